Source: an optimization exercise on an open RTL-to-GDS flow (aim: small area and a short achievable clock period). Production flows keep margins and buffers that such runs may drop.
RTL that was checked went through simulation tests only; none was proved equivalent to the original.
The runs stand in the order in which they began. Some may have run side by side, so a run need not build on the results above it, and the first need not be the original design.
The series may have gaps, and a smaller design here may also do less where the tests do not look.
The RTL of runs 2 to 7 and 9 was laid out without a check of its function.
No activity file was given, so power comes from the tool's default toggle rates.

$ cat design/flow/config.mk
export PLATFORM = sky130hd
export DESIGN_NAME = alu
export DESIGN_NICKNAME = alu
export VERILOG_FILES = /design/flow/design.v
export SDC_FILE = /design/flow/constraint.sdc
export NUM_CORES = 4
export LEC_CHECK = 0
export CAP_MARGIN = 20
export CORE_MARGIN = 2
export CORE_UTILIZATION = 40
export PLACE_DENSITY = 0.6
export SLEW_MARGIN = 20
$ cat design/flow/constraint.sdc
create_clock -name core_clock -period 16.0 [get_ports {clk}]
set_input_delay 3.2000 -clock core_clock [delete_from_list [all_inputs] [get_ports {clk}]]
set_output_delay 3.2000 -clock core_clock [all_outputs]
set_load 0.01 [all_outputs]
$ cat design/flow/design.v
module alu(instr,clk,rst,alucon,result,zero,so1,so2);
input[31:0] instr;
input clk;
input rst;
output reg [3:0] alucon;
output zero;
output reg [31:0]so1;
output reg [31:0]so2;
output reg [31:0]result;
reg[31:0] memory [26:0];
integer i;
reg[31:0] s0;
reg[31:0] s1;
reg[31:0] s2;
reg[31:0] s3;
reg[31:0] s4;
reg[31:0] s5;
reg[31:0] s6;
reg[31:0] s7;
reg[31:0] rdata;
assign zero = (result == 32'b0);
always@(posedge clk)
  if(rst)
  begin
    s0=32'b0; s1=32'b0; s2=32'b0; s3=32'b0;
    s4=32'b0; s5=32'b0; s6=32'b0; s7=32'b0;
    alucon=4'b0; so1=32'b0; so2=32'b0; result=32'b0;
    for(i=0;i<27;i=i+1)
      memory[i] = (i<18) ? i+1 : 32'b0;
  end
  else
  begin
    if(instr[31:26]==6'b000000)
      begin
        if(instr[5:0]==6'b100000)alucon=4'b0010;
        else if(instr[5:0]==6'b100010)alucon=4'b0011;
        else if(instr[5:0]==6'b100100)alucon=4'b0000;
        else if(instr[5:0]==6'b100101)alucon=4'b0001;
        else if(instr[5:0]==6'b011000)alucon=4'b0100;
      end
    else if(instr[31:26]==6'b100011)
      begin
        alucon=4'b0010;
      end
    else if(instr[31:26]==6'b101011)
      begin
        alucon=4'b0010;
      end
    else if(instr[31:26]==6'b000100)
      begin
        alucon=4'b0011;
      end
    else if(instr[31:26]==6'b001000)
      begin
        alucon=4'b0010;
      end
  if(instr[31:26]==6'b000000|| instr[31:26]==6'b000100)
      begin
        case(instr[25:21])
          5'b10000:so1=s0;
          5'b10001:so1=s1;
          5'b10010:so1=s2;
          5'b10011:so1=s3;
          5'b10100:so1=s4;
          5'b10101:so1=s5;
          5'b10110:so1=s6;
          5'b10111:so1=s7;
        endcase
        case(instr[20:16])
          5'b10000:so2=s0;
          5'b10001:so2=s1;
          5'b10010:so2=s2;
          5'b10011:so2=s3;
          5'b10100:so2=s4;
          5'b10101:so2=s5;
          5'b10110:so2=s6;
          5'b10111:so2=s7;
        endcase
      end
    else if(instr[31:26]==6'b100011 || instr[31:26]==6'b101011 || instr[31:26]==6'b001000)
      begin
        case(instr[25:21])
          5'b10000:so1=s0;
          5'b10001:so1=s1;
          5'b10010:so1=s2;
          5'b10011:so1=s3;
          5'b10100:so1=s4;
          5'b10101:so1=s5;
          5'b10110:so1=s6;
          5'b10111:so1=s7;
        endcase
        so2 = instr[15:0];
      end
    case(alucon)
        4'b0000:  result = so1&so2;
        4'b0001:  result = so1|so2;
        4'b0010:result = so1+so2;
        4'b0011:
            begin
                  result = so1-so2;
            end
        4'b0100:result = so1*so2;
    endcase
    rdata = (result < 32'd27) ? memory[result[4:0]] : 32'b0;
      case(instr[31:26])
            6'b100011: 
                  begin
                  case(instr[20:16])
                        5'b10000:s0=rdata;
                        5'b10001:s1=rdata;
                        5'b10010:s2=rdata;
                        5'b10011:s3=rdata;
                        5'b10100:s4=rdata;
                        5'b10101:s5=rdata;
                        5'b10110:s6=rdata;
                        5'b10111:s7=rdata;
                  endcase
                  end
            6'b101011: 
                  if(result < 32'd27)
                  begin
                  case(instr[20:16])
                        5'b10000:memory[result[4:0]]=s0;
                        5'b10001:memory[result[4:0]]=s1;
                        5'b10010:memory[result[4:0]]=s2;
                        5'b10011:memory[result[4:0]]=s3;
                        5'b10100:memory[result[4:0]]=s4;
                        5'b10101:memory[result[4:0]]=s5;
                        5'b10110:memory[result[4:0]]=s6;
                        5'b10111:memory[result[4:0]]=s7;
                  endcase
                  end
            6'b000000:
                  case(instr[15:11])
                        5'b10000:s0=result;
                        5'b10001:s1=result;
                        5'b10010:s2=result;
                        5'b10011:s3=result;
                        5'b10100:s4=result;
                        5'b10101:s5=result;
                        5'b10110:s6=result;
                        5'b10111:s7=result;
                  endcase
            6'b001000:
                  case(instr[20:16])
                        5'b10000:s0=result;
                        5'b10001:s1=result;
                        5'b10010:s2=result;
                        5'b10011:s3=result;
                        5'b10100:s4=result;
                        5'b10101:s5=result;
                        5'b10110:s6=result;
                        5'b10111:s7=result;
                  endcase
      endcase
      end
endmodule
$ cat design/flow/run.sh
#!/bin/bash
# synth_recipe.tcl (not shown) runs the flow's synth.tcl, then flattens the netlist and writes it again
# the make line also repeats each setting of config.mk as NAME=value (left out here)
make -C /OpenROAD-flow-scripts/flow DESIGN_CONFIG=/design/flow/config.mk WORK_HOME=/design/flow/orfs CLKGATE_MAP_FILE= SYNTH_SCRIPT=/design/flow/synth_recipe.tcl finish
==> impl_metrics.py, run 1 <==
metrics = {
    "global_routing": {
        "grt_util_all_layers": 0.3438,
        "grt_pass1_vias": 64550,
        "grt.overflow.total": 0,
        "antenna_found_initial": 14,
        "grt_first_pass_wirelength_um": 467200,
        "grt_max_degree": 294,
    },
    "worst_setup_path": {
        "rr_endpoint": "memory[0][16]$_SDFFE_PP0P_",
        "cpMostUsedCell": "fa_1",
        "criticalPathCategory": "primary input to flop",
        "crit_path_end": "s7[19]$_SDFFE_PP0P_",
        "arrival_ps": 15870,
        "cp.required_ps": 16690,
        "r2r_slack_ps": 4340,
        "reg2reg_from": "s3[3]$_SDFFE_PP0P_",
        "cp_slowest_cell": "nor2_1",
        "reg2regPathDepth": 37,
        "start_kind": "primary input",
        "max_stage_delay_ps": 840,
        "endpoint_kind": "flop",
        "startpoint": "instr[23]",
        "crit_fanout": 10,
    },
    "timing": {
        "final_hold_viol_count": 0,
        "fmax_mhz": 65.86,
        "worst-slew-pin-transition_ps": 1248,
        "slew-limit-headroom": 0.1673,
        "drv_slew": 0,
        "tns_ps": 0,
        "finalCritPeriodShare": 0.9490,
        "finClkSkew_ps": 34.81,
        "setup_viol": 0,
        "period_minus_slack_ps": 15180,
        "rsz0062_at_grt": "no",
        "setup_ws_ps": 815.7,
    },
    "detailed_routing": {
        "wl_per_cell_um": 30.53,
        "vias_per_cell": 6.394,
        "first_pass_iters": 10,
        "drc": 0,
        "num_vias": 68440,
        "wl_um": 326800,
        "ant_nets": 0,
        "drtIter0Drc": 9387,
    },
    "placement": {
        "hpwl_um": 224100,
        "place.gp.congestion": 1.034,
        "dp.cells": 10450,
        "io_buffer_count": 134,
        "post-place-ws_ps": 395.1,
    },
    "synthesis": {
        "syn_area_mm2": 0.07209,
        "synth.largest_area_cell": "dfxtp_1",
        "synth-async-reset-ratio": 0,
        "ys_ff_latch": 1220,
        "synth_cell_types": 97,
        "synth_cells": 8351,
        "yosysTopAreaCellShare": 0.3388,
        "synth-edff-count": 0,
        "synthFlopType": "dfxtp_1",
        "yosysWarnings": 2,
        "yosysMostFrequentCell": "dfxtp_1",
        "synth.net_count": 8949,
        "synthTopCellsByCount": "1220 x dfxtp_1, 935 x nor2_1, 779 x o21ai_0, 684 x nand3b_1, 660 x clkbuf_1",
        "ys_top_cells_by_area": "dfxtp_1 34%, fa_1 11%, nand3b_1 7.1%, o21ai_0 5.4%, nor2_1 4.9%",
        "seq_area_frac_synth": 0.3388,
        "synth.avg_cell_area_um2": 8.632,
    },
    "clock_tree": {
        "clkTransAtPathRegs_ps": 60,
        "clock_path_buffers": 3,
        "cts_max_level": 4,
        "cts_tree": "built",
        "clockRootBuffer": "clkbuf_16",
        "clk_latency_ps": 820,
        "postCtsHoldBufs": 0,
        "cts-resized-gates": 0,
        "cts-buffers-inserted": 137,
        "postCtsSetupBuffers": 0,
        "cts_sinks": 1220,
    },
    "power_and_ir_drop": {
        "power.density_mw_per_mm2": 88.38,
        "cellLeakagePower_nw": 29.76,
        "ir_drop_v": 0.0001006,
    },
    "job": {
        "cap_violations": 0,
    },
    "layout": {
        "nNetsFinal": 8832,
        "fillCellCount": 17370,
        "area_delta_synth_final_pct": 13.16,
        "layout-drive-gt1-share": 0.08442,
        "instances_no_fill": 10700,
    },
    "floorplanning": {
        "num_rows": 155,
        "initial_core_util": 0.4031,
        "die-area_mm2": 0.1836,
        "die_w_um": 428.5,
        "core_mm2": 0.1788,
        "io_pins": 135,
        "dieHeight_um": 428.5,
    },
    "run_status": {
        "status": "timing/DRC/antenna clean",
    },
    "hold_path": {
        "hp-class": "flop to flop",
    },
}
## worst min path at each step
stage | startpoint | end | depth (start not counted)
CTS | memory[26][3]$_SDFFE_PP0P_ | memory[26][3]$_SDFFE_PP0P_ | 2
finish | memory[24][3]$_SDFFE_PP0P_ | memory[24][3]$_SDFFE_PP0P_ | 2
global route | memory[26][3]$_SDFFE_PP0P_ | memory[26][3]$_SDFFE_PP0P_ | 2
detailed placement | memory[24][2]$_SDFFE_PP0P_ | memory[24][2]$_SDFFE_PP0P_ | 2
floorplan | memory[24][2]$_SDFFE_PP0P_ | memory[24][2]$_SDFFE_PP0P_ | 2
global placement | memory[24][3]$_SDFFE_PP0P_ | memory[24][3]$_SDFFE_PP0P_ | 2
## cell type report
class | count | area (um^2) | area share
Tap cell | 2355 | 2947 | 0.03612
Multi-Input combinational cell | 5921 | 43570 | 0.5341
Clock buffer | 212 | 4001 | 0.04905
Timing Repair Buffer | 488 | 4369 | 0.05356
Antenna cell | 10 | 25.02 | 0.0003068
Inverter | 466 | 1749 | 0.02144
Clock inverter | 32 | 493.0 | 0.006043
Sequential cell | 1220 | 24420 | 0.2994
## critical path: cells and delay by family
kind | cells | cell delay [ps]
AO/OA/AOI/OAI | 12 | 2880
AND/OR/NAND/NOR | 8 | 4070
adder cells (fa/ha/maj) | 9 | 3840
XOR/XNOR | 1 | 180
buffers and inverters | 9 | 1700
## sequential cells by signal (all words and copies together) (netlist names)
signal,count
alucon,4
memory,864
result,32
s0,32
s1,32
s2,32
s3,32
s4,32
s5,32
s6,32
s7,32
so1,32
so2,32
## report_power, final
part	total, mW	switching [mW]	internal (mW)
sequential	3.10	0.0387	3.06
clock	3.22	1.41	1.81
combinational	0.891	0.639	0.251
total	7.21	2.09	5.12
## routing by layer
layer / global-route usage / part of all wire / vias to the layer above
met5: 0 / 0.00025 / -
li1: - / - / 29370
met1: 0.4485 / 0.39 / 33820
met4: 0.2173 / 0.075 / 12
met2: 0.5118 / 0.42 / 4271
met3: 0.08015 / 0.11 / 968
## cell families (layout without fill, tap and decap cells)
kind of cell | after synthesis | after routing | share of synthesized area
and+or+nand+nor | 2789 | 2789 | 0.2067
AOI/OAI and AO/OA | 2242 | 2242 | 0.2059
DFF | 1220 | 1220 | 0.3388
buffers and inverters | 1210 | 1198 | 0.06380
adders and majority gates | 564 | 564 | 0.1405
muxes | 206 | 206 | 0.02878
xor gates and xnor gates | 120 | 120 | 0.01553
other | 0 | 10 | 0
## stage by stage
| stage | hold slack, ps | power, mW | area, um^2 | utilization |
|---|---|---|---|---|
| global route | 475.0 | 7.361 | 81550 | 0.4561 |
| floorplan | 431.7 | 3.625 | 72090 | - |
| detailed placement | 455.6 | 4.017 | 77040 | 0.4308 |
| CTS | 466.5 | 7.184 | 81530 | 0.4560 |
| finish | 465.0 | 7.210 | 81570 | 0.4562 |
| global placement | 451.8 | 4.020 | 77020 | 0.4308 |
## placed cells by master (no fill, tap or decap), types with 286 or more instances in the layout
master    count
buf_4       324
fa_1        409
a211oi_1    286
dfxtp_1    1220
inv_1       456
nor2_1      911
nand2_1     412
a22oi_1     308
nand3b_1    684
o21ai_0     776
==> run 2, diff against run 1 <==
==> design/flow/design.v (replaced) <==
module alu(instr,clk,rst,alucon,result,zero,so1,so2);
input [31:0] instr;
input clk;
input rst;
output [3:0] alucon;
output zero;
output reg [31:0] so1;
output reg [31:0] so2;
output [31:0] result;
  reg [2:0] ac;
  assign alucon = {1'b0, ac};
  reg [31:0] s0, s1, s2, s3, s4, s5, s6, s7;
  reg [32*27-1:0] mem;   
  reg        pend;       
  reg [2:0]  pend_rd;    
  reg        pend_ld;    
  reg [4:0]  maddr;      
  reg        mok;        
  reg [31:0] row0;
  reg [31:0] row1;
  reg [31:0] row2;
  reg [31:0] row3;
  reg cin;
  wire ps1 = row0[0] ^ row1[0];
  wire pc2 = row0[0] & row1[0];
  wire ps3 = row0[1] ^ row1[1] ^ row2[1];
  wire pc4 = (row0[1] & row1[1]) | (row0[1] & row2[1]) | (row1[1] & row2[1]);
  wire ps5 = row0[2] ^ row1[2] ^ row2[2];
  wire pc6 = (row0[2] & row1[2]) | (row0[2] & row2[2]) | (row1[2] & row2[2]);
  wire ps7 = row0[3] ^ row1[3] ^ row2[3];
  wire pc8 = (row0[3] & row1[3]) | (row0[3] & row2[3]) | (row1[3] & row2[3]);
  wire ps9 = row0[4] ^ row1[4] ^ row2[4];
  wire pc10 = (row0[4] & row1[4]) | (row0[4] & row2[4]) | (row1[4] & row2[4]);
  wire ps11 = row0[5] ^ row1[5] ^ row2[5];
  wire pc12 = (row0[5] & row1[5]) | (row0[5] & row2[5]) | (row1[5] & row2[5]);
  wire ps13 = row0[6] ^ row1[6] ^ row2[6];
  wire pc14 = (row0[6] & row1[6]) | (row0[6] & row2[6]) | (row1[6] & row2[6]);
  wire ps15 = row0[7] ^ row1[7] ^ row2[7];
  wire pc16 = (row0[7] & row1[7]) | (row0[7] & row2[7]) | (row1[7] & row2[7]);
  wire ps17 = row0[8] ^ row1[8] ^ row2[8];
  wire pc18 = (row0[8] & row1[8]) | (row0[8] & row2[8]) | (row1[8] & row2[8]);
  wire ps19 = row0[9] ^ row1[9] ^ row2[9];
  wire pc20 = (row0[9] & row1[9]) | (row0[9] & row2[9]) | (row1[9] & row2[9]);
  wire ps21 = row0[10] ^ row1[10] ^ row2[10];
  wire pc22 = (row0[10] & row1[10]) | (row0[10] & row2[10]) | (row1[10] & row2[10]);
  wire ps23 = row0[11] ^ row1[11] ^ row2[11];
  wire pc24 = (row0[11] & row1[11]) | (row0[11] & row2[11]) | (row1[11] & row2[11]);
  wire ps25 = row0[12] ^ row1[12] ^ row2[12];
  wire pc26 = (row0[12] & row1[12]) | (row0[12] & row2[12]) | (row1[12] & row2[12]);
  wire ps27 = row0[13] ^ row1[13] ^ row2[13];
  wire pc28 = (row0[13] & row1[13]) | (row0[13] & row2[13]) | (row1[13] & row2[13]);
  wire ps29 = row0[14] ^ row1[14] ^ row2[14];
  wire pc30 = (row0[14] & row1[14]) | (row0[14] & row2[14]) | (row1[14] & row2[14]);
  wire ps31 = row0[15] ^ row1[15] ^ row2[15];
  wire pc32 = (row0[15] & row1[15]) | (row0[15] & row2[15]) | (row1[15] & row2[15]);
  wire ps33 = row0[16] ^ row1[16] ^ row2[16];
  wire pc34 = (row0[16] & row1[16]) | (row0[16] & row2[16]) | (row1[16] & row2[16]);
  wire ps35 = row0[17] ^ row1[17] ^ row2[17];
  wire pc36 = (row0[17] & row1[17]) | (row0[17] & row2[17]) | (row1[17] & row2[17]);
  wire ps37 = row0[18] ^ row1[18] ^ row2[18];
  wire pc38 = (row0[18] & row1[18]) | (row0[18] & row2[18]) | (row1[18] & row2[18]);
  wire ps39 = row0[19] ^ row1[19] ^ row2[19];
  wire pc40 = (row0[19] & row1[19]) | (row0[19] & row2[19]) | (row1[19] & row2[19]);
  wire ps41 = row0[20] ^ row1[20] ^ row2[20];
  wire pc42 = (row0[20] & row1[20]) | (row0[20] & row2[20]) | (row1[20] & row2[20]);
  wire ps43 = row0[21] ^ row1[21] ^ row2[21];
  wire pc44 = (row0[21] & row1[21]) | (row0[21] & row2[21]) | (row1[21] & row2[21]);
  wire ps45 = row0[22] ^ row1[22] ^ row2[22];
  wire pc46 = (row0[22] & row1[22]) | (row0[22] & row2[22]) | (row1[22] & row2[22]);
  wire ps47 = row0[23] ^ row1[23] ^ row2[23];
  wire pc48 = (row0[23] & row1[23]) | (row0[23] & row2[23]) | (row1[23] & row2[23]);
  wire ps49 = row0[24] ^ row1[24] ^ row2[24];
  wire pc50 = (row0[24] & row1[24]) | (row0[24] & row2[24]) | (row1[24] & row2[24]);
  wire ps51 = row0[25] ^ row1[25] ^ row2[25];
  wire pc52 = (row0[25] & row1[25]) | (row0[25] & row2[25]) | (row1[25] & row2[25]);
  wire ps53 = row0[26] ^ row1[26] ^ row2[26];
  wire pc54 = (row0[26] & row1[26]) | (row0[26] & row2[26]) | (row1[26] & row2[26]);
  wire ps55 = row0[27] ^ row1[27] ^ row2[27];
  wire pc56 = (row0[27] & row1[27]) | (row0[27] & row2[27]) | (row1[27] & row2[27]);
  wire ps57 = row0[28] ^ row1[28] ^ row2[28];
  wire pc58 = (row0[28] & row1[28]) | (row0[28] & row2[28]) | (row1[28] & row2[28]);
  wire ps59 = row0[29] ^ row1[29] ^ row2[29];
  wire pc60 = (row0[29] & row1[29]) | (row0[29] & row2[29]) | (row1[29] & row2[29]);
  wire ps61 = row0[30] ^ row1[30] ^ row2[30];
  wire pc62 = (row0[30] & row1[30]) | (row0[30] & row2[30]) | (row1[30] & row2[30]);
  wire ps63 = row0[31] ^ row1[31] ^ row2[31];
  wire pc64 = (row0[31] & row1[31]) | (row0[31] & row2[31]) | (row1[31] & row2[31]);
  wire ps65 = row2[0] ^ row3[0];
  wire pc66 = row2[0] & row3[0];
  wire ps67 = row3[1] ^ ps3 ^ pc2;
  wire pc68 = (row3[1] & ps3) | (row3[1] & pc2) | (ps3 & pc2);
  wire ps69 = row3[2] ^ ps5 ^ pc4;
  wire pc70 = (row3[2] & ps5) | (row3[2] & pc4) | (ps5 & pc4);
  wire ps71 = row3[3] ^ ps7 ^ pc6;
  wire pc72 = (row3[3] & ps7) | (row3[3] & pc6) | (ps7 & pc6);
  wire ps73 = row3[4] ^ ps9 ^ pc8;
  wire pc74 = (row3[4] & ps9) | (row3[4] & pc8) | (ps9 & pc8);
  wire ps75 = row3[5] ^ ps11 ^ pc10;
  wire pc76 = (row3[5] & ps11) | (row3[5] & pc10) | (ps11 & pc10);
  wire ps77 = row3[6] ^ ps13 ^ pc12;
  wire pc78 = (row3[6] & ps13) | (row3[6] & pc12) | (ps13 & pc12);
  wire ps79 = row3[7] ^ ps15 ^ pc14;
  wire pc80 = (row3[7] & ps15) | (row3[7] & pc14) | (ps15 & pc14);
  wire ps81 = row3[8] ^ ps17 ^ pc16;
  wire pc82 = (row3[8] & ps17) | (row3[8] & pc16) | (ps17 & pc16);
  wire ps83 = row3[9] ^ ps19 ^ pc18;
  wire pc84 = (row3[9] & ps19) | (row3[9] & pc18) | (ps19 & pc18);
  wire ps85 = row3[10] ^ ps21 ^ pc20;
  wire pc86 = (row3[10] & ps21) | (row3[10] & pc20) | (ps21 & pc20);
  wire ps87 = row3[11] ^ ps23 ^ pc22;
  wire pc88 = (row3[11] & ps23) | (row3[11] & pc22) | (ps23 & pc22);
  wire ps89 = row3[12] ^ ps25 ^ pc24;
  wire pc90 = (row3[12] & ps25) | (row3[12] & pc24) | (ps25 & pc24);
  wire ps91 = row3[13] ^ ps27 ^ pc26;
  wire pc92 = (row3[13] & ps27) | (row3[13] & pc26) | (ps27 & pc26);
  wire ps93 = row3[14] ^ ps29 ^ pc28;
  wire pc94 = (row3[14] & ps29) | (row3[14] & pc28) | (ps29 & pc28);
  wire ps95 = row3[15] ^ ps31 ^ pc30;
  wire pc96 = (row3[15] & ps31) | (row3[15] & pc30) | (ps31 & pc30);
  wire ps97 = row3[16] ^ ps33 ^ pc32;
  wire pc98 = (row3[16] & ps33) | (row3[16] & pc32) | (ps33 & pc32);
  wire ps99 = row3[17] ^ ps35 ^ pc34;
  wire pc100 = (row3[17] & ps35) | (row3[17] & pc34) | (ps35 & pc34);
  wire ps101 = row3[18] ^ ps37 ^ pc36;
  wire pc102 = (row3[18] & ps37) | (row3[18] & pc36) | (ps37 & pc36);
  wire ps103 = row3[19] ^ ps39 ^ pc38;
  wire pc104 = (row3[19] & ps39) | (row3[19] & pc38) | (ps39 & pc38);
  wire ps105 = row3[20] ^ ps41 ^ pc40;
  wire pc106 = (row3[20] & ps41) | (row3[20] & pc40) | (ps41 & pc40);
  wire ps107 = row3[21] ^ ps43 ^ pc42;
  wire pc108 = (row3[21] & ps43) | (row3[21] & pc42) | (ps43 & pc42);
  wire ps109 = row3[22] ^ ps45 ^ pc44;
  wire pc110 = (row3[22] & ps45) | (row3[22] & pc44) | (ps45 & pc44);
  wire ps111 = row3[23] ^ ps47 ^ pc46;
  wire pc112 = (row3[23] & ps47) | (row3[23] & pc46) | (ps47 & pc46);
  wire ps113 = row3[24] ^ ps49 ^ pc48;
  wire pc114 = (row3[24] & ps49) | (row3[24] & pc48) | (ps49 & pc48);
  wire ps115 = row3[25] ^ ps51 ^ pc50;
  wire pc116 = (row3[25] & ps51) | (row3[25] & pc50) | (ps51 & pc50);
  wire ps117 = row3[26] ^ ps53 ^ pc52;
  wire pc118 = (row3[26] & ps53) | (row3[26] & pc52) | (ps53 & pc52);
  wire ps119 = row3[27] ^ ps55 ^ pc54;
  wire pc120 = (row3[27] & ps55) | (row3[27] & pc54) | (ps55 & pc54);
  wire ps121 = row3[28] ^ ps57 ^ pc56;
  wire pc122 = (row3[28] & ps57) | (row3[28] & pc56) | (ps57 & pc56);
  wire ps123 = row3[29] ^ ps59 ^ pc58;
  wire pc124 = (row3[29] & ps59) | (row3[29] & pc58) | (ps59 & pc58);
  wire ps125 = row3[30] ^ ps61 ^ pc60;
  wire pc126 = (row3[30] & ps61) | (row3[30] & pc60) | (ps61 & pc60);
  wire ps127 = row3[31] ^ ps63 ^ pc62;
  wire pc128 = (row3[31] & ps63) | (row3[31] & pc62) | (ps63 & pc62);
  wire [31:0] fa_ = {ps127, ps125, ps123, ps121, ps119, ps117, ps115, ps113, ps111, ps109, ps107, ps105, ps103, ps101, ps99, ps97, ps95, ps93, ps91, ps89, ps87, ps85, ps83, ps81, ps79, ps77, ps75, ps73, ps71, ps69, ps67, ps1};
  wire [31:0] fb_ = {pc126, pc124, pc122, pc120, pc118, pc116, pc114, pc112, pc110, pc108, pc106, pc104, pc102, pc100, pc98, pc96, pc94, pc92, pc90, pc88, pc86, pc84, pc82, pc80, pc78, pc76, pc74, pc72, pc70, pc68, pc66, ps65};
  wire [31:0] sum = fa_ + fb_ + {31'b0, cin};
  wire zsum = ~|(fa_ ^ fb_ ^ {fa_[30:0] | fb_[30:0], cin});
  wire [31:0] andv = so1 & so2;
  wire [31:0] orv = so1 | so2;
  assign result = (ac == 3'd0) ? andv : (ac == 3'd1) ? orv : sum;
  assign zero = (ac == 3'd0) ? ~|andv : (ac == 3'd1) ? ~|orv : zsum;
  reg [31:0] mrd;
  always @* begin
    case (maddr)
      5'd0: mrd = mem[31:0];
      5'd1: mrd = mem[63:32];
      5'd2: mrd = mem[95:64];
      5'd3: mrd = mem[127:96];
      5'd4: mrd = mem[159:128];
      5'd5: mrd = mem[191:160];
      5'd6: mrd = mem[223:192];
      5'd7: mrd = mem[255:224];
      5'd8: mrd = mem[287:256];
      5'd9: mrd = mem[319:288];
      5'd10: mrd = mem[351:320];
      5'd11: mrd = mem[383:352];
      5'd12: mrd = mem[415:384];
      5'd13: mrd = mem[447:416];
      5'd14: mrd = mem[479:448];
      5'd15: mrd = mem[511:480];
      5'd16: mrd = mem[543:512];
      5'd17: mrd = mem[575:544];
      5'd18: mrd = mem[607:576];
      5'd19: mrd = mem[639:608];
      5'd20: mrd = mem[671:640];
      5'd21: mrd = mem[703:672];
      5'd22: mrd = mem[735:704];
      5'd23: mrd = mem[767:736];
      5'd24: mrd = mem[799:768];
      5'd25: mrd = mem[831:800];
      5'd26: mrd = mem[863:832];
      default: mrd = 32'b0;
    endcase
  end
  wire [31:0] pv = pend_ld ? (mok ? mrd : 32'b0) : result;
  wire [5:0] op = instr[31:26];
  wire [5:0] fn = instr[5:0];
  wire [4:0] rs = instr[25:21];
  wire [4:0] rt = instr[20:16];
  wire [4:0] rd = instr[15:11];
  wire [15:0] imm = instr[15:0];
  wire isR  = op == 6'h00;
  wire isLW = op == 6'h23;
  wire isSW = op == 6'h2b;
  wire isAI = op == 6'h08;
  wire isBQ = op == 6'h04;
  wire isI  = isLW | isSW | isAI;
  wire rs_ok = rs[4:3] == 2'b10;
  wire rt_ok = rt[4:3] == 2'b10;
  wire rd_ok = rd[4:3] == 2'b10;
  reg [2:0] ac_n;
  always @* begin
    ac_n = ac;
    if (isR) begin
      if (fn == 6'h20) ac_n = 3'd2;
      else if (fn == 6'h22) ac_n = 3'd3;
      else if (fn == 6'h24) ac_n = 3'd0;
      else if (fn == 6'h25) ac_n = 3'd1;
      else if (fn == 6'h18) ac_n = 3'd4;
    end else if (isI) ac_n = 3'd2;
    else if (isBQ) ac_n = 3'd3;
  end
  function [31:0] rdreg(input [2:0] a);
    case (a)
      3'd0: rdreg = s0; 3'd1: rdreg = s1; 3'd2: rdreg = s2; 3'd3: rdreg = s3;
      3'd4: rdreg = s4; 3'd5: rdreg = s5; 3'd6: rdreg = s6; default: rdreg = s7;
    endcase
  endfunction
  wire [31:0] r1 = (pend && pend_rd == rs[2:0]) ? pv : rdreg(rs[2:0]);
  wire [31:0] r2 = (pend && pend_rd == rt[2:0]) ? pv : rdreg(rt[2:0]);
  wire [31:0] x = ((isR | isBQ | isI) & rs_ok) ? r1 : so1;
  wire [31:0] y = ((isR | isBQ) & rt_ok) ? r2 : isI ? {16'b0, imm} : so2;
  wire [31:0] eb = {16'b0, imm};
  wire [5:0] ea_lo = {1'b0, x[4:0]} + {1'b0, imm[4:0]};
  wire [31:0] ea_ph = x ^ eb;
  wire [31:0] ea_pg = x | eb;
  wire ea_hz = (ea_ph[5] == ea_lo[5]) & (ea_ph[31:6] == ea_pg[30:5]);
  wire ea_ok = ea_hz & (ea_lo[4:0] < 5'd27);
  wire bn0 = y[1] & ~(y[0] & 1'b0);
  wire b10 = y[0] ^ 1'b0;
  wire b20 = (y[1] & ~y[0] & ~1'b0) | (~y[1] & y[0] & 1'b0);
  wire [31:0] pp0 = ({32{b10}} & x[31:0] | {32{b20}} & {x[30:0], 1'b0}) ^ {32{bn0}};
  wire bn1 = y[3] & ~(y[2] & y[1]);
  wire b11 = y[2] ^ y[1];
  wire b21 = (y[3] & ~y[2] & ~y[1]) | (~y[3] & y[2] & y[1]);
  wire [29:0] pp1 = ({30{b11}} & x[29:0] | {30{b21}} & {x[28:0], 1'b0}) ^ {30{bn1}};
  wire bn2 = y[5] & ~(y[4] & y[3]);
  wire b12 = y[4] ^ y[3];
  wire b22 = (y[5] & ~y[4] & ~y[3]) | (~y[5] & y[4] & y[3]);
  wire [27:0] pp2 = ({28{b12}} & x[27:0] | {28{b22}} & {x[26:0], 1'b0}) ^ {28{bn2}};
  wire bn3 = y[7] & ~(y[6] & y[5]);
  wire b13 = y[6] ^ y[5];
  wire b23 = (y[7] & ~y[6] & ~y[5]) | (~y[7] & y[6] & y[5]);
  wire [25:0] pp3 = ({26{b13}} & x[25:0] | {26{b23}} & {x[24:0], 1'b0}) ^ {26{bn3}};
  wire bn4 = y[9] & ~(y[8] & y[7]);
  wire b14 = y[8] ^ y[7];
  wire b24 = (y[9] & ~y[8] & ~y[7]) | (~y[9] & y[8] & y[7]);
  wire [23:0] pp4 = ({24{b14}} & x[23:0] | {24{b24}} & {x[22:0], 1'b0}) ^ {24{bn4}};
  wire bn5 = y[11] & ~(y[10] & y[9]);
  wire b15 = y[10] ^ y[9];
  wire b25 = (y[11] & ~y[10] & ~y[9]) | (~y[11] & y[10] & y[9]);
  wire [21:0] pp5 = ({22{b15}} & x[21:0] | {22{b25}} & {x[20:0], 1'b0}) ^ {22{bn5}};
  wire bn6 = y[13] & ~(y[12] & y[11]);
  wire b16 = y[12] ^ y[11];
  wire b26 = (y[13] & ~y[12] & ~y[11]) | (~y[13] & y[12] & y[11]);
  wire [19:0] pp6 = ({20{b16}} & x[19:0] | {20{b26}} & {x[18:0], 1'b0}) ^ {20{bn6}};
  wire bn7 = y[15] & ~(y[14] & y[13]);
  wire b17 = y[14] ^ y[13];
  wire b27 = (y[15] & ~y[14] & ~y[13]) | (~y[15] & y[14] & y[13]);
  wire [17:0] pp7 = ({18{b17}} & x[17:0] | {18{b27}} & {x[16:0], 1'b0}) ^ {18{bn7}};
  wire bn8 = y[17] & ~(y[16] & y[15]);
  wire b18 = y[16] ^ y[15];
  wire b28 = (y[17] & ~y[16] & ~y[15]) | (~y[17] & y[16] & y[15]);
  wire [15:0] pp8 = ({16{b18}} & x[15:0] | {16{b28}} & {x[14:0], 1'b0}) ^ {16{bn8}};
  wire bn9 = y[19] & ~(y[18] & y[17]);
  wire b19 = y[18] ^ y[17];
  wire b29 = (y[19] & ~y[18] & ~y[17]) | (~y[19] & y[18] & y[17]);
  wire [13:0] pp9 = ({14{b19}} & x[13:0] | {14{b29}} & {x[12:0], 1'b0}) ^ {14{bn9}};
  wire bn10 = y[21] & ~(y[20] & y[19]);
  wire b110 = y[20] ^ y[19];
  wire b210 = (y[21] & ~y[20] & ~y[19]) | (~y[21] & y[20] & y[19]);
  wire [11:0] pp10 = ({12{b110}} & x[11:0] | {12{b210}} & {x[10:0], 1'b0}) ^ {12{bn10}};
  wire bn11 = y[23] & ~(y[22] & y[21]);
  wire b111 = y[22] ^ y[21];
  wire b211 = (y[23] & ~y[22] & ~y[21]) | (~y[23] & y[22] & y[21]);
  wire [9:0] pp11 = ({10{b111}} & x[9:0] | {10{b211}} & {x[8:0], 1'b0}) ^ {10{bn11}};
  wire bn12 = y[25] & ~(y[24] & y[23]);
  wire b112 = y[24] ^ y[23];
  wire b212 = (y[25] & ~y[24] & ~y[23]) | (~y[25] & y[24] & y[23]);
  wire [7:0] pp12 = ({8{b112}} & x[7:0] | {8{b212}} & {x[6:0], 1'b0}) ^ {8{bn12}};
  wire bn13 = y[27] & ~(y[26] & y[25]);
  wire b113 = y[26] ^ y[25];
  wire b213 = (y[27] & ~y[26] & ~y[25]) | (~y[27] & y[26] & y[25]);
  wire [5:0] pp13 = ({6{b113}} & x[5:0] | {6{b213}} & {x[4:0], 1'b0}) ^ {6{bn13}};
  wire bn14 = y[29] & ~(y[28] & y[27]);
  wire b114 = y[28] ^ y[27];
  wire b214 = (y[29] & ~y[28] & ~y[27]) | (~y[29] & y[28] & y[27]);
  wire [3:0] pp14 = ({4{b114}} & x[3:0] | {4{b214}} & {x[2:0], 1'b0}) ^ {4{bn14}};
  wire bn15 = y[31] & ~(y[30] & y[29]);
  wire b115 = y[30] ^ y[29];
  wire b215 = (y[31] & ~y[30] & ~y[29]) | (~y[31] & y[30] & y[29]);
  wire pp15_0 = b115 & x[0];
  wire pp15_1 = b115 ? (x[1] ^ (bn15 & x[0])) : (b215 & x[0]);
  wire ms129 = pp0[24] ^ pp1[22];
  wire mc130 = pp0[24] & pp1[22];
  wire ms131 = pp0[25] ^ pp1[23];
  wire mc132 = pp0[25] & pp1[23];
  wire ms133 = pp0[26] ^ pp1[24] ^ pp2[22];
  wire mc134 = (pp0[26] & pp1[24]) | (pp0[26] & pp2[22]) | (pp1[24] & pp2[22]);
  wire ms135 = pp3[20] ^ pp4[18];
  wire mc136 = pp3[20] & pp4[18];
  wire ms137 = pp0[27] ^ pp1[25] ^ pp2[23];
  wire mc138 = (pp0[27] & pp1[25]) | (pp0[27] & pp2[23]) | (pp1[25] & pp2[23]);
  wire ms139 = pp3[21] ^ pp4[19];
  wire mc140 = pp3[21] & pp4[19];
  wire ms141 = pp0[28] ^ pp1[26] ^ pp2[24];
  wire mc142 = (pp0[28] & pp1[26]) | (pp0[28] & pp2[24]) | (pp1[26] & pp2[24]);
  wire ms143 = pp3[22] ^ pp4[20] ^ pp5[18];
  wire mc144 = (pp3[22] & pp4[20]) | (pp3[22] & pp5[18]) | (pp4[20] & pp5[18]);
  wire ms145 = pp6[16] ^ pp7[14];
  wire mc146 = pp6[16] & pp7[14];
  wire ms147 = pp0[29] ^ pp1[27] ^ pp2[25];
  wire mc148 = (pp0[29] & pp1[27]) | (pp0[29] & pp2[25]) | (pp1[27] & pp2[25]);
  wire ms149 = pp3[23] ^ pp4[21] ^ pp5[19];
  wire mc150 = (pp3[23] & pp4[21]) | (pp3[23] & pp5[19]) | (pp4[21] & pp5[19]);
  wire ms151 = pp6[17] ^ pp7[15];
  wire mc152 = pp6[17] & pp7[15];
  wire ms153 = pp0[30] ^ pp1[28] ^ pp2[26];
  wire mc154 = (pp0[30] & pp1[28]) | (pp0[30] & pp2[26]) | (pp1[28] & pp2[26]);
  wire ms155 = pp3[24] ^ pp4[22] ^ pp5[20];
  wire mc156 = (pp3[24] & pp4[22]) | (pp3[24] & pp5[20]) | (pp4[22] & pp5[20]);
  wire ms157 = pp6[18] ^ pp7[16] ^ pp8[14];
  wire mc158 = (pp6[18] & pp7[16]) | (pp6[18] & pp8[14]) | (pp7[16] & pp8[14]);
  wire ms159 = pp0[31] ^ pp1[29] ^ pp2[27];
  wire mc160 = (pp0[31] & pp1[29]) | (pp0[31] & pp2[27]) | (pp1[29] & pp2[27]);
  wire ms161 = pp3[25] ^ pp4[23] ^ pp5[21];
  wire mc162 = (pp3[25] & pp4[23]) | (pp3[25] & pp5[21]) | (pp4[23] & pp5[21]);
  wire ms163 = pp6[19] ^ pp7[17] ^ pp8[15];
  wire mc164 = (pp6[19] & pp7[17]) | (pp6[19] & pp8[15]) | (pp7[17] & pp8[15]);
  wire ms165 = pp0[16] ^ pp1[14];
  wire mc166 = pp0[16] & pp1[14];
  wire ms167 = pp0[17] ^ pp1[15];
  wire mc168 = pp0[17] & pp1[15];
  wire ms169 = pp0[18] ^ pp1[16] ^ pp2[14];
  wire mc170 = (pp0[18] & pp1[16]) | (pp0[18] & pp2[14]) | (pp1[16] & pp2[14]);
  wire ms171 = pp3[12] ^ pp4[10];
  wire mc172 = pp3[12] & pp4[10];
  wire ms173 = pp0[19] ^ pp1[17] ^ pp2[15];
  wire mc174 = (pp0[19] & pp1[17]) | (pp0[19] & pp2[15]) | (pp1[17] & pp2[15]);
  wire ms175 = pp3[13] ^ pp4[11];
  wire mc176 = pp3[13] & pp4[11];
  wire ms177 = pp0[20] ^ pp1[18] ^ pp2[16];
  wire mc178 = (pp0[20] & pp1[18]) | (pp0[20] & pp2[16]) | (pp1[18] & pp2[16]);
  wire ms179 = pp3[14] ^ pp4[12] ^ pp5[10];
  wire mc180 = (pp3[14] & pp4[12]) | (pp3[14] & pp5[10]) | (pp4[12] & pp5[10]);
  wire ms181 = pp6[8] ^ pp7[6];
  wire mc182 = pp6[8] & pp7[6];
  wire ms183 = pp0[21] ^ pp1[19] ^ pp2[17];
  wire mc184 = (pp0[21] & pp1[19]) | (pp0[21] & pp2[17]) | (pp1[19] & pp2[17]);
  wire ms185 = pp3[15] ^ pp4[13] ^ pp5[11];
  wire mc186 = (pp3[15] & pp4[13]) | (pp3[15] & pp5[11]) | (pp4[13] & pp5[11]);
  wire ms187 = pp6[9] ^ pp7[7];
  wire mc188 = pp6[9] & pp7[7];
  wire ms189 = pp0[22] ^ pp1[20] ^ pp2[18];
  wire mc190 = (pp0[22] & pp1[20]) | (pp0[22] & pp2[18]) | (pp1[20] & pp2[18]);
  wire ms191 = pp3[16] ^ pp4[14] ^ pp5[12];
  wire mc192 = (pp3[16] & pp4[14]) | (pp3[16] & pp5[12]) | (pp4[14] & pp5[12]);
  wire ms193 = pp6[10] ^ pp7[8] ^ pp8[6];
  wire mc194 = (pp6[10] & pp7[8]) | (pp6[10] & pp8[6]) | (pp7[8] & pp8[6]);
  wire ms195 = pp9[4] ^ pp10[2];
  wire mc196 = pp9[4] & pp10[2];
  wire ms197 = pp0[23] ^ pp1[21] ^ pp2[19];
  wire mc198 = (pp0[23] & pp1[21]) | (pp0[23] & pp2[19]) | (pp1[21] & pp2[19]);
  wire ms199 = pp3[17] ^ pp4[15] ^ pp5[13];
  wire mc200 = (pp3[17] & pp4[15]) | (pp3[17] & pp5[13]) | (pp4[15] & pp5[13]);
  wire ms201 = pp6[11] ^ pp7[9] ^ pp8[7];
  wire mc202 = (pp6[11] & pp7[9]) | (pp6[11] & pp8[7]) | (pp7[9] & pp8[7]);
  wire ms203 = pp9[5] ^ pp10[3];
  wire mc204 = pp9[5] & pp10[3];
  wire ms205 = pp2[20] ^ pp3[18] ^ pp4[16];
  wire mc206 = (pp2[20] & pp3[18]) | (pp2[20] & pp4[16]) | (pp3[18] & pp4[16]);
  wire ms207 = pp5[14] ^ pp6[12] ^ pp7[10];
  wire mc208 = (pp5[14] & pp6[12]) | (pp5[14] & pp7[10]) | (pp6[12] & pp7[10]);
  wire ms209 = pp8[8] ^ pp9[6] ^ pp10[4];
  wire mc210 = (pp8[8] & pp9[6]) | (pp8[8] & pp10[4]) | (pp9[6] & pp10[4]);
  wire ms211 = pp11[2] ^ pp12[0] ^ bn12;
  wire mc212 = (pp11[2] & pp12[0]) | (pp11[2] & bn12) | (pp12[0] & bn12);
  wire ms213 = pp2[21] ^ pp3[19] ^ pp4[17];
  wire mc214 = (pp2[21] & pp3[19]) | (pp2[21] & pp4[17]) | (pp3[19] & pp4[17]);
  wire ms215 = pp5[15] ^ pp6[13] ^ pp7[11];
  wire mc216 = (pp5[15] & pp6[13]) | (pp5[15] & pp7[11]) | (pp6[13] & pp7[11]);
  wire ms217 = pp8[9] ^ pp9[7] ^ pp10[5];
  wire mc218 = (pp8[9] & pp9[7]) | (pp8[9] & pp10[5]) | (pp9[7] & pp10[5]);
  wire ms219 = pp11[3] ^ pp12[1] ^ ms131;
  wire mc220 = (pp11[3] & pp12[1]) | (pp11[3] & ms131) | (pp12[1] & ms131);
  wire ms221 = pp5[16] ^ pp6[14] ^ pp7[12];
  wire mc222 = (pp5[16] & pp6[14]) | (pp5[16] & pp7[12]) | (pp6[14] & pp7[12]);
  wire ms223 = pp8[10] ^ pp9[8] ^ pp10[6];
  wire mc224 = (pp8[10] & pp9[8]) | (pp8[10] & pp10[6]) | (pp9[8] & pp10[6]);
  wire ms225 = pp11[4] ^ pp12[2] ^ pp13[0];
  wire mc226 = (pp11[4] & pp12[2]) | (pp11[4] & pp13[0]) | (pp12[2] & pp13[0]);
  wire ms227 = bn13 ^ ms133 ^ ms135;
  wire mc228 = (bn13 & ms133) | (bn13 & ms135) | (ms133 & ms135);
  wire ms229 = pp5[17] ^ pp6[15] ^ pp7[13];
  wire mc230 = (pp5[17] & pp6[15]) | (pp5[17] & pp7[13]) | (pp6[15] & pp7[13]);
  wire ms231 = pp8[11] ^ pp9[9] ^ pp10[7];
  wire mc232 = (pp8[11] & pp9[9]) | (pp8[11] & pp10[7]) | (pp9[9] & pp10[7]);
  wire ms233 = pp11[5] ^ pp12[3] ^ pp13[1];
  wire mc234 = (pp11[5] & pp12[3]) | (pp11[5] & pp13[1]) | (pp12[3] & pp13[1]);
  wire ms235 = ms137 ^ ms139 ^ mc134;
  wire mc236 = (ms137 & ms139) | (ms137 & mc134) | (ms139 & mc134);
  wire ms237 = pp8[12] ^ pp9[10] ^ pp10[8];
  wire mc238 = (pp8[12] & pp9[10]) | (pp8[12] & pp10[8]) | (pp9[10] & pp10[8]);
  wire ms239 = pp11[6] ^ pp12[4] ^ pp13[2];
  wire mc240 = (pp11[6] & pp12[4]) | (pp11[6] & pp13[2]) | (pp12[4] & pp13[2]);
  wire ms241 = pp14[0] ^ bn14 ^ ms141;
  wire mc242 = (pp14[0] & bn14) | (pp14[0] & ms141) | (bn14 & ms141);
  wire ms243 = ms143 ^ ms145 ^ mc138;
  wire mc244 = (ms143 & ms145) | (ms143 & mc138) | (ms145 & mc138);
  wire ms245 = pp8[13] ^ pp9[11] ^ pp10[9];
  wire mc246 = (pp8[13] & pp9[11]) | (pp8[13] & pp10[9]) | (pp9[11] & pp10[9]);
  wire ms247 = pp11[7] ^ pp12[5] ^ pp13[3];
  wire mc248 = (pp11[7] & pp12[5]) | (pp11[7] & pp13[3]) | (pp12[5] & pp13[3]);
  wire ms249 = pp14[1] ^ ms147 ^ ms149;
  wire mc250 = (pp14[1] & ms147) | (pp14[1] & ms149) | (ms147 & ms149);
  wire ms251 = ms151 ^ mc142 ^ mc144;
  wire mc252 = (ms151 & mc142) | (ms151 & mc144) | (mc142 & mc144);
  wire ms253 = pp9[12] ^ pp10[10] ^ pp11[8];
  wire mc254 = (pp9[12] & pp10[10]) | (pp9[12] & pp11[8]) | (pp10[10] & pp11[8]);
  wire ms255 = pp12[6] ^ pp13[4] ^ pp14[2];
  wire mc256 = (pp12[6] & pp13[4]) | (pp12[6] & pp14[2]) | (pp13[4] & pp14[2]);
  wire ms257 = pp15_0 ^ ms153 ^ ms155;
  wire mc258 = (pp15_0 & ms153) | (pp15_0 & ms155) | (ms153 & ms155);
  wire ms259 = ms157 ^ mc148 ^ mc150;
  wire mc260 = (ms157 & mc148) | (ms157 & mc150) | (mc148 & mc150);
  wire ms261 = pp9[13] ^ pp10[11] ^ pp11[9];
  wire mc262 = (pp9[13] & pp10[11]) | (pp9[13] & pp11[9]) | (pp10[11] & pp11[9]);
  wire ms263 = pp12[7] ^ pp13[5] ^ pp14[3];
  wire mc264 = (pp12[7] & pp13[5]) | (pp12[7] & pp14[3]) | (pp13[5] & pp14[3]);
  wire ms265 = pp15_1 ^ ms159 ^ ms161;
  wire mc266 = (pp15_1 & ms159) | (pp15_1 & ms161) | (ms159 & ms161);
  wire ms267 = ms163 ^ mc154 ^ mc156;
  wire mc268 = (ms163 & mc154) | (ms163 & mc156) | (mc154 & mc156);
  wire ms269 = pp0[10] ^ pp1[8];
  wire mc270 = pp0[10] & pp1[8];
  wire ms271 = pp0[11] ^ pp1[9];
  wire mc272 = pp0[11] & pp1[9];
  wire ms273 = pp0[12] ^ pp1[10] ^ pp2[8];
  wire mc274 = (pp0[12] & pp1[10]) | (pp0[12] & pp2[8]) | (pp1[10] & pp2[8]);
  wire ms275 = pp3[6] ^ pp4[4];
  wire mc276 = pp3[6] & pp4[4];
  wire ms277 = pp0[13] ^ pp1[11] ^ pp2[9];
  wire mc278 = (pp0[13] & pp1[11]) | (pp0[13] & pp2[9]) | (pp1[11] & pp2[9]);
  wire ms279 = pp3[7] ^ pp4[5];
  wire mc280 = pp3[7] & pp4[5];
  wire ms281 = pp0[14] ^ pp1[12] ^ pp2[10];
  wire mc282 = (pp0[14] & pp1[12]) | (pp0[14] & pp2[10]) | (pp1[12] & pp2[10]);
  wire ms283 = pp3[8] ^ pp4[6] ^ pp5[4];
  wire mc284 = (pp3[8] & pp4[6]) | (pp3[8] & pp5[4]) | (pp4[6] & pp5[4]);
  wire ms285 = pp6[2] ^ pp7[0];
  wire mc286 = pp6[2] & pp7[0];
  wire ms287 = pp0[15] ^ pp1[13] ^ pp2[11];
  wire mc288 = (pp0[15] & pp1[13]) | (pp0[15] & pp2[11]) | (pp1[13] & pp2[11]);
  wire ms289 = pp3[9] ^ pp4[7] ^ pp5[5];
  wire mc290 = (pp3[9] & pp4[7]) | (pp3[9] & pp5[5]) | (pp4[7] & pp5[5]);
  wire ms291 = pp6[3] ^ pp7[1];
  wire mc292 = pp6[3] & pp7[1];
  wire ms293 = pp2[12] ^ pp3[10] ^ pp4[8];
  wire mc294 = (pp2[12] & pp3[10]) | (pp2[12] & pp4[8]) | (pp3[10] & pp4[8]);
  wire ms295 = pp5[6] ^ pp6[4] ^ pp7[2];
  wire mc296 = (pp5[6] & pp6[4]) | (pp5[6] & pp7[2]) | (pp6[4] & pp7[2]);
  wire ms297 = pp8[0] ^ bn8 ^ ms165;
  wire mc298 = (pp8[0] & bn8) | (pp8[0] & ms165) | (bn8 & ms165);
  wire ms299 = pp2[13] ^ pp3[11] ^ pp4[9];
  wire mc300 = (pp2[13] & pp3[11]) | (pp2[13] & pp4[9]) | (pp3[11] & pp4[9]);
  wire ms301 = pp5[7] ^ pp6[5] ^ pp7[3];
  wire mc302 = (pp5[7] & pp6[5]) | (pp5[7] & pp7[3]) | (pp6[5] & pp7[3]);
  wire ms303 = pp8[1] ^ ms167 ^ mc166;
  wire mc304 = (pp8[1] & ms167) | (pp8[1] & mc166) | (ms167 & mc166);
  wire ms305 = pp5[8] ^ pp6[6] ^ pp7[4];
  wire mc306 = (pp5[8] & pp6[6]) | (pp5[8] & pp7[4]) | (pp6[6] & pp7[4]);
  wire ms307 = pp8[2] ^ pp9[0] ^ bn9;
  wire mc308 = (pp8[2] & pp9[0]) | (pp8[2] & bn9) | (pp9[0] & bn9);
  wire ms309 = ms169 ^ ms171 ^ mc168;
  wire mc310 = (ms169 & ms171) | (ms169 & mc168) | (ms171 & mc168);
  wire ms311 = pp5[9] ^ pp6[7] ^ pp7[5];
  wire mc312 = (pp5[9] & pp6[7]) | (pp5[9] & pp7[5]) | (pp6[7] & pp7[5]);
  wire ms313 = pp8[3] ^ pp9[1] ^ ms173;
  wire mc314 = (pp8[3] & pp9[1]) | (pp8[3] & ms173) | (pp9[1] & ms173);
  wire ms315 = ms175 ^ mc170 ^ mc172;
  wire mc316 = (ms175 & mc170) | (ms175 & mc172) | (mc170 & mc172);
  wire ms317 = pp8[4] ^ pp9[2] ^ pp10[0];
  wire mc318 = (pp8[4] & pp9[2]) | (pp8[4] & pp10[0]) | (pp9[2] & pp10[0]);
  wire ms319 = bn10 ^ ms177 ^ ms179;
  wire mc320 = (bn10 & ms177) | (bn10 & ms179) | (ms177 & ms179);
  wire ms321 = ms181 ^ mc174 ^ mc176;
  wire mc322 = (ms181 & mc174) | (ms181 & mc176) | (mc174 & mc176);
  wire ms323 = pp8[5] ^ pp9[3] ^ pp10[1];
  wire mc324 = (pp8[5] & pp9[3]) | (pp8[5] & pp10[1]) | (pp9[3] & pp10[1]);
  wire ms325 = ms183 ^ ms185 ^ ms187;
  wire mc326 = (ms183 & ms185) | (ms183 & ms187) | (ms185 & ms187);
  wire ms327 = mc178 ^ mc180 ^ mc182;
  wire mc328 = (mc178 & mc180) | (mc178 & mc182) | (mc180 & mc182);
  wire ms329 = pp11[0] ^ bn11 ^ ms189;
  wire mc330 = (pp11[0] & bn11) | (pp11[0] & ms189) | (bn11 & ms189);
  wire ms331 = ms191 ^ ms193 ^ ms195;
  wire mc332 = (ms191 & ms193) | (ms191 & ms195) | (ms193 & ms195);
  wire ms333 = mc184 ^ mc186 ^ mc188;
  wire mc334 = (mc184 & mc186) | (mc184 & mc188) | (mc186 & mc188);
  wire ms335 = pp11[1] ^ ms197 ^ ms199;
  wire mc336 = (pp11[1] & ms197) | (pp11[1] & ms199) | (ms197 & ms199);
  wire ms337 = ms201 ^ ms203 ^ mc190;
  wire mc338 = (ms201 & ms203) | (ms201 & mc190) | (ms203 & mc190);
  wire ms339 = mc192 ^ mc194 ^ mc196;
  wire mc340 = (mc192 & mc194) | (mc192 & mc196) | (mc194 & mc196);
  wire ms341 = ms129 ^ ms205 ^ ms207;
  wire mc342 = (ms129 & ms205) | (ms129 & ms207) | (ms205 & ms207);
  wire ms343 = ms209 ^ ms211 ^ mc198;
  wire mc344 = (ms209 & ms211) | (ms209 & mc198) | (ms211 & mc198);
  wire ms345 = mc200 ^ mc202 ^ mc204;
  wire mc346 = (mc200 & mc202) | (mc200 & mc204) | (mc202 & mc204);
  wire ms347 = mc130 ^ ms213 ^ ms215;
  wire mc348 = (mc130 & ms213) | (mc130 & ms215) | (ms213 & ms215);
  wire ms349 = ms217 ^ ms219 ^ mc206;
  wire mc350 = (ms217 & ms219) | (ms217 & mc206) | (ms219 & mc206);
  wire ms351 = mc208 ^ mc210 ^ mc212;
  wire mc352 = (mc208 & mc210) | (mc208 & mc212) | (mc210 & mc212);
  wire ms353 = mc132 ^ ms221 ^ ms223;
  wire mc354 = (mc132 & ms221) | (mc132 & ms223) | (ms221 & ms223);
  wire ms355 = ms225 ^ ms227 ^ mc214;
  wire mc356 = (ms225 & ms227) | (ms225 & mc214) | (ms227 & mc214);
  wire ms357 = mc216 ^ mc218 ^ mc220;
  wire mc358 = (mc216 & mc218) | (mc216 & mc220) | (mc218 & mc220);
  wire ms359 = mc136 ^ ms229 ^ ms231;
  wire mc360 = (mc136 & ms229) | (mc136 & ms231) | (ms229 & ms231);
  wire ms361 = ms233 ^ ms235 ^ mc222;
  wire mc362 = (ms233 & ms235) | (ms233 & mc222) | (ms235 & mc222);
  wire ms363 = mc224 ^ mc226 ^ mc228;
  wire mc364 = (mc224 & mc226) | (mc224 & mc228) | (mc226 & mc228);
  wire ms365 = mc140 ^ ms237 ^ ms239;
  wire mc366 = (mc140 & ms237) | (mc140 & ms239) | (ms237 & ms239);
  wire ms367 = ms241 ^ ms243 ^ mc230;
  wire mc368 = (ms241 & ms243) | (ms241 & mc230) | (ms243 & mc230);
  wire ms369 = mc232 ^ mc234 ^ mc236;
  wire mc370 = (mc232 & mc234) | (mc232 & mc236) | (mc234 & mc236);
  wire ms371 = mc146 ^ ms245 ^ ms247;
  wire mc372 = (mc146 & ms245) | (mc146 & ms247) | (ms245 & ms247);
  wire ms373 = ms249 ^ ms251 ^ mc238;
  wire mc374 = (ms249 & ms251) | (ms249 & mc238) | (ms251 & mc238);
  wire ms375 = mc240 ^ mc242 ^ mc244;
  wire mc376 = (mc240 & mc242) | (mc240 & mc244) | (mc242 & mc244);
  wire ms377 = mc152 ^ ms253 ^ ms255;
  wire mc378 = (mc152 & ms253) | (mc152 & ms255) | (ms253 & ms255);
  wire ms379 = ms257 ^ ms259 ^ mc246;
  wire mc380 = (ms257 & ms259) | (ms257 & mc246) | (ms259 & mc246);
  wire ms381 = mc248 ^ mc250 ^ mc252;
  wire mc382 = (mc248 & mc250) | (mc248 & mc252) | (mc250 & mc252);
  wire ms383 = mc158 ^ ms261 ^ ms263;
  wire mc384 = (mc158 & ms261) | (mc158 & ms263) | (ms261 & ms263);
  wire ms385 = ms265 ^ ms267 ^ mc254;
  wire mc386 = (ms265 & ms267) | (ms265 & mc254) | (ms267 & mc254);
  wire ms387 = mc256 ^ mc258 ^ mc260;
  wire mc388 = (mc256 & mc258) | (mc256 & mc260) | (mc258 & mc260);
  wire ms389 = pp0[6] ^ pp1[4];
  wire mc390 = pp0[6] & pp1[4];
  wire ms391 = pp0[7] ^ pp1[5];
  wire mc392 = pp0[7] & pp1[5];
  wire ms393 = pp0[8] ^ pp1[6] ^ pp2[4];
  wire mc394 = (pp0[8] & pp1[6]) | (pp0[8] & pp2[4]) | (pp1[6] & pp2[4]);
  wire ms395 = pp3[2] ^ pp4[0];
  wire mc396 = pp3[2] & pp4[0];
  wire ms397 = pp0[9] ^ pp1[7] ^ pp2[5];
  wire mc398 = (pp0[9] & pp1[7]) | (pp0[9] & pp2[5]) | (pp1[7] & pp2[5]);
  wire ms399 = pp3[3] ^ pp4[1];
  wire mc400 = pp3[3] & pp4[1];
  wire ms401 = pp2[6] ^ pp3[4] ^ pp4[2];
  wire mc402 = (pp2[6] & pp3[4]) | (pp2[6] & pp4[2]) | (pp3[4] & pp4[2]);
  wire ms403 = pp5[0] ^ bn5 ^ ms269;
  wire mc404 = (pp5[0] & bn5) | (pp5[0] & ms269) | (bn5 & ms269);
  wire ms405 = pp2[7] ^ pp3[5] ^ pp4[3];
  wire mc406 = (pp2[7] & pp3[5]) | (pp2[7] & pp4[3]) | (pp3[5] & pp4[3]);
  wire ms407 = pp5[1] ^ ms271 ^ mc270;
  wire mc408 = (pp5[1] & ms271) | (pp5[1] & mc270) | (ms271 & mc270);
  wire ms409 = pp5[2] ^ pp6[0] ^ bn6;
  wire mc410 = (pp5[2] & pp6[0]) | (pp5[2] & bn6) | (pp6[0] & bn6);
  wire ms411 = ms273 ^ ms275 ^ mc272;
  wire mc412 = (ms273 & ms275) | (ms273 & mc272) | (ms275 & mc272);
  wire ms413 = pp5[3] ^ pp6[1] ^ ms277;
  wire mc414 = (pp5[3] & pp6[1]) | (pp5[3] & ms277) | (pp6[1] & ms277);
  wire ms415 = ms279 ^ mc274 ^ mc276;
  wire mc416 = (ms279 & mc274) | (ms279 & mc276) | (mc274 & mc276);
  wire ms417 = bn7 ^ ms281 ^ ms283;
  wire mc418 = (bn7 & ms281) | (bn7 & ms283) | (ms281 & ms283);
  wire ms419 = ms285 ^ mc278 ^ mc280;
  wire mc420 = (ms285 & mc278) | (ms285 & mc280) | (mc278 & mc280);
  wire ms421 = ms287 ^ ms289 ^ ms291;
  wire mc422 = (ms287 & ms289) | (ms287 & ms291) | (ms289 & ms291);
  wire ms423 = mc282 ^ mc284 ^ mc286;
  wire mc424 = (mc282 & mc284) | (mc282 & mc286) | (mc284 & mc286);
  wire ms425 = ms293 ^ ms295 ^ ms297;
  wire mc426 = (ms293 & ms295) | (ms293 & ms297) | (ms295 & ms297);
  wire ms427 = mc288 ^ mc290 ^ mc292;
  wire mc428 = (mc288 & mc290) | (mc288 & mc292) | (mc290 & mc292);
  wire ms429 = ms299 ^ ms301 ^ ms303;
  wire mc430 = (ms299 & ms301) | (ms299 & ms303) | (ms301 & ms303);
  wire ms431 = mc294 ^ mc296 ^ mc298;
  wire mc432 = (mc294 & mc296) | (mc294 & mc298) | (mc296 & mc298);
  wire ms433 = ms305 ^ ms307 ^ ms309;
  wire mc434 = (ms305 & ms307) | (ms305 & ms309) | (ms307 & ms309);
  wire ms435 = mc300 ^ mc302 ^ mc304;
  wire mc436 = (mc300 & mc302) | (mc300 & mc304) | (mc302 & mc304);
  wire ms437 = ms311 ^ ms313 ^ ms315;
  wire mc438 = (ms311 & ms313) | (ms311 & ms315) | (ms313 & ms315);
  wire ms439 = mc306 ^ mc308 ^ mc310;
  wire mc440 = (mc306 & mc308) | (mc306 & mc310) | (mc308 & mc310);
  wire ms441 = ms317 ^ ms319 ^ ms321;
  wire mc442 = (ms317 & ms319) | (ms317 & ms321) | (ms319 & ms321);
  wire ms443 = mc312 ^ mc314 ^ mc316;
  wire mc444 = (mc312 & mc314) | (mc312 & mc316) | (mc314 & mc316);
  wire ms445 = ms323 ^ ms325 ^ ms327;
  wire mc446 = (ms323 & ms325) | (ms323 & ms327) | (ms325 & ms327);
  wire ms447 = mc318 ^ mc320 ^ mc322;
  wire mc448 = (mc318 & mc320) | (mc318 & mc322) | (mc320 & mc322);
  wire ms449 = ms329 ^ ms331 ^ ms333;
  wire mc450 = (ms329 & ms331) | (ms329 & ms333) | (ms331 & ms333);
  wire ms451 = mc324 ^ mc326 ^ mc328;
  wire mc452 = (mc324 & mc326) | (mc324 & mc328) | (mc326 & mc328);
  wire ms453 = ms335 ^ ms337 ^ ms339;
  wire mc454 = (ms335 & ms337) | (ms335 & ms339) | (ms337 & ms339);
  wire ms455 = mc330 ^ mc332 ^ mc334;
  wire mc456 = (mc330 & mc332) | (mc330 & mc334) | (mc332 & mc334);
  wire ms457 = ms341 ^ ms343 ^ ms345;
  wire mc458 = (ms341 & ms343) | (ms341 & ms345) | (ms343 & ms345);
  wire ms459 = mc336 ^ mc338 ^ mc340;
  wire mc460 = (mc336 & mc338) | (mc336 & mc340) | (mc338 & mc340);
  wire ms461 = ms347 ^ ms349 ^ ms351;
  wire mc462 = (ms347 & ms349) | (ms347 & ms351) | (ms349 & ms351);
  wire ms463 = mc342 ^ mc344 ^ mc346;
  wire mc464 = (mc342 & mc344) | (mc342 & mc346) | (mc344 & mc346);
  wire ms465 = ms353 ^ ms355 ^ ms357;
  wire mc466 = (ms353 & ms355) | (ms353 & ms357) | (ms355 & ms357);
  wire ms467 = mc348 ^ mc350 ^ mc352;
  wire mc468 = (mc348 & mc350) | (mc348 & mc352) | (mc350 & mc352);
  wire ms469 = ms359 ^ ms361 ^ ms363;
  wire mc470 = (ms359 & ms361) | (ms359 & ms363) | (ms361 & ms363);
  wire ms471 = mc354 ^ mc356 ^ mc358;
  wire mc472 = (mc354 & mc356) | (mc354 & mc358) | (mc356 & mc358);
  wire ms473 = ms365 ^ ms367 ^ ms369;
  wire mc474 = (ms365 & ms367) | (ms365 & ms369) | (ms367 & ms369);
  wire ms475 = mc360 ^ mc362 ^ mc364;
  wire mc476 = (mc360 & mc362) | (mc360 & mc364) | (mc362 & mc364);
  wire ms477 = ms371 ^ ms373 ^ ms375;
  wire mc478 = (ms371 & ms373) | (ms371 & ms375) | (ms373 & ms375);
  wire ms479 = mc366 ^ mc368 ^ mc370;
  wire mc480 = (mc366 & mc368) | (mc366 & mc370) | (mc368 & mc370);
  wire ms481 = ms377 ^ ms379 ^ ms381;
  wire mc482 = (ms377 & ms379) | (ms377 & ms381) | (ms379 & ms381);
  wire ms483 = mc372 ^ mc374 ^ mc376;
  wire mc484 = (mc372 & mc374) | (mc372 & mc376) | (mc374 & mc376);
  wire ms485 = ms383 ^ ms385 ^ ms387;
  wire mc486 = (ms383 & ms385) | (ms383 & ms387) | (ms385 & ms387);
  wire ms487 = mc378 ^ mc380 ^ mc382;
  wire mc488 = (mc378 & mc380) | (mc378 & mc382) | (mc380 & mc382);
  wire [31:0] mrow0 = {ms485, ms481, ms477, ms473, ms469, ms465, ms461, ms457, ms453, ms449, ms445, ms441, ms437, ms433, ms429, ms425, ms421, ms417, ms413, ms409, ms405, ms401, ms397, bn4, pp2[3], pp2[2], pp0[5], pp0[4], pp0[3], pp0[2], pp0[1], pp0[0]};
  wire [31:0] mrow1 = {ms487, ms483, ms479, ms475, ms471, ms467, ms463, ms459, ms455, ms451, ms447, ms443, ms439, ms435, ms431, ms427, ms423, ms419, ms415, ms411, ms407, ms403, ms399, ms393, pp3[1], pp3[0], pp1[3], pp1[2], pp1[1], pp1[0], 1'b0, bn0};
  wire [31:0] mrow2 = {mc482, mc478, mc474, mc470, mc466, mc462, mc458, mc454, mc450, mc446, mc442, mc438, mc434, mc430, mc426, mc422, mc418, mc414, mc410, mc406, mc402, mc398, mc394, ms395, ms391, bn3, pp2[1], pp2[0], 1'b0, bn1, 1'b0, 1'b0};
  wire [31:0] mrow3 = {mc484, mc480, mc476, mc472, mc468, mc464, mc460, mc456, mc452, mc448, mc444, mc440, mc436, mc432, mc428, mc424, mc420, mc416, mc412, mc408, mc404, mc400, mc396, mc392, mc390, ms389, 1'b0, bn2, 1'b0, 1'b0, 1'b0, 1'b0};
  wire mul_n = ac_n == 3'd4;
  wire sub_n = ac_n == 3'd3;
  always @(posedge clk) begin
    if (rst) begin
      ac <= 3'd0; so1 <= 32'b0; so2 <= 32'b0;
      pend <= 1'b0;
    end else begin
      ac <= ac_n; so1 <= x; so2 <= y;
      pend <= (isR & rd_ok) | ((isAI | isLW) & rt_ok);
    end
    pend_rd <= isR ? rd[2:0] : rt[2:0];
    pend_ld <= isLW;
    maddr <= ea_lo[4:0];
    mok <= ea_ok;
    row0 <= mul_n ? mrow0 : x;
    row1 <= mul_n ? mrow1 : (sub_n ? ~y : y);
    row2 <= mul_n ? mrow2 : 32'b0;
    row3 <= mul_n ? mrow3 : 32'b0;
    cin <= sub_n & ~mul_n;
  end
  wire [31:0] pv0 = pv & {32{~rst}};
  wire [7:0] swe;
  genvar w;
  generate
    for (w = 0; w < 8; w = w + 1) begin : g_swe
      assign swe[w] = rst | (pend && pend_rd == w);
    end
  endgenerate
  always @(posedge clk) begin
    if (swe[0]) s0 <= pv0;
    if (swe[1]) s1 <= pv0;
    if (swe[2]) s2 <= pv0;
    if (swe[3]) s3 <= pv0;
    if (swe[4]) s4 <= pv0;
    if (swe[5]) s5 <= pv0;
    if (swe[6]) s6 <= pv0;
    if (swe[7]) s7 <= pv0;
  end
  wire st = isSW & rt_ok & ea_ok;
  wire [31:0] sd = r2;
  wire [31:0] sd0 = sd & {32{~rst}};
  wire [31:0] sd1 = sd | {32{rst}};
  generate
    for (w = 0; w < 27; w = w + 1) begin : g_mem
      wire we = rst | (st && ea_lo[4:0] == w);
      wire [31:0] c = (w < 18) ? w + 1 : 32'b0;
      always @(posedge clk)
        if (we) mem[32*w +: 32] <= (c & sd1) | (~c & sd0);
    end
  endgenerate
endmodule
==> run 2 against run 1 <==
Still clean. Total power grew 15%. Non-clock buffer count is 128 lower. Hold slack improved by 480 ps. Critical path depth down 15. Clock-buffer cell count fell by 34. Largest power group is now registers.
==> impl_metrics.py, run 2 <==
metrics = {
    "timing": {
        "finalHoldWorstSlack_ps": 942.4,
        "rsz0062_at_grt": "no",
        "worst-slew-pin-transition_ps": 1337,
        "finClkSkew_ps": 62.35,
        "drv_slew": 0,
        "final_hold_viol_count": 0,
        "fmax_mhz": 89.20,
        "period_minus_slack_ps": 11210,
        "finalCritPeriodShare": 0.7006,
        "slew-limit-headroom": 0.1088,
        "tns_ps": 0,
        "setup_viol": 0,
    },
    "power_and_ir_drop": {
        "power.density_mw_per_mm2": 107.7,
        "clkPwrFrac": 0.400,
        "internal-power_mw": 6.068,
        "ir_drop_v": 0.00009082,
        "cellLeakagePower_nw": 28.18,
        "p_switching_mw": 2.213,
        "comb_power_share": 0.114,
        "swShare": 0.2672,
        "p_total_mw": 8.281,
        "p_seq_frac": 0.487,
    },
    "synthesis": {
        "synthTopCellsByCount": "1120 x edfxtp_1, 468 x a22oi_1, 322 x nor2_1, 295 x clkbuf_1, 293 x inv_1",
        "synth_cells": 5527,
        "syn_area_mm2": 0.06766,
        "synth_cell_types": 98,
        "yosysMostFrequentCell": "edfxtp_1",
        "synth.avg_cell_area_um2": 12.24,
        "ys_top_cells_by_area": "edfxtp_1 50%, dfxtp_1 5.9%, fa_1 5.7%, a22oi_1 5.2%, xnor2_1 3.0%",
        "yosysTopAreaCellShare": 0.4971,
        "synth.largest_area_cell": "edfxtp_1",
        "ys_ff_latch": 1319,
        "synth-edff-count": 1120,
        "yosysWarnings": 1,
        "synth-async-reset-ratio": 0,
        "synth.net_count": 5876,
        "synthFlopType": "edfxtp_1",
        "seq_area_frac_synth": 0.5559,
    },
    "detailed_routing": {
        "first_pass_iters": 7,
        "vias_per_cell": 6.494,
        "ant_nets": 0,
        "drc": 0,
        "wl_per_cell_um": 36.31,
        "drtIter0Drc": 8632,
        "wl_um": 288200,
        "num_vias": 51540,
    },
    "worst_setup_path": {
        "crit_fanout": 53,
        "cp_slowest_cell": "ha_1",
        "max_stage_delay_ps": 960,
        "criticalPathCategory": "primary input to flop",
        "cp.required_ps": 16720,
        "start_kind": "primary input",
        "arrival_ps": 11930,
        "path_cells": "buf_4 -> buf_4 -> and2_1 -> nand2_1 -> o221a_2 -> a211oi_1 -> o21ai_0 -> ha_1 -> a22oi_1 -> xnor2_1 -> fa_1 -> inv_1 -> fa_1 -> xnor2_1 -> xnor2_1 -> xnor2_1 -> xnor2_1 -> xnor2_1 -> xnor2_1 -> xnor3_1 -> xnor3_1 -> xnor3_1 -> xnor3_1 -> mux2i_1",
        "cpMostUsedCell": "xnor2_1",
        "endpoint_kind": "flop",
    },
    "placement": {
        "hpwl_um": 192700,
        "place.gp.congestion": 1.004,
        "io_buffer_count": 133,
        "placed_cell_area_mm2": 0.07213,
    },
    "global_routing": {
        "grt_most_used_layer": "met2",
        "use_met2": 0.4592,
        "grt_pass1_vias": 48010,
        "grt_util_all_layers": 0.3266,
        "antenna_found_initial": 22,
        "grtUsageMet3": 0.09672,
        "grt.overflow.total": 0,
        "grt_max_degree": 92,
        "grt_util_met1": 0.4437,
        "grt_first_pass_wirelength_um": 394100,
    },
    "job": {
        "cap_violations": 0,
    },
    "layout": {
        "final_area_mm2": 0.07687,
        "largest_register_ffs": 864,
        "area_delta_synth_final_pct": 13.62,
        "nNetsFinal": 5958,
        "layout-drive-gt1-share": 0.1210,
        "fin_util": 0.4587,
        "final_common_cell": "edfxtp_1",
        "layout_common_cells": "1120 x edfxtp_1, 468 x a22oi_1, 293 x inv_1",
    },
    "clock_tree": {
        "cts-resized-gates": 0,
        "cts_max_level": 4,
        "cts_tree": "built",
        "cts-buffers-inserted": 142,
        "clock_path_buffers": 3,
        "postCtsSetupBuffers": 0,
        "clockRootBuffer": "clkbuf_16",
        "cts_sinks": 1319,
        "clkTransAtPathRegs_ps": 70,
        "postCtsHoldBufs": 0,
        "clk_latency_ps": 830,
    },
    "hold_path": {
        "hp-class": "flop to flop",
    },
    "floorplanning": {
        "num_rows": 150,
        "core_mm2": 0.1676,
        "die_w_um": 415.3,
        "initial_core_util": 0.4037,
        "die-area_mm2": 0.1725,
        "dieHeight_um": 415.3,
        "io_pins": 135,
    },
    "run_status": {
        "status": "timing/DRC/antenna clean",
    },
}
## run 2: cell count changes after synthesis, moves of 145 or more
cell      before   now
dfxtp_1     1220   199
a22oi_1      308   468
a211oi_1     286    24
xnor2_1       90   235
nand3b_1     684     9
fa_1         409   192
clkbuf_1     660   295
nor2_1       935   322
edfxtp_1       0  1120
o21ai_0      779   137
inv_1        456   293
## run 2: per-layer routing
layer	vias to the layer above	routed length [um]
li1	20880	-
met1	25980	110000
met2	3930	118800
met3	739	38820
met4	14	20510
met5	-	93
## run 2: cell families (layout without fill, tap and decap cells)
kind of cell | count (synthesis) | count (layout) | synth area share
muxes | 162 | 162 | 0.03379
adders and majority gates | 332 | 332 | 0.08207
xor gates and xnor gates | 375 | 375 | 0.04967
AOI/OAI and AO/OA | 1333 | 1333 | 0.1419
DFF | 1319 | 1319 | 0.5559
and+or+nand+nor | 1288 | 1288 | 0.09516
other | 1 | 13 | 0.00005542
buffers and inverters | 717 | 911 | 0.04142
## run 2: power by group through the flow
stage | Clock, mW | Sequential (mW) | Combinational (mW)
2_1_floorplan | 0 | 4.07 | 0.487
3_3_place_gp | 0 | 4.09 | 0.897
3_5_place_dp | 0 | 4.10 | 0.903
4_1_cts | 3.32 | 4.03 | 0.907
5_1_grt | 3.45 | 4.05 | 0.967
6_report | 3.31 | 4.03 | 0.943
## run 2: worst max-delay path: cells and delay by family
kind | cells | cell delay [ps]
XOR/XNOR | 11 | 2720
adder cells (fa/ha/maj) | 3 | 1940
AO/OA/AOI/OAI | 4 | 1690
buffers and inverters | 3 | 1310
AND/OR/NAND/NOR | 2 | 850
multiplexers | 1 | 140
## run 2: metrics by stage
stage	instances	setup slack, ps
6_report	7937	4790
5_1_grt	7929	4444
4_1_cts	7923	5033
3_5_place_dp	7667	4198
3_3_place_gp	7667	4491
2_1_floorplan	5527	4512
## run 2: layout make-up
cell class                      instances  area, um^2
Fill cell                           15130       90720
Sequential cell                      1319       37620
Multi-Input combinational cell       3491       27680
Clock buffer                          178        3781
Timing Repair Buffer                  360        3020
Tap cell                             2204        2758
Inverter                              295        1107
Clock inverter                         78       883.3
Antenna cell                           12       30.03
## run 2: path summary, 6_finish.rpt
check,start,to,slack [ps],cells past startpoint
max,instr[16],row0[31]$_DFF_P_,4790,24
min,so1[12]$_SDFF_PP0_,so1[12]$_SDFF_PP0_,940,5
max reg2reg,maddr[4]$_DFF_P_,row0[31]$_DFF_P_,5700,27
min reg2reg,so1[12]$_SDFF_PP0_,so1[12]$_SDFF_PP0_,940,5
==> run 3, diff against run 2 <==
--- a/design/flow/config.mk
+++ b/design/flow/config.mk
@@ -5,6 +5,7 @@
 export SDC_FILE = /design/flow/constraint.sdc
 export NUM_CORES = 4
 export LEC_CHECK = 0
+export ABC_AREA = 1
 export CAP_MARGIN = 20
 export CORE_MARGIN = 2
 export CORE_UTILIZATION = 40
==> run 3 against run 2 <==
Still clean. Core utilization is essentially flat. Die area grew 2.0%. Synthesized area grew 2.0%. Clock power is essentially flat. Clock skew grew 2.8 ps. Via count grew 9.1%. Synthesized cell count grew 31%. Critical path type unchanged. Largest cell class unchanged. Largest power group unchanged. Highest routed layer unchanged.
==> impl_metrics.py, run 3 <==
metrics = {
    "run_status": {
        "status": "timing/DRC/antenna clean",
    },
    "layout": {
        "layout_common_cells": "1931 x nand2_1, 1120 x edfxtp_1, 845 x inv_1",
        "nNetsFinal": 7703,
        "fin_util": 0.4584,
        "largest_register_ffs": 864,
        "fillCellCount": 16270,
        "area_delta_synth_final_pct": 13.94,
        "final_area_mm2": 0.07863,
        "final_common_cell": "nand2_1",
        "layout-drive-gt1-share": 0.07428,
    },
    "floorplanning": {
        "die-area_mm2": 0.1759,
        "io_pins": 135,
        "core_mm2": 0.1715,
        "die_w_um": 419.4,
        "dieHeight_um": 419.4,
        "num_rows": 152,
        "initial_core_util": 0.4023,
    },
    "synthesis": {
        "synth_cell_types": 63,
        "ys_top_cells_by_area": "edfxtp_1 49%, nand2_1 11%, dfxtp_1 5.8%, fa_1 5.6%, inv_1 4.6%",
        "seq_area_frac_synth": 0.5451,
        "synth.largest_area_cell": "edfxtp_1",
        "synthFlopType": "edfxtp_1",
        "synth.avg_cell_area_um2": 9.546,
        "synth_cells": 7229,
        "ys_ff_latch": 1319,
        "synth-edff-count": 1120,
        "yosysWarnings": 1,
        "yosysMostFrequentCell": "nand2_1",
        "yosysTopAreaCellShare": 0.4873,
        "syn_area_mm2": 0.06901,
        "synthTopCellsByCount": "1934 x nand2_1, 1120 x edfxtp_1, 848 x inv_1, 585 x nor2_1, 363 x o22ai_1",
        "synth.net_count": 7578,
        "synth-async-reset-ratio": 0,
    },
    "detailed_routing": {
        "drc": 0,
        "num_vias": 56250,
        "wl_um": 274500,
        "wl_per_cell_um": 28.04,
        "first_pass_iters": 8,
        "ant_nets": 0,
        "drtIter0Drc": 8133,
        "vias_per_cell": 5.748,
    },
    "worst_setup_path": {
        "crit_fanout": 37,
        "criticalPathCategory": "primary input to flop",
        "arrival_ps": 11020,
        "cp_slowest_cell": "o21ai_4",
        "start_kind": "primary input",
        "max_stage_delay_ps": 650,
        "cp.required_ps": 16500,
        "endpoint_kind": "flop",
    },
    "power_and_ir_drop": {
        "p_seq_frac": 0.483,
        "comb_power_share": 0.125,
        "power.density_mw_per_mm2": 107.7,
        "p_switching_mw": 2.321,
        "swShare": 0.2740,
        "ir_drop_v": 0.00009876,
        "clkPwrFrac": 0.392,
        "cellLeakagePower_nw": 32.77,
        "internal-power_mw": 6.151,
    },
    "clock_tree": {
        "clk_latency_ps": 820,
        "postCtsSetupBuffers": 0,
        "cts_tree": "built",
        "postCtsHoldBufs": 0,
        "cts_sinks": 1319,
        "cts-buffers-inserted": 144,
        "cts-resized-gates": 0,
        "clock_path_buffers": 3,
        "clkTransAtPathRegs_ps": 70,
        "cts_max_level": 4,
        "clockRootBuffer": "clkbuf_16",
    },
    "job": {
        "cap_violations": 0,
    },
    "timing": {
        "setup_ws_ps": 5481,
        "drv_slew": 0,
        "worst-slew-pin-transition_ps": 1291,
        "final_hold_viol_count": 0,
        "rsz0062_at_grt": "no",
        "period_minus_slack_ps": 10520,
        "setup_viol": 0,
        "finClkSkew_ps": 65.17,
        "fmax_mhz": 95.06,
        "finalCritPeriodShare": 0.6575,
        "slew-limit-headroom": 0.1303,
        "tns_ps": 0,
    },
    "global_routing": {
        "antenna_found_initial": 10,
        "grt_max_degree": 68,
        "grt.overflow.total": 0,
        "grt_pass1_vias": 52510,
        "grt_util_all_layers": 0.3075,
        "grt_first_pass_wirelength_um": 386000,
    },
    "placement": {
        "placed_cell_area_mm2": 0.07382,
        "io_buffer_count": 133,
        "hpwl_um": 189300,
        "post-place-ws_ps": 4392,
        "place.gp.congestion": 1.034,
    },
    "hold_path": {
        "hp-class": "flop to flop",
    },
}
-- run 3: path summary, 6_finish.rpt --
path | start | endpoint | slack, ps | cells after the start
max | instr[27] | mem[576]$_DFFE_PP_ | 5480 | 27
min | so2[31]$_SDFF_PP0_ | so2[31]$_SDFF_PP0_ | 760 | 4
max reg2reg | row0[6]$_DFF_P_ | mem[576]$_DFFE_PP_ | 7070 | 30
min reg2reg | so2[31]$_SDFF_PP0_ | so2[31]$_SDFF_PP0_ | 760 | 4
-- run 3: critical path, delay by kind of cell --
family                     cells  cell delay (ps)
adders and majority gates      2              620
AOI/OAI and AO/OA              3             1250
and+or+nand+nor               11             2560
buffers and inverters         10             3090
xor gates and xnor gates       1              230
-- run 3: metal layers --
| metal | wire length [um] | global-route usage | share of wire |
|---|---|---|---|
| met5 | 69 | 0 | 0.00025 |
| met3 | 29370 | 0.06607 | 0.11 |
| met2 | 119200 | 0.4632 | 0.43 |
| met4 | 18770 | 0.1749 | 0.068 |
| met1 | 107000 | 0.4106 | 0.39 |
-- run 3: cell type report --
cell class / instances / area [um^2] / share of cell area
tap: 2310 / 2890 / 0.03676
inverter: 894 / 3358 / 0.04271
timing repair buffer: 302 / 2701 / 0.03435
clock inverter: 88 / 947.2 / 0.01205
clock buffer: 176 / 3784 / 0.04812
antenna: 5 / 12.51 / 0.0001591
multi-input combinational: 4693 / 27330 / 0.3475
sequential: 1319 / 37620 / 0.4784
-- run 3: logic make-up after synthesis --
family | Yosys count | share of synthesized area
AO/OA/AOI/OAI | 1018 | 0.09080
flip-flops | 1319 | 0.5451
other | 1 | 0.00005434
multiplexers | 2 | 0.0002901
AND/OR/NAND/NOR | 3104 | 0.1845
buffers and inverters | 1217 | 0.06919
adder cells (fa/ha/maj) | 315 | 0.07800
XOR/XNOR | 253 | 0.03211
-- run 3: power by group through the flow --
| stage | clock [mW] | sequential (mW) | combinational [mW] |
|---|---|---|---|
| global route | 3.49 | 4.11 | 1.11 |
| detailed placement | 0 | 4.16 | 1.03 |
| CTS | 3.36 | 4.09 | 1.03 |
| global placement | 0 | 4.15 | 1.02 |
| floorplan | 0 | 4.14 | 0.540 |
| finish | 3.32 | 4.09 | 1.06 |
-- run 3: per-stage QoR --
stage	cells	power [mW]	hold slack (ps)
2_1_floorplan	7229	4.684	611.4
3_3_place_gp	9512	5.172	746.7
3_5_place_dp	9515	5.189	734.8
4_1_cts	9779	8.483	747.7
5_1_grt	9783	8.712	770.9
6_report	9787	8.473	762.4
==> run 4, diff against run 3 <==
==> design/flow/design.v (replaced) <==
module alu(instr,clk,rst,alucon,result,zero,so1,so2);
input [31:0] instr;
input clk;
input rst;
output [3:0] alucon;
output zero;
output reg [31:0] so1;
output reg [31:0] so2;
output [31:0] result;
  reg [2:0] ac;
  assign alucon = {1'b0, ac};
  reg [31:0] s0, s1, s2, s3, s4, s5, s6, s7;
  reg [32*27-1:0] mem;   
  reg        pend;       
  reg [2:0]  pend_rd;    
  reg        pend_ld;    
  reg [4:0]  maddr;      
  reg        mok;        
  reg        st;         
  reg [31:0] sdr;        
  reg [31:0] row0;
  reg [31:0] row1;
  reg [31:0] row2;
  reg [31:0] row3;
  wire ps1 = row0[0] ^ row1[0];
  wire pc2 = row0[0] & row1[0];
  wire ps3 = row0[1] ^ row1[1] ^ row2[1];
  wire pc4 = (row0[1] & row1[1]) | (row0[1] & row2[1]) | (row1[1] & row2[1]);
  wire ps5 = row0[2] ^ row1[2] ^ row2[2];
  wire pc6 = (row0[2] & row1[2]) | (row0[2] & row2[2]) | (row1[2] & row2[2]);
  wire ps7 = row0[3] ^ row1[3] ^ row2[3];
  wire pc8 = (row0[3] & row1[3]) | (row0[3] & row2[3]) | (row1[3] & row2[3]);
  wire ps9 = row0[4] ^ row1[4] ^ row2[4];
  wire pc10 = (row0[4] & row1[4]) | (row0[4] & row2[4]) | (row1[4] & row2[4]);
  wire ps11 = row0[5] ^ row1[5] ^ row2[5];
  wire pc12 = (row0[5] & row1[5]) | (row0[5] & row2[5]) | (row1[5] & row2[5]);
  wire ps13 = row0[6] ^ row1[6] ^ row2[6];
  wire pc14 = (row0[6] & row1[6]) | (row0[6] & row2[6]) | (row1[6] & row2[6]);
  wire ps15 = row0[7] ^ row1[7] ^ row2[7];
  wire pc16 = (row0[7] & row1[7]) | (row0[7] & row2[7]) | (row1[7] & row2[7]);
  wire ps17 = row0[8] ^ row1[8] ^ row2[8];
  wire pc18 = (row0[8] & row1[8]) | (row0[8] & row2[8]) | (row1[8] & row2[8]);
  wire ps19 = row0[9] ^ row1[9] ^ row2[9];
  wire pc20 = (row0[9] & row1[9]) | (row0[9] & row2[9]) | (row1[9] & row2[9]);
  wire ps21 = row0[10] ^ row1[10] ^ row2[10];
  wire pc22 = (row0[10] & row1[10]) | (row0[10] & row2[10]) | (row1[10] & row2[10]);
  wire ps23 = row0[11] ^ row1[11] ^ row2[11];
  wire pc24 = (row0[11] & row1[11]) | (row0[11] & row2[11]) | (row1[11] & row2[11]);
  wire ps25 = row0[12] ^ row1[12] ^ row2[12];
  wire pc26 = (row0[12] & row1[12]) | (row0[12] & row2[12]) | (row1[12] & row2[12]);
  wire ps27 = row0[13] ^ row1[13] ^ row2[13];
  wire pc28 = (row0[13] & row1[13]) | (row0[13] & row2[13]) | (row1[13] & row2[13]);
  wire ps29 = row0[14] ^ row1[14] ^ row2[14];
  wire pc30 = (row0[14] & row1[14]) | (row0[14] & row2[14]) | (row1[14] & row2[14]);
  wire ps31 = row0[15] ^ row1[15] ^ row2[15];
  wire pc32 = (row0[15] & row1[15]) | (row0[15] & row2[15]) | (row1[15] & row2[15]);
  wire ps33 = row0[16] ^ row1[16] ^ row2[16];
  wire pc34 = (row0[16] & row1[16]) | (row0[16] & row2[16]) | (row1[16] & row2[16]);
  wire ps35 = row0[17] ^ row1[17] ^ row2[17];
  wire pc36 = (row0[17] & row1[17]) | (row0[17] & row2[17]) | (row1[17] & row2[17]);
  wire ps37 = row0[18] ^ row1[18] ^ row2[18];
  wire pc38 = (row0[18] & row1[18]) | (row0[18] & row2[18]) | (row1[18] & row2[18]);
  wire ps39 = row0[19] ^ row1[19] ^ row2[19];
  wire pc40 = (row0[19] & row1[19]) | (row0[19] & row2[19]) | (row1[19] & row2[19]);
  wire ps41 = row0[20] ^ row1[20] ^ row2[20];
  wire pc42 = (row0[20] & row1[20]) | (row0[20] & row2[20]) | (row1[20] & row2[20]);
  wire ps43 = row0[21] ^ row1[21] ^ row2[21];
  wire pc44 = (row0[21] & row1[21]) | (row0[21] & row2[21]) | (row1[21] & row2[21]);
  wire ps45 = row0[22] ^ row1[22] ^ row2[22];
  wire pc46 = (row0[22] & row1[22]) | (row0[22] & row2[22]) | (row1[22] & row2[22]);
  wire ps47 = row0[23] ^ row1[23] ^ row2[23];
  wire pc48 = (row0[23] & row1[23]) | (row0[23] & row2[23]) | (row1[23] & row2[23]);
  wire ps49 = row0[24] ^ row1[24] ^ row2[24];
  wire pc50 = (row0[24] & row1[24]) | (row0[24] & row2[24]) | (row1[24] & row2[24]);
  wire ps51 = row0[25] ^ row1[25] ^ row2[25];
  wire pc52 = (row0[25] & row1[25]) | (row0[25] & row2[25]) | (row1[25] & row2[25]);
  wire ps53 = row0[26] ^ row1[26] ^ row2[26];
  wire pc54 = (row0[26] & row1[26]) | (row0[26] & row2[26]) | (row1[26] & row2[26]);
  wire ps55 = row0[27] ^ row1[27] ^ row2[27];
  wire pc56 = (row0[27] & row1[27]) | (row0[27] & row2[27]) | (row1[27] & row2[27]);
  wire ps57 = row0[28] ^ row1[28] ^ row2[28];
  wire pc58 = (row0[28] & row1[28]) | (row0[28] & row2[28]) | (row1[28] & row2[28]);
  wire ps59 = row0[29] ^ row1[29] ^ row2[29];
  wire pc60 = (row0[29] & row1[29]) | (row0[29] & row2[29]) | (row1[29] & row2[29]);
  wire ps61 = row0[30] ^ row1[30] ^ row2[30];
  wire pc62 = (row0[30] & row1[30]) | (row0[30] & row2[30]) | (row1[30] & row2[30]);
  wire ps63 = row0[31] ^ row1[31] ^ row2[31];
  wire pc64 = (row0[31] & row1[31]) | (row0[31] & row2[31]) | (row1[31] & row2[31]);
  wire ps65 = row2[0] ^ row3[0];
  wire pc66 = row2[0] & row3[0];
  wire ps67 = row3[1] ^ ps3 ^ pc2;
  wire pc68 = (row3[1] & ps3) | (row3[1] & pc2) | (ps3 & pc2);
  wire ps69 = row3[2] ^ ps5 ^ pc4;
  wire pc70 = (row3[2] & ps5) | (row3[2] & pc4) | (ps5 & pc4);
  wire ps71 = row3[3] ^ ps7 ^ pc6;
  wire pc72 = (row3[3] & ps7) | (row3[3] & pc6) | (ps7 & pc6);
  wire ps73 = row3[4] ^ ps9 ^ pc8;
  wire pc74 = (row3[4] & ps9) | (row3[4] & pc8) | (ps9 & pc8);
  wire ps75 = row3[5] ^ ps11 ^ pc10;
  wire pc76 = (row3[5] & ps11) | (row3[5] & pc10) | (ps11 & pc10);
  wire ps77 = row3[6] ^ ps13 ^ pc12;
  wire pc78 = (row3[6] & ps13) | (row3[6] & pc12) | (ps13 & pc12);
  wire ps79 = row3[7] ^ ps15 ^ pc14;
  wire pc80 = (row3[7] & ps15) | (row3[7] & pc14) | (ps15 & pc14);
  wire ps81 = row3[8] ^ ps17 ^ pc16;
  wire pc82 = (row3[8] & ps17) | (row3[8] & pc16) | (ps17 & pc16);
  wire ps83 = row3[9] ^ ps19 ^ pc18;
  wire pc84 = (row3[9] & ps19) | (row3[9] & pc18) | (ps19 & pc18);
  wire ps85 = row3[10] ^ ps21 ^ pc20;
  wire pc86 = (row3[10] & ps21) | (row3[10] & pc20) | (ps21 & pc20);
  wire ps87 = row3[11] ^ ps23 ^ pc22;
  wire pc88 = (row3[11] & ps23) | (row3[11] & pc22) | (ps23 & pc22);
  wire ps89 = row3[12] ^ ps25 ^ pc24;
  wire pc90 = (row3[12] & ps25) | (row3[12] & pc24) | (ps25 & pc24);
  wire ps91 = row3[13] ^ ps27 ^ pc26;
  wire pc92 = (row3[13] & ps27) | (row3[13] & pc26) | (ps27 & pc26);
  wire ps93 = row3[14] ^ ps29 ^ pc28;
  wire pc94 = (row3[14] & ps29) | (row3[14] & pc28) | (ps29 & pc28);
  wire ps95 = row3[15] ^ ps31 ^ pc30;
  wire pc96 = (row3[15] & ps31) | (row3[15] & pc30) | (ps31 & pc30);
  wire ps97 = row3[16] ^ ps33 ^ pc32;
  wire pc98 = (row3[16] & ps33) | (row3[16] & pc32) | (ps33 & pc32);
  wire ps99 = row3[17] ^ ps35 ^ pc34;
  wire pc100 = (row3[17] & ps35) | (row3[17] & pc34) | (ps35 & pc34);
  wire ps101 = row3[18] ^ ps37 ^ pc36;
  wire pc102 = (row3[18] & ps37) | (row3[18] & pc36) | (ps37 & pc36);
  wire ps103 = row3[19] ^ ps39 ^ pc38;
  wire pc104 = (row3[19] & ps39) | (row3[19] & pc38) | (ps39 & pc38);
  wire ps105 = row3[20] ^ ps41 ^ pc40;
  wire pc106 = (row3[20] & ps41) | (row3[20] & pc40) | (ps41 & pc40);
  wire ps107 = row3[21] ^ ps43 ^ pc42;
  wire pc108 = (row3[21] & ps43) | (row3[21] & pc42) | (ps43 & pc42);
  wire ps109 = row3[22] ^ ps45 ^ pc44;
  wire pc110 = (row3[22] & ps45) | (row3[22] & pc44) | (ps45 & pc44);
  wire ps111 = row3[23] ^ ps47 ^ pc46;
  wire pc112 = (row3[23] & ps47) | (row3[23] & pc46) | (ps47 & pc46);
  wire ps113 = row3[24] ^ ps49 ^ pc48;
  wire pc114 = (row3[24] & ps49) | (row3[24] & pc48) | (ps49 & pc48);
  wire ps115 = row3[25] ^ ps51 ^ pc50;
  wire pc116 = (row3[25] & ps51) | (row3[25] & pc50) | (ps51 & pc50);
  wire ps117 = row3[26] ^ ps53 ^ pc52;
  wire pc118 = (row3[26] & ps53) | (row3[26] & pc52) | (ps53 & pc52);
  wire ps119 = row3[27] ^ ps55 ^ pc54;
  wire pc120 = (row3[27] & ps55) | (row3[27] & pc54) | (ps55 & pc54);
  wire ps121 = row3[28] ^ ps57 ^ pc56;
  wire pc122 = (row3[28] & ps57) | (row3[28] & pc56) | (ps57 & pc56);
  wire ps123 = row3[29] ^ ps59 ^ pc58;
  wire pc124 = (row3[29] & ps59) | (row3[29] & pc58) | (ps59 & pc58);
  wire ps125 = row3[30] ^ ps61 ^ pc60;
  wire pc126 = (row3[30] & ps61) | (row3[30] & pc60) | (ps61 & pc60);
  wire ps127 = row3[31] ^ ps63 ^ pc62;
  wire pc128 = (row3[31] & ps63) | (row3[31] & pc62) | (ps63 & pc62);
  wire [31:0] fa_ = {ps127, ps125, ps123, ps121, ps119, ps117, ps115, ps113, ps111, ps109, ps107, ps105, ps103, ps101, ps99, ps97, ps95, ps93, ps91, ps89, ps87, ps85, ps83, ps81, ps79, ps77, ps75, ps73, ps71, ps69, ps67, ps1};
  wire [31:0] fb_ = {pc126, pc124, pc122, pc120, pc118, pc116, pc114, pc112, pc110, pc108, pc106, pc104, pc102, pc100, pc98, pc96, pc94, pc92, pc90, pc88, pc86, pc84, pc82, pc80, pc78, pc76, pc74, pc72, pc70, pc68, pc66, ps65};
  wire mul = ac[2];
  wire sub = ~ac[2] & ac[1] & ac[0];
  wire arith = ac[2] | ac[1];
  wire [31:0] aa = mul ? fa_ : so1;
  wire [31:0] ab = mul ? fb_ : so2 ^ {32{sub}};
  wire [31:0] sum = aa + ab + {31'b0, sub};
  wire zsum = ~|(aa ^ ab ^ {aa[30:0] | ab[30:0], sub});
  wire [31:0] andv = so1 & so2;
  wire [31:0] orv = so1 | so2;
  assign result = arith ? sum : ac[0] ? orv : andv;
  assign zero = arith ? zsum : ac[0] ? ~|orv : ~|andv;
  reg [31:0] mrd;
  always @* begin
    case (maddr)
      5'd0: mrd = mem[31:0];
      5'd1: mrd = mem[63:32];
      5'd2: mrd = mem[95:64];
      5'd3: mrd = mem[127:96];
      5'd4: mrd = mem[159:128];
      5'd5: mrd = mem[191:160];
      5'd6: mrd = mem[223:192];
      5'd7: mrd = mem[255:224];
      5'd8: mrd = mem[287:256];
      5'd9: mrd = mem[319:288];
      5'd10: mrd = mem[351:320];
      5'd11: mrd = mem[383:352];
      5'd12: mrd = mem[415:384];
      5'd13: mrd = mem[447:416];
      5'd14: mrd = mem[479:448];
      5'd15: mrd = mem[511:480];
      5'd16: mrd = mem[543:512];
      5'd17: mrd = mem[575:544];
      5'd18: mrd = mem[607:576];
      5'd19: mrd = mem[639:608];
      5'd20: mrd = mem[671:640];
      5'd21: mrd = mem[703:672];
      5'd22: mrd = mem[735:704];
      5'd23: mrd = mem[767:736];
      5'd24: mrd = mem[799:768];
      5'd25: mrd = mem[831:800];
      5'd26: mrd = mem[863:832];
      default: mrd = 32'b0;
    endcase
  end
  wire [31:0] pv = pend_ld ? (mok ? mrd : 32'b0) : result;
  wire [5:0] op = instr[31:26];
  wire [5:0] fn = instr[5:0];
  wire [4:0] rs = instr[25:21];
  wire [4:0] rt = instr[20:16];
  wire [4:0] rd = instr[15:11];
  wire [15:0] imm = instr[15:0];
  wire isR  = op == 6'h00;
  wire isLW = op == 6'h23;
  wire isSW = op == 6'h2b;
  wire isAI = op == 6'h08;
  wire isBQ = op == 6'h04;
  wire isI  = isLW | isSW | isAI;
  wire rs_ok = rs[4:3] == 2'b10;
  wire rt_ok = rt[4:3] == 2'b10;
  wire rd_ok = rd[4:3] == 2'b10;
  reg [2:0] ac_n;
  always @* begin
    ac_n = ac;
    if (isR) begin
      if (fn == 6'h20) ac_n = 3'd2;
      else if (fn == 6'h22) ac_n = 3'd3;
      else if (fn == 6'h24) ac_n = 3'd0;
      else if (fn == 6'h25) ac_n = 3'd1;
      else if (fn == 6'h18) ac_n = 3'd4;
    end else if (isI) ac_n = 3'd2;
    else if (isBQ) ac_n = 3'd3;
  end
  function [31:0] rdreg(input [2:0] a);
    case (a)
      3'd0: rdreg = s0; 3'd1: rdreg = s1; 3'd2: rdreg = s2; 3'd3: rdreg = s3;
      3'd4: rdreg = s4; 3'd5: rdreg = s5; 3'd6: rdreg = s6; default: rdreg = s7;
    endcase
  endfunction
  wire [31:0] r1 = (pend && pend_rd == rs[2:0]) ? pv : rdreg(rs[2:0]);
  wire [31:0] r2 = (pend && pend_rd == rt[2:0]) ? pv : rdreg(rt[2:0]);
  wire [31:0] x = ((isR | isBQ | isI) & rs_ok) ? r1 : so1;
  wire [31:0] y = ((isR | isBQ) & rt_ok) ? r2 : isI ? {16'b0, imm} : so2;
  wire [31:0] eb = {16'b0, imm};
  wire [5:0] ea_lo = {1'b0, x[4:0]} + {1'b0, imm[4:0]};
  wire [31:0] ea_ph = x ^ eb;
  wire [31:0] ea_pg = x | eb;
  wire ea_hz = (ea_ph[5] == ea_lo[5]) & (ea_ph[31:6] == ea_pg[30:5]);
  wire ea_ok = ea_hz & (ea_lo[4:0] < 5'd27);
  wire bn0 = y[1] & ~(y[0] & 1'b0);
  wire b10 = y[0] ^ 1'b0;
  wire b20 = (y[1] & ~y[0] & ~1'b0) | (~y[1] & y[0] & 1'b0);
  wire [31:0] pp0 = ({32{b10}} & x[31:0] | {32{b20}} & {x[30:0], 1'b0}) ^ {32{bn0}};
  wire bn1 = y[3] & ~(y[2] & y[1]);
  wire b11 = y[2] ^ y[1];
  wire b21 = (y[3] & ~y[2] & ~y[1]) | (~y[3] & y[2] & y[1]);
  wire [29:0] pp1 = ({30{b11}} & x[29:0] | {30{b21}} & {x[28:0], 1'b0}) ^ {30{bn1}};
  wire bn2 = y[5] & ~(y[4] & y[3]);
  wire b12 = y[4] ^ y[3];
  wire b22 = (y[5] & ~y[4] & ~y[3]) | (~y[5] & y[4] & y[3]);
  wire [27:0] pp2 = ({28{b12}} & x[27:0] | {28{b22}} & {x[26:0], 1'b0}) ^ {28{bn2}};
  wire bn3 = y[7] & ~(y[6] & y[5]);
  wire b13 = y[6] ^ y[5];
  wire b23 = (y[7] & ~y[6] & ~y[5]) | (~y[7] & y[6] & y[5]);
  wire [25:0] pp3 = ({26{b13}} & x[25:0] | {26{b23}} & {x[24:0], 1'b0}) ^ {26{bn3}};
  wire bn4 = y[9] & ~(y[8] & y[7]);
  wire b14 = y[8] ^ y[7];
  wire b24 = (y[9] & ~y[8] & ~y[7]) | (~y[9] & y[8] & y[7]);
  wire [23:0] pp4 = ({24{b14}} & x[23:0] | {24{b24}} & {x[22:0], 1'b0}) ^ {24{bn4}};
  wire bn5 = y[11] & ~(y[10] & y[9]);
  wire b15 = y[10] ^ y[9];
  wire b25 = (y[11] & ~y[10] & ~y[9]) | (~y[11] & y[10] & y[9]);
  wire [21:0] pp5 = ({22{b15}} & x[21:0] | {22{b25}} & {x[20:0], 1'b0}) ^ {22{bn5}};
  wire bn6 = y[13] & ~(y[12] & y[11]);
  wire b16 = y[12] ^ y[11];
  wire b26 = (y[13] & ~y[12] & ~y[11]) | (~y[13] & y[12] & y[11]);
  wire [19:0] pp6 = ({20{b16}} & x[19:0] | {20{b26}} & {x[18:0], 1'b0}) ^ {20{bn6}};
  wire bn7 = y[15] & ~(y[14] & y[13]);
  wire b17 = y[14] ^ y[13];
  wire b27 = (y[15] & ~y[14] & ~y[13]) | (~y[15] & y[14] & y[13]);
  wire [17:0] pp7 = ({18{b17}} & x[17:0] | {18{b27}} & {x[16:0], 1'b0}) ^ {18{bn7}};
  wire bn8 = y[17] & ~(y[16] & y[15]);
  wire b18 = y[16] ^ y[15];
  wire b28 = (y[17] & ~y[16] & ~y[15]) | (~y[17] & y[16] & y[15]);
  wire [15:0] pp8 = ({16{b18}} & x[15:0] | {16{b28}} & {x[14:0], 1'b0}) ^ {16{bn8}};
  wire bn9 = y[19] & ~(y[18] & y[17]);
  wire b19 = y[18] ^ y[17];
  wire b29 = (y[19] & ~y[18] & ~y[17]) | (~y[19] & y[18] & y[17]);
  wire [13:0] pp9 = ({14{b19}} & x[13:0] | {14{b29}} & {x[12:0], 1'b0}) ^ {14{bn9}};
  wire bn10 = y[21] & ~(y[20] & y[19]);
  wire b110 = y[20] ^ y[19];
  wire b210 = (y[21] & ~y[20] & ~y[19]) | (~y[21] & y[20] & y[19]);
  wire [11:0] pp10 = ({12{b110}} & x[11:0] | {12{b210}} & {x[10:0], 1'b0}) ^ {12{bn10}};
  wire bn11 = y[23] & ~(y[22] & y[21]);
  wire b111 = y[22] ^ y[21];
  wire b211 = (y[23] & ~y[22] & ~y[21]) | (~y[23] & y[22] & y[21]);
  wire [9:0] pp11 = ({10{b111}} & x[9:0] | {10{b211}} & {x[8:0], 1'b0}) ^ {10{bn11}};
  wire bn12 = y[25] & ~(y[24] & y[23]);
  wire b112 = y[24] ^ y[23];
  wire b212 = (y[25] & ~y[24] & ~y[23]) | (~y[25] & y[24] & y[23]);
  wire [7:0] pp12 = ({8{b112}} & x[7:0] | {8{b212}} & {x[6:0], 1'b0}) ^ {8{bn12}};
  wire bn13 = y[27] & ~(y[26] & y[25]);
  wire b113 = y[26] ^ y[25];
  wire b213 = (y[27] & ~y[26] & ~y[25]) | (~y[27] & y[26] & y[25]);
  wire [5:0] pp13 = ({6{b113}} & x[5:0] | {6{b213}} & {x[4:0], 1'b0}) ^ {6{bn13}};
  wire bn14 = y[29] & ~(y[28] & y[27]);
  wire b114 = y[28] ^ y[27];
  wire b214 = (y[29] & ~y[28] & ~y[27]) | (~y[29] & y[28] & y[27]);
  wire [3:0] pp14 = ({4{b114}} & x[3:0] | {4{b214}} & {x[2:0], 1'b0}) ^ {4{bn14}};
  wire bn15 = y[31] & ~(y[30] & y[29]);
  wire b115 = y[30] ^ y[29];
  wire b215 = (y[31] & ~y[30] & ~y[29]) | (~y[31] & y[30] & y[29]);
  wire pp15_0 = b115 & x[0];
  wire pp15_1 = b115 ? (x[1] ^ (bn15 & x[0])) : (b215 & x[0]);
  wire ms129 = pp0[24] ^ pp1[22];
  wire mc130 = pp0[24] & pp1[22];
  wire ms131 = pp0[25] ^ pp1[23];
  wire mc132 = pp0[25] & pp1[23];
  wire ms133 = pp0[26] ^ pp1[24] ^ pp2[22];
  wire mc134 = (pp0[26] & pp1[24]) | (pp0[26] & pp2[22]) | (pp1[24] & pp2[22]);
  wire ms135 = pp3[20] ^ pp4[18];
  wire mc136 = pp3[20] & pp4[18];
  wire ms137 = pp0[27] ^ pp1[25] ^ pp2[23];
  wire mc138 = (pp0[27] & pp1[25]) | (pp0[27] & pp2[23]) | (pp1[25] & pp2[23]);
  wire ms139 = pp3[21] ^ pp4[19];
  wire mc140 = pp3[21] & pp4[19];
  wire ms141 = pp0[28] ^ pp1[26] ^ pp2[24];
  wire mc142 = (pp0[28] & pp1[26]) | (pp0[28] & pp2[24]) | (pp1[26] & pp2[24]);
  wire ms143 = pp3[22] ^ pp4[20] ^ pp5[18];
  wire mc144 = (pp3[22] & pp4[20]) | (pp3[22] & pp5[18]) | (pp4[20] & pp5[18]);
  wire ms145 = pp6[16] ^ pp7[14];
  wire mc146 = pp6[16] & pp7[14];
  wire ms147 = pp0[29] ^ pp1[27] ^ pp2[25];
  wire mc148 = (pp0[29] & pp1[27]) | (pp0[29] & pp2[25]) | (pp1[27] & pp2[25]);
  wire ms149 = pp3[23] ^ pp4[21] ^ pp5[19];
  wire mc150 = (pp3[23] & pp4[21]) | (pp3[23] & pp5[19]) | (pp4[21] & pp5[19]);
  wire ms151 = pp6[17] ^ pp7[15];
  wire mc152 = pp6[17] & pp7[15];
  wire ms153 = pp0[30] ^ pp1[28] ^ pp2[26];
  wire mc154 = (pp0[30] & pp1[28]) | (pp0[30] & pp2[26]) | (pp1[28] & pp2[26]);
  wire ms155 = pp3[24] ^ pp4[22] ^ pp5[20];
  wire mc156 = (pp3[24] & pp4[22]) | (pp3[24] & pp5[20]) | (pp4[22] & pp5[20]);
  wire ms157 = pp6[18] ^ pp7[16] ^ pp8[14];
  wire mc158 = (pp6[18] & pp7[16]) | (pp6[18] & pp8[14]) | (pp7[16] & pp8[14]);
  wire ms159 = pp0[16] ^ pp1[14];
  wire mc160 = pp0[16] & pp1[14];
  wire ms161 = pp0[17] ^ pp1[15];
  wire mc162 = pp0[17] & pp1[15];
  wire ms163 = pp0[18] ^ pp1[16] ^ pp2[14];
  wire mc164 = (pp0[18] & pp1[16]) | (pp0[18] & pp2[14]) | (pp1[16] & pp2[14]);
  wire ms165 = pp3[12] ^ pp4[10];
  wire mc166 = pp3[12] & pp4[10];
  wire ms167 = pp0[19] ^ pp1[17] ^ pp2[15];
  wire mc168 = (pp0[19] & pp1[17]) | (pp0[19] & pp2[15]) | (pp1[17] & pp2[15]);
  wire ms169 = pp3[13] ^ pp4[11];
  wire mc170 = pp3[13] & pp4[11];
  wire ms171 = pp0[20] ^ pp1[18] ^ pp2[16];
  wire mc172 = (pp0[20] & pp1[18]) | (pp0[20] & pp2[16]) | (pp1[18] & pp2[16]);
  wire ms173 = pp3[14] ^ pp4[12] ^ pp5[10];
  wire mc174 = (pp3[14] & pp4[12]) | (pp3[14] & pp5[10]) | (pp4[12] & pp5[10]);
  wire ms175 = pp6[8] ^ pp7[6];
  wire mc176 = pp6[8] & pp7[6];
  wire ms177 = pp0[21] ^ pp1[19] ^ pp2[17];
  wire mc178 = (pp0[21] & pp1[19]) | (pp0[21] & pp2[17]) | (pp1[19] & pp2[17]);
  wire ms179 = pp3[15] ^ pp4[13] ^ pp5[11];
  wire mc180 = (pp3[15] & pp4[13]) | (pp3[15] & pp5[11]) | (pp4[13] & pp5[11]);
  wire ms181 = pp6[9] ^ pp7[7];
  wire mc182 = pp6[9] & pp7[7];
  wire ms183 = pp0[22] ^ pp1[20] ^ pp2[18];
  wire mc184 = (pp0[22] & pp1[20]) | (pp0[22] & pp2[18]) | (pp1[20] & pp2[18]);
  wire ms185 = pp3[16] ^ pp4[14] ^ pp5[12];
  wire mc186 = (pp3[16] & pp4[14]) | (pp3[16] & pp5[12]) | (pp4[14] & pp5[12]);
  wire ms187 = pp6[10] ^ pp7[8] ^ pp8[6];
  wire mc188 = (pp6[10] & pp7[8]) | (pp6[10] & pp8[6]) | (pp7[8] & pp8[6]);
  wire ms189 = pp9[4] ^ pp10[2];
  wire mc190 = pp9[4] & pp10[2];
  wire ms191 = pp0[23] ^ pp1[21] ^ pp2[19];
  wire mc192 = (pp0[23] & pp1[21]) | (pp0[23] & pp2[19]) | (pp1[21] & pp2[19]);
  wire ms193 = pp3[17] ^ pp4[15] ^ pp5[13];
  wire mc194 = (pp3[17] & pp4[15]) | (pp3[17] & pp5[13]) | (pp4[15] & pp5[13]);
  wire ms195 = pp6[11] ^ pp7[9] ^ pp8[7];
  wire mc196 = (pp6[11] & pp7[9]) | (pp6[11] & pp8[7]) | (pp7[9] & pp8[7]);
  wire ms197 = pp9[5] ^ pp10[3];
  wire mc198 = pp9[5] & pp10[3];
  wire ms199 = pp2[20] ^ pp3[18] ^ pp4[16];
  wire mc200 = (pp2[20] & pp3[18]) | (pp2[20] & pp4[16]) | (pp3[18] & pp4[16]);
  wire ms201 = pp5[14] ^ pp6[12] ^ pp7[10];
  wire mc202 = (pp5[14] & pp6[12]) | (pp5[14] & pp7[10]) | (pp6[12] & pp7[10]);
  wire ms203 = pp8[8] ^ pp9[6] ^ pp10[4];
  wire mc204 = (pp8[8] & pp9[6]) | (pp8[8] & pp10[4]) | (pp9[6] & pp10[4]);
  wire ms205 = pp11[2] ^ pp12[0] ^ bn12;
  wire mc206 = (pp11[2] & pp12[0]) | (pp11[2] & bn12) | (pp12[0] & bn12);
  wire ms207 = pp2[21] ^ pp3[19] ^ pp4[17];
  wire mc208 = (pp2[21] & pp3[19]) | (pp2[21] & pp4[17]) | (pp3[19] & pp4[17]);
  wire ms209 = pp5[15] ^ pp6[13] ^ pp7[11];
  wire mc210 = (pp5[15] & pp6[13]) | (pp5[15] & pp7[11]) | (pp6[13] & pp7[11]);
  wire ms211 = pp8[9] ^ pp9[7] ^ pp10[5];
  wire mc212 = (pp8[9] & pp9[7]) | (pp8[9] & pp10[5]) | (pp9[7] & pp10[5]);
  wire ms213 = pp11[3] ^ pp12[1] ^ ms131;
  wire mc214 = (pp11[3] & pp12[1]) | (pp11[3] & ms131) | (pp12[1] & ms131);
  wire ms215 = pp5[16] ^ pp6[14] ^ pp7[12];
  wire mc216 = (pp5[16] & pp6[14]) | (pp5[16] & pp7[12]) | (pp6[14] & pp7[12]);
  wire ms217 = pp8[10] ^ pp9[8] ^ pp10[6];
  wire mc218 = (pp8[10] & pp9[8]) | (pp8[10] & pp10[6]) | (pp9[8] & pp10[6]);
  wire ms219 = pp11[4] ^ pp12[2] ^ pp13[0];
  wire mc220 = (pp11[4] & pp12[2]) | (pp11[4] & pp13[0]) | (pp12[2] & pp13[0]);
  wire ms221 = bn13 ^ ms133 ^ ms135;
  wire mc222 = (bn13 & ms133) | (bn13 & ms135) | (ms133 & ms135);
  wire ms223 = pp5[17] ^ pp6[15] ^ pp7[13];
  wire mc224 = (pp5[17] & pp6[15]) | (pp5[17] & pp7[13]) | (pp6[15] & pp7[13]);
  wire ms225 = pp8[11] ^ pp9[9] ^ pp10[7];
  wire mc226 = (pp8[11] & pp9[9]) | (pp8[11] & pp10[7]) | (pp9[9] & pp10[7]);
  wire ms227 = pp11[5] ^ pp12[3] ^ pp13[1];
  wire mc228 = (pp11[5] & pp12[3]) | (pp11[5] & pp13[1]) | (pp12[3] & pp13[1]);
  wire ms229 = ms137 ^ ms139 ^ mc134;
  wire mc230 = (ms137 & ms139) | (ms137 & mc134) | (ms139 & mc134);
  wire ms231 = pp8[12] ^ pp9[10] ^ pp10[8];
  wire mc232 = (pp8[12] & pp9[10]) | (pp8[12] & pp10[8]) | (pp9[10] & pp10[8]);
  wire ms233 = pp11[6] ^ pp12[4] ^ pp13[2];
  wire mc234 = (pp11[6] & pp12[4]) | (pp11[6] & pp13[2]) | (pp12[4] & pp13[2]);
  wire ms235 = pp14[0] ^ bn14 ^ ms141;
  wire mc236 = (pp14[0] & bn14) | (pp14[0] & ms141) | (bn14 & ms141);
  wire ms237 = ms143 ^ ms145 ^ mc138;
  wire mc238 = (ms143 & ms145) | (ms143 & mc138) | (ms145 & mc138);
  wire ms239 = pp8[13] ^ pp9[11] ^ pp10[9];
  wire mc240 = (pp8[13] & pp9[11]) | (pp8[13] & pp10[9]) | (pp9[11] & pp10[9]);
  wire ms241 = pp11[7] ^ pp12[5] ^ pp13[3];
  wire mc242 = (pp11[7] & pp12[5]) | (pp11[7] & pp13[3]) | (pp12[5] & pp13[3]);
  wire ms243 = pp14[1] ^ ms147 ^ ms149;
  wire mc244 = (pp14[1] & ms147) | (pp14[1] & ms149) | (ms147 & ms149);
  wire ms245 = ms151 ^ mc142 ^ mc144;
  wire mc246 = (ms151 & mc142) | (ms151 & mc144) | (mc142 & mc144);
  wire ms247 = pp9[12] ^ pp10[10] ^ pp11[8];
  wire mc248 = (pp9[12] & pp10[10]) | (pp9[12] & pp11[8]) | (pp10[10] & pp11[8]);
  wire ms249 = pp12[6] ^ pp13[4] ^ pp14[2];
  wire mc250 = (pp12[6] & pp13[4]) | (pp12[6] & pp14[2]) | (pp13[4] & pp14[2]);
  wire ms251 = pp15_0 ^ ms153 ^ ms155;
  wire mc252 = (pp15_0 & ms153) | (pp15_0 & ms155) | (ms153 & ms155);
  wire ms253 = ms157 ^ mc148 ^ mc150;
  wire mc254 = (ms157 & mc148) | (ms157 & mc150) | (mc148 & mc150);
  wire ms255 = pp0[10] ^ pp1[8];
  wire mc256 = pp0[10] & pp1[8];
  wire ms257 = pp0[11] ^ pp1[9];
  wire mc258 = pp0[11] & pp1[9];
  wire ms259 = pp0[12] ^ pp1[10] ^ pp2[8];
  wire mc260 = (pp0[12] & pp1[10]) | (pp0[12] & pp2[8]) | (pp1[10] & pp2[8]);
  wire ms261 = pp3[6] ^ pp4[4];
  wire mc262 = pp3[6] & pp4[4];
  wire ms263 = pp0[13] ^ pp1[11] ^ pp2[9];
  wire mc264 = (pp0[13] & pp1[11]) | (pp0[13] & pp2[9]) | (pp1[11] & pp2[9]);
  wire ms265 = pp3[7] ^ pp4[5];
  wire mc266 = pp3[7] & pp4[5];
  wire ms267 = pp0[14] ^ pp1[12] ^ pp2[10];
  wire mc268 = (pp0[14] & pp1[12]) | (pp0[14] & pp2[10]) | (pp1[12] & pp2[10]);
  wire ms269 = pp3[8] ^ pp4[6] ^ pp5[4];
  wire mc270 = (pp3[8] & pp4[6]) | (pp3[8] & pp5[4]) | (pp4[6] & pp5[4]);
  wire ms271 = pp6[2] ^ pp7[0];
  wire mc272 = pp6[2] & pp7[0];
  wire ms273 = pp0[15] ^ pp1[13] ^ pp2[11];
  wire mc274 = (pp0[15] & pp1[13]) | (pp0[15] & pp2[11]) | (pp1[13] & pp2[11]);
  wire ms275 = pp3[9] ^ pp4[7] ^ pp5[5];
  wire mc276 = (pp3[9] & pp4[7]) | (pp3[9] & pp5[5]) | (pp4[7] & pp5[5]);
  wire ms277 = pp6[3] ^ pp7[1];
  wire mc278 = pp6[3] & pp7[1];
  wire ms279 = pp2[12] ^ pp3[10] ^ pp4[8];
  wire mc280 = (pp2[12] & pp3[10]) | (pp2[12] & pp4[8]) | (pp3[10] & pp4[8]);
  wire ms281 = pp5[6] ^ pp6[4] ^ pp7[2];
  wire mc282 = (pp5[6] & pp6[4]) | (pp5[6] & pp7[2]) | (pp6[4] & pp7[2]);
  wire ms283 = pp8[0] ^ bn8 ^ ms159;
  wire mc284 = (pp8[0] & bn8) | (pp8[0] & ms159) | (bn8 & ms159);
  wire ms285 = pp2[13] ^ pp3[11] ^ pp4[9];
  wire mc286 = (pp2[13] & pp3[11]) | (pp2[13] & pp4[9]) | (pp3[11] & pp4[9]);
  wire ms287 = pp5[7] ^ pp6[5] ^ pp7[3];
  wire mc288 = (pp5[7] & pp6[5]) | (pp5[7] & pp7[3]) | (pp6[5] & pp7[3]);
  wire ms289 = pp8[1] ^ ms161 ^ mc160;
  wire mc290 = (pp8[1] & ms161) | (pp8[1] & mc160) | (ms161 & mc160);
  wire ms291 = pp5[8] ^ pp6[6] ^ pp7[4];
  wire mc292 = (pp5[8] & pp6[6]) | (pp5[8] & pp7[4]) | (pp6[6] & pp7[4]);
  wire ms293 = pp8[2] ^ pp9[0] ^ bn9;
  wire mc294 = (pp8[2] & pp9[0]) | (pp8[2] & bn9) | (pp9[0] & bn9);
  wire ms295 = ms163 ^ ms165 ^ mc162;
  wire mc296 = (ms163 & ms165) | (ms163 & mc162) | (ms165 & mc162);
  wire ms297 = pp5[9] ^ pp6[7] ^ pp7[5];
  wire mc298 = (pp5[9] & pp6[7]) | (pp5[9] & pp7[5]) | (pp6[7] & pp7[5]);
  wire ms299 = pp8[3] ^ pp9[1] ^ ms167;
  wire mc300 = (pp8[3] & pp9[1]) | (pp8[3] & ms167) | (pp9[1] & ms167);
  wire ms301 = ms169 ^ mc164 ^ mc166;
  wire mc302 = (ms169 & mc164) | (ms169 & mc166) | (mc164 & mc166);
  wire ms303 = pp8[4] ^ pp9[2] ^ pp10[0];
  wire mc304 = (pp8[4] & pp9[2]) | (pp8[4] & pp10[0]) | (pp9[2] & pp10[0]);
  wire ms305 = bn10 ^ ms171 ^ ms173;
  wire mc306 = (bn10 & ms171) | (bn10 & ms173) | (ms171 & ms173);
  wire ms307 = ms175 ^ mc168 ^ mc170;
  wire mc308 = (ms175 & mc168) | (ms175 & mc170) | (mc168 & mc170);
  wire ms309 = pp8[5] ^ pp9[3] ^ pp10[1];
  wire mc310 = (pp8[5] & pp9[3]) | (pp8[5] & pp10[1]) | (pp9[3] & pp10[1]);
  wire ms311 = ms177 ^ ms179 ^ ms181;
  wire mc312 = (ms177 & ms179) | (ms177 & ms181) | (ms179 & ms181);
  wire ms313 = mc172 ^ mc174 ^ mc176;
  wire mc314 = (mc172 & mc174) | (mc172 & mc176) | (mc174 & mc176);
  wire ms315 = pp11[0] ^ bn11 ^ ms183;
  wire mc316 = (pp11[0] & bn11) | (pp11[0] & ms183) | (bn11 & ms183);
  wire ms317 = ms185 ^ ms187 ^ ms189;
  wire mc318 = (ms185 & ms187) | (ms185 & ms189) | (ms187 & ms189);
  wire ms319 = mc178 ^ mc180 ^ mc182;
  wire mc320 = (mc178 & mc180) | (mc178 & mc182) | (mc180 & mc182);
  wire ms321 = pp11[1] ^ ms191 ^ ms193;
  wire mc322 = (pp11[1] & ms191) | (pp11[1] & ms193) | (ms191 & ms193);
  wire ms323 = ms195 ^ ms197 ^ mc184;
  wire mc324 = (ms195 & ms197) | (ms195 & mc184) | (ms197 & mc184);
  wire ms325 = mc186 ^ mc188 ^ mc190;
  wire mc326 = (mc186 & mc188) | (mc186 & mc190) | (mc188 & mc190);
  wire ms327 = ms129 ^ ms199 ^ ms201;
  wire mc328 = (ms129 & ms199) | (ms129 & ms201) | (ms199 & ms201);
  wire ms329 = ms203 ^ ms205 ^ mc192;
  wire mc330 = (ms203 & ms205) | (ms203 & mc192) | (ms205 & mc192);
  wire ms331 = mc194 ^ mc196 ^ mc198;
  wire mc332 = (mc194 & mc196) | (mc194 & mc198) | (mc196 & mc198);
  wire ms333 = mc130 ^ ms207 ^ ms209;
  wire mc334 = (mc130 & ms207) | (mc130 & ms209) | (ms207 & ms209);
  wire ms335 = ms211 ^ ms213 ^ mc200;
  wire mc336 = (ms211 & ms213) | (ms211 & mc200) | (ms213 & mc200);
  wire ms337 = mc202 ^ mc204 ^ mc206;
  wire mc338 = (mc202 & mc204) | (mc202 & mc206) | (mc204 & mc206);
  wire ms339 = mc132 ^ ms215 ^ ms217;
  wire mc340 = (mc132 & ms215) | (mc132 & ms217) | (ms215 & ms217);
  wire ms341 = ms219 ^ ms221 ^ mc208;
  wire mc342 = (ms219 & ms221) | (ms219 & mc208) | (ms221 & mc208);
  wire ms343 = mc210 ^ mc212 ^ mc214;
  wire mc344 = (mc210 & mc212) | (mc210 & mc214) | (mc212 & mc214);
  wire ms345 = mc136 ^ ms223 ^ ms225;
  wire mc346 = (mc136 & ms223) | (mc136 & ms225) | (ms223 & ms225);
  wire ms347 = ms227 ^ ms229 ^ mc216;
  wire mc348 = (ms227 & ms229) | (ms227 & mc216) | (ms229 & mc216);
  wire ms349 = mc218 ^ mc220 ^ mc222;
  wire mc350 = (mc218 & mc220) | (mc218 & mc222) | (mc220 & mc222);
  wire ms351 = mc140 ^ ms231 ^ ms233;
  wire mc352 = (mc140 & ms231) | (mc140 & ms233) | (ms231 & ms233);
  wire ms353 = ms235 ^ ms237 ^ mc224;
  wire mc354 = (ms235 & ms237) | (ms235 & mc224) | (ms237 & mc224);
  wire ms355 = mc226 ^ mc228 ^ mc230;
  wire mc356 = (mc226 & mc228) | (mc226 & mc230) | (mc228 & mc230);
  wire ms357 = mc146 ^ ms239 ^ ms241;
  wire mc358 = (mc146 & ms239) | (mc146 & ms241) | (ms239 & ms241);
  wire ms359 = ms243 ^ ms245 ^ mc232;
  wire mc360 = (ms243 & ms245) | (ms243 & mc232) | (ms245 & mc232);
  wire ms361 = mc234 ^ mc236 ^ mc238;
  wire mc362 = (mc234 & mc236) | (mc234 & mc238) | (mc236 & mc238);
  wire ms363 = mc152 ^ ms247 ^ ms249;
  wire mc364 = (mc152 & ms247) | (mc152 & ms249) | (ms247 & ms249);
  wire ms365 = ms251 ^ ms253 ^ mc240;
  wire mc366 = (ms251 & ms253) | (ms251 & mc240) | (ms253 & mc240);
  wire ms367 = mc242 ^ mc244 ^ mc246;
  wire mc368 = (mc242 & mc244) | (mc242 & mc246) | (mc244 & mc246);
  wire ms369 = pp0[6] ^ pp1[4];
  wire mc370 = pp0[6] & pp1[4];
  wire ms371 = pp0[7] ^ pp1[5];
  wire mc372 = pp0[7] & pp1[5];
  wire ms373 = pp0[8] ^ pp1[6] ^ pp2[4];
  wire mc374 = (pp0[8] & pp1[6]) | (pp0[8] & pp2[4]) | (pp1[6] & pp2[4]);
  wire ms375 = pp3[2] ^ pp4[0];
  wire mc376 = pp3[2] & pp4[0];
  wire ms377 = pp0[9] ^ pp1[7] ^ pp2[5];
  wire mc378 = (pp0[9] & pp1[7]) | (pp0[9] & pp2[5]) | (pp1[7] & pp2[5]);
  wire ms379 = pp3[3] ^ pp4[1];
  wire mc380 = pp3[3] & pp4[1];
  wire ms381 = pp2[6] ^ pp3[4] ^ pp4[2];
  wire mc382 = (pp2[6] & pp3[4]) | (pp2[6] & pp4[2]) | (pp3[4] & pp4[2]);
  wire ms383 = pp5[0] ^ bn5 ^ ms255;
  wire mc384 = (pp5[0] & bn5) | (pp5[0] & ms255) | (bn5 & ms255);
  wire ms385 = pp2[7] ^ pp3[5] ^ pp4[3];
  wire mc386 = (pp2[7] & pp3[5]) | (pp2[7] & pp4[3]) | (pp3[5] & pp4[3]);
  wire ms387 = pp5[1] ^ ms257 ^ mc256;
  wire mc388 = (pp5[1] & ms257) | (pp5[1] & mc256) | (ms257 & mc256);
  wire ms389 = pp5[2] ^ pp6[0] ^ bn6;
  wire mc390 = (pp5[2] & pp6[0]) | (pp5[2] & bn6) | (pp6[0] & bn6);
  wire ms391 = ms259 ^ ms261 ^ mc258;
  wire mc392 = (ms259 & ms261) | (ms259 & mc258) | (ms261 & mc258);
  wire ms393 = pp5[3] ^ pp6[1] ^ ms263;
  wire mc394 = (pp5[3] & pp6[1]) | (pp5[3] & ms263) | (pp6[1] & ms263);
  wire ms395 = ms265 ^ mc260 ^ mc262;
  wire mc396 = (ms265 & mc260) | (ms265 & mc262) | (mc260 & mc262);
  wire ms397 = bn7 ^ ms267 ^ ms269;
  wire mc398 = (bn7 & ms267) | (bn7 & ms269) | (ms267 & ms269);
  wire ms399 = ms271 ^ mc264 ^ mc266;
  wire mc400 = (ms271 & mc264) | (ms271 & mc266) | (mc264 & mc266);
  wire ms401 = ms273 ^ ms275 ^ ms277;
  wire mc402 = (ms273 & ms275) | (ms273 & ms277) | (ms275 & ms277);
  wire ms403 = mc268 ^ mc270 ^ mc272;
  wire mc404 = (mc268 & mc270) | (mc268 & mc272) | (mc270 & mc272);
  wire ms405 = ms279 ^ ms281 ^ ms283;
  wire mc406 = (ms279 & ms281) | (ms279 & ms283) | (ms281 & ms283);
  wire ms407 = mc274 ^ mc276 ^ mc278;
  wire mc408 = (mc274 & mc276) | (mc274 & mc278) | (mc276 & mc278);
  wire ms409 = ms285 ^ ms287 ^ ms289;
  wire mc410 = (ms285 & ms287) | (ms285 & ms289) | (ms287 & ms289);
  wire ms411 = mc280 ^ mc282 ^ mc284;
  wire mc412 = (mc280 & mc282) | (mc280 & mc284) | (mc282 & mc284);
  wire ms413 = ms291 ^ ms293 ^ ms295;
  wire mc414 = (ms291 & ms293) | (ms291 & ms295) | (ms293 & ms295);
  wire ms415 = mc286 ^ mc288 ^ mc290;
  wire mc416 = (mc286 & mc288) | (mc286 & mc290) | (mc288 & mc290);
  wire ms417 = ms297 ^ ms299 ^ ms301;
  wire mc418 = (ms297 & ms299) | (ms297 & ms301) | (ms299 & ms301);
  wire ms419 = mc292 ^ mc294 ^ mc296;
  wire mc420 = (mc292 & mc294) | (mc292 & mc296) | (mc294 & mc296);
  wire ms421 = ms303 ^ ms305 ^ ms307;
  wire mc422 = (ms303 & ms305) | (ms303 & ms307) | (ms305 & ms307);
  wire ms423 = mc298 ^ mc300 ^ mc302;
  wire mc424 = (mc298 & mc300) | (mc298 & mc302) | (mc300 & mc302);
  wire ms425 = ms309 ^ ms311 ^ ms313;
  wire mc426 = (ms309 & ms311) | (ms309 & ms313) | (ms311 & ms313);
  wire ms427 = mc304 ^ mc306 ^ mc308;
  wire mc428 = (mc304 & mc306) | (mc304 & mc308) | (mc306 & mc308);
  wire ms429 = ms315 ^ ms317 ^ ms319;
  wire mc430 = (ms315 & ms317) | (ms315 & ms319) | (ms317 & ms319);
  wire ms431 = mc310 ^ mc312 ^ mc314;
  wire mc432 = (mc310 & mc312) | (mc310 & mc314) | (mc312 & mc314);
  wire ms433 = ms321 ^ ms323 ^ ms325;
  wire mc434 = (ms321 & ms323) | (ms321 & ms325) | (ms323 & ms325);
  wire ms435 = mc316 ^ mc318 ^ mc320;
  wire mc436 = (mc316 & mc318) | (mc316 & mc320) | (mc318 & mc320);
  wire ms437 = ms327 ^ ms329 ^ ms331;
  wire mc438 = (ms327 & ms329) | (ms327 & ms331) | (ms329 & ms331);
  wire ms439 = mc322 ^ mc324 ^ mc326;
  wire mc440 = (mc322 & mc324) | (mc322 & mc326) | (mc324 & mc326);
  wire ms441 = ms333 ^ ms335 ^ ms337;
  wire mc442 = (ms333 & ms335) | (ms333 & ms337) | (ms335 & ms337);
  wire ms443 = mc328 ^ mc330 ^ mc332;
  wire mc444 = (mc328 & mc330) | (mc328 & mc332) | (mc330 & mc332);
  wire ms445 = ms339 ^ ms341 ^ ms343;
  wire mc446 = (ms339 & ms341) | (ms339 & ms343) | (ms341 & ms343);
  wire ms447 = mc334 ^ mc336 ^ mc338;
  wire mc448 = (mc334 & mc336) | (mc334 & mc338) | (mc336 & mc338);
  wire ms449 = ms345 ^ ms347 ^ ms349;
  wire mc450 = (ms345 & ms347) | (ms345 & ms349) | (ms347 & ms349);
  wire ms451 = mc340 ^ mc342 ^ mc344;
  wire mc452 = (mc340 & mc342) | (mc340 & mc344) | (mc342 & mc344);
  wire ms453 = ms351 ^ ms353 ^ ms355;
  wire mc454 = (ms351 & ms353) | (ms351 & ms355) | (ms353 & ms355);
  wire ms455 = mc346 ^ mc348 ^ mc350;
  wire mc456 = (mc346 & mc348) | (mc346 & mc350) | (mc348 & mc350);
  wire ms457 = ms357 ^ ms359 ^ ms361;
  wire mc458 = (ms357 & ms359) | (ms357 & ms361) | (ms359 & ms361);
  wire ms459 = mc352 ^ mc354 ^ mc356;
  wire mc460 = (mc352 & mc354) | (mc352 & mc356) | (mc354 & mc356);
  wire ms461 = ms363 ^ ms365 ^ ms367;
  wire mc462 = (ms363 & ms365) | (ms363 & ms367) | (ms365 & ms367);
  wire ms463 = mc358 ^ mc360 ^ mc362;
  wire mc464 = (mc358 & mc360) | (mc358 & mc362) | (mc360 & mc362);
  wire x465 = pp0[31] ^ pp1[29];
  wire x466 = pp2[27] ^ pp3[25];
  wire x467 = pp4[23] ^ pp5[21];
  wire x468 = pp6[19] ^ pp7[17];
  wire x469 = pp8[15] ^ pp9[13];
  wire x470 = pp10[11] ^ pp11[9];
  wire x471 = pp12[7] ^ pp13[5];
  wire x472 = pp14[3] ^ pp15_1;
  wire x473 = x465 ^ x466;
  wire x474 = x467 ^ x468;
  wire x475 = x469 ^ x470;
  wire x476 = x471 ^ x472;
  wire x477 = x473 ^ x474;
  wire x478 = x475 ^ x476;
  wire x479 = x477 ^ x478;
  wire x480 = mc154 ^ mc248;
  wire x481 = mc254 ^ mc368;
  wire x482 = x480 ^ x481;
  wire x483 = mc156 ^ mc250;
  wire x484 = mc364 ^ mc462;
  wire x485 = x483 ^ x484;
  wire x486 = mc158 ^ mc252;
  wire x487 = mc366 ^ mc464;
  wire x488 = x486 ^ x487;
  wire [31:0] mrow0 = {x479, ms461, ms457, ms453, ms449, ms445, ms441, ms437, ms433, ms429, ms425, ms421, ms417, ms413, ms409, ms405, ms401, ms397, ms393, ms389, ms385, ms381, ms377, bn4, pp2[3], pp2[2], pp0[5], pp0[4], pp0[3], pp0[2], pp0[1], pp0[0]};
  wire [31:0] mrow1 = {x482, ms463, ms459, ms455, ms451, ms447, ms443, ms439, ms435, ms431, ms427, ms423, ms419, ms415, ms411, ms407, ms403, ms399, ms395, ms391, ms387, ms383, ms379, ms373, pp3[1], pp3[0], pp1[3], pp1[2], pp1[1], pp1[0], 1'b0, bn0};
  wire [31:0] mrow2 = {x485, mc458, mc454, mc450, mc446, mc442, mc438, mc434, mc430, mc426, mc422, mc418, mc414, mc410, mc406, mc402, mc398, mc394, mc390, mc386, mc382, mc378, mc374, ms375, ms371, bn3, pp2[1], pp2[0], 1'b0, bn1, 1'b0, 1'b0};
  wire [31:0] mrow3 = {x488, mc460, mc456, mc452, mc448, mc444, mc440, mc436, mc432, mc428, mc424, mc420, mc416, mc412, mc408, mc404, mc400, mc396, mc392, mc388, mc384, mc380, mc376, mc372, mc370, ms369, 1'b0, bn2, 1'b0, 1'b0, 1'b0, 1'b0};
  always @(posedge clk) begin
    if (rst) begin
      ac <= 3'd0; so1 <= 32'b0; so2 <= 32'b0;
      pend <= 1'b0; st <= 1'b0;
    end else begin
      ac <= ac_n; so1 <= x; so2 <= y;
      pend <= (isR & rd_ok) | ((isAI | isLW) & rt_ok);
      st <= isSW & rt_ok & ea_ok;
    end
    pend_rd <= isR ? rd[2:0] : rt[2:0];
    pend_ld <= isLW;
    maddr <= ea_lo[4:0];
    mok <= ea_ok;
    sdr <= r2;
    row0 <= mrow0;
    row1 <= mrow1;
    row2 <= mrow2;
    row3 <= mrow3;
  end
  wire [31:0] pv0 = pv & {32{~rst}};
  wire [7:0] swe;
  genvar w;
  generate
    for (w = 0; w < 8; w = w + 1) begin : g_swe
      assign swe[w] = rst | (pend && pend_rd == w);
    end
  endgenerate
  always @(posedge clk) begin
    if (swe[0]) s0 <= pv0;
    if (swe[1]) s1 <= pv0;
    if (swe[2]) s2 <= pv0;
    if (swe[3]) s3 <= pv0;
    if (swe[4]) s4 <= pv0;
    if (swe[5]) s5 <= pv0;
    if (swe[6]) s6 <= pv0;
    if (swe[7]) s7 <= pv0;
  end
  wire [31:0] sd = sdr;
  wire [31:0] sd0 = sd & {32{~rst}};
  wire [31:0] sd1 = sd | {32{rst}};
  generate
    for (w = 0; w < 27; w = w + 1) begin : g_mem
      wire we = rst | (st && maddr == w);
      wire [31:0] c = (w < 18) ? w + 1 : 32'b0;
      always @(posedge clk)
        if (we) mem[32*w +: 32] <= (c & sd1) | (~c & sd0);
    end
  endgenerate
endmodule
==> design/flow/flow/run.sh (new file) <==
#!/bin/bash
# Layout flow: the standard ORFS flow (standard synthesis, floorplan,
# placement, CTS, routing) with a larger setup-slack target for the timing
# repair steps, so that the repair keeps improving paths that already meet
# the 16 ns clock. The clock, I/O delays and all constraints are the standard flow's.
set -euo pipefail
MARGIN=9
TNS=10
sed -e "s/\"\${@:-finish}\"/SETUP_SLACK_MARGIN=$MARGIN TNS_END_PERCENT=$TNS \"\${@:-finish}\"/" standard.sh > standard_margin.sh
grep -q "SETUP_SLACK_MARGIN=$MARGIN TNS_END_PERCENT" standard_margin.sh
bash standard_margin.sh > standard.log 2>&1
==> design/flow/standard.sh (new file) <==
#!/bin/bash
# synth_recipe.tcl (not shown) runs the flow's synth.tcl, then flattens the netlist and writes it again
# the make line also repeats each setting of config.mk as NAME=value (left out here)
make -C /OpenROAD-flow-scripts/flow DESIGN_CONFIG=/design/flow/config.mk WORK_HOME=/design/flow/orfs CLKGATE_MAP_FILE= SYNTH_SCRIPT=/design/flow/synth_recipe.tcl "${@:-finish}"
--- a/design/flow/config.mk
+++ b/design/flow/config.mk
@@ -5,7 +5,6 @@
 export SDC_FILE = /design/flow/constraint.sdc
 export NUM_CORES = 4
 export LEC_CHECK = 0
-export ABC_AREA = 1
 export CAP_MARGIN = 20
 export CORE_MARGIN = 2
 export CORE_UTILIZATION = 40
removed: design/flow/run.sh
==> run 4 against run 3 <==
Clock-buffer cell count increased by 13. Register-to-register slack improved by 1100 ps. Final area increased by 3.6%. Cell count decreased by 17%. Combinational power about the same. Total power increased by 1.4%. Critical path type is now flop to output pin. Critical endpoint is now result[28].
==> impl_metrics.py, run 4 <==
metrics = {
    "layout": {
        "fin_util": 0.4798,
        "multi_input_area_mm2": 0.02964,
        "layout-drive-gt1-share": 0.1944,
        "layout_common_cells": "1120 x edfxtp_1, 509 x a22oi_1, 329 x buf_4",
        "fillCellCount": 14900,
        "final_common_cell": "edfxtp_1",
        "seqCellArea_mm2": 0.03825,
        "largest_register_ffs": 864,
        "area_delta_synth_final_pct": 18.85,
        "nNetsFinal": 6112,
    },
    "worst_setup_path": {
        "rr_endpoint": "row2[31]$_DFF_P_",
        "criticalPathCategory": "flop to output pin",
        "startpoint": "row0[13]$_DFF_P_",
        "r2r_slack_ps": 8160,
        "start_kind": "flop",
        "cp.required_ps": 12800,
        "crit_path_end": "result[28]",
        "arrival_ps": 4840,
        "reg2regPathDepth": 23,
        "endpoint_kind": "output pin",
        "crit_fanout": 5,
        "reg2reg_from": "maddr[4]$_DFF_P_",
    },
    "synthesis": {
        "ys_top_cells_by_area": "edfxtp_1 49%, dfxtp_1 6.7%, fa_1 5.7%, a22oi_1 5.6%, xnor2_1 3.7%",
        "synth-async-reset-ratio": 0,
        "seq_area_frac_synth": 0.5576,
        "yosysWarnings": 1,
        "ys_ff_latch": 1350,
        "synthTopCellsByCount": "1120 x edfxtp_1, 516 x a22oi_1, 310 x inv_1, 290 x xnor2_1, 281 x nor2_1",
        "synth-edff-count": 1120,
        "synthFlopType": "edfxtp_1",
        "yosysTopAreaCellShare": 0.4904,
        "synth.net_count": 5865,
        "synth_cell_types": 122,
        "yosysMostFrequentCell": "edfxtp_1",
        "synth_cells": 5516,
        "synth.avg_cell_area_um2": 12.43,
        "syn_area_mm2": 0.06858,
        "synth.largest_area_cell": "edfxtp_1",
    },
    "clock_tree": {
        "clk_latency_ps": 840,
        "clockRootBuffer": "clkbuf_16",
        "postCtsHoldBufs": 0,
        "cts-buffers-inserted": 142,
        "cts_tree": "built",
        "cts_max_level": 4,
        "cts_sinks": 1350,
        "clkTransAtPathRegs_ps": 70,
        "clock_path_buffers": 3,
    },
    "detailed_routing": {
        "vias_per_cell": 6.523,
        "wl_per_cell_um": 36.18,
        "first_pass_iters": 11,
        "ant_nets": 0,
        "num_vias": 52850,
        "wl_um": 293100,
        "drtIter0Drc": 8749,
        "drc": 0,
    },
    "timing": {
        "finalCritPeriodShare": 0.5025,
        "slew-limit-headroom": 0.1367,
        "finalHoldWorstSlack_ps": 614.8,
        "tns_ps": 0,
        "fmax_mhz": 124.4,
        "period_minus_slack_ps": 8039,
        "final_hold_viol_count": 0,
        "setup_ws_ps": 7961,
        "drv_slew": 0,
        "finClkSkew_ps": 49.76,
        "rsz0062_at_grt": "yes",
        "setup_viol": 0,
        "worst-slew-pin-transition_ps": 1284,
    },
    "placement": {
        "hpwl_um": 189900,
        "place.gp.congestion": 1.015,
        "io_buffer_count": 133,
        "post-place-ws_ps": 5829,
    },
    "floorplanning": {
        "dieHeight_um": 418.1,
        "num_rows": 151,
        "die_w_um": 418.1,
        "initial_core_util": 0.4037,
        "io_pins": 135,
        "die-area_mm2": 0.1748,
        "core_mm2": 0.1698,
    },
    "job": {
        "cap_violations": 0,
    },
    "global_routing": {
        "grt.overflow.total": 0,
        "grt_pass1_vias": 49740,
        "grt_first_pass_wirelength_um": 401400,
        "grt_util_all_layers": 0.3292,
        "grt_max_degree": 67,
        "antenna_found_initial": 14,
    },
    "power_and_ir_drop": {
        "power.density_mw_per_mm2": 105.4,
        "cellLeakagePower_nw": 29.42,
        "ir_drop_v": 0.0001253,
        "p_total_mw": 8.591,
    },
    "hold_path": {
        "hp-class": "flop to flop",
    },
    "run_status": {
        "status": "timing/DRC/antenna clean",
    },
}
[run 4: cell types whose count changed after synthesis, moves of 51 or more]
cell	before	now
clkbuf_1	181	248
nor2_1	585	281
o21ai_0	187	136
o22ai_1	363	40
nor2b_1	0	87
xnor2_1	21	290
and3_1	1	168
nand2_1	1934	236
inv_1	848	310
mux2i_1	2	59
mux2_2	0	55
xor2_1	232	92
a22oi_1	22	516
nand3_1	355	81
[run 4: per-stage QoR]
step | std cells | instance area (um^2)
floorplan | 5516 | 68930
global placement | 7689 | 73010
global route | 8093 | 81480
finish | 8102 | 81500
detailed placement | 7691 | 73060
CTS | 8051 | 80590
[run 4: worst min-delay path by stage]
stage | endpoint | depth (start not counted) | start | slack [ps]
global placement | mem[484]$_DFFE_PP_ | 1 | sdr[4]$_DFF_P_ | 620
floorplan | mem[484]$_DFFE_PP_ | 1 | sdr[4]$_DFF_P_ | 500
CTS | mem[548]$_DFFE_PP_ | 1 | sdr[4]$_DFF_P_ | 610
detailed placement | mem[484]$_DFFE_PP_ | 1 | sdr[4]$_DFF_P_ | 620
finish | mem[548]$_DFFE_PP_ | 1 | sdr[4]$_DFF_P_ | 610
global route | mem[548]$_DFFE_PP_ | 1 | sdr[4]$_DFF_P_ | 630
[run 4: worst max-delay path, cell delays in order, from the launching register on]
cell and delay (ps):
dfxtp_1 310, inv_1 60, fa_1 550, fa_1 440, a21oi_1 250, ha_2 390, a21oi_1 270, o21bai_1 120
a21oi_2 220, a21boi_2 210, buf_4 140, o21ai_2 80, a21oi_4 260, xnor2_2 160, nor2_2 80, a31oi_4 340
buf_6 160
[run 4: cells by family after synthesis]
kind of cell / Yosys count / synth area share
AOI/OAI and AO/OA: 1389 / 0.1452
xor gates and xnor gates: 392 / 0.05200
adders and majority gates: 334 / 0.08148
buffers and inverters: 732 / 0.04432
DFF: 1350 / 0.5576
muxes: 157 / 0.03164
other: 1 / 0.00005468
and+or+nand+nor: 1161 / 0.08774
[run 4: what timing repair did]
action | 4_1_cts | 5_1_grt
setup endpoints to repair | 138 | 99
gates cloned | 13 | 2
pin swaps | 81 | 52
resized for setup | 461 | 117
setup buffers | 91 | 37
[run 4: cell type report]
| class | count | area share |
|---|---|---|
| Antenna cell | 9 | 0.0002763 |
| Timing Repair Buffer | 519 | 0.06041 |
| Multi-Input combinational cell | 3434 | 0.3637 |
| Clock buffer | 189 | 0.04704 |
| Tap cell | 2218 | 0.03405 |
| Inverter | 316 | 0.01514 |
| Sequential cell | 1350 | 0.4693 |
| Clock inverter | 67 | 0.01009 |
[run 4: where the power goes]
group | internal (mW) | total, mW | switching [mW]
logic | 0.333 | 1.08 | 0.748
clock network | 1.90 | 3.35 | 1.45
registers | 4.07 | 4.16 | 0.0834
[run 4: metal layers]
| metal | GRT usage | vias up | share of wire |
|---|---|---|---|
| met4 | 0.2046 | 6 | 0.075 |
| met2 | 0.4649 | 4217 | 0.42 |
| met3 | 0.09478 | 828 | 0.13 |
| met1 | 0.4446 | 26550 | 0.38 |
| met5 | 0 | - | 0.00028 |
| li1 | - | 21250 | - |
==> run 5, diff against run 4 <==
--- a/design/flow/flow/run.sh
+++ b/design/flow/flow/run.sh
@@ -4,7 +4,7 @@
 # repair steps, so that the repair keeps improving paths that already meet
 # the 16 ns clock. The clock, I/O delays and all constraints are the standard flow's.
 set -euo pipefail
-MARGIN=9
+MARGIN=7
 TNS=10
 sed -e "s/\"\${@:-finish}\"/SETUP_SLACK_MARGIN=$MARGIN TNS_END_PERCENT=$TNS \"\${@:-finish}\"/" standard.sh > standard_margin.sh
 grep -q "SETUP_SLACK_MARGIN=$MARGIN TNS_END_PERCENT" standard_margin.sh
==> run 5 against run 4 <==
Highest routed layer unchanged. Synthesized cell count stayed put. Setup slack got worse by 1100 ps. Flip-flop and latch count unchanged. Still clean. Critical path type unchanged. Combinational power decreased by 7%. Largest cell class unchanged. Non-clock buffer count shrank 141. First-iteration DRC count shrank 4.4%.
==> impl_metrics.py, run 5 <==
metrics = {
    "synthesis": {
        "syn_area_mm2": 0.06858,
        "yosysMostFrequentCell": "edfxtp_1",
        "yosysWarnings": 1,
        "ys_top_cells_by_area": "edfxtp_1 49%, dfxtp_1 6.7%, fa_1 5.7%, a22oi_1 5.6%, xnor2_1 3.7%",
        "synth.largest_area_cell": "edfxtp_1",
        "synthFlopType": "edfxtp_1",
        "yosysTopAreaCellShare": 0.4904,
        "synth-async-reset-ratio": 0,
        "synth_cell_types": 122,
        "synth_cells": 5516,
        "synth.avg_cell_area_um2": 12.43,
        "synth.net_count": 5865,
        "synth-edff-count": 1120,
        "seq_area_frac_synth": 0.5576,
        "ys_ff_latch": 1350,
        "synthTopCellsByCount": "1120 x edfxtp_1, 516 x a22oi_1, 310 x inv_1, 290 x xnor2_1, 281 x nor2_1",
    },
    "layout": {
        "largest_register_ffs": 864,
        "fillCellCount": 15070,
        "final_common_cell": "edfxtp_1",
        "layout_common_cells": "1120 x edfxtp_1, 516 x a22oi_1, 309 x inv_1",
        "nNetsFinal": 5975,
        "seqCellArea_mm2": 0.03824,
        "area_delta_synth_final_pct": 14.02,
        "multi_input_area_mm2": 0.02785,
        "layout-drive-gt1-share": 0.1327,
    },
    "placement": {
        "place.gp.congestion": 1.009,
        "hpwl_um": 190300,
        "io_buffer_count": 133,
    },
    "timing": {
        "rsz0062_at_grt": "yes",
        "finalHoldWorstSlack_ps": 625.7,
        "tns_ps": 0,
        "setup_viol": 0,
        "final_hold_viol_count": 0,
        "finClkSkew_ps": 42.99,
        "drv_slew": 0,
        "slew-limit-headroom": 0.1448,
        "fmax_mhz": 109.2,
        "period_minus_slack_ps": 9157,
        "worst-slew-pin-transition_ps": 1274,
        "finalCritPeriodShare": 0.5723,
    },
    "clock_tree": {
        "cts_tree": "built",
        "cts_max_level": 4,
        "clock_path_buffers": 3,
        "clk_latency_ps": 830,
        "cts_sinks": 1350,
        "cts-buffers-inserted": 144,
        "clockRootBuffer": "clkbuf_16",
        "clkTransAtPathRegs_ps": 60,
    },
    "detailed_routing": {
        "wl_um": 289400,
        "wl_per_cell_um": 36.31,
        "drtIter0Drc": 8364,
        "vias_per_cell": 6.502,
        "ant_nets": 0,
        "first_pass_iters": 6,
        "num_vias": 51820,
        "drc": 0,
    },
    "floorplanning": {
        "initial_core_util": 0.4037,
        "die-area_mm2": 0.1748,
        "num_rows": 151,
        "dieHeight_um": 418.1,
        "io_pins": 135,
        "core_mm2": 0.1698,
        "die_w_um": 418.1,
    },
    "power_and_ir_drop": {
        "cellLeakagePower_nw": 28.32,
        "power.density_mw_per_mm2": 110.5,
        "ir_drop_v": 0.0001239,
        "p_switching_mw": 2.269,
        "clkPwrFrac": 0.403,
        "p_seq_frac": 0.481,
        "comb_power_share": 0.116,
        "swShare": 0.2628,
        "internal-power_mw": 6.367,
    },
    "worst_setup_path": {
        "criticalPathCategory": "flop to output pin",
        "endpoint_kind": "output pin",
        "cp.required_ps": 12800,
        "crit_fanout": 11,
        "start_kind": "flop",
        "arrival_ps": 5960,
    },
    "global_routing": {
        "grt_pass1_vias": 48040,
        "antenna_found_initial": 20,
        "grt.overflow.total": 0,
        "grt_util_all_layers": 0.3227,
        "grt_first_pass_wirelength_um": 393300,
        "grt_max_degree": 77,
    },
    "hold_path": {
        "hp-class": "flop to flop",
    },
    "job": {
        "cap_violations": 0,
    },
    "run_status": {
        "status": "timing/DRC/antenna clean",
    },
}
run 5: cell counts after synthesis:
No cell type changed its count.
run 5: path summary, 6_finish.rpt:
path                      startpoint            endpoint  slack [ps]  depth (start not counted)
setup / recovery    row0[19]$_DFF_P_          result[28]        6840                         15
hold / removal        sdr[4]$_DFF_P_  mem[484]$_DFFE_PP_         630                          1
setup reg to reg  ac[2]$_SDFFE_PP0P_    row2[31]$_DFF_P_        6940                         24
hold reg to reg       sdr[4]$_DFF_P_  mem[484]$_DFFE_PP_         630                          1
run 5: cells by family (layout without fill, tap and decap cells):
family	Yosys count	count (layout)	synth area share
compound gates	1389	1390	0.1452
xor+xnor	392	392	0.05200
fa+ha+maj	334	334	0.08148
buf+inv	732	959	0.04432
flops	1350	1350	0.5576
mux	157	157	0.03164
other cells	1	9	0.00005468
simple gates	1161	1161	0.08774
run 5: metrics by stage:
stage | setup slack, ps | power, mW | utilization | cell area [um^2] | std cells
after floorplan | 7032 | 4.719 | - | 68590 | 5516
after global placement | 5861 | 5.172 | 0.4296 | 72970 | 7691
after detailed placement | 5794 | 5.188 | 0.4297 | 72980 | 7691
after CTS | 6874 | 8.616 | 0.4592 | 78000 | 7957
after global routing | 6808 | 8.832 | 0.4603 | 78170 | 7963
final | 6843 | 8.637 | 0.4604 | 78190 | 7970
run 5: layout make-up:
| cell class | instances | share of cell area |
|---|---|---|
| Timing Repair inverter | 1 | 0.00006401 |
| Inverter | 316 | 0.01536 |
| Tap cell | 2218 | 0.03549 |
| Multi-Input combinational cell | 3435 | 0.3562 |
| Timing Repair Buffer | 378 | 0.04104 |
| Sequential cell | 1350 | 0.4891 |
| Antenna cell | 8 | 0.0002560 |
| Clock buffer | 190 | 0.05026 |
| Clock inverter | 74 | 0.01219 |
run 5: critical path, stage by stage, from the launching register on:
cell             delay, ps
dfxtp_1                300
inv_1                   50
fa_1                   550
fa_1                   510
a21oi_1                340
ha_2                   440
a21oi_1                240
o21a_1                 340
o31ai_1                150
a221oi_1               280
o21ai_0                200
a21oi_2                350
xnor2_1                240
nor2_1                 160
a31oi_4                360
clkdlybuf4s50_1        610
run 5: power by group through the flow:
stage	clock [mW]	sequential [mW]	combinational, mW
2_1_floorplan	0	4.20	0.521
3_3_place_gp	0	4.22	0.953
3_5_place_dp	0	4.23	0.962
4_1_cts	3.50	4.15	0.969
5_1_grt	3.63	4.17	1.04
6_report	3.48	4.15	1.00
run 5: metal layers:
layer	vias up	track usage	part of all wire
li1	20950	-	-
met3	747	0.08363	0.13
met2	3952	0.4613	0.42
met5	-	0.005557	0.0010
met4	24	0.2015	0.073
met1	26150	0.4362	0.38
run 5: repair_timing:
item,CTS,global route
cloned,0,2
gates resized for setup,34,34
setup buffers,2,2
endpoints found under the setup margin,41,22
hold buffers,0,0
pin swaps,1,2
==> run 6, diff against run 5 <==
--- a/design/flow/flow/run.sh
+++ b/design/flow/flow/run.sh
@@ -4,7 +4,7 @@
 # repair steps, so that the repair keeps improving paths that already meet
 # the 16 ns clock. The clock, I/O delays and all constraints are the standard flow's.
 set -euo pipefail
-MARGIN=7
+MARGIN=9
 TNS=10
 sed -e "s/\"\${@:-finish}\"/SETUP_SLACK_MARGIN=$MARGIN TNS_END_PERCENT=$TNS \"\${@:-finish}\"/" standard.sh > standard_margin.sh
 grep -q "SETUP_SLACK_MARGIN=$MARGIN TNS_END_PERCENT" standard_margin.sh
==> design/flow/config.mk (replaced) <==
export PLATFORM = sky130hd
export DESIGN_NAME = alu
export DESIGN_NICKNAME = alu
export VERILOG_FILES = /design/flow/design.v
export SDC_FILE = /design/flow/constraint.sdc
export NUM_CORES = 4
export LEC_CHECK = 0
export ABC_AREA = 1
export CAP_MARGIN = 20
export CORE_MARGIN = 2
export CORE_UTILIZATION = 55
export CTS_BUF_LIST = sky130_fd_sc_hd__clkbuf_8
export PLACE_DENSITY = 0.7
export SLEW_MARGIN = 20
==> run 6 against run 5 <==
Cell count is 19% higher. Hold slack better by 5.5 ps. Still clean on timing, DRC and antenna. Flip-flop and latch count stayed put. Non-clock buffer count is 107 higher. Clock power is 18% lower.
==> impl_metrics.py, run 6 <==
metrics = {
    "detailed_routing": {
        "wl_per_cell_um": 29.48,
        "drc": 0,
        "wl_um": 279100,
        "ant_nets": 0,
        "num_vias": 58520,
        "first_pass_iters": 10,
        "vias_per_cell": 6.182,
        "drtIter0Drc": 9790,
    },
    "synthesis": {
        "yosysWarnings": 1,
        "yosysMostFrequentCell": "nand2_1",
        "ys_ff_latch": 1350,
        "seq_area_frac_synth": 0.5484,
        "synth.avg_cell_area_um2": 9.633,
        "ys_top_cells_by_area": "edfxtp_1 48%, nand2_1 11%, dfxtp_1 6.6%, fa_1 5.6%, inv_1 4.4%",
        "synthFlopType": "edfxtp_1",
        "synth.largest_area_cell": "edfxtp_1",
        "syn_area_mm2": 0.06973,
        "synthSimpleGateAreaFrac": 0.1915,
        "synth_cells": 7238,
        "synth-async-reset-ratio": 0,
        "synth_fa_ha_area_frac": 0.07770,
        "synth_top_family_by_area": "simple AND/OR/NAND/NOR gates",
        "synth_cell_types": 63,
        "yosysTopAreaCellShare": 0.4823,
        "synth-xor-area-share": 0.03819,
        "synth-edff-count": 1120,
        "synth_compound_area_frac": 0.07468,
        "synthTopCellsByCount": "2040 x nand2_1, 1120 x edfxtp_1, 824 x inv_1, 516 x nor2_1, 375 x nand3_1",
        "synth.net_count": 7587,
        "synthMuxAreaShare": 0.0004307,
    },
    "layout": {
        "fin_util": 0.6568,
        "layout-drive-gt1-share": 0.1661,
        "largest_register_ffs": 864,
        "final_area_mm2": 0.08258,
        "fillCellCount": 9907,
        "area_delta_synth_final_pct": 18.44,
        "seqCellArea_mm2": 0.03826,
        "instances_no_fill": 9467,
        "final_common_cell": "nand2_1",
        "multi_input_area_mm2": 0.02977,
        "nNetsFinal": 7982,
        "layout_common_cells": "1916 x nand2_1, 1120 x edfxtp_1, 825 x inv_1",
    },
    "worst_setup_path": {
        "reg2regPathDepth": 27,
        "endpoint_kind": "output pin",
        "start_kind": "flop",
        "reg2reg_from": "maddr[3]$_DFF_P_",
        "crit_path_end": "result[4]",
        "startpoint": "ac[2]$_SDFFE_PP0P_",
        "crit_fanout": 32,
        "criticalPathCategory": "flop to output pin",
        "cp.required_ps": 12800,
        "arrival_ps": 4550,
        "r2r_slack_ps": 8740,
        "rr_endpoint": "row2[31]$_DFF_P_",
    },
    "timing": {
        "period_minus_slack_ps": 7747,
        "rsz0062_at_grt": "yes",
        "tns_ps": 0,
        "worst-slew-pin-transition_ps": 1217,
        "setup_viol": 0,
        "slew-limit-headroom": 0.1885,
        "finalCritPeriodShare": 0.4842,
        "final_hold_viol_count": 0,
        "finClkSkew_ps": 81.33,
        "drv_slew": 0,
        "fmax_mhz": 129.1,
    },
    "clock_tree": {
        "clock_path_buffers": 3,
        "clk_latency_ps": 990,
        "clockRootBuffer": "clkbuf_8",
        "cts_sinks": 1350,
        "cts_max_level": 4,
        "cts-buffers-inserted": 215,
        "clkTransAtPathRegs_ps": 60,
        "cts_tree": "built",
    },
    "global_routing": {
        "grt_util_all_layers": 0.4233,
        "antenna_found_initial": 20,
        "grt_first_pass_wirelength_um": 391500,
        "grt_pass1_vias": 54400,
        "grt.overflow.total": 0,
        "grt_max_degree": 74,
    },
    "power_and_ir_drop": {
        "internal-power_mw": 5.854,
        "comb_power_share": 0.143,
        "swShare": 0.2874,
        "ir_drop_v": 0.0001138,
        "clkPwrFrac": 0.347,
        "cellLeakagePower_nw": 34.81,
        "p_seq_frac": 0.509,
        "power.density_mw_per_mm2": 99.47,
        "p_switching_mw": 2.361,
        "p_total_mw": 8.215,
    },
    "placement": {
        "place.gp.congestion": 1.059,
        "placed_cell_area_mm2": 0.07325,
        "dp.cells": 8852,
        "io_buffer_count": 133,
        "hpwl_um": 185800,
    },
    "floorplanning": {
        "core_mm2": 0.1257,
        "initial_core_util": 0.5546,
        "dieHeight_um": 360.1,
        "num_rows": 130,
        "io_pins": 135,
        "die-area_mm2": 0.1296,
        "die_w_um": 360.1,
    },
    "run_status": {
        "status": "timing/DRC/antenna clean",
    },
    "job": {
        "cap_violations": 0,
    },
    "hold_path": {
        "hp-class": "flop to flop",
    },
}
run 6: cell types whose count changed after synthesis, sizes merged, moves of 55 or more:
| cell | before | now |
|---|---|---|
| a21oi | 222 | 165 |
| a22oi | 517 | 5 |
| and3 | 169 | 1 |
| clkbuf | 252 | 154 |
| inv | 314 | 865 |
| mux2 | 55 | 0 |
| mux2i | 61 | 3 |
| nand2 | 238 | 2065 |
| nand3 | 82 | 379 |
| nor2 | 292 | 547 |
| nor2b | 88 | 0 |
| o22ai | 40 | 359 |
| xnor2 | 290 | 25 |
| xor2 | 93 | 279 |
run 6: how the worst min path moves through the flow:
stage	from	end	slack, ps	depth (start not counted)
5_1_grt	sdr[3]$_DFF_P_	mem[163]$_DFFE_PP_	630	2
2_1_floorplan	sdr[4]$_DFF_P_	mem[484]$_DFFE_PP_	510	2
4_1_cts	sdr[4]$_DFF_P_	mem[484]$_DFFE_PP_	640	2
6_report	sdr[3]$_DFF_P_	mem[163]$_DFFE_PP_	630	2
3_3_place_gp	sdr[4]$_DFF_P_	mem[548]$_DFFE_PP_	610	2
3_5_place_dp	sdr[4]$_DFF_P_	mem[548]$_DFFE_PP_	620	2
run 6: cell families after synthesis:
group / Yosys count
DFF: 1350
AOI/OAI and AO/OA: 850
adders and majority gates: 317
other: 1
and+or+nand+nor: 3214
muxes: 3
xor gates and xnor gates: 304
buffers and inverters: 1199
run 6: what timing repair did:
item	in CTS	in global routing
setup buffers	178	12
endpoints found under the hold margin	0	0
hold buffers	0	0
gates cloned	23	0
gates resized for setup	763	124
endpoints found under the setup margin	142	77
pin swaps	169	63
run 6: metal layers:
metal  vias up  GRT usage  routed length, um
met1     28050     0.5961             107400
li1      25010          -                  -
met2      4568     0.5818             113000
met5         -          0                114
met3       880     0.1440              42310
met4        18     0.2118              16300
run 6: through the flow:
stage / hold slack [ps] / setup WS [ps]
5_1_grt: 634.0 / 8189
3_5_place_dp: 624.9 / 5970
6_report: 631.2 / 8253
2_1_floorplan: 509.0 / 8562
3_3_place_gp: 607.1 / 5964
4_1_cts: 639.0 / 8271
run 6: critical path: stages, from the launching register on:
cell	delay (ps)
dfxtp_4	350
buf_12	120
buf_4	240
nor2_2	110
buf_4	390
clkinvlp_4	610
buf_4	480
nor3_1	440
a31oi_2	200
clkdlybuf4s50_1	600
run 6: final cells by class:
cell class	instances	share of cell area
diodes	13	0.0003939
clock buffers	227	0.03783
clock inverters	161	0.01144
inverters	884	0.04347
multi-input cells	4691	0.3605
flip-flops and latches	1350	0.4633
well taps	1650	0.02500
repair buffers	485	0.05759
repair inverters	6	0.0005000
run 6: power groups by stage:
| stage | clock [mW] | sequential (mW) | combinational (mW) |
|---|---|---|---|
| global placement | 0 | 4.24 | 0.998 |
| CTS | 2.86 | 4.18 | 1.13 |
| detailed placement | 0 | 4.25 | 1.01 |
| global route | 3.01 | 4.20 | 1.23 |
| floorplan | 0 | 4.23 | 0.550 |
| finish | 2.85 | 4.18 | 1.18 |
==> run 7, diff against run 6 <==
--- a/design/flow/design.v
+++ b/design/flow/design.v
@@ -16,6 +16,7 @@
   reg        pend_ld;    
   reg [4:0]  maddr;      
   reg        mok;        
+  reg [26:0] lsel;       
   reg        st;         
   reg [31:0] sdr;        
   reg [31:0] row0;
@@ -164,39 +165,13 @@
   assign result = arith ? sum : ac[0] ? orv : andv;
   assign zero = arith ? zsum : ac[0] ? ~|orv : ~|andv;
   reg [31:0] mrd;
+  integer k;
   always @* begin
-    case (maddr)
-      5'd0: mrd = mem[31:0];
-      5'd1: mrd = mem[63:32];
-      5'd2: mrd = mem[95:64];
-      5'd3: mrd = mem[127:96];
-      5'd4: mrd = mem[159:128];
-      5'd5: mrd = mem[191:160];
-      5'd6: mrd = mem[223:192];
-      5'd7: mrd = mem[255:224];
-      5'd8: mrd = mem[287:256];
-      5'd9: mrd = mem[319:288];
-      5'd10: mrd = mem[351:320];
-      5'd11: mrd = mem[383:352];
-      5'd12: mrd = mem[415:384];
-      5'd13: mrd = mem[447:416];
-      5'd14: mrd = mem[479:448];
-      5'd15: mrd = mem[511:480];
-      5'd16: mrd = mem[543:512];
-      5'd17: mrd = mem[575:544];
-      5'd18: mrd = mem[607:576];
-      5'd19: mrd = mem[639:608];
-      5'd20: mrd = mem[671:640];
-      5'd21: mrd = mem[703:672];
-      5'd22: mrd = mem[735:704];
-      5'd23: mrd = mem[767:736];
-      5'd24: mrd = mem[799:768];
-      5'd25: mrd = mem[831:800];
-      5'd26: mrd = mem[863:832];
-      default: mrd = 32'b0;
-    endcase
+    mrd = 32'b0;
+    for (k = 0; k < 27; k = k + 1)
+      mrd = mrd | (mem[32*k +: 32] & {32{lsel[k]}});
   end
-  wire [31:0] pv = pend_ld ? (mok ? mrd : 32'b0) : result;
+  wire [31:0] pv = mrd | (result & {32{~pend_ld}});
   wire [5:0] op = instr[31:26];
   wire [5:0] fn = instr[5:0];
   wire [4:0] rs = instr[25:21];
@@ -230,8 +205,30 @@
       3'd4: rdreg = s4; 3'd5: rdreg = s5; 3'd6: rdreg = s6; default: rdreg = s7;
     endcase
   endfunction
-  wire [31:0] r1 = (pend && pend_rd == rs[2:0]) ? pv : rdreg(rs[2:0]);
-  wire [31:0] r2 = (pend && pend_rd == rt[2:0]) ? pv : rdreg(rt[2:0]);
+  wire [7:0] pf, d1, d2;
+  wire [31:0] sv [0:7];
+  assign sv[0] = s0; assign sv[1] = s1; assign sv[2] = s2; assign sv[3] = s3;
+  assign sv[4] = s4; assign sv[5] = s5; assign sv[6] = s6; assign sv[7] = s7;
+  genvar g;
+  generate
+    for (g = 0; g < 8; g = g + 1) begin : g_rsel
+      assign pf[g] = pend & (pend_rd == g);
+      assign d1[g] = rs[2:0] == g;
+      assign d2[g] = rt[2:0] == g;
+    end
+  endgenerate
+  wire h1 = |(d1 & pf);
+  wire h2 = |(d2 & pf);
+  reg [31:0] r1, r2;
+  integer m;
+  always @* begin
+    r1 = pv & {32{h1}};
+    r2 = pv & {32{h2}};
+    for (m = 0; m < 8; m = m + 1) begin
+      r1 = r1 | (sv[m] & {32{d1[m] & ~pf[m]}});
+      r2 = r2 | (sv[m] & {32{d2[m] & ~pf[m]}});
+    end
+  end
   wire [31:0] x = ((isR | isBQ | isI) & rs_ok) ? r1 : so1;
   wire [31:0] y = ((isR | isBQ) & rt_ok) ? r2 : isI ? {16'b0, imm} : so2;
   wire [31:0] eb = {16'b0, imm};
@@ -240,69 +237,76 @@
   wire [31:0] ea_pg = x | eb;
   wire ea_hz = (ea_ph[5] == ea_lo[5]) & (ea_ph[31:6] == ea_pg[30:5]);
   wire ea_ok = ea_hz & (ea_lo[4:0] < 5'd27);
-  wire bn0 = y[1] & ~(y[0] & 1'b0);
+  wire [26:0] lsel_n;
+  genvar q;
+  generate
+    for (q = 0; q < 27; q = q + 1) begin : g_lsel
+      assign lsel_n[q] = isLW & ea_ok & (ea_lo[4:0] == q);
+    end
+  endgenerate
+  wire bn0 = y[1];
   wire b10 = y[0] ^ 1'b0;
-  wire b20 = (y[1] & ~y[0] & ~1'b0) | (~y[1] & y[0] & 1'b0);
+  wire b20 = (y[1] ^ y[0]) & ~(y[0] ^ 1'b0);
   wire [31:0] pp0 = ({32{b10}} & x[31:0] | {32{b20}} & {x[30:0], 1'b0}) ^ {32{bn0}};
-  wire bn1 = y[3] & ~(y[2] & y[1]);
+  wire bn1 = y[3];
   wire b11 = y[2] ^ y[1];
-  wire b21 = (y[3] & ~y[2] & ~y[1]) | (~y[3] & y[2] & y[1]);
+  wire b21 = (y[3] ^ y[2]) & ~(y[2] ^ y[1]);
   wire [29:0] pp1 = ({30{b11}} & x[29:0] | {30{b21}} & {x[28:0], 1'b0}) ^ {30{bn1}};
-  wire bn2 = y[5] & ~(y[4] & y[3]);
+  wire bn2 = y[5];
   wire b12 = y[4] ^ y[3];
-  wire b22 = (y[5] & ~y[4] & ~y[3]) | (~y[5] & y[4] & y[3]);
+  wire b22 = (y[5] ^ y[4]) & ~(y[4] ^ y[3]);
   wire [27:0] pp2 = ({28{b12}} & x[27:0] | {28{b22}} & {x[26:0], 1'b0}) ^ {28{bn2}};
-  wire bn3 = y[7] & ~(y[6] & y[5]);
+  wire bn3 = y[7];
   wire b13 = y[6] ^ y[5];
-  wire b23 = (y[7] & ~y[6] & ~y[5]) | (~y[7] & y[6] & y[5]);
+  wire b23 = (y[7] ^ y[6]) & ~(y[6] ^ y[5]);
   wire [25:0] pp3 = ({26{b13}} & x[25:0] | {26{b23}} & {x[24:0], 1'b0}) ^ {26{bn3}};
-  wire bn4 = y[9] & ~(y[8] & y[7]);
+  wire bn4 = y[9];
   wire b14 = y[8] ^ y[7];
-  wire b24 = (y[9] & ~y[8] & ~y[7]) | (~y[9] & y[8] & y[7]);
+  wire b24 = (y[9] ^ y[8]) & ~(y[8] ^ y[7]);
   wire [23:0] pp4 = ({24{b14}} & x[23:0] | {24{b24}} & {x[22:0], 1'b0}) ^ {24{bn4}};
-  wire bn5 = y[11] & ~(y[10] & y[9]);
+  wire bn5 = y[11];
   wire b15 = y[10] ^ y[9];
-  wire b25 = (y[11] & ~y[10] & ~y[9]) | (~y[11] & y[10] & y[9]);
+  wire b25 = (y[11] ^ y[10]) & ~(y[10] ^ y[9]);
   wire [21:0] pp5 = ({22{b15}} & x[21:0] | {22{b25}} & {x[20:0], 1'b0}) ^ {22{bn5}};
-  wire bn6 = y[13] & ~(y[12] & y[11]);
+  wire bn6 = y[13];
   wire b16 = y[12] ^ y[11];
-  wire b26 = (y[13] & ~y[12] & ~y[11]) | (~y[13] & y[12] & y[11]);
+  wire b26 = (y[13] ^ y[12]) & ~(y[12] ^ y[11]);
   wire [19:0] pp6 = ({20{b16}} & x[19:0] | {20{b26}} & {x[18:0], 1'b0}) ^ {20{bn6}};
-  wire bn7 = y[15] & ~(y[14] & y[13]);
+  wire bn7 = y[15];
   wire b17 = y[14] ^ y[13];
-  wire b27 = (y[15] & ~y[14] & ~y[13]) | (~y[15] & y[14] & y[13]);
+  wire b27 = (y[15] ^ y[14]) & ~(y[14] ^ y[13]);
   wire [17:0] pp7 = ({18{b17}} & x[17:0] | {18{b27}} & {x[16:0], 1'b0}) ^ {18{bn7}};
-  wire bn8 = y[17] & ~(y[16] & y[15]);
+  wire bn8 = y[17];
   wire b18 = y[16] ^ y[15];
-  wire b28 = (y[17] & ~y[16] & ~y[15]) | (~y[17] & y[16] & y[15]);
+  wire b28 = (y[17] ^ y[16]) & ~(y[16] ^ y[15]);
   wire [15:0] pp8 = ({16{b18}} & x[15:0] | {16{b28}} & {x[14:0], 1'b0}) ^ {16{bn8}};
-  wire bn9 = y[19] & ~(y[18] & y[17]);
+  wire bn9 = y[19];
   wire b19 = y[18] ^ y[17];
-  wire b29 = (y[19] & ~y[18] & ~y[17]) | (~y[19] & y[18] & y[17]);
+  wire b29 = (y[19] ^ y[18]) & ~(y[18] ^ y[17]);
   wire [13:0] pp9 = ({14{b19}} & x[13:0] | {14{b29}} & {x[12:0], 1'b0}) ^ {14{bn9}};
-  wire bn10 = y[21] & ~(y[20] & y[19]);
+  wire bn10 = y[21];
   wire b110 = y[20] ^ y[19];
-  wire b210 = (y[21] & ~y[20] & ~y[19]) | (~y[21] & y[20] & y[19]);
+  wire b210 = (y[21] ^ y[20]) & ~(y[20] ^ y[19]);
   wire [11:0] pp10 = ({12{b110}} & x[11:0] | {12{b210}} & {x[10:0], 1'b0}) ^ {12{bn10}};
-  wire bn11 = y[23] & ~(y[22] & y[21]);
+  wire bn11 = y[23];
   wire b111 = y[22] ^ y[21];
-  wire b211 = (y[23] & ~y[22] & ~y[21]) | (~y[23] & y[22] & y[21]);
+  wire b211 = (y[23] ^ y[22]) & ~(y[22] ^ y[21]);
   wire [9:0] pp11 = ({10{b111}} & x[9:0] | {10{b211}} & {x[8:0], 1'b0}) ^ {10{bn11}};
-  wire bn12 = y[25] & ~(y[24] & y[23]);
+  wire bn12 = y[25];
   wire b112 = y[24] ^ y[23];
-  wire b212 = (y[25] & ~y[24] & ~y[23]) | (~y[25] & y[24] & y[23]);
+  wire b212 = (y[25] ^ y[24]) & ~(y[24] ^ y[23]);
   wire [7:0] pp12 = ({8{b112}} & x[7:0] | {8{b212}} & {x[6:0], 1'b0}) ^ {8{bn12}};
-  wire bn13 = y[27] & ~(y[26] & y[25]);
+  wire bn13 = y[27];
   wire b113 = y[26] ^ y[25];
-  wire b213 = (y[27] & ~y[26] & ~y[25]) | (~y[27] & y[26] & y[25]);
+  wire b213 = (y[27] ^ y[26]) & ~(y[26] ^ y[25]);
   wire [5:0] pp13 = ({6{b113}} & x[5:0] | {6{b213}} & {x[4:0], 1'b0}) ^ {6{bn13}};
-  wire bn14 = y[29] & ~(y[28] & y[27]);
+  wire bn14 = y[29];
   wire b114 = y[28] ^ y[27];
-  wire b214 = (y[29] & ~y[28] & ~y[27]) | (~y[29] & y[28] & y[27]);
+  wire b214 = (y[29] ^ y[28]) & ~(y[28] ^ y[27]);
   wire [3:0] pp14 = ({4{b114}} & x[3:0] | {4{b214}} & {x[2:0], 1'b0}) ^ {4{bn14}};
-  wire bn15 = y[31] & ~(y[30] & y[29]);
+  wire bn15 = y[31];
   wire b115 = y[30] ^ y[29];
-  wire b215 = (y[31] & ~y[30] & ~y[29]) | (~y[31] & y[30] & y[29]);
+  wire b215 = (y[31] ^ y[30]) & ~(y[30] ^ y[29]);
   wire pp15_0 = b115 & x[0];
   wire pp15_1 = b115 ? (x[1] ^ (bn15 & x[0])) : (b215 & x[0]);
   wire ms129 = pp0[24] ^ pp1[22];
@@ -682,6 +686,7 @@
     pend_ld <= isLW;
     maddr <= ea_lo[4:0];
     mok <= ea_ok;
+    lsel <= lsel_n;
     sdr <= r2;
     row0 <= mrow0;
     row1 <= mrow1;
--- a/design/flow/config.mk
+++ b/design/flow/config.mk
@@ -9,6 +9,7 @@
 export CAP_MARGIN = 20
 export CORE_MARGIN = 2
 export CORE_UTILIZATION = 55
-export CTS_BUF_LIST = sky130_fd_sc_hd__clkbuf_8
+export CTS_CLUSTER_DIAMETER = 100
+export CTS_CLUSTER_SIZE = 30
 export PLACE_DENSITY = 0.7
 export SLEW_MARGIN = 20
==> run 7 against run 6 <==
Still clean. Non-clock buffer count is 129 higher. Sequential share of layout area is 1.6 points higher. Sequential power is 2% higher. Total power is 14% lower.
==> impl_metrics.py, run 7 <==
metrics = {
    "layout": {
        "instances_no_fill": 8649,
        "largest_register_ffs": 864,
        "layout-drive-gt1-share": 0.1994,
        "area_delta_synth_final_pct": 19.11,
        "final_common_cell": "nand2_1",
        "fillCellCount": 9430,
        "nNetsFinal": 7291,
        "layout_common_cells": "1501 x nand2_1, 1120 x edfxtp_1, 629 x inv_1",
    },
    "synthesis": {
        "synth_cells": 6565,
        "syn_area_mm2": 0.06805,
        "synth.net_count": 6899,
        "yosysWarnings": 1,
        "synth-edff-count": 1120,
        "ys_ff_latch": 1376,
        "synth.avg_cell_area_um2": 10.37,
        "yosysTopAreaCellShare": 0.4942,
        "synth-async-reset-ratio": 0,
        "synthFlopType": "edfxtp_1",
        "yosysMostFrequentCell": "nand2_1",
        "synth_cell_types": 71,
        "synthTopCellsByCount": "1699 x nand2_1, 1120 x edfxtp_1, 693 x inv_1, 348 x nor2_1, 285 x o22ai_1",
        "seq_area_frac_synth": 0.5695,
        "ys_top_cells_by_area": "edfxtp_1 49%, nand2_1 9.4%, dfxtp_1 7.5%, fa_1 5.7%, inv_1 3.8%",
        "synth.largest_area_cell": "edfxtp_1",
    },
    "detailed_routing": {
        "num_vias": 56330,
        "ant_nets": 0,
        "wl_um": 286400,
        "first_pass_iters": 7,
        "drc": 0,
        "vias_per_cell": 6.513,
        "wl_per_cell_um": 33.12,
        "drtIter0Drc": 9012,
    },
    "worst_setup_path": {
        "path_cells": "buf_6 -> nand2_4 -> nor3_4 -> o21ai_2 -> nand2_2 -> buf_12 -> inv_8 -> o21ai_4 -> nand2_2 -> buf_12 -> buf_12 -> nor4_4 -> a21boi_2 -> inv_2 -> buf_6 -> o22ai_1 -> xor2_1 -> fa_2 -> fa_1 -> fa_1 -> inv_1 -> fa_1",
        "cp_slowest_cell": "fa_1",
        "start_kind": "primary input",
        "cp.required_ps": 16660,
        "max_stage_delay_ps": 550,
        "reg2reg_from": "row0[4]$_DFF_P_",
        "endpoint_kind": "flop",
        "r2r_slack_ps": 8880,
        "arrival_ps": 7980,
        "crit_fanout": 8,
        "criticalPathCategory": "primary input to flop",
        "startpoint": "instr[31]",
    },
    "clock_tree": {
        "cts-buffers-inserted": 54,
        "cts_max_level": 2,
        "cts_tree": "built",
        "clockRootBuffer": "clkbuf_16",
        "cts_sinks": 1376,
        "clock_path_buffers": 3,
        "clkTransAtPathRegs_ps": 120,
        "postCtsHoldBufs": 0,
        "clk_latency_ps": 750,
    },
    "placement": {
        "hpwl_um": 179600,
        "io_buffer_count": 133,
        "place.gp.congestion": 1.132,
        "dp.cells": 8183,
    },
    "floorplanning": {
        "dieHeight_um": 355.8,
        "num_rows": 129,
        "initial_core_util": 0.5519,
        "die-area_mm2": 0.1266,
        "io_pins": 135,
        "core_mm2": 0.1233,
        "die_w_um": 355.8,
    },
    "timing": {
        "rsz0062_at_grt": "yes",
        "tns_ps": 0,
        "slew-limit-headroom": 0.1179,
        "fmax_mhz": 136.6,
        "setup_viol": 0,
        "final_hold_viol_count": 0,
        "period_minus_slack_ps": 7322,
        "finalCritPeriodShare": 0.4577,
        "drv_slew": 0,
        "worst-slew-pin-transition_ps": 1316,
        "finClkSkew_ps": 46.67,
    },
    "run_status": {
        "status": "timing/DRC/antenna clean",
    },
    "power_and_ir_drop": {
        "ir_drop_v": 0.0001288,
        "cellLeakagePower_nw": 32.53,
        "power.density_mw_per_mm2": 87.57,
    },
    "global_routing": {
        "antenna_found_initial": 16,
        "grt_first_pass_wirelength_um": 394900,
        "grt_util_all_layers": 0.4471,
        "grt.overflow.total": 0,
        "grt_pass1_vias": 52930,
        "grt_max_degree": 57,
    },
    "job": {
        "cap_violations": 0,
    },
    "hold_path": {
        "min_from": "sdr[4]$_DFF_P_",
        "hp-class": "flop to flop",
    },
}
==> run 7: cell types whose count changed after synthesis, sizes merged, moves of 34 or more <==
cell | previous run | this run
a22o | 0 | 87
a221oi | 68 | 113
a21oi | 165 | 131
nand4 | 119 | 167
nor3 | 27 | 61
nand2 | 2065 | 1730
o22ai | 359 | 286
inv | 865 | 733
nor2 | 547 | 369
nand3 | 379 | 271
==> run 7: cell families (layout without fill, tap and decap cells) <==
family | count (synthesis) | count (layout) | synth area share
and+or+nand+nor | 2673 | 2678 | 0.1660
DFF | 1376 | 1376 | 0.5695
buffers and inverters | 1034 | 1466 | 0.06110
AOI/OAI and AO/OA | 888 | 888 | 0.08882
adders and majority gates | 300 | 300 | 0.07656
xor gates and xnor gates | 288 | 288 | 0.03718
muxes | 5 | 5 | 0.0007538
other | 1 | 11 | 0.00005510
==> run 7: final timing paths <==
check / end / cells past startpoint
worst max-delay path: row0[28]$_DFF_P_ / 22
worst min register to register: mem[484]$_DFFE_PP_ / 2
worst min-delay path: mem[484]$_DFFE_PP_ / 2
worst max register to register: row2[31]$_DFF_P_ / 33
==> run 7: where the power goes <==
part	switching, mW	internal (mW)
clock	1.13	0.681
combinational	0.700	0.323
sequential	0.105	4.16
total	1.94	5.16
==> run 7: through the flow <==
step                  util  instance area [um^2]  setup slack (ps)  hold WS [ps]  power [mW]
detailed placement  0.5816                 71720              5847         573.3       5.164
floorplan                -                 68440              8765         477.3       4.784
finish              0.6573                 81060              8678         605.3       7.098
global placement    0.5815                 71710              5881         562.0       5.148
global route        0.6571                 81030              8584         632.8       7.260
CTS                 0.6497                 80110              8744         603.1       7.014
==> run 7: area by class of cell <==
class	instances	area, um^2	area share
Antenna cell	10	25.02	0.0003087
Clock buffer	89	1483	0.01829
Multi-Input combinational cell	4160	29150	0.3597
Tap cell	1637	2048	0.02527
Sequential cell	1376	38820	0.4789
Inverter	742	3055	0.03769
Timing Repair inverter	9	53.80	0.0006637
Timing Repair Buffer	614	6223	0.07678
Clock inverter	12	195.2	0.002408
==> run 7: repair_timing <==
item | 4_1_cts | 5_1_grt
pin swaps | 259 | 118
gates cloned | 37 | 0
resized for setup | 987 | 190
buffers inserted | 294 | 24
setup endpoints to repair | 161 | 100
==> run 7: critical path: cells and delay by family <==
family | cells | cell delay, ps
AOI/OAI and AO/OA | 4 | 430
xor gates and xnor gates | 1 | 280
adders and majority gates | 4 | 2040
buffers and inverters | 8 | 980
and+or+nand+nor | 5 | 1030
==> run 7: metal layers <==
metal	GRT usage	up-vias	routed length (um)
li1	-	23240	-
met1	0.5364	26780	93890
met2	0.6735	4966	123000
met3	0.1544	1334	42330
met4	0.3219	18	27050
met5	0	-	196
==> run 8, diff against run 7 <==
--- a/design/flow/design.v
+++ b/design/flow/design.v
@@ -23,6 +23,7 @@
   reg [31:0] row1;
   reg [31:0] row2;
   reg [31:0] row3;
+  reg cin;
   wire ps1 = row0[0] ^ row1[0];
   wire pc2 = row0[0] & row1[0];
   wire ps3 = row0[1] ^ row1[1] ^ row2[1];
@@ -153,13 +154,9 @@
   wire pc128 = (row3[31] & ps63) | (row3[31] & pc62) | (ps63 & pc62);
   wire [31:0] fa_ = {ps127, ps125, ps123, ps121, ps119, ps117, ps115, ps113, ps111, ps109, ps107, ps105, ps103, ps101, ps99, ps97, ps95, ps93, ps91, ps89, ps87, ps85, ps83, ps81, ps79, ps77, ps75, ps73, ps71, ps69, ps67, ps1};
   wire [31:0] fb_ = {pc126, pc124, pc122, pc120, pc118, pc116, pc114, pc112, pc110, pc108, pc106, pc104, pc102, pc100, pc98, pc96, pc94, pc92, pc90, pc88, pc86, pc84, pc82, pc80, pc78, pc76, pc74, pc72, pc70, pc68, pc66, ps65};
-  wire mul = ac[2];
-  wire sub = ~ac[2] & ac[1] & ac[0];
   wire arith = ac[2] | ac[1];
-  wire [31:0] aa = mul ? fa_ : so1;
-  wire [31:0] ab = mul ? fb_ : so2 ^ {32{sub}};
-  wire [31:0] sum = aa + ab + {31'b0, sub};
-  wire zsum = ~|(aa ^ ab ^ {aa[30:0] | ab[30:0], sub});
+  wire [31:0] sum = fa_ + fb_ + {31'b0, cin};
+  wire zsum = ~|(fa_ ^ fb_ ^ {fa_[30:0] | fb_[30:0], cin});
   wire [31:0] andv = so1 & so2;
   wire [31:0] orv = so1 | so2;
   assign result = arith ? sum : ac[0] ? orv : andv;
@@ -673,6 +670,8 @@
   wire [31:0] mrow1 = {x482, ms463, ms459, ms455, ms451, ms447, ms443, ms439, ms435, ms431, ms427, ms423, ms419, ms415, ms411, ms407, ms403, ms399, ms395, ms391, ms387, ms383, ms379, ms373, pp3[1], pp3[0], pp1[3], pp1[2], pp1[1], pp1[0], 1'b0, bn0};
   wire [31:0] mrow2 = {x485, mc458, mc454, mc450, mc446, mc442, mc438, mc434, mc430, mc426, mc422, mc418, mc414, mc410, mc406, mc402, mc398, mc394, mc390, mc386, mc382, mc378, mc374, ms375, ms371, bn3, pp2[1], pp2[0], 1'b0, bn1, 1'b0, 1'b0};
   wire [31:0] mrow3 = {x488, mc460, mc456, mc452, mc448, mc444, mc440, mc436, mc432, mc428, mc424, mc420, mc416, mc412, mc408, mc404, mc400, mc396, mc392, mc388, mc384, mc380, mc376, mc372, mc370, ms369, 1'b0, bn2, 1'b0, 1'b0, 1'b0, 1'b0};
+  wire mul_n = ac_n == 3'd4;
+  wire sub_n = ac_n == 3'd3;
   always @(posedge clk) begin
     if (rst) begin
       ac <= 3'd0; so1 <= 32'b0; so2 <= 32'b0;
@@ -688,10 +687,11 @@
     mok <= ea_ok;
     lsel <= lsel_n;
     sdr <= r2;
-    row0 <= mrow0;
-    row1 <= mrow1;
-    row2 <= mrow2;
-    row3 <= mrow3;
+    row0 <= mul_n ? mrow0 : x;
+    row1 <= mul_n ? mrow1 : (sub_n ? ~y : y);
+    row2 <= mul_n ? mrow2 : 32'b0;
+    row3 <= mul_n ? mrow3 : 32'b0;
+    cin <= sub_n & ~mul_n;
   end
   wire [31:0] pv0 = pv & {32{~rst}};
   wire [7:0] swe;
--- a/design/flow/config.mk
+++ b/design/flow/config.mk
@@ -9,7 +9,7 @@
 export CAP_MARGIN = 20
 export CORE_MARGIN = 2
 export CORE_UTILIZATION = 55
-export CTS_CLUSTER_DIAMETER = 100
-export CTS_CLUSTER_SIZE = 30
+export CTS_CLUSTER_DIAMETER = 80
+export CTS_CLUSTER_SIZE = 20
 export PLACE_DENSITY = 0.7
 export SLEW_MARGIN = 20
==> run 8 against run 7 <==
Register-to-register slack improved by 100 ps. Non-clock buffer count down 37. Fmax is 1.8% lower.
==> impl_metrics.py, run 8 <==
metrics = {
    "run_status": {
        "status": "timing/DRC/antenna clean",
    },
    "layout": {
        "nNetsFinal": 7419,
        "layout-drive-gt1-share": 0.1672,
        "area_delta_synth_final_pct": 18.03,
        "final_common_cell": "nand2_1",
        "layout_common_cells": "1647 x nand2_1, 1120 x edfxtp_1, 639 x inv_1",
        "instances_no_fill": 8795,
        "largest_register_ffs": 864,
    },
    "synthesis": {
        "ys_ff_latch": 1378,
        "synth-async-reset-ratio": 0,
        "yosysWarnings": 1,
        "seq_area_frac_synth": 0.5663,
        "syn_area_mm2": 0.06850,
        "synth.largest_area_cell": "edfxtp_1",
        "synthTopCellsByCount": "1761 x nand2_1, 1120 x edfxtp_1, 676 x inv_1, 427 x nor2_1, 270 x o22ai_1",
        "synth-edff-count": 1120,
        "ys_top_cells_by_area": "edfxtp_1 49%, nand2_1 9.6%, dfxtp_1 7.5%, fa_1 5.6%, inv_1 3.7%",
        "synthFlopType": "edfxtp_1",
        "synth_cell_types": 70,
        "synth.avg_cell_area_um2": 10.22,
        "synth.net_count": 7038,
        "yosysTopAreaCellShare": 0.4909,
        "synth_cells": 6704,
        "yosysMostFrequentCell": "nand2_1",
    },
    "timing": {
        "finClkSkew_ps": 78.15,
        "slew-limit-headroom": 0.1700,
        "rsz0062_at_grt": "yes",
        "drv_slew": 0,
        "fmax_mhz": 134.1,
        "final_hold_viol_count": 0,
        "worst-slew-pin-transition_ps": 1240,
        "setup_viol": 0,
        "finalCritPeriodShare": 0.4659,
        "period_minus_slack_ps": 7455,
        "tns_ps": 0,
    },
    "worst_setup_path": {
        "crit_fanout": 15,
        "start_kind": "primary input",
        "endpoint_kind": "flop",
        "criticalPathCategory": "primary input to flop",
        "cp.required_ps": 16570,
        "arrival_ps": 8020,
        "r2r_slack_ps": 8980,
    },
    "clock_tree": {
        "cts-buffers-inserted": 83,
        "cts_max_level": 3,
        "clk_latency_ps": 770,
        "clock_path_buffers": 3,
        "clockRootBuffer": "clkbuf_16",
        "cts_sinks": 1378,
        "clkTransAtPathRegs_ps": 90,
        "cts_tree": "built",
    },
    "floorplanning": {
        "die-area_mm2": 0.1274,
        "io_pins": 135,
        "dieHeight_um": 356.9,
        "initial_core_util": 0.5541,
        "num_rows": 129,
        "die_w_um": 356.9,
        "core_mm2": 0.1236,
    },
    "global_routing": {
        "grt_pass1_vias": 53590,
        "grt.overflow.total": 0,
        "grt_util_all_layers": 0.4468,
        "grt_first_pass_wirelength_um": 397000,
        "grt_max_degree": 66,
        "antenna_found_initial": 19,
    },
    "power_and_ir_drop": {
        "cellLeakagePower_nw": 32.49,
        "power.density_mw_per_mm2": 91.30,
        "comb_power_share": 0.126,
        "clkPwrFrac": 0.306,
        "p_switching_mw": 1.973,
        "ir_drop_v": 0.0001194,
        "p_seq_frac": 0.568,
        "internal-power_mw": 5.409,
        "swShare": 0.2672,
    },
    "detailed_routing": {
        "drc": 0,
        "wl_per_cell_um": 32.52,
        "vias_per_cell": 6.439,
        "drtIter0Drc": 9190,
        "ant_nets": 0,
        "num_vias": 56630,
        "wl_um": 286000,
        "first_pass_iters": 9,
    },
    "hold_path": {
        "hp-class": "flop to flop",
    },
    "placement": {
        "dp.cells": 8322,
        "place.gp.congestion": 1.041,
        "io_buffer_count": 133,
        "hpwl_um": 179000,
    },
    "job": {
        "cap_violations": 0,
    },
}
-- run 8: kinds of logic after synthesis --
| logic type | count (synthesis) | share of synthesized area |
|---|---|---|
| XOR/XNOR | 262 | 0.03350 |
| buffers and inverters | 1026 | 0.06133 |
| adder cells (fa/ha/maj) | 300 | 0.07583 |
| AO/OA/AOI/OAI | 908 | 0.08849 |
| other | 1 | 0.00005474 |
| AND/OR/NAND/NOR | 2827 | 0.1742 |
| flip-flops | 1378 | 0.5663 |
| multiplexers | 2 | 0.0002922 |
-- run 8: worst paths after layout --
kind,end,depth (start not counted),start
setup / recovery,row0[20]$_DFF_P_,24,instr[17]
hold reg to reg,sdr[1]$_DFF_P_,4,s1[1]$_DFFE_PP_
setup reg to reg,row2[31]$_SDFF_PP0_,34,row0[6]$_DFF_P_
hold / removal,sdr[1]$_DFF_P_,4,s1[1]$_DFFE_PP_
-- run 8: metal layers --
layer	GRT usage	vias to the layer above	part of all wire	wire length (um)
met1	0.5452	27050	0.34	96570
li1	-	23650	-	-
met5	0	-	0.00060	171
met4	0.2971	20	0.085	24200
met2	0.6577	4642	0.42	120500
met3	0.1764	1273	0.16	44520
-- run 8: timing repair --
| action | in CTS | in global routing |
|---|---|---|
| cloned | 34 | 0 |
| pin swaps | 178 | 49 |
| gates resized for setup | 747 | 73 |
| endpoints found under the setup margin | 171 | 116 |
| hold buffers | 0 | 0 |
| hold endpoints to repair | 0 | 0 |
| buffers inserted | 260 | 16 |
-- run 8: critical path, stage by stage --
cell,delay (ps)
buf_12,130
inv_12,50
nor2_4,40
nand2_4,120
buf_6,120
nor2_4,40
buf_12,180
buf_16,130
nand2_1,50
o2111ai_1,120
nor2_2,260
nand2_2,110
nand2_1,120
nand2_4,110
buf_4,230
nor2_1,150
buf_4,290
nor3_1,70
a221oi_1,760
fa_1,610
fa_1,530
fa_1,410
nand2_1,70
o21ai_0,90
-- run 8: power by group through the flow --
| stage | Combinational, mW | Sequential [mW] | Clock [mW] |
|---|---|---|---|
| 2_1_floorplan | 0.418 | 4.26 | 0 |
| 3_3_place_gp | 0.729 | 4.27 | 0 |
| 3_5_place_dp | 0.733 | 4.27 | 0 |
| 4_1_cts | 0.869 | 4.19 | 2.25 |
| 5_1_grt | 0.957 | 4.21 | 2.38 |
| 6_report | 0.927 | 4.20 | 2.26 |
-- run 8: final cells by class --
cell class / instances / area, um^2
inverter: 726 / 3042
multi-input combinational: 4309 / 28640
fill: 9761 / 42780
timing repair buffer: 577 / 5670
clock buffer: 139 / 2297
clock inverter: 15 / 252.7
tap: 1637 / 2048
antenna: 4 / 10.01
timing repair inverter: 10 / 60.06
sequential: 1378 / 38830
-- run 8: metrics by stage --
stage	power, mW	setup WS (ps)	area [um^2]	hold WS, ps	util
5_1_grt	7.555	8420	80850	672.4	0.6539
4_1_cts	7.314	8767	80330	680.8	0.6497
3_5_place_dp	5.006	5559	72140	637.0	0.5835
6_report	7.382	8545	80860	691.3	0.6540
3_3_place_gp	4.996	5650	72120	636.5	0.5833
2_1_floorplan	4.673	8607	68880	495.7	-
==> run 9, diff against run 8 <==
==> design/flow/design.v (replaced) <==
module alu(instr,clk,rst,alucon,result,zero,so1,so2);
input [31:0] instr;
input clk;
input rst;
output [3:0] alucon;
output zero;
output reg [31:0] so1;
output reg [31:0] so2;
output [31:0] result;
  reg [2:0] ac;
  assign alucon = {1'b0, ac};
  reg [31:0] s0, s1, s2, s3, s4, s5, s6, s7;
  reg [32*27-1:0] mem;   
  reg        pend;       
  reg [2:0]  pend_rd;    
  reg        pend_ld;    
  reg [4:0]  maddr;      
  reg        mok;        
  reg [26:0] lsel;       
  reg        st;         
  reg [31:0] sdr;        
  reg [31:0] row0;
  reg [31:0] row1;
  reg cin;
  wire [31:0] fa_ = {row0[31], row0[30], row0[29], row0[28], row0[27], row0[26], row0[25], row0[24], row0[23], row0[22], row0[21], row0[20], row0[19], row0[18], row0[17], row0[16], row0[15], row0[14], row0[13], row0[12], row0[11], row0[10], row0[9], row0[8], row0[7], row0[6], row0[5], row0[4], row0[3], row0[2], row0[1], row0[0]};
  wire [31:0] fb_ = {row1[31], row1[30], row1[29], row1[28], row1[27], row1[26], row1[25], row1[24], row1[23], row1[22], row1[21], row1[20], row1[19], row1[18], row1[17], row1[16], row1[15], row1[14], row1[13], row1[12], row1[11], row1[10], row1[9], row1[8], row1[7], row1[6], row1[5], row1[4], row1[3], row1[2], row1[1], row1[0]};
  wire arith = ac[2] | ac[1];
  wire [31:0] sum = fa_ + fb_ + {31'b0, cin};
  wire zsum = ~|(fa_ ^ fb_ ^ {fa_[30:0] | fb_[30:0], cin});
  wire [31:0] andv = so1 & so2;
  wire [31:0] orv = so1 | so2;
  assign result = arith ? sum : ac[0] ? orv : andv;
  assign zero = arith ? zsum : ac[0] ? ~|orv : ~|andv;
  reg [31:0] mrd;
  integer k;
  always @* begin
    mrd = 32'b0;
    for (k = 0; k < 27; k = k + 1)
      mrd = mrd | (mem[32*k +: 32] & {32{lsel[k]}});
  end
  wire [31:0] pv = mrd | (result & {32{~pend_ld}});
  wire [5:0] op = instr[31:26];
  wire [5:0] fn = instr[5:0];
  wire [4:0] rs = instr[25:21];
  wire [4:0] rt = instr[20:16];
  wire [4:0] rd = instr[15:11];
  wire [15:0] imm = instr[15:0];
  wire isR  = op == 6'h00;
  wire isLW = op == 6'h23;
  wire isSW = op == 6'h2b;
  wire isAI = op == 6'h08;
  wire isBQ = op == 6'h04;
  wire isI  = isLW | isSW | isAI;
  wire rs_ok = rs[4:3] == 2'b10;
  wire rt_ok = rt[4:3] == 2'b10;
  wire rd_ok = rd[4:3] == 2'b10;
  reg [2:0] ac_n;
  always @* begin
    ac_n = ac;
    if (isR) begin
      if (fn == 6'h20) ac_n = 3'd2;
      else if (fn == 6'h22) ac_n = 3'd3;
      else if (fn == 6'h24) ac_n = 3'd0;
      else if (fn == 6'h25) ac_n = 3'd1;
      else if (fn == 6'h18) ac_n = 3'd4;
    end else if (isI) ac_n = 3'd2;
    else if (isBQ) ac_n = 3'd3;
  end
  function [31:0] rdreg(input [2:0] a);
    case (a)
      3'd0: rdreg = s0; 3'd1: rdreg = s1; 3'd2: rdreg = s2; 3'd3: rdreg = s3;
      3'd4: rdreg = s4; 3'd5: rdreg = s5; 3'd6: rdreg = s6; default: rdreg = s7;
    endcase
  endfunction
  wire [7:0] pf, d1, d2;
  wire [31:0] sv [0:7];
  assign sv[0] = s0; assign sv[1] = s1; assign sv[2] = s2; assign sv[3] = s3;
  assign sv[4] = s4; assign sv[5] = s5; assign sv[6] = s6; assign sv[7] = s7;
  genvar g;
  generate
    for (g = 0; g < 8; g = g + 1) begin : g_rsel
      assign pf[g] = pend & (pend_rd == g);
      assign d1[g] = rs[2:0] == g;
      assign d2[g] = rt[2:0] == g;
    end
  endgenerate
  wire h1 = |(d1 & pf);
  wire h2 = |(d2 & pf);
  reg [31:0] r1, r2;
  integer m;
  always @* begin
    r1 = pv & {32{h1}};
    r2 = pv & {32{h2}};
    for (m = 0; m < 8; m = m + 1) begin
      r1 = r1 | (sv[m] & {32{d1[m] & ~pf[m]}});
      r2 = r2 | (sv[m] & {32{d2[m] & ~pf[m]}});
    end
  end
  wire [31:0] x = ((isR | isBQ | isI) & rs_ok) ? r1 : so1;
  wire [31:0] y = ((isR | isBQ) & rt_ok) ? r2 : isI ? {16'b0, imm} : so2;
  wire [31:0] eb = {16'b0, imm};
  wire [5:0] ea_lo = {1'b0, x[4:0]} + {1'b0, imm[4:0]};
  wire [31:0] ea_ph = x ^ eb;
  wire [31:0] ea_pg = x | eb;
  wire ea_hz = (ea_ph[5] == ea_lo[5]) & (ea_ph[31:6] == ea_pg[30:5]);
  wire ea_ok = ea_hz & (ea_lo[4:0] < 5'd27);
  wire [26:0] lsel_n;
  genvar q;
  generate
    for (q = 0; q < 27; q = q + 1) begin : g_lsel
      assign lsel_n[q] = isLW & ea_ok & (ea_lo[4:0] == q);
    end
  endgenerate
  wire bn0 = y[1];
  wire b10 = y[0] ^ 1'b0;
  wire b20 = (y[1] ^ y[0]) & ~(y[0] ^ 1'b0);
  wire [31:0] pp0 = ({32{b10}} & x[31:0] | {32{b20}} & {x[30:0], 1'b0}) ^ {32{bn0}};
  wire bn1 = y[3];
  wire b11 = y[2] ^ y[1];
  wire b21 = (y[3] ^ y[2]) & ~(y[2] ^ y[1]);
  wire [29:0] pp1 = ({30{b11}} & x[29:0] | {30{b21}} & {x[28:0], 1'b0}) ^ {30{bn1}};
  wire bn2 = y[5];
  wire b12 = y[4] ^ y[3];
  wire b22 = (y[5] ^ y[4]) & ~(y[4] ^ y[3]);
  wire [27:0] pp2 = ({28{b12}} & x[27:0] | {28{b22}} & {x[26:0], 1'b0}) ^ {28{bn2}};
  wire bn3 = y[7];
  wire b13 = y[6] ^ y[5];
  wire b23 = (y[7] ^ y[6]) & ~(y[6] ^ y[5]);
  wire [25:0] pp3 = ({26{b13}} & x[25:0] | {26{b23}} & {x[24:0], 1'b0}) ^ {26{bn3}};
  wire bn4 = y[9];
  wire b14 = y[8] ^ y[7];
  wire b24 = (y[9] ^ y[8]) & ~(y[8] ^ y[7]);
  wire [23:0] pp4 = ({24{b14}} & x[23:0] | {24{b24}} & {x[22:0], 1'b0}) ^ {24{bn4}};
  wire bn5 = y[11];
  wire b15 = y[10] ^ y[9];
  wire b25 = (y[11] ^ y[10]) & ~(y[10] ^ y[9]);
  wire [21:0] pp5 = ({22{b15}} & x[21:0] | {22{b25}} & {x[20:0], 1'b0}) ^ {22{bn5}};
  wire bn6 = y[13];
  wire b16 = y[12] ^ y[11];
  wire b26 = (y[13] ^ y[12]) & ~(y[12] ^ y[11]);
  wire [19:0] pp6 = ({20{b16}} & x[19:0] | {20{b26}} & {x[18:0], 1'b0}) ^ {20{bn6}};
  wire bn7 = y[15];
  wire b17 = y[14] ^ y[13];
  wire b27 = (y[15] ^ y[14]) & ~(y[14] ^ y[13]);
  wire [17:0] pp7 = ({18{b17}} & x[17:0] | {18{b27}} & {x[16:0], 1'b0}) ^ {18{bn7}};
  wire bn8 = y[17];
  wire b18 = y[16] ^ y[15];
  wire b28 = (y[17] ^ y[16]) & ~(y[16] ^ y[15]);
  wire [15:0] pp8 = ({16{b18}} & x[15:0] | {16{b28}} & {x[14:0], 1'b0}) ^ {16{bn8}};
  wire bn9 = y[19];
  wire b19 = y[18] ^ y[17];
  wire b29 = (y[19] ^ y[18]) & ~(y[18] ^ y[17]);
  wire [13:0] pp9 = ({14{b19}} & x[13:0] | {14{b29}} & {x[12:0], 1'b0}) ^ {14{bn9}};
  wire bn10 = y[21];
  wire b110 = y[20] ^ y[19];
  wire b210 = (y[21] ^ y[20]) & ~(y[20] ^ y[19]);
  wire [11:0] pp10 = ({12{b110}} & x[11:0] | {12{b210}} & {x[10:0], 1'b0}) ^ {12{bn10}};
  wire bn11 = y[23];
  wire b111 = y[22] ^ y[21];
  wire b211 = (y[23] ^ y[22]) & ~(y[22] ^ y[21]);
  wire [9:0] pp11 = ({10{b111}} & x[9:0] | {10{b211}} & {x[8:0], 1'b0}) ^ {10{bn11}};
  wire bn12 = y[25];
  wire b112 = y[24] ^ y[23];
  wire b212 = (y[25] ^ y[24]) & ~(y[24] ^ y[23]);
  wire [7:0] pp12 = ({8{b112}} & x[7:0] | {8{b212}} & {x[6:0], 1'b0}) ^ {8{bn12}};
  wire bn13 = y[27];
  wire b113 = y[26] ^ y[25];
  wire b213 = (y[27] ^ y[26]) & ~(y[26] ^ y[25]);
  wire [5:0] pp13 = ({6{b113}} & x[5:0] | {6{b213}} & {x[4:0], 1'b0}) ^ {6{bn13}};
  wire bn14 = y[29];
  wire b114 = y[28] ^ y[27];
  wire b214 = (y[29] ^ y[28]) & ~(y[28] ^ y[27]);
  wire [3:0] pp14 = ({4{b114}} & x[3:0] | {4{b214}} & {x[2:0], 1'b0}) ^ {4{bn14}};
  wire bn15 = y[31];
  wire b115 = y[30] ^ y[29];
  wire b215 = (y[31] ^ y[30]) & ~(y[30] ^ y[29]);
  wire pp15_0 = b115 & x[0];
  wire pp15_1 = b115 ? (x[1] ^ (bn15 & x[0])) : (b215 & x[0]);
  wire ms1 = pp0[24] ^ pp1[22];
  wire mc2 = pp0[24] & pp1[22];
  wire ms3 = pp0[25] ^ pp1[23];
  wire mc4 = pp0[25] & pp1[23];
  wire ms5 = pp0[26] ^ pp1[24] ^ pp2[22];
  wire mc6 = (pp0[26] & pp1[24]) | (pp0[26] & pp2[22]) | (pp1[24] & pp2[22]);
  wire ms7 = pp3[20] ^ pp4[18];
  wire mc8 = pp3[20] & pp4[18];
  wire ms9 = pp0[27] ^ pp1[25] ^ pp2[23];
  wire mc10 = (pp0[27] & pp1[25]) | (pp0[27] & pp2[23]) | (pp1[25] & pp2[23]);
  wire ms11 = pp3[21] ^ pp4[19];
  wire mc12 = pp3[21] & pp4[19];
  wire ms13 = pp0[28] ^ pp1[26] ^ pp2[24];
  wire mc14 = (pp0[28] & pp1[26]) | (pp0[28] & pp2[24]) | (pp1[26] & pp2[24]);
  wire ms15 = pp3[22] ^ pp4[20] ^ pp5[18];
  wire mc16 = (pp3[22] & pp4[20]) | (pp3[22] & pp5[18]) | (pp4[20] & pp5[18]);
  wire ms17 = pp6[16] ^ pp7[14];
  wire mc18 = pp6[16] & pp7[14];
  wire ms19 = pp0[29] ^ pp1[27] ^ pp2[25];
  wire mc20 = (pp0[29] & pp1[27]) | (pp0[29] & pp2[25]) | (pp1[27] & pp2[25]);
  wire ms21 = pp3[23] ^ pp4[21] ^ pp5[19];
  wire mc22 = (pp3[23] & pp4[21]) | (pp3[23] & pp5[19]) | (pp4[21] & pp5[19]);
  wire ms23 = pp6[17] ^ pp7[15];
  wire mc24 = pp6[17] & pp7[15];
  wire ms25 = pp0[30] ^ pp1[28] ^ pp2[26];
  wire mc26 = (pp0[30] & pp1[28]) | (pp0[30] & pp2[26]) | (pp1[28] & pp2[26]);
  wire ms27 = pp3[24] ^ pp4[22] ^ pp5[20];
  wire mc28 = (pp3[24] & pp4[22]) | (pp3[24] & pp5[20]) | (pp4[22] & pp5[20]);
  wire ms29 = pp6[18] ^ pp7[16] ^ pp8[14];
  wire mc30 = (pp6[18] & pp7[16]) | (pp6[18] & pp8[14]) | (pp7[16] & pp8[14]);
  wire ms31 = pp0[16] ^ pp1[14];
  wire mc32 = pp0[16] & pp1[14];
  wire ms33 = pp0[17] ^ pp1[15];
  wire mc34 = pp0[17] & pp1[15];
  wire ms35 = pp0[18] ^ pp1[16] ^ pp2[14];
  wire mc36 = (pp0[18] & pp1[16]) | (pp0[18] & pp2[14]) | (pp1[16] & pp2[14]);
  wire ms37 = pp3[12] ^ pp4[10];
  wire mc38 = pp3[12] & pp4[10];
  wire ms39 = pp0[19] ^ pp1[17] ^ pp2[15];
  wire mc40 = (pp0[19] & pp1[17]) | (pp0[19] & pp2[15]) | (pp1[17] & pp2[15]);
  wire ms41 = pp3[13] ^ pp4[11];
  wire mc42 = pp3[13] & pp4[11];
  wire ms43 = pp0[20] ^ pp1[18] ^ pp2[16];
  wire mc44 = (pp0[20] & pp1[18]) | (pp0[20] & pp2[16]) | (pp1[18] & pp2[16]);
  wire ms45 = pp3[14] ^ pp4[12] ^ pp5[10];
  wire mc46 = (pp3[14] & pp4[12]) | (pp3[14] & pp5[10]) | (pp4[12] & pp5[10]);
  wire ms47 = pp6[8] ^ pp7[6];
  wire mc48 = pp6[8] & pp7[6];
  wire ms49 = pp0[21] ^ pp1[19] ^ pp2[17];
  wire mc50 = (pp0[21] & pp1[19]) | (pp0[21] & pp2[17]) | (pp1[19] & pp2[17]);
  wire ms51 = pp3[15] ^ pp4[13] ^ pp5[11];
  wire mc52 = (pp3[15] & pp4[13]) | (pp3[15] & pp5[11]) | (pp4[13] & pp5[11]);
  wire ms53 = pp6[9] ^ pp7[7];
  wire mc54 = pp6[9] & pp7[7];
  wire ms55 = pp0[22] ^ pp1[20] ^ pp2[18];
  wire mc56 = (pp0[22] & pp1[20]) | (pp0[22] & pp2[18]) | (pp1[20] & pp2[18]);
  wire ms57 = pp3[16] ^ pp4[14] ^ pp5[12];
  wire mc58 = (pp3[16] & pp4[14]) | (pp3[16] & pp5[12]) | (pp4[14] & pp5[12]);
  wire ms59 = pp6[10] ^ pp7[8] ^ pp8[6];
  wire mc60 = (pp6[10] & pp7[8]) | (pp6[10] & pp8[6]) | (pp7[8] & pp8[6]);
  wire ms61 = pp9[4] ^ pp10[2];
  wire mc62 = pp9[4] & pp10[2];
  wire ms63 = pp0[23] ^ pp1[21] ^ pp2[19];
  wire mc64 = (pp0[23] & pp1[21]) | (pp0[23] & pp2[19]) | (pp1[21] & pp2[19]);
  wire ms65 = pp3[17] ^ pp4[15] ^ pp5[13];
  wire mc66 = (pp3[17] & pp4[15]) | (pp3[17] & pp5[13]) | (pp4[15] & pp5[13]);
  wire ms67 = pp6[11] ^ pp7[9] ^ pp8[7];
  wire mc68 = (pp6[11] & pp7[9]) | (pp6[11] & pp8[7]) | (pp7[9] & pp8[7]);
  wire ms69 = pp9[5] ^ pp10[3];
  wire mc70 = pp9[5] & pp10[3];
  wire ms71 = pp2[20] ^ pp3[18] ^ pp4[16];
  wire mc72 = (pp2[20] & pp3[18]) | (pp2[20] & pp4[16]) | (pp3[18] & pp4[16]);
  wire ms73 = pp5[14] ^ pp6[12] ^ pp7[10];
  wire mc74 = (pp5[14] & pp6[12]) | (pp5[14] & pp7[10]) | (pp6[12] & pp7[10]);
  wire ms75 = pp8[8] ^ pp9[6] ^ pp10[4];
  wire mc76 = (pp8[8] & pp9[6]) | (pp8[8] & pp10[4]) | (pp9[6] & pp10[4]);
  wire ms77 = pp11[2] ^ pp12[0] ^ bn12;
  wire mc78 = (pp11[2] & pp12[0]) | (pp11[2] & bn12) | (pp12[0] & bn12);
  wire ms79 = pp2[21] ^ pp3[19] ^ pp4[17];
  wire mc80 = (pp2[21] & pp3[19]) | (pp2[21] & pp4[17]) | (pp3[19] & pp4[17]);
  wire ms81 = pp5[15] ^ pp6[13] ^ pp7[11];
  wire mc82 = (pp5[15] & pp6[13]) | (pp5[15] & pp7[11]) | (pp6[13] & pp7[11]);
  wire ms83 = pp8[9] ^ pp9[7] ^ pp10[5];
  wire mc84 = (pp8[9] & pp9[7]) | (pp8[9] & pp10[5]) | (pp9[7] & pp10[5]);
  wire ms85 = pp11[3] ^ pp12[1] ^ ms3;
  wire mc86 = (pp11[3] & pp12[1]) | (pp11[3] & ms3) | (pp12[1] & ms3);
  wire ms87 = pp5[16] ^ pp6[14] ^ pp7[12];
  wire mc88 = (pp5[16] & pp6[14]) | (pp5[16] & pp7[12]) | (pp6[14] & pp7[12]);
  wire ms89 = pp8[10] ^ pp9[8] ^ pp10[6];
  wire mc90 = (pp8[10] & pp9[8]) | (pp8[10] & pp10[6]) | (pp9[8] & pp10[6]);
  wire ms91 = pp11[4] ^ pp12[2] ^ pp13[0];
  wire mc92 = (pp11[4] & pp12[2]) | (pp11[4] & pp13[0]) | (pp12[2] & pp13[0]);
  wire ms93 = bn13 ^ ms5 ^ ms7;
  wire mc94 = (bn13 & ms5) | (bn13 & ms7) | (ms5 & ms7);
  wire ms95 = pp5[17] ^ pp6[15] ^ pp7[13];
  wire mc96 = (pp5[17] & pp6[15]) | (pp5[17] & pp7[13]) | (pp6[15] & pp7[13]);
  wire ms97 = pp8[11] ^ pp9[9] ^ pp10[7];
  wire mc98 = (pp8[11] & pp9[9]) | (pp8[11] & pp10[7]) | (pp9[9] & pp10[7]);
  wire ms99 = pp11[5] ^ pp12[3] ^ pp13[1];
  wire mc100 = (pp11[5] & pp12[3]) | (pp11[5] & pp13[1]) | (pp12[3] & pp13[1]);
  wire ms101 = ms9 ^ ms11 ^ mc6;
  wire mc102 = (ms9 & ms11) | (ms9 & mc6) | (ms11 & mc6);
  wire ms103 = pp8[12] ^ pp9[10] ^ pp10[8];
  wire mc104 = (pp8[12] & pp9[10]) | (pp8[12] & pp10[8]) | (pp9[10] & pp10[8]);
  wire ms105 = pp11[6] ^ pp12[4] ^ pp13[2];
  wire mc106 = (pp11[6] & pp12[4]) | (pp11[6] & pp13[2]) | (pp12[4] & pp13[2]);
  wire ms107 = pp14[0] ^ bn14 ^ ms13;
  wire mc108 = (pp14[0] & bn14) | (pp14[0] & ms13) | (bn14 & ms13);
  wire ms109 = ms15 ^ ms17 ^ mc10;
  wire mc110 = (ms15 & ms17) | (ms15 & mc10) | (ms17 & mc10);
  wire ms111 = pp8[13] ^ pp9[11] ^ pp10[9];
  wire mc112 = (pp8[13] & pp9[11]) | (pp8[13] & pp10[9]) | (pp9[11] & pp10[9]);
  wire ms113 = pp11[7] ^ pp12[5] ^ pp13[3];
  wire mc114 = (pp11[7] & pp12[5]) | (pp11[7] & pp13[3]) | (pp12[5] & pp13[3]);
  wire ms115 = pp14[1] ^ ms19 ^ ms21;
  wire mc116 = (pp14[1] & ms19) | (pp14[1] & ms21) | (ms19 & ms21);
  wire ms117 = ms23 ^ mc14 ^ mc16;
  wire mc118 = (ms23 & mc14) | (ms23 & mc16) | (mc14 & mc16);
  wire ms119 = pp9[12] ^ pp10[10] ^ pp11[8];
  wire mc120 = (pp9[12] & pp10[10]) | (pp9[12] & pp11[8]) | (pp10[10] & pp11[8]);
  wire ms121 = pp12[6] ^ pp13[4] ^ pp14[2];
  wire mc122 = (pp12[6] & pp13[4]) | (pp12[6] & pp14[2]) | (pp13[4] & pp14[2]);
  wire ms123 = pp15_0 ^ ms25 ^ ms27;
  wire mc124 = (pp15_0 & ms25) | (pp15_0 & ms27) | (ms25 & ms27);
  wire ms125 = ms29 ^ mc20 ^ mc22;
  wire mc126 = (ms29 & mc20) | (ms29 & mc22) | (mc20 & mc22);
  wire ms127 = pp0[10] ^ pp1[8];
  wire mc128 = pp0[10] & pp1[8];
  wire ms129 = pp0[11] ^ pp1[9];
  wire mc130 = pp0[11] & pp1[9];
  wire ms131 = pp0[12] ^ pp1[10] ^ pp2[8];
  wire mc132 = (pp0[12] & pp1[10]) | (pp0[12] & pp2[8]) | (pp1[10] & pp2[8]);
  wire ms133 = pp3[6] ^ pp4[4];
  wire mc134 = pp3[6] & pp4[4];
  wire ms135 = pp0[13] ^ pp1[11] ^ pp2[9];
  wire mc136 = (pp0[13] & pp1[11]) | (pp0[13] & pp2[9]) | (pp1[11] & pp2[9]);
  wire ms137 = pp3[7] ^ pp4[5];
  wire mc138 = pp3[7] & pp4[5];
  wire ms139 = pp0[14] ^ pp1[12] ^ pp2[10];
  wire mc140 = (pp0[14] & pp1[12]) | (pp0[14] & pp2[10]) | (pp1[12] & pp2[10]);
  wire ms141 = pp3[8] ^ pp4[6] ^ pp5[4];
  wire mc142 = (pp3[8] & pp4[6]) | (pp3[8] & pp5[4]) | (pp4[6] & pp5[4]);
  wire ms143 = pp6[2] ^ pp7[0];
  wire mc144 = pp6[2] & pp7[0];
  wire ms145 = pp0[15] ^ pp1[13] ^ pp2[11];
  wire mc146 = (pp0[15] & pp1[13]) | (pp0[15] & pp2[11]) | (pp1[13] & pp2[11]);
  wire ms147 = pp3[9] ^ pp4[7] ^ pp5[5];
  wire mc148 = (pp3[9] & pp4[7]) | (pp3[9] & pp5[5]) | (pp4[7] & pp5[5]);
  wire ms149 = pp6[3] ^ pp7[1];
  wire mc150 = pp6[3] & pp7[1];
  wire ms151 = pp2[12] ^ pp3[10] ^ pp4[8];
  wire mc152 = (pp2[12] & pp3[10]) | (pp2[12] & pp4[8]) | (pp3[10] & pp4[8]);
  wire ms153 = pp5[6] ^ pp6[4] ^ pp7[2];
  wire mc154 = (pp5[6] & pp6[4]) | (pp5[6] & pp7[2]) | (pp6[4] & pp7[2]);
  wire ms155 = pp8[0] ^ bn8 ^ ms31;
  wire mc156 = (pp8[0] & bn8) | (pp8[0] & ms31) | (bn8 & ms31);
  wire ms157 = pp2[13] ^ pp3[11] ^ pp4[9];
  wire mc158 = (pp2[13] & pp3[11]) | (pp2[13] & pp4[9]) | (pp3[11] & pp4[9]);
  wire ms159 = pp5[7] ^ pp6[5] ^ pp7[3];
  wire mc160 = (pp5[7] & pp6[5]) | (pp5[7] & pp7[3]) | (pp6[5] & pp7[3]);
  wire ms161 = pp8[1] ^ ms33 ^ mc32;
  wire mc162 = (pp8[1] & ms33) | (pp8[1] & mc32) | (ms33 & mc32);
  wire ms163 = pp5[8] ^ pp6[6] ^ pp7[4];
  wire mc164 = (pp5[8] & pp6[6]) | (pp5[8] & pp7[4]) | (pp6[6] & pp7[4]);
  wire ms165 = pp8[2] ^ pp9[0] ^ bn9;
  wire mc166 = (pp8[2] & pp9[0]) | (pp8[2] & bn9) | (pp9[0] & bn9);
  wire ms167 = ms35 ^ ms37 ^ mc34;
  wire mc168 = (ms35 & ms37) | (ms35 & mc34) | (ms37 & mc34);
  wire ms169 = pp5[9] ^ pp6[7] ^ pp7[5];
  wire mc170 = (pp5[9] & pp6[7]) | (pp5[9] & pp7[5]) | (pp6[7] & pp7[5]);
  wire ms171 = pp8[3] ^ pp9[1] ^ ms39;
  wire mc172 = (pp8[3] & pp9[1]) | (pp8[3] & ms39) | (pp9[1] & ms39);
  wire ms173 = ms41 ^ mc36 ^ mc38;
  wire mc174 = (ms41 & mc36) | (ms41 & mc38) | (mc36 & mc38);
  wire ms175 = pp8[4] ^ pp9[2] ^ pp10[0];
  wire mc176 = (pp8[4] & pp9[2]) | (pp8[4] & pp10[0]) | (pp9[2] & pp10[0]);
  wire ms177 = bn10 ^ ms43 ^ ms45;
  wire mc178 = (bn10 & ms43) | (bn10 & ms45) | (ms43 & ms45);
  wire ms179 = ms47 ^ mc40 ^ mc42;
  wire mc180 = (ms47 & mc40) | (ms47 & mc42) | (mc40 & mc42);
  wire ms181 = pp8[5] ^ pp9[3] ^ pp10[1];
  wire mc182 = (pp8[5] & pp9[3]) | (pp8[5] & pp10[1]) | (pp9[3] & pp10[1]);
  wire ms183 = ms49 ^ ms51 ^ ms53;
  wire mc184 = (ms49 & ms51) | (ms49 & ms53) | (ms51 & ms53);
  wire ms185 = mc44 ^ mc46 ^ mc48;
  wire mc186 = (mc44 & mc46) | (mc44 & mc48) | (mc46 & mc48);
  wire ms187 = pp11[0] ^ bn11 ^ ms55;
  wire mc188 = (pp11[0] & bn11) | (pp11[0] & ms55) | (bn11 & ms55);
  wire ms189 = ms57 ^ ms59 ^ ms61;
  wire mc190 = (ms57 & ms59) | (ms57 & ms61) | (ms59 & ms61);
  wire ms191 = mc50 ^ mc52 ^ mc54;
  wire mc192 = (mc50 & mc52) | (mc50 & mc54) | (mc52 & mc54);
  wire ms193 = pp11[1] ^ ms63 ^ ms65;
  wire mc194 = (pp11[1] & ms63) | (pp11[1] & ms65) | (ms63 & ms65);
  wire ms195 = ms67 ^ ms69 ^ mc56;
  wire mc196 = (ms67 & ms69) | (ms67 & mc56) | (ms69 & mc56);
  wire ms197 = mc58 ^ mc60 ^ mc62;
  wire mc198 = (mc58 & mc60) | (mc58 & mc62) | (mc60 & mc62);
  wire ms199 = ms1 ^ ms71 ^ ms73;
  wire mc200 = (ms1 & ms71) | (ms1 & ms73) | (ms71 & ms73);
  wire ms201 = ms75 ^ ms77 ^ mc64;
  wire mc202 = (ms75 & ms77) | (ms75 & mc64) | (ms77 & mc64);
  wire ms203 = mc66 ^ mc68 ^ mc70;
  wire mc204 = (mc66 & mc68) | (mc66 & mc70) | (mc68 & mc70);
  wire ms205 = mc2 ^ ms79 ^ ms81;
  wire mc206 = (mc2 & ms79) | (mc2 & ms81) | (ms79 & ms81);
  wire ms207 = ms83 ^ ms85 ^ mc72;
  wire mc208 = (ms83 & ms85) | (ms83 & mc72) | (ms85 & mc72);
  wire ms209 = mc74 ^ mc76 ^ mc78;
  wire mc210 = (mc74 & mc76) | (mc74 & mc78) | (mc76 & mc78);
  wire ms211 = mc4 ^ ms87 ^ ms89;
  wire mc212 = (mc4 & ms87) | (mc4 & ms89) | (ms87 & ms89);
  wire ms213 = ms91 ^ ms93 ^ mc80;
  wire mc214 = (ms91 & ms93) | (ms91 & mc80) | (ms93 & mc80);
  wire ms215 = mc82 ^ mc84 ^ mc86;
  wire mc216 = (mc82 & mc84) | (mc82 & mc86) | (mc84 & mc86);
  wire ms217 = mc8 ^ ms95 ^ ms97;
  wire mc218 = (mc8 & ms95) | (mc8 & ms97) | (ms95 & ms97);
  wire ms219 = ms99 ^ ms101 ^ mc88;
  wire mc220 = (ms99 & ms101) | (ms99 & mc88) | (ms101 & mc88);
  wire ms221 = mc90 ^ mc92 ^ mc94;
  wire mc222 = (mc90 & mc92) | (mc90 & mc94) | (mc92 & mc94);
  wire ms223 = mc12 ^ ms103 ^ ms105;
  wire mc224 = (mc12 & ms103) | (mc12 & ms105) | (ms103 & ms105);
  wire ms225 = ms107 ^ ms109 ^ mc96;
  wire mc226 = (ms107 & ms109) | (ms107 & mc96) | (ms109 & mc96);
  wire ms227 = mc98 ^ mc100 ^ mc102;
  wire mc228 = (mc98 & mc100) | (mc98 & mc102) | (mc100 & mc102);
  wire ms229 = mc18 ^ ms111 ^ ms113;
  wire mc230 = (mc18 & ms111) | (mc18 & ms113) | (ms111 & ms113);
  wire ms231 = ms115 ^ ms117 ^ mc104;
  wire mc232 = (ms115 & ms117) | (ms115 & mc104) | (ms117 & mc104);
  wire ms233 = mc106 ^ mc108 ^ mc110;
  wire mc234 = (mc106 & mc108) | (mc106 & mc110) | (mc108 & mc110);
  wire ms235 = mc24 ^ ms119 ^ ms121;
  wire mc236 = (mc24 & ms119) | (mc24 & ms121) | (ms119 & ms121);
  wire ms237 = ms123 ^ ms125 ^ mc112;
  wire mc238 = (ms123 & ms125) | (ms123 & mc112) | (ms125 & mc112);
  wire ms239 = mc114 ^ mc116 ^ mc118;
  wire mc240 = (mc114 & mc116) | (mc114 & mc118) | (mc116 & mc118);
  wire ms241 = pp0[6] ^ pp1[4];
  wire mc242 = pp0[6] & pp1[4];
  wire ms243 = pp0[7] ^ pp1[5];
  wire mc244 = pp0[7] & pp1[5];
  wire ms245 = pp0[8] ^ pp1[6] ^ pp2[4];
  wire mc246 = (pp0[8] & pp1[6]) | (pp0[8] & pp2[4]) | (pp1[6] & pp2[4]);
  wire ms247 = pp3[2] ^ pp4[0];
  wire mc248 = pp3[2] & pp4[0];
  wire ms249 = pp0[9] ^ pp1[7] ^ pp2[5];
  wire mc250 = (pp0[9] & pp1[7]) | (pp0[9] & pp2[5]) | (pp1[7] & pp2[5]);
  wire ms251 = pp3[3] ^ pp4[1];
  wire mc252 = pp3[3] & pp4[1];
  wire ms253 = pp2[6] ^ pp3[4] ^ pp4[2];
  wire mc254 = (pp2[6] & pp3[4]) | (pp2[6] & pp4[2]) | (pp3[4] & pp4[2]);
  wire ms255 = pp5[0] ^ bn5 ^ ms127;
  wire mc256 = (pp5[0] & bn5) | (pp5[0] & ms127) | (bn5 & ms127);
  wire ms257 = pp2[7] ^ pp3[5] ^ pp4[3];
  wire mc258 = (pp2[7] & pp3[5]) | (pp2[7] & pp4[3]) | (pp3[5] & pp4[3]);
  wire ms259 = pp5[1] ^ ms129 ^ mc128;
  wire mc260 = (pp5[1] & ms129) | (pp5[1] & mc128) | (ms129 & mc128);
  wire ms261 = pp5[2] ^ pp6[0] ^ bn6;
  wire mc262 = (pp5[2] & pp6[0]) | (pp5[2] & bn6) | (pp6[0] & bn6);
  wire ms263 = ms131 ^ ms133 ^ mc130;
  wire mc264 = (ms131 & ms133) | (ms131 & mc130) | (ms133 & mc130);
  wire ms265 = pp5[3] ^ pp6[1] ^ ms135;
  wire mc266 = (pp5[3] & pp6[1]) | (pp5[3] & ms135) | (pp6[1] & ms135);
  wire ms267 = ms137 ^ mc132 ^ mc134;
  wire mc268 = (ms137 & mc132) | (ms137 & mc134) | (mc132 & mc134);
  wire ms269 = bn7 ^ ms139 ^ ms141;
  wire mc270 = (bn7 & ms139) | (bn7 & ms141) | (ms139 & ms141);
  wire ms271 = ms143 ^ mc136 ^ mc138;
  wire mc272 = (ms143 & mc136) | (ms143 & mc138) | (mc136 & mc138);
  wire ms273 = ms145 ^ ms147 ^ ms149;
  wire mc274 = (ms145 & ms147) | (ms145 & ms149) | (ms147 & ms149);
  wire ms275 = mc140 ^ mc142 ^ mc144;
  wire mc276 = (mc140 & mc142) | (mc140 & mc144) | (mc142 & mc144);
  wire ms277 = ms151 ^ ms153 ^ ms155;
  wire mc278 = (ms151 & ms153) | (ms151 & ms155) | (ms153 & ms155);
  wire ms279 = mc146 ^ mc148 ^ mc150;
  wire mc280 = (mc146 & mc148) | (mc146 & mc150) | (mc148 & mc150);
  wire ms281 = ms157 ^ ms159 ^ ms161;
  wire mc282 = (ms157 & ms159) | (ms157 & ms161) | (ms159 & ms161);
  wire ms283 = mc152 ^ mc154 ^ mc156;
  wire mc284 = (mc152 & mc154) | (mc152 & mc156) | (mc154 & mc156);
  wire ms285 = ms163 ^ ms165 ^ ms167;
  wire mc286 = (ms163 & ms165) | (ms163 & ms167) | (ms165 & ms167);
  wire ms287 = mc158 ^ mc160 ^ mc162;
  wire mc288 = (mc158 & mc160) | (mc158 & mc162) | (mc160 & mc162);
  wire ms289 = ms169 ^ ms171 ^ ms173;
  wire mc290 = (ms169 & ms171) | (ms169 & ms173) | (ms171 & ms173);
  wire ms291 = mc164 ^ mc166 ^ mc168;
  wire mc292 = (mc164 & mc166) | (mc164 & mc168) | (mc166 & mc168);
  wire ms293 = ms175 ^ ms177 ^ ms179;
  wire mc294 = (ms175 & ms177) | (ms175 & ms179) | (ms177 & ms179);
  wire ms295 = mc170 ^ mc172 ^ mc174;
  wire mc296 = (mc170 & mc172) | (mc170 & mc174) | (mc172 & mc174);
  wire ms297 = ms181 ^ ms183 ^ ms185;
  wire mc298 = (ms181 & ms183) | (ms181 & ms185) | (ms183 & ms185);
  wire ms299 = mc176 ^ mc178 ^ mc180;
  wire mc300 = (mc176 & mc178) | (mc176 & mc180) | (mc178 & mc180);
  wire ms301 = ms187 ^ ms189 ^ ms191;
  wire mc302 = (ms187 & ms189) | (ms187 & ms191) | (ms189 & ms191);
  wire ms303 = mc182 ^ mc184 ^ mc186;
  wire mc304 = (mc182 & mc184) | (mc182 & mc186) | (mc184 & mc186);
  wire ms305 = ms193 ^ ms195 ^ ms197;
  wire mc306 = (ms193 & ms195) | (ms193 & ms197) | (ms195 & ms197);
  wire ms307 = mc188 ^ mc190 ^ mc192;
  wire mc308 = (mc188 & mc190) | (mc188 & mc192) | (mc190 & mc192);
  wire ms309 = ms199 ^ ms201 ^ ms203;
  wire mc310 = (ms199 & ms201) | (ms199 & ms203) | (ms201 & ms203);
  wire ms311 = mc194 ^ mc196 ^ mc198;
  wire mc312 = (mc194 & mc196) | (mc194 & mc198) | (mc196 & mc198);
  wire ms313 = ms205 ^ ms207 ^ ms209;
  wire mc314 = (ms205 & ms207) | (ms205 & ms209) | (ms207 & ms209);
  wire ms315 = mc200 ^ mc202 ^ mc204;
  wire mc316 = (mc200 & mc202) | (mc200 & mc204) | (mc202 & mc204);
  wire ms317 = ms211 ^ ms213 ^ ms215;
  wire mc318 = (ms211 & ms213) | (ms211 & ms215) | (ms213 & ms215);
  wire ms319 = mc206 ^ mc208 ^ mc210;
  wire mc320 = (mc206 & mc208) | (mc206 & mc210) | (mc208 & mc210);
  wire ms321 = ms217 ^ ms219 ^ ms221;
  wire mc322 = (ms217 & ms219) | (ms217 & ms221) | (ms219 & ms221);
  wire ms323 = mc212 ^ mc214 ^ mc216;
  wire mc324 = (mc212 & mc214) | (mc212 & mc216) | (mc214 & mc216);
  wire ms325 = ms223 ^ ms225 ^ ms227;
  wire mc326 = (ms223 & ms225) | (ms223 & ms227) | (ms225 & ms227);
  wire ms327 = mc218 ^ mc220 ^ mc222;
  wire mc328 = (mc218 & mc220) | (mc218 & mc222) | (mc220 & mc222);
  wire ms329 = ms229 ^ ms231 ^ ms233;
  wire mc330 = (ms229 & ms231) | (ms229 & ms233) | (ms231 & ms233);
  wire ms331 = mc224 ^ mc226 ^ mc228;
  wire mc332 = (mc224 & mc226) | (mc224 & mc228) | (mc226 & mc228);
  wire ms333 = ms235 ^ ms237 ^ ms239;
  wire mc334 = (ms235 & ms237) | (ms235 & ms239) | (ms237 & ms239);
  wire ms335 = mc230 ^ mc232 ^ mc234;
  wire mc336 = (mc230 & mc232) | (mc230 & mc234) | (mc232 & mc234);
  wire ms337 = pp0[4] ^ pp1[2];
  wire mc338 = pp0[4] & pp1[2];
  wire ms339 = pp0[5] ^ pp1[3];
  wire mc340 = pp0[5] & pp1[3];
  wire ms341 = pp2[2] ^ pp3[0] ^ bn3;
  wire mc342 = (pp2[2] & pp3[0]) | (pp2[2] & bn3) | (pp3[0] & bn3);
  wire ms343 = pp2[3] ^ pp3[1] ^ ms243;
  wire mc344 = (pp2[3] & pp3[1]) | (pp2[3] & ms243) | (pp3[1] & ms243);
  wire ms345 = bn4 ^ ms245 ^ ms247;
  wire mc346 = (bn4 & ms245) | (bn4 & ms247) | (ms245 & ms247);
  wire ms347 = ms249 ^ ms251 ^ mc246;
  wire mc348 = (ms249 & ms251) | (ms249 & mc246) | (ms251 & mc246);
  wire ms349 = ms253 ^ ms255 ^ mc250;
  wire mc350 = (ms253 & ms255) | (ms253 & mc250) | (ms255 & mc250);
  wire ms351 = ms257 ^ ms259 ^ mc254;
  wire mc352 = (ms257 & ms259) | (ms257 & mc254) | (ms259 & mc254);
  wire ms353 = ms261 ^ ms263 ^ mc258;
  wire mc354 = (ms261 & ms263) | (ms261 & mc258) | (ms263 & mc258);
  wire ms355 = ms265 ^ ms267 ^ mc262;
  wire mc356 = (ms265 & ms267) | (ms265 & mc262) | (ms267 & mc262);
  wire ms357 = ms269 ^ ms271 ^ mc266;
  wire mc358 = (ms269 & ms271) | (ms269 & mc266) | (ms271 & mc266);
  wire ms359 = ms273 ^ ms275 ^ mc270;
  wire mc360 = (ms273 & ms275) | (ms273 & mc270) | (ms275 & mc270);
  wire ms361 = ms277 ^ ms279 ^ mc274;
  wire mc362 = (ms277 & ms279) | (ms277 & mc274) | (ms279 & mc274);
  wire ms363 = ms281 ^ ms283 ^ mc278;
  wire mc364 = (ms281 & ms283) | (ms281 & mc278) | (ms283 & mc278);
  wire ms365 = ms285 ^ ms287 ^ mc282;
  wire mc366 = (ms285 & ms287) | (ms285 & mc282) | (ms287 & mc282);
  wire ms367 = ms289 ^ ms291 ^ mc286;
  wire mc368 = (ms289 & ms291) | (ms289 & mc286) | (ms291 & mc286);
  wire ms369 = ms293 ^ ms295 ^ mc290;
  wire mc370 = (ms293 & ms295) | (ms293 & mc290) | (ms295 & mc290);
  wire ms371 = ms297 ^ ms299 ^ mc294;
  wire mc372 = (ms297 & ms299) | (ms297 & mc294) | (ms299 & mc294);
  wire ms373 = ms301 ^ ms303 ^ mc298;
  wire mc374 = (ms301 & ms303) | (ms301 & mc298) | (ms303 & mc298);
  wire ms375 = ms305 ^ ms307 ^ mc302;
  wire mc376 = (ms305 & ms307) | (ms305 & mc302) | (ms307 & mc302);
  wire ms377 = ms309 ^ ms311 ^ mc306;
  wire mc378 = (ms309 & ms311) | (ms309 & mc306) | (ms311 & mc306);
  wire ms379 = ms313 ^ ms315 ^ mc310;
  wire mc380 = (ms313 & ms315) | (ms313 & mc310) | (ms315 & mc310);
  wire ms381 = ms317 ^ ms319 ^ mc314;
  wire mc382 = (ms317 & ms319) | (ms317 & mc314) | (ms319 & mc314);
  wire ms383 = ms321 ^ ms323 ^ mc318;
  wire mc384 = (ms321 & ms323) | (ms321 & mc318) | (ms323 & mc318);
  wire ms385 = ms325 ^ ms327 ^ mc322;
  wire mc386 = (ms325 & ms327) | (ms325 & mc322) | (ms327 & mc322);
  wire ms387 = ms329 ^ ms331 ^ mc326;
  wire mc388 = (ms329 & ms331) | (ms329 & mc326) | (ms331 & mc326);
  wire ms389 = ms333 ^ ms335 ^ mc330;
  wire mc390 = (ms333 & ms335) | (ms333 & mc330) | (ms335 & mc330);
  wire ms391 = pp0[2] ^ pp1[0];
  wire mc392 = pp0[2] & pp1[0];
  wire ms393 = pp0[3] ^ pp1[1];
  wire mc394 = pp0[3] & pp1[1];
  wire ms395 = pp2[0] ^ bn2 ^ ms337;
  wire mc396 = (pp2[0] & bn2) | (pp2[0] & ms337) | (bn2 & ms337);
  wire ms397 = pp2[1] ^ ms339 ^ mc338;
  wire mc398 = (pp2[1] & ms339) | (pp2[1] & mc338) | (ms339 & mc338);
  wire ms399 = ms241 ^ ms341 ^ mc340;
  wire mc400 = (ms241 & ms341) | (ms241 & mc340) | (ms341 & mc340);
  wire ms401 = mc242 ^ ms343 ^ mc342;
  wire mc402 = (mc242 & ms343) | (mc242 & mc342) | (ms343 & mc342);
  wire ms403 = mc244 ^ ms345 ^ mc344;
  wire mc404 = (mc244 & ms345) | (mc244 & mc344) | (ms345 & mc344);
  wire ms405 = mc248 ^ ms347 ^ mc346;
  wire mc406 = (mc248 & ms347) | (mc248 & mc346) | (ms347 & mc346);
  wire ms407 = mc252 ^ ms349 ^ mc348;
  wire mc408 = (mc252 & ms349) | (mc252 & mc348) | (ms349 & mc348);
  wire ms409 = mc256 ^ ms351 ^ mc350;
  wire mc410 = (mc256 & ms351) | (mc256 & mc350) | (ms351 & mc350);
  wire ms411 = mc260 ^ ms353 ^ mc352;
  wire mc412 = (mc260 & ms353) | (mc260 & mc352) | (ms353 & mc352);
  wire ms413 = mc264 ^ ms355 ^ mc354;
  wire mc414 = (mc264 & ms355) | (mc264 & mc354) | (ms355 & mc354);
  wire ms415 = mc268 ^ ms357 ^ mc356;
  wire mc416 = (mc268 & ms357) | (mc268 & mc356) | (ms357 & mc356);
  wire ms417 = mc272 ^ ms359 ^ mc358;
  wire mc418 = (mc272 & ms359) | (mc272 & mc358) | (ms359 & mc358);
  wire ms419 = mc276 ^ ms361 ^ mc360;
  wire mc420 = (mc276 & ms361) | (mc276 & mc360) | (ms361 & mc360);
  wire ms421 = mc280 ^ ms363 ^ mc362;
  wire mc422 = (mc280 & ms363) | (mc280 & mc362) | (ms363 & mc362);
  wire ms423 = mc284 ^ ms365 ^ mc364;
  wire mc424 = (mc284 & ms365) | (mc284 & mc364) | (ms365 & mc364);
  wire ms425 = mc288 ^ ms367 ^ mc366;
  wire mc426 = (mc288 & ms367) | (mc288 & mc366) | (ms367 & mc366);
  wire ms427 = mc292 ^ ms369 ^ mc368;
  wire mc428 = (mc292 & ms369) | (mc292 & mc368) | (ms369 & mc368);
  wire ms429 = mc296 ^ ms371 ^ mc370;
  wire mc430 = (mc296 & ms371) | (mc296 & mc370) | (ms371 & mc370);
  wire ms431 = mc300 ^ ms373 ^ mc372;
  wire mc432 = (mc300 & ms373) | (mc300 & mc372) | (ms373 & mc372);
  wire ms433 = mc304 ^ ms375 ^ mc374;
  wire mc434 = (mc304 & ms375) | (mc304 & mc374) | (ms375 & mc374);
  wire ms435 = mc308 ^ ms377 ^ mc376;
  wire mc436 = (mc308 & ms377) | (mc308 & mc376) | (ms377 & mc376);
  wire ms437 = mc312 ^ ms379 ^ mc378;
  wire mc438 = (mc312 & ms379) | (mc312 & mc378) | (ms379 & mc378);
  wire ms439 = mc316 ^ ms381 ^ mc380;
  wire mc440 = (mc316 & ms381) | (mc316 & mc380) | (ms381 & mc380);
  wire ms441 = mc320 ^ ms383 ^ mc382;
  wire mc442 = (mc320 & ms383) | (mc320 & mc382) | (ms383 & mc382);
  wire ms443 = mc324 ^ ms385 ^ mc384;
  wire mc444 = (mc324 & ms385) | (mc324 & mc384) | (ms385 & mc384);
  wire ms445 = mc328 ^ ms387 ^ mc386;
  wire mc446 = (mc328 & ms387) | (mc328 & mc386) | (ms387 & mc386);
  wire ms447 = mc332 ^ ms389 ^ mc388;
  wire mc448 = (mc332 & ms389) | (mc332 & mc388) | (ms389 & mc388);
  wire x449 = pp0[31] ^ pp1[29];
  wire x450 = pp2[27] ^ pp3[25];
  wire x451 = pp4[23] ^ pp5[21];
  wire x452 = pp6[19] ^ pp7[17];
  wire x453 = pp8[15] ^ pp9[13];
  wire x454 = pp10[11] ^ pp11[9];
  wire x455 = pp12[7] ^ pp13[5];
  wire x456 = pp14[3] ^ pp15_1;
  wire x457 = x449 ^ x450;
  wire x458 = x451 ^ x452;
  wire x459 = x453 ^ x454;
  wire x460 = x455 ^ x456;
  wire x461 = x457 ^ x458;
  wire x462 = x459 ^ x460;
  wire x463 = x461 ^ x462;
  wire x464 = mc26 ^ mc28;
  wire x465 = mc30 ^ mc120;
  wire x466 = mc122 ^ mc124;
  wire x467 = mc126 ^ mc236;
  wire x468 = mc238 ^ mc240;
  wire x469 = mc334 ^ mc336;
  wire x470 = mc390 ^ mc448;
  wire x471 = x464 ^ x465;
  wire x472 = x466 ^ x467;
  wire x473 = x468 ^ x469;
  wire x474 = x471 ^ x472;
  wire x475 = x473 ^ x470;
  wire x476 = x474 ^ x475;
  wire [31:0] mrow0 = {x463, ms447, ms445, ms443, ms441, ms439, ms437, ms435, ms433, ms431, ms429, ms427, ms425, ms423, ms421, ms419, ms417, ms415, ms413, ms411, ms409, ms407, ms405, ms403, ms401, ms399, ms397, ms395, ms393, bn1, pp0[1], pp0[0]};
  wire [31:0] mrow1 = {x476, mc446, mc444, mc442, mc440, mc438, mc436, mc434, mc432, mc430, mc428, mc426, mc424, mc422, mc420, mc418, mc416, mc414, mc412, mc410, mc408, mc406, mc404, mc402, mc400, mc398, mc396, mc394, mc392, ms391, 1'b0, bn0};
  wire mul_n = ac_n == 3'd4;
  wire sub_n = ac_n == 3'd3;
  always @(posedge clk) begin
    if (rst) begin
      ac <= 3'd0; so1 <= 32'b0; so2 <= 32'b0;
      pend <= 1'b0; st <= 1'b0;
    end else begin
      ac <= ac_n; so1 <= x; so2 <= y;
      pend <= (isR & rd_ok) | ((isAI | isLW) & rt_ok);
      st <= isSW & rt_ok & ea_ok;
    end
    pend_rd <= isR ? rd[2:0] : rt[2:0];
    pend_ld <= isLW;
    maddr <= ea_lo[4:0];
    mok <= ea_ok;
    lsel <= lsel_n;
    sdr <= r2;
    row0 <= mul_n ? mrow0 : x;
    row1 <= mul_n ? mrow1 : (sub_n ? ~y : y);
    cin <= sub_n & ~mul_n;
  end
  wire [31:0] pv0 = pv & {32{~rst}};
  wire [7:0] swe;
  genvar w;
  generate
    for (w = 0; w < 8; w = w + 1) begin : g_swe
      assign swe[w] = rst | (pend && pend_rd == w);
    end
  endgenerate
  always @(posedge clk) begin
    if (swe[0]) s0 <= pv0;
    if (swe[1]) s1 <= pv0;
    if (swe[2]) s2 <= pv0;
    if (swe[3]) s3 <= pv0;
    if (swe[4]) s4 <= pv0;
    if (swe[5]) s5 <= pv0;
    if (swe[6]) s6 <= pv0;
    if (swe[7]) s7 <= pv0;
  end
  wire [31:0] sd = sdr;
  wire [31:0] sd0 = sd & {32{~rst}};
  wire [31:0] sd1 = sd | {32{rst}};
  generate
    for (w = 0; w < 27; w = w + 1) begin : g_mem
      wire we = rst | (st && maddr == w);
      wire [31:0] c = (w < 18) ? w + 1 : 32'b0;
      always @(posedge clk)
        if (we) mem[32*w +: 32] <= (c & sd1) | (~c & sd0);
    end
  endgenerate
endmodule
==> design/flow/flow/run.sh (replaced) <==
#!/bin/bash
# Layout flow: the standard ORFS flow (standard synthesis, floorplan,
# placement, CTS, routing) with a larger setup-slack target for the timing
# repair steps, so that the repair keeps improving paths that already meet
# the 16 ns clock. The clock, I/O delays and all constraints are the standard flow's.
# Synthesis is the standard script with ADDER_MAP_FILE empty, so that
# full and half adders are mapped as ordinary gates rather than as the
# (slower) fa/ha cells; registers are unaffected.
set -euo pipefail
MARGIN=9
TNS=10
sed -e "s/\"\${@:-finish}\"/SETUP_SLACK_MARGIN=$MARGIN TNS_END_PERCENT=$TNS ADDER_MAP_FILE= \"\${@:-finish}\"/" standard.sh > standard_margin.sh
grep -q "SETUP_SLACK_MARGIN=$MARGIN TNS_END_PERCENT=$TNS ADDER_MAP_FILE=" standard_margin.sh
bash standard_margin.sh > standard.log 2>&1
==> run 9 against run 8 <==
Still clean on timing, DRC and antenna. Critical path depth increased by 12. Sequential power decreased by 3%. Non-clock buffer count increased by 58. Register-to-register slack improved by 600 ps. Critical path type unchanged.
==> impl_metrics.py, run 9 <==
metrics = {
    "run_status": {
        "status": "timing/DRC/antenna clean",
    },
    "power_and_ir_drop": {
        "ir_drop_v": 0.0001408,
        "cellLeakagePower_nw": 35.92,
        "power.density_mw_per_mm2": 90.92,
    },
    "timing": {
        "tns_ps": 0,
        "fmax_mhz": 137.8,
        "worst-slew-pin-transition_ps": 1328,
        "rsz0062_at_grt": "yes",
        "period_minus_slack_ps": 7254,
        "finalCritPeriodShare": 0.4534,
        "setup_viol": 0,
        "drv_slew": 0,
        "finClkSkew_ps": 74.25,
        "final_hold_viol_count": 0,
        "slew-limit-headroom": 0.1113,
    },
    "synthesis": {
        "synth-edff-count": 1120,
        "synth.net_count": 8195,
        "syn_area_mm2": 0.07079,
        "yosysMostFrequentCell": "nand2_1",
        "yosysWarnings": 1,
        "seq_area_frac_synth": 0.5323,
        "yosysTopAreaCellShare": 0.4751,
        "synth.largest_area_cell": "edfxtp_1",
        "synth_cell_types": 76,
        "ys_ff_latch": 1322,
        "synthFlopType": "edfxtp_1",
        "synth.avg_cell_area_um2": 8.674,
        "synth_cells": 8161,
        "synthTopCellsByCount": "2882 x nand2_1, 1120 x edfxtp_1, 662 x nand3_1, 645 x inv_1, 390 x nor2_1",
        "synth-async-reset-ratio": 0,
        "ys_top_cells_by_area": "edfxtp_1 48%, nand2_1 15%, dfxtp_1 5.7%, nand3_1 4.7%, inv_1 3.4%",
    },
    "floorplanning": {
        "initial_core_util": 0.5544,
        "io_pins": 135,
        "die-area_mm2": 0.1316,
        "core_mm2": 0.1277,
        "dieHeight_um": 362.8,
        "num_rows": 131,
        "die_w_um": 362.8,
    },
    "layout": {
        "area_delta_synth_final_pct": 19.83,
        "fin_util": 0.6643,
        "final_common_cell": "nand2_1",
        "nNetsFinal": 8618,
        "fillCellCount": 10170,
        "largest_register_ffs": 864,
        "layout_common_cells": "2631 x nand2_1, 1120 x edfxtp_1, 609 x inv_1",
        "layout-drive-gt1-share": 0.1793,
    },
    "placement": {
        "hpwl_um": 195200,
        "io_buffer_count": 133,
        "place.gp.congestion": 1.048,
    },
    "clock_tree": {
        "postCtsHoldBufs": 0,
        "cts-buffers-inserted": 85,
        "cts_max_level": 3,
        "clock_path_buffers": 3,
        "cts_sinks": 1322,
        "clkTransAtPathRegs_ps": 90,
        "clockRootBuffer": "clkbuf_16",
        "cts_tree": "built",
        "clk_latency_ps": 760,
    },
    "detailed_routing": {
        "drtIter0Drc": 11510,
        "drc": 0,
        "wl_per_cell_um": 30.43,
        "first_pass_iters": 14,
        "ant_nets": 0,
        "num_vias": 67320,
        "vias_per_cell": 6.519,
        "wl_um": 314200,
    },
    "worst_setup_path": {
        "cp_slowest_cell": "nand4_1",
        "cpMostUsedCell": "buf_4",
        "arrival_ps": 7880,
        "crit_fanout": 4,
        "cp.required_ps": 16630,
        "start_kind": "primary input",
        "endpoint_kind": "flop",
        "criticalPathCategory": "primary input to flop",
        "max_stage_delay_ps": 250,
    },
    "hold_path": {
        "hp-class": "flop to flop",
    },
    "global_routing": {
        "grt_pass1_vias": 60160,
        "grt_first_pass_wirelength_um": 425000,
        "grt_util_all_layers": 0.4534,
        "grt_max_degree": 63,
        "grt.overflow.total": 0,
        "antenna_found_initial": 25,
    },
    "job": {
        "cap_violations": 0,
    },
}
run 9: changes by cell type after synthesis, moves of 35 or more:
cell / previous run / this run
xnor2_1: 19 / 58
a21oi_1: 129 / 199
nand2_1: 1761 / 2882
o22ai_1: 270 / 215
nand2_2: 40 / 80
dfxtp_1: 258 / 202
clkbuf_1: 129 / 92
nand3_1: 248 / 662
fa_1: 192 / 0
nor2_1: 427 / 390
buf_2: 105 / 148
ha_1: 108 / 0
o21ai_0: 167 / 202
run 9: path summary, 6_finish.rpt:
path	startpoint	to	slack (ps)	cells after the start
worst min-delay path	s2[0]$_DFFE_PP_	sdr[0]$_DFF_P_	680	2
worst max-delay path	instr[30]	lsel[13]$_DFF_P_	8750	36
worst min register to register	s2[0]$_DFFE_PP_	sdr[0]$_DFF_P_	680	2
worst max register to register	ac[2]$_SDFF_PP0_	row0[24]$_DFF_P_	9580	33
run 9: layout make-up:
cell class                      instances  area, um^2  area share
Antenna cell                           19       47.55   0.0005605
Clock buffer                          126        2323     0.02739
Clock inverter                         22       310.3    0.003658
Inverter                              721        3065     0.03614
Multi-Input combinational cell       5813       32410      0.3821
Sequential cell                      1322       37720      0.4447
Tap cell                             1662        2079     0.02452
Timing Repair Buffer                  635        6822     0.08042
Timing Repair inverter                  6       51.30   0.0006048
run 9: critical path: cells and delay by family:
family,cells,cell delay [ps]
buffers and inverters,31,3560
AND/OR/NAND/NOR,5,1110
run 9: routing by layer:
layer,GRT usage,share of wire,up-vias
met4,0.2799,0.085,38
met1,0.5618,0.34,31630
li1,-,-,28590
met5,0.005919,0.0013,-
met2,0.6803,0.42,5528
met3,0.1576,0.16,1528
run 9: metrics by stage:
stage | instance area [um^2] | cells | worst slack (ps) | hold slack, ps | total power, mW
6_report | 84820 | 10330 | 8746 | 677.3 | 7.712
2_1_floorplan | 70790 | 8161 | 9266 | 482.2 | 4.838
3_5_place_dp | 74280 | 9813 | 6072 | 602.3 | 5.219
3_3_place_gp | 74270 | 9812 | 6131 | 587.5 | 5.195
5_1_grt | 84770 | 10310 | 8565 | 670.6 | 7.913
4_1_cts | 81570 | 10170 | 8991 | 656.2 | 7.528
run 9: logic make-up (layout without fill, tap and decap cells):
family                 Yosys count  in the layout  share of synthesized area
AO/OA/AOI/OAI                 1040           1040                    0.09844
XOR/XNOR                       338            338                    0.04278
buffers and inverters         1030           1510                    0.06065
flip-flops                    1322           1322                     0.5323
other                            1             20                 0.00005298
AND/OR/NAND/NOR               4430           4434                     0.2658
run 9: what timing repair did:
action,CTS,global route
cloned,29,14
endpoints found under the hold margin,0,0
setup buffers,175,127
resized for setup,634,448
pin swaps,87,180
setup endpoints to repair,92,77
run 9: report_power, final:
part	internal, mW	switching [mW]	total (mW)	leakage (nW)
Combinational	0.425	0.954	1.38	21.5
Sequential	3.98	0.0831	4.06	13.1
Clock	1.04	1.23	2.27	1.26
==> run 10, diff against run 9 <==
==> design/flow/design.v: back to that of run 8 <==
==> run 10 against run 9 <==
Synthesized area grew 2.4%. Register-to-register slack gained 660 ps. Critical path depth shrank 16. Synthesized cell count shrank 0.42%. Total power shrank 1.1%.
==> impl_metrics.py, run 10 <==
metrics = {
    "synthesis": {
        "synthTopCellsByCount": "2723 x nand2_1, 1120 x edfxtp_1, 658 x nand3_1, 656 x inv_1, 349 x nor2_1",
        "yosysTopAreaCellShare": 0.4640,
        "seq_area_frac_synth": 0.5352,
        "synth_cells": 8127,
        "synth_cell_types": 88,
        "synthFlopType": "edfxtp_1",
        "synth-async-reset-ratio": 0,
        "syn_area_mm2": 0.07248,
        "ys_top_cells_by_area": "edfxtp_1 46%, nand2_1 14%, dfxtp_1 7.1%, nand3_1 4.5%, inv_1 3.4%",
        "synth.net_count": 8161,
        "synth-edff-count": 1120,
        "synth.largest_area_cell": "edfxtp_1",
        "yosysMostFrequentCell": "nand2_1",
        "synth.avg_cell_area_um2": 8.919,
        "yosysWarnings": 1,
        "ys_ff_latch": 1378,
    },
    "power_and_ir_drop": {
        "power.density_mw_per_mm2": 90.55,
        "cellLeakagePower_nw": 35.05,
        "ir_drop_v": 0.0001211,
    },
    "floorplanning": {
        "dieHeight_um": 367.0,
        "core_mm2": 0.1311,
        "die_w_um": 367.0,
        "die-area_mm2": 0.1347,
        "num_rows": 133,
        "initial_core_util": 0.5528,
        "io_pins": 135,
    },
    "worst_setup_path": {
        "crit_fanout": 6,
        "path_cells": "inv_1 -> nand2_1 -> nand2_1 -> nand2_1 -> nand3_1 -> nand2_1 -> nand2_1 -> nand2_4 -> nor2_1 -> inv_1 -> nand2_2 -> nor2_1 -> inv_2 -> nor3_4 -> nand3_1 -> nand2_1 -> nand2_1 -> nand3_2 -> and2_4 -> clkdlybuf4s50_1",
        "crit_family": "simple AND/OR/NAND/NOR gates",
        "cp.required_ps": 12800,
        "cp_slowest_cell": "clkdlybuf4s50_1",
        "endpoint_kind": "output pin",
        "criticalPathCategory": "flop to output pin",
        "arrival_ps": 3870,
        "start_kind": "flop",
        "max_stage_delay_ps": 540,
        "cpMostUsedCell": "nand2_1",
        "crit_buf_inv": 4,
    },
    "layout": {
        "largest_register_ffs": 864,
        "layout-drive-gt1-share": 0.1702,
        "area_delta_synth_final_pct": 16.22,
        "fillCellCount": 10830,
        "final_common_cell": "nand2_1",
        "seqCellArea_mm2": 0.03883,
        "multi_input_area_mm2": 0.03175,
        "layout_common_cells": "2612 x nand2_1, 1120 x edfxtp_1, 619 x inv_1",
        "nNetsFinal": 8510,
        "fin_util": 0.6424,
    },
    "run_status": {
        "status": "timing/DRC/antenna clean",
    },
    "detailed_routing": {
        "vias_per_cell": 6.361,
        "ant_nets": 0,
        "num_vias": 65600,
        "wl_per_cell_um": 29.67,
        "drtIter0Drc": 10230,
        "first_pass_iters": 7,
        "drc": 0,
        "wl_um": 306000,
    },
    "timing": {
        "drv_slew": 0,
        "worst-slew-pin-transition_ps": 1283,
        "period_minus_slack_ps": 7067,
        "rsz0062_at_grt": "yes",
        "fmax_mhz": 141.5,
        "tns_ps": 0,
        "setup_viol": 0,
        "finalHoldWorstSlack_ps": 668.2,
        "finalCritPeriodShare": 0.4417,
        "finClkSkew_ps": 62.83,
        "final_hold_viol_count": 0,
        "slew-limit-headroom": 0.1337,
    },
    "clock_tree": {
        "clkTransAtPathRegs_ps": 80,
        "clockRootBuffer": "clkbuf_16",
        "clk_latency_ps": 780,
        "cts_sinks": 1378,
        "clock_path_buffers": 3,
        "postCtsHoldBufs": 0,
        "cts_tree": "built",
        "cts-buffers-inserted": 86,
        "cts_max_level": 3,
    },
    "global_routing": {
        "grt_util_all_layers": 0.4341,
        "grt_max_degree": 107,
        "grt_pass1_vias": 59040,
        "grt_first_pass_wirelength_um": 418900,
        "antenna_found_initial": 23,
        "grt.overflow.total": 0,
    },
    "job": {
        "cap_violations": 0,
    },
    "placement": {
        "place.gp.congestion": 1.041,
        "io_buffer_count": 133,
        "hpwl_um": 195800,
    },
    "hold_path": {
        "hp-class": "flop to flop",
    },
}
[run 10: changes by cell type after synthesis, sizes merged, moves of 19 or more]
cell	before	now
nand2	2971	2907
nand3	673	713
nor2	411	386
a221oi	110	129
inv	711	738
clkbuf	92	144
o21ai	265	225
a2111oi	16	36
xor2	275	245
a22o	96	73
xnor2	63	44
dfxtp	202	258
buf	217	158
[run 10: routing by layer]
metal | up-vias | wire length [um] | track usage | share of wire
met3 | 1282 | 44240 | 0.1317 | 0.14
met4 | 20 | 23650 | 0.2573 | 0.077
li1 | 28460 | - | - | -
met1 | 30840 | 109400 | 0.5623 | 0.36
met5 | - | 129 | 0 | 0.00042
met2 | 5003 | 128600 | 0.6436 | 0.42
[run 10: final cells by class]
| class | count | share of cell area |
|---|---|---|
| Antenna cell | 10 | 0.0002970 |
| Clock buffer | 134 | 0.02768 |
| Clock inverter | 26 | 0.004634 |
| Inverter | 746 | 0.03667 |
| Multi-Input combinational cell | 5707 | 0.3769 |
| Sequential cell | 1378 | 0.4609 |
| Tap cell | 1755 | 0.02607 |
| Timing Repair Buffer | 555 | 0.06654 |
| Timing Repair inverter | 2 | 0.0002376 |
[run 10: stage by stage]
step / setup WS [ps] / cells / power, mW / cell area [um^2]
2_1_floorplan: 9565 / 8127 / 4.818 / 72480
3_3_place_gp: 6626 / 9895 / 5.159 / 76300
3_5_place_dp: 6551 / 9895 / 5.176 / 76300
4_1_cts: 8843 / 10200 / 7.525 / 81940
5_1_grt: 8784 / 10300 / 7.812 / 84220
6_report: 8933 / 10310 / 7.628 / 84240
[run 10: logic make-up (layout without fill, tap and decap cells)]
family | after synthesis | count (layout) | share of synthesized area
and+or+nand+nor | 4360 | 4366 | 0.2656
buffers and inverters | 1048 | 1463 | 0.06083
AOI/OAI and AO/OA | 1051 | 1051 | 0.1022
other | 1 | 11 | 0.00005174
DFF | 1378 | 1378 | 0.5352
xor gates and xnor gates | 289 | 289 | 0.03606
[run 10: power by group]
group	internal, mW	switching, mW	total [mW]
sequential	4.12	0.0792	4.20
clock	1.07	1.29	2.36
combinational	0.300	0.773	1.07
total	5.48	2.14	7.63
[run 10: final timing paths]
kind,startpoint,to,slack [ps],depth (start not counted)
worst max-delay path,row0[25]$_DFF_P_,result[27],8930,20
worst min register to register,sdr[4]$_DFF_P_,mem[548]$_DFFE_PP_,670,2
worst max register to register,row0[3]$_DFF_P_,row0[31]$_DFF_P_,10240,36
worst min-delay path,sdr[4]$_DFF_P_,mem[548]$_DFFE_PP_,670,2
[run 10: worst reg2reg max path: cells and delay by family, from the launching register on]
kind	cells	cell delay, ps
XOR/XNOR	1	350
flip-flops	1	430
buffers and inverters	5	560
AND/OR/NAND/NOR	28	4020
AO/OA/AOI/OAI	2	280
[run 10: repair_timing]
item / CTS / global route
setup endpoints to repair: 150 / 122
gates resized for setup: 352 / 321
pin swaps: 48 / 69
buffers inserted: 123 / 96
cloned: 17 / 12
==> run 11, diff against run 10 <==
==> design/flow/design.v (replaced) <==
module alu(instr,clk,rst,alucon,result,zero,so1,so2);
input [31:0] instr;
input clk;
input rst;
output [3:0] alucon;
output zero;
output reg [31:0] so1;
output reg [31:0] so2;
output [31:0] result;
  reg [2:0] ac;
  assign alucon = {1'b0, ac};
  reg [31:0] s0, s1, s2, s3, s4, s5, s6, s7;
  reg [32*27-1:0] mem;   
  reg        pend;       
  reg [2:0]  pend_rd;    
  reg        pend_ld;    
  reg [4:0]  maddr;      
  reg        mok;        
  reg [26:0] lsel;       
  reg        st;         
  reg [31:0] sdr;        
  reg [31:0] row0;
  reg [31:0] row1;
  reg [31:0] row2;
  reg [31:0] row3;
  reg cin;
  wire ps1 = row0[0] ^ row1[0];
  wire pc2 = row0[0] & row1[0];
  wire ph5 = row0[1] ^ row1[1];
  wire ps3 = ph5 ^ row2[1];
  wire pc4 = ph5 ? row2[1] : row0[1];
  wire ph8 = row0[2] ^ row1[2];
  wire ps6 = ph8 ^ row2[2];
  wire pc7 = ph8 ? row2[2] : row0[2];
  wire ph11 = row0[3] ^ row1[3];
  wire ps9 = ph11 ^ row2[3];
  wire pc10 = ph11 ? row2[3] : row0[3];
  wire ph14 = row0[4] ^ row1[4];
  wire ps12 = ph14 ^ row2[4];
  wire pc13 = ph14 ? row2[4] : row0[4];
  wire ph17 = row0[5] ^ row1[5];
  wire ps15 = ph17 ^ row2[5];
  wire pc16 = ph17 ? row2[5] : row0[5];
  wire ph20 = row0[6] ^ row1[6];
  wire ps18 = ph20 ^ row2[6];
  wire pc19 = ph20 ? row2[6] : row0[6];
  wire ph23 = row0[7] ^ row1[7];
  wire ps21 = ph23 ^ row2[7];
  wire pc22 = ph23 ? row2[7] : row0[7];
  wire ph26 = row0[8] ^ row1[8];
  wire ps24 = ph26 ^ row2[8];
  wire pc25 = ph26 ? row2[8] : row0[8];
  wire ph29 = row0[9] ^ row1[9];
  wire ps27 = ph29 ^ row2[9];
  wire pc28 = ph29 ? row2[9] : row0[9];
  wire ph32 = row0[10] ^ row1[10];
  wire ps30 = ph32 ^ row2[10];
  wire pc31 = ph32 ? row2[10] : row0[10];
  wire ph35 = row0[11] ^ row1[11];
  wire ps33 = ph35 ^ row2[11];
  wire pc34 = ph35 ? row2[11] : row0[11];
  wire ph38 = row0[12] ^ row1[12];
  wire ps36 = ph38 ^ row2[12];
  wire pc37 = ph38 ? row2[12] : row0[12];
  wire ph41 = row0[13] ^ row1[13];
  wire ps39 = ph41 ^ row2[13];
  wire pc40 = ph41 ? row2[13] : row0[13];
  wire ph44 = row0[14] ^ row1[14];
  wire ps42 = ph44 ^ row2[14];
  wire pc43 = ph44 ? row2[14] : row0[14];
  wire ph47 = row0[15] ^ row1[15];
  wire ps45 = ph47 ^ row2[15];
  wire pc46 = ph47 ? row2[15] : row0[15];
  wire ph50 = row0[16] ^ row1[16];
  wire ps48 = ph50 ^ row2[16];
  wire pc49 = ph50 ? row2[16] : row0[16];
  wire ph53 = row0[17] ^ row1[17];
  wire ps51 = ph53 ^ row2[17];
  wire pc52 = ph53 ? row2[17] : row0[17];
  wire ph56 = row0[18] ^ row1[18];
  wire ps54 = ph56 ^ row2[18];
  wire pc55 = ph56 ? row2[18] : row0[18];
  wire ph59 = row0[19] ^ row1[19];
  wire ps57 = ph59 ^ row2[19];
  wire pc58 = ph59 ? row2[19] : row0[19];
  wire ph62 = row0[20] ^ row1[20];
  wire ps60 = ph62 ^ row2[20];
  wire pc61 = ph62 ? row2[20] : row0[20];
  wire ph65 = row0[21] ^ row1[21];
  wire ps63 = ph65 ^ row2[21];
  wire pc64 = ph65 ? row2[21] : row0[21];
  wire ph68 = row0[22] ^ row1[22];
  wire ps66 = ph68 ^ row2[22];
  wire pc67 = ph68 ? row2[22] : row0[22];
  wire ph71 = row0[23] ^ row1[23];
  wire ps69 = ph71 ^ row2[23];
  wire pc70 = ph71 ? row2[23] : row0[23];
  wire ph74 = row0[24] ^ row1[24];
  wire ps72 = ph74 ^ row2[24];
  wire pc73 = ph74 ? row2[24] : row0[24];
  wire ph77 = row0[25] ^ row1[25];
  wire ps75 = ph77 ^ row2[25];
  wire pc76 = ph77 ? row2[25] : row0[25];
  wire ph80 = row0[26] ^ row1[26];
  wire ps78 = ph80 ^ row2[26];
  wire pc79 = ph80 ? row2[26] : row0[26];
  wire ph83 = row0[27] ^ row1[27];
  wire ps81 = ph83 ^ row2[27];
  wire pc82 = ph83 ? row2[27] : row0[27];
  wire ph86 = row0[28] ^ row1[28];
  wire ps84 = ph86 ^ row2[28];
  wire pc85 = ph86 ? row2[28] : row0[28];
  wire ph89 = row0[29] ^ row1[29];
  wire ps87 = ph89 ^ row2[29];
  wire pc88 = ph89 ? row2[29] : row0[29];
  wire ph92 = row0[30] ^ row1[30];
  wire ps90 = ph92 ^ row2[30];
  wire pc91 = ph92 ? row2[30] : row0[30];
  wire ph95 = row0[31] ^ row1[31];
  wire ps93 = ph95 ^ row2[31];
  wire pc94 = ph95 ? row2[31] : row0[31];
  wire ps96 = row2[0] ^ row3[0];
  wire pc97 = row2[0] & row3[0];
  wire ph100 = row3[1] ^ ps3;
  wire ps98 = ph100 ^ pc2;
  wire pc99 = ph100 ? pc2 : row3[1];
  wire ph103 = row3[2] ^ ps6;
  wire ps101 = ph103 ^ pc4;
  wire pc102 = ph103 ? pc4 : row3[2];
  wire ph106 = row3[3] ^ ps9;
  wire ps104 = ph106 ^ pc7;
  wire pc105 = ph106 ? pc7 : row3[3];
  wire ph109 = row3[4] ^ ps12;
  wire ps107 = ph109 ^ pc10;
  wire pc108 = ph109 ? pc10 : row3[4];
  wire ph112 = row3[5] ^ ps15;
  wire ps110 = ph112 ^ pc13;
  wire pc111 = ph112 ? pc13 : row3[5];
  wire ph115 = row3[6] ^ ps18;
  wire ps113 = ph115 ^ pc16;
  wire pc114 = ph115 ? pc16 : row3[6];
  wire ph118 = row3[7] ^ ps21;
  wire ps116 = ph118 ^ pc19;
  wire pc117 = ph118 ? pc19 : row3[7];
  wire ph121 = row3[8] ^ ps24;
  wire ps119 = ph121 ^ pc22;
  wire pc120 = ph121 ? pc22 : row3[8];
  wire ph124 = row3[9] ^ ps27;
  wire ps122 = ph124 ^ pc25;
  wire pc123 = ph124 ? pc25 : row3[9];
  wire ph127 = row3[10] ^ ps30;
  wire ps125 = ph127 ^ pc28;
  wire pc126 = ph127 ? pc28 : row3[10];
  wire ph130 = row3[11] ^ ps33;
  wire ps128 = ph130 ^ pc31;
  wire pc129 = ph130 ? pc31 : row3[11];
  wire ph133 = row3[12] ^ ps36;
  wire ps131 = ph133 ^ pc34;
  wire pc132 = ph133 ? pc34 : row3[12];
  wire ph136 = row3[13] ^ ps39;
  wire ps134 = ph136 ^ pc37;
  wire pc135 = ph136 ? pc37 : row3[13];
  wire ph139 = row3[14] ^ ps42;
  wire ps137 = ph139 ^ pc40;
  wire pc138 = ph139 ? pc40 : row3[14];
  wire ph142 = row3[15] ^ ps45;
  wire ps140 = ph142 ^ pc43;
  wire pc141 = ph142 ? pc43 : row3[15];
  wire ph145 = row3[16] ^ ps48;
  wire ps143 = ph145 ^ pc46;
  wire pc144 = ph145 ? pc46 : row3[16];
  wire ph148 = row3[17] ^ ps51;
  wire ps146 = ph148 ^ pc49;
  wire pc147 = ph148 ? pc49 : row3[17];
  wire ph151 = row3[18] ^ ps54;
  wire ps149 = ph151 ^ pc52;
  wire pc150 = ph151 ? pc52 : row3[18];
  wire ph154 = row3[19] ^ ps57;
  wire ps152 = ph154 ^ pc55;
  wire pc153 = ph154 ? pc55 : row3[19];
  wire ph157 = row3[20] ^ ps60;
  wire ps155 = ph157 ^ pc58;
  wire pc156 = ph157 ? pc58 : row3[20];
  wire ph160 = row3[21] ^ ps63;
  wire ps158 = ph160 ^ pc61;
  wire pc159 = ph160 ? pc61 : row3[21];
  wire ph163 = row3[22] ^ ps66;
  wire ps161 = ph163 ^ pc64;
  wire pc162 = ph163 ? pc64 : row3[22];
  wire ph166 = row3[23] ^ ps69;
  wire ps164 = ph166 ^ pc67;
  wire pc165 = ph166 ? pc67 : row3[23];
  wire ph169 = row3[24] ^ ps72;
  wire ps167 = ph169 ^ pc70;
  wire pc168 = ph169 ? pc70 : row3[24];
  wire ph172 = row3[25] ^ ps75;
  wire ps170 = ph172 ^ pc73;
  wire pc171 = ph172 ? pc73 : row3[25];
  wire ph175 = row3[26] ^ ps78;
  wire ps173 = ph175 ^ pc76;
  wire pc174 = ph175 ? pc76 : row3[26];
  wire ph178 = row3[27] ^ ps81;
  wire ps176 = ph178 ^ pc79;
  wire pc177 = ph178 ? pc79 : row3[27];
  wire ph181 = row3[28] ^ ps84;
  wire ps179 = ph181 ^ pc82;
  wire pc180 = ph181 ? pc82 : row3[28];
  wire ph184 = row3[29] ^ ps87;
  wire ps182 = ph184 ^ pc85;
  wire pc183 = ph184 ? pc85 : row3[29];
  wire ph187 = row3[30] ^ ps90;
  wire ps185 = ph187 ^ pc88;
  wire pc186 = ph187 ? pc88 : row3[30];
  wire ph190 = row3[31] ^ ps93;
  wire ps188 = ph190 ^ pc91;
  wire pc189 = ph190 ? pc91 : row3[31];
  wire [31:0] fa_ = {ps188, ps185, ps182, ps179, ps176, ps173, ps170, ps167, ps164, ps161, ps158, ps155, ps152, ps149, ps146, ps143, ps140, ps137, ps134, ps131, ps128, ps125, ps122, ps119, ps116, ps113, ps110, ps107, ps104, ps101, ps98, ps1};
  wire [31:0] fb_ = {pc186, pc183, pc180, pc177, pc174, pc171, pc168, pc165, pc162, pc159, pc156, pc153, pc150, pc147, pc144, pc141, pc138, pc135, pc132, pc129, pc126, pc123, pc120, pc117, pc114, pc111, pc108, pc105, pc102, pc99, pc97, ps96};
  wire arith = ac[2] | ac[1];
  wire [31:0] sum = fa_ + fb_ + {31'b0, cin};
  wire zsum = ~|(fa_ ^ fb_ ^ {fa_[30:0] | fb_[30:0], cin});
  wire [31:0] andv = so1 & so2;
  wire [31:0] orv = so1 | so2;
  assign result = arith ? sum : ac[0] ? orv : andv;
  assign zero = arith ? zsum : ac[0] ? ~|orv : ~|andv;
  reg [31:0] mrd;
  integer k;
  always @* begin
    mrd = 32'b0;
    for (k = 0; k < 27; k = k + 1)
      mrd = mrd | (mem[32*k +: 32] & {32{lsel[k]}});
  end
  wire [31:0] pv = mrd | (result & {32{~pend_ld}});
  wire [5:0] op = instr[31:26];
  wire [5:0] fn = instr[5:0];
  wire [4:0] rs = instr[25:21];
  wire [4:0] rt = instr[20:16];
  wire [4:0] rd = instr[15:11];
  wire [15:0] imm = instr[15:0];
  wire isR  = op == 6'h00;
  wire isLW = op == 6'h23;
  wire isSW = op == 6'h2b;
  wire isAI = op == 6'h08;
  wire isBQ = op == 6'h04;
  wire isI  = isLW | isSW | isAI;
  wire rs_ok = rs[4:3] == 2'b10;
  wire rt_ok = rt[4:3] == 2'b10;
  wire rd_ok = rd[4:3] == 2'b10;
  reg [2:0] ac_n;
  always @* begin
    ac_n = ac;
    if (isR) begin
      if (fn == 6'h20) ac_n = 3'd2;
      else if (fn == 6'h22) ac_n = 3'd3;
      else if (fn == 6'h24) ac_n = 3'd0;
      else if (fn == 6'h25) ac_n = 3'd1;
      else if (fn == 6'h18) ac_n = 3'd4;
    end else if (isI) ac_n = 3'd2;
    else if (isBQ) ac_n = 3'd3;
  end
  function [31:0] rdreg(input [2:0] a);
    case (a)
      3'd0: rdreg = s0; 3'd1: rdreg = s1; 3'd2: rdreg = s2; 3'd3: rdreg = s3;
      3'd4: rdreg = s4; 3'd5: rdreg = s5; 3'd6: rdreg = s6; default: rdreg = s7;
    endcase
  endfunction
  wire [7:0] pf, d1, d2;
  wire [31:0] sv [0:7];
  assign sv[0] = s0; assign sv[1] = s1; assign sv[2] = s2; assign sv[3] = s3;
  assign sv[4] = s4; assign sv[5] = s5; assign sv[6] = s6; assign sv[7] = s7;
  genvar g;
  generate
    for (g = 0; g < 8; g = g + 1) begin : g_rsel
      assign pf[g] = pend & (pend_rd == g);
      assign d1[g] = rs[2:0] == g;
      assign d2[g] = rt[2:0] == g;
    end
  endgenerate
  wire h1 = |(d1 & pf);
  wire h2 = |(d2 & pf);
  reg [31:0] r1, r2;
  integer m;
  always @* begin
    r1 = pv & {32{h1}};
    r2 = pv & {32{h2}};
    for (m = 0; m < 8; m = m + 1) begin
      r1 = r1 | (sv[m] & {32{d1[m] & ~pf[m]}});
      r2 = r2 | (sv[m] & {32{d2[m] & ~pf[m]}});
    end
  end
  wire [31:0] x = ((isR | isBQ | isI) & rs_ok) ? r1 : so1;
  wire [31:0] y = ((isR | isBQ) & rt_ok) ? r2 : isI ? {16'b0, imm} : so2;
  wire [31:0] eb = {16'b0, imm};
  wire [5:0] ea_lo = {1'b0, x[4:0]} + {1'b0, imm[4:0]};
  wire [31:0] ea_ph = x ^ eb;
  wire [31:0] ea_pg = x | eb;
  wire ea_hz = (ea_ph[5] == ea_lo[5]) & (ea_ph[31:6] == ea_pg[30:5]);
  wire ea_ok = ea_hz & (ea_lo[4:0] < 5'd27);
  wire [26:0] lsel_n;
  genvar q;
  generate
    for (q = 0; q < 27; q = q + 1) begin : g_lsel
      assign lsel_n[q] = isLW & ea_ok & (ea_lo[4:0] == q);
    end
  endgenerate
  wire bn0 = y[1];
  wire b10 = y[0] ^ 1'b0;
  wire b20 = (y[1] ^ y[0]) & ~(y[0] ^ 1'b0);
  wire [31:0] pp0 = ({32{b10}} & x[31:0] | {32{b20}} & {x[30:0], 1'b0}) ^ {32{bn0}};
  wire bn1 = y[3];
  wire b11 = y[2] ^ y[1];
  wire b21 = (y[3] ^ y[2]) & ~(y[2] ^ y[1]);
  wire [29:0] pp1 = ({30{b11}} & x[29:0] | {30{b21}} & {x[28:0], 1'b0}) ^ {30{bn1}};
  wire bn2 = y[5];
  wire b12 = y[4] ^ y[3];
  wire b22 = (y[5] ^ y[4]) & ~(y[4] ^ y[3]);
  wire [27:0] pp2 = ({28{b12}} & x[27:0] | {28{b22}} & {x[26:0], 1'b0}) ^ {28{bn2}};
  wire bn3 = y[7];
  wire b13 = y[6] ^ y[5];
  wire b23 = (y[7] ^ y[6]) & ~(y[6] ^ y[5]);
  wire [25:0] pp3 = ({26{b13}} & x[25:0] | {26{b23}} & {x[24:0], 1'b0}) ^ {26{bn3}};
  wire bn4 = y[9];
  wire b14 = y[8] ^ y[7];
  wire b24 = (y[9] ^ y[8]) & ~(y[8] ^ y[7]);
  wire [23:0] pp4 = ({24{b14}} & x[23:0] | {24{b24}} & {x[22:0], 1'b0}) ^ {24{bn4}};
  wire bn5 = y[11];
  wire b15 = y[10] ^ y[9];
  wire b25 = (y[11] ^ y[10]) & ~(y[10] ^ y[9]);
  wire [21:0] pp5 = ({22{b15}} & x[21:0] | {22{b25}} & {x[20:0], 1'b0}) ^ {22{bn5}};
  wire bn6 = y[13];
  wire b16 = y[12] ^ y[11];
  wire b26 = (y[13] ^ y[12]) & ~(y[12] ^ y[11]);
  wire [19:0] pp6 = ({20{b16}} & x[19:0] | {20{b26}} & {x[18:0], 1'b0}) ^ {20{bn6}};
  wire bn7 = y[15];
  wire b17 = y[14] ^ y[13];
  wire b27 = (y[15] ^ y[14]) & ~(y[14] ^ y[13]);
  wire [17:0] pp7 = ({18{b17}} & x[17:0] | {18{b27}} & {x[16:0], 1'b0}) ^ {18{bn7}};
  wire bn8 = y[17];
  wire b18 = y[16] ^ y[15];
  wire b28 = (y[17] ^ y[16]) & ~(y[16] ^ y[15]);
  wire [15:0] pp8 = ({16{b18}} & x[15:0] | {16{b28}} & {x[14:0], 1'b0}) ^ {16{bn8}};
  wire bn9 = y[19];
  wire b19 = y[18] ^ y[17];
  wire b29 = (y[19] ^ y[18]) & ~(y[18] ^ y[17]);
  wire [13:0] pp9 = ({14{b19}} & x[13:0] | {14{b29}} & {x[12:0], 1'b0}) ^ {14{bn9}};
  wire bn10 = y[21];
  wire b110 = y[20] ^ y[19];
  wire b210 = (y[21] ^ y[20]) & ~(y[20] ^ y[19]);
  wire [11:0] pp10 = ({12{b110}} & x[11:0] | {12{b210}} & {x[10:0], 1'b0}) ^ {12{bn10}};
  wire bn11 = y[23];
  wire b111 = y[22] ^ y[21];
  wire b211 = (y[23] ^ y[22]) & ~(y[22] ^ y[21]);
  wire [9:0] pp11 = ({10{b111}} & x[9:0] | {10{b211}} & {x[8:0], 1'b0}) ^ {10{bn11}};
  wire bn12 = y[25];
  wire b112 = y[24] ^ y[23];
  wire b212 = (y[25] ^ y[24]) & ~(y[24] ^ y[23]);
  wire [7:0] pp12 = ({8{b112}} & x[7:0] | {8{b212}} & {x[6:0], 1'b0}) ^ {8{bn12}};
  wire bn13 = y[27];
  wire b113 = y[26] ^ y[25];
  wire b213 = (y[27] ^ y[26]) & ~(y[26] ^ y[25]);
  wire [5:0] pp13 = ({6{b113}} & x[5:0] | {6{b213}} & {x[4:0], 1'b0}) ^ {6{bn13}};
  wire bn14 = y[29];
  wire b114 = y[28] ^ y[27];
  wire b214 = (y[29] ^ y[28]) & ~(y[28] ^ y[27]);
  wire [3:0] pp14 = ({4{b114}} & x[3:0] | {4{b214}} & {x[2:0], 1'b0}) ^ {4{bn14}};
  wire bn15 = y[31];
  wire b115 = y[30] ^ y[29];
  wire b215 = (y[31] ^ y[30]) & ~(y[30] ^ y[29]);
  wire pp15_0 = b115 & x[0];
  wire pp15_1 = b115 ? (x[1] ^ (bn15 & x[0])) : (b215 & x[0]);
  wire ms191 = pp0[24] ^ pp1[22];
  wire mc192 = pp0[24] & pp1[22];
  wire ms193 = pp0[25] ^ pp1[23];
  wire mc194 = pp0[25] & pp1[23];
  wire mh197 = pp0[26] ^ pp1[24];
  wire ms195 = mh197 ^ pp2[22];
  wire mc196 = mh197 ? pp2[22] : pp0[26];
  wire ms198 = pp3[20] ^ pp4[18];
  wire mc199 = pp3[20] & pp4[18];
  wire mh202 = pp0[27] ^ pp1[25];
  wire ms200 = mh202 ^ pp2[23];
  wire mc201 = mh202 ? pp2[23] : pp0[27];
  wire ms203 = pp3[21] ^ pp4[19];
  wire mc204 = pp3[21] & pp4[19];
  wire mh207 = pp0[28] ^ pp1[26];
  wire ms205 = mh207 ^ pp2[24];
  wire mc206 = mh207 ? pp2[24] : pp0[28];
  wire mh210 = pp3[22] ^ pp4[20];
  wire ms208 = mh210 ^ pp5[18];
  wire mc209 = mh210 ? pp5[18] : pp3[22];
  wire ms211 = pp6[16] ^ pp7[14];
  wire mc212 = pp6[16] & pp7[14];
  wire mh215 = pp0[29] ^ pp1[27];
  wire ms213 = mh215 ^ pp2[25];
  wire mc214 = mh215 ? pp2[25] : pp0[29];
  wire mh218 = pp3[23] ^ pp4[21];
  wire ms216 = mh218 ^ pp5[19];
  wire mc217 = mh218 ? pp5[19] : pp3[23];
  wire ms219 = pp6[17] ^ pp7[15];
  wire mc220 = pp6[17] & pp7[15];
  wire mh223 = pp0[30] ^ pp1[28];
  wire ms221 = mh223 ^ pp2[26];
  wire mc222 = mh223 ? pp2[26] : pp0[30];
  wire mh226 = pp3[24] ^ pp4[22];
  wire ms224 = mh226 ^ pp5[20];
  wire mc225 = mh226 ? pp5[20] : pp3[24];
  wire mh229 = pp6[18] ^ pp7[16];
  wire ms227 = mh229 ^ pp8[14];
  wire mc228 = mh229 ? pp8[14] : pp6[18];
  wire ms230 = pp0[16] ^ pp1[14];
  wire mc231 = pp0[16] & pp1[14];
  wire ms232 = pp0[17] ^ pp1[15];
  wire mc233 = pp0[17] & pp1[15];
  wire mh236 = pp0[18] ^ pp1[16];
  wire ms234 = mh236 ^ pp2[14];
  wire mc235 = mh236 ? pp2[14] : pp0[18];
  wire ms237 = pp3[12] ^ pp4[10];
  wire mc238 = pp3[12] & pp4[10];
  wire mh241 = pp0[19] ^ pp1[17];
  wire ms239 = mh241 ^ pp2[15];
  wire mc240 = mh241 ? pp2[15] : pp0[19];
  wire ms242 = pp3[13] ^ pp4[11];
  wire mc243 = pp3[13] & pp4[11];
  wire mh246 = pp0[20] ^ pp1[18];
  wire ms244 = mh246 ^ pp2[16];
  wire mc245 = mh246 ? pp2[16] : pp0[20];
  wire mh249 = pp3[14] ^ pp4[12];
  wire ms247 = mh249 ^ pp5[10];
  wire mc248 = mh249 ? pp5[10] : pp3[14];
  wire ms250 = pp6[8] ^ pp7[6];
  wire mc251 = pp6[8] & pp7[6];
  wire mh254 = pp0[21] ^ pp1[19];
  wire ms252 = mh254 ^ pp2[17];
  wire mc253 = mh254 ? pp2[17] : pp0[21];
  wire mh257 = pp3[15] ^ pp4[13];
  wire ms255 = mh257 ^ pp5[11];
  wire mc256 = mh257 ? pp5[11] : pp3[15];
  wire ms258 = pp6[9] ^ pp7[7];
  wire mc259 = pp6[9] & pp7[7];
  wire mh262 = pp0[22] ^ pp1[20];
  wire ms260 = mh262 ^ pp2[18];
  wire mc261 = mh262 ? pp2[18] : pp0[22];
  wire mh265 = pp3[16] ^ pp4[14];
  wire ms263 = mh265 ^ pp5[12];
  wire mc264 = mh265 ? pp5[12] : pp3[16];
  wire mh268 = pp6[10] ^ pp7[8];
  wire ms266 = mh268 ^ pp8[6];
  wire mc267 = mh268 ? pp8[6] : pp6[10];
  wire ms269 = pp9[4] ^ pp10[2];
  wire mc270 = pp9[4] & pp10[2];
  wire mh273 = pp0[23] ^ pp1[21];
  wire ms271 = mh273 ^ pp2[19];
  wire mc272 = mh273 ? pp2[19] : pp0[23];
  wire mh276 = pp3[17] ^ pp4[15];
  wire ms274 = mh276 ^ pp5[13];
  wire mc275 = mh276 ? pp5[13] : pp3[17];
  wire mh279 = pp6[11] ^ pp7[9];
  wire ms277 = mh279 ^ pp8[7];
  wire mc278 = mh279 ? pp8[7] : pp6[11];
  wire ms280 = pp9[5] ^ pp10[3];
  wire mc281 = pp9[5] & pp10[3];
  wire mh284 = pp2[20] ^ pp3[18];
  wire ms282 = mh284 ^ pp4[16];
  wire mc283 = mh284 ? pp4[16] : pp2[20];
  wire mh287 = pp5[14] ^ pp6[12];
  wire ms285 = mh287 ^ pp7[10];
  wire mc286 = mh287 ? pp7[10] : pp5[14];
  wire mh290 = pp8[8] ^ pp9[6];
  wire ms288 = mh290 ^ pp10[4];
  wire mc289 = mh290 ? pp10[4] : pp8[8];
  wire mh293 = pp11[2] ^ pp12[0];
  wire ms291 = mh293 ^ bn12;
  wire mc292 = mh293 ? bn12 : pp11[2];
  wire mh296 = pp2[21] ^ pp3[19];
  wire ms294 = mh296 ^ pp4[17];
  wire mc295 = mh296 ? pp4[17] : pp2[21];
  wire mh299 = pp5[15] ^ pp6[13];
  wire ms297 = mh299 ^ pp7[11];
  wire mc298 = mh299 ? pp7[11] : pp5[15];
  wire mh302 = pp8[9] ^ pp9[7];
  wire ms300 = mh302 ^ pp10[5];
  wire mc301 = mh302 ? pp10[5] : pp8[9];
  wire mh305 = pp11[3] ^ pp12[1];
  wire ms303 = mh305 ^ ms193;
  wire mc304 = mh305 ? ms193 : pp11[3];
  wire mh308 = pp5[16] ^ pp6[14];
  wire ms306 = mh308 ^ pp7[12];
  wire mc307 = mh308 ? pp7[12] : pp5[16];
  wire mh311 = pp8[10] ^ pp9[8];
  wire ms309 = mh311 ^ pp10[6];
  wire mc310 = mh311 ? pp10[6] : pp8[10];
  wire mh314 = pp11[4] ^ pp12[2];
  wire ms312 = mh314 ^ pp13[0];
  wire mc313 = mh314 ? pp13[0] : pp11[4];
  wire mh317 = bn13 ^ ms195;
  wire ms315 = mh317 ^ ms198;
  wire mc316 = mh317 ? ms198 : bn13;
  wire mh320 = pp5[17] ^ pp6[15];
  wire ms318 = mh320 ^ pp7[13];
  wire mc319 = mh320 ? pp7[13] : pp5[17];
  wire mh323 = pp8[11] ^ pp9[9];
  wire ms321 = mh323 ^ pp10[7];
  wire mc322 = mh323 ? pp10[7] : pp8[11];
  wire mh326 = pp11[5] ^ pp12[3];
  wire ms324 = mh326 ^ pp13[1];
  wire mc325 = mh326 ? pp13[1] : pp11[5];
  wire mh329 = ms200 ^ ms203;
  wire ms327 = mh329 ^ mc196;
  wire mc328 = mh329 ? mc196 : ms200;
  wire mh332 = pp8[12] ^ pp9[10];
  wire ms330 = mh332 ^ pp10[8];
  wire mc331 = mh332 ? pp10[8] : pp8[12];
  wire mh335 = pp11[6] ^ pp12[4];
  wire ms333 = mh335 ^ pp13[2];
  wire mc334 = mh335 ? pp13[2] : pp11[6];
  wire mh338 = pp14[0] ^ bn14;
  wire ms336 = mh338 ^ ms205;
  wire mc337 = mh338 ? ms205 : pp14[0];
  wire mh341 = ms208 ^ ms211;
  wire ms339 = mh341 ^ mc201;
  wire mc340 = mh341 ? mc201 : ms208;
  wire mh344 = pp8[13] ^ pp9[11];
  wire ms342 = mh344 ^ pp10[9];
  wire mc343 = mh344 ? pp10[9] : pp8[13];
  wire mh347 = pp11[7] ^ pp12[5];
  wire ms345 = mh347 ^ pp13[3];
  wire mc346 = mh347 ? pp13[3] : pp11[7];
  wire mh350 = pp14[1] ^ ms213;
  wire ms348 = mh350 ^ ms216;
  wire mc349 = mh350 ? ms216 : pp14[1];
  wire mh353 = ms219 ^ mc206;
  wire ms351 = mh353 ^ mc209;
  wire mc352 = mh353 ? mc209 : ms219;
  wire mh356 = pp9[12] ^ pp10[10];
  wire ms354 = mh356 ^ pp11[8];
  wire mc355 = mh356 ? pp11[8] : pp9[12];
  wire mh359 = pp12[6] ^ pp13[4];
  wire ms357 = mh359 ^ pp14[2];
  wire mc358 = mh359 ? pp14[2] : pp12[6];
  wire mh362 = pp15_0 ^ ms221;
  wire ms360 = mh362 ^ ms224;
  wire mc361 = mh362 ? ms224 : pp15_0;
  wire mh365 = ms227 ^ mc214;
  wire ms363 = mh365 ^ mc217;
  wire mc364 = mh365 ? mc217 : ms227;
  wire ms366 = pp0[10] ^ pp1[8];
  wire mc367 = pp0[10] & pp1[8];
  wire ms368 = pp0[11] ^ pp1[9];
  wire mc369 = pp0[11] & pp1[9];
  wire mh372 = pp0[12] ^ pp1[10];
  wire ms370 = mh372 ^ pp2[8];
  wire mc371 = mh372 ? pp2[8] : pp0[12];
  wire ms373 = pp3[6] ^ pp4[4];
  wire mc374 = pp3[6] & pp4[4];
  wire mh377 = pp0[13] ^ pp1[11];
  wire ms375 = mh377 ^ pp2[9];
  wire mc376 = mh377 ? pp2[9] : pp0[13];
  wire ms378 = pp3[7] ^ pp4[5];
  wire mc379 = pp3[7] & pp4[5];
  wire mh382 = pp0[14] ^ pp1[12];
  wire ms380 = mh382 ^ pp2[10];
  wire mc381 = mh382 ? pp2[10] : pp0[14];
  wire mh385 = pp3[8] ^ pp4[6];
  wire ms383 = mh385 ^ pp5[4];
  wire mc384 = mh385 ? pp5[4] : pp3[8];
  wire ms386 = pp6[2] ^ pp7[0];
  wire mc387 = pp6[2] & pp7[0];
  wire mh390 = pp0[15] ^ pp1[13];
  wire ms388 = mh390 ^ pp2[11];
  wire mc389 = mh390 ? pp2[11] : pp0[15];
  wire mh393 = pp3[9] ^ pp4[7];
  wire ms391 = mh393 ^ pp5[5];
  wire mc392 = mh393 ? pp5[5] : pp3[9];
  wire ms394 = pp6[3] ^ pp7[1];
  wire mc395 = pp6[3] & pp7[1];
  wire mh398 = pp2[12] ^ pp3[10];
  wire ms396 = mh398 ^ pp4[8];
  wire mc397 = mh398 ? pp4[8] : pp2[12];
  wire mh401 = pp5[6] ^ pp6[4];
  wire ms399 = mh401 ^ pp7[2];
  wire mc400 = mh401 ? pp7[2] : pp5[6];
  wire mh404 = pp8[0] ^ bn8;
  wire ms402 = mh404 ^ ms230;
  wire mc403 = mh404 ? ms230 : pp8[0];
  wire mh407 = pp2[13] ^ pp3[11];
  wire ms405 = mh407 ^ pp4[9];
  wire mc406 = mh407 ? pp4[9] : pp2[13];
  wire mh410 = pp5[7] ^ pp6[5];
  wire ms408 = mh410 ^ pp7[3];
  wire mc409 = mh410 ? pp7[3] : pp5[7];
  wire mh413 = pp8[1] ^ ms232;
  wire ms411 = mh413 ^ mc231;
  wire mc412 = mh413 ? mc231 : pp8[1];
  wire mh416 = pp5[8] ^ pp6[6];
  wire ms414 = mh416 ^ pp7[4];
  wire mc415 = mh416 ? pp7[4] : pp5[8];
  wire mh419 = pp8[2] ^ pp9[0];
  wire ms417 = mh419 ^ bn9;
  wire mc418 = mh419 ? bn9 : pp8[2];
  wire mh422 = ms234 ^ ms237;
  wire ms420 = mh422 ^ mc233;
  wire mc421 = mh422 ? mc233 : ms234;
  wire mh425 = pp5[9] ^ pp6[7];
  wire ms423 = mh425 ^ pp7[5];
  wire mc424 = mh425 ? pp7[5] : pp5[9];
  wire mh428 = pp8[3] ^ pp9[1];
  wire ms426 = mh428 ^ ms239;
  wire mc427 = mh428 ? ms239 : pp8[3];
  wire mh431 = ms242 ^ mc235;
  wire ms429 = mh431 ^ mc238;
  wire mc430 = mh431 ? mc238 : ms242;
  wire mh434 = pp8[4] ^ pp9[2];
  wire ms432 = mh434 ^ pp10[0];
  wire mc433 = mh434 ? pp10[0] : pp8[4];
  wire mh437 = bn10 ^ ms244;
  wire ms435 = mh437 ^ ms247;
  wire mc436 = mh437 ? ms247 : bn10;
  wire mh440 = ms250 ^ mc240;
  wire ms438 = mh440 ^ mc243;
  wire mc439 = mh440 ? mc243 : ms250;
  wire mh443 = pp8[5] ^ pp9[3];
  wire ms441 = mh443 ^ pp10[1];
  wire mc442 = mh443 ? pp10[1] : pp8[5];
  wire mh446 = ms252 ^ ms255;
  wire ms444 = mh446 ^ ms258;
  wire mc445 = mh446 ? ms258 : ms252;
  wire mh449 = mc245 ^ mc248;
  wire ms447 = mh449 ^ mc251;
  wire mc448 = mh449 ? mc251 : mc245;
  wire mh452 = pp11[0] ^ bn11;
  wire ms450 = mh452 ^ ms260;
  wire mc451 = mh452 ? ms260 : pp11[0];
  wire mh455 = ms263 ^ ms266;
  wire ms453 = mh455 ^ ms269;
  wire mc454 = mh455 ? ms269 : ms263;
  wire mh458 = mc253 ^ mc256;
  wire ms456 = mh458 ^ mc259;
  wire mc457 = mh458 ? mc259 : mc253;
  wire mh461 = pp11[1] ^ ms271;
  wire ms459 = mh461 ^ ms274;
  wire mc460 = mh461 ? ms274 : pp11[1];
  wire mh464 = ms277 ^ ms280;
  wire ms462 = mh464 ^ mc261;
  wire mc463 = mh464 ? mc261 : ms277;
  wire mh467 = mc264 ^ mc267;
  wire ms465 = mh467 ^ mc270;
  wire mc466 = mh467 ? mc270 : mc264;
  wire mh470 = ms191 ^ ms282;
  wire ms468 = mh470 ^ ms285;
  wire mc469 = mh470 ? ms285 : ms191;
  wire mh473 = ms288 ^ ms291;
  wire ms471 = mh473 ^ mc272;
  wire mc472 = mh473 ? mc272 : ms288;
  wire mh476 = mc275 ^ mc278;
  wire ms474 = mh476 ^ mc281;
  wire mc475 = mh476 ? mc281 : mc275;
  wire mh479 = mc192 ^ ms294;
  wire ms477 = mh479 ^ ms297;
  wire mc478 = mh479 ? ms297 : mc192;
  wire mh482 = ms300 ^ ms303;
  wire ms480 = mh482 ^ mc283;
  wire mc481 = mh482 ? mc283 : ms300;
  wire mh485 = mc286 ^ mc289;
  wire ms483 = mh485 ^ mc292;
  wire mc484 = mh485 ? mc292 : mc286;
  wire mh488 = mc194 ^ ms306;
  wire ms486 = mh488 ^ ms309;
  wire mc487 = mh488 ? ms309 : mc194;
  wire mh491 = ms312 ^ ms315;
  wire ms489 = mh491 ^ mc295;
  wire mc490 = mh491 ? mc295 : ms312;
  wire mh494 = mc298 ^ mc301;
  wire ms492 = mh494 ^ mc304;
  wire mc493 = mh494 ? mc304 : mc298;
  wire mh497 = mc199 ^ ms318;
  wire ms495 = mh497 ^ ms321;
  wire mc496 = mh497 ? ms321 : mc199;
  wire mh500 = ms324 ^ ms327;
  wire ms498 = mh500 ^ mc307;
  wire mc499 = mh500 ? mc307 : ms324;
  wire mh503 = mc310 ^ mc313;
  wire ms501 = mh503 ^ mc316;
  wire mc502 = mh503 ? mc316 : mc310;
  wire mh506 = mc204 ^ ms330;
  wire ms504 = mh506 ^ ms333;
  wire mc505 = mh506 ? ms333 : mc204;
  wire mh509 = ms336 ^ ms339;
  wire ms507 = mh509 ^ mc319;
  wire mc508 = mh509 ? mc319 : ms336;
  wire mh512 = mc322 ^ mc325;
  wire ms510 = mh512 ^ mc328;
  wire mc511 = mh512 ? mc328 : mc322;
  wire mh515 = mc212 ^ ms342;
  wire ms513 = mh515 ^ ms345;
  wire mc514 = mh515 ? ms345 : mc212;
  wire mh518 = ms348 ^ ms351;
  wire ms516 = mh518 ^ mc331;
  wire mc517 = mh518 ? mc331 : ms348;
  wire mh521 = mc334 ^ mc337;
  wire ms519 = mh521 ^ mc340;
  wire mc520 = mh521 ? mc340 : mc334;
  wire mh524 = mc220 ^ ms354;
  wire ms522 = mh524 ^ ms357;
  wire mc523 = mh524 ? ms357 : mc220;
  wire mh527 = ms360 ^ ms363;
  wire ms525 = mh527 ^ mc343;
  wire mc526 = mh527 ? mc343 : ms360;
  wire mh530 = mc346 ^ mc349;
  wire ms528 = mh530 ^ mc352;
  wire mc529 = mh530 ? mc352 : mc346;
  wire ms531 = pp0[6] ^ pp1[4];
  wire mc532 = pp0[6] & pp1[4];
  wire ms533 = pp0[7] ^ pp1[5];
  wire mc534 = pp0[7] & pp1[5];
  wire mh537 = pp0[8] ^ pp1[6];
  wire ms535 = mh537 ^ pp2[4];
  wire mc536 = mh537 ? pp2[4] : pp0[8];
  wire ms538 = pp3[2] ^ pp4[0];
  wire mc539 = pp3[2] & pp4[0];
  wire mh542 = pp0[9] ^ pp1[7];
  wire ms540 = mh542 ^ pp2[5];
  wire mc541 = mh542 ? pp2[5] : pp0[9];
  wire ms543 = pp3[3] ^ pp4[1];
  wire mc544 = pp3[3] & pp4[1];
  wire mh547 = pp2[6] ^ pp3[4];
  wire ms545 = mh547 ^ pp4[2];
  wire mc546 = mh547 ? pp4[2] : pp2[6];
  wire mh550 = pp5[0] ^ bn5;
  wire ms548 = mh550 ^ ms366;
  wire mc549 = mh550 ? ms366 : pp5[0];
  wire mh553 = pp2[7] ^ pp3[5];
  wire ms551 = mh553 ^ pp4[3];
  wire mc552 = mh553 ? pp4[3] : pp2[7];
  wire mh556 = pp5[1] ^ ms368;
  wire ms554 = mh556 ^ mc367;
  wire mc555 = mh556 ? mc367 : pp5[1];
  wire mh559 = pp5[2] ^ pp6[0];
  wire ms557 = mh559 ^ bn6;
  wire mc558 = mh559 ? bn6 : pp5[2];
  wire mh562 = ms370 ^ ms373;
  wire ms560 = mh562 ^ mc369;
  wire mc561 = mh562 ? mc369 : ms370;
  wire mh565 = pp5[3] ^ pp6[1];
  wire ms563 = mh565 ^ ms375;
  wire mc564 = mh565 ? ms375 : pp5[3];
  wire mh568 = ms378 ^ mc371;
  wire ms566 = mh568 ^ mc374;
  wire mc567 = mh568 ? mc374 : ms378;
  wire mh571 = bn7 ^ ms380;
  wire ms569 = mh571 ^ ms383;
  wire mc570 = mh571 ? ms383 : bn7;
  wire mh574 = ms386 ^ mc376;
  wire ms572 = mh574 ^ mc379;
  wire mc573 = mh574 ? mc379 : ms386;
  wire mh577 = ms388 ^ ms391;
  wire ms575 = mh577 ^ ms394;
  wire mc576 = mh577 ? ms394 : ms388;
  wire mh580 = mc381 ^ mc384;
  wire ms578 = mh580 ^ mc387;
  wire mc579 = mh580 ? mc387 : mc381;
  wire mh583 = ms396 ^ ms399;
  wire ms581 = mh583 ^ ms402;
  wire mc582 = mh583 ? ms402 : ms396;
  wire mh586 = mc389 ^ mc392;
  wire ms584 = mh586 ^ mc395;
  wire mc585 = mh586 ? mc395 : mc389;
  wire mh589 = ms405 ^ ms408;
  wire ms587 = mh589 ^ ms411;
  wire mc588 = mh589 ? ms411 : ms405;
  wire mh592 = mc397 ^ mc400;
  wire ms590 = mh592 ^ mc403;
  wire mc591 = mh592 ? mc403 : mc397;
  wire mh595 = ms414 ^ ms417;
  wire ms593 = mh595 ^ ms420;
  wire mc594 = mh595 ? ms420 : ms414;
  wire mh598 = mc406 ^ mc409;
  wire ms596 = mh598 ^ mc412;
  wire mc597 = mh598 ? mc412 : mc406;
  wire mh601 = ms423 ^ ms426;
  wire ms599 = mh601 ^ ms429;
  wire mc600 = mh601 ? ms429 : ms423;
  wire mh604 = mc415 ^ mc418;
  wire ms602 = mh604 ^ mc421;
  wire mc603 = mh604 ? mc421 : mc415;
  wire mh607 = ms432 ^ ms435;
  wire ms605 = mh607 ^ ms438;
  wire mc606 = mh607 ? ms438 : ms432;
  wire mh610 = mc424 ^ mc427;
  wire ms608 = mh610 ^ mc430;
  wire mc609 = mh610 ? mc430 : mc424;
  wire mh613 = ms441 ^ ms444;
  wire ms611 = mh613 ^ ms447;
  wire mc612 = mh613 ? ms447 : ms441;
  wire mh616 = mc433 ^ mc436;
  wire ms614 = mh616 ^ mc439;
  wire mc615 = mh616 ? mc439 : mc433;
  wire mh619 = ms450 ^ ms453;
  wire ms617 = mh619 ^ ms456;
  wire mc618 = mh619 ? ms456 : ms450;
  wire mh622 = mc442 ^ mc445;
  wire ms620 = mh622 ^ mc448;
  wire mc621 = mh622 ? mc448 : mc442;
  wire mh625 = ms459 ^ ms462;
  wire ms623 = mh625 ^ ms465;
  wire mc624 = mh625 ? ms465 : ms459;
  wire mh628 = mc451 ^ mc454;
  wire ms626 = mh628 ^ mc457;
  wire mc627 = mh628 ? mc457 : mc451;
  wire mh631 = ms468 ^ ms471;
  wire ms629 = mh631 ^ ms474;
  wire mc630 = mh631 ? ms474 : ms468;
  wire mh634 = mc460 ^ mc463;
  wire ms632 = mh634 ^ mc466;
  wire mc633 = mh634 ? mc466 : mc460;
  wire mh637 = ms477 ^ ms480;
  wire ms635 = mh637 ^ ms483;
  wire mc636 = mh637 ? ms483 : ms477;
  wire mh640 = mc469 ^ mc472;
  wire ms638 = mh640 ^ mc475;
  wire mc639 = mh640 ? mc475 : mc469;
  wire mh643 = ms486 ^ ms489;
  wire ms641 = mh643 ^ ms492;
  wire mc642 = mh643 ? ms492 : ms486;
  wire mh646 = mc478 ^ mc481;
  wire ms644 = mh646 ^ mc484;
  wire mc645 = mh646 ? mc484 : mc478;
  wire mh649 = ms495 ^ ms498;
  wire ms647 = mh649 ^ ms501;
  wire mc648 = mh649 ? ms501 : ms495;
  wire mh652 = mc487 ^ mc490;
  wire ms650 = mh652 ^ mc493;
  wire mc651 = mh652 ? mc493 : mc487;
  wire mh655 = ms504 ^ ms507;
  wire ms653 = mh655 ^ ms510;
  wire mc654 = mh655 ? ms510 : ms504;
  wire mh658 = mc496 ^ mc499;
  wire ms656 = mh658 ^ mc502;
  wire mc657 = mh658 ? mc502 : mc496;
  wire mh661 = ms513 ^ ms516;
  wire ms659 = mh661 ^ ms519;
  wire mc660 = mh661 ? ms519 : ms513;
  wire mh664 = mc505 ^ mc508;
  wire ms662 = mh664 ^ mc511;
  wire mc663 = mh664 ? mc511 : mc505;
  wire mh667 = ms522 ^ ms525;
  wire ms665 = mh667 ^ ms528;
  wire mc666 = mh667 ? ms528 : ms522;
  wire mh670 = mc514 ^ mc517;
  wire ms668 = mh670 ^ mc520;
  wire mc669 = mh670 ? mc520 : mc514;
  wire x671 = pp0[31] ^ pp1[29];
  wire x672 = pp2[27] ^ pp3[25];
  wire x673 = pp4[23] ^ pp5[21];
  wire x674 = pp6[19] ^ pp7[17];
  wire x675 = pp8[15] ^ pp9[13];
  wire x676 = pp10[11] ^ pp11[9];
  wire x677 = pp12[7] ^ pp13[5];
  wire x678 = pp14[3] ^ pp15_1;
  wire x679 = x671 ^ x672;
  wire x680 = x673 ^ x674;
  wire x681 = x675 ^ x676;
  wire x682 = x677 ^ x678;
  wire x683 = x679 ^ x680;
  wire x684 = x681 ^ x682;
  wire x685 = x683 ^ x684;
  wire x686 = mc222 ^ mc355;
  wire x687 = mc364 ^ mc529;
  wire x688 = x686 ^ x687;
  wire x689 = mc225 ^ mc358;
  wire x690 = mc523 ^ mc666;
  wire x691 = x689 ^ x690;
  wire x692 = mc228 ^ mc361;
  wire x693 = mc526 ^ mc669;
  wire x694 = x692 ^ x693;
  wire [31:0] mrow0 = {x685, ms665, ms659, ms653, ms647, ms641, ms635, ms629, ms623, ms617, ms611, ms605, ms599, ms593, ms587, ms581, ms575, ms569, ms563, ms557, ms551, ms545, ms540, bn4, pp2[3], pp2[2], pp0[5], pp0[4], pp0[3], pp0[2], pp0[1], pp0[0]};
  wire [31:0] mrow1 = {x688, ms668, ms662, ms656, ms650, ms644, ms638, ms632, ms626, ms620, ms614, ms608, ms602, ms596, ms590, ms584, ms578, ms572, ms566, ms560, ms554, ms548, ms543, ms535, pp3[1], pp3[0], pp1[3], pp1[2], pp1[1], pp1[0], 1'b0, bn0};
  wire [31:0] mrow2 = {x691, mc660, mc654, mc648, mc642, mc636, mc630, mc624, mc618, mc612, mc606, mc600, mc594, mc588, mc582, mc576, mc570, mc564, mc558, mc552, mc546, mc541, mc536, ms538, ms533, bn3, pp2[1], pp2[0], 1'b0, bn1, 1'b0, 1'b0};
  wire [31:0] mrow3 = {x694, mc663, mc657, mc651, mc645, mc639, mc633, mc627, mc621, mc615, mc609, mc603, mc597, mc591, mc585, mc579, mc573, mc567, mc561, mc555, mc549, mc544, mc539, mc534, mc532, ms531, 1'b0, bn2, 1'b0, 1'b0, 1'b0, 1'b0};
  wire mul_n = ac_n == 3'd4;
  wire sub_n = ac_n == 3'd3;
  always @(posedge clk) begin
    if (rst) begin
      ac <= 3'd0; so1 <= 32'b0; so2 <= 32'b0;
      pend <= 1'b0; st <= 1'b0;
    end else begin
      ac <= ac_n; so1 <= x; so2 <= y;
      pend <= (isR & rd_ok) | ((isAI | isLW) & rt_ok);
      st <= isSW & rt_ok & ea_ok;
    end
    pend_rd <= isR ? rd[2:0] : rt[2:0];
    pend_ld <= isLW;
    maddr <= ea_lo[4:0];
    mok <= ea_ok;
    lsel <= lsel_n;
    sdr <= r2;
    row0 <= mul_n ? mrow0 : x;
    row1 <= mul_n ? mrow1 : (sub_n ? ~y : y);
    row2 <= mul_n ? mrow2 : 32'b0;
    row3 <= mul_n ? mrow3 : 32'b0;
    cin <= sub_n & ~mul_n;
  end
  wire [31:0] pv0 = pv & {32{~rst}};
  wire [7:0] swe;
  genvar w;
  generate
    for (w = 0; w < 8; w = w + 1) begin : g_swe
      assign swe[w] = rst | (pend && pend_rd == w);
    end
  endgenerate
  always @(posedge clk) begin
    if (swe[0]) s0 <= pv0;
    if (swe[1]) s1 <= pv0;
    if (swe[2]) s2 <= pv0;
    if (swe[3]) s3 <= pv0;
    if (swe[4]) s4 <= pv0;
    if (swe[5]) s5 <= pv0;
    if (swe[6]) s6 <= pv0;
    if (swe[7]) s7 <= pv0;
  end
  wire [31:0] sd = sdr;
  wire [31:0] sd0 = sd & {32{~rst}};
  wire [31:0] sd1 = sd | {32{rst}};
  generate
    for (w = 0; w < 27; w = w + 1) begin : g_mem
      wire we = rst | (st && maddr == w);
      wire [31:0] c = (w < 18) ? w + 1 : 32'b0;
      always @(posedge clk)
        if (we) mem[32*w +: 32] <= (c & sd1) | (~c & sd0);
    end
  endgenerate
endmodule
--- a/design/flow/config.mk
+++ b/design/flow/config.mk
@@ -8,8 +8,8 @@
 export ABC_AREA = 1
 export CAP_MARGIN = 20
 export CORE_MARGIN = 2
-export CORE_UTILIZATION = 55
+export CORE_UTILIZATION = 65
 export CTS_CLUSTER_DIAMETER = 80
 export CTS_CLUSTER_SIZE = 20
-export PLACE_DENSITY = 0.7
+export PLACE_DENSITY = 0.8
 export SLEW_MARGIN = 20
==> run 11 against run 10 <==
Still clean. Sequential power barely moved. Register-to-register slack worse by 550 ps. Via count shrank 1.6%. Final area shrank 3.9%. Synthesized area shrank 3.0%. Combinational power down 7%. Fmax is 3.0% lower. Cell count is 9.0% lower. Critical endpoint is now row1[22]$_DFF_P_. Largest power group unchanged.
==> impl_metrics.py, run 11 <==
metrics = {
    "floorplanning": {
        "num_rows": 120,
        "core_mm2": 0.1072,
        "io_pins": 135,
        "initial_core_util": 0.6559,
        "die_w_um": 332.9,
        "die-area_mm2": 0.1108,
        "dieHeight_um": 332.9,
    },
    "timing": {
        "rsz0062_at_grt": "yes",
        "fmax_mhz": 137.2,
        "drv_slew": 0,
        "finalHoldWorstSlack_ps": 575.6,
        "worst-slew-pin-transition_ps": 1204,
        "final_hold_viol_count": 0,
        "setup_viol": 0,
        "tns_ps": 0,
        "finClkSkew_ps": 40.85,
        "setup_ws_ps": 8712,
        "period_minus_slack_ps": 7288,
        "finalCritPeriodShare": 0.4555,
        "slew-limit-headroom": 0.1971,
    },
    "worst_setup_path": {
        "endpoint_kind": "flop",
        "crit_family": "simple AND/OR/NAND/NOR gates",
        "start_kind": "primary input",
        "reg2reg_from": "lsel[13]$_DFF_P_",
        "cp.required_ps": 16660,
        "arrival_ps": 7950,
        "cpMostUsedCell": "nand2_1",
        "crit_buf_inv": 6,
        "crit_fanout": 28,
        "cp_slowest_cell": "o21ai_1",
        "criticalPathCategory": "primary input to flop",
        "max_stage_delay_ps": 780,
        "startpoint": "instr[16]",
    },
    "placement": {
        "placed_cell_area_mm2": 0.07378,
        "dp.cells": 9000,
        "post-place-ws_ps": 5602,
        "hpwl_um": 176100,
        "io_buffer_count": 133,
        "place.gp.congestion": 1.071,
    },
    "power_and_ir_drop": {
        "p_total_mw": 7.446,
        "ir_drop_v": 0.0001238,
        "power.density_mw_per_mm2": 91.96,
        "cellLeakagePower_nw": 32.43,
    },
    "detailed_routing": {
        "first_pass_iters": 15,
        "wl_per_cell_um": 30.47,
        "wl_um": 285900,
        "vias_per_cell": 6.881,
        "drc": 0,
        "ant_nets": 0,
        "drtIter0Drc": 12080,
        "num_vias": 64560,
    },
    "layout": {
        "area_delta_synth_final_pct": 15.15,
        "layout_common_cells": "2135 x nand2_1, 1120 x edfxtp_1, 581 x inv_1",
        "fin_util": 0.7553,
        "seqCellArea_mm2": 0.03882,
        "multi_input_area_mm2": 0.02995,
        "final_common_cell": "nand2_1",
        "nNetsFinal": 7944,
        "instances_no_fill": 9382,
        "layout-drive-gt1-share": 0.1600,
        "largest_register_ffs": 864,
        "final_area_mm2": 0.08097,
        "fillCellCount": 7194,
    },
    "synthesis": {
        "synth_cell_types": 82,
        "synth.largest_area_cell": "edfxtp_1",
        "synthFlopType": "edfxtp_1",
        "synth-async-reset-ratio": 0,
        "synth_cells": 7603,
        "yosysWarnings": 1,
        "synth.avg_cell_area_um2": 9.248,
        "synthTopCellsByCount": "2233 x nand2_1, 1120 x edfxtp_1, 608 x inv_1, 493 x nand3_1, 374 x nor2_1",
        "ys_ff_latch": 1378,
        "synth.net_count": 7637,
        "seq_area_frac_synth": 0.5518,
        "syn_area_mm2": 0.07031,
        "yosysTopAreaCellShare": 0.4783,
        "ys_top_cells_by_area": "edfxtp_1 48%, nand2_1 12%, dfxtp_1 7.3%, nand3_1 3.5%, xor2_1 3.5%",
        "synth-edff-count": 1120,
        "yosysMostFrequentCell": "nand2_1",
    },
    "run_status": {
        "status": "timing/DRC/antenna clean",
    },
    "clock_tree": {
        "clkTransAtPathRegs_ps": 80,
        "clk_latency_ps": 730,
        "clock_path_buffers": 3,
        "cts_tree": "built",
        "cts_sinks": 1378,
        "cts-buffers-inserted": 83,
        "clockRootBuffer": "clkbuf_16",
        "postCtsHoldBufs": 0,
        "cts_max_level": 3,
    },
    "global_routing": {
        "grt_max_degree": 84,
        "grt_first_pass_wirelength_um": 392700,
        "grt.overflow.total": 0,
        "grt_util_all_layers": 0.4914,
        "grt_pass1_vias": 59290,
        "antenna_found_initial": 13,
    },
    "hold_path": {
        "hp-class": "flop to flop",
        "min_from": "s7[5]$_DFFE_PP_",
    },
    "job": {
        "cap_violations": 0,
    },
}
## run 11: cell families after synthesis
kind of cell / count (synthesis) / share of synthesized area
AND/OR/NAND/NOR: 3665 / 0.2299
flip-flops: 1378 / 0.5518
AO/OA/AOI/OAI: 1204 / 0.1160
buffers and inverters: 1006 / 0.05781
XOR/XNOR: 340 / 0.04320
adder cells (fa/ha/maj): 8 / 0.001192
other: 1 / 0.00005333
multiplexers: 1 / 0.0001424
## run 11: layer usage
layer	part of all wire	wire length, um	global-route usage	up-vias
met5	0.0011	323	0.004342	-
met4	0.10	28620	0.3650	12
li1	-	-	-	26880
met2	0.41	116800	0.7157	6149
met1	0.32	90610	0.5889	29620
met3	0.17	49530	0.1955	1901
## run 11: what timing repair did
action / in CTS / in global routing
setup endpoints to repair: 182 / 120
endpoints found under the hold margin: 0 / 0
pin swaps: 39 / 73
cloned: 13 / 16
gates resized for setup: 289 / 367
buffers inserted: 59 / 139
## run 11: tightest hold or removal path: cells and delay by family (launching register included)
family,cells,cell delay [ps]
compound gates,1,80
flops,1,380
simple gates,1,90
## run 11: layout make-up
| cell class | count | area share |
|---|---|---|
| well taps | 1403 | 0.02168 |
| multi-input cells | 5229 | 0.3699 |
| repair inverters | 4 | 0.0004327 |
| clock inverters | 15 | 0.002704 |
| repair buffers | 520 | 0.06172 |
| inverters | 694 | 0.03550 |
| diodes | 9 | 0.0002782 |
| clock buffers | 130 | 0.02836 |
| flip-flops and latches | 1378 | 0.4795 |
## run 11: worst paths after layout
path | cells past startpoint | slack, ps | to
setup reg to reg | 24 | 9690 | row1[22]$_DFF_P_
hold / removal | 2 | 580 | sdr[5]$_DFF_P_
hold reg to reg | 2 | 580 | sdr[5]$_DFF_P_
setup / recovery | 26 | 8710 | row1[22]$_DFF_P_
## run 11: where the power goes
part	internal [mW]	switching, mW
clock network	1.02	1.22
logic	0.277	0.727
registers	4.12	0.0837
total	5.41	2.04
==> run 12, diff against run 11 <==
--- a/design/flow/config.mk
+++ b/design/flow/config.mk
@@ -8,8 +8,8 @@
 export ABC_AREA = 1
 export CAP_MARGIN = 20
 export CORE_MARGIN = 2
-export CORE_UTILIZATION = 65
+export CORE_UTILIZATION = 55
 export CTS_CLUSTER_DIAMETER = 80
 export CTS_CLUSTER_SIZE = 20
-export PLACE_DENSITY = 0.8
+export PLACE_DENSITY = 0.7
 export SLEW_MARGIN = 20
==> run 12 against run 11 <==
Critical endpoint is now result[30]. Still clean. Critical path type is now flop to output pin. Register-to-register slack better by 260 ps. Flip-flop and latch count is the same. Core utilization decreased by 11 points. Final area increased by 0.88%.
==> impl_metrics.py, run 12 <==
metrics = {
    "run_status": {
        "status": "timing/DRC/antenna clean",
    },
    "detailed_routing": {
        "drtIter0Drc": 9890,
        "wl_per_cell_um": 29.61,
        "wl_um": 285500,
        "num_vias": 62470,
        "first_pass_iters": 11,
        "vias_per_cell": 6.478,
        "ant_nets": 0,
        "drc": 0,
    },
    "layout": {
        "fin_util": 0.6422,
        "final_common_cell": "nand2_1",
        "layout-drive-gt1-share": 0.1652,
        "instances_no_fill": 9643,
        "largest_register_ffs": 864,
        "final_area_mm2": 0.08168,
        "area_delta_synth_final_pct": 16.16,
        "nNetsFinal": 7939,
        "layout_common_cells": "2125 x nand2_1, 1120 x edfxtp_1, 584 x inv_1",
    },
    "synthesis": {
        "synth_cell_types": 82,
        "synth.net_count": 7637,
        "synth.largest_area_cell": "edfxtp_1",
        "yosysTopAreaCellShare": 0.4783,
        "ys_top_cells_by_area": "edfxtp_1 48%, nand2_1 12%, dfxtp_1 7.3%, nand3_1 3.5%, xor2_1 3.5%",
        "synth-edff-count": 1120,
        "seq_area_frac_synth": 0.5518,
        "synthTopCellsByCount": "2233 x nand2_1, 1120 x edfxtp_1, 608 x inv_1, 493 x nand3_1, 374 x nor2_1",
        "synth.avg_cell_area_um2": 9.248,
        "synthFlopType": "edfxtp_1",
        "yosysWarnings": 1,
        "ys_ff_latch": 1378,
        "yosysMostFrequentCell": "nand2_1",
        "synth-async-reset-ratio": 0,
        "syn_area_mm2": 0.07031,
        "synth_cells": 7603,
    },
    "worst_setup_path": {
        "criticalPathCategory": "flop to output pin",
        "arrival_ps": 3940,
        "path_cells": "inv_1 -> nand2_2 -> nand2_1 -> nand2_1 -> nand2_1 -> nor2_1 -> a21oi_1 -> o21ai_4 -> nand2_2 -> a21boi_4 -> nand2_1 -> nand3_1 -> nand3_1 -> nand2_1 -> nand2_1 -> nand3_2 -> and2_1 -> clkdlybuf4s50_1",
        "cp.required_ps": 12800,
        "max_stage_delay_ps": 560,
        "cp_slowest_cell": "clkdlybuf4s50_1",
        "crit_fanout": 3,
        "cpMostUsedCell": "nand2_1",
        "endpoint_kind": "output pin",
        "start_kind": "flop",
    },
    "timing": {
        "finalCritPeriodShare": 0.4461,
        "slew-limit-headroom": 0.1008,
        "finClkSkew_ps": 54.34,
        "setup_ws_ps": 8863,
        "tns_ps": 0,
        "worst-slew-pin-transition_ps": 1337,
        "fmax_mhz": 140.1,
        "final_hold_viol_count": 0,
        "drv_slew": 0,
        "rsz0062_at_grt": "yes",
        "finalHoldWorstSlack_ps": 613.9,
        "period_minus_slack_ps": 7137,
        "setup_viol": 0,
    },
    "floorplanning": {
        "io_pins": 135,
        "num_rows": 131,
        "die_w_um": 361.6,
        "initial_core_util": 0.5528,
        "core_mm2": 0.1272,
        "die-area_mm2": 0.1307,
        "dieHeight_um": 361.6,
    },
    "clock_tree": {
        "clock_path_buffers": 3,
        "clk_latency_ps": 760,
        "cts_tree": "built",
        "cts_sinks": 1378,
        "postCtsHoldBufs": 0,
        "clockRootBuffer": "clkbuf_16",
        "cts_max_level": 3,
        "cts-buffers-inserted": 87,
        "clkTransAtPathRegs_ps": 90,
    },
    "power_and_ir_drop": {
        "p_total_mw": 7.549,
        "power.density_mw_per_mm2": 92.43,
        "cellLeakagePower_nw": 32.59,
        "ir_drop_v": 0.0001384,
    },
    "placement": {
        "io_buffer_count": 133,
        "dp.cells": 9261,
        "placed_cell_area_mm2": 0.07414,
        "hpwl_um": 180600,
        "place.gp.congestion": 1.054,
        "post-place-ws_ps": 5817,
    },
    "global_routing": {
        "grt_util_all_layers": 0.4222,
        "grt_first_pass_wirelength_um": 396300,
        "antenna_found_initial": 12,
        "grt_pass1_vias": 57110,
        "grt_max_degree": 64,
        "grt.overflow.total": 0,
    },
    "job": {
        "cap_violations": 0,
    },
    "hold_path": {
        "hp-class": "flop to flop",
    },
}
## run 12: cell types whose count changed in the layout (fill, tap and decap cells not counted), moves of 10 or more
cell,previous run,this run
nand2_4,73,63
nand2_1,2135,2125
buf_4,327,316
nor2_2,42,30
nor2_4,21,31
nand2_2,133,146
## run 12: report_power, final
part           internal, mW  switching [mW]  leakage (nW)
combinational         0.276           0.710          17.7
clock                  1.10            1.27          1.33
sequential             4.12          0.0773          13.6
## run 12: worst max-delay path: cells and delay by family (launching register included)
kind	cells	cell delay (ps)
and+or+nand+nor	13	1670
buffers and inverters	2	610
AOI/OAI and AO/OA	3	560
DFF	1	360
## run 12: cell families after synthesis
kind of cell | synth area share
flip-flops | 0.5518
AND/OR/NAND/NOR | 0.2299
adder cells (fa/ha/maj) | 0.001192
other | 0.00005333
XOR/XNOR | 0.04320
multiplexers | 0.0001424
buffers and inverters | 0.05781
AO/OA/AOI/OAI | 0.1160
## run 12: metal layers
| metal | vias to the layer above | routed length [um] | track usage |
|---|---|---|---|
| met3 | 1257 | 40760 | 0.1302 |
| met5 | - | 69 | 0 |
| met1 | 29520 | 99950 | 0.5303 |
| met2 | 4821 | 121900 | 0.6362 |
| met4 | 10 | 22860 | 0.2661 |
| li1 | 26860 | - | - |
## run 12: cell type report
class / instances / area, um^2
Sequential cell: 1378 / 38830
Clock buffer: 132 / 2366
Fill cell: 10280 / 45510
Clock inverter: 31 / 425.4
Timing Repair inverter: 4 / 35.03
Tap cell: 1662 / 2079
Antenna cell: 2 / 5.005
Inverter: 694 / 2867
Timing Repair Buffer: 516 / 5021
Multi-Input combinational cell: 5224 / 30050
## run 12: repair_timing
action / in CTS / in global routing
endpoints found under the setup margin: 159 / 120
hold endpoints to repair: 0 / 0
setup buffers: 80 / 111
gates cloned: 15 / 10
resized for setup: 386 / 295
pin swaps: 57 / 77
## run 12: worst paths after layout
path | start | endpoint | slack (ps) | depth (start not counted)
worst min-delay path | s3[9]$_DFFE_PP_ | sdr[9]$_DFF_P_ | 610 | 2
worst max-delay path | row0[2]$_DFF_P_ | result[30] | 8860 | 18
worst max register to register | ac[2]$_SDFF_PP0_ | lsel[14]$_DFF_P_ | 9950 | 30
worst min register to register | s3[9]$_DFFE_PP_ | sdr[9]$_DFF_P_ | 610 | 2
==> run 13, diff against run 12 <==
==> design/flow/flow/run.sh (replaced) <==
#!/bin/bash
# Layout flow: the standard ORFS flow (standard synthesis, floorplan,
# placement, CTS, routing) with these changes:
# - a larger setup-slack target for the timing repair steps, so that the
#   repair keeps improving paths that already meet the 16 ns clock (the
#   clock, I/O delays and all constraints are the standard flow's);
# - synthesis is the standard script with ADDER_MAP_FILE empty, so that
#   full and half adders are mapped as ordinary gates rather than as the
#   (slower) fa/ha cells; registers are unaffected;
# - every input and output port is still buffered, with buf_4 cells instead
#   of the default choice (a clkdlybuf4s50 delay cell on the outputs).
set -euo pipefail
MARGIN=9
TNS=10
sed -e "s/\"\${@:-finish}\"/SETUP_SLACK_MARGIN=$MARGIN TNS_END_PERCENT=$TNS ADDER_MAP_FILE= 'BUFFER_PORTS_ARGS=-buffer_cell sky130_fd_sc_hd__buf_4' \"\${@:-finish}\"/" standard.sh > standard_margin.sh
grep -q "SETUP_SLACK_MARGIN=$MARGIN TNS_END_PERCENT=$TNS ADDER_MAP_FILE= 'BUFFER_PORTS_ARGS=-buffer_cell sky130_fd_sc_hd__buf_4'" standard_margin.sh
bash standard_margin.sh > standard.log 2>&1
==> run 13 against run 12 <==
Clock skew up 37 ps. Core utilization down 0.50 points. Via count shrank 0.86%. Critical path depth grew 13. Setup slack improved by 160 ps. Wire length is 0.12% lower. Non-clock buffer count fell by 18. Clock power shrank 2%. Cell count decreased by 0.25%. Die area is the same. Sequential power hardly changed. Flip-flop and latch count did not move. Critical path type is now primary input to flop. Largest power group unchanged. Highest routed layer unchanged.
==> impl_metrics.py, run 13 <==
metrics = {
    "timing": {
        "drv_slew": 0,
        "tns_ps": 0,
        "slew-limit-headroom": 0.1595,
        "finalHoldWorstSlack_ps": 582.9,
        "period_minus_slack_ps": 6980,
        "final_hold_viol_count": 0,
        "setup_viol": 0,
        "fmax_mhz": 143.3,
        "finClkSkew_ps": 91.74,
        "worst-slew-pin-transition_ps": 1261,
        "rsz0062_at_grt": "yes",
        "finalCritPeriodShare": 0.4362,
    },
    "synthesis": {
        "synthTopCellsByCount": "2233 x nand2_1, 1120 x edfxtp_1, 608 x inv_1, 493 x nand3_1, 374 x nor2_1",
        "yosysTopAreaCellShare": 0.4783,
        "synth.largest_area_cell": "edfxtp_1",
        "syn_area_mm2": 0.07031,
        "yosysMostFrequentCell": "nand2_1",
        "ys_ff_latch": 1378,
        "synth_cell_types": 82,
        "yosysWarnings": 1,
        "synth_cells": 7603,
        "synth-async-reset-ratio": 0,
        "synth.net_count": 7637,
        "synth-edff-count": 1120,
        "synthFlopType": "edfxtp_1",
        "seq_area_frac_synth": 0.5518,
        "synth.avg_cell_area_um2": 9.248,
        "ys_top_cells_by_area": "edfxtp_1 48%, nand2_1 12%, dfxtp_1 7.3%, nand3_1 3.5%, xor2_1 3.5%",
    },
    "placement": {
        "io_buffer_count": 133,
        "hpwl_um": 178600,
        "dp.cells": 9256,
        "placed_cell_area_mm2": 0.07381,
        "place.gp.congestion": 1.055,
    },
    "layout": {
        "layout-drive-gt1-share": 0.1763,
        "area_delta_synth_final_pct": 15.26,
        "fillCellCount": 10270,
        "nNetsFinal": 7923,
        "largest_register_ffs": 864,
        "multi_input_area_mm2": 0.03004,
        "layout_common_cells": "2130 x nand2_1, 1120 x edfxtp_1, 582 x inv_1",
        "final_common_cell": "nand2_1",
        "instances_no_fill": 9619,
        "final_area_mm2": 0.08105,
        "seqCellArea_mm2": 0.03883,
    },
    "clock_tree": {
        "cts_max_level": 3,
        "clock_path_buffers": 3,
        "clockRootBuffer": "clkbuf_16",
        "clkTransAtPathRegs_ps": 80,
        "cts_sinks": 1378,
        "postCtsHoldBufs": 0,
        "cts_tree": "built",
        "clk_latency_ps": 770,
        "cts-buffers-inserted": 85,
    },
    "floorplanning": {
        "die_w_um": 361.6,
        "dieHeight_um": 361.6,
        "core_mm2": 0.1272,
        "io_pins": 135,
        "initial_core_util": 0.5528,
        "die-area_mm2": 0.1307,
        "num_rows": 131,
    },
    "global_routing": {
        "grt_first_pass_wirelength_um": 389000,
        "grt_most_used_layer": "met2",
        "antenna_found_initial": 14,
        "grt_util_met1": 0.5236,
        "grt_pass1_vias": 56140,
        "grtUsageMet3": 0.1264,
        "grt_util_all_layers": 0.4147,
        "use_met2": 0.6221,
        "grt.overflow.total": 0,
        "grt_max_degree": 107,
    },
    "hold_path": {
        "hp-class": "flop to flop",
    },
    "worst_setup_path": {
        "crit_fanout": 11,
        "endpoint_kind": "flop",
        "arrival_ps": 7570,
        "max_stage_delay_ps": 310,
        "cp.required_ps": 16590,
        "start_kind": "primary input",
        "criticalPathCategory": "primary input to flop",
        "cpMostUsedCell": "nand2_1",
        "cp_slowest_cell": "or2_2",
    },
    "power_and_ir_drop": {
        "p_switching_mw": 2.052,
        "clkPwrFrac": 0.309,
        "power.density_mw_per_mm2": 92.78,
        "internal-power_mw": 5.468,
        "comb_power_share": 0.134,
        "swShare": 0.2729,
        "cellLeakagePower_nw": 32.60,
        "ir_drop_v": 0.0001248,
        "p_seq_frac": 0.557,
    },
    "run_status": {
        "status": "timing/DRC/antenna clean",
    },
    "detailed_routing": {
        "num_vias": 61930,
        "ant_nets": 0,
        "vias_per_cell": 6.438,
        "wl_per_cell_um": 29.64,
        "drc": 0,
        "first_pass_iters": 10,
        "drtIter0Drc": 9842,
        "wl_um": 285100,
    },
    "job": {
        "cap_violations": 0,
    },
}
run 13: final timing paths:
check	start	depth (start not counted)	to	slack (ps)
min	sdr[4]$_DFF_P_	2	mem[516]$_DFFE_PP_	580
max reg2reg	lsel[22]$_DFF_P_	31	row0[24]$_DFF_P_	9970
max	instr[17]	31	row0[24]$_DFF_P_	9020
min reg2reg	sdr[4]$_DFF_P_	2	mem[516]$_DFFE_PP_	580
run 13: worst max-delay path: cells and delay by family:
kind                   cells  cell delay (ps)
AO/OA/AOI/OAI              4              740
buffers and inverters      9             1250
XOR/XNOR                   3              540
AND/OR/NAND/NOR           15             1760
run 13: per-stage QoR:
stage | total power [mW] | utilization | setup WS [ps]
final | 7.520 | 0.6372 | 9020
after global routing | 7.695 | 0.6371 | 8794
after CTS | 7.385 | 0.6110 | 8901
after detailed placement | 5.106 | 0.5803 | 5550
after global placement | 5.087 | 0.5803 | 5779
after floorplan | 4.774 | - | 9255
run 13: area by class of cell:
class | instances | area share
antenna | 4 | 0.0001235
clock buffer | 128 | 0.02902
clock inverter | 23 | 0.004014
inverter | 694 | 0.03594
multi-input combinational | 5225 | 0.3706
sequential | 1378 | 0.4792
tap | 1662 | 0.02566
timing repair buffer | 498 | 0.05464
timing repair inverter | 7 | 0.0008491
run 13: per-layer routing:
layer	share of wire	vias to the layer above
met5	0.00054	-
met1	0.34	28870
met3	0.15	1345
met2	0.42	4887
met4	0.082	14
li1	-	26810
run 13: power groups by stage:
stage | combinational, mW | clock (mW) | sequential (mW)
2_1_floorplan | 0.521 | 0 | 4.25
3_3_place_gp | 0.827 | 0 | 4.26
3_5_place_dp | 0.837 | 0 | 4.27
4_1_cts | 0.873 | 2.33 | 4.19
5_1_grt | 1.05 | 2.44 | 4.21
6_report | 1.01 | 2.32 | 4.19
run 13: cells by family after synthesis:
family | count (synthesis) | share of synthesized area
xor gates and xnor gates | 340 | 0.04320
other | 1 | 0.00005333
DFF | 1378 | 0.5518
muxes | 1 | 0.0001424
and+or+nand+nor | 3665 | 0.2299
AOI/OAI and AO/OA | 1204 | 0.1160
buffers and inverters | 1006 | 0.05781
adders and majority gates | 8 | 0.001192
run 13: repair_timing:
action                                  4_1_cts  5_1_grt
buffers inserted                             36      144
endpoints found under the setup margin      169      109
resized for setup                           179      431
gates cloned                                 10       17
pin swaps                                    16      110
==> run 14, diff against run 13 <==
==> design/flow/design.v (replaced) <==
module alu(instr,clk,rst,alucon,result,zero,so1,so2);
input [31:0] instr;
input clk;
input rst;
output [3:0] alucon;
output zero;
output reg [31:0] so1;
output reg [31:0] so2;
output [31:0] result;
  reg [2:0] ac;
  assign alucon = {1'b0, ac};
  reg [31:0] s0, s1, s2, s3, s4, s5, s6, s7;
  reg [32*27-1:0] mem;   
  reg        pend;       
  reg [2:0]  pend_rd;    
  reg        pend_ld;    
  reg [4:0]  maddr;      
  reg        mok;        
  reg [26:0] lsel;       
  reg        st;         
  reg [31:0] sdr;        
  reg [31:0] row0;
  reg [31:0] row1;
  reg [31:0] row2;
  reg [31:0] row3;
  reg [31:0] row4;
  reg [31:0] row5;
  reg cin;
  wire ph3 = row0[0] ^ row1[0];
  wire ps1 = ph3 ^ row2[0];
  wire pc2 = ph3 ? row2[0] : row0[0];
  wire ph6 = row0[1] ^ row1[1];
  wire ps4 = ph6 ^ row2[1];
  wire pc5 = ph6 ? row2[1] : row0[1];
  wire ps7 = row3[1] ^ row4[1];
  wire pc8 = row3[1] & row4[1];
  wire ph11 = row0[2] ^ row1[2];
  wire ps9 = ph11 ^ row2[2];
  wire pc10 = ph11 ? row2[2] : row0[2];
  wire ph14 = row3[2] ^ row4[2];
  wire ps12 = ph14 ^ row5[2];
  wire pc13 = ph14 ? row5[2] : row3[2];
  wire ph17 = row0[3] ^ row1[3];
  wire ps15 = ph17 ^ row2[3];
  wire pc16 = ph17 ? row2[3] : row0[3];
  wire ph20 = row3[3] ^ row4[3];
  wire ps18 = ph20 ^ row5[3];
  wire pc19 = ph20 ? row5[3] : row3[3];
  wire ph23 = row0[4] ^ row1[4];
  wire ps21 = ph23 ^ row2[4];
  wire pc22 = ph23 ? row2[4] : row0[4];
  wire ph26 = row3[4] ^ row4[4];
  wire ps24 = ph26 ^ row5[4];
  wire pc25 = ph26 ? row5[4] : row3[4];
  wire ph29 = row0[5] ^ row1[5];
  wire ps27 = ph29 ^ row2[5];
  wire pc28 = ph29 ? row2[5] : row0[5];
  wire ph32 = row3[5] ^ row4[5];
  wire ps30 = ph32 ^ row5[5];
  wire pc31 = ph32 ? row5[5] : row3[5];
  wire ph35 = row0[6] ^ row1[6];
  wire ps33 = ph35 ^ row2[6];
  wire pc34 = ph35 ? row2[6] : row0[6];
  wire ph38 = row3[6] ^ row4[6];
  wire ps36 = ph38 ^ row5[6];
  wire pc37 = ph38 ? row5[6] : row3[6];
  wire ph41 = row0[7] ^ row1[7];
  wire ps39 = ph41 ^ row2[7];
  wire pc40 = ph41 ? row2[7] : row0[7];
  wire ph44 = row3[7] ^ row4[7];
  wire ps42 = ph44 ^ row5[7];
  wire pc43 = ph44 ? row5[7] : row3[7];
  wire ph47 = row0[8] ^ row1[8];
  wire ps45 = ph47 ^ row2[8];
  wire pc46 = ph47 ? row2[8] : row0[8];
  wire ph50 = row3[8] ^ row4[8];
  wire ps48 = ph50 ^ row5[8];
  wire pc49 = ph50 ? row5[8] : row3[8];
  wire ph53 = row0[9] ^ row1[9];
  wire ps51 = ph53 ^ row2[9];
  wire pc52 = ph53 ? row2[9] : row0[9];
  wire ph56 = row3[9] ^ row4[9];
  wire ps54 = ph56 ^ row5[9];
  wire pc55 = ph56 ? row5[9] : row3[9];
  wire ph59 = row0[10] ^ row1[10];
  wire ps57 = ph59 ^ row2[10];
  wire pc58 = ph59 ? row2[10] : row0[10];
  wire ph62 = row3[10] ^ row4[10];
  wire ps60 = ph62 ^ row5[10];
  wire pc61 = ph62 ? row5[10] : row3[10];
  wire ph65 = row0[11] ^ row1[11];
  wire ps63 = ph65 ^ row2[11];
  wire pc64 = ph65 ? row2[11] : row0[11];
  wire ph68 = row3[11] ^ row4[11];
  wire ps66 = ph68 ^ row5[11];
  wire pc67 = ph68 ? row5[11] : row3[11];
  wire ph71 = row0[12] ^ row1[12];
  wire ps69 = ph71 ^ row2[12];
  wire pc70 = ph71 ? row2[12] : row0[12];
  wire ph74 = row3[12] ^ row4[12];
  wire ps72 = ph74 ^ row5[12];
  wire pc73 = ph74 ? row5[12] : row3[12];
  wire ph77 = row0[13] ^ row1[13];
  wire ps75 = ph77 ^ row2[13];
  wire pc76 = ph77 ? row2[13] : row0[13];
  wire ph80 = row3[13] ^ row4[13];
  wire ps78 = ph80 ^ row5[13];
  wire pc79 = ph80 ? row5[13] : row3[13];
  wire ph83 = row0[14] ^ row1[14];
  wire ps81 = ph83 ^ row2[14];
  wire pc82 = ph83 ? row2[14] : row0[14];
  wire ph86 = row3[14] ^ row4[14];
  wire ps84 = ph86 ^ row5[14];
  wire pc85 = ph86 ? row5[14] : row3[14];
  wire ph89 = row0[15] ^ row1[15];
  wire ps87 = ph89 ^ row2[15];
  wire pc88 = ph89 ? row2[15] : row0[15];
  wire ph92 = row3[15] ^ row4[15];
  wire ps90 = ph92 ^ row5[15];
  wire pc91 = ph92 ? row5[15] : row3[15];
  wire ph95 = row0[16] ^ row1[16];
  wire ps93 = ph95 ^ row2[16];
  wire pc94 = ph95 ? row2[16] : row0[16];
  wire ph98 = row3[16] ^ row4[16];
  wire ps96 = ph98 ^ row5[16];
  wire pc97 = ph98 ? row5[16] : row3[16];
  wire ph101 = row0[17] ^ row1[17];
  wire ps99 = ph101 ^ row2[17];
  wire pc100 = ph101 ? row2[17] : row0[17];
  wire ph104 = row3[17] ^ row4[17];
  wire ps102 = ph104 ^ row5[17];
  wire pc103 = ph104 ? row5[17] : row3[17];
  wire ph107 = row0[18] ^ row1[18];
  wire ps105 = ph107 ^ row2[18];
  wire pc106 = ph107 ? row2[18] : row0[18];
  wire ph110 = row3[18] ^ row4[18];
  wire ps108 = ph110 ^ row5[18];
  wire pc109 = ph110 ? row5[18] : row3[18];
  wire ph113 = row0[19] ^ row1[19];
  wire ps111 = ph113 ^ row2[19];
  wire pc112 = ph113 ? row2[19] : row0[19];
  wire ph116 = row3[19] ^ row4[19];
  wire ps114 = ph116 ^ row5[19];
  wire pc115 = ph116 ? row5[19] : row3[19];
  wire ph119 = row0[20] ^ row1[20];
  wire ps117 = ph119 ^ row2[20];
  wire pc118 = ph119 ? row2[20] : row0[20];
  wire ph122 = row3[20] ^ row4[20];
  wire ps120 = ph122 ^ row5[20];
  wire pc121 = ph122 ? row5[20] : row3[20];
  wire ph125 = row0[21] ^ row1[21];
  wire ps123 = ph125 ^ row2[21];
  wire pc124 = ph125 ? row2[21] : row0[21];
  wire ph128 = row3[21] ^ row4[21];
  wire ps126 = ph128 ^ row5[21];
  wire pc127 = ph128 ? row5[21] : row3[21];
  wire ph131 = row0[22] ^ row1[22];
  wire ps129 = ph131 ^ row2[22];
  wire pc130 = ph131 ? row2[22] : row0[22];
  wire ph134 = row3[22] ^ row4[22];
  wire ps132 = ph134 ^ row5[22];
  wire pc133 = ph134 ? row5[22] : row3[22];
  wire ph137 = row0[23] ^ row1[23];
  wire ps135 = ph137 ^ row2[23];
  wire pc136 = ph137 ? row2[23] : row0[23];
  wire ph140 = row3[23] ^ row4[23];
  wire ps138 = ph140 ^ row5[23];
  wire pc139 = ph140 ? row5[23] : row3[23];
  wire ph143 = row0[24] ^ row1[24];
  wire ps141 = ph143 ^ row2[24];
  wire pc142 = ph143 ? row2[24] : row0[24];
  wire ph146 = row3[24] ^ row4[24];
  wire ps144 = ph146 ^ row5[24];
  wire pc145 = ph146 ? row5[24] : row3[24];
  wire ph149 = row0[25] ^ row1[25];
  wire ps147 = ph149 ^ row2[25];
  wire pc148 = ph149 ? row2[25] : row0[25];
  wire ph152 = row3[25] ^ row4[25];
  wire ps150 = ph152 ^ row5[25];
  wire pc151 = ph152 ? row5[25] : row3[25];
  wire ph155 = row0[26] ^ row1[26];
  wire ps153 = ph155 ^ row2[26];
  wire pc154 = ph155 ? row2[26] : row0[26];
  wire ph158 = row3[26] ^ row4[26];
  wire ps156 = ph158 ^ row5[26];
  wire pc157 = ph158 ? row5[26] : row3[26];
  wire ph161 = row0[27] ^ row1[27];
  wire ps159 = ph161 ^ row2[27];
  wire pc160 = ph161 ? row2[27] : row0[27];
  wire ph164 = row3[27] ^ row4[27];
  wire ps162 = ph164 ^ row5[27];
  wire pc163 = ph164 ? row5[27] : row3[27];
  wire ph167 = row0[28] ^ row1[28];
  wire ps165 = ph167 ^ row2[28];
  wire pc166 = ph167 ? row2[28] : row0[28];
  wire ph170 = row3[28] ^ row4[28];
  wire ps168 = ph170 ^ row5[28];
  wire pc169 = ph170 ? row5[28] : row3[28];
  wire ph173 = row0[29] ^ row1[29];
  wire ps171 = ph173 ^ row2[29];
  wire pc172 = ph173 ? row2[29] : row0[29];
  wire ph176 = row3[29] ^ row4[29];
  wire ps174 = ph176 ^ row5[29];
  wire pc175 = ph176 ? row5[29] : row3[29];
  wire ph179 = row0[30] ^ row1[30];
  wire ps177 = ph179 ^ row2[30];
  wire pc178 = ph179 ? row2[30] : row0[30];
  wire ph182 = row3[30] ^ row4[30];
  wire ps180 = ph182 ^ row5[30];
  wire pc181 = ph182 ? row5[30] : row3[30];
  wire ph185 = row0[31] ^ row1[31];
  wire ps183 = ph185 ^ row2[31];
  wire pc184 = ph185 ? row2[31] : row0[31];
  wire ph188 = row3[31] ^ row4[31];
  wire ps186 = ph188 ^ row5[31];
  wire pc187 = ph188 ? row5[31] : row3[31];
  wire ps189 = row3[0] ^ row4[0];
  wire pc190 = row3[0] & row4[0];
  wire ph193 = row5[1] ^ ps4;
  wire ps191 = ph193 ^ ps7;
  wire pc192 = ph193 ? ps7 : row5[1];
  wire ph196 = ps9 ^ ps12;
  wire ps194 = ph196 ^ pc5;
  wire pc195 = ph196 ? pc5 : ps9;
  wire ph199 = ps15 ^ ps18;
  wire ps197 = ph199 ^ pc10;
  wire pc198 = ph199 ? pc10 : ps15;
  wire ph202 = ps21 ^ ps24;
  wire ps200 = ph202 ^ pc16;
  wire pc201 = ph202 ? pc16 : ps21;
  wire ph205 = ps27 ^ ps30;
  wire ps203 = ph205 ^ pc22;
  wire pc204 = ph205 ? pc22 : ps27;
  wire ph208 = ps33 ^ ps36;
  wire ps206 = ph208 ^ pc28;
  wire pc207 = ph208 ? pc28 : ps33;
  wire ph211 = ps39 ^ ps42;
  wire ps209 = ph211 ^ pc34;
  wire pc210 = ph211 ? pc34 : ps39;
  wire ph214 = ps45 ^ ps48;
  wire ps212 = ph214 ^ pc40;
  wire pc213 = ph214 ? pc40 : ps45;
  wire ph217 = ps51 ^ ps54;
  wire ps215 = ph217 ^ pc46;
  wire pc216 = ph217 ? pc46 : ps51;
  wire ph220 = ps57 ^ ps60;
  wire ps218 = ph220 ^ pc52;
  wire pc219 = ph220 ? pc52 : ps57;
  wire ph223 = ps63 ^ ps66;
  wire ps221 = ph223 ^ pc58;
  wire pc222 = ph223 ? pc58 : ps63;
  wire ph226 = ps69 ^ ps72;
  wire ps224 = ph226 ^ pc64;
  wire pc225 = ph226 ? pc64 : ps69;
  wire ph229 = ps75 ^ ps78;
  wire ps227 = ph229 ^ pc70;
  wire pc228 = ph229 ? pc70 : ps75;
  wire ph232 = ps81 ^ ps84;
  wire ps230 = ph232 ^ pc76;
  wire pc231 = ph232 ? pc76 : ps81;
  wire ph235 = ps87 ^ ps90;
  wire ps233 = ph235 ^ pc82;
  wire pc234 = ph235 ? pc82 : ps87;
  wire ph238 = ps93 ^ ps96;
  wire ps236 = ph238 ^ pc88;
  wire pc237 = ph238 ? pc88 : ps93;
  wire ph241 = ps99 ^ ps102;
  wire ps239 = ph241 ^ pc94;
  wire pc240 = ph241 ? pc94 : ps99;
  wire ph244 = ps105 ^ ps108;
  wire ps242 = ph244 ^ pc100;
  wire pc243 = ph244 ? pc100 : ps105;
  wire ph247 = ps111 ^ ps114;
  wire ps245 = ph247 ^ pc106;
  wire pc246 = ph247 ? pc106 : ps111;
  wire ph250 = ps117 ^ ps120;
  wire ps248 = ph250 ^ pc112;
  wire pc249 = ph250 ? pc112 : ps117;
  wire ph253 = ps123 ^ ps126;
  wire ps251 = ph253 ^ pc118;
  wire pc252 = ph253 ? pc118 : ps123;
  wire ph256 = ps129 ^ ps132;
  wire ps254 = ph256 ^ pc124;
  wire pc255 = ph256 ? pc124 : ps129;
  wire ph259 = ps135 ^ ps138;
  wire ps257 = ph259 ^ pc130;
  wire pc258 = ph259 ? pc130 : ps135;
  wire ph262 = ps141 ^ ps144;
  wire ps260 = ph262 ^ pc136;
  wire pc261 = ph262 ? pc136 : ps141;
  wire ph265 = ps147 ^ ps150;
  wire ps263 = ph265 ^ pc142;
  wire pc264 = ph265 ? pc142 : ps147;
  wire ph268 = ps153 ^ ps156;
  wire ps266 = ph268 ^ pc148;
  wire pc267 = ph268 ? pc148 : ps153;
  wire ph271 = ps159 ^ ps162;
  wire ps269 = ph271 ^ pc154;
  wire pc270 = ph271 ? pc154 : ps159;
  wire ph274 = ps165 ^ ps168;
  wire ps272 = ph274 ^ pc160;
  wire pc273 = ph274 ? pc160 : ps165;
  wire ph277 = ps171 ^ ps174;
  wire ps275 = ph277 ^ pc166;
  wire pc276 = ph277 ? pc166 : ps171;
  wire ph280 = ps177 ^ ps180;
  wire ps278 = ph280 ^ pc172;
  wire pc279 = ph280 ? pc172 : ps177;
  wire ph283 = ps183 ^ ps186;
  wire ps281 = ph283 ^ pc178;
  wire pc282 = ph283 ? pc178 : ps183;
  wire ps284 = row5[0] ^ ps1;
  wire pc285 = row5[0] & ps1;
  wire ph288 = pc2 ^ ps191;
  wire ps286 = ph288 ^ pc190;
  wire pc287 = ph288 ? pc190 : pc2;
  wire ph291 = pc8 ^ ps194;
  wire ps289 = ph291 ^ pc192;
  wire pc290 = ph291 ? pc192 : pc8;
  wire ph294 = pc13 ^ ps197;
  wire ps292 = ph294 ^ pc195;
  wire pc293 = ph294 ? pc195 : pc13;
  wire ph297 = pc19 ^ ps200;
  wire ps295 = ph297 ^ pc198;
  wire pc296 = ph297 ? pc198 : pc19;
  wire ph300 = pc25 ^ ps203;
  wire ps298 = ph300 ^ pc201;
  wire pc299 = ph300 ? pc201 : pc25;
  wire ph303 = pc31 ^ ps206;
  wire ps301 = ph303 ^ pc204;
  wire pc302 = ph303 ? pc204 : pc31;
  wire ph306 = pc37 ^ ps209;
  wire ps304 = ph306 ^ pc207;
  wire pc305 = ph306 ? pc207 : pc37;
  wire ph309 = pc43 ^ ps212;
  wire ps307 = ph309 ^ pc210;
  wire pc308 = ph309 ? pc210 : pc43;
  wire ph312 = pc49 ^ ps215;
  wire ps310 = ph312 ^ pc213;
  wire pc311 = ph312 ? pc213 : pc49;
  wire ph315 = pc55 ^ ps218;
  wire ps313 = ph315 ^ pc216;
  wire pc314 = ph315 ? pc216 : pc55;
  wire ph318 = pc61 ^ ps221;
  wire ps316 = ph318 ^ pc219;
  wire pc317 = ph318 ? pc219 : pc61;
  wire ph321 = pc67 ^ ps224;
  wire ps319 = ph321 ^ pc222;
  wire pc320 = ph321 ? pc222 : pc67;
  wire ph324 = pc73 ^ ps227;
  wire ps322 = ph324 ^ pc225;
  wire pc323 = ph324 ? pc225 : pc73;
  wire ph327 = pc79 ^ ps230;
  wire ps325 = ph327 ^ pc228;
  wire pc326 = ph327 ? pc228 : pc79;
  wire ph330 = pc85 ^ ps233;
  wire ps328 = ph330 ^ pc231;
  wire pc329 = ph330 ? pc231 : pc85;
  wire ph333 = pc91 ^ ps236;
  wire ps331 = ph333 ^ pc234;
  wire pc332 = ph333 ? pc234 : pc91;
  wire ph336 = pc97 ^ ps239;
  wire ps334 = ph336 ^ pc237;
  wire pc335 = ph336 ? pc237 : pc97;
  wire ph339 = pc103 ^ ps242;
  wire ps337 = ph339 ^ pc240;
  wire pc338 = ph339 ? pc240 : pc103;
  wire ph342 = pc109 ^ ps245;
  wire ps340 = ph342 ^ pc243;
  wire pc341 = ph342 ? pc243 : pc109;
  wire ph345 = pc115 ^ ps248;
  wire ps343 = ph345 ^ pc246;
  wire pc344 = ph345 ? pc246 : pc115;
  wire ph348 = pc121 ^ ps251;
  wire ps346 = ph348 ^ pc249;
  wire pc347 = ph348 ? pc249 : pc121;
  wire ph351 = pc127 ^ ps254;
  wire ps349 = ph351 ^ pc252;
  wire pc350 = ph351 ? pc252 : pc127;
  wire ph354 = pc133 ^ ps257;
  wire ps352 = ph354 ^ pc255;
  wire pc353 = ph354 ? pc255 : pc133;
  wire ph357 = pc139 ^ ps260;
  wire ps355 = ph357 ^ pc258;
  wire pc356 = ph357 ? pc258 : pc139;
  wire ph360 = pc145 ^ ps263;
  wire ps358 = ph360 ^ pc261;
  wire pc359 = ph360 ? pc261 : pc145;
  wire ph363 = pc151 ^ ps266;
  wire ps361 = ph363 ^ pc264;
  wire pc362 = ph363 ? pc264 : pc151;
  wire ph366 = pc157 ^ ps269;
  wire ps364 = ph366 ^ pc267;
  wire pc365 = ph366 ? pc267 : pc157;
  wire ph369 = pc163 ^ ps272;
  wire ps367 = ph369 ^ pc270;
  wire pc368 = ph369 ? pc270 : pc163;
  wire ph372 = pc169 ^ ps275;
  wire ps370 = ph372 ^ pc273;
  wire pc371 = ph372 ? pc273 : pc169;
  wire ph375 = pc175 ^ ps278;
  wire ps373 = ph375 ^ pc276;
  wire pc374 = ph375 ? pc276 : pc175;
  wire ph378 = pc181 ^ ps281;
  wire ps376 = ph378 ^ pc279;
  wire pc377 = ph378 ? pc279 : pc181;
  wire [31:0] fa_ = {ps376, ps373, ps370, ps367, ps364, ps361, ps358, ps355, ps352, ps349, ps346, ps343, ps340, ps337, ps334, ps331, ps328, ps325, ps322, ps319, ps316, ps313, ps310, ps307, ps304, ps301, ps298, ps295, ps292, ps289, ps286, ps189};
  wire [31:0] fb_ = {pc374, pc371, pc368, pc365, pc362, pc359, pc356, pc353, pc350, pc347, pc344, pc341, pc338, pc335, pc332, pc329, pc326, pc323, pc320, pc317, pc314, pc311, pc308, pc305, pc302, pc299, pc296, pc293, pc290, pc287, pc285, ps284};
  wire arith = ac[2] | ac[1];
  wire [31:0] sum = fa_ + fb_ + {31'b0, cin};
  wire zsum = ~|(fa_ ^ fb_ ^ {fa_[30:0] | fb_[30:0], cin});
  wire [31:0] andv = so1 & so2;
  wire [31:0] orv = so1 | so2;
  assign result = arith ? sum : ac[0] ? orv : andv;
  assign zero = arith ? zsum : ac[0] ? ~|orv : ~|andv;
  reg [31:0] mrd;
  integer k;
  always @* begin
    mrd = 32'b0;
    for (k = 0; k < 27; k = k + 1)
      mrd = mrd | (mem[32*k +: 32] & {32{lsel[k]}});
  end
  wire [31:0] pv = mrd | (result & {32{~pend_ld}});
  wire [5:0] op = instr[31:26];
  wire [5:0] fn = instr[5:0];
  wire [4:0] rs = instr[25:21];
  wire [4:0] rt = instr[20:16];
  wire [4:0] rd = instr[15:11];
  wire [15:0] imm = instr[15:0];
  wire isR  = op == 6'h00;
  wire isLW = op == 6'h23;
  wire isSW = op == 6'h2b;
  wire isAI = op == 6'h08;
  wire isBQ = op == 6'h04;
  wire isI  = isLW | isSW | isAI;
  wire rs_ok = rs[4:3] == 2'b10;
  wire rt_ok = rt[4:3] == 2'b10;
  wire rd_ok = rd[4:3] == 2'b10;
  reg [2:0] ac_n;
  always @* begin
    ac_n = ac;
    if (isR) begin
      if (fn == 6'h20) ac_n = 3'd2;
      else if (fn == 6'h22) ac_n = 3'd3;
      else if (fn == 6'h24) ac_n = 3'd0;
      else if (fn == 6'h25) ac_n = 3'd1;
      else if (fn == 6'h18) ac_n = 3'd4;
    end else if (isI) ac_n = 3'd2;
    else if (isBQ) ac_n = 3'd3;
  end
  function [31:0] rdreg(input [2:0] a);
    case (a)
      3'd0: rdreg = s0; 3'd1: rdreg = s1; 3'd2: rdreg = s2; 3'd3: rdreg = s3;
      3'd4: rdreg = s4; 3'd5: rdreg = s5; 3'd6: rdreg = s6; default: rdreg = s7;
    endcase
  endfunction
  wire [7:0] pf, d1, d2;
  wire [31:0] sv [0:7];
  assign sv[0] = s0; assign sv[1] = s1; assign sv[2] = s2; assign sv[3] = s3;
  assign sv[4] = s4; assign sv[5] = s5; assign sv[6] = s6; assign sv[7] = s7;
  genvar g;
  generate
    for (g = 0; g < 8; g = g + 1) begin : g_rsel
      assign pf[g] = pend & (pend_rd == g);
      assign d1[g] = rs[2:0] == g;
      assign d2[g] = rt[2:0] == g;
    end
  endgenerate
  wire h1 = |(d1 & pf);
  wire h2 = |(d2 & pf);
  reg [31:0] r1, r2;
  integer m;
  always @* begin
    r1 = pv & {32{h1}};
    r2 = pv & {32{h2}};
    for (m = 0; m < 8; m = m + 1) begin
      r1 = r1 | (sv[m] & {32{d1[m] & ~pf[m]}});
      r2 = r2 | (sv[m] & {32{d2[m] & ~pf[m]}});
    end
  end
  wire [31:0] x = ((isR | isBQ | isI) & rs_ok) ? r1 : so1;
  wire [31:0] y = ((isR | isBQ) & rt_ok) ? r2 : isI ? {16'b0, imm} : so2;
  wire [31:0] eb = {16'b0, imm};
  wire [5:0] ea_lo = {1'b0, x[4:0]} + {1'b0, imm[4:0]};
  wire [31:0] ea_ph = x ^ eb;
  wire [31:0] ea_pg = x | eb;
  wire ea_hz = (ea_ph[5] == ea_lo[5]) & (ea_ph[31:6] == ea_pg[30:5]);
  wire ea_ok = ea_hz & (ea_lo[4:0] < 5'd27);
  wire [26:0] lsel_n;
  genvar q;
  generate
    for (q = 0; q < 27; q = q + 1) begin : g_lsel
      assign lsel_n[q] = isLW & ea_ok & (ea_lo[4:0] == q);
    end
  endgenerate
  wire bn0 = y[1];
  wire b10 = y[0] ^ 1'b0;
  wire b20 = (y[1] ^ y[0]) & ~(y[0] ^ 1'b0);
  wire [31:0] pp0 = ({32{b10}} & x[31:0] | {32{b20}} & {x[30:0], 1'b0}) ^ {32{bn0}};
  wire bn1 = y[3];
  wire b11 = y[2] ^ y[1];
  wire b21 = (y[3] ^ y[2]) & ~(y[2] ^ y[1]);
  wire [29:0] pp1 = ({30{b11}} & x[29:0] | {30{b21}} & {x[28:0], 1'b0}) ^ {30{bn1}};
  wire bn2 = y[5];
  wire b12 = y[4] ^ y[3];
  wire b22 = (y[5] ^ y[4]) & ~(y[4] ^ y[3]);
  wire [27:0] pp2 = ({28{b12}} & x[27:0] | {28{b22}} & {x[26:0], 1'b0}) ^ {28{bn2}};
  wire bn3 = y[7];
  wire b13 = y[6] ^ y[5];
  wire b23 = (y[7] ^ y[6]) & ~(y[6] ^ y[5]);
  wire [25:0] pp3 = ({26{b13}} & x[25:0] | {26{b23}} & {x[24:0], 1'b0}) ^ {26{bn3}};
  wire bn4 = y[9];
  wire b14 = y[8] ^ y[7];
  wire b24 = (y[9] ^ y[8]) & ~(y[8] ^ y[7]);
  wire [23:0] pp4 = ({24{b14}} & x[23:0] | {24{b24}} & {x[22:0], 1'b0}) ^ {24{bn4}};
  wire bn5 = y[11];
  wire b15 = y[10] ^ y[9];
  wire b25 = (y[11] ^ y[10]) & ~(y[10] ^ y[9]);
  wire [21:0] pp5 = ({22{b15}} & x[21:0] | {22{b25}} & {x[20:0], 1'b0}) ^ {22{bn5}};
  wire bn6 = y[13];
  wire b16 = y[12] ^ y[11];
  wire b26 = (y[13] ^ y[12]) & ~(y[12] ^ y[11]);
  wire [19:0] pp6 = ({20{b16}} & x[19:0] | {20{b26}} & {x[18:0], 1'b0}) ^ {20{bn6}};
  wire bn7 = y[15];
  wire b17 = y[14] ^ y[13];
  wire b27 = (y[15] ^ y[14]) & ~(y[14] ^ y[13]);
  wire [17:0] pp7 = ({18{b17}} & x[17:0] | {18{b27}} & {x[16:0], 1'b0}) ^ {18{bn7}};
  wire bn8 = y[17];
  wire b18 = y[16] ^ y[15];
  wire b28 = (y[17] ^ y[16]) & ~(y[16] ^ y[15]);
  wire [15:0] pp8 = ({16{b18}} & x[15:0] | {16{b28}} & {x[14:0], 1'b0}) ^ {16{bn8}};
  wire bn9 = y[19];
  wire b19 = y[18] ^ y[17];
  wire b29 = (y[19] ^ y[18]) & ~(y[18] ^ y[17]);
  wire [13:0] pp9 = ({14{b19}} & x[13:0] | {14{b29}} & {x[12:0], 1'b0}) ^ {14{bn9}};
  wire bn10 = y[21];
  wire b110 = y[20] ^ y[19];
  wire b210 = (y[21] ^ y[20]) & ~(y[20] ^ y[19]);
  wire [11:0] pp10 = ({12{b110}} & x[11:0] | {12{b210}} & {x[10:0], 1'b0}) ^ {12{bn10}};
  wire bn11 = y[23];
  wire b111 = y[22] ^ y[21];
  wire b211 = (y[23] ^ y[22]) & ~(y[22] ^ y[21]);
  wire [9:0] pp11 = ({10{b111}} & x[9:0] | {10{b211}} & {x[8:0], 1'b0}) ^ {10{bn11}};
  wire bn12 = y[25];
  wire b112 = y[24] ^ y[23];
  wire b212 = (y[25] ^ y[24]) & ~(y[24] ^ y[23]);
  wire [7:0] pp12 = ({8{b112}} & x[7:0] | {8{b212}} & {x[6:0], 1'b0}) ^ {8{bn12}};
  wire bn13 = y[27];
  wire b113 = y[26] ^ y[25];
  wire b213 = (y[27] ^ y[26]) & ~(y[26] ^ y[25]);
  wire [5:0] pp13 = ({6{b113}} & x[5:0] | {6{b213}} & {x[4:0], 1'b0}) ^ {6{bn13}};
  wire bn14 = y[29];
  wire b114 = y[28] ^ y[27];
  wire b214 = (y[29] ^ y[28]) & ~(y[28] ^ y[27]);
  wire [3:0] pp14 = ({4{b114}} & x[3:0] | {4{b214}} & {x[2:0], 1'b0}) ^ {4{bn14}};
  wire bn15 = y[31];
  wire b115 = y[30] ^ y[29];
  wire b215 = (y[31] ^ y[30]) & ~(y[30] ^ y[29]);
  wire pp15_0 = b115 & x[0];
  wire pp15_1 = b115 ? (x[1] ^ (bn15 & x[0])) : (b215 & x[0]);
  wire ms379 = pp0[24] ^ pp1[22];
  wire mc380 = pp0[24] & pp1[22];
  wire ms381 = pp0[25] ^ pp1[23];
  wire mc382 = pp0[25] & pp1[23];
  wire mh385 = pp0[26] ^ pp1[24];
  wire ms383 = mh385 ^ pp2[22];
  wire mc384 = mh385 ? pp2[22] : pp0[26];
  wire ms386 = pp3[20] ^ pp4[18];
  wire mc387 = pp3[20] & pp4[18];
  wire mh390 = pp0[27] ^ pp1[25];
  wire ms388 = mh390 ^ pp2[23];
  wire mc389 = mh390 ? pp2[23] : pp0[27];
  wire ms391 = pp3[21] ^ pp4[19];
  wire mc392 = pp3[21] & pp4[19];
  wire mh395 = pp0[28] ^ pp1[26];
  wire ms393 = mh395 ^ pp2[24];
  wire mc394 = mh395 ? pp2[24] : pp0[28];
  wire mh398 = pp3[22] ^ pp4[20];
  wire ms396 = mh398 ^ pp5[18];
  wire mc397 = mh398 ? pp5[18] : pp3[22];
  wire ms399 = pp6[16] ^ pp7[14];
  wire mc400 = pp6[16] & pp7[14];
  wire mh403 = pp0[29] ^ pp1[27];
  wire ms401 = mh403 ^ pp2[25];
  wire mc402 = mh403 ? pp2[25] : pp0[29];
  wire mh406 = pp3[23] ^ pp4[21];
  wire ms404 = mh406 ^ pp5[19];
  wire mc405 = mh406 ? pp5[19] : pp3[23];
  wire ms407 = pp6[17] ^ pp7[15];
  wire mc408 = pp6[17] & pp7[15];
  wire mh411 = pp0[30] ^ pp1[28];
  wire ms409 = mh411 ^ pp2[26];
  wire mc410 = mh411 ? pp2[26] : pp0[30];
  wire mh414 = pp3[24] ^ pp4[22];
  wire ms412 = mh414 ^ pp5[20];
  wire mc413 = mh414 ? pp5[20] : pp3[24];
  wire mh417 = pp6[18] ^ pp7[16];
  wire ms415 = mh417 ^ pp8[14];
  wire mc416 = mh417 ? pp8[14] : pp6[18];
  wire ms418 = pp0[16] ^ pp1[14];
  wire mc419 = pp0[16] & pp1[14];
  wire ms420 = pp0[17] ^ pp1[15];
  wire mc421 = pp0[17] & pp1[15];
  wire mh424 = pp0[18] ^ pp1[16];
  wire ms422 = mh424 ^ pp2[14];
  wire mc423 = mh424 ? pp2[14] : pp0[18];
  wire ms425 = pp3[12] ^ pp4[10];
  wire mc426 = pp3[12] & pp4[10];
  wire mh429 = pp0[19] ^ pp1[17];
  wire ms427 = mh429 ^ pp2[15];
  wire mc428 = mh429 ? pp2[15] : pp0[19];
  wire ms430 = pp3[13] ^ pp4[11];
  wire mc431 = pp3[13] & pp4[11];
  wire mh434 = pp0[20] ^ pp1[18];
  wire ms432 = mh434 ^ pp2[16];
  wire mc433 = mh434 ? pp2[16] : pp0[20];
  wire mh437 = pp3[14] ^ pp4[12];
  wire ms435 = mh437 ^ pp5[10];
  wire mc436 = mh437 ? pp5[10] : pp3[14];
  wire ms438 = pp6[8] ^ pp7[6];
  wire mc439 = pp6[8] & pp7[6];
  wire mh442 = pp0[21] ^ pp1[19];
  wire ms440 = mh442 ^ pp2[17];
  wire mc441 = mh442 ? pp2[17] : pp0[21];
  wire mh445 = pp3[15] ^ pp4[13];
  wire ms443 = mh445 ^ pp5[11];
  wire mc444 = mh445 ? pp5[11] : pp3[15];
  wire ms446 = pp6[9] ^ pp7[7];
  wire mc447 = pp6[9] & pp7[7];
  wire mh450 = pp0[22] ^ pp1[20];
  wire ms448 = mh450 ^ pp2[18];
  wire mc449 = mh450 ? pp2[18] : pp0[22];
  wire mh453 = pp3[16] ^ pp4[14];
  wire ms451 = mh453 ^ pp5[12];
  wire mc452 = mh453 ? pp5[12] : pp3[16];
  wire mh456 = pp6[10] ^ pp7[8];
  wire ms454 = mh456 ^ pp8[6];
  wire mc455 = mh456 ? pp8[6] : pp6[10];
  wire ms457 = pp9[4] ^ pp10[2];
  wire mc458 = pp9[4] & pp10[2];
  wire mh461 = pp0[23] ^ pp1[21];
  wire ms459 = mh461 ^ pp2[19];
  wire mc460 = mh461 ? pp2[19] : pp0[23];
  wire mh464 = pp3[17] ^ pp4[15];
  wire ms462 = mh464 ^ pp5[13];
  wire mc463 = mh464 ? pp5[13] : pp3[17];
  wire mh467 = pp6[11] ^ pp7[9];
  wire ms465 = mh467 ^ pp8[7];
  wire mc466 = mh467 ? pp8[7] : pp6[11];
  wire ms468 = pp9[5] ^ pp10[3];
  wire mc469 = pp9[5] & pp10[3];
  wire mh472 = pp2[20] ^ pp3[18];
  wire ms470 = mh472 ^ pp4[16];
  wire mc471 = mh472 ? pp4[16] : pp2[20];
  wire mh475 = pp5[14] ^ pp6[12];
  wire ms473 = mh475 ^ pp7[10];
  wire mc474 = mh475 ? pp7[10] : pp5[14];
  wire mh478 = pp8[8] ^ pp9[6];
  wire ms476 = mh478 ^ pp10[4];
  wire mc477 = mh478 ? pp10[4] : pp8[8];
  wire mh481 = pp11[2] ^ pp12[0];
  wire ms479 = mh481 ^ bn12;
  wire mc480 = mh481 ? bn12 : pp11[2];
  wire mh484 = pp2[21] ^ pp3[19];
  wire ms482 = mh484 ^ pp4[17];
  wire mc483 = mh484 ? pp4[17] : pp2[21];
  wire mh487 = pp5[15] ^ pp6[13];
  wire ms485 = mh487 ^ pp7[11];
  wire mc486 = mh487 ? pp7[11] : pp5[15];
  wire mh490 = pp8[9] ^ pp9[7];
  wire ms488 = mh490 ^ pp10[5];
  wire mc489 = mh490 ? pp10[5] : pp8[9];
  wire mh493 = pp11[3] ^ pp12[1];
  wire ms491 = mh493 ^ ms381;
  wire mc492 = mh493 ? ms381 : pp11[3];
  wire mh496 = pp5[16] ^ pp6[14];
  wire ms494 = mh496 ^ pp7[12];
  wire mc495 = mh496 ? pp7[12] : pp5[16];
  wire mh499 = pp8[10] ^ pp9[8];
  wire ms497 = mh499 ^ pp10[6];
  wire mc498 = mh499 ? pp10[6] : pp8[10];
  wire mh502 = pp11[4] ^ pp12[2];
  wire ms500 = mh502 ^ pp13[0];
  wire mc501 = mh502 ? pp13[0] : pp11[4];
  wire mh505 = bn13 ^ ms383;
  wire ms503 = mh505 ^ ms386;
  wire mc504 = mh505 ? ms386 : bn13;
  wire mh508 = pp5[17] ^ pp6[15];
  wire ms506 = mh508 ^ pp7[13];
  wire mc507 = mh508 ? pp7[13] : pp5[17];
  wire mh511 = pp8[11] ^ pp9[9];
  wire ms509 = mh511 ^ pp10[7];
  wire mc510 = mh511 ? pp10[7] : pp8[11];
  wire mh514 = pp11[5] ^ pp12[3];
  wire ms512 = mh514 ^ pp13[1];
  wire mc513 = mh514 ? pp13[1] : pp11[5];
  wire mh517 = ms388 ^ ms391;
  wire ms515 = mh517 ^ mc384;
  wire mc516 = mh517 ? mc384 : ms388;
  wire mh520 = pp8[12] ^ pp9[10];
  wire ms518 = mh520 ^ pp10[8];
  wire mc519 = mh520 ? pp10[8] : pp8[12];
  wire mh523 = pp11[6] ^ pp12[4];
  wire ms521 = mh523 ^ pp13[2];
  wire mc522 = mh523 ? pp13[2] : pp11[6];
  wire mh526 = pp14[0] ^ bn14;
  wire ms524 = mh526 ^ ms393;
  wire mc525 = mh526 ? ms393 : pp14[0];
  wire mh529 = ms396 ^ ms399;
  wire ms527 = mh529 ^ mc389;
  wire mc528 = mh529 ? mc389 : ms396;
  wire mh532 = pp8[13] ^ pp9[11];
  wire ms530 = mh532 ^ pp10[9];
  wire mc531 = mh532 ? pp10[9] : pp8[13];
  wire mh535 = pp11[7] ^ pp12[5];
  wire ms533 = mh535 ^ pp13[3];
  wire mc534 = mh535 ? pp13[3] : pp11[7];
  wire mh538 = pp14[1] ^ ms401;
  wire ms536 = mh538 ^ ms404;
  wire mc537 = mh538 ? ms404 : pp14[1];
  wire mh541 = ms407 ^ mc394;
  wire ms539 = mh541 ^ mc397;
  wire mc540 = mh541 ? mc397 : ms407;
  wire mh544 = pp9[12] ^ pp10[10];
  wire ms542 = mh544 ^ pp11[8];
  wire mc543 = mh544 ? pp11[8] : pp9[12];
  wire mh547 = pp12[6] ^ pp13[4];
  wire ms545 = mh547 ^ pp14[2];
  wire mc546 = mh547 ? pp14[2] : pp12[6];
  wire mh550 = pp15_0 ^ ms409;
  wire ms548 = mh550 ^ ms412;
  wire mc549 = mh550 ? ms412 : pp15_0;
  wire mh553 = ms415 ^ mc402;
  wire ms551 = mh553 ^ mc405;
  wire mc552 = mh553 ? mc405 : ms415;
  wire ms554 = pp0[10] ^ pp1[8];
  wire mc555 = pp0[10] & pp1[8];
  wire ms556 = pp0[11] ^ pp1[9];
  wire mc557 = pp0[11] & pp1[9];
  wire mh560 = pp0[12] ^ pp1[10];
  wire ms558 = mh560 ^ pp2[8];
  wire mc559 = mh560 ? pp2[8] : pp0[12];
  wire ms561 = pp3[6] ^ pp4[4];
  wire mc562 = pp3[6] & pp4[4];
  wire mh565 = pp0[13] ^ pp1[11];
  wire ms563 = mh565 ^ pp2[9];
  wire mc564 = mh565 ? pp2[9] : pp0[13];
  wire ms566 = pp3[7] ^ pp4[5];
  wire mc567 = pp3[7] & pp4[5];
  wire mh570 = pp0[14] ^ pp1[12];
  wire ms568 = mh570 ^ pp2[10];
  wire mc569 = mh570 ? pp2[10] : pp0[14];
  wire mh573 = pp3[8] ^ pp4[6];
  wire ms571 = mh573 ^ pp5[4];
  wire mc572 = mh573 ? pp5[4] : pp3[8];
  wire ms574 = pp6[2] ^ pp7[0];
  wire mc575 = pp6[2] & pp7[0];
  wire mh578 = pp0[15] ^ pp1[13];
  wire ms576 = mh578 ^ pp2[11];
  wire mc577 = mh578 ? pp2[11] : pp0[15];
  wire mh581 = pp3[9] ^ pp4[7];
  wire ms579 = mh581 ^ pp5[5];
  wire mc580 = mh581 ? pp5[5] : pp3[9];
  wire ms582 = pp6[3] ^ pp7[1];
  wire mc583 = pp6[3] & pp7[1];
  wire mh586 = pp2[12] ^ pp3[10];
  wire ms584 = mh586 ^ pp4[8];
  wire mc585 = mh586 ? pp4[8] : pp2[12];
  wire mh589 = pp5[6] ^ pp6[4];
  wire ms587 = mh589 ^ pp7[2];
  wire mc588 = mh589 ? pp7[2] : pp5[6];
  wire mh592 = pp8[0] ^ bn8;
  wire ms590 = mh592 ^ ms418;
  wire mc591 = mh592 ? ms418 : pp8[0];
  wire mh595 = pp2[13] ^ pp3[11];
  wire ms593 = mh595 ^ pp4[9];
  wire mc594 = mh595 ? pp4[9] : pp2[13];
  wire mh598 = pp5[7] ^ pp6[5];
  wire ms596 = mh598 ^ pp7[3];
  wire mc597 = mh598 ? pp7[3] : pp5[7];
  wire mh601 = pp8[1] ^ ms420;
  wire ms599 = mh601 ^ mc419;
  wire mc600 = mh601 ? mc419 : pp8[1];
  wire mh604 = pp5[8] ^ pp6[6];
  wire ms602 = mh604 ^ pp7[4];
  wire mc603 = mh604 ? pp7[4] : pp5[8];
  wire mh607 = pp8[2] ^ pp9[0];
  wire ms605 = mh607 ^ bn9;
  wire mc606 = mh607 ? bn9 : pp8[2];
  wire mh610 = ms422 ^ ms425;
  wire ms608 = mh610 ^ mc421;
  wire mc609 = mh610 ? mc421 : ms422;
  wire mh613 = pp5[9] ^ pp6[7];
  wire ms611 = mh613 ^ pp7[5];
  wire mc612 = mh613 ? pp7[5] : pp5[9];
  wire mh616 = pp8[3] ^ pp9[1];
  wire ms614 = mh616 ^ ms427;
  wire mc615 = mh616 ? ms427 : pp8[3];
  wire mh619 = ms430 ^ mc423;
  wire ms617 = mh619 ^ mc426;
  wire mc618 = mh619 ? mc426 : ms430;
  wire mh622 = pp8[4] ^ pp9[2];
  wire ms620 = mh622 ^ pp10[0];
  wire mc621 = mh622 ? pp10[0] : pp8[4];
  wire mh625 = bn10 ^ ms432;
  wire ms623 = mh625 ^ ms435;
  wire mc624 = mh625 ? ms435 : bn10;
  wire mh628 = ms438 ^ mc428;
  wire ms626 = mh628 ^ mc431;
  wire mc627 = mh628 ? mc431 : ms438;
  wire mh631 = pp8[5] ^ pp9[3];
  wire ms629 = mh631 ^ pp10[1];
  wire mc630 = mh631 ? pp10[1] : pp8[5];
  wire mh634 = ms440 ^ ms443;
  wire ms632 = mh634 ^ ms446;
  wire mc633 = mh634 ? ms446 : ms440;
  wire mh637 = mc433 ^ mc436;
  wire ms635 = mh637 ^ mc439;
  wire mc636 = mh637 ? mc439 : mc433;
  wire mh640 = pp11[0] ^ bn11;
  wire ms638 = mh640 ^ ms448;
  wire mc639 = mh640 ? ms448 : pp11[0];
  wire mh643 = ms451 ^ ms454;
  wire ms641 = mh643 ^ ms457;
  wire mc642 = mh643 ? ms457 : ms451;
  wire mh646 = mc441 ^ mc444;
  wire ms644 = mh646 ^ mc447;
  wire mc645 = mh646 ? mc447 : mc441;
  wire mh649 = pp11[1] ^ ms459;
  wire ms647 = mh649 ^ ms462;
  wire mc648 = mh649 ? ms462 : pp11[1];
  wire mh652 = ms465 ^ ms468;
  wire ms650 = mh652 ^ mc449;
  wire mc651 = mh652 ? mc449 : ms465;
  wire mh655 = mc452 ^ mc455;
  wire ms653 = mh655 ^ mc458;
  wire mc654 = mh655 ? mc458 : mc452;
  wire mh658 = ms379 ^ ms470;
  wire ms656 = mh658 ^ ms473;
  wire mc657 = mh658 ? ms473 : ms379;
  wire mh661 = ms476 ^ ms479;
  wire ms659 = mh661 ^ mc460;
  wire mc660 = mh661 ? mc460 : ms476;
  wire mh664 = mc463 ^ mc466;
  wire ms662 = mh664 ^ mc469;
  wire mc663 = mh664 ? mc469 : mc463;
  wire mh667 = mc380 ^ ms482;
  wire ms665 = mh667 ^ ms485;
  wire mc666 = mh667 ? ms485 : mc380;
  wire mh670 = ms488 ^ ms491;
  wire ms668 = mh670 ^ mc471;
  wire mc669 = mh670 ? mc471 : ms488;
  wire mh673 = mc474 ^ mc477;
  wire ms671 = mh673 ^ mc480;
  wire mc672 = mh673 ? mc480 : mc474;
  wire mh676 = mc382 ^ ms494;
  wire ms674 = mh676 ^ ms497;
  wire mc675 = mh676 ? ms497 : mc382;
  wire mh679 = ms500 ^ ms503;
  wire ms677 = mh679 ^ mc483;
  wire mc678 = mh679 ? mc483 : ms500;
  wire mh682 = mc486 ^ mc489;
  wire ms680 = mh682 ^ mc492;
  wire mc681 = mh682 ? mc492 : mc486;
  wire mh685 = mc387 ^ ms506;
  wire ms683 = mh685 ^ ms509;
  wire mc684 = mh685 ? ms509 : mc387;
  wire mh688 = ms512 ^ ms515;
  wire ms686 = mh688 ^ mc495;
  wire mc687 = mh688 ? mc495 : ms512;
  wire mh691 = mc498 ^ mc501;
  wire ms689 = mh691 ^ mc504;
  wire mc690 = mh691 ? mc504 : mc498;
  wire mh694 = mc392 ^ ms518;
  wire ms692 = mh694 ^ ms521;
  wire mc693 = mh694 ? ms521 : mc392;
  wire mh697 = ms524 ^ ms527;
  wire ms695 = mh697 ^ mc507;
  wire mc696 = mh697 ? mc507 : ms524;
  wire mh700 = mc510 ^ mc513;
  wire ms698 = mh700 ^ mc516;
  wire mc699 = mh700 ? mc516 : mc510;
  wire mh703 = mc400 ^ ms530;
  wire ms701 = mh703 ^ ms533;
  wire mc702 = mh703 ? ms533 : mc400;
  wire mh706 = ms536 ^ ms539;
  wire ms704 = mh706 ^ mc519;
  wire mc705 = mh706 ? mc519 : ms536;
  wire mh709 = mc522 ^ mc525;
  wire ms707 = mh709 ^ mc528;
  wire mc708 = mh709 ? mc528 : mc522;
  wire mh712 = mc408 ^ ms542;
  wire ms710 = mh712 ^ ms545;
  wire mc711 = mh712 ? ms545 : mc408;
  wire mh715 = ms548 ^ ms551;
  wire ms713 = mh715 ^ mc531;
  wire mc714 = mh715 ? mc531 : ms548;
  wire mh718 = mc534 ^ mc537;
  wire ms716 = mh718 ^ mc540;
  wire mc717 = mh718 ? mc540 : mc534;
  wire x719 = pp0[31] ^ pp1[29];
  wire x720 = pp2[27] ^ pp3[25];
  wire x721 = pp4[23] ^ pp5[21];
  wire x722 = pp6[19] ^ pp7[17];
  wire x723 = pp8[15] ^ pp9[13];
  wire x724 = pp10[11] ^ pp11[9];
  wire x725 = pp12[7] ^ pp13[5];
  wire x726 = pp14[3] ^ pp15_1;
  wire x727 = x719 ^ x720;
  wire x728 = x721 ^ x722;
  wire x729 = x723 ^ x724;
  wire x730 = x725 ^ x726;
  wire x731 = x727 ^ x728;
  wire x732 = x729 ^ x730;
  wire x733 = x731 ^ x732;
  wire x734 = mc410 ^ mc549;
  wire x735 = mc413 ^ mc552;
  wire x736 = mc416 ^ mc711;
  wire x737 = mc543 ^ mc714;
  wire x738 = mc546 ^ mc717;
  wire [31:0] mrow0 = {x733, ms710, ms701, ms692, ms683, ms674, ms665, ms656, ms647, ms638, ms629, ms620, ms611, ms602, ms593, ms584, ms576, bn7, pp5[3], pp5[2], pp2[7], pp2[6], pp0[9], pp0[8], pp0[7], pp0[6], pp0[5], pp0[4], pp0[3], pp0[2], pp0[1], pp0[0]};
  wire [31:0] mrow1 = {x734, ms713, ms704, ms695, ms686, ms677, ms668, ms659, ms650, ms641, ms632, ms623, ms614, ms605, ms596, ms587, ms579, ms568, pp6[1], pp6[0], pp3[5], pp3[4], pp1[7], pp1[6], pp1[5], pp1[4], pp1[3], pp1[2], pp1[1], pp1[0], 1'b0, bn0};
  wire [31:0] mrow2 = {x735, ms716, ms707, ms698, ms689, ms680, ms671, ms662, ms653, ms644, ms635, ms626, ms617, ms608, ms599, ms590, ms582, ms571, ms563, bn6, pp4[3], pp4[2], pp2[5], pp2[4], pp2[3], pp2[2], pp2[1], pp2[0], 1'b0, bn1, 1'b0, 1'b0};
  wire [31:0] mrow3 = {x736, mc702, mc693, mc684, mc675, mc666, mc657, mc648, mc639, mc630, mc621, mc612, mc603, mc594, mc585, mc577, mc569, ms574, ms566, ms558, pp5[1], pp5[0], pp3[3], pp3[2], pp3[1], pp3[0], 1'b0, bn2, 1'b0, 1'b0, 1'b0, 1'b0};
  wire [31:0] mrow4 = {x737, mc705, mc696, mc687, mc678, mc669, mc660, mc651, mc642, mc633, mc624, mc615, mc606, mc597, mc588, mc580, mc572, mc564, mc559, ms561, ms556, bn5, pp4[1], pp4[0], 1'b0, bn3, 1'b0, 1'b0, 1'b0, 1'b0, 1'b0, 1'b0};
  wire [31:0] mrow5 = {x738, mc708, mc699, mc690, mc681, mc672, mc663, mc654, mc645, mc636, mc627, mc618, mc609, mc600, mc591, mc583, mc575, mc567, mc562, mc557, mc555, ms554, 1'b0, bn4, 1'b0, 1'b0, 1'b0, 1'b0, 1'b0, 1'b0, 1'b0, 1'b0};
  wire mul_n = ac_n == 3'd4;
  wire sub_n = ac_n == 3'd3;
  always @(posedge clk) begin
    if (rst) begin
      ac <= 3'd0; so1 <= 32'b0; so2 <= 32'b0;
      pend <= 1'b0; st <= 1'b0;
    end else begin
      ac <= ac_n; so1 <= x; so2 <= y;
      pend <= (isR & rd_ok) | ((isAI | isLW) & rt_ok);
      st <= isSW & rt_ok & ea_ok;
    end
    pend_rd <= isR ? rd[2:0] : rt[2:0];
    pend_ld <= isLW;
    maddr <= ea_lo[4:0];
    mok <= ea_ok;
    lsel <= lsel_n;
    sdr <= r2;
    row0 <= mul_n ? mrow0 : x;
    row1 <= mul_n ? mrow1 : (sub_n ? ~y : y);
    row2 <= mul_n ? mrow2 : 32'b0;
    row3 <= mul_n ? mrow3 : 32'b0;
    row4 <= mul_n ? mrow4 : 32'b0;
    row5 <= mul_n ? mrow5 : 32'b0;
    cin <= sub_n & ~mul_n;
  end
  wire [31:0] pv0 = pv & {32{~rst}};
  wire [7:0] swe;
  genvar w;
  generate
    for (w = 0; w < 8; w = w + 1) begin : g_swe
      assign swe[w] = rst | (pend && pend_rd == w);
    end
  endgenerate
  always @(posedge clk) begin
    if (swe[0]) s0 <= pv0;
    if (swe[1]) s1 <= pv0;
    if (swe[2]) s2 <= pv0;
    if (swe[3]) s3 <= pv0;
    if (swe[4]) s4 <= pv0;
    if (swe[5]) s5 <= pv0;
    if (swe[6]) s6 <= pv0;
    if (swe[7]) s7 <= pv0;
  end
  wire [31:0] sd = sdr;
  wire [31:0] sd0 = sd & {32{~rst}};
  wire [31:0] sd1 = sd | {32{rst}};
  generate
    for (w = 0; w < 27; w = w + 1) begin : g_mem
      wire we = rst | (st && maddr == w);
      wire [31:0] c = (w < 18) ? w + 1 : 32'b0;
      always @(posedge clk)
        if (we) mem[32*w +: 32] <= (c & sd1) | (~c & sd0);
    end
  endgenerate
endmodule
==> run 14 against run 13 <==
Largest power group unchanged. Cell count up 4.2%. Synthesized cell count grew 5.9%. Core utilization shrank 2.3 points. Register-to-register slack worse by 340 ps. Still clean on timing, DRC and antenna. Largest cell class unchanged. Clock skew down 15 ps. Sequential power is 3% higher. Clock-buffer cell count up 11. Highest routed layer unchanged. Critical path depth fell by 15. Flip-flop and latch count increased by 48.
==> impl_metrics.py, run 14 <==
metrics = {
    "run_status": {
        "status": "timing/DRC/antenna clean",
    },
    "timing": {
        "fmax_mhz": 134.7,
        "slew-limit-headroom": 0.1857,
        "final_hold_viol_count": 0,
        "tns_ps": 0,
        "finClkSkew_ps": 76.64,
        "period_minus_slack_ps": 7426,
        "drv_slew": 0,
        "finalCritPeriodShare": 0.4641,
        "rsz0062_at_grt": "yes",
        "setup_viol": 0,
        "worst-slew-pin-transition_ps": 1191,
        "finalHoldWorstSlack_ps": 593.3,
    },
    "clock_tree": {
        "cts_max_level": 3,
        "clk_latency_ps": 780,
        "postCtsHoldBufs": 0,
        "clkTransAtPathRegs_ps": 80,
        "cts_tree": "built",
        "clockRootBuffer": "clkbuf_16",
        "cts-buffers-inserted": 88,
        "clock_path_buffers": 3,
        "cts_sinks": 1426,
    },
    "detailed_routing": {
        "vias_per_cell": 6.334,
        "drtIter0Drc": 9612,
        "ant_nets": 0,
        "wl_per_cell_um": 28.86,
        "first_pass_iters": 9,
        "num_vias": 63480,
        "wl_um": 289300,
        "drc": 0,
    },
    "layout": {
        "layout-drive-gt1-share": 0.1260,
        "largest_register_ffs": 864,
        "fin_util": 0.6144,
        "area_delta_synth_final_pct": 10.70,
        "final_area_mm2": 0.07966,
        "final_common_cell": "nand2_1",
        "nNetsFinal": 8228,
        "layout_common_cells": "2578 x nand2_1, 1120 x edfxtp_1, 716 x inv_1",
    },
    "synthesis": {
        "synthFlopType": "edfxtp_1",
        "seq_area_frac_synth": 0.5525,
        "synth_cell_types": 82,
        "yosysMostFrequentCell": "nand2_1",
        "synth.largest_area_cell": "edfxtp_1",
        "yosysWarnings": 1,
        "synth.avg_cell_area_um2": 8.933,
        "ys_ff_latch": 1426,
        "synthTopCellsByCount": "2611 x nand2_1, 1120 x edfxtp_1, 726 x inv_1, 615 x nand3_1, 333 x nor2_1",
        "ys_top_cells_by_area": "edfxtp_1 47%, nand2_1 14%, dfxtp_1 8.5%, nand3_1 4.3%, inv_1 3.8%",
        "yosysTopAreaCellShare": 0.4674,
        "syn_area_mm2": 0.07196,
        "synth.net_count": 8089,
        "synth_cells": 8055,
        "synth-async-reset-ratio": 0,
        "synth-edff-count": 1120,
    },
    "global_routing": {
        "grt_first_pass_wirelength_um": 405000,
        "grt_max_degree": 88,
        "antenna_found_initial": 13,
        "grt.overflow.total": 0,
        "grt_util_all_layers": 0.4195,
        "grt_pass1_vias": 57600,
    },
    "job": {
        "cap_violations": 0,
    },
    "hold_path": {
        "min_from": "s0[5]$_DFFE_PP_",
        "hp-class": "flop to flop",
    },
    "worst_setup_path": {
        "r2r_slack_ps": 9630,
        "arrival_ps": 4230,
        "crit_fanout": 3,
        "crit_family": "simple AND/OR/NAND/NOR gates",
        "endpoint_kind": "output pin",
        "cp_num_cells": 16,
        "crit_buf_inv": 2,
        "cp_slowest_cell": "xor2_4",
        "crit_path_end": "zero",
        "reg2regPathDepth": 43,
        "path_cells": "or2_2 -> nand2_2 -> xor2_2 -> or2_2 -> nand3_1 -> nand4_1 -> buf_4 -> nand2_2 -> xor2_4 -> o22ai_2 -> a221oi_2 -> nand2_1 -> a2111oi_2 -> nand4_1 -> o21ai_2 -> buf_4",
        "cp.required_ps": 12800,
        "max_stage_delay_ps": 360,
        "reg2reg_from": "row1[20]$_DFF_P_",
        "rr_endpoint": "row1[25]$_DFF_P_",
        "startpoint": "row1[30]$_DFF_P_",
        "start_kind": "flop",
        "criticalPathCategory": "flop to output pin",
    },
    "power_and_ir_drop": {
        "cellLeakagePower_nw": 32.91,
        "ir_drop_v": 0.0001171,
        "power.density_mw_per_mm2": 95.83,
    },
    "floorplanning": {
        "initial_core_util": 0.5550,
        "die_w_um": 365.7,
        "num_rows": 132,
        "dieHeight_um": 365.7,
        "io_pins": 135,
        "core_mm2": 0.1296,
        "die-area_mm2": 0.1337,
    },
    "placement": {
        "hpwl_um": 192000,
        "place.gp.congestion": 1.060,
        "io_buffer_count": 133,
        "placed_cell_area_mm2": 0.07561,
    },
}
[run 14: changes by cell type after synthesis, sizes merged, moves of 26 or more]
cell	previous run	this run
nand2	2348	2735
nand3	531	662
xor2	288	174
inv	690	799
dfxtp	258	306
nor2	402	361
buf	158	122
a21oi	252	284
clkbuf	154	182
o21ai	273	246
o22ai	267	240
xnor2	52	26
[run 14: worst reg2reg max path, delay by kind of cell (launching register included)]
kind / cells / cell delay, ps
AOI/OAI and AO/OA: 1 / 120
DFF: 1 / 390
and+or+nand+nor: 37 / 5070
buffers and inverters: 5 / 700
[run 14: final cells by class]
type                            instances  area [um^2]
Clock inverter                         25        325.3
Timing Repair inverter                  2        16.27
Fill cell                           11040        49990
Multi-Input combinational cell       5522        28860
Sequential cell                      1426        39790
Clock buffer                          139         2466
Antenna cell                           12        30.03
Timing Repair Buffer                  350         2858
Inverter                              804         3136
Tap cell                             1742         2180
[run 14: through the flow]
stage	total power, mW	setup WS (ps)	instances
after global routing	7.828	8420	10010
after CTS	7.571	8529	9987
final	7.634	8574	10020
after global placement	5.223	7232	9809
after floorplan	4.882	9483	8055
after detailed placement	5.238	7078	9809
[run 14: layer usage]
metal,vias to the layer above,wire length [um],GRT usage
li1,27910,-,-
met1,29810,104600,0.5434
met2,4694,122200,0.6188
met3,1061,41270,0.1283
met4,6,21160,0.2545
met5,-,39,0
[run 14: how the worst min path moves through the flow]
stage	endpoint	slack [ps]	depth (start not counted)
after global placement	sdr[7]$_DFF_P_	540	2
after global routing	sdr[5]$_DFF_P_	570	2
after CTS	sdr[5]$_DFF_P_	550	2
after floorplan	sdr[24]$_DFF_P_	480	2
after detailed placement	sdr[7]$_DFF_P_	540	2
final	sdr[5]$_DFF_P_	590	2
[run 14: power by group]
part	total [mW]	switching [mW]	internal [mW]
Sequential	4.31	0.0763	4.24
Combinational	0.920	0.695	0.225
Clock	2.40	1.29	1.11
Total	7.63	2.06	5.57
[run 14: cells by family (layout without fill, tap and decap cells)]
family	Yosys count	count (layout)	share of synthesized area
simple gates	4152	4154	0.2527
flops	1426	1426	0.5525
buf+inv	1109	1320	0.06218
xor+xnor	200	200	0.02476
compound gates	1167	1167	0.1078
other cells	1	13	0.00005211
[run 14: what timing repair did]
item / CTS / global route
hold endpoints to repair: 0 / 0
gates cloned: 3 / 3
endpoints found under the setup margin: 140 / 162
resized for setup: 60 / 167
pin swaps: 10 / 14
buffers inserted: 11 / 18

separate check: timing with driven ports:
No port has a modelled driver above. Below, the same layouts with a new extraction and two added sets of constraints. Step 1 assumes that a clkbuf_16 drives the clock port and a buf_2 every other input. Step 2 adds t to the input delays and takes it off the output delays; t is the mean of the earliest and latest rising clock arrival at the registers after step 1. Input paths then give back, and output paths get back, about the clock's delay inside the block. Slacks: ideal ports / drivers / drivers and shift; pairs: ideal ports / drivers.
| run | shift t [ns] | slack for setup (ns) | worst setup path after step 2 | latest minus earliest clock arrival (ns) | worst slew at a driven data input, ns |
|---|---|---|---|---|---|
| run 1 | 0.879 | 0.816 / 0.847 / -0.031 | input to register | 0.035 / 0.035 | 0.06 |
| run 2 | 0.884 | 4.790 / 4.700 / 3.816 | input to register | 0.062 / 0.062 | 0.22 |
| run 3 | 0.873 | 5.481 / 5.535 / 4.662 | input to register | 0.065 / 0.066 | 0.20 |
| run 4 | 0.897 | 7.961 / 7.879 / 7.258 | input to register | 0.051 / 0.051 | 0.11 |
| run 5 | 0.891 | 6.843 / 6.761 / 6.230 | input to register | 0.043 / 0.043 | 0.07 |
| run 6 | 1.030 | 8.253 / 8.172 / 7.709 | input to register | 0.082 / 0.081 | 0.08 |
| run 7 | 0.807 | 8.678 / 8.616 / 7.908 | input to register | 0.047 / 0.047 | 0.19 |
| run 8 | 0.806 | 8.545 / 8.565 / 7.759 | input to register | 0.078 / 0.078 | 0.15 |
| run 9 | 0.805 | 8.746 / 8.715 / 7.981 | input to register | 0.074 / 0.074 | 0.16 |
| run 10 | 0.836 | 8.933 / 8.846 / 8.266 | input to register | 0.063 / 0.062 | 0.14 |
| run 11 | 0.786 | 8.712 / 8.764 / 7.978 | input to register | 0.041 / 0.040 | 0.09 |
| run 12 | 0.809 | 8.863 / 8.785 / 8.151 | input to register | 0.054 / 0.054 | 0.13 |
| run 13 | 0.802 | 9.020 / 9.003 / 8.267 | input to register | 0.091 / 0.092 | 0.04 |
| run 14 | 0.817 | 8.574 / 8.495 / 7.945 | input to register | 0.078 / 0.078 | 0.12 |
Met with ideal ports but missed after step 2: setup timing in run 1. For run 2, which loses most, drivers alone change the setup slack by -0.090 ns; drivers and shift together by -0.974 ns.
